This is an optimization exercise on Yosys and OpenROAD, whose aim is small area, a short achievable clock period and few clock cycles per item, not a production implementation. Where RTL was checked, it was by simulation tests only, not by an equivalence proof against the original. Order is by start time. A run may have started before the one above it ended, and the first run may already hold edits. Not every run is shown, and edits may drop behaviour that the tests do not exercise. Only the layout flow was run in runs 4 and 12; the RTL was not checked for function there.

<file path="flow/config.mk">
export PLATFORM = sky130hd
export DESIGN_NAME = des_enc
export DESIGN_NICKNAME = des_enc
export VERILOG_FILES = /design/flow/design.v
export SDC_FILE = /design/flow/constraint.sdc
export NUM_CORES = 8
export LEC_CHECK = 0
export CAP_MARGIN = 20
export CORE_MARGIN = 2
export CORE_UTILIZATION = 40
export SLEW_MARGIN = 20
</file>
<file path="flow/constraint.sdc">
create_clock -name core_clock -period 50.0 [get_ports {clk}]
set_input_delay 10.0000 -clock core_clock [delete_from_list [all_inputs] [get_ports {clk}]]
set_output_delay 10.0000 -clock core_clock [all_outputs]
set_load 0.01 [all_outputs]
</file>
<file path="flow/design.v">
module ip #(
    parameter logic EN = 1
) (
    input [63:0] data_in,
    output [63:0] data_out
);
generate
    if (EN)
        assign data_out = {
            data_in[64-58], data_in[64-50], data_in[64-42], data_in[64-34],
            data_in[64-26], data_in[64-18], data_in[64-10], data_in[64-2],
            data_in[64-60], data_in[64-52], data_in[64-44], data_in[64-36],
            data_in[64-28], data_in[64-20], data_in[64-12], data_in[64-4],
            data_in[64-62], data_in[64-54], data_in[64-46], data_in[64-38],
            data_in[64-30], data_in[64-22], data_in[64-14], data_in[64-6],
            data_in[64-64], data_in[64-56], data_in[64-48], data_in[64-40],
            data_in[64-32], data_in[64-24], data_in[64-16], data_in[64-8],
            data_in[64-57], data_in[64-49], data_in[64-41], data_in[64-33],
            data_in[64-25], data_in[64-17], data_in[64-9], data_in[64-1],
            data_in[64-59], data_in[64-51], data_in[64-43], data_in[64-35],
            data_in[64-27], data_in[64-19], data_in[64-11], data_in[64-3],
            data_in[64-61], data_in[64-53], data_in[64-45], data_in[64-37],
            data_in[64-29], data_in[64-21], data_in[64-13], data_in[64-5],
            data_in[64-63], data_in[64-55], data_in[64-47], data_in[64-39],
            data_in[64-31], data_in[64-23], data_in[64-15], data_in[64-7]
        };
    else
        assign data_out = {
            data_in[64-40], data_in[64-8], data_in[64-48], data_in[64-16],
            data_in[64-56], data_in[64-24], data_in[64-64], data_in[64-32],
            data_in[64-39], data_in[64-7], data_in[64-47], data_in[64-15],
            data_in[64-55], data_in[64-23], data_in[64-63], data_in[64-31],
            data_in[64-38], data_in[64-6], data_in[64-46], data_in[64-14],
            data_in[64-54], data_in[64-22], data_in[64-62], data_in[64-30],
            data_in[64-37], data_in[64-5], data_in[64-45], data_in[64-13],
            data_in[64-53], data_in[64-21], data_in[64-61], data_in[64-29],
            data_in[64-36], data_in[64-4], data_in[64-44], data_in[64-12],
            data_in[64-52], data_in[64-20], data_in[64-60], data_in[64-28],
            data_in[64-35], data_in[64-3], data_in[64-43], data_in[64-11],
            data_in[64-51], data_in[64-19], data_in[64-59], data_in[64-27],
            data_in[64-34], data_in[64-2], data_in[64-42], data_in[64-10],
            data_in[64-50], data_in[64-18], data_in[64-58], data_in[64-26],
            data_in[64-33], data_in[64-1], data_in[64-41], data_in[64-9],
            data_in[64-49], data_in[64-17], data_in[64-57], data_in[64-25]
        };
endgenerate
endmodule
module key_schedule (
    input [63:0] data_in,
    output [767:0] data_out
);
wire [55:0] data_mid[17];
assign data_mid[0] = {
    data_in[64-57], data_in[64-49], data_in[64-41], data_in[64-33],
    data_in[64-25], data_in[64-17], data_in[64-9], data_in[64-1],
    data_in[64-58], data_in[64-50], data_in[64-42], data_in[64-34],
    data_in[64-26], data_in[64-18], data_in[64-10], data_in[64-2],
    data_in[64-59], data_in[64-51], data_in[64-43], data_in[64-35],
    data_in[64-27], data_in[64-19], data_in[64-11], data_in[64-3],
    data_in[64-60], data_in[64-52], data_in[64-44], data_in[64-36],
    data_in[64-63], data_in[64-55], data_in[64-47], data_in[64-39],
    data_in[64-31], data_in[64-23], data_in[64-15], data_in[64-7],
    data_in[64-62], data_in[64-54], data_in[64-46], data_in[64-38],
    data_in[64-30], data_in[64-22], data_in[64-14], data_in[64-6],
    data_in[64-61], data_in[64-53], data_in[64-45], data_in[64-37],
    data_in[64-29], data_in[64-21], data_in[64-13], data_in[64-5],
    data_in[64-28], data_in[64-20], data_in[64-12], data_in[64-4]
};
genvar index;
generate
    for (index = 0; index < 16; index = index + 1) begin: gen_key
        localparam int N = index == 0 || index == 1 || index == 8 || index == 15 ? 0 : 1;
        localparam int IN = index + 1;
        assign data_mid[IN] = {
            data_mid[index][55-N-1:28],
            data_mid[index][55:55-N],
            data_mid[index][27-N-1:0],
            data_mid[index][27:27-N]
        };
        assign data_out[index*48+:48] = {
            data_mid[IN][56-14], data_mid[IN][56-17], data_mid[IN][56-11],
            data_mid[IN][56-24], data_mid[IN][56-1], data_mid[IN][56-5],
            data_mid[IN][56-3], data_mid[IN][56-28], data_mid[IN][56-15],
            data_mid[IN][56-6], data_mid[IN][56-21], data_mid[IN][56-10],
            data_mid[IN][56-23], data_mid[IN][56-19], data_mid[IN][56-12],
            data_mid[IN][56-4], data_mid[IN][56-26], data_mid[IN][56-8],
            data_mid[IN][56-16], data_mid[IN][56-7], data_mid[IN][56-27],
            data_mid[IN][56-20], data_mid[IN][56-13], data_mid[IN][56-2],
            data_mid[IN][56-41], data_mid[IN][56-52], data_mid[IN][56-31],
            data_mid[IN][56-37], data_mid[IN][56-47], data_mid[IN][56-55],
            data_mid[IN][56-30], data_mid[IN][56-40], data_mid[IN][56-51],
            data_mid[IN][56-45], data_mid[IN][56-33], data_mid[IN][56-48],
            data_mid[IN][56-44], data_mid[IN][56-49], data_mid[IN][56-39],
            data_mid[IN][56-56], data_mid[IN][56-34], data_mid[IN][56-53],
            data_mid[IN][56-46], data_mid[IN][56-42], data_mid[IN][56-50],
            data_mid[IN][56-36], data_mid[IN][56-29], data_mid[IN][56-32]
        };
    end
endgenerate
endmodule
module sbox (
    input [47:0] data_in,
    output [31:0] data_out
);
wire [2047:0] DATA = {
    4'd14, 4'd4, 4'd13, 4'd1, 4'd2, 4'd15, 4'd11, 4'd8,
    4'd3, 4'd10, 4'd6, 4'd12, 4'd5, 4'd9, 4'd0, 4'd7,
    4'd0, 4'd15, 4'd7, 4'd4, 4'd14, 4'd2, 4'd13, 4'd1,
    4'd10, 4'd6, 4'd12, 4'd11, 4'd9, 4'd5, 4'd3, 4'd8,
    4'd4, 4'd1, 4'd14, 4'd8, 4'd13, 4'd6, 4'd2, 4'd11,
    4'd15, 4'd12, 4'd9, 4'd7, 4'd3, 4'd10, 4'd5, 4'd0,
    4'd15, 4'd12, 4'd8, 4'd2, 4'd4, 4'd9, 4'd1, 4'd7,
    4'd5, 4'd11, 4'd3, 4'd14, 4'd10, 4'd0, 4'd6, 4'd13,
    4'd15, 4'd1, 4'd8, 4'd14, 4'd6, 4'd11, 4'd3, 4'd4,
    4'd9, 4'd7, 4'd2, 4'd13, 4'd12, 4'd0, 4'd5, 4'd10,
    4'd3, 4'd13, 4'd4, 4'd7, 4'd15, 4'd2, 4'd8, 4'd14,
    4'd12, 4'd0, 4'd1, 4'd10, 4'd6, 4'd9, 4'd11, 4'd5,
    4'd0, 4'd14, 4'd7, 4'd11, 4'd10, 4'd4, 4'd13, 4'd1,
    4'd5, 4'd8, 4'd12, 4'd6, 4'd9, 4'd3, 4'd2, 4'd15,
    4'd13, 4'd8, 4'd10, 4'd1, 4'd3, 4'd15, 4'd4, 4'd2,
    4'd11, 4'd6, 4'd7, 4'd12, 4'd0, 4'd5, 4'd14, 4'd9,
    4'd10, 4'd0, 4'd9, 4'd14, 4'd6, 4'd3, 4'd15, 4'd5,
    4'd1, 4'd13, 4'd12, 4'd7, 4'd11, 4'd4, 4'd2, 4'd8,
    4'd13, 4'd7, 4'd0, 4'd9, 4'd3, 4'd4, 4'd6, 4'd10,
    4'd2, 4'd8, 4'd5, 4'd14, 4'd12, 4'd11, 4'd15, 4'd1,
    4'd13, 4'd6, 4'd4, 4'd9, 4'd8, 4'd15, 4'd3, 4'd0,
    4'd11, 4'd1, 4'd2, 4'd12, 4'd5, 4'd10, 4'd14, 4'd7,
    4'd1, 4'd10, 4'd13, 4'd0, 4'd6, 4'd9, 4'd8, 4'd7,
    4'd4, 4'd15, 4'd14, 4'd3, 4'd11, 4'd5, 4'd2, 4'd12,
    4'd7, 4'd13, 4'd14, 4'd3, 4'd0, 4'd6, 4'd9, 4'd10,
    4'd1, 4'd2, 4'd8, 4'd5, 4'd11, 4'd12, 4'd4, 4'd15,
    4'd13, 4'd8, 4'd11, 4'd5, 4'd6, 4'd15, 4'd0, 4'd3,
    4'd4, 4'd7, 4'd2, 4'd12, 4'd1, 4'd10, 4'd14, 4'd9,
    4'd10, 4'd6, 4'd9, 4'd0, 4'd12, 4'd11, 4'd7, 4'd13,
    4'd15, 4'd1, 4'd3, 4'd14, 4'd5, 4'd2, 4'd8, 4'd4,
    4'd3, 4'd15, 4'd0, 4'd6, 4'd10, 4'd1, 4'd13, 4'd8,
    4'd9, 4'd4, 4'd5, 4'd11, 4'd12, 4'd7, 4'd2, 4'd14,
    4'd2, 4'd12, 4'd4, 4'd1, 4'd7, 4'd10, 4'd11, 4'd6,
    4'd8, 4'd5, 4'd3, 4'd15, 4'd13, 4'd0, 4'd14, 4'd9,
    4'd14, 4'd11, 4'd2, 4'd12, 4'd4, 4'd7, 4'd13, 4'd1,
    4'd5, 4'd0, 4'd15, 4'd10, 4'd3, 4'd9, 4'd8, 4'd6,
    4'd4, 4'd2, 4'd1, 4'd11, 4'd10, 4'd13, 4'd7, 4'd8,
    4'd15, 4'd9, 4'd12, 4'd5, 4'd6, 4'd3, 4'd0, 4'd14,
    4'd11, 4'd8, 4'd12, 4'd7, 4'd1, 4'd14, 4'd2, 4'd13,
    4'd6, 4'd15, 4'd0, 4'd9, 4'd10, 4'd4, 4'd5, 4'd3,
    4'd12, 4'd1, 4'd10, 4'd15, 4'd9, 4'd2, 4'd6, 4'd8,
    4'd0, 4'd13, 4'd3, 4'd4, 4'd14, 4'd7, 4'd5, 4'd11,
    4'd10, 4'd15, 4'd4, 4'd2, 4'd7, 4'd12, 4'd9, 4'd5,
    4'd6, 4'd1, 4'd13, 4'd14, 4'd0, 4'd11, 4'd3, 4'd8,
    4'd9, 4'd14, 4'd15, 4'd5, 4'd2, 4'd8, 4'd12, 4'd3,
    4'd7, 4'd0, 4'd4, 4'd10, 4'd1, 4'd13, 4'd11, 4'd6,
    4'd4, 4'd3, 4'd2, 4'd12, 4'd9, 4'd5, 4'd15, 4'd10,
    4'd11, 4'd14, 4'd1, 4'd7, 4'd6, 4'd0, 4'd8, 4'd13,
    4'd4, 4'd11, 4'd2, 4'd14, 4'd15, 4'd0, 4'd8, 4'd13,
    4'd3, 4'd12, 4'd9, 4'd7, 4'd5, 4'd10, 4'd6, 4'd1,
    4'd13, 4'd0, 4'd11, 4'd7, 4'd4, 4'd9, 4'd1, 4'd10,
    4'd14, 4'd3, 4'd5, 4'd12, 4'd2, 4'd15, 4'd8, 4'd6,
    4'd1, 4'd4, 4'd11, 4'd13, 4'd12, 4'd3, 4'd7, 4'd14,
    4'd10, 4'd15, 4'd6, 4'd8, 4'd0, 4'd5, 4'd9, 4'd2,
    4'd6, 4'd11, 4'd13, 4'd8, 4'd1, 4'd4, 4'd10, 4'd7,
    4'd9, 4'd5, 4'd0, 4'd15, 4'd14, 4'd2, 4'd3, 4'd12,
    4'd13, 4'd2, 4'd8, 4'd4, 4'd6, 4'd15, 4'd11, 4'd1,
    4'd10, 4'd9, 4'd3, 4'd14, 4'd5, 4'd0, 4'd12, 4'd7,
    4'd1, 4'd15, 4'd13, 4'd8, 4'd10, 4'd3, 4'd7, 4'd4,
    4'd12, 4'd5, 4'd6, 4'd11, 4'd0, 4'd14, 4'd9, 4'd2,
    4'd7, 4'd11, 4'd4, 4'd1, 4'd9, 4'd12, 4'd14, 4'd2,
    4'd0, 4'd6, 4'd10, 4'd13, 4'd15, 4'd3, 4'd5, 4'd8,
    4'd2, 4'd1, 4'd14, 4'd7, 4'd4, 4'd10, 4'd8, 4'd13,
    4'd15, 4'd12, 4'd9, 4'd0, 4'd3, 4'd5, 4'd6, 4'd11
};
genvar index;
generate
for (index = 0; index < 8; index = index + 1) begin: gen_sbox
    localparam int START = index * 256;
    wire [7:0] index_now = {
        ~data_in[index * 6 + 5],
        ~data_in[index * 6 + 0],
        ~data_in[index * 6 + 4],
        ~data_in[index * 6 + 3],
        ~data_in[index * 6 + 2],
        ~data_in[index * 6 + 1],
        2'b00
    };
    assign data_out[index*4+:4] = DATA[START+index_now+:4];
end
endgenerate
endmodule
module feistel (
    input [63:0] data_in,
    input [47:0] key,
    output [63:0] data_out
);
wire [31:0] data_right;
wire [31:0] data_sbox;
wire [47:0] data_expansion;
assign data_right = data_in[31:0];
assign data_out[63:32] = data_in[31:0];
assign data_expansion = {
    data_right[32-32], data_right[32-1], data_right[32-2],
    data_right[32-3], data_right[32-4], data_right[32-5],
    data_right[32-4], data_right[32-5], data_right[32-6],
    data_right[32-7], data_right[32-8], data_right[32-9],
    data_right[32-8], data_right[32-9], data_right[32-10],
    data_right[32-11], data_right[32-12], data_right[32-13],
    data_right[32-12], data_right[32-13], data_right[32-14],
    data_right[32-15], data_right[32-16], data_right[32-17],
    data_right[32-16], data_right[32-17], data_right[32-18],
    data_right[32-19], data_right[32-20], data_right[32-21],
    data_right[32-20], data_right[32-21], data_right[32-22],
    data_right[32-23], data_right[32-24], data_right[32-25],
    data_right[32-24], data_right[32-25], data_right[32-26],
    data_right[32-27], data_right[32-28], data_right[32-29],
    data_right[32-28], data_right[32-29], data_right[32-30],
    data_right[32-31], data_right[32-32], data_right[32-1]
} ^ key;
sbox sbox_inst (
    .data_in(data_expansion),
    .data_out(data_sbox)
);
assign data_out[31:0] = {
    data_sbox[32-16], data_sbox[32-7], data_sbox[32-20], data_sbox[32-21],
    data_sbox[32-29], data_sbox[32-12], data_sbox[32-28], data_sbox[32-17],
    data_sbox[32-1], data_sbox[32-15], data_sbox[32-23], data_sbox[32-26],
    data_sbox[32-5], data_sbox[32-18], data_sbox[32-31], data_sbox[32-10],
    data_sbox[32-2], data_sbox[32-8], data_sbox[32-24], data_sbox[32-14],
    data_sbox[32-32], data_sbox[32-27], data_sbox[32-3], data_sbox[32-9],
    data_sbox[32-19], data_sbox[32-13], data_sbox[32-30], data_sbox[32-6],
    data_sbox[32-22], data_sbox[32-11], data_sbox[32-4], data_sbox[32-25]
} ^ data_in[63:32];
endmodule
module des_en (
    input [63:0] data_in,
    input [63:0] key,
    output [63:0] data_out
);
wire [767:0] keys_all;
wire [1087:0] data_mid;
ip #(
    .EN(1'b1)
) ip_inst1 (
    .data_in(data_in),
    .data_out(data_mid[63:0])
);
key_schedule keys_inst (
    .data_in(key),
    .data_out(keys_all)
);
genvar index;
generate
    for (index = 0; index < 16; index = index + 1) begin: gen_feistel
        feistel feistel_inst (
            .data_in(data_mid[index*64+:64]),
            .key(keys_all[index*48+:48]),
            .data_out(data_mid[index*64+64+:64])
        );
    end
endgenerate
ip #(
    .EN(1'b0)
) ip_inst2 (
    .data_in({data_mid[1055:1024], data_mid[1087:1056]}),
    .data_out(data_out)
);
endmodule
module des_enc (
    input         clk,
    input         rst,
    input         in_valid,
    output        in_ready,
    input  [63:0] in_block,
    input  [63:0] in_key,
    output        out_valid,
    output [63:0] out_block
);
reg        valid_q;
reg        out_valid_q;
reg [63:0] block_q;
reg [63:0] key_q;
reg [63:0] out_q;
wire [63:0] cipher;
des_en des_inst (
    .data_in(block_q),
    .key(key_q),
    .data_out(cipher)
);
always @(posedge clk) begin
    if (rst) begin
        valid_q <= 1'b0;
        out_valid_q <= 1'b0;
    end else begin
        valid_q <= in_valid;
        out_valid_q <= valid_q;
    end
    block_q <= in_block;
    key_q <= in_key;
    out_q <= cipher;
end
assign in_ready = 1'b1;
assign out_valid = out_valid_q;
assign out_block = out_q;
endmodule
</file>
<file path="flow/run.sh">
#!/bin/bash
# synth_recipe.tcl (not shown) runs the flow's synth.tcl, then flattens the netlist and writes it again
# the make line also repeats each setting of config.mk as NAME=value (left out here)
make -C /OpenROAD-flow-scripts/flow DESIGN_CONFIG=/design/flow/config.mk WORK_HOME=/design/flow/orfs CLKGATE_MAP_FILE= SYNTH_SCRIPT=/design/flow/synth_recipe.tcl finish
</file>
==> impl_metrics.tcl, run 1 <==
set metrics [dict create \
    status "finished clean" \
    vias 123923 \
    htreeDepth 4 \
    path_class "reg -> reg" \
    timing.final.hold_violations 0 \
    clockBufferDepth 3 \
    core-area_um2 288000 \
    min_period_ns 40.22 \
    io_buffers 187 \
    post_cts_buffers 0 \
    via_per_inst 6.66 \
    cts_buffers 25 \
    syn_avg_cell_area_um2 7.66 \
    regArea_um2 3790 \
    crit_path_max_fanout 15 \
    fin_crit_sh_pct 80.4 \
    synth_cell_type_count 168 \
    critPathLaunch "key_q[10]" \
    grt_pass1_wl_um 740000 \
    num-nets-final 15883 \
    skew_ns 0.0431 \
    drt_wl_total_um 516000 \
    initial_core_util_pct 40.2 \
    ant_nets 0 \
    grt_pass1_vias 106812 \
    multiInputGateArea_um2 105000 \
    antenna_found_initial 15 \
    synth_top_cell_area_share_pct 11.4 \
    grt_max_degree 36 \
    async_reset_ff_share_pct 0 \
    netlist_area_um2 116000 \
    place_congestion 1.07 \
    clock_latency_ns 0.58 \
    fin_tns_setup_ns 0 \
    worst_path_largest_cell_delay_ns 0.90 \
    drive_above_1_share_pct 10.6 \
    fp.dieH_um 541 \
    slew-limit-headroom_pct 10.1 \
    clkSlewWorstSetupHoldPaths_ns 0.08 \
    crit_path_top_delay_cell "xnor2_1" \
    worst_pin_slew_ns 1.34 \
    synth_largest_area_cell "xnor2_1" \
    ctsHoldBuffers 0 \
    hold_path_class "reg -> reg" \
    syn_nets 16148 \
    n_fill_cell 29298 \
    yosysMostFrequentCell "xnor2_1" \
    cp-endpoint "out_q[44]" \
    ios 197 \
    setup_viol 0 \
    yosysSeqAreaShare_pct 3.22 \
    cts_tree "built" \
    rrSetupSlack_ns 9.78 \
    min_from "valid_q" \
    grt.overflow.total 0 \
    cts_sinks 186 \
    r2r-start "key_q[10]" \
    synth-edff-count 0 \
    fmax_mhz 24.9 \
    area_growth_pct 5.57 \
    die_x_um 541 \
    cp-start-kind "flip-flop" \
    dp_hpwl_um 401000 \
    dieArea_um2 293000 \
    drc 0 \
    final-max-slew-violation-count 0 \
    drt_pass1_iterations 8 \
    r2r_cells 113 \
    cts_root_buffer "clkbuf_16" \
    crit_required_ns 50.41 \
    synthFlopType "dfxtp_1" \
    gr-usage-all-layers_pct 33.2 \
    netlist_top_cells_area "xnor2_1 11%, ha_1 10%, mux2i_1 5.2%" \
    synthCells 15077 \
    drt_iter0_drc 17660 \
    wl_per_cell_um 27.7 \
    yosys-top-cells-count "1499 x xnor2_1, 961 x nor2_1, 940 x ha_1" \
    r2r_end "out_q[44]" \
    synth_warnings 2 \
    ys_ff_latch 186 \
    rows 197 \
    critPathArrivalTime_ns 40.64 \
    holdPathStages 1 \
    critPathCaptureType "flip-flop" \
    cts-resized-gates 0 \
    cap_violations 0 \
    rsz0062_at_grt "no" \
]
## final cells by class
cell class / instances / share of cell area [%]
multi-input combinational: 13173 / 85.8
timing repair buffer: 594 / 4.05
tap: 3781 / 3.88
sequential: 186 / 3.11
inverter: 832 / 2.56
clock buffer: 29 / 0.542
clock inverter: 4 / 0.0421
antenna: 11 / 0.0226
## worst min path at each step
stage,end
after floorplan,out_valid_q
after global placement,out_valid_q
after detailed placement,out_valid_q
after CTS,out_valid_q
after global routing,out_valid_q
final,out_valid_q
## per-stage QoR
step	utilization [%]	instance area [µm²]	setup slack (ns)	hold slack [ns]	std cells
after floorplan	-	116000	19.94	0.414	15077
after global placement	42.1	121000	11.15	0.469	18561
after detailed placement	42.1	121000	11.06	0.467	18563
after CTS	42.3	122000	10.96	0.479	18596
after global routing	42.4	122000	8.32	0.504	18599
final	42.4	122000	9.78	0.469	18610
## worst max-delay path, delay by kind of cell (launching register included)
| family | cells | cell delay, ns |
|---|---|---|
| AO/OA/AOI/OAI | 42 | 12.58 |
| XOR/XNOR | 15 | 8.92 |
| adder cells (fa/ha/maj) | 14 | 5.21 |
| buffers and inverters | 18 | 4.37 |
| flip-flops | 1 | 0.53 |
| multiplexers | 5 | 2.77 |
| AND/OR/NAND/NOR | 19 | 5.49 |
## placed cells by master (no fill, tap or decap), types with 362 or more instances in the layout
| master | n |
|---|---|
| nor2_1 | 961 |
| o21ai_0 | 654 |
| a21oi_1 | 829 |
| inv_1 | 722 |
| nand3_1 | 640 |
| xnor2_1 | 1460 |
| nand2_1 | 939 |
| nor3_1 | 595 |
| ha_1 | 940 |
| buf_4 | 404 |
| o211ai_1 | 362 |
| mux2i_1 | 602 |
## metal layers
layer / wire length [µm] / vias up / global-route usage (%) / share of wire, %
met1: 203000 / 59006 / 43.3 / 39
li1: - / 56330 / - / -
met3: 60600 / 1387 / 8.57 / 12
met4: 44800 / 14 / 23.6 / 8.7
met5: 106 / - / 0 / 0.021
met2: 207000 / 7186 / 47.1 / 40
## sequential cells by signal, summed over array words and instances, names as in the netlist
| name | cells |
|---|---|
| block_q | 64 |
| key_q | 56 |
| out_q | 64 |
| out_valid_q | 1 |
| valid_q | 1 |
## cells by family after synthesis
family	synth area share, %
buf+inv	6.57
fa+ha+maj	10.2
compound gates	30.0
simple gates	18.7
mux	10.1
xor+xnor	21.1
other cells	0.00325
flops	3.22
Testbench counts, summed over its fixed seeds: cycles 2,064, items 2,048.
Power of run 1 is not shown: default switching activity piles up to over one toggle a cycle in this logic, so the estimate is an artifact.
==> run 2: changes to the inputs <==
==> flow/design.v (replaced) <==
module des_ip (
    input  [63:0] x,
    output [63:0] y
);
assign y = {x[6], x[14], x[22], x[30], x[38], x[46], x[54], x[62], x[4], x[12], x[20], x[28], x[36], x[44], x[52], x[60], x[2], x[10], x[18], x[26], x[34], x[42], x[50], x[58], x[0], x[8], x[16], x[24], x[32], x[40], x[48], x[56], x[7], x[15], x[23], x[31], x[39], x[47], x[55], x[63], x[5], x[13], x[21], x[29], x[37], x[45], x[53], x[61], x[3], x[11], x[19], x[27], x[35], x[43], x[51], x[59], x[1], x[9], x[17], x[25], x[33], x[41], x[49], x[57]};
endmodule
module des_fp (
    input  [63:0] x,
    output [63:0] y
);
assign y = {x[24], x[56], x[16], x[48], x[8], x[40], x[0], x[32], x[25], x[57], x[17], x[49], x[9], x[41], x[1], x[33], x[26], x[58], x[18], x[50], x[10], x[42], x[2], x[34], x[27], x[59], x[19], x[51], x[11], x[43], x[3], x[35], x[28], x[60], x[20], x[52], x[12], x[44], x[4], x[36], x[29], x[61], x[21], x[53], x[13], x[45], x[5], x[37], x[30], x[62], x[22], x[54], x[14], x[46], x[6], x[38], x[31], x[63], x[23], x[55], x[15], x[47], x[7], x[39]};
endmodule
module des_pc1 (
    input  [63:0] key,
    output [55:0] cd
);
assign cd = {key[7], key[15], key[23], key[31], key[39], key[47], key[55], key[63], key[6], key[14], key[22], key[30], key[38], key[46], key[54], key[62], key[5], key[13], key[21], key[29], key[37], key[45], key[53], key[61], key[4], key[12], key[20], key[28], key[1], key[9], key[17], key[25], key[33], key[41], key[49], key[57], key[2], key[10], key[18], key[26], key[34], key[42], key[50], key[58], key[3], key[11], key[19], key[27], key[35], key[43], key[51], key[59], key[36], key[44], key[52], key[60]};
endmodule
module des_subkey1 (
    input  [55:0] cd,
    output [47:0] k
);
assign k = {cd[41], cd[38], cd[44], cd[31], cd[54], cd[50], cd[52], cd[55], cd[40], cd[49], cd[34], cd[45], cd[32], cd[36], cd[43], cd[51], cd[29], cd[47], cd[39], cd[48], cd[28], cd[35], cd[42], cd[53], cd[14], cd[3], cd[24], cd[18], cd[8], cd[0], cd[25], cd[15], cd[4], cd[10], cd[22], cd[7], cd[11], cd[6], cd[16], cd[27], cd[21], cd[2], cd[9], cd[13], cd[5], cd[19], cd[26], cd[23]};
endmodule
module des_subkey2 (
    input  [55:0] cd,
    output [47:0] k
);
assign k = {cd[40], cd[37], cd[43], cd[30], cd[53], cd[49], cd[51], cd[54], cd[39], cd[48], cd[33], cd[44], cd[31], cd[35], cd[42], cd[50], cd[28], cd[46], cd[38], cd[47], cd[55], cd[34], cd[41], cd[52], cd[13], cd[2], cd[23], cd[17], cd[7], cd[27], cd[24], cd[14], cd[3], cd[9], cd[21], cd[6], cd[10], cd[5], cd[15], cd[26], cd[20], cd[1], cd[8], cd[12], cd[4], cd[18], cd[25], cd[22]};
endmodule
module des_subkey3 (
    input  [55:0] cd,
    output [47:0] k
);
assign k = {cd[38], cd[35], cd[41], cd[28], cd[51], cd[47], cd[49], cd[52], cd[37], cd[46], cd[31], cd[42], cd[29], cd[33], cd[40], cd[48], cd[54], cd[44], cd[36], cd[45], cd[53], cd[32], cd[39], cd[50], cd[11], cd[0], cd[21], cd[15], cd[5], cd[25], cd[22], cd[12], cd[1], cd[7], cd[19], cd[4], cd[8], cd[3], cd[13], cd[24], cd[18], cd[27], cd[6], cd[10], cd[2], cd[16], cd[23], cd[20]};
endmodule
module des_subkey4 (
    input  [55:0] cd,
    output [47:0] k
);
assign k = {cd[36], cd[33], cd[39], cd[54], cd[49], cd[45], cd[47], cd[50], cd[35], cd[44], cd[29], cd[40], cd[55], cd[31], cd[38], cd[46], cd[52], cd[42], cd[34], cd[43], cd[51], cd[30], cd[37], cd[48], cd[9], cd[26], cd[19], cd[13], cd[3], cd[23], cd[20], cd[10], cd[27], cd[5], cd[17], cd[2], cd[6], cd[1], cd[11], cd[22], cd[16], cd[25], cd[4], cd[8], cd[0], cd[14], cd[21], cd[18]};
endmodule
module des_subkey5 (
    input  [55:0] cd,
    output [47:0] k
);
assign k = {cd[34], cd[31], cd[37], cd[52], cd[47], cd[43], cd[45], cd[48], cd[33], cd[42], cd[55], cd[38], cd[53], cd[29], cd[36], cd[44], cd[50], cd[40], cd[32], cd[41], cd[49], cd[28], cd[35], cd[46], cd[7], cd[24], cd[17], cd[11], cd[1], cd[21], cd[18], cd[8], cd[25], cd[3], cd[15], cd[0], cd[4], cd[27], cd[9], cd[20], cd[14], cd[23], cd[2], cd[6], cd[26], cd[12], cd[19], cd[16]};
endmodule
module des_subkey6 (
    input  [55:0] cd,
    output [47:0] k
);
assign k = {cd[32], cd[29], cd[35], cd[50], cd[45], cd[41], cd[43], cd[46], cd[31], cd[40], cd[53], cd[36], cd[51], cd[55], cd[34], cd[42], cd[48], cd[38], cd[30], cd[39], cd[47], cd[54], cd[33], cd[44], cd[5], cd[22], cd[15], cd[9], cd[27], cd[19], cd[16], cd[6], cd[23], cd[1], cd[13], cd[26], cd[2], cd[25], cd[7], cd[18], cd[12], cd[21], cd[0], cd[4], cd[24], cd[10], cd[17], cd[14]};
endmodule
module des_subkey7 (
    input  [55:0] cd,
    output [47:0] k
);
assign k = {cd[30], cd[55], cd[33], cd[48], cd[43], cd[39], cd[41], cd[44], cd[29], cd[38], cd[51], cd[34], cd[49], cd[53], cd[32], cd[40], cd[46], cd[36], cd[28], cd[37], cd[45], cd[52], cd[31], cd[42], cd[3], cd[20], cd[13], cd[7], cd[25], cd[17], cd[14], cd[4], cd[21], cd[27], cd[11], cd[24], cd[0], cd[23], cd[5], cd[16], cd[10], cd[19], cd[26], cd[2], cd[22], cd[8], cd[15], cd[12]};
endmodule
module des_subkey8 (
    input  [55:0] cd,
    output [47:0] k
);
assign k = {cd[28], cd[53], cd[31], cd[46], cd[41], cd[37], cd[39], cd[42], cd[55], cd[36], cd[49], cd[32], cd[47], cd[51], cd[30], cd[38], cd[44], cd[34], cd[54], cd[35], cd[43], cd[50], cd[29], cd[40], cd[1], cd[18], cd[11], cd[5], cd[23], cd[15], cd[12], cd[2], cd[19], cd[25], cd[9], cd[22], cd[26], cd[21], cd[3], cd[14], cd[8], cd[17], cd[24], cd[0], cd[20], cd[6], cd[13], cd[10]};
endmodule
module des_subkey9 (
    input  [55:0] cd,
    output [47:0] k
);
assign k = {cd[55], cd[52], cd[30], cd[45], cd[40], cd[36], cd[38], cd[41], cd[54], cd[35], cd[48], cd[31], cd[46], cd[50], cd[29], cd[37], cd[43], cd[33], cd[53], cd[34], cd[42], cd[49], cd[28], cd[39], cd[0], cd[17], cd[10], cd[4], cd[22], cd[14], cd[11], cd[1], cd[18], cd[24], cd[8], cd[21], cd[25], cd[20], cd[2], cd[13], cd[7], cd[16], cd[23], cd[27], cd[19], cd[5], cd[12], cd[9]};
endmodule
module des_subkey10 (
    input  [55:0] cd,
    output [47:0] k
);
assign k = {cd[53], cd[50], cd[28], cd[43], cd[38], cd[34], cd[36], cd[39], cd[52], cd[33], cd[46], cd[29], cd[44], cd[48], cd[55], cd[35], cd[41], cd[31], cd[51], cd[32], cd[40], cd[47], cd[54], cd[37], cd[26], cd[15], cd[8], cd[2], cd[20], cd[12], cd[9], cd[27], cd[16], cd[22], cd[6], cd[19], cd[23], cd[18], cd[0], cd[11], cd[5], cd[14], cd[21], cd[25], cd[17], cd[3], cd[10], cd[7]};
endmodule
module des_subkey11 (
    input  [55:0] cd,
    output [47:0] k
);
assign k = {cd[51], cd[48], cd[54], cd[41], cd[36], cd[32], cd[34], cd[37], cd[50], cd[31], cd[44], cd[55], cd[42], cd[46], cd[53], cd[33], cd[39], cd[29], cd[49], cd[30], cd[38], cd[45], cd[52], cd[35], cd[24], cd[13], cd[6], cd[0], cd[18], cd[10], cd[7], cd[25], cd[14], cd[20], cd[4], cd[17], cd[21], cd[16], cd[26], cd[9], cd[3], cd[12], cd[19], cd[23], cd[15], cd[1], cd[8], cd[5]};
endmodule
module des_subkey12 (
    input  [55:0] cd,
    output [47:0] k
);
assign k = {cd[49], cd[46], cd[52], cd[39], cd[34], cd[30], cd[32], cd[35], cd[48], cd[29], cd[42], cd[53], cd[40], cd[44], cd[51], cd[31], cd[37], cd[55], cd[47], cd[28], cd[36], cd[43], cd[50], cd[33], cd[22], cd[11], cd[4], cd[26], cd[16], cd[8], cd[5], cd[23], cd[12], cd[18], cd[2], cd[15], cd[19], cd[14], cd[24], cd[7], cd[1], cd[10], cd[17], cd[21], cd[13], cd[27], cd[6], cd[3]};
endmodule
module des_subkey13 (
    input  [55:0] cd,
    output [47:0] k
);
assign k = {cd[47], cd[44], cd[50], cd[37], cd[32], cd[28], cd[30], cd[33], cd[46], cd[55], cd[40], cd[51], cd[38], cd[42], cd[49], cd[29], cd[35], cd[53], cd[45], cd[54], cd[34], cd[41], cd[48], cd[31], cd[20], cd[9], cd[2], cd[24], cd[14], cd[6], cd[3], cd[21], cd[10], cd[16], cd[0], cd[13], cd[17], cd[12], cd[22], cd[5], cd[27], cd[8], cd[15], cd[19], cd[11], cd[25], cd[4], cd[1]};
endmodule
module des_subkey14 (
    input  [55:0] cd,
    output [47:0] k
);
assign k = {cd[45], cd[42], cd[48], cd[35], cd[30], cd[54], cd[28], cd[31], cd[44], cd[53], cd[38], cd[49], cd[36], cd[40], cd[47], cd[55], cd[33], cd[51], cd[43], cd[52], cd[32], cd[39], cd[46], cd[29], cd[18], cd[7], cd[0], cd[22], cd[12], cd[4], cd[1], cd[19], cd[8], cd[14], cd[26], cd[11], cd[15], cd[10], cd[20], cd[3], cd[25], cd[6], cd[13], cd[17], cd[9], cd[23], cd[2], cd[27]};
endmodule
module des_subkey15 (
    input  [55:0] cd,
    output [47:0] k
);
assign k = {cd[43], cd[40], cd[46], cd[33], cd[28], cd[52], cd[54], cd[29], cd[42], cd[51], cd[36], cd[47], cd[34], cd[38], cd[45], cd[53], cd[31], cd[49], cd[41], cd[50], cd[30], cd[37], cd[44], cd[55], cd[16], cd[5], cd[26], cd[20], cd[10], cd[2], cd[27], cd[17], cd[6], cd[12], cd[24], cd[9], cd[13], cd[8], cd[18], cd[1], cd[23], cd[4], cd[11], cd[15], cd[7], cd[21], cd[0], cd[25]};
endmodule
module des_subkey16 (
    input  [55:0] cd,
    output [47:0] k
);
assign k = {cd[42], cd[39], cd[45], cd[32], cd[55], cd[51], cd[53], cd[28], cd[41], cd[50], cd[35], cd[46], cd[33], cd[37], cd[44], cd[52], cd[30], cd[48], cd[40], cd[49], cd[29], cd[36], cd[43], cd[54], cd[15], cd[4], cd[25], cd[19], cd[9], cd[1], cd[26], cd[16], cd[5], cd[11], cd[23], cd[8], cd[12], cd[7], cd[17], cd[0], cd[22], cd[3], cd[10], cd[14], cd[6], cd[20], cd[27], cd[24]};
endmodule
module des_sbk1 (
    input  [5:0] r,
    input  [5:0] k,
    input  [3:0] l,
    output [3:0] o
);
wire [5:0] b = r ^ k;
reg  [3:0] v;
always @* begin
    case (b)
        6'd0: v = 4'd14;
        6'd1: v = 4'd0;
        6'd2: v = 4'd4;
        6'd3: v = 4'd15;
        6'd4: v = 4'd13;
        6'd5: v = 4'd7;
        6'd6: v = 4'd1;
        6'd7: v = 4'd4;
        6'd8: v = 4'd2;
        6'd9: v = 4'd14;
        6'd10: v = 4'd15;
        6'd11: v = 4'd2;
        6'd12: v = 4'd11;
        6'd13: v = 4'd13;
        6'd14: v = 4'd8;
        6'd15: v = 4'd1;
        6'd16: v = 4'd3;
        6'd17: v = 4'd10;
        6'd18: v = 4'd10;
        6'd19: v = 4'd6;
        6'd20: v = 4'd6;
        6'd21: v = 4'd12;
        6'd22: v = 4'd12;
        6'd23: v = 4'd11;
        6'd24: v = 4'd5;
        6'd25: v = 4'd9;
        6'd26: v = 4'd9;
        6'd27: v = 4'd5;
        6'd28: v = 4'd0;
        6'd29: v = 4'd3;
        6'd30: v = 4'd7;
        6'd31: v = 4'd8;
        6'd32: v = 4'd4;
        6'd33: v = 4'd15;
        6'd34: v = 4'd1;
        6'd35: v = 4'd12;
        6'd36: v = 4'd14;
        6'd37: v = 4'd8;
        6'd38: v = 4'd8;
        6'd39: v = 4'd2;
        6'd40: v = 4'd13;
        6'd41: v = 4'd4;
        6'd42: v = 4'd6;
        6'd43: v = 4'd9;
        6'd44: v = 4'd2;
        6'd45: v = 4'd1;
        6'd46: v = 4'd11;
        6'd47: v = 4'd7;
        6'd48: v = 4'd15;
        6'd49: v = 4'd5;
        6'd50: v = 4'd12;
        6'd51: v = 4'd11;
        6'd52: v = 4'd9;
        6'd53: v = 4'd3;
        6'd54: v = 4'd7;
        6'd55: v = 4'd14;
        6'd56: v = 4'd3;
        6'd57: v = 4'd10;
        6'd58: v = 4'd10;
        6'd59: v = 4'd0;
        6'd60: v = 4'd5;
        6'd61: v = 4'd6;
        6'd62: v = 4'd0;
        6'd63: v = 4'd13;
        default: v = 4'd0;
    endcase
end
assign o = l ^ v;
endmodule
module des_sbk2 (
    input  [5:0] r,
    input  [5:0] k,
    input  [3:0] l,
    output [3:0] o
);
wire [5:0] b = r ^ k;
reg  [3:0] v;
always @* begin
    case (b)
        6'd0: v = 4'd15;
        6'd1: v = 4'd3;
        6'd2: v = 4'd1;
        6'd3: v = 4'd13;
        6'd4: v = 4'd8;
        6'd5: v = 4'd4;
        6'd6: v = 4'd14;
        6'd7: v = 4'd7;
        6'd8: v = 4'd6;
        6'd9: v = 4'd15;
        6'd10: v = 4'd11;
        6'd11: v = 4'd2;
        6'd12: v = 4'd3;
        6'd13: v = 4'd8;
        6'd14: v = 4'd4;
        6'd15: v = 4'd14;
        6'd16: v = 4'd9;
        6'd17: v = 4'd12;
        6'd18: v = 4'd7;
        6'd19: v = 4'd0;
        6'd20: v = 4'd2;
        6'd21: v = 4'd1;
        6'd22: v = 4'd13;
        6'd23: v = 4'd10;
        6'd24: v = 4'd12;
        6'd25: v = 4'd6;
        6'd26: v = 4'd0;
        6'd27: v = 4'd9;
        6'd28: v = 4'd5;
        6'd29: v = 4'd11;
        6'd30: v = 4'd10;
        6'd31: v = 4'd5;
        6'd32: v = 4'd0;
        6'd33: v = 4'd13;
        6'd34: v = 4'd14;
        6'd35: v = 4'd8;
        6'd36: v = 4'd7;
        6'd37: v = 4'd10;
        6'd38: v = 4'd11;
        6'd39: v = 4'd1;
        6'd40: v = 4'd10;
        6'd41: v = 4'd3;
        6'd42: v = 4'd4;
        6'd43: v = 4'd15;
        6'd44: v = 4'd13;
        6'd45: v = 4'd4;
        6'd46: v = 4'd1;
        6'd47: v = 4'd2;
        6'd48: v = 4'd5;
        6'd49: v = 4'd11;
        6'd50: v = 4'd8;
        6'd51: v = 4'd6;
        6'd52: v = 4'd12;
        6'd53: v = 4'd7;
        6'd54: v = 4'd6;
        6'd55: v = 4'd12;
        6'd56: v = 4'd9;
        6'd57: v = 4'd0;
        6'd58: v = 4'd3;
        6'd59: v = 4'd5;
        6'd60: v = 4'd2;
        6'd61: v = 4'd14;
        6'd62: v = 4'd15;
        6'd63: v = 4'd9;
        default: v = 4'd0;
    endcase
end
assign o = l ^ v;
endmodule
module des_sbk3 (
    input  [5:0] r,
    input  [5:0] k,
    input  [3:0] l,
    output [3:0] o
);
wire [5:0] b = r ^ k;
reg  [3:0] v;
always @* begin
    case (b)
        6'd0: v = 4'd10;
        6'd1: v = 4'd13;
        6'd2: v = 4'd0;
        6'd3: v = 4'd7;
        6'd4: v = 4'd9;
        6'd5: v = 4'd0;
        6'd6: v = 4'd14;
        6'd7: v = 4'd9;
        6'd8: v = 4'd6;
        6'd9: v = 4'd3;
        6'd10: v = 4'd3;
        6'd11: v = 4'd4;
        6'd12: v = 4'd15;
        6'd13: v = 4'd6;
        6'd14: v = 4'd5;
        6'd15: v = 4'd10;
        6'd16: v = 4'd1;
        6'd17: v = 4'd2;
        6'd18: v = 4'd13;
        6'd19: v = 4'd8;
        6'd20: v = 4'd12;
        6'd21: v = 4'd5;
        6'd22: v = 4'd7;
        6'd23: v = 4'd14;
        6'd24: v = 4'd11;
        6'd25: v = 4'd12;
        6'd26: v = 4'd4;
        6'd27: v = 4'd11;
        6'd28: v = 4'd2;
        6'd29: v = 4'd15;
        6'd30: v = 4'd8;
        6'd31: v = 4'd1;
        6'd32: v = 4'd13;
        6'd33: v = 4'd1;
        6'd34: v = 4'd6;
        6'd35: v = 4'd10;
        6'd36: v = 4'd4;
        6'd37: v = 4'd13;
        6'd38: v = 4'd9;
        6'd39: v = 4'd0;
        6'd40: v = 4'd8;
        6'd41: v = 4'd6;
        6'd42: v = 4'd15;
        6'd43: v = 4'd9;
        6'd44: v = 4'd3;
        6'd45: v = 4'd8;
        6'd46: v = 4'd0;
        6'd47: v = 4'd7;
        6'd48: v = 4'd11;
        6'd49: v = 4'd4;
        6'd50: v = 4'd1;
        6'd51: v = 4'd15;
        6'd52: v = 4'd2;
        6'd53: v = 4'd14;
        6'd54: v = 4'd12;
        6'd55: v = 4'd3;
        6'd56: v = 4'd5;
        6'd57: v = 4'd11;
        6'd58: v = 4'd10;
        6'd59: v = 4'd5;
        6'd60: v = 4'd14;
        6'd61: v = 4'd2;
        6'd62: v = 4'd7;
        6'd63: v = 4'd12;
        default: v = 4'd0;
    endcase
end
assign o = l ^ v;
endmodule
module des_sbk4 (
    input  [5:0] r,
    input  [5:0] k,
    input  [3:0] l,
    output [3:0] o
);
wire [5:0] b = r ^ k;
reg  [3:0] v;
always @* begin
    case (b)
        6'd0: v = 4'd7;
        6'd1: v = 4'd13;
        6'd2: v = 4'd13;
        6'd3: v = 4'd8;
        6'd4: v = 4'd14;
        6'd5: v = 4'd11;
        6'd6: v = 4'd3;
        6'd7: v = 4'd5;
        6'd8: v = 4'd0;
        6'd9: v = 4'd6;
        6'd10: v = 4'd6;
        6'd11: v = 4'd15;
        6'd12: v = 4'd9;
        6'd13: v = 4'd0;
        6'd14: v = 4'd10;
        6'd15: v = 4'd3;
        6'd16: v = 4'd1;
        6'd17: v = 4'd4;
        6'd18: v = 4'd2;
        6'd19: v = 4'd7;
        6'd20: v = 4'd8;
        6'd21: v = 4'd2;
        6'd22: v = 4'd5;
        6'd23: v = 4'd12;
        6'd24: v = 4'd11;
        6'd25: v = 4'd1;
        6'd26: v = 4'd12;
        6'd27: v = 4'd10;
        6'd28: v = 4'd4;
        6'd29: v = 4'd14;
        6'd30: v = 4'd15;
        6'd31: v = 4'd9;
        6'd32: v = 4'd10;
        6'd33: v = 4'd3;
        6'd34: v = 4'd6;
        6'd35: v = 4'd15;
        6'd36: v = 4'd9;
        6'd37: v = 4'd0;
        6'd38: v = 4'd0;
        6'd39: v = 4'd6;
        6'd40: v = 4'd12;
        6'd41: v = 4'd10;
        6'd42: v = 4'd11;
        6'd43: v = 4'd1;
        6'd44: v = 4'd7;
        6'd45: v = 4'd13;
        6'd46: v = 4'd13;
        6'd47: v = 4'd8;
        6'd48: v = 4'd15;
        6'd49: v = 4'd9;
        6'd50: v = 4'd1;
        6'd51: v = 4'd4;
        6'd52: v = 4'd3;
        6'd53: v = 4'd5;
        6'd54: v = 4'd14;
        6'd55: v = 4'd11;
        6'd56: v = 4'd5;
        6'd57: v = 4'd12;
        6'd58: v = 4'd2;
        6'd59: v = 4'd7;
        6'd60: v = 4'd8;
        6'd61: v = 4'd2;
        6'd62: v = 4'd4;
        6'd63: v = 4'd14;
        default: v = 4'd0;
    endcase
end
assign o = l ^ v;
endmodule
module des_sbk5 (
    input  [5:0] r,
    input  [5:0] k,
    input  [3:0] l,
    output [3:0] o
);
wire [5:0] b = r ^ k;
reg  [3:0] v;
always @* begin
    case (b)
        6'd0: v = 4'd2;
        6'd1: v = 4'd14;
        6'd2: v = 4'd12;
        6'd3: v = 4'd11;
        6'd4: v = 4'd4;
        6'd5: v = 4'd2;
        6'd6: v = 4'd1;
        6'd7: v = 4'd12;
        6'd8: v = 4'd7;
        6'd9: v = 4'd4;
        6'd10: v = 4'd10;
        6'd11: v = 4'd7;
        6'd12: v = 4'd11;
        6'd13: v = 4'd13;
        6'd14: v = 4'd6;
        6'd15: v = 4'd1;
        6'd16: v = 4'd8;
        6'd17: v = 4'd5;
        6'd18: v = 4'd5;
        6'd19: v = 4'd0;
        6'd20: v = 4'd3;
        6'd21: v = 4'd15;
        6'd22: v = 4'd15;
        6'd23: v = 4'd10;
        6'd24: v = 4'd13;
        6'd25: v = 4'd3;
        6'd26: v = 4'd0;
        6'd27: v = 4'd9;
        6'd28: v = 4'd14;
        6'd29: v = 4'd8;
        6'd30: v = 4'd9;
        6'd31: v = 4'd6;
        6'd32: v = 4'd4;
        6'd33: v = 4'd11;
        6'd34: v = 4'd2;
        6'd35: v = 4'd8;
        6'd36: v = 4'd1;
        6'd37: v = 4'd12;
        6'd38: v = 4'd11;
        6'd39: v = 4'd7;
        6'd40: v = 4'd10;
        6'd41: v = 4'd1;
        6'd42: v = 4'd13;
        6'd43: v = 4'd14;
        6'd44: v = 4'd7;
        6'd45: v = 4'd2;
        6'd46: v = 4'd8;
        6'd47: v = 4'd13;
        6'd48: v = 4'd15;
        6'd49: v = 4'd6;
        6'd50: v = 4'd9;
        6'd51: v = 4'd15;
        6'd52: v = 4'd12;
        6'd53: v = 4'd0;
        6'd54: v = 4'd5;
        6'd55: v = 4'd9;
        6'd56: v = 4'd6;
        6'd57: v = 4'd10;
        6'd58: v = 4'd3;
        6'd59: v = 4'd4;
        6'd60: v = 4'd0;
        6'd61: v = 4'd5;
        6'd62: v = 4'd14;
        6'd63: v = 4'd3;
        default: v = 4'd0;
    endcase
end
assign o = l ^ v;
endmodule
module des_sbk6 (
    input  [5:0] r,
    input  [5:0] k,
    input  [3:0] l,
    output [3:0] o
);
wire [5:0] b = r ^ k;
reg  [3:0] v;
always @* begin
    case (b)
        6'd0: v = 4'd12;
        6'd1: v = 4'd10;
        6'd2: v = 4'd1;
        6'd3: v = 4'd15;
        6'd4: v = 4'd10;
        6'd5: v = 4'd4;
        6'd6: v = 4'd15;
        6'd7: v = 4'd2;
        6'd8: v = 4'd9;
        6'd9: v = 4'd7;
        6'd10: v = 4'd2;
        6'd11: v = 4'd12;
        6'd12: v = 4'd6;
        6'd13: v = 4'd9;
        6'd14: v = 4'd8;
        6'd15: v = 4'd5;
        6'd16: v = 4'd0;
        6'd17: v = 4'd6;
        6'd18: v = 4'd13;
        6'd19: v = 4'd1;
        6'd20: v = 4'd3;
        6'd21: v = 4'd13;
        6'd22: v = 4'd4;
        6'd23: v = 4'd14;
        6'd24: v = 4'd14;
        6'd25: v = 4'd0;
        6'd26: v = 4'd7;
        6'd27: v = 4'd11;
        6'd28: v = 4'd5;
        6'd29: v = 4'd3;
        6'd30: v = 4'd11;
        6'd31: v = 4'd8;
        6'd32: v = 4'd9;
        6'd33: v = 4'd4;
        6'd34: v = 4'd14;
        6'd35: v = 4'd3;
        6'd36: v = 4'd15;
        6'd37: v = 4'd2;
        6'd38: v = 4'd5;
        6'd39: v = 4'd12;
        6'd40: v = 4'd2;
        6'd41: v = 4'd9;
        6'd42: v = 4'd8;
        6'd43: v = 4'd5;
        6'd44: v = 4'd12;
        6'd45: v = 4'd15;
        6'd46: v = 4'd3;
        6'd47: v = 4'd10;
        6'd48: v = 4'd7;
        6'd49: v = 4'd11;
        6'd50: v = 4'd0;
        6'd51: v = 4'd14;
        6'd52: v = 4'd4;
        6'd53: v = 4'd1;
        6'd54: v = 4'd10;
        6'd55: v = 4'd7;
        6'd56: v = 4'd1;
        6'd57: v = 4'd6;
        6'd58: v = 4'd13;
        6'd59: v = 4'd0;
        6'd60: v = 4'd11;
        6'd61: v = 4'd8;
        6'd62: v = 4'd6;
        6'd63: v = 4'd13;
        default: v = 4'd0;
    endcase
end
assign o = l ^ v;
endmodule
module des_sbk7 (
    input  [5:0] r,
    input  [5:0] k,
    input  [3:0] l,
    output [3:0] o
);
wire [5:0] b = r ^ k;
reg  [3:0] v;
always @* begin
    case (b)
        6'd0: v = 4'd4;
        6'd1: v = 4'd13;
        6'd2: v = 4'd11;
        6'd3: v = 4'd0;
        6'd4: v = 4'd2;
        6'd5: v = 4'd11;
        6'd6: v = 4'd14;
        6'd7: v = 4'd7;
        6'd8: v = 4'd15;
        6'd9: v = 4'd4;
        6'd10: v = 4'd0;
        6'd11: v = 4'd9;
        6'd12: v = 4'd8;
        6'd13: v = 4'd1;
        6'd14: v = 4'd13;
        6'd15: v = 4'd10;
        6'd16: v = 4'd3;
        6'd17: v = 4'd14;
        6'd18: v = 4'd12;
        6'd19: v = 4'd3;
        6'd20: v = 4'd9;
        6'd21: v = 4'd5;
        6'd22: v = 4'd7;
        6'd23: v = 4'd12;
        6'd24: v = 4'd5;
        6'd25: v = 4'd2;
        6'd26: v = 4'd10;
        6'd27: v = 4'd15;
        6'd28: v = 4'd6;
        6'd29: v = 4'd8;
        6'd30: v = 4'd1;
        6'd31: v = 4'd6;
        6'd32: v = 4'd1;
        6'd33: v = 4'd6;
        6'd34: v = 4'd4;
        6'd35: v = 4'd11;
        6'd36: v = 4'd11;
        6'd37: v = 4'd13;
        6'd38: v = 4'd13;
        6'd39: v = 4'd8;
        6'd40: v = 4'd12;
        6'd41: v = 4'd1;
        6'd42: v = 4'd3;
        6'd43: v = 4'd4;
        6'd44: v = 4'd7;
        6'd45: v = 4'd10;
        6'd46: v = 4'd14;
        6'd47: v = 4'd7;
        6'd48: v = 4'd10;
        6'd49: v = 4'd9;
        6'd50: v = 4'd15;
        6'd51: v = 4'd5;
        6'd52: v = 4'd6;
        6'd53: v = 4'd0;
        6'd54: v = 4'd8;
        6'd55: v = 4'd15;
        6'd56: v = 4'd0;
        6'd57: v = 4'd14;
        6'd58: v = 4'd5;
        6'd59: v = 4'd2;
        6'd60: v = 4'd9;
        6'd61: v = 4'd3;
        6'd62: v = 4'd2;
        6'd63: v = 4'd12;
        default: v = 4'd0;
    endcase
end
assign o = l ^ v;
endmodule
module des_sbk8 (
    input  [5:0] r,
    input  [5:0] k,
    input  [3:0] l,
    output [3:0] o
);
wire [5:0] b = r ^ k;
reg  [3:0] v;
always @* begin
    case (b)
        6'd0: v = 4'd13;
        6'd1: v = 4'd1;
        6'd2: v = 4'd2;
        6'd3: v = 4'd15;
        6'd4: v = 4'd8;
        6'd5: v = 4'd13;
        6'd6: v = 4'd4;
        6'd7: v = 4'd8;
        6'd8: v = 4'd6;
        6'd9: v = 4'd10;
        6'd10: v = 4'd15;
        6'd11: v = 4'd3;
        6'd12: v = 4'd11;
        6'd13: v = 4'd7;
        6'd14: v = 4'd1;
        6'd15: v = 4'd4;
        6'd16: v = 4'd10;
        6'd17: v = 4'd12;
        6'd18: v = 4'd9;
        6'd19: v = 4'd5;
        6'd20: v = 4'd3;
        6'd21: v = 4'd6;
        6'd22: v = 4'd14;
        6'd23: v = 4'd11;
        6'd24: v = 4'd5;
        6'd25: v = 4'd0;
        6'd26: v = 4'd0;
        6'd27: v = 4'd14;
        6'd28: v = 4'd12;
        6'd29: v = 4'd9;
        6'd30: v = 4'd7;
        6'd31: v = 4'd2;
        6'd32: v = 4'd7;
        6'd33: v = 4'd2;
        6'd34: v = 4'd11;
        6'd35: v = 4'd1;
        6'd36: v = 4'd4;
        6'd37: v = 4'd14;
        6'd38: v = 4'd1;
        6'd39: v = 4'd7;
        6'd40: v = 4'd9;
        6'd41: v = 4'd4;
        6'd42: v = 4'd12;
        6'd43: v = 4'd10;
        6'd44: v = 4'd14;
        6'd45: v = 4'd8;
        6'd46: v = 4'd2;
        6'd47: v = 4'd13;
        6'd48: v = 4'd0;
        6'd49: v = 4'd15;
        6'd50: v = 4'd6;
        6'd51: v = 4'd12;
        6'd52: v = 4'd10;
        6'd53: v = 4'd9;
        6'd54: v = 4'd13;
        6'd55: v = 4'd0;
        6'd56: v = 4'd15;
        6'd57: v = 4'd3;
        6'd58: v = 4'd3;
        6'd59: v = 4'd5;
        6'd60: v = 4'd5;
        6'd61: v = 4'd6;
        6'd62: v = 4'd8;
        6'd63: v = 4'd11;
        default: v = 4'd0;
    endcase
end
assign o = l ^ v;
endmodule
module des_round (
    input  [31:0] l,
    input  [31:0] r,
    input  [47:0] k,
    output [31:0] r_new
);
des_sbk1 u_s1 (.r({r[0], r[31], r[30], r[29], r[28], r[27]}), .k({k[47], k[46], k[45], k[44], k[43], k[42]}), .l({l[23], l[15], l[9], l[1]}), .o({r_new[23], r_new[15], r_new[9], r_new[1]}));
des_sbk2 u_s2 (.r({r[28], r[27], r[26], r[25], r[24], r[23]}), .k({k[41], k[40], k[39], k[38], k[37], k[36]}), .l({l[19], l[4], l[30], l[14]}), .o({r_new[19], r_new[4], r_new[30], r_new[14]}));
des_sbk3 u_s3 (.r({r[24], r[23], r[22], r[21], r[20], r[19]}), .k({k[35], k[34], k[33], k[32], k[31], k[30]}), .l({l[8], l[16], l[2], l[26]}), .o({r_new[8], r_new[16], r_new[2], r_new[26]}));
des_sbk4 u_s4 (.r({r[20], r[19], r[18], r[17], r[16], r[15]}), .k({k[29], k[28], k[27], k[26], k[25], k[24]}), .l({l[6], l[12], l[22], l[31]}), .o({r_new[6], r_new[12], r_new[22], r_new[31]}));
des_sbk5 u_s5 (.r({r[16], r[15], r[14], r[13], r[12], r[11]}), .k({k[23], k[22], k[21], k[20], k[19], k[18]}), .l({l[24], l[18], l[7], l[29]}), .o({r_new[24], r_new[18], r_new[7], r_new[29]}));
des_sbk6 u_s6 (.r({r[12], r[11], r[10], r[9], r[8], r[7]}), .k({k[17], k[16], k[15], k[14], k[13], k[12]}), .l({l[28], l[3], l[21], l[13]}), .o({r_new[28], r_new[3], r_new[21], r_new[13]}));
des_sbk7 u_s7 (.r({r[8], r[7], r[6], r[5], r[4], r[3]}), .k({k[11], k[10], k[9], k[8], k[7], k[6]}), .l({l[0], l[20], l[10], l[25]}), .o({r_new[0], r_new[20], r_new[10], r_new[25]}));
des_sbk8 u_s8 (.r({r[4], r[3], r[2], r[1], r[0], r[31]}), .k({k[5], k[4], k[3], k[2], k[1], k[0]}), .l({l[27], l[5], l[17], l[11]}), .o({r_new[27], r_new[5], r_new[17], r_new[11]}));
endmodule
module des_rounds_1_4 (
    input  [63:0] lr_in,
    input  [55:0] cd,
    output [63:0] lr_out
);
wire [31:0] h [0:5];
assign h[0] = lr_in[63:32];
assign h[1] = lr_in[31:0];
wire [47:0] k1;
des_subkey1 u_k1 (.cd(cd), .k(k1));
des_round u_r1 (.l(h[0]), .r(h[1]), .k(k1), .r_new(h[2]));
wire [47:0] k2;
des_subkey2 u_k2 (.cd(cd), .k(k2));
des_round u_r2 (.l(h[1]), .r(h[2]), .k(k2), .r_new(h[3]));
wire [47:0] k3;
des_subkey3 u_k3 (.cd(cd), .k(k3));
des_round u_r3 (.l(h[2]), .r(h[3]), .k(k3), .r_new(h[4]));
wire [47:0] k4;
des_subkey4 u_k4 (.cd(cd), .k(k4));
des_round u_r4 (.l(h[3]), .r(h[4]), .k(k4), .r_new(h[5]));
assign lr_out = {h[4], h[5]};
endmodule
module des_rounds_5_8 (
    input  [63:0] lr_in,
    input  [55:0] cd,
    output [63:0] lr_out
);
wire [31:0] h [4:9];
assign h[4] = lr_in[63:32];
assign h[5] = lr_in[31:0];
wire [47:0] k5;
des_subkey5 u_k5 (.cd(cd), .k(k5));
des_round u_r5 (.l(h[4]), .r(h[5]), .k(k5), .r_new(h[6]));
wire [47:0] k6;
des_subkey6 u_k6 (.cd(cd), .k(k6));
des_round u_r6 (.l(h[5]), .r(h[6]), .k(k6), .r_new(h[7]));
wire [47:0] k7;
des_subkey7 u_k7 (.cd(cd), .k(k7));
des_round u_r7 (.l(h[6]), .r(h[7]), .k(k7), .r_new(h[8]));
wire [47:0] k8;
des_subkey8 u_k8 (.cd(cd), .k(k8));
des_round u_r8 (.l(h[7]), .r(h[8]), .k(k8), .r_new(h[9]));
assign lr_out = {h[8], h[9]};
endmodule
module des_rounds_9_12 (
    input  [63:0] lr_in,
    input  [55:0] cd,
    output [63:0] lr_out
);
wire [31:0] h [8:13];
assign h[8] = lr_in[63:32];
assign h[9] = lr_in[31:0];
wire [47:0] k9;
des_subkey9 u_k9 (.cd(cd), .k(k9));
des_round u_r9 (.l(h[8]), .r(h[9]), .k(k9), .r_new(h[10]));
wire [47:0] k10;
des_subkey10 u_k10 (.cd(cd), .k(k10));
des_round u_r10 (.l(h[9]), .r(h[10]), .k(k10), .r_new(h[11]));
wire [47:0] k11;
des_subkey11 u_k11 (.cd(cd), .k(k11));
des_round u_r11 (.l(h[10]), .r(h[11]), .k(k11), .r_new(h[12]));
wire [47:0] k12;
des_subkey12 u_k12 (.cd(cd), .k(k12));
des_round u_r12 (.l(h[11]), .r(h[12]), .k(k12), .r_new(h[13]));
assign lr_out = {h[12], h[13]};
endmodule
module des_rounds_13_16 (
    input  [63:0] lr_in,
    input  [55:0] cd,
    output [63:0] lr_out
);
wire [31:0] h [12:17];
assign h[12] = lr_in[63:32];
assign h[13] = lr_in[31:0];
wire [47:0] k13;
des_subkey13 u_k13 (.cd(cd), .k(k13));
des_round u_r13 (.l(h[12]), .r(h[13]), .k(k13), .r_new(h[14]));
wire [47:0] k14;
des_subkey14 u_k14 (.cd(cd), .k(k14));
des_round u_r14 (.l(h[13]), .r(h[14]), .k(k14), .r_new(h[15]));
wire [47:0] k15;
des_subkey15 u_k15 (.cd(cd), .k(k15));
des_round u_r15 (.l(h[14]), .r(h[15]), .k(k15), .r_new(h[16]));
wire [47:0] k16;
des_subkey16 u_k16 (.cd(cd), .k(k16));
des_round u_r16 (.l(h[15]), .r(h[16]), .k(k16), .r_new(h[17]));
assign lr_out = {h[16], h[17]};
endmodule
module des_enc (
    input         clk,
    input         rst,
    input         in_valid,
    output        in_ready,
    input  [63:0] in_block,
    input  [63:0] in_key,
    output        out_valid,
    output [63:0] out_block
);
wire [63:0] ip_w;
wire [55:0] cd_w;
des_ip u_ip (.x(in_block), .y(ip_w));
des_pc1 u_pc1 (.key(in_key), .cd(cd_w));
reg [4:0] v_q;
reg [63:0] lr0_q;
reg [55:0] cd0_q;
reg [63:0] lr1_q;
reg [55:0] cd1_q;
reg [63:0] lr2_q;
reg [55:0] cd2_q;
reg [63:0] lr3_q;
reg [55:0] cd3_q;
reg [63:0] out_q;
wire [63:0] st0_w;
des_rounds_1_4 u_st0 (.lr_in(lr0_q), .cd(cd0_q), .lr_out(st0_w));
wire [63:0] st1_w;
des_rounds_5_8 u_st1 (.lr_in(lr1_q), .cd(cd1_q), .lr_out(st1_w));
wire [63:0] st2_w;
des_rounds_9_12 u_st2 (.lr_in(lr2_q), .cd(cd2_q), .lr_out(st2_w));
wire [63:0] st3_w;
des_rounds_13_16 u_st3 (.lr_in(lr3_q), .cd(cd3_q), .lr_out(st3_w));
wire [63:0] fp_w;
des_fp u_fp (.x({st3_w[31:0], st3_w[63:32]}), .y(fp_w));
always @(posedge clk) begin
    if (rst) v_q <= 0;
    else v_q <= {v_q[3:0], in_valid};
    lr0_q <= ip_w;
    cd0_q <= cd_w;
    lr1_q <= st0_w;
    cd1_q <= cd0_q;
    lr2_q <= st1_w;
    cd2_q <= cd1_q;
    lr3_q <= st2_w;
    cd3_q <= cd2_q;
    out_q <= fp_w;
end
assign in_ready = 1'b1;
assign out_valid = v_q[4];
assign out_block = out_q;
endmodule
==> impl_metrics.tcl, run 2 <==
set metrics [dict create \
    wl_per_cell_um 25.7 \
    synth_cell_type_count 165 \
    synth_largest_area_cell "ha_1" \
    htreeDepth 3 \
    slew-limit-headroom_pct 11.0 \
    die_x_um 551 \
    area_growth_pct 6.25 \
    yosys-top-cells-count "1170 x nand2_1, 1088 x xnor2_1, 1059 x nor2_1" \
    post_cts_buffers 0 \
    gr-usage-all-layers_pct 30.6 \
    crit_required_ns 50.56 \
    dieArea_um2 304000 \
    drt_wl_total_um 489000 \
    final-max-slew-violation-count 0 \
    cp-start-kind "flip-flop" \
    yosysSeqAreaShare_pct 9.18 \
    ys_ff_latch 549 \
    cap_violations 0 \
    grt_pass1_wl_um 716000 \
    grt.overflow.total 0 \
    rsz0062_at_grt "no" \
    antenna_found_initial 20 \
    core-area_um2 297000 \
    min_period_ns 11.81 \
    place_congestion 1.01 \
    dp_hpwl_um 380000 \
    rows 200 \
    ant_nets 0 \
    async_reset_ff_share_pct 0 \
    synth-edff-count 0 \
    cts-resized-gates 0 \
    io_buffers 187 \
    fin_crit_sh_pct 23.6 \
    min_from "v_q[3]" \
    instances_no_fill 18997 \
    n_fill_cell 30164 \
    grt_max_degree 38 \
    initial_core_util_pct 40.3 \
    critPathCaptureType "flip-flop" \
    clock_latency_ns 0.74 \
    min_to "v_q[4]" \
    yosysMostFrequentCell "nand2_1" \
    syn_nets 16456 \
    fin_area_um2 127000 \
    clkSlewWorstSetupHoldPaths_ns 0.06 \
    timing.final.hold_violations 0 \
    netlist_top_cells_area "ha_1 9.5%, dfxtp_1 9.2%, xnor2_1 8.0%" \
    rrSetupSlack_ns 38.19 \
    placed_area_um2 124000 \
    drt_iter0_drc 15457 \
    r2r_end "lr3_q[17]" \
    hold_path_class "reg -> reg" \
    multiInputGateArea_um2 101000 \
    fin_tns_setup_ns 0 \
    status "finished clean" \
    via_per_inst 6.45 \
    drc 0 \
    fp.dieH_um 551 \
    path_class "reg -> reg" \
    synthCells 15417 \
    worst_pin_slew_ns 1.30 \
    holdWs_ns 0.437 \
    r2r_cells 26 \
    layout_commonest_cell "nand2_1" \
    cts_root_buffer "clkbuf_16" \
    vias 122457 \
    regArea_um2 11000 \
    synth_warnings 13 \
    critPathArrivalTime_ns 12.37 \
    drt_pass1_iterations 14 \
    clockBufferDepth 3 \
    skew_ns 0.0295 \
    fmax_mhz 84.7 \
    ctsHoldBuffers 0 \
    crit_path_max_fanout 14 \
    drive_above_1_share_pct 9.88 \
    netlist_area_um2 120000 \
    syn_avg_cell_area_um2 7.77 \
    ios 197 \
    cts_sinks 549 \
    holdPathStages 1 \
    grt_pass1_vias 107379 \
    synthFlopType "dfxtp_1" \
    cts_buffers 75 \
    r2r-start "lr2_q[23]" \
    final_cell_mix "1170 x nand2_1, 1059 x nor2_1, 1050 x xnor2_1" \
    synth_top_cell_area_share_pct 9.49 \
    setup_viol 0 \
    cts_tree "built" \
    dp_cells 18850 \
    num-nets-final 16029 \
]
run 2: changes by cell type after synthesis, sizes merged, moves of 95 or more:
cell,before,now
buf,542,656
dfxtp,186,549
inv,801,664
mux2i,609,738
nand2,944,1179
nand3,644,549
xnor2,1652,1205
xor2,429,607
run 2: through the flow:
stage,setup slack [ns],utilization (%)
2_1_floorplan,39.67,-
3_3_place_gp,38.34,41.8
3_5_place_dp,38.59,41.8
4_1_cts,38.24,42.7
5_1_grt,37.63,42.8
6_report,38.19,42.8
run 2: how the worst max path moves through the flow:
stage,start,endpoint,depth (start not counted)
global placement,lr3_q[12],out_q[60],30
floorplan,out_q[0],out_block[0],0
CTS,out_q[38],out_block[38],1
finish,lr2_q[23],lr3_q[17],26
global route,lr2_q[23],lr3_q[17],26
detailed placement,lr2_q[23],lr3_q[17],26
run 2: kinds of logic (layout without fill, tap and decap cells):
group | after synthesis | after routing | synth area share [%]
flops | 549 | 549 | 9.18
simple gates | 4525 | 4525 | 18.4
fa+ha+maj | 909 | 909 | 9.49
buf+inv | 1743 | 1377 | 6.51
compound gates | 4741 | 4741 | 29.1
mux | 990 | 990 | 9.60
xor+xnor | 1959 | 1959 | 17.7
other cells | 1 | 8 | 0.00313
run 2: worst max-delay path, cell delays in order (launching register included):
cell	delay, ns
dfxtp_1	0.85
xor2_1	0.59
ha_1	0.49
inv_1	0.21
a32o_1	0.26
a2111oi_0	0.61
nor3_2	0.26
xnor2_1	0.21
buf_4	0.23
inv_1	0.11
ha_1	0.44
a2111oi_0	0.87
o211a_1	0.27
a211oi_1	0.05
a21oi_1	0.77
xor2_1	0.43
xnor2_1	0.90
a31oi_1	0.09
a211oi_1	0.85
xnor2_2	0.34
xor2_1	0.81
inv_1	0.27
ha_1	0.36
a2111oi_0	0.39
a311oi_1	0.08
mux2i_1	0.67
xnor2_1	0.19
run 2: final cells by class:
type | instances | area share (%)
multi-input cells | 13125 | 79.7
flip-flops and latches | 549 | 8.64
well taps | 3939 | 3.87
repair buffers | 562 | 3.69
inverters | 677 | 2.01
clock buffers | 96 | 1.66
clock inverters | 42 | 0.415
diodes | 7 | 0.0138
run 2: layer usage:
metal | share of wire, % | GRT usage [%]
met4 | 8.6 | 21.8
met3 | 9.0 | 5.43
met1 | 41 | 40.1
met5 | 0.0090 | 0
met2 | 42 | 45.1
Testbench counts for the RTL of run 2, summed over its fixed seeds: cycles 2,088, items 2,048.
Power of run 2 is left out for the same reason.
## Run 3: large edit since run 2, in outline
new, not shown: flow/flow/sbk_gates.v
removed: flow/run.sh
==> flow/flow/run.sh (new file) <==
#!/bin/bash
# Own flow: the standard layout (standard.sh), with the S-box modules replaced by
# pre-mapped gate-level netlists during synthesis (see swap.tcl).
set -euo pipefail
W=$(pwd)
export SYNTH_CANONICALIZE_TCL=$W/flow/swap.tcl
bash standard.sh finish > $W/standard.log 2>&1 || { tail -50 $W/standard.log; exit 1; }
for f in $W/orfs/logs/*/*/*/*.log; do cp "$f" $W/ 2>/dev/null || true; done
tail -5 $W/standard.log
==> flow/flow/swap.tcl (new file) <==
# Run by ORFS's synthesis canonicalize step (SYNTH_CANONICALIZE_TCL): replace the
# behavioural S-box modules with the gate-level ones in sbk_gates.v. Registers and
# everything else go through the standard synthesis unchanged.
foreach m {des_sbk1 des_sbk2 des_sbk3 des_sbk4 des_sbk5 des_sbk6 des_sbk7 des_sbk8} {
  delete $m
}
read_verilog [file join [file dirname [info script]] sbk_gates.v]
hierarchy -check -top $::env(DESIGN_NAME)
==> flow/standard.sh (new file) <==
#!/bin/bash
# synth_recipe.tcl (not shown) runs the flow's synth.tcl, then flattens the netlist and writes it again
# the make line also repeats each setting of config.mk as NAME=value (left out here)
make -C /OpenROAD-flow-scripts/flow DESIGN_CONFIG=/design/flow/config.mk WORK_HOME=/design/flow/orfs CLKGATE_MAP_FILE= SYNTH_SCRIPT=/design/flow/synth_recipe.tcl "${@:-finish}"
==> impl_metrics.tcl, run 3 <==
set metrics [dict create \
    layout_commonest_cell "nand2_1" \
    status "finished clean" \
    initial_core_util_pct 40.3 \
    crit_path_top_delay_cell "xor2_1" \
    ios 197 \
    synth_top_cell_area_share_pct 16.8 \
    dp_hpwl_um 217000 \
    netlist_top_cells_area "dfxtp_1 17%, xnor2_1 13%, xor2_1 10%" \
    worst_pin_slew_ns 1.30 \
    placed_area_um2 71800 \
    worst_path_largest_cell_delay_ns 0.95 \
    num-nets-final 10225 \
    ctsHoldBuffers 0 \
    async_reset_ff_share_pct 0 \
    hold_path_class "reg -> reg" \
    cp_common_cell "xor2_1" \
    syn_avg_cell_area_um2 6.81 \
    cp_num_buf_inv 0 \
    timing.final.hold_violations 0 \
    cts_tree "built" \
    cts-resized-gates 0 \
    grt_pass1_wl_um 401000 \
    slew-limit-headroom_pct 12.2 \
    min_period_ns 12.25 \
    rows 148 \
    final_cell_mix "1152 x nand2_1, 1131 x o21ai_0, 949 x xnor2_1" \
    critPathArrivalTime_ns 12.74 \
    clkSlewWorstSetupHoldPaths_ns 0.06 \
    synth_warnings 5 \
    antenna_found_initial 7 \
    path_delay_family "XOR/XNOR gates" \
    fp.dieH_um 408 \
    htreeDepth 3 \
    grt.overflow.total 0 \
    synthCells 9612 \
    yosys-top-cells-count "1152 x nand2_1, 1136 x o21ai_0, 976 x xnor2_1" \
    cap_violations 0 \
    via_per_inst 6.14 \
    final-max-slew-violation-count 0 \
    postLayoutCoreUtil_pct 45.7 \
    fin_crit_sh_pct 24.5 \
    place_congestion 1.03 \
    n_fill_cell 16683 \
    drt_wl_total_um 274000 \
    drt_pass1_iterations 6 \
    rsz0062_at_grt "no" \
    netlist_area_um2 65400 \
    crit_required_ns 50.49 \
    io_buffers 187 \
    critPathCaptureType "flip-flop" \
    drive_above_1_share_pct 3.72 \
    post_cts_buffers 0 \
    synth_cell_type_count 51 \
    dieArea_um2 167000 \
    cts_sinks 549 \
    synthFlopType "dfxtp_1" \
    clock_latency_ns 0.70 \
    ant_nets 0 \
    yosysSeqAreaShare_pct 16.8 \
    clockBufferDepth 3 \
    grt_pass1_vias 66928 \
    ys_ff_latch 549 \
    drc 0 \
    fin_tns_setup_ns 0 \
    cts_root_buffer "clkbuf_16" \
    drt_iter0_drc 9029 \
    fin_area_um2 74300 \
    die_x_um 408 \
    path_class "reg -> reg" \
    syn_nets 9743 \
    cp-start-kind "flip-flop" \
    setup_viol 0 \
    crit_path_max_fanout 15 \
    synth_largest_area_cell "dfxtp_1" \
    core-area_um2 163000 \
    area_growth_pct 13.5 \
    gr-usage-all-layers_pct 30.8 \
    cts_buffers 69 \
    grt_max_degree 18 \
    yosysMostFrequentCell "nand2_1" \
    holdWs_ns 0.439 \
    wl_per_cell_um 22.3 \
    fmax_mhz 81.6 \
    skew_ns 0.0535 \
    synth-edff-count 0 \
    vias 75688 \
]
## run 3: cell count changes after synthesis, sizes merged, moves of 268 or more
cell,previous run,this run
mux2i,738,64
clkinv,13,288
ha,908,0
o21ai,808,1136
clkbuf,410,0
inv,664,0
nor3,600,208
a211oi,404,112
o211ai,364,96
buf,656,1
## run 3: cell families (layout without fill, tap and decap cells)
group,count (synthesis),count (layout),synth area share [%]
DFF,549,549,16.8
xor gates and xnor gates,1744,1744,23.3
and+or+nand+nor,3445,3445,24.1
muxes,64,64,0.979
buffers and inverters,289,821,1.66
AOI/OAI and AO/OA,3520,3520,33.1
other,1,2,0.00573
## run 3: path summary, 6_finish.rpt
path	endpoint	from	depth (start not counted)	slack, ns
max reg2reg	lr1_q[17]	cd0_q[34]	33	37.75
max	lr1_q[17]	cd0_q[34]	33	37.75
min	cd3_q[11]	cd2_q[11]	0	0.44
min reg2reg	cd3_q[11]	cd2_q[11]	0	0.44
## run 3: layer usage
layer  wire length (µm)  vias to the layer above  track usage (%)
met4              32000                        2             30.7
met3              18800                      844             3.70
met1             100000                    34659             34.5
met2             123000                     3989             50.0
met5                 10                        -                0
li1                   -                    36194                -
## run 3: per-stage QoR
step	instances	setup WS [ns]
floorplan	9612	39.67
global placement	12196	38.15
finish	12320	37.75
detailed placement	12198	38.12
CTS	12319	38.06
global route	12319	37.09
## run 3: area by class of cell
type / count / area [µm²] / area share [%]
sequential: 549 / 11000 / 14.8
clock buffer: 82 / 1890 / 2.54
multi-input combinational: 8774 / 53600 / 72.2
inverter: 288 / 1080 / 1.46
antenna: 1 / 2.50 / 0.00337
tap: 2175 / 2720 / 3.66
timing repair buffer: 412 / 3560 / 4.79
clock inverter: 39 / 398 / 0.536
## run 3: worst reg2reg max path: cells and delay by family (launching register included)
family,cells,cell delay (ns)
and+or+nand+nor,13,2.45
DFF,1,0.58
AOI/OAI and AO/OA,10,3.00
xor gates and xnor gates,10,5.99
Power of run 3 is left out for the same reason.
==> run 4: changes to the inputs <==
--- a/flow/design.v
+++ b/flow/design.v
@@ -759,12 +759,12 @@
 des_sbk7 u_s7 (.r({r[8], r[7], r[6], r[5], r[4], r[3]}), .k({k[11], k[10], k[9], k[8], k[7], k[6]}), .l({l[0], l[20], l[10], l[25]}), .o({r_new[0], r_new[20], r_new[10], r_new[25]}));
 des_sbk8 u_s8 (.r({r[4], r[3], r[2], r[1], r[0], r[31]}), .k({k[5], k[4], k[3], k[2], k[1], k[0]}), .l({l[27], l[5], l[17], l[11]}), .o({r_new[27], r_new[5], r_new[17], r_new[11]}));
 endmodule
-module des_rounds_1_4 (
+module des_rounds_1_5 (
     input  [63:0] lr_in,
     input  [55:0] cd,
     output [63:0] lr_out
 );
-wire [31:0] h [0:5];
+wire [31:0] h [0:6];
 assign h[0] = lr_in[63:32];
 assign h[1] = lr_in[31:0];
 wire [47:0] k1;
@@ -779,19 +779,19 @@
 wire [47:0] k4;
 des_subkey4 u_k4 (.cd(cd), .k(k4));
 des_round u_r4 (.l(h[3]), .r(h[4]), .k(k4), .r_new(h[5]));
-assign lr_out = {h[4], h[5]};
+wire [47:0] k5;
+des_subkey5 u_k5 (.cd(cd), .k(k5));
+des_round u_r5 (.l(h[4]), .r(h[5]), .k(k5), .r_new(h[6]));
+assign lr_out = {h[5], h[6]};
 endmodule
-module des_rounds_5_8 (
+module des_rounds_6_10 (
     input  [63:0] lr_in,
     input  [55:0] cd,
     output [63:0] lr_out
 );
-wire [31:0] h [4:9];
-assign h[4] = lr_in[63:32];
-assign h[5] = lr_in[31:0];
-wire [47:0] k5;
-des_subkey5 u_k5 (.cd(cd), .k(k5));
-des_round u_r5 (.l(h[4]), .r(h[5]), .k(k5), .r_new(h[6]));
+wire [31:0] h [5:11];
+assign h[5] = lr_in[63:32];
+assign h[6] = lr_in[31:0];
 wire [47:0] k6;
 des_subkey6 u_k6 (.cd(cd), .k(k6));
 des_round u_r6 (.l(h[5]), .r(h[6]), .k(k6), .r_new(h[7]));
@@ -801,38 +801,28 @@
 wire [47:0] k8;
 des_subkey8 u_k8 (.cd(cd), .k(k8));
 des_round u_r8 (.l(h[7]), .r(h[8]), .k(k8), .r_new(h[9]));
-assign lr_out = {h[8], h[9]};
-endmodule
-module des_rounds_9_12 (
-    input  [63:0] lr_in,
-    input  [55:0] cd,
-    output [63:0] lr_out
-);
-wire [31:0] h [8:13];
-assign h[8] = lr_in[63:32];
-assign h[9] = lr_in[31:0];
 wire [47:0] k9;
 des_subkey9 u_k9 (.cd(cd), .k(k9));
 des_round u_r9 (.l(h[8]), .r(h[9]), .k(k9), .r_new(h[10]));
 wire [47:0] k10;
 des_subkey10 u_k10 (.cd(cd), .k(k10));
 des_round u_r10 (.l(h[9]), .r(h[10]), .k(k10), .r_new(h[11]));
+assign lr_out = {h[10], h[11]};
+endmodule
+module des_rounds_11_16 (
+    input  [63:0] lr_in,
+    input  [55:0] cd,
+    output [63:0] lr_out
+);
+wire [31:0] h [10:17];
+assign h[10] = lr_in[63:32];
+assign h[11] = lr_in[31:0];
 wire [47:0] k11;
 des_subkey11 u_k11 (.cd(cd), .k(k11));
 des_round u_r11 (.l(h[10]), .r(h[11]), .k(k11), .r_new(h[12]));
 wire [47:0] k12;
 des_subkey12 u_k12 (.cd(cd), .k(k12));
 des_round u_r12 (.l(h[11]), .r(h[12]), .k(k12), .r_new(h[13]));
-assign lr_out = {h[12], h[13]};
-endmodule
-module des_rounds_13_16 (
-    input  [63:0] lr_in,
-    input  [55:0] cd,
-    output [63:0] lr_out
-);
-wire [31:0] h [12:17];
-assign h[12] = lr_in[63:32];
-assign h[13] = lr_in[31:0];
 wire [47:0] k13;
 des_subkey13 u_k13 (.cd(cd), .k(k13));
 des_round u_r13 (.l(h[12]), .r(h[13]), .k(k13), .r_new(h[14]));
@@ -861,40 +851,34 @@
 wire [55:0] cd_w;
 des_ip u_ip (.x(in_block), .y(ip_w));
 des_pc1 u_pc1 (.key(in_key), .cd(cd_w));
-reg [4:0] v_q;
+reg [3:0] v_q;
 reg [63:0] lr0_q;
 reg [55:0] cd0_q;
 reg [63:0] lr1_q;
 reg [55:0] cd1_q;
 reg [63:0] lr2_q;
 reg [55:0] cd2_q;
-reg [63:0] lr3_q;
-reg [55:0] cd3_q;
 reg [63:0] out_q;
 wire [63:0] st0_w;
-des_rounds_1_4 u_st0 (.lr_in(lr0_q), .cd(cd0_q), .lr_out(st0_w));
+des_rounds_1_5 u_st0 (.lr_in(lr0_q), .cd(cd0_q), .lr_out(st0_w));
 wire [63:0] st1_w;
-des_rounds_5_8 u_st1 (.lr_in(lr1_q), .cd(cd1_q), .lr_out(st1_w));
+des_rounds_6_10 u_st1 (.lr_in(lr1_q), .cd(cd1_q), .lr_out(st1_w));
 wire [63:0] st2_w;
-des_rounds_9_12 u_st2 (.lr_in(lr2_q), .cd(cd2_q), .lr_out(st2_w));
-wire [63:0] st3_w;
-des_rounds_13_16 u_st3 (.lr_in(lr3_q), .cd(cd3_q), .lr_out(st3_w));
+des_rounds_11_16 u_st2 (.lr_in(lr2_q), .cd(cd2_q), .lr_out(st2_w));
 wire [63:0] fp_w;
-des_fp u_fp (.x({st3_w[31:0], st3_w[63:32]}), .y(fp_w));
+des_fp u_fp (.x({st2_w[31:0], st2_w[63:32]}), .y(fp_w));
 always @(posedge clk) begin
     if (rst) v_q <= 0;
-    else v_q <= {v_q[3:0], in_valid};
+    else v_q <= {v_q[2:0], in_valid};
     lr0_q <= ip_w;
     cd0_q <= cd_w;
     lr1_q <= st0_w;
     cd1_q <= cd0_q;
     lr2_q <= st1_w;
     cd2_q <= cd1_q;
-    lr3_q <= st2_w;
-    cd3_q <= cd2_q;
     out_q <= fp_w;
 end
 assign in_ready = 1'b1;
-assign out_valid = v_q[4];
+assign out_valid = v_q[3];
 assign out_block = out_q;
 endmodule
--- a/flow/flow/run.sh
+++ b/flow/flow/run.sh
@@ -4,6 +4,6 @@
 set -euo pipefail
 W=$(pwd)
 export SYNTH_CANONICALIZE_TCL=$W/flow/swap.tcl
-bash standard.sh finish > $W/standard.log 2>&1 || { tail -50 $W/standard.log; exit 1; }
+bash standard.sh SETUP_SLACK_MARGIN=39 finish > $W/standard.log 2>&1 || { tail -50 $W/standard.log; exit 1; }
 for f in $W/orfs/logs/*/*/*/*.log; do cp "$f" $W/ 2>/dev/null || true; done
 tail -5 $W/standard.log
==> impl_metrics.tcl, run 4 <==
set metrics [dict create \
    ctsHoldBuffers 0 \
    syn_avg_cell_area_um2 6.64 \
    cp-start-kind "flip-flop" \
    cts_tree "built" \
    hold_path_class "reg -> reg" \
    skew_ns 0.0206 \
    fmax_mhz 83.6 \
    min_period_ns 11.96 \
    path_class "reg -> reg" \
    die_x_um 401 \
    syn_nets 9621 \
    r2r_cells 65 \
    synth_warnings 4 \
    core-area_um2 156000 \
    clockBufferDepth 3 \
    area_growth_pct 55.9 \
    htreeDepth 2 \
    critPathArrivalTime_ns 12.51 \
    synth_top_cell_area_share_pct 13.6 \
    grt_pass1_wl_um 435000 \
    cts_buffers 54 \
    r2r_end "out_q[14]" \
    grt_max_degree 18 \
    grt.overflow.total 0 \
    drt_pass1_iterations 8 \
    yosys-top-cells-count "1152 x nand2_1, 1136 x o21ai_0, 976 x xnor2_1" \
    io_buffers 187 \
    drive_above_1_share_pct 30.1 \
    fin_crit_sh_pct 23.9 \
    drt_wl_total_um 310000 \
    grt_pass1_vias 73021 \
    place_congestion 1.00 \
    fin_tns_setup_ns 0 \
    netlist_area_um2 63000 \
    initial_core_util_pct 40.3 \
    synth_largest_area_cell "dfxtp_1" \
    instances_no_fill 13318 \
    min_to "v_q[2]" \
    ant_nets 0 \
    cts_sinks 428 \
    synth_cell_type_count 51 \
    gr-usage-all-layers_pct 34.6 \
    antenna_found_initial 4 \
    fp.dieH_um 401 \
    r2r-start "lr2_q[24]" \
    final_cell_mix "1322 x buf_4, 1108 x nand2_1, 986 x o21ai_0" \
    holdPathStages 1 \
    rows 145 \
    async_reset_ff_share_pct 0 \
    final-max-slew-violation-count 0 \
    synth-edff-count 0 \
    via_per_inst 6.27 \
    yosysSeqAreaShare_pct 13.6 \
    crit_path_max_fanout 5 \
    vias 83444 \
    dp_hpwl_um 216000 \
    crit_required_ns 50.55 \
    clock_latency_ns 0.69 \
    cts_root_buffer "clkbuf_16" \
    n_fill_cell 12970 \
    crit_path_top_delay_cell "a2111oi_4" \
    ys_ff_latch 428 \
    cp_common_cell "buf_6" \
    netlist_top_cells_area "dfxtp_1 14%, xnor2_1 14%, xor2_1 11%" \
    slew-limit-headroom_pct 23.4 \
    worst_path_largest_cell_delay_ns 0.83 \
    drt_iter0_drc 10390 \
    critPathCaptureType "flip-flop" \
    layout_commonest_cell "buf_4" \
    rrSetupSlack_ns 38.04 \
    synthCells 9490 \
    cap_violations 0 \
    min_from "v_q[1]" \
    timing.final.hold_violations 0 \
    yosysMostFrequentCell "nand2_1" \
    rsz0062_at_grt "yes" \
    status "finished clean" \
    postLayoutCoreUtil_pct 62.8 \
    synthFlopType "dfxtp_1" \
    clkSlewWorstSetupHoldPaths_ns 0.07 \
    wl_per_cell_um 23.3 \
    worst_pin_slew_ns 1.15 \
    ios 197 \
    setup_viol 0 \
    dieArea_um2 161000 \
    dp_cells 11955 \
    drc 0 \
    num-nets-final 11346 \
]
## run 4: cell count changes in the layout (fill, tap and decap cells not counted), sizes merged, moves of 5 or more
| cell | change |
|---|---|
| xor2 | +5 |
| clkdlybuf4s50 | -65 |
| inv | +24 |
| xnor2 | +9 |
| buf | +1307 |
| clkinvlp | +16 |
| dfxtp | -121 |
| clkbuf | -15 |
| clkinv | -45 |
## run 4: worst max-delay path: cells and delay by family, from the launching register on
family | cells | cell delay (ns)
flops | 1 | 0.44
compound gates | 19 | 4.58
buf+inv | 15 | 2.20
simple gates | 17 | 1.71
xor+xnor | 14 | 2.84
## run 4: kinds of logic (layout without fill, tap and decap cells)
kind of cell           Yosys count  after routing  share of synthesized area (%)
AO/OA/AOI/OAI                 3520           3520                           34.4
XOR/XNOR                      1744           1758                           24.2
buffers and inverters          289           2043                           1.73
flip-flops                     428            428                           13.6
multiplexers                    64             64                           1.02
other                            1              3                        0.00595
AND/OR/NAND/NOR               3444           3444                           25.0
## run 4: what timing repair did
item                                     CTS  global route
setup buffers                            726           519
hold endpoints to repair                   0             0
resized for setup                       1955           909
pin swaps                                454           434
gates cloned                               5            11
endpoints found under the setup margin   246           161
## run 4: per-layer routing
layer | GRT usage [%] | vias up | wire length [µm]
li1 | - | 38143 | -
met1 | 37.6 | 38994 | 107000
met2 | 56.3 | 5038 | 142000
met3 | 4.40 | 1269 | 22600
met4 | 36.7 | 0 | 38900
met5 | 0 | - | 0
## run 4: per-stage QoR
step | worst slack, ns | cell area (µm²) | hold WS [ns]
after floorplan | 38.99 | 64600 | 0.376
after global placement | 33.73 | 70700 | 0.415
after detailed placement | 33.64 | 70700 | 0.422
after CTS | 38.71 | 88800 | 0.436
after global routing | 37.73 | 98200 | 0.469
final | 38.04 | 98200 | 0.432
## run 4: layout make-up
type	count	area [µm²]	area share [%]
Clock buffer	66	1490	1.51
Antenna cell	2	5.00	0.00510
Inverter	288	1170	1.19
Multi-Input combinational cell	8787	69600	70.9
Sequential cell	428	9100	9.27
Timing Repair Buffer	1656	13900	14.2
Clock inverter	33	335	0.341
Tap cell	2058	2570	2.62
## run 4: worst max path at each step
stage / start / end / slack, ns / cells past startpoint
finish: lr2_q[24] / out_q[14] / 38.04 / 65
global route: lr2_q[24] / out_q[14] / 37.73 / 65
CTS: lr2_q[24] / out_q[50] / 38.71 / 60
detailed placement: cd2_q[52] / out_q[10] / 33.64 / 45
global placement: cd2_q[52] / out_q[10] / 33.73 / 45
floorplan: lr2_q[7] / out_q[50] / 38.99 / 51
Power of run 4 is left out for the same reason.
==> run 5: changes to the inputs <==
==> flow/design.v: back to that of run 2 <==
==> impl_metrics.tcl, run 5 <==
set metrics [dict create \
    final-max-slew-violation-count 0 \
    grt_pass1_vias 67136 \
    slew-limit-headroom_pct 11.8 \
    syn_nets 9743 \
    yosysSeqAreaShare_pct 16.8 \
    hold_path_class "reg -> reg" \
    rows 148 \
    setup_viol 0 \
    drt_pass1_iterations 7 \
    status "finished clean" \
    grt.overflow.total 0 \
    cp-start-kind "flip-flop" \
    drive_above_1_share_pct 7.14 \
    cts_buffers 69 \
    worst_path_largest_cell_delay_ns 0.33 \
    area_growth_pct 16.5 \
    min_period_ns 11.13 \
    synthSimpleGateAreaFrac_pct 24.1 \
    place_congestion 1.03 \
    yosys-top-cells-count "1152 x nand2_1, 1136 x o21ai_0, 976 x xnor2_1" \
    critPathArrivalTime_ns 1.13 \
    synth-edff-count 0 \
    antenna_found_initial 6 \
    critPathCaptureType "output port" \
    synth_largest_area_cell "dfxtp_1" \
    layout_commonest_cell "nand2_1" \
    path_delay_family "flip-flops" \
    r2r-start "cd0_q[47]" \
    fp.dieH_um 408 \
    fin_crit_sh_pct 22.3 \
    dp_cells 12198 \
    critPathLaunch "out_q[60]" \
    crit_cells 1 \
    synthCells 9612 \
    worst_pin_slew_ns 1.32 \
    clockBufferDepth 3 \
    netlist_top_cells_area "dfxtp_1 17%, xnor2_1 13%, xor2_1 10%" \
    cp-endpoint "out_block[60]" \
    fin_tns_setup_ns 0 \
    crit_path_max_fanout 1 \
    synth_xor_area_share_pct 23.3 \
    drt_iter0_drc 9314 \
    rsz0062_at_grt "yes" \
    grt_max_degree 18 \
    grt_pass1_wl_um 402000 \
    htreeDepth 3 \
    r2r_cells 32 \
    initial_core_util_pct 40.3 \
    vias 76148 \
    drt_wl_total_um 275000 \
    cts_tree "built" \
    ys_ff_latch 549 \
    cp_cell_sequence "buf_6" \
    synth_warnings 5 \
    async_reset_ff_share_pct 0 \
    synth_compound_gate_area_share_pct 33.1 \
    fmax_mhz 89.9 \
    wl_per_cell_um 22.3 \
    synthAdderAreaFrac_pct 0 \
    multiInputGateArea_um2 55700 \
    muxShareOfSynthArea_pct 0.979 \
    num-nets-final 10236 \
    drc 0 \
    dieArea_um2 167000 \
    core-area_um2 163000 \
    cap_violations 0 \
    ctsHoldBuffers 0 \
    via_per_inst 6.17 \
    cts_root_buffer "clkbuf_16" \
    die_x_um 408 \
    cts_sinks 549 \
    regArea_um2 11000 \
    crit_path_top_delay_cell "dfxtp_2" \
    timing.final.hold_violations 0 \
    dp_hpwl_um 217000 \
    synthFlopType "dfxtp_1" \
    n_fill_cell 16502 \
    final_cell_mix "1152 x nand2_1, 1122 x o21ai_0, 928 x nor2_1" \
    synth_top_family_by_area "compound AO/OA/AOI/OAI gates" \
    ios 197 \
    clkSlewWorstSetupHoldPaths_ns 0.06 \
    ant_nets 0 \
    cp_num_buf_inv 1 \
    clock_latency_ns 0.70 \
    path_class "reg -> out" \
    io_buffers 187 \
    netlist_area_um2 65400 \
    synth_cell_type_count 51 \
    r2r_end "lr1_q[17]" \
    skew_ns 0.0488 \
    crit_required_ns 40.00 \
    gr-usage-all-layers_pct 30.9 \
    syn_avg_cell_area_um2 6.81 \
    instances_no_fill 12332 \
    rrSetupSlack_ns 39.29 \
    yosysMostFrequentCell "nand2_1" \
    synth_top_cell_area_share_pct 16.8 \
]
==> run 5: repair_timing <==
action	4_1_cts	5_1_grt
pin swaps	3	5
endpoints found under the hold margin	0	0
resized for setup	343	249
setup buffers	6	5
endpoints found under the setup margin	138	186
==> run 5: routing by layer <==
| layer | vias to the layer above | track usage (%) | part of all wire (%) |
|---|---|---|---|
| met4 | 2 | 31.0 | 12 |
| met5 | - | 0 | 0.0051 |
| met1 | 35053 | 34.6 | 36 |
| met3 | 849 | 3.81 | 7.0 |
| met2 | 4020 | 49.9 | 45 |
| li1 | 36224 | - | - |
==> run 5: worst min-delay path by stage <==
| stage | from | end | slack, ns | cells past startpoint |
|---|---|---|---|---|
| 2_1_floorplan | cd0_q[17] | cd1_q[17] | 0.37 | 0 |
| 3_3_place_gp | v_q[0] | v_q[1] | 0.42 | 1 |
| 3_5_place_dp | v_q[2] | v_q[3] | 0.43 | 1 |
| 4_1_cts | cd2_q[20] | cd3_q[20] | 0.44 | 0 |
| 5_1_grt | cd2_q[11] | cd3_q[11] | 0.46 | 0 |
| 6_report | v_q[1] | v_q[2] | 0.44 | 1 |
==> run 5: cell type report <==
class	count	share of cell area (%)
Sequential cell	549	14.5
Clock inverter	39	0.522
Antenna cell	2	0.00656
Inverter	288	1.42
Tap cell	2175	3.57
Multi-Input combinational cell	8774	73.0
Timing Repair Buffer	423	4.59
Clock buffer	82	2.48
==> run 5: cells by family after synthesis <==
family,count (synthesis)
other cells,1
flops,549
simple gates,3445
mux,64
xor+xnor,1744
compound gates,3520
buf+inv,289
==> run 5: metrics by stage <==
stage                     instance area [µm²]  hold WS, ns  util [%]  setup slack, ns
after floorplan                         65400        0.373         -            39.67
after global placement                  71800        0.420      44.1            38.15
after detailed placement                71800        0.431      44.2            38.12
after CTS                               74300        0.435      45.7            38.83
after global routing                    76300        0.456      46.9            38.83
final                                   76300        0.440      46.9            38.87
Testbench counts for the RTL of run 5, summed over its fixed seeds: cycles 2,088, items 2,048.
Power of run 5 is left out for the same reason.
==> run 6: changes to the inputs <==
--- a/flow/config.mk
+++ b/flow/config.mk
@@ -7,5 +7,6 @@
 export LEC_CHECK = 0
 export CAP_MARGIN = 20
 export CORE_MARGIN = 2
-export CORE_UTILIZATION = 40
+export CORE_UTILIZATION = 65
+export PLACE_DENSITY = 0.75
 export SLEW_MARGIN = 20
==> impl_metrics.tcl, run 6 <==
set metrics [dict create \
    ys_ff_latch 549 \
    cp_cell_sequence "buf_6" \
    drc 0 \
    holdPathStages 0 \
    grt_max_degree 18 \
    hold_path_class "reg -> reg" \
    synth_largest_area_cell "dfxtp_1" \
    async_reset_ff_share_pct 0 \
    n_fill_cell 7865 \
    cts_tree "built" \
    fmax_mhz 89.8 \
    status "finished clean" \
    min_period_ns 11.14 \
    critPathCaptureType "output port" \
    grt.overflow.total 0 \
    gr-usage-all-layers_pct 48.0 \
    synth_cell_type_count 51 \
    die_x_um 321 \
    setup_viol 0 \
    io_buffers 187 \
    crit_path_top_delay_cell "dfxtp_2" \
    yosysSeqAreaShare_pct 16.8 \
    r2r_end "lr1_q[9]" \
    worst_pin_slew_ns 1.20 \
    path_delay_family "flip-flops" \
    cp_num_buf_inv 1 \
    place_congestion 1.14 \
    rsz0062_at_grt "yes" \
    skew_ns 0.0391 \
    ios 197 \
    synth_top_cell_area_share_pct 16.8 \
    r2r-start "cd0_q[21]" \
    cap_violations 0 \
    via_per_inst 6.97 \
    yosysMostFrequentCell "nand2_1" \
    crit_path_max_fanout 1 \
    path_class "reg -> out" \
    rows 116 \
    final_cell_mix "1152 x nand2_1, 1123 x o21ai_0, 928 x nor2_1" \
    synthCells 9612 \
    cts_root_buffer "clkbuf_16" \
    syn_avg_cell_area_um2 6.81 \
    clockBufferDepth 3 \
    drt_pass1_iterations 14 \
    slew-limit-headroom_pct 19.7 \
    worst_path_largest_cell_delay_ns 0.32 \
    initial_core_util_pct 65.4 \
    fin_crit_sh_pct 22.3 \
    rrSetupSlack_ns 38.95 \
    cp-start-kind "flip-flop" \
    critPathArrivalTime_ns 1.14 \
    synth_warnings 5 \
    num-nets-final 10198 \
    crit_required_ns 40.00 \
    clkSlewWorstSetupHoldPaths_ns 0.07 \
    cts_sinks 549 \
    cts_buffers 68 \
    min_to "cd1_q[12]" \
    final-max-slew-violation-count 0 \
    vias 79580 \
    ant_nets 0 \
    netlist_area_um2 65400 \
    grt_pass1_wl_um 392000 \
    drt_wl_total_um 265000 \
    synthFlopType "dfxtp_1" \
    fin_tns_setup_ns 0 \
    min_from "cd0_q[12]" \
    antenna_found_initial 5 \
    htreeDepth 3 \
    layout_commonest_cell "nand2_1" \
    ctsHoldBuffers 0 \
    timing.final.hold_violations 0 \
    dieArea_um2 103000 \
    drt_iter0_drc 13445 \
    core-area_um2 100000 \
    synth-edff-count 0 \
    area_growth_pct 14.5 \
    clock_latency_ns 0.70 \
    drive_above_1_share_pct 6.83 \
    syn_nets 9743 \
    yosys-top-cells-count "1152 x nand2_1, 1136 x o21ai_0, 976 x xnor2_1" \
    netlist_top_cells_area "dfxtp_1 17%, xnor2_1 13%, xor2_1 10%" \
    wl_per_cell_um 23.2 \
    dp_hpwl_um 197000 \
    r2r_cells 35 \
    fp.dieH_um 321 \
    grt_pass1_vias 68946 \
]
-- run 6: routing by layer --
| metal | track usage, % | wire [µm] | up-vias | part of all wire [%] |
|---|---|---|---|---|
| met2 | 75.1 | 114000 | 6391 | 43 |
| met5 | 0 | 20 | - | 0.0076 |
| li1 | - | - | 36054 | - |
| met1 | 50.8 | 84700 | 35490 | 32 |
| met4 | 53.0 | 35600 | 2 | 13 |
| met3 | 11.3 | 30200 | 1643 | 11 |
-- run 6: per-stage QoR --
stage / area [µm²] / setup slack, ns / hold WS [ns] / std cells / utilization [%]
floorplan: 65400 / 39.67 / 0.373 / 9612 / -
finish: 74900 / 38.86 / 0.406 / 11423 / 74.9
CTS: 72800 / 38.86 / 0.407 / 11404 / 72.8
global route: 74900 / 38.76 / 0.421 / 11421 / 74.9
detailed placement: 70300 / 37.62 / 0.401 / 11273 / 70.3
global placement: 70300 / 37.89 / 0.419 / 11273 / 70.3
-- run 6: final cells by class --
type / instances / area (µm²) / area share (%)
Tap cell: 1298 / 1620 / 2.17
Multi-Input combinational cell: 8774 / 55600 / 74.2
Inverter: 288 / 1080 / 1.44
Antenna cell: 3 / 7.51 / 0.0100
Clock buffer: 84 / 1910 / 2.54
Sequential cell: 549 / 11000 / 14.7
Timing Repair Buffer: 386 / 3240 / 4.32
Clock inverter: 41 / 457 / 0.610
-- run 6: worst max path at each step --
| stage | start | to | slack (ns) | cells after the start |
|---|---|---|---|---|
| floorplan | out_q[0] | out_block[0] | 39.67 | 0 |
| global placement | cd0_q[2] | lr1_q[14] | 37.89 | 35 |
| detailed placement | cd0_q[2] | lr1_q[14] | 37.62 | 35 |
| CTS | v_q[4] | out_valid | 38.86 | 1 |
| global route | cd0_q[28] | lr1_q[17] | 38.76 | 35 |
| finish | out_q[37] | out_block[37] | 38.86 | 1 |
-- run 6: kinds of logic (layout without fill, tap and decap cells) --
family                    Yosys count  in the layout  synth area share [%]
xor gates and xnor gates         1744           1744                  23.3
muxes                              64             64                 0.979
other                               1              4               0.00573
and+or+nand+nor                  3445           3445                  24.1
buffers and inverters             289            799                  1.66
DFF                               549            549                  16.8
AOI/OAI and AO/OA                3520           3520                  33.1
-- run 6: repair_timing --
item,in CTS,in global routing
buffers inserted,6,9
pin swaps,3,7
endpoints found under the setup margin,123,185
resized for setup,330,258
Power of run 6 is left out for the same reason.
==> run 7: changes to the inputs <==
==> flow/flow/run.sh (replaced) <==
#!/bin/bash
# Own flow: the standard layout (standard.sh), with the S-box modules replaced by
# pre-mapped gate-level netlists during synthesis (see swap.tcl).
set -euo pipefail
W=$(pwd)
export SYNTH_CANONICALIZE_TCL=$W/flow/swap.tcl
BUFFER_PORTS_ARGS="-buffer_cell sky130_fd_sc_hd__buf_1" bash standard.sh SETUP_SLACK_MARGIN=39 finish > $W/standard.log 2>&1 || { tail -50 $W/standard.log; exit 1; }
for f in $W/orfs/logs/*/*/*/*.log; do cp "$f" $W/ 2>/dev/null || true; done
tail -5 $W/standard.log
--- a/flow/config.mk
+++ b/flow/config.mk
@@ -7,6 +7,5 @@
 export LEC_CHECK = 0
 export CAP_MARGIN = 20
 export CORE_MARGIN = 2
-export CORE_UTILIZATION = 65
-export PLACE_DENSITY = 0.75
+export CORE_UTILIZATION = 40
 export SLEW_MARGIN = 20
==> impl_metrics.tcl, run 7 <==
set metrics [dict create \
    io_buffers 187 \
    core-area_um2 163000 \
    crit_path_max_fanout 1 \
    cts_buffers 72 \
    worst_path_largest_cell_delay_ns 0.32 \
    min_to "v_q[1]" \
    yosys-top-cells-count "1152 x nand2_1, 1136 x o21ai_0, 976 x xnor2_1" \
    crit_path_top_delay_cell "dfxtp_2" \
    crit_required_ns 40.00 \
    dp_hpwl_um 218000 \
    min_period_ns 11.14 \
    netlist_top_cells_area "dfxtp_1 17%, xnor2_1 13%, xor2_1 10%" \
    syn_nets 9743 \
    holdWs_ns 0.436 \
    area_growth_pct 15.7 \
    grt.busiest_layer "met2" \
    grt.overflow.total 0 \
    cap_violations 0 \
    synthFlopType "dfxtp_1" \
    ctsHoldBuffers 0 \
    slew-limit-headroom_pct 13.0 \
    ios 197 \
    grtUsageMet2_pct 49.8 \
    grt_pass1_wl_um 405000 \
    grt_use_met3_pct 3.68 \
    async_reset_ff_share_pct 0 \
    setup_viol 0 \
    synth_warnings 5 \
    num-nets-final 10246 \
    die_x_um 408 \
    critPathCaptureType "output port" \
    netlist_area_um2 65400 \
    clock_latency_ns 0.72 \
    final-max-slew-violation-count 0 \
    yosysSeqAreaShare_pct 16.8 \
    fp.dieH_um 408 \
    place_congestion 1.04 \
    path_delay_family "flip-flops" \
    cp-start-kind "flip-flop" \
    rrSetupSlack_ns 39.42 \
    cts_tree "built" \
    layout_commonest_cell "nand2_1" \
    holdPathStages 1 \
    synthCells 9612 \
    via_per_inst 6.17 \
    clockBufferDepth 3 \
    synth_top_cell_area_share_pct 16.8 \
    cts_root_buffer "clkbuf_16" \
    r2r_end "lr3_q[30]" \
    status "finished clean" \
    skew_ns 0.0397 \
    r2r_cells 34 \
    path_class "reg -> out" \
    antenna_found_initial 3 \
    timing.final.hold_violations 0 \
    cp_cell_sequence "buf_6" \
    fin_tns_setup_ns 0 \
    fmax_mhz 89.8 \
    hold_path_class "reg -> reg" \
    drt_iter0_drc 9108 \
    n_fill_cell 16701 \
    grt_use_met1_pct 35.0 \
    ant_nets 0 \
    htreeDepth 3 \
    initial_core_util_pct 40.3 \
    clkSlewWorstSetupHoldPaths_ns 0.06 \
    yosysMostFrequentCell "nand2_1" \
    r2r-start "lr2_q[20]" \
    syn_avg_cell_area_um2 6.81 \
    final_cell_mix "1152 x nand2_1, 1124 x o21ai_0, 928 x nor2_1" \
    synth_largest_area_cell "dfxtp_1" \
    drc 0 \
    wl_per_cell_um 22.3 \
    postLayoutCoreUtil_pct 46.6 \
    rsz0062_at_grt "yes" \
    rows 148 \
    critPathArrivalTime_ns 1.14 \
    min_from "v_q[0]" \
    gr-usage-all-layers_pct 31.0 \
    synth_cell_type_count 51 \
    drt_wl_total_um 275000 \
    drt_pass1_iterations 6 \
    cts_sinks 549 \
    worst_pin_slew_ns 1.30 \
    fin_crit_sh_pct 22.3 \
    cp_num_buf_inv 1 \
    grt_max_degree 18 \
    drive_above_1_share_pct 7.18 \
    vias 76172 \
    dieArea_um2 167000 \
    grt_pass1_vias 68183 \
    synth-edff-count 0 \
    ys_ff_latch 549 \
]
[run 7: cell types whose count changed in the layout (fill, tap and decap cells not counted), moves of 5 or more]
| cell | before | now |
|---|---|---|
| buf_2 | 38 | 45 |
| clkdlybuf4s50_1 | 122 | 0 |
| buf_6 | 28 | 23 |
| dfxtp_1 | 520 | 526 |
| xnor2_2 | 164 | 159 |
| clkbuf_8 | 8 | 3 |
| xnor2_1 | 805 | 811 |
| dfxtp_2 | 29 | 23 |
| buf_4 | 193 | 239 |
| buf_1 | 0 | 122 |
| bufinv_16 | 5 | 12 |
[run 7: what timing repair did]
item,4_1_cts,5_1_grt
buffers inserted,2,8
endpoints found under the setup margin,151,188
pin swaps,1,5
gates resized for setup,145,233
[run 7: cell type report]
type	instances	area (µm²)	area share [%]
clock inverters	47	642	0.848
flip-flops and latches	549	11000	14.6
repair buffers	430	2740	3.62
clock buffers	83	1920	2.53
multi-input cells	8774	55600	73.4
inverters	288	1080	1.43
well taps	2175	2720	3.60
diodes	1	2.50	0.00331
[run 7: kinds of logic after synthesis]
group	count (synthesis)	synth area share, %
compound gates	3520	33.1
simple gates	3445	24.1
other cells	1	0.00573
xor+xnor	1744	23.3
buf+inv	289	1.66
flops	549	16.8
mux	64	0.979
[run 7: how the worst max path moves through the flow]
stage,from,to,slack (ns),cells past startpoint
final,out_q[11],out_block[11],38.86,1
after global routing,cd2_q[52],lr3_q[9],38.81,40
after CTS,out_q[17],out_block[17],38.82,1
after detailed placement,lr3_q[24],out_q[62],37.99,36
after global placement,lr3_q[24],out_q[22],37.99,36
after floorplan,out_q[0],out_block[0],39.67,0
[run 7: per-stage QoR]
| step | instances | worst slack [ns] | area (µm²) |
|---|---|---|---|
| final | 12347 | 38.86 | 75700 |
| after global routing | 12346 | 38.81 | 75700 |
| after CTS | 12335 | 38.82 | 73800 |
| after detailed placement | 12203 | 37.99 | 70600 |
| after global placement | 12201 | 37.99 | 70600 |
| after floorplan | 9612 | 39.67 | 65400 |
[run 7: layer usage]
layer	vias to the layer above	wire [µm]
met4	0	32100
met5	-	0
li1	36200	-
met1	35223	101000
met2	3911	124000
met3	838	18900
Power of run 7 is left out for the same reason.
==> run 8: changes to the inputs <==
==> flow/flow/run.sh (replaced) <==
#!/bin/bash
# Own flow: the standard layout (standard.sh), with the S-box modules replaced by
# pre-mapped gate-level netlists during synthesis (see swap.tcl).
set -euo pipefail
W=$(pwd)
export SYNTH_CANONICALIZE_TCL=$W/flow/swap.tcl
bash standard.sh SETUP_SLACK_MARGIN=39 finish > $W/standard.log 2>&1 || { tail -50 $W/standard.log; exit 1; }
for f in $W/orfs/logs/*/*/*/*.log; do cp "$f" $W/ 2>/dev/null || true; done
tail -5 $W/standard.log
--- a/flow/config.mk
+++ b/flow/config.mk
@@ -8,4 +8,7 @@
 export CAP_MARGIN = 20
 export CORE_MARGIN = 2
 export CORE_UTILIZATION = 40
+export CTS_BUF_LIST = sky130_fd_sc_hd__clkbuf_8 sky130_fd_sc_hd__clkbuf_16
+export CTS_CLUSTER_DIAMETER = 60
+export CTS_CLUSTER_SIZE = 20
 export SLEW_MARGIN = 20
==> impl_metrics.tcl, run 8 <==
set metrics [dict create \
    ctsHoldBuffers 0 \
    synth_largest_area_cell "dfxtp_1" \
    final-max-slew-violation-count 0 \
    cts_root_buffer "clkbuf_16" \
    critPathCaptureType "output port" \
    fin_tns_setup_ns 0 \
    htreeDepth 3 \
    worst_pin_slew_ns 1.26 \
    ios 197 \
    ant_nets 0 \
    synthFlopType "dfxtp_1" \
    final_cell_mix "1152 x nand2_1, 1122 x o21ai_0, 928 x nor2_1" \
    synthSimpleGateAreaFrac_pct 24.1 \
    worst_path_largest_cell_delay_ns 0.33 \
    fp.dieH_um 408 \
    clock_latency_ns 0.72 \
    netlist_area_um2 65400 \
    async_reset_ff_share_pct 0 \
    yosys-top-cells-count "1152 x nand2_1, 1136 x o21ai_0, 976 x xnor2_1" \
    synthCells 9612 \
    skew_ns 0.0399 \
    netlist_top_cells_area "dfxtp_1 17%, xnor2_1 13%, xor2_1 10%" \
    gr-usage-all-layers_pct 30.8 \
    syn_nets 9743 \
    cts_sinks 549 \
    layout_commonest_cell "nand2_1" \
    path_delay_family "flip-flops" \
    crit_path_max_fanout 1 \
    rsz0062_at_grt "yes" \
    via_per_inst 6.14 \
    synth_xor_area_share_pct 23.3 \
    critPathArrivalTime_ns 1.16 \
    syn_avg_cell_area_um2 6.81 \
    die_x_um 408 \
    num-nets-final 10237 \
    yosysMostFrequentCell "nand2_1" \
    muxShareOfSynthArea_pct 0.979 \
    initial_core_util_pct 40.3 \
    vias 75749 \
    fin_crit_sh_pct 22.3 \
    synthAdderAreaFrac_pct 0 \
    r2r-start "cd0_q[47]" \
    cts_tree "built" \
    synth_compound_gate_area_share_pct 33.1 \
    drt_iter0_drc 9481 \
    clockBufferDepth 3 \
    synth-edff-count 0 \
    antenna_found_initial 5 \
    rows 148 \
    timing.final.hold_violations 0 \
    core-area_um2 163000 \
    critPathLaunch "out_q[43]" \
    wl_per_cell_um 22.3 \
    path_class "reg -> out" \
    grt_pass1_vias 67208 \
    yosysSeqAreaShare_pct 16.8 \
    dieArea_um2 167000 \
    n_fill_cell 16466 \
    synth_top_cell_area_share_pct 16.8 \
    grt_max_degree 21 \
    fmax_mhz 89.6 \
    setup_viol 0 \
    cts_buffers 70 \
    drive_above_1_share_pct 7.24 \
    clkSlewWorstSetupHoldPaths_ns 0.07 \
    cp_num_buf_inv 1 \
    synth_top_family_by_area "compound AO/OA/AOI/OAI gates" \
    hold_path_class "reg -> reg" \
    dp_hpwl_um 217000 \
    drt_pass1_iterations 9 \
    status "finished clean" \
    synth_cell_type_count 51 \
    cap_violations 0 \
    cp_cell_sequence "buf_6" \
    grt.overflow.total 0 \
    drt_wl_total_um 275000 \
    area_growth_pct 17.0 \
    synth_warnings 5 \
    ys_ff_latch 549 \
    crit_path_top_delay_cell "dfxtp_2" \
    io_buffers 187 \
    drc 0 \
    min_from "v_q[1]" \
    slew-limit-headroom_pct 15.6 \
    grt_pass1_wl_um 402000 \
    place_congestion 1.03 \
    crit_required_ns 40.00 \
    min_period_ns 11.16 \
    cp-start-kind "flip-flop" \
]
==> run 8: cell types whose count changed in the layout (fill, tap and decap cells not counted), moves of 5 or more <==
cell             before  now
inv_12                0   12
a2111oi_0            26   18
bufinv_16            12    2
clkinv_2              9    1
buf_2                45   40
xnor2_2             159  165
buf_1               122    0
clkinv_8              1   10
xnor2_1             811  803
clkbuf_1              6    0
clkdlybuf4s50_1       0  122
buf_4               239  234
a2111oi_1             1    8
==> run 8: layout make-up <==
type                            count  area (µm²)  area share (%)
Multi-Input combinational cell   8774       55700            72.8
Sequential cell                   549       11000            14.4
Tap cell                         2175        2720            3.56
Clock buffer                       73        1790            2.34
Timing Repair Buffer              423        3490            4.56
Inverter                          288        1080            1.41
Antenna cell                        4        10.0          0.0131
Clock inverter                     54         734           0.959
==> run 8: metrics by stage <==
step / hold WS [ns] / utilization, % / instance area, µm² / std cells / setup slack [ns]
global route: 0.453 / 47.1 / 76500 / 12336 / 38.81
global placement: 0.420 / 44.1 / 71800 / 12196 / 38.15
CTS: 0.440 / 45.9 / 74600 / 12331 / 38.78
detailed placement: 0.431 / 44.2 / 71800 / 12198 / 38.12
finish: 0.441 / 47.1 / 76500 / 12340 / 38.84
floorplan: 0.373 / - / 65400 / 9612 / 39.67
==> run 8: routing by layer <==
layer | share of wire [%] | GRT usage (%)
met1 | 36 | 34.4
met2 | 45 | 50.1
met3 | 7.1 | 3.70
met4 | 11 | 31.1
met5 | 0.0047 | 0
==> run 8: cells by family (layout without fill, tap and decap cells) <==
| group | Yosys count | in the layout |
|---|---|---|
| muxes | 64 | 64 |
| and+or+nand+nor | 3445 | 3445 |
| other | 1 | 5 |
| buffers and inverters | 289 | 838 |
| AOI/OAI and AO/OA | 3520 | 3520 |
| DFF | 549 | 549 |
| xor gates and xnor gates | 1744 | 1744 |
==> run 8: final timing paths <==
kind                   end  slack [ns]  cells after the start
max reg2reg      lr1_q[17]       39.15                     32
max          out_block[43]       38.84                      1
min                 v_q[2]        0.44                      1
min reg2reg         v_q[2]        0.44                      1
==> run 8: repair_timing <==
item,4_1_cts,5_1_grt
setup endpoints to repair,141,183
pin swaps,3,6
buffers inserted,6,4
gates resized for setup,345,252
Power of run 8 is left out for the same reason.
==> run 9: too many edits to list; what changed since run 8 <==
changed, not shown: flow/flow/sbk_gates.v
==> flow/flow/run.sh (replaced) <==
#!/bin/bash
# Own flow: the standard layout (standard.sh), with the S-box modules replaced by
# pre-mapped gate-level netlists during synthesis (see swap.tcl).
set -euo pipefail
W=$(pwd)
export SYNTH_CANONICALIZE_TCL=$W/flow/swap.tcl
BUFFER_PORTS_ARGS="-buffer_cell sky130_fd_sc_hd__buf_1" bash standard.sh SETUP_SLACK_MARGIN=39 finish > $W/standard.log 2>&1 || { tail -50 $W/standard.log; exit 1; }
for f in $W/orfs/logs/*/*/*/*.log; do cp "$f" $W/ 2>/dev/null || true; done
tail -5 $W/standard.log
--- a/flow/config.mk
+++ b/flow/config.mk
@@ -8,7 +8,4 @@
 export CAP_MARGIN = 20
 export CORE_MARGIN = 2
 export CORE_UTILIZATION = 40
-export CTS_BUF_LIST = sky130_fd_sc_hd__clkbuf_8 sky130_fd_sc_hd__clkbuf_16
-export CTS_CLUSTER_DIAMETER = 60
-export CTS_CLUSTER_SIZE = 20
 export SLEW_MARGIN = 20
==> impl_metrics.tcl, run 9 <==
set metrics [dict create \
    drt_iter0_drc 5571 \
    worst_path_largest_cell_delay_ns 0.33 \
    async_reset_ff_share_pct 0 \
    drt_wl_total_um 242000 \
    synth_largest_area_cell "dfxtp_1" \
    syn_nets 7503 \
    crit_required_ns 40.00 \
    critPathCaptureType "output port" \
    final-max-slew-violation-count 0 \
    min_from "v_q[1]" \
    grt_pass1_wl_um 343000 \
    dieArea_um2 152000 \
    clkSlewWorstSetupHoldPaths_ns 0.06 \
    grt.overflow.total 0 \
    grt_pass1_vias 56009 \
    via_per_inst 6.05 \
    io_buffers 187 \
    syn_avg_cell_area_um2 8.09 \
    cp_cell_sequence "buf_6" \
    critPathArrivalTime_ns 1.10 \
    rsz0062_at_grt "yes" \
    yosysSeqAreaShare_pct 18.4 \
    crit_path_top_delay_cell "dfxtp_2" \
    fin_ws_ns 38.90 \
    drt_pass1_iterations 9 \
    synth_top_cell_area_share_pct 18.4 \
    slew-limit-headroom_pct 29.3 \
    status "finished clean" \
    holdPathStages 1 \
    dp_hpwl_um 187000 \
    multiInputGateArea_um2 56400 \
    grt_max_degree 15 \
    min_to "v_q[2]" \
    skew_ns 0.0313 \
    fmax_mhz 90.1 \
    fin_tns_setup_ns 0 \
    vias 61364 \
    cap_violations 0 \
    final_cell_mix "698 x nor2_1, 644 x nand2_1, 612 x xor2_1" \
    gr-usage-all-layers_pct 29.8 \
    fp.dieH_um 390 \
    clockBufferDepth 3 \
    drive_above_1_share_pct 22.4 \
    core-area_um2 148000 \
    fin_crit_sh_pct 22.2 \
    cts_sinks 549 \
    yosysMostFrequentCell "xor2_1" \
    synthFlopType "dfxtp_1" \
    hold_path_class "reg -> reg" \
    ctsHoldBuffers 0 \
    antenna_found_initial 2 \
    path_delay_family "flip-flops" \
    r2r_cells 49 \
    setup_viol 0 \
    instances_no_fill 10141 \
    r2r_end "lr2_q[21]" \
    layout_commonest_cell "nor2_1" \
    ios 197 \
    ys_ff_latch 549 \
    dp_slack_ns 36.12 \
    cp_num_buf_inv 1 \
    wl_per_cell_um 23.9 \
    place_congestion 1.03 \
    netlist_area_um2 59600 \
    cts_tree "built" \
    area_growth_pct 32.7 \
    netlist_top_cells_area "dfxtp_1 18%, xor2_1 14%, mux4_1 14%" \
    n_fill_cell 13029 \
    num-nets-final 8292 \
    initial_core_util_pct 40.3 \
    htreeDepth 3 \
    clock_latency_ns 0.69 \
    synth-edff-count 0 \
    cts_root_buffer "clkbuf_16" \
    ant_nets 0 \
    synth_warnings 5 \
    r2r-start "cd1_q[52]" \
    regArea_um2 11500 \
    crit_path_max_fanout 1 \
    worst_pin_slew_ns 1.06 \
    cts_buffers 67 \
    yosys-top-cells-count "976 x xor2_1, 736 x nor2_1, 688 x o21ai_0" \
    synth_cell_type_count 41 \
    drc 0 \
    min_period_ns 11.10 \
    dp_cells 9540 \
    timing.final.hold_violations 0 \
    synthCells 7372 \
    die_x_um 390 \
    cp-start-kind "flip-flop" \
    rows 141 \
    path_class "reg -> out" \
    rrSetupSlack_ns 39.11 \
]
==> run 9: changes by cell type after synthesis, sizes merged, moves of 128 or more <==
cell,before,now
a31oi,224,48
xnor2,976,592
mux2i,64,208
a21oi,864,560
nor3,208,48
nor2,928,736
nand3,320,192
nand2,1152,656
mux4,0,320
o21ai,1136,688
xor2,768,976
==> run 9: logic make-up (layout without fill, tap and decap cells) <==
group | Yosys count | count (layout) | synth area share, %
multiplexers | 528 | 528 | 17.6
flip-flops | 549 | 549 | 18.4
buffers and inverters | 353 | 1190 | 2.23
other | 1 | 2 | 0.00629
XOR/XNOR | 1568 | 1569 | 23.0
AND/OR/NAND/NOR | 2389 | 2389 | 18.7
AO/OA/AOI/OAI | 1984 | 1984 | 20.0
==> run 9: worst max path at each step <==
| stage | slack, ns | from | cells after the start | end |
|---|---|---|---|---|
| after floorplan | 39.03 | cd0_q[54] | 53 | lr1_q[1] |
| after global placement | 36.21 | lr2_q[28] | 47 | lr3_q[29] |
| after detailed placement | 36.12 | cd2_q[19] | 51 | lr3_q[1] |
| after CTS | 38.86 | out_q[24] | 1 | out_block[24] |
| after global routing | 38.66 | cd1_q[34] | 50 | lr2_q[21] |
| final | 38.90 | out_q[49] | 1 | out_block[49] |
==> run 9: cell type report <==
| type | instances | share of cell area (%) |
|---|---|---|
| Antenna cell | 1 | 0.00316 |
| Clock buffer | 87 | 2.34 |
| Clock inverter | 31 | 0.373 |
| Inverter | 352 | 1.67 |
| Multi-Input combinational cell | 6471 | 71.3 |
| Sequential cell | 549 | 14.5 |
| Tap cell | 1930 | 3.05 |
| Timing Repair Buffer | 720 | 6.79 |
==> run 9: through the flow <==
step | cell area, µm² | util, % | hold WS [ns]
final | 79100 | 53.5 | 0.431
after global routing | 79100 | 53.5 | 0.449
after CTS | 73500 | 49.7 | 0.431
after detailed placement | 63100 | 42.7 | 0.408
after global placement | 63100 | 42.7 | 0.410
after floorplan | 59600 | - | 0.373
==> run 9: repair_timing <==
item | in CTS | in global routing
resized for setup | 1114 | 774
endpoints found under the setup margin | 194 | 191
pin swaps | 153 | 238
cloned | 0 | 1
setup buffers | 207 | 274
==> run 9: layer usage <==
metal / GRT usage [%] / up-vias / wire (µm)
li1: - / 27955 / -
met1: 32.7 / 29093 / 84800
met2: 49.3 / 3456 / 113000
met3: 3.98 / 856 / 16500
met4: 28.8 / 4 / 28200
met5: 0 / - / 22
Power of run 9 is left out for the same reason.
## Run 10: large edit since run 9, in outline
changed, not shown: flow/flow/sbk_gates.v
==> impl_metrics.tcl, run 10 <==
set metrics [dict create \
    status "finished clean" \
    path_class "reg -> out" \
    grt.overflow.total 0 \
    fp.dieH_um 391 \
    clockBufferDepth 3 \
    skew_ns 0.0230 \
    r2r_cells 32 \
    n_fill_cell 13820 \
    grt_max_degree 17 \
    drt_wl_total_um 238000 \
    synthFlopType "dfxtp_1" \
    via_per_inst 6.01 \
    grt_pass1_wl_um 342000 \
    ios 197 \
    synthCells 7484 \
    r2r-start "lr1_q[0]" \
    netlist_top_cells_area "dfxtp_1 18%, xor2_1 14%, mux4_1 11%" \
    grt_pass1_vias 54564 \
    critPathCaptureType "output port" \
    yosysSeqAreaShare_pct 18.3 \
    cp_cell_sequence "buf_6" \
    place_congestion 1.00 \
    slew-limit-headroom_pct 16.7 \
    final_cell_mix "720 x nand2_1, 705 x nor2_1, 628 x o21ai_0" \
    yosys-top-cells-count "928 x xor2_1, 720 x nand2_1, 720 x nor2_1, 720 x xnor2_1, 640 x o21ai_0" \
    die_x_um 391 \
    min_from "v_q[1]" \
    clkSlewWorstSetupHoldPaths_ns 0.07 \
    final-max-slew-violation-count 0 \
    crit_path_top_delay_cell "dfxtp_2" \
    drive_above_1_share_pct 14.2 \
    synth_largest_area_cell "dfxtp_1" \
    drt_pass1_iterations 8 \
    cts_buffers 68 \
    cp-start-kind "flip-flop" \
    vias 60129 \
    crit_path_max_fanout 1 \
    r2r_end "lr2_q[7]" \
    initial_core_util_pct 40.1 \
    clock_latency_ns 0.69 \
    rsz0062_at_grt "yes" \
    num-nets-final 8064 \
    path_delay_family "flip-flops" \
    io_buffers 187 \
    min_period_ns 11.13 \
    antenna_found_initial 0 \
    synth_warnings 5 \
    ys_ff_latch 549 \
    drc 0 \
    hold_path_class "reg -> reg" \
    cp_num_buf_inv 1 \
    netlist_area_um2 60000 \
    fin_crit_sh_pct 22.3 \
    core-area_um2 149000 \
    synth_cell_type_count 47 \
    syn_nets 7615 \
    cap_violations 0 \
    layout_commonest_cell "nand2_1" \
    async_reset_ff_share_pct 0 \
    cts_root_buffer "clkbuf_16" \
    holdPathStages 1 \
    drt_iter0_drc 5920 \
    syn_avg_cell_area_um2 8.01 \
    dieArea_um2 153000 \
    rows 142 \
    synth_top_cell_area_share_pct 18.3 \
    fin_tns_setup_ns 0 \
    synth-edff-count 0 \
    timing.final.hold_violations 0 \
    crit_required_ns 40.00 \
    wl_per_cell_um 23.8 \
    area_growth_pct 24.6 \
    setup_viol 0 \
    htreeDepth 3 \
    fin_area_um2 74700 \
    dp_hpwl_um 192000 \
    placed_area_um2 63600 \
    worst_path_largest_cell_delay_ns 0.33 \
    worst_pin_slew_ns 1.25 \
    ant_nets 0 \
    min_to "v_q[2]" \
    gr-usage-all-layers_pct 29.7 \
    cts_tree "built" \
    yosysMostFrequentCell "xor2_1" \
    fmax_mhz 89.9 \
    rrSetupSlack_ns 39.21 \
    critPathArrivalTime_ns 1.13 \
    cts_sinks 549 \
]
## run 10: changes by cell type after synthesis, moves of 64 or more
cell / change
nand2b_1: -128
xnor2_1: +128
a211oi_1: +80
a21oi_1: -80
mux2i_1: +80
mux4_1: -64
nand2_1: +64
nor3_1: +64
## run 10: layer usage
layer | vias up | GRT usage [%] | wire length [µm]
li1 | 27873 | - | -
met1 | 28321 | 32.6 | 84500
met2 | 3136 | 48.9 | 110000
met3 | 799 | 3.42 | 14600
met4 | 0 | 30.5 | 29200
met5 | - | 0 | 0
## run 10: worst max path at each step
| stage | start | to | slack, ns | cells past startpoint |
|---|---|---|---|---|
| final | out_q[15] | out_block[15] | 38.87 | 1 |
| after global routing | cd0_q[43] | lr1_q[15] | 38.83 | 45 |
| after CTS | out_q[15] | out_block[15] | 38.84 | 1 |
| after detailed placement | cd1_q[18] | lr2_q[9] | 36.76 | 42 |
| after global placement | cd1_q[18] | lr2_q[9] | 36.65 | 42 |
| after floorplan | out_q[0] | out_block[0] | 39.67 | 0 |
## run 10: layout make-up
type,instances,area (µm²),share of cell area (%)
Antenna cell,1,2.50,0.00335
Clock buffer,77,1830,2.45
Clock inverter,43,526,0.704
Inverter,352,1320,1.77
Multi-Input combinational cell,6582,54600,73.1
Sequential cell,549,11200,15.0
Tap cell,2016,2520,3.38
Timing Repair Buffer,380,2700,3.61
## run 10: timing repair
action	4_1_cts	5_1_grt
hold buffers	0	0
buffers inserted	20	122
setup endpoints to repair	193	191
gates resized for setup	553	552
pin swaps	13	63
## run 10: cell families (layout without fill, tap and decap cells)
| group | count (synthesis) | in the layout | share of synthesized area (%) |
|---|---|---|---|
| multiplexers | 544 | 544 | 16.0 |
| buffers and inverters | 353 | 852 | 2.22 |
| AO/OA/AOI/OAI | 2096 | 2096 | 21.9 |
| XOR/XNOR | 1648 | 1648 | 24.1 |
| other | 1 | 2 | 0.00625 |
| flip-flops | 549 | 549 | 18.3 |
| AND/OR/NAND/NOR | 2293 | 2293 | 17.4 |
## run 10: stage by stage
stage | setup WS, ns | std cells | util (%) | hold slack (ns)
2_1_floorplan | 39.67 | 7484 | - | 0.373
3_5_place_dp | 36.76 | 9737 | 42.5 | 0.420
6_report | 38.87 | 10000 | 50.0 | 0.434
5_1_grt | 38.83 | 9999 | 50.0 | 0.450
4_1_cts | 38.84 | 9877 | 46.7 | 0.431
3_3_place_gp | 36.65 | 9737 | 42.5 | 0.415
Power of run 10 is left out for the same reason.
## Run 11: large edit since run 10, in outline
changed, not shown: flow/flow/sbk_gates.v
==> flow/flow/run.sh (replaced) <==
#!/bin/bash
# Own flow: the standard layout (standard.sh), with the S-box modules replaced by
# pre-mapped gate-level netlists during synthesis (see swap.tcl).
set -euo pipefail
W=$(pwd)
export SYNTH_CANONICALIZE_TCL=$W/flow/swap.tcl
BUFFER_PORTS_ARGS="-buffer_cell sky130_fd_sc_hd__buf_1" bash standard.sh SETUP_SLACK_MARGIN=38.85 finish > $W/standard.log 2>&1 || { tail -50 $W/standard.log; exit 1; }
for f in $W/orfs/logs/*/*/*/*.log; do cp "$f" $W/ 2>/dev/null || true; done
tail -5 $W/standard.log
==> impl_metrics.tcl, run 11 <==
set metrics [dict create \
    drive_above_1_share_pct 6.89 \
    htreeDepth 3 \
    final_cell_mix "1136 x nand2_1, 976 x nor2_1, 924 x o21ai_0" \
    skew_ns 0.0403 \
    path_delay_family "flip-flops" \
    holdPathStages 1 \
    synth_warnings 5 \
    final-max-slew-violation-count 0 \
    fin_tns_setup_ns 0 \
    grt.overflow.total 0 \
    yosysMostFrequentCell "nand2_1" \
    cp_num_buf_inv 1 \
    drt_pass1_iterations 9 \
    syn_avg_cell_area_um2 6.81 \
    hold_path_class "reg -> reg" \
    antenna_found_initial 1 \
    cts_tree "built" \
    crit_required_ns 40.00 \
    placed_area_um2 70000 \
    ant_nets 0 \
    rows 147 \
    status "finished clean" \
    crit_cells 1 \
    rsz0062_at_grt "yes" \
    initial_core_util_pct 40.4 \
    grt_pass1_wl_um 407000 \
    place_congestion 1.03 \
    fp.dieH_um 407 \
    rrSetupSlack_ns 39.06 \
    synth-edff-count 0 \
    vias 76914 \
    slew-limit-headroom_pct 21.4 \
    async_reset_ff_share_pct 0 \
    min_period_ns 11.16 \
    yosys-top-cells-count "1136 x nand2_1, 976 x nor2_1, 960 x xnor2_1" \
    grt_max_degree 17 \
    cp_cell_sequence "buf_6" \
    crit_path_top_delay_cell "dfxtp_2" \
    cts_root_buffer "clkbuf_16" \
    setup_viol 0 \
    cts_sinks 549 \
    core-area_um2 161000 \
    ys_ff_latch 549 \
    synth_cell_type_count 52 \
    area_growth_pct 15.2 \
    dieArea_um2 166000 \
    netlist_top_cells_area "dfxtp_1 17%, xnor2_1 13%, xor2_1 9.1%" \
    worst_path_largest_cell_delay_ns 0.33 \
    synthFlopType "dfxtp_1" \
    drt_iter0_drc 9970 \
    crit_path_max_fanout 1 \
    cap_violations 0 \
    netlist_area_um2 65000 \
    wl_per_cell_um 22.7 \
    cts_buffers 74 \
    cp-start-kind "flip-flop" \
    timing.final.hold_violations 0 \
    ctsHoldBuffers 0 \
    fmax_mhz 89.6 \
    fin_crit_sh_pct 22.3 \
    critPathCaptureType "output port" \
    synth_largest_area_cell "dfxtp_1" \
    path_class "reg -> out" \
    ios 197 \
    fin_area_um2 74900 \
    synthCells 9548 \
    yosysSeqAreaShare_pct 16.9 \
    clock_latency_ns 0.72 \
    n_fill_cell 16155 \
    critPathArrivalTime_ns 1.16 \
    syn_nets 9679 \
    via_per_inst 6.28 \
    clockBufferDepth 3 \
    r2r_cells 31 \
    dp_hpwl_um 218000 \
    synth_top_cell_area_share_pct 16.9 \
    io_buffers 187 \
    die_x_um 407 \
    drc 0 \
    gr-usage-all-layers_pct 31.2 \
    drt_wl_total_um 277000 \
    layout_commonest_cell "nand2_1" \
    clkSlewWorstSetupHoldPaths_ns 0.07 \
    worst_pin_slew_ns 1.17 \
    grt_pass1_vias 68357 \
    num-nets-final 10152 \
]
run 11: layout make-up:
type	count	area, µm²	area share, %
multi-input cells	8678	54800	73.2
flip-flops and latches	549	11000	14.7
well taps	2160	2700	3.61
repair buffers	398	2580	3.44
clock buffers	90	2000	2.67
inverters	320	1200	1.60
clock inverters	44	554	0.740
diodes	1	2.50	0.00334
run 11: routing by layer:
metal	global-route usage [%]	share of wire, %	vias up
met1	35.3	36	35286
met5	0	0	-
met2	49.8	45	4416
li1	-	-	36273
met4	31.9	11	0
met3	4.08	7.3	939
run 11: logic make-up (layout without fill, tap and decap cells):
| logic type | count (synthesis) | in the layout | synth area share, % |
|---|---|---|---|
| flip-flops | 549 | 549 | 16.9 |
| other | 1 | 2 | 0.00577 |
| AND/OR/NAND/NOR | 3765 | 3765 | 27.1 |
| AO/OA/AOI/OAI | 3232 | 3232 | 31.4 |
| XOR/XNOR | 1632 | 1632 | 22.0 |
| buffers and inverters | 321 | 852 | 1.86 |
| multiplexers | 48 | 48 | 0.739 |
run 11: worst paths after layout:
kind	startpoint	to
setup / recovery	out_q[25]	out_block[25]
hold / removal	v_q[0]	v_q[1]
setup reg to reg	lr2_q[20]	lr3_q[27]
hold reg to reg	v_q[0]	v_q[1]
run 11: stage by stage:
stage	setup slack, ns	hold WS, ns	utilization (%)	std cells
2_1_floorplan	39.67	0.373	-	9548
3_3_place_gp	38.29	0.417	43.5	12094
3_5_place_dp	38.24	0.428	43.5	12094
4_1_cts	38.68	0.442	45.3	12228
5_1_grt	38.69	0.440	46.5	12239
6_report	38.84	0.436	46.5	12240
run 11: what timing repair did:
action                                  4_1_cts  5_1_grt
endpoints found under the setup margin      117      191
buffers inserted                              0       10
pin swaps                                     0        4
gates resized for setup                     129      248
Power of run 11 is left out for the same reason.
==> run 12: changes to the inputs <==
--- a/flow/design.v
+++ b/flow/design.v
@@ -759,12 +759,12 @@
 des_sbk7 u_s7 (.r({r[8], r[7], r[6], r[5], r[4], r[3]}), .k({k[11], k[10], k[9], k[8], k[7], k[6]}), .l({l[0], l[20], l[10], l[25]}), .o({r_new[0], r_new[20], r_new[10], r_new[25]}));
 des_sbk8 u_s8 (.r({r[4], r[3], r[2], r[1], r[0], r[31]}), .k({k[5], k[4], k[3], k[2], k[1], k[0]}), .l({l[27], l[5], l[17], l[11]}), .o({r_new[27], r_new[5], r_new[17], r_new[11]}));
 endmodule
-module des_rounds_1_4 (
+module des_rounds_1_3 (
     input  [63:0] lr_in,
     input  [55:0] cd,
     output [63:0] lr_out
 );
-wire [31:0] h [0:5];
+wire [31:0] h [0:4];
 assign h[0] = lr_in[63:32];
 assign h[1] = lr_in[31:0];
 wire [47:0] k1;
@@ -776,66 +776,76 @@
 wire [47:0] k3;
 des_subkey3 u_k3 (.cd(cd), .k(k3));
 des_round u_r3 (.l(h[2]), .r(h[3]), .k(k3), .r_new(h[4]));
-wire [47:0] k4;
-des_subkey4 u_k4 (.cd(cd), .k(k4));
-des_round u_r4 (.l(h[3]), .r(h[4]), .k(k4), .r_new(h[5]));
-assign lr_out = {h[4], h[5]};
+assign lr_out = {h[3], h[4]};
 endmodule
-module des_rounds_5_8 (
+module des_rounds_4_6 (
     input  [63:0] lr_in,
     input  [55:0] cd,
     output [63:0] lr_out
 );
-wire [31:0] h [4:9];
-assign h[4] = lr_in[63:32];
-assign h[5] = lr_in[31:0];
+wire [31:0] h [3:7];
+assign h[3] = lr_in[63:32];
+assign h[4] = lr_in[31:0];
+wire [47:0] k4;
+des_subkey4 u_k4 (.cd(cd), .k(k4));
+des_round u_r4 (.l(h[3]), .r(h[4]), .k(k4), .r_new(h[5]));
 wire [47:0] k5;
 des_subkey5 u_k5 (.cd(cd), .k(k5));
 des_round u_r5 (.l(h[4]), .r(h[5]), .k(k5), .r_new(h[6]));
 wire [47:0] k6;
 des_subkey6 u_k6 (.cd(cd), .k(k6));
 des_round u_r6 (.l(h[5]), .r(h[6]), .k(k6), .r_new(h[7]));
+assign lr_out = {h[6], h[7]};
+endmodule
+module des_rounds_7_10 (
+    input  [63:0] lr_in,
+    input  [55:0] cd,
+    output [63:0] lr_out
+);
+wire [31:0] h [6:11];
+assign h[6] = lr_in[63:32];
+assign h[7] = lr_in[31:0];
 wire [47:0] k7;
 des_subkey7 u_k7 (.cd(cd), .k(k7));
 des_round u_r7 (.l(h[6]), .r(h[7]), .k(k7), .r_new(h[8]));
 wire [47:0] k8;
 des_subkey8 u_k8 (.cd(cd), .k(k8));
 des_round u_r8 (.l(h[7]), .r(h[8]), .k(k8), .r_new(h[9]));
-assign lr_out = {h[8], h[9]};
-endmodule
-module des_rounds_9_12 (
-    input  [63:0] lr_in,
-    input  [55:0] cd,
-    output [63:0] lr_out
-);
-wire [31:0] h [8:13];
-assign h[8] = lr_in[63:32];
-assign h[9] = lr_in[31:0];
 wire [47:0] k9;
 des_subkey9 u_k9 (.cd(cd), .k(k9));
 des_round u_r9 (.l(h[8]), .r(h[9]), .k(k9), .r_new(h[10]));
 wire [47:0] k10;
 des_subkey10 u_k10 (.cd(cd), .k(k10));
 des_round u_r10 (.l(h[9]), .r(h[10]), .k(k10), .r_new(h[11]));
+assign lr_out = {h[10], h[11]};
+endmodule
+module des_rounds_11_13 (
+    input  [63:0] lr_in,
+    input  [55:0] cd,
+    output [63:0] lr_out
+);
+wire [31:0] h [10:14];
+assign h[10] = lr_in[63:32];
+assign h[11] = lr_in[31:0];
 wire [47:0] k11;
 des_subkey11 u_k11 (.cd(cd), .k(k11));
 des_round u_r11 (.l(h[10]), .r(h[11]), .k(k11), .r_new(h[12]));
 wire [47:0] k12;
 des_subkey12 u_k12 (.cd(cd), .k(k12));
 des_round u_r12 (.l(h[11]), .r(h[12]), .k(k12), .r_new(h[13]));
-assign lr_out = {h[12], h[13]};
+wire [47:0] k13;
+des_subkey13 u_k13 (.cd(cd), .k(k13));
+des_round u_r13 (.l(h[12]), .r(h[13]), .k(k13), .r_new(h[14]));
+assign lr_out = {h[13], h[14]};
 endmodule
-module des_rounds_13_16 (
+module des_rounds_14_16 (
     input  [63:0] lr_in,
     input  [55:0] cd,
     output [63:0] lr_out
 );
-wire [31:0] h [12:17];
-assign h[12] = lr_in[63:32];
-assign h[13] = lr_in[31:0];
-wire [47:0] k13;
-des_subkey13 u_k13 (.cd(cd), .k(k13));
-des_round u_r13 (.l(h[12]), .r(h[13]), .k(k13), .r_new(h[14]));
+wire [31:0] h [13:17];
+assign h[13] = lr_in[63:32];
+assign h[14] = lr_in[31:0];
 wire [47:0] k14;
 des_subkey14 u_k14 (.cd(cd), .k(k14));
 des_round u_r14 (.l(h[13]), .r(h[14]), .k(k14), .r_new(h[15]));
@@ -861,7 +871,7 @@
 wire [55:0] cd_w;
 des_ip u_ip (.x(in_block), .y(ip_w));
 des_pc1 u_pc1 (.key(in_key), .cd(cd_w));
-reg [4:0] v_q;
+reg [5:0] v_q;
 reg [63:0] lr0_q;
 reg [55:0] cd0_q;
 reg [63:0] lr1_q;
@@ -870,20 +880,24 @@
 reg [55:0] cd2_q;
 reg [63:0] lr3_q;
 reg [55:0] cd3_q;
+reg [63:0] lr4_q;
+reg [55:0] cd4_q;
 reg [63:0] out_q;
 wire [63:0] st0_w;
-des_rounds_1_4 u_st0 (.lr_in(lr0_q), .cd(cd0_q), .lr_out(st0_w));
+des_rounds_1_3 u_st0 (.lr_in(lr0_q), .cd(cd0_q), .lr_out(st0_w));
 wire [63:0] st1_w;
-des_rounds_5_8 u_st1 (.lr_in(lr1_q), .cd(cd1_q), .lr_out(st1_w));
+des_rounds_4_6 u_st1 (.lr_in(lr1_q), .cd(cd1_q), .lr_out(st1_w));
 wire [63:0] st2_w;
-des_rounds_9_12 u_st2 (.lr_in(lr2_q), .cd(cd2_q), .lr_out(st2_w));
+des_rounds_7_10 u_st2 (.lr_in(lr2_q), .cd(cd2_q), .lr_out(st2_w));
 wire [63:0] st3_w;
-des_rounds_13_16 u_st3 (.lr_in(lr3_q), .cd(cd3_q), .lr_out(st3_w));
+des_rounds_11_13 u_st3 (.lr_in(lr3_q), .cd(cd3_q), .lr_out(st3_w));
+wire [63:0] st4_w;
+des_rounds_14_16 u_st4 (.lr_in(lr4_q), .cd(cd4_q), .lr_out(st4_w));
 wire [63:0] fp_w;
-des_fp u_fp (.x({st3_w[31:0], st3_w[63:32]}), .y(fp_w));
+des_fp u_fp (.x({st4_w[31:0], st4_w[63:32]}), .y(fp_w));
 always @(posedge clk) begin
     if (rst) v_q <= 0;
-    else v_q <= {v_q[3:0], in_valid};
+    else v_q <= {v_q[4:0], in_valid};
     lr0_q <= ip_w;
     cd0_q <= cd_w;
     lr1_q <= st0_w;
@@ -892,9 +906,11 @@
     cd2_q <= cd1_q;
     lr3_q <= st2_w;
     cd3_q <= cd2_q;
+    lr4_q <= st3_w;
+    cd4_q <= cd3_q;
     out_q <= fp_w;
 end
 assign in_ready = 1'b1;
-assign out_valid = v_q[4];
+assign out_valid = v_q[5];
 assign out_block = out_q;
 endmodule
==> flow/flow/run.sh (replaced) <==
#!/bin/bash
# Own flow: the standard layout (standard.sh), with the S-box modules replaced by
# pre-mapped gate-level netlists during synthesis (see swap.tcl).
set -euo pipefail
W=$(pwd)
export SYNTH_CANONICALIZE_TCL=$W/flow/swap.tcl
BUFFER_PORTS_ARGS="-buffer_cell sky130_fd_sc_hd__buf_1" bash standard.sh SETUP_SLACK_MARGIN=39 finish > $W/standard.log 2>&1 || { tail -50 $W/standard.log; exit 1; }
for f in $W/orfs/logs/*/*/*/*.log; do cp "$f" $W/ 2>/dev/null || true; done
tail -5 $W/standard.log
==> flow/flow/sbk_gates.v: back to that of run 9 <==
==> impl_metrics.tcl, run 12 <==
set metrics [dict create \
    worst_pin_slew_ns 1.22 \
    cp_cell_sequence "buf_6" \
    grt_max_degree 15 \
    netlist_top_cells_area "dfxtp_1 22%, xor2_1 14%, mux4_1 14%" \
    skew_ns 0.0456 \
    rows 144 \
    syn_avg_cell_area_um2 8.28 \
    num-nets-final 8050 \
    grt_pass1_vias 54872 \
    fin_area_um2 72200 \
    synth_warnings 6 \
    drt_pass1_iterations 9 \
    drc 0 \
    antenna_found_initial 4 \
    cp_num_buf_inv 1 \
    wl_per_cell_um 23.2 \
    cts_tree "built" \
    layout_commonest_cell "xor2_1" \
    path_class "reg -> out" \
    yosysMostFrequentCell "xor2_1" \
    ant_nets 0 \
    fp.dieH_um 398 \
    cap_violations 0 \
    final-max-slew-violation-count 0 \
    drt_wl_total_um 232000 \
    place_congestion 1.02 \
    core-area_um2 154000 \
    status "finished clean" \
    min_period_ns 11.16 \
    drt_iter0_drc 5407 \
    initial_core_util_pct 40.3 \
    path_delay_family "flip-flops" \
    placed_area_um2 65700 \
    via_per_inst 5.90 \
    netlist_area_um2 62100 \
    clock_latency_ns 0.72 \
    ys_ff_latch 670 \
    yosysSeqAreaShare_pct 21.6 \
    synth_cell_type_count 41 \
    rsz0062_at_grt "yes" \
    htreeDepth 3 \
    timing.final.hold_violations 0 \
    dp_hpwl_um 190000 \
    synth_top_cell_area_share_pct 21.6 \
    die_x_um 398 \
    io_buffers 187 \
    ctsHoldBuffers 0 \
    drive_above_1_share_pct 8.59 \
    worst_path_largest_cell_delay_ns 0.33 \
    synthFlopType "dfxtp_1" \
    cts_root_buffer "clkbuf_16" \
    clockBufferDepth 3 \
    grt_pass1_wl_um 335000 \
    critPathCaptureType "output port" \
    vias 59110 \
    synthCells 7494 \
    synth_largest_area_cell "dfxtp_1" \
    ios 197 \
    crit_required_ns 40.00 \
    grt.overflow.total 0 \
    slew-limit-headroom_pct 18.1 \
    syn_nets 7625 \
    cts_buffers 77 \
    cts_sinks 670 \
    fin_tns_setup_ns 0 \
    hold_path_class "reg -> reg" \
    synth-edff-count 0 \
    setup_viol 0 \
    dieArea_um2 158000 \
    gr-usage-all-layers_pct 28.0 \
    async_reset_ff_share_pct 0 \
    cp-start-kind "flip-flop" \
    crit_path_max_fanout 1 \
    crit_path_top_delay_cell "dfxtp_2" \
    critPathArrivalTime_ns 1.16 \
    area_growth_pct 16.3 \
    fin_crit_sh_pct 22.3 \
    final_cell_mix "864 x xor2_1, 728 x nor2_1, 668 x o21ai_0" \
    fmax_mhz 89.6 \
    yosys-top-cells-count "976 x xor2_1, 736 x nor2_1, 688 x o21ai_0" \
    clkSlewWorstSetupHoldPaths_ns 0.06 \
]
==> run 12: changes by cell type after synthesis, sizes merged, moves of 121 or more <==
cell / previous run / this run
nand2: 1136 / 656
dfxtp: 549 / 670
xnor2: 960 / 592
o21ai: 928 / 688
nor3: 320 / 48
mux4: 0 / 320
nand4: 160 / 16
a21oi: 864 / 560
nor2: 976 / 736
mux2i: 48 / 208
nand3: 336 / 192
xor2: 672 / 976
==> run 12: metrics by stage <==
stage / hold slack, ns / std cells / utilization, % / setup slack [ns]
after floorplan: 0.349 / 7494 / - / 39.03
after global placement: 0.351 / 9775 / 42.7 / 36.33
final: 0.371 / 10024 / 46.8 / 38.84
after CTS: 0.372 / 9953 / 45.7 / 38.80
after detailed placement: 0.364 / 9775 / 42.7 / 36.34
after global routing: 0.378 / 10023 / 46.8 / 38.81
==> run 12: final timing paths <==
check	from	to	slack, ns	depth (start not counted)
worst max-delay path	out_q[35]	out_block[35]	38.84	1
worst min-delay path	cd0_q[17]	cd1_q[17]	0.37	0
worst max register to register	cd2_q[39]	lr3_q[27]	39.23	48
worst min register to register	cd0_q[17]	cd1_q[17]	0.37	0
==> run 12: cell type report <==
cell class                 instances  area, µm²
antenna                            1       2.50
sequential                       670      13600
multi-input combinational       6471      49800
timing repair buffer             347       2240
fill                           14816      81900
tap                             2044       2560
clock inverter                    44        549
clock buffer                      95       2080
inverter                         352       1320
==> run 12: repair_timing <==
item | in CTS | in global routing
setup buffers | 39 | 68
gates resized for setup | 332 | 250
pin swaps | 38 | 56
endpoints found under the setup margin | 97 | 126
==> run 12: logic make-up (layout without fill, tap and decap cells) <==
kind of cell | count (synthesis) | count (layout) | synth area share (%)
AO/OA/AOI/OAI | 1984 | 1984 | 19.2
XOR/XNOR | 1568 | 1568 | 22.1
buffers and inverters | 353 | 838 | 2.14
flip-flops | 670 | 670 | 21.6
multiplexers | 528 | 528 | 16.9
other | 1 | 2 | 0.00604
AND/OR/NAND/NOR | 2390 | 2390 | 18.0
==> run 12: layer usage <==
layer / share of wire [%] / up-vias / GRT usage (%)
li1: - / 27761 / -
met1: 36 / 27822 / 30.5
met2: 47 / 2807 / 47.5
met3: 5.5 / 720 / 3.10
met4: 11 / 0 / 26.4
met5: 0 / - / 0
Power of run 12 is left out for the same reason.
==> run 13: too many edits to list; what changed since run 12 <==
changed, not shown: flow/flow/sbk_gates.v
==> flow/design.v: back to that of run 2 <==
==> impl_metrics.tcl, run 13 <==
set metrics [dict create \
    dieArea_um2 153000 \
    core-area_um2 149000 \
    drt_pass1_iterations 7 \
    die_x_um 391 \
    ys_ff_latch 549 \
    syn_nets 7679 \
    slew-limit-headroom_pct 27.7 \
    num-nets-final 8007 \
    cp_num_buf_inv 1 \
    rsz0062_at_grt "yes" \
    cap_violations 0 \
    skew_ns 0.0480 \
    place_congestion 1.03 \
    fin_area_um2 69300 \
    synth_largest_area_cell "dfxtp_1" \
    yosysMostFrequentCell "xor2_1" \
    synthCells 7548 \
    final-max-slew-violation-count 0 \
    grt.overflow.total 0 \
    synth-edff-count 0 \
    min_period_ns 11.16 \
    gr-usage-all-layers_pct 29.2 \
    dp_cells 9743 \
    status "finished clean" \
    crit_required_ns 40.00 \
    crit_cells 1 \
    clockBufferDepth 3 \
    crit_path_top_delay_cell "dfxtp_2" \
    cts_sinks 549 \
    cp-endpoint "out_block[43]" \
    crit_path_max_fanout 1 \
    antenna_found_initial 4 \
    hold_path_class "reg -> reg" \
    synth_warnings 5 \
    critPathCaptureType "output port" \
    synth_top_cell_area_share_pct 18.3 \
    placed_area_um2 63500 \
    drive_above_1_share_pct 8.10 \
    cts_buffers 67 \
    rrSetupSlack_ns 39.33 \
    yosys-top-cells-count "928 x xor2_1, 896 x nand2_1, 768 x nor2_1" \
    grt_pass1_vias 54876 \
    r2r-start "lr0_q[0]" \
    cp_cell_sequence "buf_6" \
    wl_per_cell_um 23.6 \
    cp-start-kind "flip-flop" \
    critPathArrivalTime_ns 1.16 \
    cts_tree "built" \
    netlist_area_um2 59900 \
    dp_hpwl_um 190000 \
    fmax_mhz 89.6 \
    worst_path_largest_cell_delay_ns 0.32 \
    r2r_end "lr1_q[27]" \
    path_delay_family "flip-flops" \
    path_class "reg -> out" \
    netlist_top_cells_area "dfxtp_1 18%, xor2_1 14%, mux4_1 11%" \
    instances_no_fill 9873 \
    n_fill_cell 14489 \
    rows 142 \
    io_buffers 187 \
    initial_core_util_pct 40.1 \
    via_per_inst 6.03 \
    ios 197 \
    layout_commonest_cell "nand2_1" \
    vias 59490 \
    drt_wl_total_um 233000 \
    htreeDepth 3 \
    cts_root_buffer "clkbuf_16" \
    synthFlopType "dfxtp_1" \
    final_cell_mix "896 x nand2_1, 768 x nor2_1, 704 x xor2_1" \
    min_from "cd0_q[12]" \
    worst_pin_slew_ns 1.08 \
    drt_iter0_drc 5930 \
    clkSlewWorstSetupHoldPaths_ns 0.06 \
    ant_nets 0 \
    area_growth_pct 15.6 \
    yosysSeqAreaShare_pct 18.3 \
    timing.final.hold_violations 0 \
    setup_viol 0 \
    holdPathStages 0 \
    grt_pass1_wl_um 337000 \
    fp.dieH_um 391 \
    syn_avg_cell_area_um2 7.94 \
    r2r_cells 39 \
    synth_cell_type_count 44 \
    drc 0 \
    async_reset_ff_share_pct 0 \
    clock_latency_ns 0.72 \
    fin_tns_setup_ns 0 \
    critPathLaunch "out_q[43]" \
    grt_max_degree 16 \
    fin_crit_sh_pct 22.3 \
    postLayoutCoreUtil_pct 46.4 \
]
run 13: cell count changes after synthesis, sizes merged, moves of 65 or more:
cell   delta
nand2   +240
xnor2   +144
a21oi   -128
dfxtp   -121
mux2i    +80
o21ai    -80
nor2b    -65
run 13: area by class of cell:
cell class	count	area [µm²]	area share (%)
Multi-Input combinational cell	6710	50800	73.4
Sequential cell	549	11100	16.0
Tap cell	1944	2430	3.51
Clock buffer	79	1780	2.57
Timing Repair Buffer	260	1480	2.14
Inverter	288	1080	1.56
Clock inverter	41	588	0.849
Antenna cell	2	5.00	0.00723
run 13: worst min-delay path by stage:
stage / end / slack, ns
6_report: cd1_q[12] / 0.42
5_1_grt: cd1_q[12] / 0.43
3_5_place_dp: cd1_q[12] / 0.40
3_3_place_gp: cd1_q[12] / 0.40
4_1_cts: cd1_q[12] / 0.41
2_1_floorplan: cd1_q[17] / 0.37
run 13: cell families after synthesis:
kind of cell,Yosys count,synth area share (%)
mux,544,16.0
buf+inv,289,1.82
simple gates,2709,21.0
flops,549,18.3
other cells,1,0.00626
xor+xnor,1664,24.3
compound gates,1792,18.5
run 13: repair_timing:
| action | 4_1_cts | 5_1_grt |
|---|---|---|
| pin swaps | 0 | 8 |
| hold buffers | 0 | 0 |
| setup buffers | 0 | 8 |
| gates resized for setup | 167 | 357 |
| endpoints found under the setup margin | 154 | 189 |
| cloned | 0 | 0 |
| hold endpoints to repair | 0 | 0 |
run 13: layer usage:
metal | wire [µm] | up-vias | global-route usage (%)
li1 | - | 27741 | -
met5 | 0 | - | 0
met3 | 13900 | 761 | 3.24
met4 | 26200 | 0 | 28.0
met1 | 85200 | 28018 | 32.4
met2 | 107000 | 2970 | 48.5
run 13: metrics by stage:
step / hold slack [ns] / setup WS, ns
global placement: 0.397 / 37.70
detailed placement: 0.405 / 37.83
floorplan: 0.373 / 39.67
global route: 0.431 / 38.81
CTS: 0.407 / 38.80
finish: 0.421 / 38.84
Testbench counts for the RTL of run 13, summed over its fixed seeds: cycles 2,088, items 2,048.
Power of run 13 is left out for the same reason.
==> run 14: changes to the inputs <==
--- a/flow/config.mk
+++ b/flow/config.mk
@@ -8,4 +8,6 @@
 export CAP_MARGIN = 20
 export CORE_MARGIN = 2
 export CORE_UTILIZATION = 40
+export CTS_CLUSTER_DIAMETER = 100
+export CTS_CLUSTER_SIZE = 30
 export SLEW_MARGIN = 20
==> impl_metrics.tcl, run 14 <==
set metrics [dict create \
    synth_cell_type_count 44 \
    worst_path_largest_cell_delay_ns 0.32 \
    num-nets-final 7977 \
    n_fill_cell 14589 \
    dp_hpwl_um 190000 \
    synthCells 7548 \
    fin_crit_sh_pct 22.2 \
    skew_ns 0.0506 \
    drt_pass1_iterations 8 \
    fmax_mhz 90.0 \
    dp_cells 9743 \
    syn_nets 7679 \
    postLayoutCoreUtil_pct 45.7 \
    drive_above_1_share_pct 7.59 \
    synth_warnings 5 \
    grt_max_degree 31 \
    ctsHoldBuffers 0 \
    yosysSeqAreaShare_pct 18.3 \
    synth_top_cell_area_share_pct 18.3 \
    cp-start-kind "flip-flop" \
    timing.final.hold_violations 0 \
    rrSetupSlack_ns 39.35 \
    fp.dieH_um 391 \
    synthFlopType "dfxtp_1" \
    synth_largest_area_cell "dfxtp_1" \
    cap_violations 0 \
    yosysMostFrequentCell "xor2_1" \
    via_per_inst 6.04 \
    initial_core_util_pct 40.1 \
    final-max-slew-violation-count 0 \
    path_delay_family "flip-flops" \
    ios 197 \
    ant_nets 0 \
    clkSlewWorstSetupHoldPaths_ns 0.10 \
    cts_buffers 34 \
    synth-edff-count 0 \
    ys_ff_latch 549 \
    cts_root_buffer "clkbuf_16" \
    rows 142 \
    area_growth_pct 14.0 \
    syn_avg_cell_area_um2 7.94 \
    clockBufferDepth 3 \
    cp_cell_sequence "buf_2" \
    min_period_ns 11.11 \
    vias 59300 \
    antenna_found_initial 5 \
    cp_num_buf_inv 1 \
    yosys-top-cells-count "928 x xor2_1, 896 x nand2_1, 768 x nor2_1" \
    critPathCaptureType "output port" \
    grt_pass1_wl_um 335000 \
    async_reset_ff_share_pct 0 \
    dp_slack_ns 37.83 \
    status "finished clean" \
    final_cell_mix "896 x nand2_1, 768 x nor2_1, 701 x xor2_1" \
    drc 0 \
    cts_sinks 549 \
    gr-usage-all-layers_pct 28.9 \
    clock_latency_ns 0.66 \
    crit_path_max_fanout 1 \
    worst_pin_slew_ns 1.12 \
    core-area_um2 149000 \
    setup_viol 0 \
    grt.overflow.total 0 \
    rsz0062_at_grt "yes" \
    netlist_top_cells_area "dfxtp_1 18%, xor2_1 14%, mux4_1 11%" \
    die_x_um 391 \
    wl_per_cell_um 23.6 \
    dieArea_um2 153000 \
    htreeDepth 2 \
    crit_required_ns 40.00 \
    netlist_area_um2 59900 \
    instances_no_fill 9812 \
    layout_commonest_cell "nand2_1" \
    drt_wl_total_um 232000 \
    cts_tree "built" \
    critPathArrivalTime_ns 1.11 \
    io_buffers 187 \
    place_congestion 1.03 \
    fin_ws_ns 38.89 \
    path_class "reg -> out" \
    hold_path_class "reg -> reg" \
    drt_iter0_drc 6253 \
    fin_tns_setup_ns 0 \
    grt_pass1_vias 54488 \
    crit_path_top_delay_cell "dfxtp_1" \
    slew-limit-headroom_pct 24.9 \
]
## run 14: logic make-up (layout without fill, tap and decap cells)
family                    Yosys count  count (layout)  share of synthesized area, %
and+or+nand+nor                  2709            2709                          21.0
AOI/OAI and AO/OA                1792            1792                          18.5
xor gates and xnor gates         1664            1664                          24.3
DFF                               549             549                          18.3
muxes                             544             544                          16.0
buffers and inverters             289             607                          1.82
other                               1               3                       0.00626
## run 14: worst paths after layout
check / cells past startpoint / endpoint / start
min: 1 / v_q[4] / v_q[3]
min reg2reg: 1 / v_q[4] / v_q[3]
max reg2reg: 35 / lr1_q[27] / cd0_q[47]
max: 1 / out_block[3] / out_q[3]
## run 14: stage by stage
step | hold WS [ns] | instance area, µm²
floorplan | 0.373 | 59900
global placement | 0.397 | 63500
detailed placement | 0.405 | 63500
CTS | 0.426 | 65600
global route | 0.446 | 68300
finish | 0.440 | 68300
## run 14: cell type report
class	instances	area [µm²]	share of cell area, %
multi-input cells	6710	50900	74.5
flip-flops and latches	549	11100	16.2
well taps	1944	2430	3.56
repair buffers	263	1510	2.21
inverters	288	1080	1.58
clock buffers	35	865	1.27
clock inverters	21	420	0.616
diodes	2	5.00	0.00733
## run 14: repair_timing
item,CTS,global route
setup buffers,0,11
pin swaps,0,10
resized for setup,175,364
setup endpoints to repair,155,189
## run 14: per-layer routing
| layer | share of wire, % | track usage (%) | vias to the layer above |
|---|---|---|---|
| met3 | 5.6 | 2.67 | 730 |
| met5 | 0.0056 | 0 | - |
| li1 | - | - | 27622 |
| met1 | 37 | 32.3 | 28063 |
| met4 | 11 | 27.1 | 2 |
| met2 | 46 | 48.5 | 2883 |
Power of run 14 is left out for the same reason.
==> run 15: changes to the inputs <==
==> flow/flow/run.sh (replaced) <==
#!/bin/bash
# Own flow: the standard layout (standard.sh), with the S-box modules replaced by
# pre-mapped gate-level netlists during synthesis (see swap.tcl).
set -euo pipefail
W=$(pwd)
export SYNTH_CANONICALIZE_TCL=$W/flow/swap.tcl
BUFFER_PORTS_ARGS="-buffer_cell sky130_fd_sc_hd__buf_1" bash standard.sh SETUP_SLACK_MARGIN=39.3 finish > $W/standard.log 2>&1 || { tail -50 $W/standard.log; exit 1; }
for f in $W/orfs/logs/*/*/*/*.log; do cp "$f" $W/ 2>/dev/null || true; done
tail -5 $W/standard.log
==> impl_metrics.tcl, run 15 <==
set metrics [dict create \
    status "finished clean" \
    netlist_top_cells_area "dfxtp_1 18%, xor2_1 14%, mux4_1 11%" \
    crit_path_top_delay_cell "dfxtp_1" \
    muxShareOfSynthArea_pct 16.0 \
    fmax_mhz 90.0 \
    synthCells 7548 \
    ctsHoldBuffers 0 \
    synthSimpleGateAreaFrac_pct 21.0 \
    synth_largest_area_cell "dfxtp_1" \
    critPathArrivalTime_ns 1.11 \
    crit_required_ns 40.00 \
    wl_per_cell_um 23.7 \
    drt_pass1_iterations 6 \
    yosys-top-cells-count "928 x xor2_1, 896 x nand2_1, 768 x nor2_1" \
    slew-limit-headroom_pct 23.5 \
    critPathCaptureType "output port" \
    htreeDepth 2 \
    cts_sinks 549 \
    cts_root_buffer "clkbuf_16" \
    postLayoutCoreUtil_pct 46.8 \
    syn_nets 7679 \
    worst_pin_slew_ns 1.14 \
    dp_cells 9743 \
    cp_cell_sequence "buf_2" \
    dieArea_um2 153000 \
    worst_path_largest_cell_delay_ns 0.32 \
    setup_viol 0 \
    clock_latency_ns 0.67 \
    netlist_area_um2 59900 \
    via_per_inst 6.06 \
    antenna_found_initial 4 \
    synthFlopType "dfxtp_1" \
    final_cell_mix "896 x nand2_1, 768 x nor2_1, 648 x xor2_1" \
    fin_tns_setup_ns 0 \
    dp_hpwl_um 190000 \
    synth_top_cell_area_share_pct 18.3 \
    area_growth_pct 16.5 \
    synth_warnings 5 \
    instances_no_fill 9830 \
    core-area_um2 149000 \
    clockBufferDepth 3 \
    grt.overflow.total 0 \
    synth_top_family_by_area "XOR/XNOR gates" \
    layout_commonest_cell "nand2_1" \
    ant_nets 0 \
    hold_path_class "reg -> reg" \
    cp_num_buf_inv 1 \
    num-nets-final 7994 \
    clkSlewWorstSetupHoldPaths_ns 0.10 \
    crit_path_max_fanout 1 \
    synth_cell_type_count 44 \
    vias 59572 \
    place_congestion 1.03 \
    drc 0 \
    fp.dieH_um 391 \
    async_reset_ff_share_pct 0 \
    drive_above_1_share_pct 9.55 \
    cp-start-kind "flip-flop" \
    grt_pass1_vias 54569 \
    min_period_ns 11.11 \
    path_class "reg -> out" \
    rows 142 \
    ys_ff_latch 549 \
    syn_avg_cell_area_um2 7.94 \
    io_buffers 187 \
    drt_iter0_drc 6026 \
    synthAdderAreaFrac_pct 0 \
    cts_tree "built" \
    drt_wl_total_um 233000 \
    rsz0062_at_grt "yes" \
    grt_max_degree 31 \
    cap_violations 0 \
    skew_ns 0.0579 \
    synth_xor_area_share_pct 24.3 \
    grt_pass1_wl_um 335000 \
    initial_core_util_pct 40.1 \
    yosysSeqAreaShare_pct 18.3 \
    die_x_um 391 \
    ios 197 \
    gr-usage-all-layers_pct 29.0 \
    timing.final.hold_violations 0 \
    final-max-slew-violation-count 0 \
    fin_crit_sh_pct 22.2 \
    cts_buffers 34 \
    synth-edff-count 0 \
    path_delay_family "flip-flops" \
    yosysMostFrequentCell "xor2_1" \
    synth_compound_gate_area_share_pct 18.5 \
]
[run 15: path summary, 6_finish.rpt]
check / start / endpoint / slack [ns] / depth (start not counted)
setup / recovery: out_q[3] / out_block[3] / 38.89 / 1
hold / removal: v_q[3] / v_q[4] / 0.44 / 1
hold reg to reg: v_q[3] / v_q[4] / 0.44 / 1
setup reg to reg: lr2_q[28] / lr3_q[15] / 39.43 / 39
[run 15: cell families (layout without fill, tap and decap cells)]
logic type	after synthesis	in the layout
other	1	4
AO/OA/AOI/OAI	1792	1792
flip-flops	549	549
XOR/XNOR	1664	1664
buffers and inverters	289	624
multiplexers	544	544
AND/OR/NAND/NOR	2709	2709
[run 15: metal layers]
layer	wire length, µm	part of all wire, %	global-route usage, %
met3	14000	6.0	2.57
met2	107000	46	48.5
met1	84900	37	32.4
met5	0	0	0
met4	26800	12	27.3
[run 15: timing repair]
| item | in CTS | in global routing |
|---|---|---|
| resized for setup | 281 | 451 |
| pin swaps | 0 | 19 |
| buffers inserted | 0 | 28 |
| endpoints found under the setup margin | 184 | 192 |
[run 15: area by class of cell]
cell class              count  area [µm²]
clock inverters            21         420
multi-input cells        6710       52200
inverters                 288        1080
repair buffers            280        1660
diodes                      3        7.51
flip-flops and latches    549       11100
well taps                1944        2430
clock buffers              35         865
fillers                 14392       79400
[run 15: metrics by stage]
stage | area [µm²] | setup WS [ns] | hold WS [ns]
after floorplan | 59900 | 39.67 | 0.373
after global placement | 63500 | 37.70 | 0.397
after detailed placement | 63500 | 37.83 | 0.405
after CTS | 66400 | 38.86 | 0.426
after global routing | 69800 | 38.85 | 0.449
final | 69800 | 38.89 | 0.440
Power of run 15 is left out for the same reason.
==> run 16: changes to the inputs <==
==> flow/flow/run.sh (replaced) <==
#!/bin/bash
# Own flow: the standard layout (standard.sh), with the S-box modules replaced by
# pre-mapped gate-level netlists during synthesis (see swap.tcl).
set -euo pipefail
W=$(pwd)
export SYNTH_CANONICALIZE_TCL=$W/flow/swap.tcl
BUFFER_PORTS_ARGS="-buffer_cell sky130_fd_sc_hd__buf_1" bash standard.sh SETUP_SLACK_MARGIN=38.5 finish > $W/standard.log 2>&1 || { tail -50 $W/standard.log; exit 1; }
for f in $W/orfs/logs/*/*/*/*.log; do cp "$f" $W/ 2>/dev/null || true; done
tail -5 $W/standard.log
==> impl_metrics.tcl, run 16 <==
set metrics [dict create \
    path_delay_family "flip-flops" \
    worst_pin_slew_ns 1.13 \
    grt_max_degree 31 \
    final-max-slew-violation-count 0 \
    place_congestion 1.03 \
    clkSlewWorstSetupHoldPaths_ns 0.10 \
    yosysSeqAreaShare_pct 18.3 \
    critPathCaptureType "output port" \
    synth_cell_type_count 44 \
    synth_largest_area_cell "dfxtp_1" \
    crit_path_max_fanout 1 \
    synth-edff-count 0 \
    fmax_mhz 89.8 \
    synth_top_cell_area_share_pct 18.3 \
    grt.overflow.total 0 \
    min_period_ns 11.14 \
    clock_latency_ns 0.67 \
    drt_pass1_iterations 6 \
    cp-start-kind "flip-flop" \
    post_cts_buffers 0 \
    crit_path_top_delay_cell "dfxtp_1" \
    min_from "cd0_q[12]" \
    vias 59163 \
    dp_slack_ns 37.83 \
    wl_per_cell_um 23.6 \
    antenna_found_initial 4 \
    layout_commonest_cell "nand2_1" \
    fin_tns_setup_ns 0 \
    hold_path_class "reg -> reg" \
    grt_pass1_wl_um 335000 \
    yosysMostFrequentCell "xor2_1" \
    syn_nets 7679 \
    gr-usage-all-layers_pct 28.9 \
    drc 0 \
    io_buffers 187 \
    cts_tree "built" \
    cp_cell_sequence "buf_1" \
    path_class "reg -> out" \
    fp.dieH_um 391 \
    fin_ws_ns 38.86 \
    yosys-top-cells-count "928 x xor2_1, 896 x nand2_1, 768 x nor2_1" \
    ios 197 \
    r2r-start "cd0_q[51]" \
    cts_root_buffer "clkbuf_16" \
    fin_crit_sh_pct 22.3 \
    critPathLaunch "out_q[3]" \
    dieArea_um2 153000 \
    syn_avg_cell_area_um2 7.94 \
    n_fill_cell 14811 \
    rows 142 \
    cap_violations 0 \
    setup_viol 0 \
    final_cell_mix "896 x nand2_1, 801 x xor2_1, 768 x nor2_1" \
    placed_area_um2 63500 \
    ctsHoldBuffers 0 \
    drive_above_1_share_pct 4.06 \
    synthCells 7548 \
    critPathArrivalTime_ns 1.14 \
    via_per_inst 6.04 \
    cts_buffers 34 \
    dp_hpwl_um 190000 \
    num-nets-final 7966 \
    timing.final.hold_violations 0 \
    ys_ff_latch 549 \
    ant_nets 0 \
    skew_ns 0.0539 \
    async_reset_ff_share_pct 0 \
    initial_core_util_pct 40.1 \
    die_x_um 391 \
    cp_num_buf_inv 1 \
    netlist_top_cells_area "dfxtp_1 18%, xor2_1 14%, mux4_1 11%" \
    clockBufferDepth 3 \
    htreeDepth 2 \
    area_growth_pct 10.8 \
    slew-limit-headroom_pct 24.3 \
    worst_path_largest_cell_delay_ns 0.33 \
    core-area_um2 149000 \
    synthFlopType "dfxtp_1" \
    fin_area_um2 66300 \
    rsz0062_at_grt "yes" \
    status "finished clean" \
    netlist_area_um2 59900 \
    crit_required_ns 40.00 \
    drt_iter0_drc 6080 \
    synth_warnings 5 \
    grt_pass1_vias 54431 \
    cts_sinks 549 \
    drt_wl_total_um 231000 \
]
-- run 16: cell counts after synthesis --
No cell type changed its count.
-- run 16: cell type report --
type	count	area [µm²]	area share, %
tap	1944	2430	3.67
antenna	3	7.51	0.0113
sequential	549	11000	16.6
timing repair buffer	252	1190	1.79
clock buffer	35	865	1.30
clock inverter	21	420	0.634
inverter	288	1080	1.63
multi-input combinational	6710	49400	74.4
-- run 16: through the flow --
step	util, %	instances	hold WS (ns)
2_1_floorplan	-	7548	0.373
3_3_place_gp	42.6	9743	0.397
3_5_place_dp	42.6	9743	0.405
4_1_cts	43.5	9799	0.426
5_1_grt	44.5	9799	0.438
6_report	44.5	9802	0.431
-- run 16: worst reg2reg max path: cells and delay by family, from the launching register on --
family	cells	cell delay, ns
AOI/OAI and AO/OA	8	1.54
xor gates and xnor gates	10	4.28
muxes	4	2.10
DFF	1	0.67
buffers and inverters	1	0.29
and+or+nand+nor	15	2.20
-- run 16: repair_timing --
item / in CTS / in global routing
pin swaps: 0 / 2
setup endpoints to repair: 51 / 112
resized for setup: 26 / 181
endpoints found under the hold margin: 0 / 0
-- run 16: path summary, 6_finish.rpt --
kind                   to  slack (ns)  depth (start not counted)
min             cd1_q[12]        0.43                          0
min reg2reg     cd1_q[12]        0.43                          0
max reg2reg      lr1_q[9]       38.86                         38
max          out_block[3]       38.86                          1
-- run 16: kinds of logic after synthesis --
group                     Yosys count  share of synthesized area [%]
AOI/OAI and AO/OA                1792                           18.5
DFF                               549                           18.3
xor gates and xnor gates         1664                           24.3
muxes                             544                           16.0
other                               1                        0.00626
buffers and inverters             289                           1.82
and+or+nand+nor                  2709                           21.0
-- run 16: routing by layer --
layer | GRT usage, % | up-vias | wire, µm
met5 | 0 | - | 0
met2 | 48.4 | 2860 | 107000
met3 | 2.67 | 733 | 13200
met4 | 27.1 | 0 | 25800
met1 | 32.3 | 27907 | 85700
li1 | - | 27663 | -
Power of run 16 is left out for the same reason.
==> run 17: changes to the inputs <==
==> flow/flow/run.sh (replaced) <==
#!/bin/bash
# Own flow: the standard layout (standard.sh), with the S-box modules replaced by
# pre-mapped gate-level netlists during synthesis (see swap.tcl).
set -euo pipefail
W=$(pwd)
export SYNTH_CANONICALIZE_TCL=$W/flow/swap.tcl
BUFFER_PORTS_ARGS="-buffer_cell sky130_fd_sc_hd__buf_1" bash standard.sh SETUP_SLACK_MARGIN=38 finish > $W/standard.log 2>&1 || { tail -50 $W/standard.log; exit 1; }
for f in $W/orfs/logs/*/*/*/*.log; do cp "$f" $W/ 2>/dev/null || true; done
tail -5 $W/standard.log
==> impl_metrics.tcl, run 17 <==
set metrics [dict create \
    status "finished clean" \
    netlist_top_cells_area "dfxtp_1 18%, xor2_1 14%, mux4_1 11%" \
    min_to "cd1_q[12]" \
    n_fill_cell 14921 \
    synth_cell_type_count 44 \
    cts_sinks 549 \
    min_period_ns 11.57 \
    yosysMostFrequentCell "xor2_1" \
    drc 0 \
    timing.final.hold_violations 0 \
    grt_pass1_vias 54399 \
    dieArea_um2 153000 \
    crit_path_max_fanout 9 \
    skew_ns 0.0577 \
    clockBufferDepth 3 \
    r2r_end "lr3_q[15]" \
    path_delay_family "XOR/XNOR gates" \
    crit_path_top_delay_cell "xnor2_1" \
    holdWs_ns 0.433 \
    rsz0062_at_grt "yes" \
    grt.overflow.total 0 \
    drt_wl_total_um 231000 \
    cts_root_buffer "clkbuf_16" \
    dp_hpwl_um 190000 \
    num-nets-final 7966 \
    netlist_area_um2 59900 \
    grt_max_degree 31 \
    antenna_found_initial 3 \
    syn_avg_cell_area_um2 7.94 \
    worst_pin_slew_ns 1.19 \
    grt_pass1_wl_um 334000 \
    cts_tree "built" \
    post_cts_buffers 0 \
    gr-usage-all-layers_pct 28.9 \
    clock_latency_ns 0.67 \
    min_from "cd0_q[12]" \
    fp.dieH_um 391 \
    drive_above_1_share_pct 2.51 \
    dp_cells 9743 \
    path_class "reg -> reg" \
    synthFlopType "dfxtp_1" \
    async_reset_ff_share_pct 0 \
    synth_top_cell_area_share_pct 18.3 \
    cp-start-kind "flip-flop" \
    ios 197 \
    synth_warnings 5 \
    drt_pass1_iterations 6 \
    instances_no_fill 9801 \
    ant_nets 0 \
    yosysSeqAreaShare_pct 18.3 \
    layout_commonest_cell "nand2_1" \
    crit_required_ns 50.50 \
    critPathCaptureType "flip-flop" \
    die_x_um 391 \
    holdPathStages 0 \
    synthCells 7548 \
    vias 59116 \
    setup_viol 0 \
    fin_tns_setup_ns 0 \
    synth-edff-count 0 \
    htreeDepth 2 \
    rows 142 \
    r2r_cells 39 \
    yosys-top-cells-count "928 x xor2_1, 896 x nand2_1, 768 x nor2_1" \
    place_congestion 1.03 \
    fmax_mhz 86.5 \
    final-max-slew-violation-count 0 \
    clkSlewWorstSetupHoldPaths_ns 0.11 \
    slew-limit-headroom_pct 20.7 \
    final_cell_mix "896 x nand2_1, 886 x xor2_1, 768 x nor2_1" \
    syn_nets 7679 \
    r2r-start "cd2_q[14]" \
    synth_largest_area_cell "dfxtp_1" \
    core-area_um2 149000 \
    hold_path_class "reg -> reg" \
    area_growth_pct 9.12 \
    via_per_inst 6.03 \
    wl_per_cell_um 23.6 \
    cp_num_buf_inv 1 \
    ys_ff_latch 549 \
    cts_buffers 34 \
    rrSetupSlack_ns 38.43 \
    drt_iter0_drc 6213 \
    ctsHoldBuffers 0 \
    io_buffers 187 \
    worst_path_largest_cell_delay_ns 0.74 \
    critPathArrivalTime_ns 12.07 \
    fin_crit_sh_pct 23.1 \
    cap_violations 0 \
    initial_core_util_pct 40.1 \
]
==> run 17: cell types whose count changed in the layout (fill, tap and decap cells not counted), sizes merged <==
cell,before,now
diode,3,2
==> run 17: layer usage <==
| layer | wire [µm] | track usage [%] | up-vias |
|---|---|---|---|
| li1 | - | - | 27731 |
| met1 | 85900 | 32.3 | 27901 |
| met2 | 107000 | 48.5 | 2819 |
| met3 | 13400 | 2.67 | 665 |
| met4 | 25100 | 26.7 | 0 |
| met5 | 0 | 0 | - |
==> run 17: worst max path at each step <==
stage	from	end	slack, ns	depth (start not counted)
3_5_place_dp	cd2_q[2]	lr3_q[3]	37.83	40
4_1_cts	cd1_q[21]	lr2_q[27]	38.01	41
6_report	cd2_q[14]	lr3_q[15]	38.43	39
3_3_place_gp	cd2_q[2]	lr3_q[21]	37.70	40
5_1_grt	cd0_q[0]	lr1_q[25]	37.96	41
2_1_floorplan	out_q[0]	out_block[0]	39.67	0
==> run 17: worst register-to-register path: cells and delay by family (launching register included) <==
family / cells / cell delay [ns]
and+or+nand+nor: 16 / 2.90
buffers and inverters: 1 / 0.32
AOI/OAI and AO/OA: 8 / 1.45
DFF: 1 / 0.70
muxes: 4 / 1.76
xor gates and xnor gates: 10 / 4.25
==> run 17: repair_timing <==
item / 4_1_cts / 5_1_grt
gates resized for setup: 5 / 70
endpoints found under the hold margin: 0 / 0
endpoints found under the setup margin: 7 / 85
==> run 17: logic make-up after synthesis <==
| family | Yosys count | share of synthesized area [%] |
|---|---|---|
| buffers and inverters | 289 | 1.82 |
| AOI/OAI and AO/OA | 1792 | 18.5 |
| muxes | 544 | 16.0 |
| DFF | 549 | 18.3 |
| other | 1 | 0.00626 |
| xor gates and xnor gates | 1664 | 24.3 |
| and+or+nand+nor | 2709 | 21.0 |
==> run 17: layout make-up <==
type	count	area, µm²	area share (%)
multi-input combinational	6710	48400	74.0
sequential	549	11000	16.8
tap	1944	2430	3.72
timing repair buffer	252	1190	1.82
inverter	288	1080	1.65
clock buffer	35	865	1.32
clock inverter	21	420	0.643
antenna	2	5.00	0.00766
==> run 17: metrics by stage <==
stage	utilization, %	setup slack, ns	instance area [µm²]
finish	43.8	38.43	65400
global route	43.8	37.96	65400
CTS	43.4	38.01	64800
detailed placement	42.6	37.83	63500
global placement	42.6	37.70	63500
floorplan	-	39.67	59900
Power of run 17 is left out for the same reason.
==> run 18: changes to the inputs <==
==> flow/flow/run.sh (replaced) <==
#!/bin/bash
# Own flow: the standard layout (standard.sh), with the S-box modules replaced by
# pre-mapped gate-level netlists during synthesis (see swap.tcl).
set -euo pipefail
W=$(pwd)
export SYNTH_CANONICALIZE_TCL=$W/flow/swap.tcl
BUFFER_PORTS_ARGS="-buffer_cell sky130_fd_sc_hd__buf_1" bash standard.sh SETUP_SLACK_MARGIN=37.5 finish > $W/standard.log 2>&1 || { tail -50 $W/standard.log; exit 1; }
for f in $W/orfs/logs/*/*/*/*.log; do cp "$f" $W/ 2>/dev/null || true; done
tail -5 $W/standard.log
==> impl_metrics.tcl, run 18 <==
set metrics [dict create \
    clockBufferDepth 3 \
    async_reset_ff_share_pct 0 \
    via_per_inst 6.05 \
    rrSetupSlack_ns 37.94 \
    fmax_mhz 82.9 \
    place_congestion 1.03 \
    synth_top_cell_area_share_pct 18.3 \
    area_growth_pct 8.43 \
    netlist_top_cells_area "dfxtp_1 18%, xor2_1 14%, mux4_1 11%" \
    multiInputGateArea_um2 48000 \
    cp-start-kind "flip-flop" \
    clock_latency_ns 0.66 \
    postLayoutCoreUtil_pct 43.5 \
    skew_ns 0.0527 \
    core-area_um2 149000 \
    ios 197 \
    antenna_found_initial 4 \
    fin_area_um2 64900 \
    dieArea_um2 153000 \
    synth_cell_type_count 44 \
    die_x_um 391 \
    netlist_area_um2 59900 \
    critPathLaunch "cd0_q[10]" \
    clkSlewWorstSetupHoldPaths_ns 0.11 \
    r2r_end "lr1_q[9]" \
    path_class "reg -> reg" \
    final_cell_mix "918 x xor2_1, 896 x nand2_1, 768 x nor2_1" \
    htreeDepth 2 \
    cts_root_buffer "clkbuf_16" \
    cp-endpoint "lr1_q[9]" \
    dp_hpwl_um 190000 \
    cp_common_cell "xnor2_1" \
    cts_buffers 34 \
    fp.dieH_um 391 \
    ctsHoldBuffers 0 \
    cap_violations 0 \
    placed_area_um2 63500 \
    synth-edff-count 0 \
    post_cts_buffers 0 \
    drt_wl_total_um 231000 \
    syn_avg_cell_area_um2 7.94 \
    final-max-slew-violation-count 0 \
    drive_above_1_share_pct 1.78 \
    yosys-top-cells-count "928 x xor2_1, 896 x nand2_1, 768 x nor2_1" \
    layout_commonest_cell "xor2_1" \
    synth_largest_area_cell "dfxtp_1" \
    yosysSeqAreaShare_pct 18.3 \
    critPathArrivalTime_ns 12.65 \
    fin_crit_sh_pct 24.1 \
    rsz0062_at_grt "yes" \
    grt.overflow.total 0 \
    crit_path_max_fanout 7 \
    min_period_ns 12.06 \
    worst_pin_slew_ns 1.20 \
    r2r-start "cd0_q[10]" \
    cts-resized-gates 0 \
    setup_viol 0 \
    grt_pass1_wl_um 334000 \
    r2r_cells 39 \
    wl_per_cell_um 23.6 \
    synthCells 7548 \
    timing.final.hold_violations 0 \
    slew-limit-headroom_pct 19.5 \
    worst_path_largest_cell_delay_ns 0.91 \
    cts_sinks 549 \
    crit_path_top_delay_cell "xnor2_1" \
    yosysMostFrequentCell "xor2_1" \
    gr-usage-all-layers_pct 28.9 \
    synthFlopType "dfxtp_1" \
    vias 59285 \
    drt_iter0_drc 6229 \
    rows 142 \
    cts_tree "built" \
    drc 0 \
    regArea_um2 11000 \
    synth_warnings 5 \
    crit_required_ns 50.58 \
    status "finished clean" \
    syn_nets 7679 \
    grt_pass1_vias 54395 \
    n_fill_cell 14957 \
    drt_pass1_iterations 6 \
    hold_path_class "reg -> reg" \
    ant_nets 0 \
    num-nets-final 7966 \
    initial_core_util_pct 40.1 \
    ys_ff_latch 549 \
    critPathCaptureType "flip-flop" \
    grt_max_degree 31 \
    fin_tns_setup_ns 0 \
    io_buffers 187 \
]
run 18: area by class of cell:
class	instances	area share, %
multi-input cells	6710	73.8
flip-flops and latches	549	16.9
well taps	1944	3.74
repair buffers	252	1.83
inverters	288	1.66
clock buffers	35	1.33
clock inverters	21	0.647
diodes	3	0.0116
run 18: worst min path at each step:
stage,from,to,slack (ns),depth (start not counted)
2_1_floorplan,cd0_q[17],cd1_q[17],0.37,0
3_3_place_gp,cd0_q[12],cd1_q[12],0.40,0
5_1_grt,cd0_q[12],cd1_q[12],0.43,0
6_report,cd0_q[12],cd1_q[12],0.43,0
3_5_place_dp,cd0_q[12],cd1_q[12],0.40,0
4_1_cts,cd0_q[12],cd1_q[12],0.43,0
run 18: kinds of logic after synthesis:
logic type	synth area share, %
xor gates and xnor gates	24.3
AOI/OAI and AO/OA	18.5
other	0.00626
and+or+nand+nor	21.0
buffers and inverters	1.82
DFF	18.3
muxes	16.0
run 18: routing by layer:
metal  up-vias  GRT usage [%]  part of all wire [%]
met5         -              0                     0
met4         0           26.7                    11
met3       689           2.67                   5.9
met2      2937           48.5                    46
met1     27865           32.3                    37
li1      27794              -                     -
run 18: per-stage QoR:
step / hold slack (ns) / std cells / setup slack (ns)
after floorplan: 0.373 / 7548 / 39.67
after global placement: 0.397 / 9743 / 37.70
after detailed placement: 0.405 / 9743 / 37.83
after CTS: 0.426 / 9799 / 37.66
after global routing: 0.435 / 9799 / 37.39
final: 0.433 / 9802 / 37.94
run 18: critical path, delay by kind of cell, from the launching register on:
| kind | cells | cell delay [ns] |
|---|---|---|
| and+or+nand+nor | 17 | 2.54 |
| AOI/OAI and AO/OA | 6 | 1.07 |
| xor gates and xnor gates | 11 | 5.42 |
| buffers and inverters | 1 | 0.29 |
| DFF | 1 | 0.46 |
| muxes | 4 | 2.17 |
Power of run 18 is left out for the same reason.
==> run 19: changes to the inputs <==
==> flow/flow/run.sh (replaced) <==
#!/bin/bash
# Own flow: the standard layout (standard.sh), with the S-box modules replaced by
# pre-mapped gate-level netlists during synthesis (see swap.tcl).
set -euo pipefail
W=$(pwd)
export SYNTH_CANONICALIZE_TCL=$W/flow/swap.tcl
BUFFER_PORTS_ARGS="-buffer_cell sky130_fd_sc_hd__buf_1" bash standard.sh SETUP_SLACK_MARGIN=38.75 finish > $W/standard.log 2>&1 || { tail -50 $W/standard.log; exit 1; }
for f in $W/orfs/logs/*/*/*/*.log; do cp "$f" $W/ 2>/dev/null || true; done
tail -5 $W/standard.log
==> impl_metrics.tcl, run 19 <==
set metrics [dict create \
    synth-edff-count 0 \
    via_per_inst 6.03 \
    critPathArrivalTime_ns 1.15 \
    cts_tree "built" \
    cts_buffers 34 \
    synth_cell_type_count 44 \
    ios 197 \
    rows 142 \
    holdWs_ns 0.424 \
    netlist_top_cells_area "dfxtp_1 18%, xor2_1 14%, mux4_1 11%" \
    path_delay_family "flip-flops" \
    layout_commonest_cell "nand2_1" \
    skew_ns 0.0563 \
    drive_above_1_share_pct 5.19 \
    status "finished clean" \
    cts_sinks 549 \
    ant_nets 0 \
    grt.overflow.total 0 \
    synthFlopType "dfxtp_1" \
    wl_per_cell_um 23.6 \
    crit_path_top_delay_cell "dfxtp_1" \
    critPathCaptureType "output port" \
    fin_tns_setup_ns 0 \
    clockBufferDepth 3 \
    drt_pass1_iterations 8 \
    cp_cell_sequence "buf_1" \
    drc 0 \
    path_class "reg -> out" \
    setup_viol 0 \
    synth_top_cell_area_share_pct 18.3 \
    grt_pass1_vias 54485 \
    final_cell_mix "896 x nand2_1, 768 x nor2_1, 750 x xor2_1" \
    synth_warnings 5 \
    worst_path_largest_cell_delay_ns 0.33 \
    async_reset_ff_share_pct 0 \
    clock_latency_ns 0.67 \
    grt_pass1_wl_um 335000 \
    fp.dieH_um 391 \
    timing.final.hold_violations 0 \
    vias 59120 \
    place_congestion 1.03 \
    antenna_found_initial 6 \
    cts_root_buffer "clkbuf_16" \
    io_buffers 187 \
    cp_num_buf_inv 1 \
    fin_crit_sh_pct 22.3 \
    dp_hpwl_um 190000 \
    htreeDepth 2 \
    core-area_um2 149000 \
    cp-start-kind "flip-flop" \
    ys_ff_latch 549 \
    crit_path_max_fanout 1 \
    clkSlewWorstSetupHoldPaths_ns 0.10 \
    cap_violations 0 \
    drt_iter0_drc 5964 \
    drt_wl_total_um 232000 \
    die_x_um 391 \
    initial_core_util_pct 40.1 \
    num-nets-final 7968 \
    area_growth_pct 11.9 \
    synthCells 7548 \
    crit_required_ns 40.00 \
    yosysSeqAreaShare_pct 18.3 \
    yosysMostFrequentCell "xor2_1" \
    slew-limit-headroom_pct 23.2 \
    worst_pin_slew_ns 1.15 \
    final-max-slew-violation-count 0 \
    dieArea_um2 153000 \
    hold_path_class "reg -> reg" \
    fmax_mhz 89.7 \
    min_period_ns 11.15 \
    synth_largest_area_cell "dfxtp_1" \
    syn_nets 7679 \
    yosys-top-cells-count "928 x xor2_1, 896 x nand2_1, 768 x nor2_1" \
    rsz0062_at_grt "yes" \
    syn_avg_cell_area_um2 7.94 \
    grt_max_degree 31 \
    gr-usage-all-layers_pct 28.9 \
    netlist_area_um2 59900 \
]
run 19: changes by cell type in the layout (fill, tap and decap cells not counted), moves of 13 or more:
cell     previous run  this run
dfxtp_2             0        20
xnor2_1           727       654
xor2_4              0        13
xor2_1            918       750
xor2_2             10       165
xnor2_2             9        77
dfxtp_1           549       529
run 19: area by class of cell:
| cell class | instances | area (µm²) |
|---|---|---|
| antenna | 3 | 7.51 |
| clock buffer | 35 | 865 |
| clock inverter | 21 | 420 |
| fill | 14743 | 82200 |
| inverter | 288 | 1080 |
| multi-input combinational | 6710 | 50000 |
| sequential | 549 | 11000 |
| tap | 1944 | 2430 |
| timing repair buffer | 254 | 1200 |
run 19: final timing paths:
path / start / end / slack [ns] / cells past startpoint
worst max-delay path: out_q[3] / out_block[3] / 38.85 / 1
worst min-delay path: cd0_q[12] / cd1_q[12] / 0.42 / 0
worst max register to register: cd0_q[16] / lr1_q[9] / 39.09 / 39
worst min register to register: cd0_q[12] / cd1_q[12] / 0.42 / 0
run 19: layer usage:
layer	GRT usage [%]	vias to the layer above	wire length, µm
met5	0	-	0
met4	27.6	0	25600
met3	2.71	695	13800
met2	48.2	2824	107000
met1	32.3	27962	85400
li1	-	27639	-
run 19: cells by family (layout without fill, tap and decap cells):
logic type / count (synthesis) / after routing / share of synthesized area, %
simple gates: 2709 / 2709 / 21.0
flops: 549 / 549 / 18.3
xor+xnor: 1664 / 1664 / 24.3
buf+inv: 289 / 598 / 1.82
mux: 544 / 544 / 16.0
other cells: 1 / 4 / 0.00626
compound gates: 1792 / 1792 / 18.5
run 19: repair_timing:
action / in CTS / in global routing
pin swaps: 0 / 4
gates resized for setup: 47 / 255
setup endpoints to repair: 71 / 122
endpoints found under the hold margin: 0 / 0
hold buffers: 0 / 0
setup buffers: 0 / 2
run 19: per-stage QoR:
stage          util (%)  cell area (µm²)  std cells  worst slack, ns
6_report           44.9            67000       9804            38.85
5_1_grt            44.9            67000       9801            38.65
4_1_cts            43.6            65100       9799            38.68
2_1_floorplan         -            59900       7548            39.67
3_5_place_dp       42.6            63500       9743            37.83
3_3_place_gp       42.6            63500       9743            37.70
Power of run 19 is left out for the same reason.
==> run 20: changes to the inputs <==
==> flow/flow/run.sh (replaced) <==
#!/bin/bash
# Own flow: the standard layout (standard.sh), with the S-box modules replaced by
# pre-mapped gate-level netlists during synthesis (see swap.tcl).
set -euo pipefail
W=$(pwd)
export SYNTH_CANONICALIZE_TCL=$W/flow/swap.tcl
BUFFER_PORTS_ARGS="-buffer_cell sky130_fd_sc_hd__buf_1" bash standard.sh SETUP_SLACK_MARGIN=38.3 finish > $W/standard.log 2>&1 || { tail -50 $W/standard.log; exit 1; }
for f in $W/orfs/logs/*/*/*/*.log; do cp "$f" $W/ 2>/dev/null || true; done
tail -5 $W/standard.log
==> impl_metrics.tcl, run 20 <==
set metrics [dict create \
    status "finished clean" \
    critPathCaptureType "flip-flop" \
    synthFlopType "dfxtp_1" \
    drt_iter0_drc 6362 \
    synth_cell_type_count 44 \
    rows 142 \
    cts_sinks 549 \
    place_congestion 1.03 \
    area_growth_pct 10.1 \
    dp_slack_ns 37.83 \
    cp_common_cell "nand2_1" \
    dieArea_um2 153000 \
    wl_per_cell_um 23.6 \
    ctsHoldBuffers 0 \
    cts_root_buffer "clkbuf_16" \
    dp_hpwl_um 190000 \
    initial_core_util_pct 40.1 \
    ys_ff_latch 549 \
    timing.final.hold_violations 0 \
    cts_buffers 34 \
    ios 197 \
    async_reset_ff_share_pct 0 \
    yosysMostFrequentCell "xor2_1" \
    num-nets-final 7966 \
    synth_top_cell_area_share_pct 18.3 \
    crit_required_ns 50.58 \
    min_to "cd1_q[12]" \
    vias 59296 \
    fp.dieH_um 391 \
    htreeDepth 2 \
    skew_ns 0.0525 \
    synth_warnings 5 \
    synth_largest_area_cell "dfxtp_1" \
    synthCells 7548 \
    r2r_end "lr2_q[9]" \
    crit_path_max_fanout 10 \
    r2r_cells 41 \
    r2r-start "cd1_q[3]" \
    hold_path_class "reg -> reg" \
    final_cell_mix "896 x nand2_1, 835 x xor2_1, 768 x nor2_1" \
    cp-start-kind "flip-flop" \
    yosys-top-cells-count "928 x xor2_1, 896 x nand2_1, 768 x nor2_1" \
    clockBufferDepth 3 \
    io_buffers 187 \
    drt_pass1_iterations 7 \
    slew-limit-headroom_pct 20.1 \
    core-area_um2 149000 \
    via_per_inst 6.05 \
    grt_max_degree 31 \
    critPathArrivalTime_ns 11.93 \
    cap_violations 0 \
    clkSlewWorstSetupHoldPaths_ns 0.11 \
    drc 0 \
    syn_avg_cell_area_um2 7.94 \
    rrSetupSlack_ns 38.65 \
    fin_tns_setup_ns 0 \
    fmax_mhz 88.1 \
    grt_pass1_vias 54402 \
    clock_latency_ns 0.66 \
    grt.overflow.total 0 \
    rsz0062_at_grt "yes" \
    final-max-slew-violation-count 0 \
    path_class "reg -> reg" \
    syn_nets 7679 \
    grt_pass1_wl_um 334000 \
    worst_path_largest_cell_delay_ns 0.71 \
    min_from "cd0_q[12]" \
    yosysSeqAreaShare_pct 18.3 \
    ant_nets 0 \
    cts_tree "built" \
    die_x_um 391 \
    drive_above_1_share_pct 3.42 \
    layout_commonest_cell "nand2_1" \
    fin_crit_sh_pct 22.7 \
    setup_viol 0 \
    synth-edff-count 0 \
    drt_wl_total_um 232000 \
    netlist_area_um2 59900 \
    netlist_top_cells_area "dfxtp_1 18%, xor2_1 14%, mux4_1 11%" \
    fin_ws_ns 38.65 \
    antenna_found_initial 3 \
    holdPathStages 0 \
    min_period_ns 11.35 \
    gr-usage-all-layers_pct 28.9 \
    worst_pin_slew_ns 1.19 \
    crit_path_top_delay_cell "xnor2_1" \
]
[run 20: cell types whose count changed in the layout (fill, tap and decap cells not counted), moves of 2 or more]
cell	before	now
xnor2_1	654	686
xor2_2	165	90
xor2_1	750	835
xnor2_2	77	49
dfxtp_2	20	1
buf_4	67	65
xor2_4	13	3
xnor2_4	5	1
dfxtp_1	529	548
[run 20: logic make-up after synthesis]
kind of cell	synth area share [%]
buf+inv	1.82
xor+xnor	24.3
other cells	0.00626
compound gates	18.5
mux	16.0
simple gates	21.0
flops	18.3
[run 20: per-stage QoR]
stage	std cells	cell area (µm²)	hold WS, ns	util [%]
final	9801	65900	0.430	44.2
after global routing	9799	65900	0.435	44.2
after CTS	9799	64900	0.426	43.5
after detailed placement	9743	63500	0.405	42.6
after global placement	9743	63500	0.397	42.6
after floorplan	7548	59900	0.373	-
[run 20: layout make-up]
| cell class | count | area [µm²] |
|---|---|---|
| Tap cell | 1944 | 2430 |
| Clock buffer | 35 | 865 |
| Inverter | 288 | 1080 |
| Timing Repair Buffer | 252 | 1190 |
| Sequential cell | 549 | 11000 |
| Clock inverter | 21 | 420 |
| Antenna cell | 2 | 5.00 |
| Fill cell | 14855 | 83300 |
| Multi-Input combinational cell | 6710 | 49000 |
[run 20: what timing repair did]
action                                  4_1_cts  5_1_grt
resized for setup                            15      136
endpoints found under the hold margin         0        0
setup buffers                                 0        0
endpoints found under the setup margin       31      105
pin swaps                                     0        1
[run 20: critical path: cells and delay by family (launching register included)]
kind,cells,cell delay [ns]
muxes,4,1.75
and+or+nand+nor,20,3.11
DFF,1,0.42
buffers and inverters,2,0.55
AOI/OAI and AO/OA,6,0.87
xor gates and xnor gates,9,4.55
[run 20: worst max-delay path by stage]
stage | depth (start not counted) | to | slack, ns | from
2_1_floorplan | 0 | out_block[0] | 39.67 | out_q[0]
3_3_place_gp | 40 | lr3_q[21] | 37.70 | cd2_q[2]
3_5_place_dp | 40 | lr3_q[3] | 37.83 | cd2_q[2]
4_1_cts | 38 | lr3_q[3] | 38.30 | lr2_q[28]
5_1_grt | 44 | out_q[50] | 38.24 | lr3_q[0]
6_report | 41 | lr2_q[9] | 38.65 | cd1_q[3]
[run 20: metal layers]
layer	GRT usage, %	routed length, µm
met5	0	0
met4	26.8	25700
met3	2.69	13600
met2	48.5	107000
met1	32.3	85800
Power of run 20 is left out for the same reason.
==> run 21: too many edits to list; what changed since run 20 <==
changed, not shown: flow/flow/sbk_gates.v
==> flow/flow/run.sh (replaced) <==
#!/bin/bash
# Own flow: the standard layout (standard.sh), with the S-box modules replaced by
# pre-mapped gate-level netlists during synthesis (see swap.tcl).
set -euo pipefail
W=$(pwd)
export SYNTH_CANONICALIZE_TCL=$W/flow/swap.tcl
BUFFER_PORTS_ARGS="-buffer_cell sky130_fd_sc_hd__buf_1" bash standard.sh SETUP_SLACK_MARGIN=39 finish > $W/standard.log 2>&1 || { tail -50 $W/standard.log; exit 1; }
for f in $W/orfs/logs/*/*/*/*.log; do cp "$f" $W/ 2>/dev/null || true; done
tail -5 $W/standard.log
==> impl_metrics.tcl, run 21 <==
set metrics [dict create \
    syn_avg_cell_area_um2 6.72 \
    crit_required_ns 40.00 \
    status "finished clean" \
    synth_warnings 5 \
    drc 0 \
    clkSlewWorstSetupHoldPaths_ns 0.11 \
    rows 140 \
    fmax_mhz 90.0 \
    hold_path_class "reg -> reg" \
    netlist_area_um2 58500 \
    wl_per_cell_um 21.8 \
    timing.final.hold_violations 0 \
    syn_nets 8831 \
    async_reset_ff_share_pct 0 \
    synth_cell_type_count 34 \
    synthFlopType "dfxtp_1" \
    cts_root_buffer "clkbuf_16" \
    cap_violations 0 \
    crit_path_max_fanout 1 \
    htreeDepth 2 \
    layout_commonest_cell "nand2_1" \
    fin_crit_sh_pct 22.2 \
    worst_path_largest_cell_delay_ns 0.34 \
    r2r_cells 37 \
    cts_sinks 549 \
    core-area_um2 145000 \
    yosysSeqAreaShare_pct 18.8 \
    cp-start-kind "flip-flop" \
    grt_pass1_wl_um 348000 \
    path_delay_family "flip-flops" \
    worst_pin_slew_ns 1.21 \
    post_cts_buffers 0 \
    critPathArrivalTime_ns 1.11 \
    io_buffers 187 \
    drt_wl_total_um 239000 \
    antenna_found_initial 1 \
    path_class "reg -> out" \
    vias 64255 \
    min_from "cd0_q[12]" \
    grt_use_met1_pct 33.5 \
    grt_use_met3_pct 2.80 \
    holdPathStages 0 \
    rrSetupSlack_ns 39.48 \
    grtUsageMet2_pct 50.7 \
    skew_ns 0.0487 \
    r2r_end "lr1_q[8]" \
    die_x_um 386 \
    ys_ff_latch 549 \
    initial_core_util_pct 40.2 \
    yosys-top-cells-count "1712 x nand2_1, 1360 x nor2_1, 880 x xor2_1" \
    num-nets-final 9112 \
    synth_largest_area_cell "dfxtp_1" \
    grt_pass1_vias 58881 \
    netlist_top_cells_area "dfxtp_1 19%, xor2_1 13%, xnor2_1 12%" \
    slew-limit-headroom_pct 18.5 \
    rsz0062_at_grt "yes" \
    grt_max_degree 31 \
    grt.overflow.total 0 \
    fin_tns_setup_ns 0 \
    dp_hpwl_um 197000 \
    clock_latency_ns 0.67 \
    fp.dieH_um 386 \
    ios 197 \
    place_congestion 1.03 \
    cts_tree "built" \
    critPathCaptureType "output port" \
    synthCells 8700 \
    cp_num_buf_inv 1 \
    n_fill_cell 14841 \
    setup_viol 0 \
    r2r-start "cd0_q[19]" \
    cp_cell_sequence "buf_6" \
    drt_pass1_iterations 13 \
    dieArea_um2 149000 \
    gr-usage-all-layers_pct 30.7 \
    ant_nets 0 \
    final-max-slew-violation-count 0 \
    via_per_inst 5.88 \
    drive_above_1_share_pct 4.76 \
    synth-edff-count 0 \
    yosysMostFrequentCell "nand2_1" \
    min_period_ns 11.11 \
    grt.busiest_layer "met2" \
    crit_path_top_delay_cell "dfxtp_2" \
    cts_buffers 37 \
    min_to "cd1_q[12]" \
    clockBufferDepth 3 \
    area_growth_pct 11.8 \
    drt_iter0_drc 8789 \
    final_cell_mix "1712 x nand2_1, 1360 x nor2_1, 791 x xor2_1" \
    synth_top_cell_area_share_pct 18.8 \
]
==> run 21: cell types whose count changed in the layout (fill, tap and decap cells not counted), sizes merged, moves of 141 or more <==
cell / previous run / this run
clkinv: 299 / 440
mux2i: 288 / 128
nor2: 768 / 1360
mux4: 256 / 0
nand2: 896 / 1712
a222oi: 0 / 384
==> run 21: worst max-delay path by stage <==
stage                     slack, ns      start  cells after the start       endpoint
after floorplan               39.67   out_q[0]                      0   out_block[0]
after global placement        38.60  cd0_q[10]                     33       lr1_q[8]
after detailed placement      38.64  cd0_q[10]                     34       lr1_q[8]
after CTS                     38.86  out_q[11]                      1  out_block[11]
after global routing          38.85  out_q[22]                      1  out_block[22]
final                         38.89  out_q[11]                      1  out_block[11]
==> run 21: metrics by stage <==
| stage | cell area, µm² | setup slack (ns) | hold slack, ns | util [%] | cells |
|---|---|---|---|---|---|
| finish | 65400 | 38.89 | 0.411 | 45.0 | 10927 |
| global route | 65400 | 38.85 | 0.413 | 45.0 | 10926 |
| CTS | 63700 | 38.86 | 0.419 | 43.8 | 10926 |
| detailed placement | 62000 | 38.64 | 0.418 | 42.6 | 10859 |
| global placement | 62000 | 38.60 | 0.418 | 42.6 | 10858 |
| floorplan | 58500 | 39.67 | 0.373 | - | 8700 |
==> run 21: kinds of logic after synthesis <==
group	count (synthesis)	share of synthesized area [%]
other	1	0.00641
AO/OA/AOI/OAI	2000	22.7
buffers and inverters	433	2.79
XOR/XNOR	1664	24.9
flip-flops	549	18.8
multiplexers	128	2.19
AND/OR/NAND/NOR	3925	28.6
==> run 21: final cells by class <==
class | instances | area, µm² | share of cell area (%)
clock inverters | 29 | 542 | 0.828
diodes | 1 | 2.50 | 0.00383
clock buffers | 38 | 940 | 1.44
multi-input cells | 7718 | 47400 | 72.5
repair buffers | 243 | 1440 | 2.20
well taps | 1917 | 2400 | 3.67
inverters | 432 | 1620 | 2.48
flip-flops and latches | 549 | 11100 | 16.9
==> run 21: what timing repair did <==
action / CTS / global route
gates resized for setup: 89 / 260
setup endpoints to repair: 83 / 193
hold buffers: 0 / 0
==> run 21: metal layers <==
| layer | part of all wire [%] | vias to the layer above |
|---|---|---|
| li1 | - | 30659 |
| met1 | 36 | 29301 |
| met2 | 45 | 3482 |
| met3 | 6.5 | 813 |
| met4 | 13 | 0 |
| met5 | 0 | - |
Power of run 21 is left out for the same reason.
==> run 22: changes to the inputs <==
==> flow/flow/run.sh (replaced) <==
#!/bin/bash
# Own flow: the standard layout (standard.sh), with the S-box modules replaced by
# pre-mapped gate-level netlists during synthesis (see swap.tcl).
set -euo pipefail
W=$(pwd)
export SYNTH_CANONICALIZE_TCL=$W/flow/swap.tcl
BUFFER_PORTS_ARGS="-buffer_cell sky130_fd_sc_hd__buf_1" bash standard.sh SETUP_SLACK_MARGIN=38.75 finish > $W/standard.log 2>&1 || { tail -50 $W/standard.log; exit 1; }
for f in $W/orfs/logs/*/*/*/*.log; do cp "$f" $W/ 2>/dev/null || true; done
tail -5 $W/standard.log
==> impl_metrics.tcl, run 22 <==
set metrics [dict create \
    synth_largest_area_cell "dfxtp_1" \
    yosysMostFrequentCell "nand2_1" \
    synth_warnings 5 \
    skew_ns 0.0467 \
    setup_viol 0 \
    htreeDepth 2 \
    cts_sinks 549 \
    crit_path_top_delay_cell "dfxtp_1" \
    r2r-start "cd2_q[45]" \
    vias 64274 \
    initial_core_util_pct 40.2 \
    min_from "cd0_q[12]" \
    min_period_ns 11.15 \
    drt_wl_total_um 239000 \
    grt_pass1_wl_um 348000 \
    slew-limit-headroom_pct 18.8 \
    gr-usage-all-layers_pct 30.7 \
    drt_iter0_drc 9002 \
    antenna_found_initial 2 \
    fmax_mhz 89.7 \
    worst_path_largest_cell_delay_ns 0.35 \
    via_per_inst 5.88 \
    synth_cell_type_count 34 \
    clkSlewWorstSetupHoldPaths_ns 0.11 \
    io_buffers 187 \
    worst_pin_slew_ns 1.21 \
    async_reset_ff_share_pct 0 \
    holdWs_ns 0.417 \
    crit_path_max_fanout 1 \
    postLayoutCoreUtil_pct 44.2 \
    ios 197 \
    ant_nets 0 \
    critPathLaunch "out_q[35]" \
    synthCells 8700 \
    cts_root_buffer "clkbuf_16" \
    critPathCaptureType "output port" \
    syn_avg_cell_area_um2 6.72 \
    status "finished clean" \
    cp-start-kind "flip-flop" \
    post_cts_buffers 0 \
    fp.dieH_um 386 \
    rsz0062_at_grt "yes" \
    drive_above_1_share_pct 2.54 \
    timing.final.hold_violations 0 \
    syn_nets 8831 \
    synth-edff-count 0 \
    cp_cell_sequence "buf_1" \
    cts_tree "built" \
    clock_latency_ns 0.67 \
    netlist_top_cells_area "dfxtp_1 19%, xor2_1 13%, xnor2_1 12%" \
    yosysSeqAreaShare_pct 18.8 \
    dp_hpwl_um 197000 \
    netlist_area_um2 58500 \
    dieArea_um2 149000 \
    fin_crit_sh_pct 22.3 \
    n_fill_cell 14956 \
    crit_required_ns 40.00 \
    layout_commonest_cell "nand2_1" \
    critPathArrivalTime_ns 1.15 \
    grt.overflow.total 0 \
    cp_num_buf_inv 1 \
    cts_buffers 37 \
    yosys-top-cells-count "1712 x nand2_1, 1360 x nor2_1, 880 x xor2_1" \
    path_delay_family "flip-flops" \
    wl_per_cell_um 21.8 \
    rows 140 \
    cap_violations 0 \
    ys_ff_latch 549 \
    num-nets-final 9112 \
    grt_pass1_vias 58861 \
    final-max-slew-violation-count 0 \
    fin_tns_setup_ns 0 \
    clockBufferDepth 3 \
    synthFlopType "dfxtp_1" \
    core-area_um2 145000 \
    place_congestion 1.03 \
    synth_top_cell_area_share_pct 18.8 \
    path_class "reg -> out" \
    drt_pass1_iterations 13 \
    area_growth_pct 9.95 \
    die_x_um 386 \
    final_cell_mix "1712 x nand2_1, 1360 x nor2_1, 836 x xor2_1" \
    grt_max_degree 31 \
    hold_path_class "reg -> reg" \
    drc 0 \
]
-- run 22: cell counts after synthesis --
Identical to the previous run, type by type.
-- run 22: layout make-up --
cell class                 count  area (µm²)  share of cell area [%]
antenna                        1        2.50                 0.00389
timing repair buffer         243        1120                    1.75
clock inverter                29         542                   0.843
tap                         1917        2400                    3.73
sequential                   549       11000                    17.1
clock buffer                  38         940                    1.46
multi-input combinational   7718       46700                    72.6
inverter                     432        1620                    2.52
-- run 22: logic make-up after synthesis --
kind of cell | after synthesis | synth area share [%]
other | 1 | 0.00641
multiplexers | 128 | 2.19
AND/OR/NAND/NOR | 3925 | 28.6
XOR/XNOR | 1664 | 24.9
buffers and inverters | 433 | 2.79
AO/OA/AOI/OAI | 2000 | 22.7
flip-flops | 549 | 18.8
-- run 22: path summary, 6_finish.rpt --
check / end / slack [ns] / cells after the start
hold reg to reg: cd1_q[12] / 0.42 / 0
hold / removal: cd1_q[12] / 0.42 / 0
setup reg to reg: lr3_q[25] / 39.17 / 40
setup / recovery: out_block[35] / 38.85 / 1
-- run 22: routing by layer --
layer | vias up | share of wire, % | track usage, %
met5 | - | 0 | 0
met3 | 766 | 6.7 | 2.82
met1 | 29380 | 36 | 33.5
li1 | 30725 | - | -
met2 | 3403 | 45 | 50.7
met4 | 0 | 13 | 32.3
-- run 22: through the flow --
| step | setup slack, ns | std cells | instance area (µm²) |
|---|---|---|---|
| 6_report | 38.85 | 10927 | 64300 |
| 5_1_grt | 38.66 | 10926 | 64300 |
| 4_1_cts | 38.76 | 10926 | 63500 |
| 3_5_place_dp | 38.64 | 10859 | 62000 |
| 3_3_place_gp | 38.60 | 10858 | 62000 |
| 2_1_floorplan | 39.67 | 8700 | 58500 |
-- run 22: repair_timing --
item	4_1_cts	5_1_grt
endpoints found under the setup margin	1	122
pin swaps	0	0
hold buffers	0	0
resized for setup	1	104
Power of run 22 is left out for the same reason.
## Run 23: large edit since run 22, in outline
changed, not shown: flow/flow/sbk_gates.v
==> impl_metrics.tcl, run 23 <==
set metrics [dict create \
    drt_pass1_iterations 22 \
    io_buffers 187 \
    grt_pass1_vias 58556 \
    cp_cell_sequence "buf_1" \
    fp.dieH_um 385 \
    path_class "reg -> out" \
    fin_crit_sh_pct 22.3 \
    synthSimpleGateAreaFrac_pct 25.0 \
    yosysMostFrequentCell "nand2_1" \
    netlist_top_cells_area "dfxtp_1 19%, xnor2_1 13%, xor2_1 12%" \
    worst_pin_slew_ns 1.20 \
    antenna_found_initial 1 \
    wl_per_cell_um 22.5 \
    timing.final.hold_violations 0 \
    area_growth_pct 12.1 \
    muxShareOfSynthArea_pct 0 \
    gr-usage-all-layers_pct 31.3 \
    synth_warnings 5 \
    worst_path_largest_cell_delay_ns 0.34 \
    yosys-top-cells-count "1568 x nand2_1, 1152 x nor2_1, 848 x xnor2_1" \
    num-nets-final 9008 \
    htreeDepth 2 \
    drc 0 \
    crit_required_ns 40.00 \
    status "finished clean" \
    dieArea_um2 148000 \
    cts_root_buffer "clkbuf_16" \
    cts-resized-gates 11 \
    clkSlewWorstSetupHoldPaths_ns 0.11 \
    path_delay_family "flip-flops" \
    cap_violations 0 \
    synth_top_cell_area_share_pct 19.0 \
    setup_viol 0 \
    synth_cell_type_count 34 \
    synth-edff-count 0 \
    netlist_area_um2 57900 \
    synthCells 8588 \
    critPathArrivalTime_ns 1.17 \
    async_reset_ff_share_pct 0 \
    synthAdderAreaFrac_pct 0 \
    drive_above_1_share_pct 3.85 \
    slew-limit-headroom_pct 19.7 \
    synth_largest_area_cell "dfxtp_1" \
    initial_core_util_pct 40.3 \
    crit_path_top_delay_cell "dfxtp_1" \
    drt_wl_total_um 243000 \
    cts_sinks 549 \
    syn_avg_cell_area_um2 6.75 \
    cp-start-kind "flip-flop" \
    critPathCaptureType "output port" \
    syn_nets 8719 \
    drt_iter0_drc 8930 \
    clockBufferDepth 3 \
    grt.overflow.total 0 \
    grt_max_degree 31 \
    synthFlopType "dfxtp_1" \
    rows 139 \
    via_per_inst 5.97 \
    clock_latency_ns 0.69 \
    die_x_um 385 \
    core-area_um2 144000 \
    ant_nets 0 \
    rsz0062_at_grt "yes" \
    fmax_mhz 89.5 \
    final_cell_mix "1568 x nand2_1, 1152 x nor2_1, 749 x xor2_1" \
    synth_top_family_by_area "compound AO/OA/AOI/OAI gates" \
    min_period_ns 11.17 \
    grt_pass1_wl_um 352000 \
    post_cts_buffers 0 \
    cts_tree "built" \
    cp_num_buf_inv 1 \
    synth_compound_gate_area_share_pct 27.4 \
    dp_hpwl_um 200000 \
    place_congestion 1.05 \
    final-max-slew-violation-count 0 \
    fin_tns_setup_ns 0 \
    crit_path_max_fanout 1 \
    cts_buffers 42 \
    ys_ff_latch 549 \
    synth_xor_area_share_pct 25.2 \
    yosysSeqAreaShare_pct 19.0 \
    ctsHoldBuffers 0 \
    skew_ns 0.0454 \
    ios 197 \
    hold_path_class "reg -> reg" \
    vias 64552 \
    layout_commonest_cell "nand2_1" \
]
==> run 23: cell types whose count changed in the layout (fill, tap and decap cells not counted), sizes merged, moves of 96 or more <==
cell    delta
nor2     -208
a22oi    +144
nand2    -144
mux2i    -128
nand2b   -112
clkinv   +106
o21ai     +96
==> run 23: path summary, 6_finish.rpt <==
check	from	to	slack (ns)	cells after the start
worst min-delay path	cd2_q[45]	cd3_q[45]	0.43	0
worst max register to register	lr3_q[21]	out_q[42]	39.17	38
worst max-delay path	out_q[41]	out_block[41]	38.83	1
worst min register to register	cd2_q[45]	cd3_q[45]	0.43	0
==> run 23: layer usage <==
layer / vias up / wire length, µm / track usage, %
met1: 29313 / 85700 / 33.4
met4: 2 / 30900 / 33.9
met5: - / 13 / 0
met3: 833 / 16700 / 3.45
li1: 30825 / - / -
met2: 3579 / 110000 / 51.9
==> run 23: cell type report <==
type                    instances  area (µm²)
fillers                     14555       78700
multi-input cells            7510       46600
flip-flops and latches        549       11000
well taps                    1903        2380
inverters                     528        1980
repair buffers                246        1140
clock buffers                  46        1130
clock inverters                29         677
diodes                          1        2.50
==> run 23: cell families after synthesis <==
family | after synthesis
compound gates | 2416
xor+xnor | 1664
buf+inv | 529
flops | 549
other cells | 1
simple gates | 3429
==> run 23: per-stage QoR <==
stage          util [%]  hold WS [ns]  worst slack (ns)  std cells  area, µm²
2_1_floorplan         -         0.373             39.67       8588      57900
3_3_place_gp       42.8         0.421             38.22      10735      61500
3_5_place_dp       42.8         0.424             38.39      10735      61500
4_1_cts            44.1         0.432             38.72      10810      63300
5_1_grt            45.2         0.463             38.70      10811      64900
6_report           45.2         0.432             38.83      10812      64900
Power of run 23 is left out for the same reason.
## Run 24: large edit since run 23, in outline
changed, not shown: flow/flow/sbk_gates.v
==> impl_metrics.tcl, run 24 <==
set metrics [dict create \
    instances_no_fill 10997 \
    grt_pass1_vias 58998 \
    postLayoutCoreUtil_pct 44.3 \
    dp_cells 10923 \
    drt_wl_total_um 239000 \
    worst_path_largest_cell_delay_ns 0.34 \
    die_x_um 386 \
    crit_required_ns 40.00 \
    fin_tns_setup_ns 0 \
    synthCells 8764 \
    syn_avg_cell_area_um2 6.65 \
    synth_warnings 5 \
    final-max-slew-violation-count 0 \
    critPathCaptureType "output port" \
    worst_pin_slew_ns 1.26 \
    netlist_area_um2 58300 \
    initial_core_util_pct 40.1 \
    rows 140 \
    timing.final.hold_violations 0 \
    min_period_ns 11.14 \
    path_class "reg -> out" \
    status "finished clean" \
    path_delay_family "flip-flops" \
    skew_ns 0.0351 \
    ant_nets 0 \
    dp_slack_ns 38.44 \
    synth_largest_area_cell "dfxtp_1" \
    dieArea_um2 149000 \
    netlist_top_cells_area "dfxtp_1 19%, xor2_1 13%, xnor2_1 12%" \
    gr-usage-all-layers_pct 30.7 \
    cts_sinks 549 \
    crit_path_top_delay_cell "dfxtp_1" \
    via_per_inst 5.91 \
    place_congestion 1.05 \
    cp_cell_sequence "buf_1" \
    post_cts_buffers 0 \
    drive_above_1_share_pct 2.66 \
    antenna_found_initial 9 \
    drt_pass1_iterations 14 \
    htreeDepth 2 \
    yosys-top-cells-count "1648 x nand2_1, 1424 x nor2_1, 896 x xor2_1" \
    n_fill_cell 14810 \
    drc 0 \
    cts_tree "built" \
    critPathArrivalTime_ns 1.14 \
    synth_cell_type_count 34 \
    num-nets-final 9177 \
    clock_latency_ns 0.65 \
    cts_root_buffer "clkbuf_16" \
    vias 65010 \
    fin_ws_ns 38.86 \
    area_growth_pct 10.2 \
    hold_path_class "reg -> reg" \
    slew-limit-headroom_pct 15.5 \
    drt_iter0_drc 9254 \
    cp_num_buf_inv 1 \
    synth_top_cell_area_share_pct 18.9 \
    grt_max_degree 31 \
    synthFlopType "dfxtp_1" \
    ios 197 \
    final_cell_mix "1648 x nand2_1, 1424 x nor2_1, 829 x xor2_1" \
    rsz0062_at_grt "yes" \
    core-area_um2 145000 \
    clockBufferDepth 3 \
    fin_crit_sh_pct 22.3 \
    dp_hpwl_um 197000 \
    syn_nets 8895 \
    fp.dieH_um 386 \
    layout_commonest_cell "nand2_1" \
    io_buffers 187 \
    regArea_um2 11000 \
    cts_buffers 38 \
    yosysMostFrequentCell "nand2_1" \
    grt_pass1_wl_um 348000 \
    fmax_mhz 89.7 \
    wl_per_cell_um 21.7 \
    async_reset_ff_share_pct 0 \
    grt.overflow.total 0 \
    clkSlewWorstSetupHoldPaths_ns 0.11 \
    ys_ff_latch 549 \
    setup_viol 0 \
    crit_path_max_fanout 1 \
    cap_violations 0 \
    multiInputGateArea_um2 46400 \
    yosysSeqAreaShare_pct 18.9 \
    synth-edff-count 0 \
    cp-start-kind "flip-flop" \
    ctsHoldBuffers 0 \
]
## run 24: path summary, 6_finish.rpt
| kind | slack [ns] | to | start | cells past startpoint |
|---|---|---|---|---|
| setup / recovery | 38.86 | out_block[19] | out_q[19] | 1 |
| hold / removal | 0.44 | cd2_q[4] | cd1_q[4] | 0 |
| setup reg to reg | 39.31 | out_q[60] | lr3_q[4] | 40 |
| hold reg to reg | 0.44 | cd2_q[4] | cd1_q[4] | 0 |
## run 24: cell families (layout without fill, tap and decap cells)
family	count (synthesis)	after routing	synth area share [%]
flops	549	549	18.9
simple gates	3973	3973	29.1
compound gates	2096	2096	23.9
other cells	1	5	0.00643
buf+inv	481	793	3.10
xor+xnor	1664	1664	25.0
## run 24: timing repair
| action | CTS | global route |
|---|---|---|
| endpoints found under the setup margin | 15 | 110 |
| resized for setup | 5 | 111 |
| pin swaps | 0 | 0 |
## run 24: stage by stage
| step | cell area (µm²) | hold WS [ns] |
|---|---|---|
| 5_1_grt | 64300 | 0.449 |
| 2_1_floorplan | 58300 | 0.373 |
| 6_report | 64300 | 0.441 |
| 3_3_place_gp | 61800 | 0.425 |
| 4_1_cts | 63400 | 0.441 |
| 3_5_place_dp | 61800 | 0.427 |
## run 24: layout make-up
cell class              count  area share (%)
multi-input cells        7734            72.2
flip-flops and latches    549            17.1
well taps                1917            3.73
inverters                 480            2.80
repair buffers            243            1.75
clock buffers              41            1.55
clock inverters            29           0.866
diodes                      4          0.0156
## run 24: worst reg2reg max path, delay by kind of cell (launching register included)
family	cells	cell delay [ns]
compound gates	10	2.19
xor+xnor	11	4.22
flops	1	0.69
simple gates	19	3.45
## run 24: per-layer routing
metal | track usage, % | vias to the layer above | part of all wire (%)
met1 | 33.4 | 29511 | 36
met2 | 50.8 | 3732 | 45
met3 | 3.22 | 819 | 7.3
li1 | - | 30944 | -
met5 | 0 | - | 0.011
met4 | 31.7 | 4 | 12
Power of run 24 is left out for the same reason.
==> run 25: changes to the inputs <==
--- a/flow/flow/sbk_gates.v
+++ b/flow/flow/sbk_gates.v
@@ -8,55 +8,49 @@
 wire [5:0] x;
 wire [3:0] y;
 wire [15:0] z;
-wire n21, n22, n23, n24, n25, n26, n28, n29, n30, n31, n32, n34, n35, n36, n37, n39, n40, n41, n42, n43, n44, n45, n49, n52, n53, n54;
-sky130_fd_sc_hd__xnor2_1 i0 (.A(r[0]), .B(k[0]), .Y(x[0]));
+wire n21, n22, n23, n24, n25, n26, n27, n28, n29, n30, n33, n34, n35, n36, n39, n41, n42, n45, n49, n53;
+sky130_fd_sc_hd__xor2_1 i0 (.A(r[0]), .B(k[0]), .X(x[0]));
 sky130_fd_sc_hd__xnor2_1 i1 (.A(r[1]), .B(k[1]), .Y(x[1]));
-sky130_fd_sc_hd__xor2_1 i2 (.A(r[2]), .B(k[2]), .X(x[2]));
+sky130_fd_sc_hd__xnor2_1 i2 (.A(r[2]), .B(k[2]), .Y(x[2]));
 sky130_fd_sc_hd__xor2_1 i3 (.A(r[3]), .B(k[3]), .X(x[3]));
-sky130_fd_sc_hd__xnor2_1 i4 (.A(r[4]), .B(k[4]), .Y(x[4]));
+sky130_fd_sc_hd__xor2_1 i4 (.A(r[4]), .B(k[4]), .X(x[4]));
 sky130_fd_sc_hd__xnor2_1 i5 (.A(r[5]), .B(k[5]), .Y(x[5]));
-sky130_fd_sc_hd__clkinv_1 g0 (.A(x[5]), .Y(n21));
-sky130_fd_sc_hd__nand2_1 g1 (.A(n21), .B(x[2]), .Y(n22));
-sky130_fd_sc_hd__xor2_1 g2 (.A(x[5]), .B(x[2]), .X(n23));
-sky130_fd_sc_hd__nor2_1 g3 (.A(x[3]), .B(n23), .Y(n24));
-sky130_fd_sc_hd__nor2_1 g4 (.A(x[2]), .B(x[0]), .Y(n25));
-sky130_fd_sc_hd__xor2_1 g5 (.A(x[2]), .B(x[0]), .X(n26));
-sky130_fd_sc_hd__nor2_1 g6 (.A(n24), .B(n26), .Y(z[00]));
-sky130_fd_sc_hd__nor2_1 g7 (.A(x[5]), .B(x[3]), .Y(n28));
-sky130_fd_sc_hd__nand2b_1 g8 (.A_N(x[0]), .B(n23), .Y(n29));
-sky130_fd_sc_hd__and2_0 g9 (.A(x[5]), .B(x[2]), .X(n30));
-sky130_fd_sc_hd__nand2_1 g10 (.A(x[0]), .B(n30), .Y(n31));
-sky130_fd_sc_hd__nand2_1 g11 (.A(n29), .B(n31), .Y(n32));
-sky130_fd_sc_hd__a21oi_1 g12 (.A1(x[0]), .A2(n28), .B1(n32), .Y(z[01]));
-sky130_fd_sc_hd__nand2_1 g13 (.A(x[3]), .B(n23), .Y(n34));
-sky130_fd_sc_hd__nor2_1 g14 (.A(x[3]), .B(x[0]), .Y(n35));
-sky130_fd_sc_hd__xnor2_1 g15 (.A(x[3]), .B(x[0]), .Y(n36));
-sky130_fd_sc_hd__or2_0 g16 (.A(n23), .B(n36), .X(n37));
-sky130_fd_sc_hd__nand2_1 g17 (.A(n34), .B(n37), .Y(z[02]));
-sky130_fd_sc_hd__nor2_1 g18 (.A(n22), .B(n36), .Y(n39));
-sky130_fd_sc_hd__nand2_1 g19 (.A(x[5]), .B(x[3]), .Y(n40));
-sky130_fd_sc_hd__nor2_1 g20 (.A(x[0]), .B(n28), .Y(n41));
-sky130_fd_sc_hd__nand2_1 g21 (.A(x[5]), .B(n35), .Y(n42));
-sky130_fd_sc_hd__nand2_1 g22 (.A(n40), .B(n41), .Y(n43));
-sky130_fd_sc_hd__o21ai_0 g23 (.A1(n30), .A2(n43), .B1(n37), .Y(n44));
-sky130_fd_sc_hd__nor2_1 g24 (.A(n25), .B(n34), .Y(n45));
-sky130_fd_sc_hd__nor2_1 g25 (.A(n24), .B(n45), .Y(z[09]));
-sky130_fd_sc_hd__a21oi_1 g26 (.A1(n26), .A2(z[09]), .B1(n44), .Y(z[10]));
-sky130_fd_sc_hd__a21oi_1 g27 (.A1(n22), .A2(z[10]), .B1(n39), .Y(z[03]));
-sky130_fd_sc_hd__and2_0 g28 (.A(n21), .B(n26), .X(n49));
-sky130_fd_sc_hd__a21o_1 g29 (.A1(n32), .A2(n36), .B1(n45), .X(z[13]));
-sky130_fd_sc_hd__o21bai_1 g30 (.A1(n21), .A2(z[13]), .B1_N(n49), .Y(z[04]));
-sky130_fd_sc_hd__nor2_1 g31 (.A(n25), .B(n28), .Y(n52));
-sky130_fd_sc_hd__nor2_1 g32 (.A(n35), .B(n52), .Y(n53));
-sky130_fd_sc_hd__a21oi_1 g33 (.A1(x[2]), .A2(n43), .B1(n53), .Y(n54));
-sky130_fd_sc_hd__clkinv_1 g34 (.A(n54), .Y(z[05]));
-sky130_fd_sc_hd__or2_0 g35 (.A(n44), .B(n49), .X(z[14]));
-sky130_fd_sc_hd__a21boi_0 g36 (.A1(n36), .A2(z[14]), .B1_N(n34), .Y(z[06]));
-sky130_fd_sc_hd__nor2_1 g37 (.A(n44), .B(n45), .Y(z[07]));
-sky130_fd_sc_hd__a21oi_1 g38 (.A1(x[5]), .A2(n35), .B1(n53), .Y(z[08]));
-sky130_fd_sc_hd__nand2_1 g39 (.A(n31), .B(n43), .Y(z[11]));
-sky130_fd_sc_hd__o21ai_0 g40 (.A1(n30), .A2(z[07]), .B1(n42), .Y(z[12]));
-sky130_fd_sc_hd__a21oi_1 g41 (.A1(n21), .A2(n54), .B1(n30), .Y(z[15]));
+sky130_fd_sc_hd__clkinv_1 g0 (.A(x[2]), .Y(n21));
+sky130_fd_sc_hd__nor2_1 g1 (.A(x[2]), .B(x[0]), .Y(n22));
+sky130_fd_sc_hd__xnor2_1 g2 (.A(x[2]), .B(x[0]), .Y(n23));
+sky130_fd_sc_hd__nor2_1 g3 (.A(x[5]), .B(n23), .Y(n24));
+sky130_fd_sc_hd__nand2_1 g4 (.A(x[5]), .B(x[2]), .Y(n25));
+sky130_fd_sc_hd__xnor2_1 g5 (.A(x[5]), .B(x[2]), .Y(n26));
+sky130_fd_sc_hd__nor2_1 g6 (.A(x[3]), .B(x[0]), .Y(n27));
+sky130_fd_sc_hd__nand2_1 g7 (.A(x[3]), .B(x[0]), .Y(n28));
+sky130_fd_sc_hd__nor2_1 g8 (.A(n21), .B(n28), .Y(n29));
+sky130_fd_sc_hd__nor2_1 g9 (.A(n27), .B(n29), .Y(n30));
+sky130_fd_sc_hd__o21ai_0 g10 (.A1(n22), .A2(n26), .B1(n30), .Y(z[09]));
+sky130_fd_sc_hd__a21oi_1 g11 (.A1(x[5]), .A2(z[09]), .B1(n24), .Y(z[00]));
+sky130_fd_sc_hd__nor2b_1 g12 (.A(x[3]), .B_N(x[5]), .Y(n33));
+sky130_fd_sc_hd__nand2b_1 g13 (.A_N(x[5]), .B(x[3]), .Y(n34));
+sky130_fd_sc_hd__nand2b_1 g14 (.A_N(n33), .B(n34), .Y(n35));
+sky130_fd_sc_hd__and2_0 g15 (.A(x[0]), .B(n35), .X(n36));
+sky130_fd_sc_hd__o22a_1 g16 (.A1(n30), .A2(n33), .B1(n36), .B2(x[2]), .X(z[01]));
+sky130_fd_sc_hd__o22ai_1 g17 (.A1(x[3]), .A2(x[0]), .B1(n24), .B2(n26), .Y(z[02]));
+sky130_fd_sc_hd__xor2_1 g18 (.A(x[3]), .B(n26), .X(n39));
+sky130_fd_sc_hd__nor2_1 g19 (.A(n29), .B(n39), .Y(z[13]));
+sky130_fd_sc_hd__o21a_1 g20 (.A1(n24), .A2(n26), .B1(z[13]), .X(n41));
+sky130_fd_sc_hd__a32o_1 g21 (.A1(x[3]), .A2(x[0]), .A3(n25), .B1(n33), .B2(n23), .X(n42));
+sky130_fd_sc_hd__nor2_1 g22 (.A(n41), .B(n42), .Y(z[03]));
+sky130_fd_sc_hd__o21ai_0 g23 (.A1(x[3]), .A2(n26), .B1(n23), .Y(z[04]));
+sky130_fd_sc_hd__a21oi_1 g24 (.A1(x[5]), .A2(x[2]), .B1(x[0]), .Y(n45));
+sky130_fd_sc_hd__a22o_1 g25 (.A1(x[0]), .A2(n26), .B1(n34), .B2(n45), .X(z[05]));
+sky130_fd_sc_hd__o21ai_0 g26 (.A1(x[0]), .A2(n39), .B1(n28), .Y(z[06]));
+sky130_fd_sc_hd__or2_0 g27 (.A(n24), .B(n42), .X(z[10]));
+sky130_fd_sc_hd__nor2_1 g28 (.A(n35), .B(z[10]), .Y(n49));
+sky130_fd_sc_hd__a21oi_1 g29 (.A1(n21), .A2(n36), .B1(n49), .Y(z[07]));
+sky130_fd_sc_hd__nor2_1 g30 (.A(n36), .B(n41), .Y(z[08]));
+sky130_fd_sc_hd__o21ai_0 g31 (.A1(x[5]), .A2(z[01]), .B1(n25), .Y(z[11]));
+sky130_fd_sc_hd__nand2_1 g32 (.A(x[0]), .B(n33), .Y(n53));
+sky130_fd_sc_hd__o21ai_0 g33 (.A1(n30), .A2(n33), .B1(n53), .Y(z[12]));
+sky130_fd_sc_hd__a21oi_1 g34 (.A1(x[5]), .A2(n27), .B1(z[10]), .Y(z[14]));
+sky130_fd_sc_hd__a21o_1 g35 (.A1(x[5]), .A2(n22), .B1(n36), .X(z[15]));
 wire na, nb, d0, d1, d2, d3;
 sky130_fd_sc_hd__clkinv_1 ia (.A(x[1]), .Y(na));
 sky130_fd_sc_hd__clkinv_1 ib (.A(x[4]), .Y(nb));
@@ -82,8 +76,8 @@
 sky130_fd_sc_hd__nand2_1 c3 (.A(p3), .B(q3), .Y(y[3]));
 sky130_fd_sc_hd__xnor2_1 o0 (.A(l[0]), .B(y[0]), .Y(o[0]));
 sky130_fd_sc_hd__xnor2_1 o1 (.A(l[1]), .B(y[1]), .Y(o[1]));
-sky130_fd_sc_hd__xnor2_1 o2 (.A(l[2]), .B(y[2]), .Y(o[2]));
-sky130_fd_sc_hd__xnor2_1 o3 (.A(l[3]), .B(y[3]), .Y(o[3]));
+sky130_fd_sc_hd__xor2_1 o2 (.A(l[2]), .B(y[2]), .X(o[2]));
+sky130_fd_sc_hd__xor2_1 o3 (.A(l[3]), .B(y[3]), .X(o[3]));
 endmodule
 
 module des_sbk2 (r, k, l, o);
@@ -475,55 +469,50 @@
 wire [5:0] x;
 wire [3:0] y;
 wire [15:0] z;
-wire n21, n22, n23, n24, n25, n26, n27, n28, n29, n30, n31, n32, n33, n35, n36, n38, n39, n40, n42, n44, n47, n48, n51, n54, n56, n61;
+wire n21, n22, n23, n24, n25, n26, n27, n28, n29, n30, n31, n32, n35, n38, n39, n40, n42, n43, n46, n50, n56;
 sky130_fd_sc_hd__xor2_1 i0 (.A(r[0]), .B(k[0]), .X(x[0]));
 sky130_fd_sc_hd__xor2_1 i1 (.A(r[1]), .B(k[1]), .X(x[1]));
 sky130_fd_sc_hd__xor2_1 i2 (.A(r[2]), .B(k[2]), .X(x[2]));
 sky130_fd_sc_hd__xor2_1 i3 (.A(r[3]), .B(k[3]), .X(x[3]));
 sky130_fd_sc_hd__xor2_1 i4 (.A(r[4]), .B(k[4]), .X(x[4]));
 sky130_fd_sc_hd__xor2_1 i5 (.A(r[5]), .B(k[5]), .X(x[5]));
-sky130_fd_sc_hd__clkinv_1 g0 (.A(x[3]), .Y(n21));
+sky130_fd_sc_hd__clkinv_1 g0 (.A(x[1]), .Y(n21));
 sky130_fd_sc_hd__nor2_1 g1 (.A(x[1]), .B(x[0]), .Y(n22));
 sky130_fd_sc_hd__nand2_1 g2 (.A(x[3]), .B(n22), .Y(n23));
-sky130_fd_sc_hd__nand2_1 g3 (.A(x[1]), .B(x[0]), .Y(n24));
-sky130_fd_sc_hd__nor2b_1 g4 (.A(n22), .B_N(n24), .Y(n25));
-sky130_fd_sc_hd__nor2b_1 g5 (.A(x[3]), .B_N(x[5]), .Y(n26));
-sky130_fd_sc_hd__nand2_1 g6 (.A(x[5]), .B(n21), .Y(n27));
-sky130_fd_sc_hd__nor2_1 g7 (.A(x[5]), .B(n21), .Y(n28));
-sky130_fd_sc_hd__nor2_1 g8 (.A(n26), .B(n28), .Y(n29));
-sky130_fd_sc_hd__nor2_1 g9 (.A(n25), .B(n29), .Y(n30));
-sky130_fd_sc_hd__nand2b_1 g10 (.A_N(x[5]), .B(n25), .Y(n31));
-sky130_fd_sc_hd__nor2_1 g11 (.A(x[3]), .B(n31), .Y(n32));
-sky130_fd_sc_hd__nor2_1 g12 (.A(n30), .B(n32), .Y(n33));
-sky130_fd_sc_hd__o21ai_0 g13 (.A1(n22), .A2(n33), .B1(n23), .Y(z[00]));
-sky130_fd_sc_hd__nand2b_1 g14 (.A_N(x[5]), .B(x[0]), .Y(n35));
-sky130_fd_sc_hd__nand2_1 g15 (.A(n27), .B(n35), .Y(n36));
-sky130_fd_sc_hd__xnor2_1 g16 (.A(n25), .B(n36), .Y(z[01]));
-sky130_fd_sc_hd__nor2b_1 g17 (.A(x[0]), .B_N(x[1]), .Y(n38));
-sky130_fd_sc_hd__nor2_1 g18 (.A(n22), .B(n27), .Y(n39));
-sky130_fd_sc_hd__a21oi_1 g19 (.A1(n24), .A2(n28), .B1(n39), .Y(n40));
-sky130_fd_sc_hd__clkinv_1 g20 (.A(n40), .Y(z[10]));
-sky130_fd_sc_hd__nor2_1 g21 (.A(n38), .B(n40), .Y(n42));
-sky130_fd_sc_hd__a22oi_1 g22 (.A1(n29), .A2(n38), .B1(n42), .B2(n31), .Y(z[02]));
-sky130_fd_sc_hd__nand4_1 g23 (.A(n25), .B(n27), .C(n35), .D(n40), .Y(n44));
-sky130_fd_sc_hd__nor2b_1 g24 (.A(n30), .B_N(n44), .Y(z[14]));
-sky130_fd_sc_hd__and2_0 g25 (.A(n33), .B(n44), .X(z[03]));
-sky130_fd_sc_hd__a21oi_1 g26 (.A1(n21), .A2(n25), .B1(z[02]), .Y(n47));
-sky130_fd_sc_hd__nor2_1 g27 (.A(n38), .B(n39), .Y(n48));
-sky130_fd_sc_hd__nand2_1 g28 (.A(z[03]), .B(n48), .Y(z[08]));
-sky130_fd_sc_hd__a21oi_1 g29 (.A1(z[03]), .A2(n48), .B1(n47), .Y(z[04]));
-sky130_fd_sc_hd__nand2_1 g30 (.A(x[1]), .B(n26), .Y(n51));
-sky130_fd_sc_hd__o21ai_0 g31 (.A1(n26), .A2(z[03]), .B1(n51), .Y(z[05]));
-sky130_fd_sc_hd__nand2_1 g32 (.A(n23), .B(z[02]), .Y(z[06]));
-sky130_fd_sc_hd__nand2_1 g33 (.A(x[5]), .B(n48), .Y(n54));
-sky130_fd_sc_hd__nand2_1 g34 (.A(n31), .B(n54), .Y(z[07]));
-sky130_fd_sc_hd__nor2_1 g35 (.A(x[1]), .B(z[06]), .Y(n56));
-sky130_fd_sc_hd__nor2_1 g36 (.A(n30), .B(n56), .Y(z[09]));
-sky130_fd_sc_hd__o21ai_0 g37 (.A1(z[07]), .A2(z[09]), .B1(n44), .Y(z[11]));
-sky130_fd_sc_hd__nand2_1 g38 (.A(z[08]), .B(n51), .Y(z[12]));
-sky130_fd_sc_hd__nand2_1 g39 (.A(n24), .B(n33), .Y(z[13]));
-sky130_fd_sc_hd__nand2_1 g40 (.A(x[1]), .B(n31), .Y(n61));
-sky130_fd_sc_hd__o22ai_1 g41 (.A1(x[1]), .A2(n29), .B1(n42), .B2(n61), .Y(z[15]));
+sky130_fd_sc_hd__nand2_1 g3 (.A(x[5]), .B(x[3]), .Y(n24));
+sky130_fd_sc_hd__nand2_1 g4 (.A(x[1]), .B(x[0]), .Y(n25));
+sky130_fd_sc_hd__nor2b_1 g5 (.A(n22), .B_N(n25), .Y(n26));
+sky130_fd_sc_hd__nand2b_1 g6 (.A_N(n22), .B(n25), .Y(n27));
+sky130_fd_sc_hd__or2_0 g7 (.A(x[5]), .B(x[3]), .X(n28));
+sky130_fd_sc_hd__nand2_1 g8 (.A(n24), .B(n28), .Y(n29));
+sky130_fd_sc_hd__nor2_1 g9 (.A(n26), .B(n29), .Y(n30));
+sky130_fd_sc_hd__o21ai_0 g10 (.A1(x[5]), .A2(x[0]), .B1(n24), .Y(n31));
+sky130_fd_sc_hd__nand3_1 g11 (.A(n26), .B(n29), .C(n31), .Y(n32));
+sky130_fd_sc_hd__nor2b_1 g12 (.A(n30), .B_N(n32), .Y(z[14]));
+sky130_fd_sc_hd__o21a_1 g13 (.A1(n27), .A2(n28), .B1(z[14]), .X(z[03]));
+sky130_fd_sc_hd__a21o_1 g14 (.A1(x[5]), .A2(x[3]), .B1(z[03]), .X(n35));
+sky130_fd_sc_hd__o21ai_0 g15 (.A1(n22), .A2(n35), .B1(n23), .Y(z[00]));
+sky130_fd_sc_hd__xnor2_1 g16 (.A(n27), .B(n31), .Y(z[01]));
+sky130_fd_sc_hd__nor2b_1 g17 (.A(x[3]), .B_N(x[5]), .Y(n38));
+sky130_fd_sc_hd__nand2_1 g18 (.A(x[0]), .B(n38), .Y(n39));
+sky130_fd_sc_hd__nand2b_1 g19 (.A_N(x[0]), .B(x[1]), .Y(n40));
+sky130_fd_sc_hd__nand3_1 g20 (.A(z[03]), .B(n39), .C(n40), .Y(z[08]));
+sky130_fd_sc_hd__o21ai_0 g21 (.A1(x[0]), .A2(n24), .B1(n23), .Y(n42));
+sky130_fd_sc_hd__a21oi_1 g22 (.A1(x[0]), .A2(n38), .B1(n42), .Y(n43));
+sky130_fd_sc_hd__o21ai_0 g23 (.A1(n28), .A2(n40), .B1(n43), .Y(z[06]));
+sky130_fd_sc_hd__nand2_1 g24 (.A(z[08]), .B(z[06]), .Y(z[02]));
+sky130_fd_sc_hd__nand2_1 g25 (.A(x[1]), .B(n38), .Y(n46));
+sky130_fd_sc_hd__nand2_1 g26 (.A(z[08]), .B(n46), .Y(z[12]));
+sky130_fd_sc_hd__a21oi_1 g27 (.A1(n40), .A2(z[12]), .B1(n42), .Y(z[04]));
+sky130_fd_sc_hd__o21ai_0 g28 (.A1(z[03]), .A2(n38), .B1(n46), .Y(z[05]));
+sky130_fd_sc_hd__nand3_1 g29 (.A(x[5]), .B(n39), .C(n40), .Y(n50));
+sky130_fd_sc_hd__o21ai_0 g30 (.A1(x[5]), .A2(n27), .B1(n50), .Y(z[07]));
+sky130_fd_sc_hd__a21oi_1 g31 (.A1(n21), .A2(n43), .B1(n30), .Y(z[09]));
+sky130_fd_sc_hd__a21oi_1 g32 (.A1(n27), .A2(n43), .B1(n29), .Y(z[10]));
+sky130_fd_sc_hd__o21ai_0 g33 (.A1(z[07]), .A2(z[09]), .B1(n32), .Y(z[11]));
+sky130_fd_sc_hd__nand2_1 g34 (.A(n25), .B(n35), .Y(z[13]));
+sky130_fd_sc_hd__o211ai_1 g35 (.A1(x[5]), .A2(x[0]), .B1(n39), .C1(x[1]), .Y(n56));
+sky130_fd_sc_hd__o21ai_0 g36 (.A1(x[1]), .A2(n29), .B1(n56), .Y(z[15]));
 wire na, nb, d0, d1, d2, d3;
 sky130_fd_sc_hd__clkinv_1 ia (.A(x[2]), .Y(na));
 sky130_fd_sc_hd__clkinv_1 ib (.A(x[4]), .Y(nb));
==> impl_metrics.tcl, run 25 <==
set metrics [dict create \
    netlist_top_cells_area "dfxtp_1 19%, xor2_1 14%, xnor2_1 11%" \
    cts_sinks 549 \
    grt.overflow.total 0 \
    critPathCaptureType "output port" \
    ant_nets 0 \
    place_congestion 1.04 \
    fp.dieH_um 385 \
    cts_buffers 36 \
    post_cts_buffers 0 \
    syn_avg_cell_area_um2 6.76 \
    cp_num_buf_inv 1 \
    path_delay_family "flip-flops" \
    yosys-top-cells-count "1504 x nand2_1, 1232 x nor2_1, 928 x xor2_1" \
    rows 139 \
    drt_wl_total_um 239000 \
    multiInputGateArea_um2 46300 \
    slew-limit-headroom_pct 18.1 \
    drc 0 \
    htreeDepth 2 \
    die_x_um 385 \
    yosysSeqAreaShare_pct 18.9 \
    layout_commonest_cell "nand2_1" \
    hold_path_class "reg -> reg" \
    final_cell_mix "1504 x nand2_1, 1232 x nor2_1, 860 x xor2_1" \
    async_reset_ff_share_pct 0 \
    cap_violations 0 \
    via_per_inst 5.95 \
    syn_nets 8719 \
    final-max-slew-violation-count 0 \
    regArea_um2 11000 \
    dieArea_um2 148000 \
    synth-edff-count 0 \
    path_class "reg -> out" \
    status "finished clean" \
    io_buffers 187 \
    crit_path_top_delay_cell "dfxtp_1" \
    synth_cell_type_count 37 \
    synth_top_cell_area_share_pct 18.9 \
    cp_cell_sequence "buf_1" \
    drt_pass1_iterations 16 \
    synthFlopType "dfxtp_1" \
    drive_above_1_share_pct 2.63 \
    wl_per_cell_um 22.2 \
    min_period_ns 11.13 \
    clock_latency_ns 0.68 \
    cts_root_buffer "clkbuf_16" \
    synth_largest_area_cell "dfxtp_1" \
    worst_pin_slew_ns 1.22 \
    drt_iter0_drc 8557 \
    yosysMostFrequentCell "nand2_1" \
    synth_warnings 5 \
    area_growth_pct 10.1 \
    clockBufferDepth 3 \
    ios 197 \
    rrSetupSlack_ns 39.20 \
    fin_tns_setup_ns 0 \
    cp-start-kind "flip-flop" \
    setup_viol 0 \
    rsz0062_at_grt "yes" \
    n_fill_cell 14612 \
    skew_ns 0.0549 \
    initial_core_util_pct 40.4 \
    fin_crit_sh_pct 22.3 \
    timing.final.hold_violations 0 \
    netlist_area_um2 58100 \
    dp_hpwl_um 197000 \
    grt_pass1_wl_um 349000 \
    grt_max_degree 31 \
    crit_required_ns 40.00 \
    vias 64290 \
    antenna_found_initial 5 \
    crit_path_max_fanout 1 \
    clkSlewWorstSetupHoldPaths_ns 0.10 \
    gr-usage-all-layers_pct 30.9 \
    cts_tree "built" \
    core-area_um2 144000 \
    num-nets-final 9000 \
    critPathArrivalTime_ns 1.13 \
    worst_path_largest_cell_delay_ns 0.32 \
    synthCells 8588 \
    ys_ff_latch 549 \
    grt_pass1_vias 57964 \
    fmax_mhz 89.9 \
]
## run 25: path summary, 6_finish.rpt
kind,from,end,cells after the start
worst min register to register,cd0_q[17],cd1_q[17],0
worst max register to register,cd0_q[44],lr1_q[21],37
worst max-delay path,v_q[4],out_valid,1
worst min-delay path,cd0_q[17],cd1_q[17],0
## run 25: stage by stage
step           hold slack [ns]  cell area [µm²]  instances  utilization (%)  setup WS [ns]
4_1_cts                  0.422            63100      10799             43.9          38.81
3_3_place_gp             0.403            61600      10734             42.8          38.34
5_1_grt                  0.428            64000      10799             44.5          38.65
2_1_floorplan            0.373            58100       8588                -          39.67
3_5_place_dp             0.409            61600      10734             42.8          38.35
6_report                 0.422            64000      10800             44.5          38.87
## run 25: cells by family after synthesis
family | share of synthesized area (%)
buf+inv | 2.91
compound gates | 26.0
simple gates | 27.1
other cells | 0.00646
xor+xnor | 25.1
flops | 18.9
## run 25: cell type report
cell class                      count  area share (%)
Multi-Input combinational cell   7590            72.4
Sequential cell                   549            17.2
Tap cell                         1903            3.72
Inverter                          448            2.63
Timing Repair Buffer              244            1.77
Clock buffer                       41            1.50
Clock inverter                     24           0.743
Antenna cell                        1         0.00391
## run 25: per-layer routing
metal	global-route usage, %	part of all wire [%]	vias up
met4	31.3	12	4
met2	51.5	45	3623
met3	3.32	6.8	801
li1	-	-	30670
met1	33.5	36	29192
met5	0	0.012	-
## run 25: what timing repair did
action                                  4_1_cts  5_1_grt
endpoints found under the setup margin       13      124
hold buffers                                  0        0
cloned                                        0        0
resized for setup                             6      113
Power of run 25 is left out for the same reason.
==> run 26: too many edits to list; what changed since run 25 <==
changed, not shown: flow/flow/sbk_gates.v
==> impl_metrics.tcl, run 26 <==
set metrics [dict create \
    status "finished clean" \
    cp_cell_sequence "buf_1" \
    drt_iter0_drc 8469 \
    worst_path_largest_cell_delay_ns 0.35 \
    fp.dieH_um 378 \
    synth-edff-count 0 \
    yosysMostFrequentCell "nand2_1" \
    grt_pass1_vias 57753 \
    drt_wl_total_um 245000 \
    drt_pass1_iterations 15 \
    regArea_um2 11000 \
    clock_latency_ns 0.69 \
    die_x_um 378 \
    dp_hpwl_um 202000 \
    async_reset_ff_share_pct 0 \
    multiInputGateArea_um2 46200 \
    fmax_mhz 89.7 \
    core-area_um2 139000 \
    critPathArrivalTime_ns 1.15 \
    cp-start-kind "flip-flop" \
    dieArea_um2 143000 \
    timing.final.hold_violations 0 \
    crit_path_max_fanout 1 \
    n_fill_cell 14293 \
    cap_violations 0 \
    hold_path_class "reg -> reg" \
    syn_nets 8319 \
    netlist_area_um2 56100 \
    rsz0062_at_grt "no" \
    fin_tns_setup_ns 0 \
    wl_per_cell_um 23.6 \
    num-nets-final 8595 \
    crit_path_top_delay_cell "dfxtp_1" \
    clkSlewWorstSetupHoldPaths_ns 0.11 \
    synthCells 8188 \
    grt_max_degree 31 \
    cts_sinks 549 \
    cts_root_buffer "clkbuf_16" \
    min_period_ns 11.15 \
    path_delay_family "flip-flops" \
    grt_pass1_wl_um 353000 \
    vias 63176 \
    ys_ff_latch 549 \
    final_cell_mix "1552 x nand2_1, 1168 x nor2_1, 786 x xor2_1" \
    fin_ws_ns 38.85 \
    setup_viol 0 \
    slew-limit-headroom_pct 23.1 \
    netlist_top_cells_area "dfxtp_1 20%, xor2_1 14%, xnor2_1 10%" \
    yosys-top-cells-count "1552 x nand2_1, 1168 x nor2_1, 896 x xor2_1" \
    cts_tree "built" \
    gr-usage-all-layers_pct 32.7 \
    dp_slack_ns 38.43 \
    critPathCaptureType "output port" \
    antenna_found_initial 3 \
    synth_cell_type_count 35 \
    synth_largest_area_cell "dfxtp_1" \
    via_per_inst 6.09 \
    syn_avg_cell_area_um2 6.85 \
    io_buffers 187 \
    initial_core_util_pct 40.3 \
    worst_pin_slew_ns 1.15 \
    drive_above_1_share_pct 4.11 \
    synthFlopType "dfxtp_1" \
    cts_buffers 38 \
    drc 0 \
    htreeDepth 2 \
    synth_warnings 5 \
    ios 197 \
    final-max-slew-violation-count 0 \
    synth_top_cell_area_share_pct 19.6 \
    area_growth_pct 11.8 \
    place_congestion 1.07 \
    crit_required_ns 40.00 \
    skew_ns 0.0551 \
    yosysSeqAreaShare_pct 19.6 \
    clockBufferDepth 3 \
    cp_num_buf_inv 1 \
    path_class "reg -> out" \
    layout_commonest_cell "nand2_1" \
    fin_crit_sh_pct 22.3 \
    rows 137 \
    grt.overflow.total 0 \
    ant_nets 0 \
]
run 26: cells by family after synthesis:
kind of cell           share of synthesized area, %
other                                       0.00668
AND/OR/NAND/NOR                                27.2
XOR/XNOR                                       24.5
buffers and inverters                          1.19
flip-flops                                     19.6
AO/OA/AOI/OAI                                  27.5
run 26: layout make-up:
cell class / instances / share of cell area [%]
Sequential cell: 549 / 17.5
Antenna cell: 3 / 0.0120
Timing Repair Buffer: 237 / 1.72
Tap cell: 1876 / 3.74
Clock inverter: 25 / 0.676
Clock buffer: 44 / 1.67
Inverter: 176 / 1.05
Multi-Input combinational cell: 7462 / 73.6
run 26: stage by stage:
step                cells  util [%]  cell area (µm²)  hold WS, ns
CTS                 10369      43.9            61100        0.432
floorplan            8188         -            56100        0.373
finish              10372      45.0            62700        0.430
detailed placement  10300      42.7            59500        0.416
global route        10369      45.0            62700        0.441
global placement    10300      42.7            59500        0.421
run 26: worst paths after layout:
path,startpoint,endpoint,slack [ns],cells after the start
setup / recovery,out_q[19],out_block[19],38.85,1
hold / removal,cd1_q[4],cd2_q[4],0.43,0
setup reg to reg,cd1_q[34],lr2_q[21],39.24,40
hold reg to reg,cd1_q[4],cd2_q[4],0.43,0
run 26: layer usage:
metal	up-vias	share of wire (%)	global-route usage, %
li1	29750	-	-
met1	29168	35	34.4
met2	3441	46	54.7
met3	817	6.7	3.64
met4	0	13	35.4
met5	-	0	0
run 26: timing repair:
item,in CTS,in global routing
hold buffers,0,0
buffers inserted,0,0
endpoints found under the setup margin,36,128
gates resized for setup,19,231
Power of run 26 is left out for the same reason.
==> run 27: too many edits to list; what changed since run 26 <==
changed, not shown: flow/flow/sbk_gates.v
==> impl_metrics.tcl, run 27 <==
set metrics [dict create \
    status "finished clean" \
    syn_nets 8271 \
    clkSlewWorstSetupHoldPaths_ns 0.11 \
    drc 0 \
    cp_num_buf_inv 1 \
    min_period_ns 11.17 \
    async_reset_ff_share_pct 0 \
    wl_per_cell_um 22.3 \
    clock_latency_ns 0.68 \
    fp.dieH_um 377 \
    r2r_end "lr3_q[22]" \
    via_per_inst 6.11 \
    antenna_found_initial 4 \
    min_from "cd1_q[54]" \
    dp_hpwl_um 187000 \
    num-nets-final 8536 \
    drt_pass1_iterations 14 \
    drt_wl_total_um 229000 \
    holdPathStages 0 \
    final_cell_mix "1520 x nand2_1, 1248 x nor2_1, 823 x xor2_1" \
    r2r_cells 38 \
    layout_commonest_cell "nand2_1" \
    core-area_um2 138000 \
    synth-edff-count 0 \
    gr-usage-all-layers_pct 30.6 \
    ant_nets 0 \
    yosys-top-cells-count "1520 x nand2_1, 1248 x nor2_1, 912 x xor2_1" \
    crit_required_ns 40.00 \
    place_congestion 1.08 \
    cp-start-kind "flip-flop" \
    fmax_mhz 89.6 \
    netlist_area_um2 55700 \
    slew-limit-headroom_pct 28.5 \
    cts_buffers 41 \
    rrSetupSlack_ns 39.22 \
    syn_avg_cell_area_um2 6.84 \
    dieArea_um2 142000 \
    cts_sinks 549 \
    path_class "reg -> out" \
    synthCells 8140 \
    area_growth_pct 10.9 \
    path_delay_family "flip-flops" \
    vias 62496 \
    cap_violations 0 \
    io_buffers 187 \
    cts_root_buffer "clkbuf_16" \
    cts_tree "built" \
    cp_cell_sequence "buf_1" \
    setup_viol 0 \
    drive_above_1_share_pct 2.96 \
    initial_core_util_pct 40.4 \
    crit_path_max_fanout 1 \
    final-max-slew-violation-count 0 \
    synth_top_cell_area_share_pct 19.7 \
    ys_ff_latch 549 \
    die_x_um 377 \
    hold_path_class "reg -> reg" \
    fin_tns_setup_ns 0 \
    crit_path_top_delay_cell "dfxtp_1" \
    worst_pin_slew_ns 1.06 \
    skew_ns 0.0484 \
    worst_path_largest_cell_delay_ns 0.35 \
    ios 197 \
    rows 136 \
    grt_pass1_wl_um 333000 \
    yosysSeqAreaShare_pct 19.7 \
    critPathCaptureType "output port" \
    synth_largest_area_cell "dfxtp_1" \
    clockBufferDepth 3 \
    netlist_top_cells_area "dfxtp_1 20%, xor2_1 14%, xnor2_1 11%" \
    rsz0062_at_grt "yes" \
    drt_iter0_drc 8868 \
    synthFlopType "dfxtp_1" \
    htreeDepth 2 \
    min_to "cd2_q[54]" \
    grt_pass1_vias 56285 \
    grt.overflow.total 0 \
    critPathArrivalTime_ns 1.17 \
    fin_crit_sh_pct 22.3 \
    timing.final.hold_violations 0 \
    n_fill_cell 14034 \
    r2r-start "lr2_q[8]" \
    yosysMostFrequentCell "nand2_1" \
    grt_max_degree 31 \
    synth_warnings 5 \
    synth_cell_type_count 35 \
]
==> run 27: worst max path at each step <==
stage	start	depth (start not counted)	to
after CTS	cd0_q[21]	40	lr1_q[2]
after global routing	cd0_q[2]	44	lr1_q[2]
after detailed placement	cd0_q[21]	43	lr1_q[2]
final	out_q[39]	1	out_block[39]
after floorplan	out_q[0]	0	out_block[0]
after global placement	cd0_q[21]	43	lr1_q[2]
==> run 27: cell type report <==
cell class                      count  area (µm²)  share of cell area, %
Multi-Input combinational cell   7382       45000                   72.9
Sequential cell                   549       11000                   17.8
Tap cell                         1794        2240                   3.64
Clock buffer                       42        1040                   1.69
Timing Repair Buffer              223         972                   1.58
Inverter                          208         781                   1.27
Clock inverter                     30         673                   1.09
Antenna cell                        2        5.00                0.00811
==> run 27: kinds of logic (layout without fill, tap and decap cells) <==
group | Yosys count | in the layout | share of synthesized area [%]
AND/OR/NAND/NOR | 3509 | 3509 | 26.5
buffers and inverters | 209 | 503 | 1.42
other | 1 | 3 | 0.00674
AO/OA/AOI/OAI | 2288 | 2288 | 27.4
flip-flops | 549 | 549 | 19.7
XOR/XNOR | 1584 | 1584 | 24.9
==> run 27: repair_timing <==
item	4_1_cts	5_1_grt
setup endpoints to repair	17	128
gates resized for setup	5	156
hold buffers	0	0
pin swaps	0	0
buffers inserted	0	0
==> run 27: through the flow <==
stage	worst slack, ns	instance area [µm²]	cells	hold slack, ns	util [%]
6_report	38.83	61700	10230	0.409	44.8
5_1_grt	38.62	61700	10228	0.417	44.8
4_1_cts	38.73	60600	10228	0.401	44.0
3_5_place_dp	38.27	58900	10156	0.421	42.7
3_3_place_gp	38.33	58900	10156	0.422	42.7
2_1_floorplan	39.67	55700	8140	0.373	-
==> run 27: layer usage <==
layer  routed length [µm]  global-route usage [%]  part of all wire, %  vias to the layer above
met2               101000                    50.1                   44                     3797
met3                17900                    3.68                  7.9                      822
met5                   13                       0               0.0057                        -
met1                80700                    33.3                   35                    28435
met4                29200                    32.3                   13                        2
li1                     -                       -                    -                    29440
Power of run 27 is left out for the same reason.
==> run 28: changes to the inputs <==
==> flow/flow/run.sh (replaced) <==
#!/bin/bash
# Own flow: the standard layout (standard.sh), with the S-box modules replaced by
# pre-mapped gate-level netlists during synthesis (see swap.tcl).
set -euo pipefail
W=$(pwd)
export SYNTH_CANONICALIZE_TCL=$W/flow/swap.tcl
BUFFER_PORTS_ARGS="-buffer_cell sky130_fd_sc_hd__buf_1" bash standard.sh SETUP_SLACK_MARGIN=38.5 finish > $W/standard.log 2>&1 || { tail -50 $W/standard.log; exit 1; }
for f in $W/orfs/logs/*/*/*/*.log; do cp "$f" $W/ 2>/dev/null || true; done
tail -5 $W/standard.log
==> impl_metrics.tcl, run 28 <==
set metrics [dict create \
    synth_warnings 5 \
    ant_nets 0 \
    synthFlopType "dfxtp_1" \
    layout_commonest_cell "nand2_1" \
    via_per_inst 6.10 \
    cts_sinks 549 \
    final_cell_mix "1520 x nand2_1, 1248 x nor2_1, 861 x xor2_1" \
    status "finished clean" \
    syn_nets 8271 \
    hold_path_class "reg -> reg" \
    yosys-top-cells-count "1520 x nand2_1, 1248 x nor2_1, 912 x xor2_1" \
    critPathArrivalTime_ns 1.17 \
    cp_num_buf_inv 1 \
    crit_path_top_delay_cell "dfxtp_1" \
    grt_max_degree 31 \
    setup_viol 0 \
    rrSetupSlack_ns 38.94 \
    rows 136 \
    dieArea_um2 142000 \
    synth_largest_area_cell "dfxtp_1" \
    ios 197 \
    ys_ff_latch 549 \
    critPathCaptureType "output port" \
    async_reset_ff_share_pct 0 \
    drt_pass1_iterations 17 \
    grt_pass1_vias 56284 \
    cts_tree "built" \
    final-max-slew-violation-count 0 \
    cp_cell_sequence "buf_1" \
    drc 0 \
    fin_crit_sh_pct 22.3 \
    fp.dieH_um 377 \
    cap_violations 0 \
    clockBufferDepth 3 \
    path_class "reg -> out" \
    fmax_mhz 89.5 \
    dp_hpwl_um 187000 \
    instances_no_fill 10231 \
    skew_ns 0.0460 \
    worst_pin_slew_ns 1.14 \
    dp_cells 10156 \
    path_delay_family "flip-flops" \
    netlist_top_cells_area "dfxtp_1 20%, xor2_1 14%, xnor2_1 11%" \
    worst_path_largest_cell_delay_ns 0.35 \
    fin_tns_setup_ns 0 \
    area_growth_pct 10.0 \
    yosysMostFrequentCell "nand2_1" \
    gr-usage-all-layers_pct 30.6 \
    postLayoutCoreUtil_pct 44.4 \
    drt_wl_total_um 228000 \
    synth-edff-count 0 \
    drt_iter0_drc 8934 \
    wl_per_cell_um 22.3 \
    synth_top_cell_area_share_pct 19.7 \
    slew-limit-headroom_pct 23.6 \
    grt.overflow.total 0 \
    core-area_um2 138000 \
    netlist_area_um2 55700 \
    place_congestion 1.08 \
    io_buffers 187 \
    initial_core_util_pct 40.4 \
    n_fill_cell 14094 \
    antenna_found_initial 4 \
    synth_cell_type_count 35 \
    cts_root_buffer "clkbuf_16" \
    htreeDepth 2 \
    cp-start-kind "flip-flop" \
    die_x_um 377 \
    num-nets-final 8536 \
    cts_buffers 41 \
    yosysSeqAreaShare_pct 19.7 \
    syn_avg_cell_area_um2 6.84 \
    rsz0062_at_grt "yes" \
    clkSlewWorstSetupHoldPaths_ns 0.11 \
    crit_path_max_fanout 1 \
    clock_latency_ns 0.68 \
    timing.final.hold_violations 0 \
    crit_required_ns 40.00 \
    ctsHoldBuffers 0 \
    holdWs_ns 0.414 \
    vias 62416 \
    synthCells 8140 \
    drive_above_1_share_pct 2.24 \
    grt_pass1_wl_um 333000 \
    min_period_ns 11.17 \
]
run 28: changes by cell type in the layout (fill, tap and decap cells not counted), sizes merged:
cell,change
diode,+1
run 28: worst paths after layout:
kind                            startpoint       endpoint  cells past startpoint
worst max register to register    cd0_q[7]       lr1_q[2]                     38
worst min register to register   cd1_q[54]      cd2_q[54]                      0
worst min-delay path             cd1_q[54]      cd2_q[54]                      0
worst max-delay path             out_q[39]  out_block[39]                      1
run 28: layout make-up:
type | instances | area, µm² | share of cell area (%)
diodes | 3 | 7.51 | 0.0123
clock buffers | 42 | 1040 | 1.70
clock inverters | 30 | 673 | 1.10
inverters | 208 | 781 | 1.27
multi-input cells | 7382 | 44500 | 72.7
flip-flops and latches | 549 | 11000 | 17.9
well taps | 1794 | 2240 | 3.67
repair buffers | 223 | 972 | 1.59
run 28: through the flow:
step           worst slack (ns)  cell area [µm²]
2_1_floorplan             39.67            55700
3_3_place_gp              38.33            58900
3_5_place_dp              38.27            58900
4_1_cts                   38.52            60600
5_1_grt                   38.38            61200
6_report                  38.83            61200
run 28: routing by layer:
metal,up-vias,global-route usage [%],share of wire [%]
met2,3681,50.0,44
met3,804,3.72,7.7
met1,28464,33.3,36
met5,-,0,0.0057
li1,29465,-,-
met4,2,32.5,13
run 28: what timing repair did:
action                                 CTS  global route
setup buffers                            0             0
setup endpoints to repair                3           117
gates resized for setup                  3            90
endpoints found under the hold margin    0             0
run 28: cell families after synthesis:
logic type / after synthesis / synth area share [%]
buf+inv: 209 / 1.42
other cells: 1 / 0.00674
simple gates: 3509 / 26.5
compound gates: 2288 / 27.4
flops: 549 / 19.7
xor+xnor: 1584 / 24.9
Power of run 28 is left out for the same reason.
==> run 29: changes to the inputs <==
==> flow/flow/run.sh (replaced) <==
#!/bin/bash
# Own flow: the standard layout (standard.sh), with the S-box modules replaced by
# pre-mapped gate-level netlists during synthesis (see swap.tcl).
set -euo pipefail
W=$(pwd)
export SYNTH_CANONICALIZE_TCL=$W/flow/swap.tcl
BUFFER_PORTS_ARGS="-buffer_cell sky130_fd_sc_hd__buf_1" bash standard.sh SETUP_SLACK_MARGIN=38.6 finish > $W/standard.log 2>&1 || { tail -50 $W/standard.log; exit 1; }
for f in $W/orfs/logs/*/*/*/*.log; do cp "$f" $W/ 2>/dev/null || true; done
tail -5 $W/standard.log
==> impl_metrics.tcl, run 29 <==
set metrics [dict create \
    worst_path_largest_cell_delay_ns 0.35 \
    syn_nets 8271 \
    die_x_um 377 \
    fin_tns_setup_ns 0 \
    rows 136 \
    cts_tree "built" \
    synth_largest_area_cell "dfxtp_1" \
    area_growth_pct 10.3 \
    crit_path_max_fanout 1 \
    grt.overflow.total 0 \
    cp_num_buf_inv 1 \
    vias 62416 \
    drive_above_1_share_pct 2.49 \
    cts_root_buffer "clkbuf_16" \
    synth_warnings 5 \
    critPathCaptureType "output port" \
    place_congestion 1.08 \
    cap_violations 0 \
    drt_iter0_drc 8782 \
    grt_use_met1_pct 33.3 \
    grt_max_degree 31 \
    final_cell_mix "1520 x nand2_1, 1248 x nor2_1, 847 x xor2_1" \
    layout_commonest_cell "nand2_1" \
    grt_pass1_vias 56285 \
    drt_wl_total_um 229000 \
    num-nets-final 8536 \
    slew-limit-headroom_pct 24.9 \
    worst_pin_slew_ns 1.12 \
    yosysMostFrequentCell "nand2_1" \
    yosysSeqAreaShare_pct 19.7 \
    fin_crit_sh_pct 22.3 \
    grt_pass1_wl_um 333000 \
    crit_required_ns 40.00 \
    hold_path_class "reg -> reg" \
    status "finished clean" \
    muxShareOfSynthArea_pct 0 \
    syn_avg_cell_area_um2 6.84 \
    clockBufferDepth 3 \
    gr-usage-all-layers_pct 30.6 \
    grt.busiest_layer "met2" \
    cts_sinks 549 \
    synth_top_family_by_area "compound AO/OA/AOI/OAI gates" \
    cp_cell_sequence "buf_1" \
    wl_per_cell_um 22.3 \
    ctsHoldBuffers 0 \
    ios 197 \
    fmax_mhz 89.5 \
    n_fill_cell 14071 \
    skew_ns 0.0466 \
    critPathArrivalTime_ns 1.17 \
    postLayoutCoreUtil_pct 44.6 \
    min_period_ns 11.17 \
    synthCells 8140 \
    crit_path_top_delay_cell "dfxtp_1" \
    cts_buffers 41 \
    synth_cell_type_count 35 \
    grtUsageMet2_pct 50.1 \
    dp_slack_ns 38.27 \
    synth_xor_area_share_pct 24.9 \
    drt_pass1_iterations 13 \
    path_class "reg -> out" \
    synthAdderAreaFrac_pct 0 \
    synth-edff-count 0 \
    core-area_um2 138000 \
    yosys-top-cells-count "1520 x nand2_1, 1248 x nor2_1, 912 x xor2_1" \
    netlist_top_cells_area "dfxtp_1 20%, xor2_1 14%, xnor2_1 11%" \
    cp-start-kind "flip-flop" \
    regArea_um2 11000 \
    ys_ff_latch 549 \
    path_delay_family "flip-flops" \
    netlist_area_um2 55700 \
    grt_use_met3_pct 3.68 \
    clkSlewWorstSetupHoldPaths_ns 0.11 \
    timing.final.hold_violations 0 \
    fin_ws_ns 38.83 \
    synthSimpleGateAreaFrac_pct 26.5 \
    antenna_found_initial 4 \
    dp_hpwl_um 187000 \
    synthFlopType "dfxtp_1" \
    io_buffers 187 \
    synth_top_cell_area_share_pct 19.7 \
    fp.dieH_um 377 \
    rsz0062_at_grt "yes" \
    htreeDepth 2 \
    async_reset_ff_share_pct 0 \
    via_per_inst 6.10 \
    multiInputGateArea_um2 44700 \
    setup_viol 0 \
    ant_nets 0 \
    initial_core_util_pct 40.4 \
    dieArea_um2 142000 \
    clock_latency_ns 0.68 \
    drc 0 \
    final-max-slew-violation-count 0 \
    synth_compound_gate_area_share_pct 27.4 \
]
==> run 29: path summary, 6_finish.rpt <==
kind / from / endpoint / slack, ns / depth (start not counted)
setup / recovery: out_q[39] / out_block[39] / 38.83 / 1
hold / removal: cd1_q[54] / cd2_q[54] / 0.41 / 0
setup reg to reg: lr3_q[8] / out_q[40] / 39.01 / 38
hold reg to reg: cd1_q[54] / cd2_q[54] / 0.41 / 0
==> run 29: stage by stage <==
| stage | instances | cell area [µm²] | hold slack [ns] |
|---|---|---|---|
| 4_1_cts | 10228 | 60600 | 0.401 |
| 5_1_grt | 10228 | 61400 | 0.417 |
| 6_report | 10230 | 61400 | 0.412 |
| 2_1_floorplan | 8140 | 55700 | 0.373 |
| 3_3_place_gp | 10156 | 58900 | 0.422 |
| 3_5_place_dp | 10156 | 58900 | 0.421 |
==> run 29: kinds of logic (layout without fill, tap and decap cells) <==
kind of cell	after synthesis	after routing
AOI/OAI and AO/OA	2288	2288
xor gates and xnor gates	1584	1584
buffers and inverters	209	503
DFF	549	549
other	1	3
and+or+nand+nor	3509	3509
==> run 29: layout make-up <==
class,count,share of cell area (%)
antenna,2,0.00815
clock buffer,42,1.69
clock inverter,30,1.10
inverter,208,1.27
multi-input combinational,7382,72.8
sequential,549,17.9
tap,1794,3.66
timing repair buffer,223,1.58
==> run 29: routing by layer <==
| metal | up-vias | wire length [µm] |
|---|---|---|
| met3 | 803 | 18200 |
| li1 | 29445 | - |
| met2 | 3704 | 101000 |
| met1 | 28460 | 80400 |
| met5 | - | 22 |
| met4 | 4 | 29100 |
==> run 29: repair_timing <==
action                                  CTS  global route
resized for setup                         5           113
endpoints found under the setup margin    5           120
gates cloned                              0             0
endpoints found under the hold margin     0             0
setup buffers                             0             0
Power of run 29 is left out for the same reason.
## Run 30: large edit since run 29, in outline
changed, not shown: flow/flow/sbk_gates.v
==> flow/flow/run.sh (replaced) <==
#!/bin/bash
# Own flow: the standard layout (standard.sh), with the S-box modules replaced by
# pre-mapped gate-level netlists during synthesis (see swap.tcl).
set -euo pipefail
W=$(pwd)
export SYNTH_CANONICALIZE_TCL=$W/flow/swap.tcl
BUFFER_PORTS_ARGS="-buffer_cell sky130_fd_sc_hd__buf_1" bash standard.sh SETUP_SLACK_MARGIN=38.75 finish > $W/standard.log 2>&1 || { tail -50 $W/standard.log; exit 1; }
for f in $W/orfs/logs/*/*/*/*.log; do cp "$f" $W/ 2>/dev/null || true; done
tail -5 $W/standard.log
==> impl_metrics.tcl, run 30 <==
set metrics [dict create \
    r2r_cells 43 \
    fmax_mhz 89.7 \
    drt_pass1_iterations 14 \
    setup_viol 0 \
    dp_slack_ns 37.98 \
    cap_violations 0 \
    grt_pass1_vias 56568 \
    holdWs_ns 0.451 \
    cts_buffers 38 \
    cts_sinks 549 \
    place_congestion 1.05 \
    netlist_area_um2 55100 \
    grt.overflow.total 0 \
    regArea_um2 11000 \
    worst_path_largest_cell_delay_ns 0.33 \
    fin_crit_sh_pct 22.3 \
    clkSlewWorstSetupHoldPaths_ns 0.11 \
    timing.final.hold_violations 0 \
    antenna_found_initial 2 \
    worst_pin_slew_ns 1.17 \
    path_delay_family "flip-flops" \
    synthCells 8092 \
    cp-start-kind "flip-flop" \
    fin_ws_ns 38.86 \
    drt_wl_total_um 231000 \
    htreeDepth 2 \
    synth_largest_area_cell "dfxtp_1" \
    ios 197 \
    multiInputGateArea_um2 46000 \
    vias 62509 \
    synth-edff-count 0 \
    async_reset_ff_share_pct 0 \
    critPathArrivalTime_ns 1.14 \
    dieArea_um2 141000 \
    synth_warnings 5 \
    yosysMostFrequentCell "nand2_1" \
    cts_root_buffer "clkbuf_16" \
    area_growth_pct 14.1 \
    rsz0062_at_grt "yes" \
    hold_path_class "reg -> reg" \
    gr-usage-all-layers_pct 31.3 \
    die_x_um 375 \
    clock_latency_ns 0.66 \
    wl_per_cell_um 22.7 \
    layout_commonest_cell "nand2_1" \
    rows 136 \
    skew_ns 0.0270 \
    synth_cell_type_count 39 \
    cp_num_buf_inv 1 \
    crit_cells 1 \
    min_period_ns 11.14 \
    crit_path_top_delay_cell "dfxtp_1" \
    via_per_inst 6.13 \
    diodes 0 \
    initial_core_util_pct 40.2 \
    syn_nets 8223 \
    netlist_top_cells_area "dfxtp_1 20%, xor2_1 13%, xnor2_1 11%" \
    n_fill_cell 13807 \
    cts_tree "built" \
    ys_ff_latch 549 \
    io_buffers 187 \
    grt_max_degree 31 \
    cp-endpoint "out_block[24]" \
    final_cell_mix "1551 x nand2_1, 1255 x nor2_1, 690 x xor2_1" \
    crit_path_max_fanout 1 \
    path_class "reg -> out" \
    critPathLaunch "out_q[24]" \
    rrSetupSlack_ns 39.16 \
    crit_required_ns 40.00 \
    slew-limit-headroom_pct 21.4 \
    r2r_end "lr3_q[8]" \
    yosys-top-cells-count "1552 x nand2_1, 1264 x nor2_1, 848 x xor2_1" \
    r2r-start "cd2_q[53]" \
    yosysSeqAreaShare_pct 20.0 \
    num-nets-final 8508 \
    status "finished clean" \
    critPathCaptureType "output port" \
    synthFlopType "dfxtp_1" \
    drc 0 \
    ctsHoldBuffers 0 \
    drt_iter0_drc 8867 \
    clockBufferDepth 3 \
    core-area_um2 137000 \
    fin_tns_setup_ns 0 \
    dp_hpwl_um 190000 \
    synth_top_cell_area_share_pct 20.0 \
    drive_above_1_share_pct 5.53 \
    fp.dieH_um 375 \
    cp_cell_sequence "buf_1" \
    ant_nets 0 \
    syn_avg_cell_area_um2 6.81 \
    final-max-slew-violation-count 0 \
    grt_pass1_wl_um 337000 \
]
==> run 30: repair_timing <==
action                     CTS  global route
setup endpoints to repair   56           128
pin swaps                    0            16
buffers inserted             0            21
resized for setup           27           360
==> run 30: layout make-up <==
cell class                 count  share of cell area, %
multi-input combinational   7350                   73.3
sequential                   549                   17.6
tap                         1794                   3.57
timing repair buffer         246                   1.98
clock buffer                  43                   1.68
inverter                     192                   1.15
clock inverter                26                  0.777
==> run 30: per-layer routing <==
layer | vias up | GRT usage, % | part of all wire, % | routed length, µm
met5 | - | 0 | 0 | 0
met4 | 0 | 33.8 | 13 | 29800
met3 | 839 | 3.71 | 7.5 | 17300
met2 | 3671 | 51.2 | 45 | 103000
met1 | 28535 | 33.8 | 35 | 80900
li1 | 29464 | - | - | -
==> run 30: worst min path at each step <==
| stage | from | endpoint | slack (ns) | depth (start not counted) |
|---|---|---|---|---|
| after floorplan | cd0_q[17] | cd1_q[17] | 0.37 | 0 |
| final | cd2_q[0] | cd3_q[0] | 0.45 | 0 |
| after global routing | cd0_q[30] | cd1_q[30] | 0.45 | 0 |
| after detailed placement | v_q[3] | v_q[4] | 0.43 | 1 |
| after global placement | v_q[1] | v_q[2] | 0.42 | 1 |
| after CTS | cd0_q[30] | cd1_q[30] | 0.46 | 0 |
==> run 30: through the flow <==
stage               util [%]  area (µm²)  std cells
floorplan                  -       55100       8092
global placement        42.5       58300      10110
detailed placement      42.5       58300      10110
CTS                     43.8       60100      10179
global route            45.8       62800      10200
finish                  45.8       62800      10200
==> run 30: kinds of logic after synthesis <==
kind of cell              Yosys count  synth area share [%]
buffers and inverters             193                  1.32
muxes                              16                 0.291
other                               1               0.00681
DFF                               549                  20.0
and+or+nand+nor                  3509                  26.5
xor gates and xnor gates         1552                  24.7
AOI/OAI and AO/OA                2272                  27.3
Power of run 30 is left out for the same reason.
==> run 31: changes to the inputs <==
--- a/flow/flow/sbk_gates.v
+++ b/flow/flow/sbk_gates.v
@@ -159,66 +159,66 @@
 output [3:0] o;
 wire [5:0] x;
 wire [3:0] y;
-wire c0, c3, c5, c10, c12, c13, c14, c16, c17, c18, c20, c22, c24, c25, c26, c28, c33, c34, c37, c38, c39, c41, c43, c45, c46, c48, c50, c51, c52, c53, c54, c57, c58, c59, c60, c62, c64, c65, c66, c67, c72, c73, c74, c75, c76, c79, c85, c86, c88;
+wire c1, c2, c7, c8, c10, c12, c16, c18, c19, c23, c26, c29, c30, c32, c33, c34, c36, c37, c38, c39, c40, c41, c42, c43, c45, c46, c47, c49, c51, c52, c53, c55, c56, c58, c59, c61, c63, c65, c66, c67, c68, c70, c71, c72, c74, c76, c80, c84, c87;
 sky130_fd_sc_hd__xnor2_1 i0 (.A(r[0]), .B(k[0]), .Y(x[0]));
 sky130_fd_sc_hd__xor2_1 i1 (.A(r[1]), .B(k[1]), .X(x[1]));
 sky130_fd_sc_hd__xor2_1 i2 (.A(r[2]), .B(k[2]), .X(x[2]));
 sky130_fd_sc_hd__xnor2_1 i3 (.A(r[3]), .B(k[3]), .Y(x[3]));
 sky130_fd_sc_hd__xnor2_1 i4 (.A(r[4]), .B(k[4]), .Y(x[4]));
 sky130_fd_sc_hd__xor2_1 i5 (.A(r[5]), .B(k[5]), .X(x[5]));
-sky130_fd_sc_hd__nand2_1 g0 (.A(x[2]), .B(x[3]), .Y(c0));
-sky130_fd_sc_hd__nor2_1 g3 (.A(x[4]), .B(x[5]), .Y(c3));
-sky130_fd_sc_hd__xor2_1 g5 (.A(x[0]), .B(x[2]), .X(c5));
-sky130_fd_sc_hd__xor2_1 g10 (.A(x[3]), .B(x[0]), .X(c10));
-sky130_fd_sc_hd__nand2_1 g12 (.A(x[1]), .B(c10), .Y(c12));
-sky130_fd_sc_hd__o21ai_0 g13 (.A1(x[1]), .A2(c5), .B1(c12), .Y(c13));
-sky130_fd_sc_hd__clkinv_1 g14 (.A(c13), .Y(c14));
-sky130_fd_sc_hd__o21ai_0 g16 (.A1(x[3]), .A2(c14), .B1(x[1]), .Y(c16));
-sky130_fd_sc_hd__nor2_1 g17 (.A(c3), .B(x[4]), .Y(c17));
-sky130_fd_sc_hd__xnor2_1 g18 (.A(x[3]), .B(x[1]), .Y(c18));
-sky130_fd_sc_hd__nor2_1 g20 (.A(c10), .B(x[1]), .Y(c20));
-sky130_fd_sc_hd__nor2b_1 g22 (.A(c20), .B_N(c12), .Y(c22));
-sky130_fd_sc_hd__nor2_1 g24 (.A(c5), .B(c22), .Y(c24));
-sky130_fd_sc_hd__a21oi_1 g25 (.A1(c5), .A2(c18), .B1(c24), .Y(c25));
-sky130_fd_sc_hd__nand2_1 g26 (.A(c12), .B(x[2]), .Y(c26));
-sky130_fd_sc_hd__a21boi_0 g28 (.A1(c25), .A2(c13), .B1_N(c26), .Y(c28));
-sky130_fd_sc_hd__nor2_1 g33 (.A(c3), .B(x[5]), .Y(c33));
-sky130_fd_sc_hd__a222oi_1 g34 (.A1(c3), .A2(c14), .B1(c28), .B2(c17), .C1(c13), .C2(c33), .Y(c34));
-sky130_fd_sc_hd__nor3_1 g37 (.A(c33), .B(c3), .C(c17), .Y(c37));
-sky130_fd_sc_hd__nand2_1 g38 (.A(c25), .B(c37), .Y(c38));
-sky130_fd_sc_hd__nor2_1 g39 (.A(c16), .B(c0), .Y(c39));
-sky130_fd_sc_hd__nand2_1 g41 (.A(x[2]), .B(c5), .Y(c41));
-sky130_fd_sc_hd__xnor2_1 g43 (.A(c18), .B(c5), .Y(c43));
-sky130_fd_sc_hd__nand2b_1 g45 (.A_N(x[3]), .B(c43), .Y(c45));
-sky130_fd_sc_hd__nand2_1 g46 (.A(c38), .B(c34), .Y(c46));
-sky130_fd_sc_hd__xnor2_1 g48 (.A(c5), .B(c16), .Y(c48));
-sky130_fd_sc_hd__a31oi_1 g50 (.A1(c26), .A2(x[1]), .A3(c5), .B1(c20), .Y(c50));
-sky130_fd_sc_hd__nand2_1 g51 (.A(c41), .B(c50), .Y(c51));
-sky130_fd_sc_hd__nand2_1 g52 (.A(c51), .B(c45), .Y(c52));
-sky130_fd_sc_hd__nor2_1 g53 (.A(c39), .B(c52), .Y(c53));
-sky130_fd_sc_hd__nor2_1 g54 (.A(c53), .B(c24), .Y(c54));
-sky130_fd_sc_hd__o21ai_0 g57 (.A1(c43), .A2(x[1]), .B1(c22), .Y(c57));
-sky130_fd_sc_hd__nor2_1 g58 (.A(x[1]), .B(c41), .Y(c58));
-sky130_fd_sc_hd__o22ai_1 g59 (.A1(x[1]), .A2(x[3]), .B1(c58), .B2(c43), .Y(c59));
-sky130_fd_sc_hd__a222oi_1 g60 (.A1(c3), .A2(c54), .B1(c57), .B2(c17), .C1(c59), .C2(c33), .Y(c60));
-sky130_fd_sc_hd__nor2_1 g62 (.A(x[1]), .B(c18), .Y(c62));
-sky130_fd_sc_hd__nor2_1 g64 (.A(c39), .B(c62), .Y(c64));
-sky130_fd_sc_hd__nand3_1 g65 (.A(c64), .B(c45), .C(c37), .Y(c65));
-sky130_fd_sc_hd__nand2_1 g66 (.A(c48), .B(c37), .Y(c66));
-sky130_fd_sc_hd__nand2_1 g67 (.A(c45), .B(c25), .Y(c67));
-sky130_fd_sc_hd__o21ai_0 g72 (.A1(c50), .A2(c62), .B1(c0), .Y(c72));
-sky130_fd_sc_hd__clkinv_1 g73 (.A(c43), .Y(c73));
-sky130_fd_sc_hd__a222oi_1 g74 (.A1(c72), .A2(c3), .B1(c50), .B2(c17), .C1(c33), .C2(c52), .Y(c74));
-sky130_fd_sc_hd__nand2_1 g75 (.A(c53), .B(c37), .Y(c75));
-sky130_fd_sc_hd__a21oi_1 g76 (.A1(c64), .A2(c26), .B1(c58), .Y(c76));
-sky130_fd_sc_hd__a222oi_1 g79 (.A1(c67), .A2(c3), .B1(c17), .B2(c73), .C1(c33), .C2(c76), .Y(c79));
-sky130_fd_sc_hd__nand2_1 g85 (.A(c75), .B(c74), .Y(c85));
-sky130_fd_sc_hd__nand2_1 g86 (.A(c66), .B(c79), .Y(c86));
-sky130_fd_sc_hd__nand2_1 g88 (.A(c65), .B(c60), .Y(c88));
-assign y[0] = c46;
-assign y[1] = c88;
-assign y[2] = c85;
-assign y[3] = c86;
+sky130_fd_sc_hd__nand2_1 g1 (.A(x[3]), .B(x[2]), .Y(c1));
+sky130_fd_sc_hd__nor2_1 g2 (.A(x[5]), .B(x[4]), .Y(c2));
+sky130_fd_sc_hd__xor2_1 g7 (.A(x[2]), .B(x[0]), .X(c7));
+sky130_fd_sc_hd__xor2_1 g8 (.A(x[0]), .B(x[3]), .X(c8));
+sky130_fd_sc_hd__nand2_1 g10 (.A(x[1]), .B(c8), .Y(c10));
+sky130_fd_sc_hd__o21ai_0 g12 (.A1(x[1]), .A2(c7), .B1(c10), .Y(c12));
+sky130_fd_sc_hd__o21ai_0 g16 (.A1(c10), .A2(x[3]), .B1(x[1]), .Y(c16));
+sky130_fd_sc_hd__nor2_1 g18 (.A(x[4]), .B(c2), .Y(c18));
+sky130_fd_sc_hd__xnor2_1 g19 (.A(x[3]), .B(x[1]), .Y(c19));
+sky130_fd_sc_hd__nor2_1 g23 (.A(x[1]), .B(c8), .Y(c23));
+sky130_fd_sc_hd__nor2b_1 g26 (.A(c23), .B_N(c10), .Y(c26));
+sky130_fd_sc_hd__clkinv_1 g29 (.A(c12), .Y(c29));
+sky130_fd_sc_hd__nor2_1 g30 (.A(c7), .B(c26), .Y(c30));
+sky130_fd_sc_hd__a21oi_1 g32 (.A1(c19), .A2(c7), .B1(c30), .Y(c32));
+sky130_fd_sc_hd__nand2_1 g33 (.A(x[2]), .B(c10), .Y(c33));
+sky130_fd_sc_hd__a21boi_0 g34 (.A1(c12), .A2(c32), .B1_N(c33), .Y(c34));
+sky130_fd_sc_hd__nor2_1 g36 (.A(x[5]), .B(c2), .Y(c36));
+sky130_fd_sc_hd__a222oi_1 g37 (.A1(c29), .A2(c2), .B1(c34), .B2(c18), .C1(c36), .C2(c12), .Y(c37));
+sky130_fd_sc_hd__nor3_1 g38 (.A(c18), .B(c2), .C(c36), .Y(c38));
+sky130_fd_sc_hd__nand2_1 g39 (.A(c38), .B(c32), .Y(c39));
+sky130_fd_sc_hd__nor2_1 g40 (.A(c1), .B(c16), .Y(c40));
+sky130_fd_sc_hd__nand2_1 g41 (.A(x[2]), .B(c7), .Y(c41));
+sky130_fd_sc_hd__xnor2_1 g42 (.A(c7), .B(c19), .Y(c42));
+sky130_fd_sc_hd__nand2b_1 g43 (.A_N(x[3]), .B(c42), .Y(c43));
+sky130_fd_sc_hd__nand2_1 g45 (.A(c39), .B(c37), .Y(c45));
+sky130_fd_sc_hd__a31oi_1 g46 (.A1(c33), .A2(x[1]), .A3(c7), .B1(c23), .Y(c46));
+sky130_fd_sc_hd__nand2_1 g47 (.A(c41), .B(c46), .Y(c47));
+sky130_fd_sc_hd__nand2_1 g49 (.A(c43), .B(c47), .Y(c49));
+sky130_fd_sc_hd__nor2_1 g51 (.A(c40), .B(c49), .Y(c51));
+sky130_fd_sc_hd__nor2_1 g52 (.A(c51), .B(c30), .Y(c52));
+sky130_fd_sc_hd__clkinv_1 g53 (.A(c42), .Y(c53));
+sky130_fd_sc_hd__o21ai_0 g55 (.A1(x[1]), .A2(c42), .B1(c26), .Y(c55));
+sky130_fd_sc_hd__nor2_1 g56 (.A(c41), .B(x[1]), .Y(c56));
+sky130_fd_sc_hd__o22ai_1 g58 (.A1(x[1]), .A2(c43), .B1(c42), .B2(c56), .Y(c58));
+sky130_fd_sc_hd__a222oi_1 g59 (.A1(c52), .A2(c2), .B1(c18), .B2(c55), .C1(c58), .C2(c36), .Y(c59));
+sky130_fd_sc_hd__nor2_1 g61 (.A(x[1]), .B(c19), .Y(c61));
+sky130_fd_sc_hd__nor2_1 g63 (.A(c40), .B(c61), .Y(c63));
+sky130_fd_sc_hd__nand3_1 g65 (.A(c43), .B(c63), .C(c38), .Y(c65));
+sky130_fd_sc_hd__nand2_1 g66 (.A(c43), .B(c32), .Y(c66));
+sky130_fd_sc_hd__xnor2_1 g67 (.A(c16), .B(c7), .Y(c67));
+sky130_fd_sc_hd__nand2_1 g68 (.A(c67), .B(c38), .Y(c68));
+sky130_fd_sc_hd__o21ai_0 g70 (.A1(c46), .A2(c61), .B1(c1), .Y(c70));
+sky130_fd_sc_hd__a222oi_1 g71 (.A1(c2), .A2(c70), .B1(c46), .B2(c18), .C1(c36), .C2(c49), .Y(c71));
+sky130_fd_sc_hd__nand2_1 g72 (.A(c38), .B(c51), .Y(c72));
+sky130_fd_sc_hd__a21oi_1 g74 (.A1(c63), .A2(c33), .B1(c56), .Y(c74));
+sky130_fd_sc_hd__a222oi_1 g76 (.A1(c66), .A2(c2), .B1(c53), .B2(c18), .C1(c74), .C2(c36), .Y(c76));
+sky130_fd_sc_hd__nand2_1 g80 (.A(c71), .B(c72), .Y(c80));
+sky130_fd_sc_hd__nand2_1 g84 (.A(c76), .B(c68), .Y(c84));
+sky130_fd_sc_hd__nand2_1 g87 (.A(c65), .B(c59), .Y(c87));
+assign y[0] = c45;
+assign y[1] = c87;
+assign y[2] = c80;
+assign y[3] = c84;
 sky130_fd_sc_hd__xor2_1 o0 (.A(l[0]), .B(y[0]), .X(o[0]));
 sky130_fd_sc_hd__xor2_1 o1 (.A(l[1]), .B(y[1]), .X(o[1]));
 sky130_fd_sc_hd__xor2_1 o2 (.A(l[2]), .B(y[2]), .X(o[2]));
@@ -291,72 +291,75 @@
 output [3:0] o;
 wire [5:0] x;
 wire [3:0] y;
-wire c0, c5, c7, c8, c10, c12, c13, c14, c18, c19, c20, c22, c23, c25, c26, c28, c30, c33, c34, c37, c38, c39, c41, c43, c45, c47, c50, c51, c52, c53, c54, c57, c58, c59, c61, c62, c63, c64, c65, c67, c68, c69, c71, c74, c75, c79, c80, c82, c83, c85, c90, c92;
+wire c2, c3, c6, c7, c8, c10, c11, c12, c13, c14, c18, c19, c23, c25, c27, c29, c34, c37, c39, c40, c42, c43, c44, c47, c49, c50, c51, c52, c55, c57, c60, c61, c62, c63, c65, c66, c67, c68, c69, c71, c72, c74, c75, c78, c84, c85, c86, c87, c88, c89, c90, c94, c96, c98, c99;
 sky130_fd_sc_hd__xor2_1 i0 (.A(r[0]), .B(k[0]), .X(x[0]));
-sky130_fd_sc_hd__xnor2_1 i1 (.A(r[1]), .B(k[1]), .Y(x[1]));
-sky130_fd_sc_hd__xor2_1 i2 (.A(r[2]), .B(k[2]), .X(x[2]));
-sky130_fd_sc_hd__xor2_1 i3 (.A(r[3]), .B(k[3]), .X(x[3]));
-sky130_fd_sc_hd__xnor2_1 i4 (.A(r[4]), .B(k[4]), .Y(x[4]));
-sky130_fd_sc_hd__xnor2_1 i5 (.A(r[5]), .B(k[5]), .Y(x[5]));
-sky130_fd_sc_hd__nor2_1 g0 (.A(x[4]), .B(x[2]), .Y(c0));
-sky130_fd_sc_hd__clkinv_1 g5 (.A(x[3]), .Y(c5));
-sky130_fd_sc_hd__nand2_1 g7 (.A(x[4]), .B(x[2]), .Y(c7));
-sky130_fd_sc_hd__nor2_1 g8 (.A(x[5]), .B(c5), .Y(c8));
-sky130_fd_sc_hd__nor2_1 g10 (.A(x[0]), .B(c5), .Y(c10));
-sky130_fd_sc_hd__nor2_1 g12 (.A(x[5]), .B(x[1]), .Y(c12));
-sky130_fd_sc_hd__o21ai_0 g13 (.A1(c8), .A2(x[0]), .B1(x[1]), .Y(c13));
-sky130_fd_sc_hd__and2_0 g14 (.A(x[5]), .B(x[1]), .X(c14));
-sky130_fd_sc_hd__nor2_1 g18 (.A(c14), .B(c12), .Y(c18));
-sky130_fd_sc_hd__a21oi_1 g19 (.A1(x[1]), .A2(c13), .B1(c12), .Y(c19));
-sky130_fd_sc_hd__nand2b_1 g20 (.A_N(x[0]), .B(c12), .Y(c20));
-sky130_fd_sc_hd__nand3_1 g22 (.A(c18), .B(x[0]), .C(c5), .Y(c22));
-sky130_fd_sc_hd__o211ai_1 g23 (.A1(c18), .A2(c5), .B1(c20), .C1(c22), .Y(c23));
-sky130_fd_sc_hd__o22ai_1 g25 (.A1(x[5]), .A2(c5), .B1(c10), .B2(c12), .Y(c25));
-sky130_fd_sc_hd__o21ai_0 g26 (.A1(c13), .A2(c23), .B1(c25), .Y(c26));
-sky130_fd_sc_hd__a21o_1 g28 (.A1(x[0]), .A2(c5), .B1(c10), .X(c28));
-sky130_fd_sc_hd__nor4_1 g30 (.A(x[0]), .B(c12), .C(c14), .D(x[3]), .Y(c30));
-sky130_fd_sc_hd__a21oi_1 g33 (.A1(c14), .A2(c28), .B1(c30), .Y(c33));
-sky130_fd_sc_hd__o21ai_0 g34 (.A1(c26), .A2(c5), .B1(c33), .Y(c34));
-sky130_fd_sc_hd__nor2_1 g37 (.A(c12), .B(c34), .Y(c37));
-sky130_fd_sc_hd__a21oi_1 g38 (.A1(c8), .A2(c20), .B1(c37), .Y(c38));
-sky130_fd_sc_hd__nor2_1 g39 (.A(c0), .B(x[2]), .Y(c39));
-sky130_fd_sc_hd__nand3_1 g41 (.A(x[0]), .B(c18), .C(x[3]), .Y(c41));
-sky130_fd_sc_hd__nand3_1 g43 (.A(c33), .B(c20), .C(c41), .Y(c43));
-sky130_fd_sc_hd__nand2_1 g45 (.A(c43), .B(x[3]), .Y(c45));
-sky130_fd_sc_hd__nand2_1 g47 (.A(c22), .B(c45), .Y(c47));
-sky130_fd_sc_hd__nor2_1 g50 (.A(x[4]), .B(c0), .Y(c50));
-sky130_fd_sc_hd__and3_1 g51 (.A(x[3]), .B(x[1]), .C(x[0]), .X(c51));
-sky130_fd_sc_hd__a21oi_1 g52 (.A1(c18), .A2(x[1]), .B1(c51), .Y(c52));
-sky130_fd_sc_hd__mux2i_1 g53 (.A0(c41), .A1(c47), .S(c52), .Y(c53));
-sky130_fd_sc_hd__a222oi_1 g54 (.A1(c0), .A2(c38), .B1(c47), .B2(c39), .C1(c50), .C2(c53), .Y(c54));
-sky130_fd_sc_hd__inv_1 g57 (.A(c7), .Y(c57));
-sky130_fd_sc_hd__nand2_1 g58 (.A(x[1]), .B(c53), .Y(c58));
-sky130_fd_sc_hd__o311a_1 g59 (.A1(c5), .A2(x[1]), .A3(x[0]), .B1(c57), .C1(c22), .X(c59));
-sky130_fd_sc_hd__nand2_1 g61 (.A(c58), .B(c59), .Y(c61));
-sky130_fd_sc_hd__nand2_1 g62 (.A(c54), .B(c61), .Y(c62));
-sky130_fd_sc_hd__nand2_1 g63 (.A(c28), .B(c12), .Y(c63));
-sky130_fd_sc_hd__nand2_1 g64 (.A(c63), .B(c52), .Y(c64));
-sky130_fd_sc_hd__a211oi_1 g65 (.A1(c12), .A2(c28), .B1(c30), .C1(c51), .Y(c65));
-sky130_fd_sc_hd__o21a_1 g67 (.A1(c34), .A2(c25), .B1(c52), .X(c67));
-sky130_fd_sc_hd__a222oi_1 g68 (.A1(c0), .A2(c64), .B1(c39), .B2(c65), .C1(c50), .C2(c67), .Y(c68));
-sky130_fd_sc_hd__nand2_1 g69 (.A(c57), .B(c26), .Y(c69));
-sky130_fd_sc_hd__nand2_1 g71 (.A(c69), .B(c68), .Y(c71));
-sky130_fd_sc_hd__o21ai_0 g74 (.A1(c43), .A2(x[5]), .B1(c33), .Y(c74));
-sky130_fd_sc_hd__a222oi_1 g75 (.A1(c0), .A2(c74), .B1(c34), .B2(c39), .C1(c50), .C2(c43), .Y(c75));
-sky130_fd_sc_hd__o21ai_0 g79 (.A1(c8), .A2(c19), .B1(c41), .Y(c79));
-sky130_fd_sc_hd__o22ai_1 g80 (.A1(c59), .A2(c75), .B1(c43), .B2(c7), .Y(c80));
-sky130_fd_sc_hd__a21oi_1 g82 (.A1(c79), .A2(c63), .B1(c51), .Y(c82));
-sky130_fd_sc_hd__o32a_1 g83 (.A1(c30), .A2(c64), .A3(c28), .B1(c52), .B2(c34), .X(c83));
-sky130_fd_sc_hd__a222oi_1 g85 (.A1(c79), .A2(c0), .B1(c82), .B2(c39), .C1(c83), .C2(c50), .Y(c85));
-sky130_fd_sc_hd__nand2_1 g90 (.A(c23), .B(c57), .Y(c90));
-sky130_fd_sc_hd__nand2_1 g92 (.A(c90), .B(c85), .Y(c92));
-assign y[0] = c62;
-assign y[1] = c71;
-assign y[2] = c80;
-assign y[3] = c92;
-sky130_fd_sc_hd__xor2_1 o0 (.A(l[0]), .B(y[0]), .X(o[0]));
+sky130_fd_sc_hd__xor2_1 i1 (.A(r[1]), .B(k[1]), .X(x[1]));
+sky130_fd_sc_hd__xnor2_1 i2 (.A(r[2]), .B(k[2]), .Y(x[2]));
+sky130_fd_sc_hd__xnor2_1 i3 (.A(r[3]), .B(k[3]), .Y(x[3]));
+sky130_fd_sc_hd__xor2_1 i4 (.A(r[4]), .B(k[4]), .X(x[4]));
+sky130_fd_sc_hd__xor2_1 i5 (.A(r[5]), .B(k[5]), .X(x[5]));
+sky130_fd_sc_hd__nor2_1 g2 (.A(x[1]), .B(x[5]), .Y(c2));
+sky130_fd_sc_hd__and3_1 g3 (.A(x[2]), .B(x[4]), .C(x[4]), .X(c3));
+sky130_fd_sc_hd__xor2_1 g6 (.A(x[4]), .B(x[3]), .X(c6));
+sky130_fd_sc_hd__a21oi_1 g7 (.A1(x[2]), .A2(x[0]), .B1(c6), .Y(c7));
+sky130_fd_sc_hd__xor2_1 g8 (.A(x[0]), .B(x[2]), .X(c8));
+sky130_fd_sc_hd__nand2_1 g10 (.A(c8), .B(x[4]), .Y(c10));
+sky130_fd_sc_hd__clkinv_1 g11 (.A(c10), .Y(c11));
+sky130_fd_sc_hd__nor3_1 g12 (.A(x[2]), .B(x[4]), .C(x[0]), .Y(c12));
+sky130_fd_sc_hd__a21oi_1 g13 (.A1(x[0]), .A2(x[4]), .B1(c12), .Y(c13));
+sky130_fd_sc_hd__nor2_1 g14 (.A(c8), .B(x[4]), .Y(c14));
+sky130_fd_sc_hd__nand2_1 g18 (.A(x[3]), .B(c13), .Y(c18));
+sky130_fd_sc_hd__o22ai_1 g19 (.A1(x[3]), .A2(c13), .B1(c18), .B2(c14), .Y(c19));
+sky130_fd_sc_hd__xnor2_1 g23 (.A(c7), .B(c3), .Y(c23));
+sky130_fd_sc_hd__nor2_1 g25 (.A(c2), .B(x[1]), .Y(c25));
+sky130_fd_sc_hd__a21oi_1 g27 (.A1(c23), .A2(c11), .B1(c14), .Y(c27));
+sky130_fd_sc_hd__nor2_1 g29 (.A(x[5]), .B(c2), .Y(c29));
+sky130_fd_sc_hd__nand3_1 g34 (.A(x[2]), .B(x[3]), .C(c6), .Y(c34));
+sky130_fd_sc_hd__nand2_1 g37 (.A(x[3]), .B(c34), .Y(c37));
+sky130_fd_sc_hd__o21ai_0 g39 (.A1(c7), .A2(x[2]), .B1(c37), .Y(c39));
+sky130_fd_sc_hd__xnor2_1 g40 (.A(x[0]), .B(c39), .Y(c40));
+sky130_fd_sc_hd__a222oi_1 g42 (.A1(c2), .A2(c23), .B1(c27), .B2(c25), .C1(c40), .C2(c29), .Y(c42));
+sky130_fd_sc_hd__nor2b_1 g43 (.A(c29), .B_N(x[1]), .Y(c43));
+sky130_fd_sc_hd__a21boi_0 g44 (.A1(c8), .A2(c18), .B1_N(c37), .Y(c44));
+sky130_fd_sc_hd__nand2_1 g47 (.A(c43), .B(c44), .Y(c47));
+sky130_fd_sc_hd__nand2_1 g49 (.A(c47), .B(c42), .Y(c49));
+sky130_fd_sc_hd__nand2_1 g50 (.A(c3), .B(x[2]), .Y(c50));
+sky130_fd_sc_hd__nand2b_1 g51 (.A_N(x[3]), .B(x[0]), .Y(c51));
+sky130_fd_sc_hd__and3_1 g52 (.A(c6), .B(x[2]), .C(x[0]), .X(c52));
+sky130_fd_sc_hd__a21oi_1 g55 (.A1(c51), .A2(c50), .B1(c52), .Y(c55));
+sky130_fd_sc_hd__a21oi_1 g57 (.A1(x[3]), .A2(c12), .B1(c55), .Y(c57));
+sky130_fd_sc_hd__nor2_1 g60 (.A(c7), .B(c52), .Y(c60));
+sky130_fd_sc_hd__nor2_1 g61 (.A(c12), .B(c11), .Y(c61));
+sky130_fd_sc_hd__nand2_1 g62 (.A(c57), .B(c51), .Y(c62));
+sky130_fd_sc_hd__o21ai_0 g63 (.A1(c60), .A2(x[4]), .B1(c50), .Y(c63));
+sky130_fd_sc_hd__o22ai_1 g65 (.A1(c62), .A2(c60), .B1(c51), .B2(c27), .Y(c65));
+sky130_fd_sc_hd__nor2_1 g66 (.A(c55), .B(c12), .Y(c66));
+sky130_fd_sc_hd__a222oi_1 g67 (.A1(c2), .A2(c57), .B1(c25), .B2(c63), .C1(c29), .C2(c65), .Y(c67));
+sky130_fd_sc_hd__nand2_1 g68 (.A(c43), .B(c60), .Y(c68));
+sky130_fd_sc_hd__nand2_1 g69 (.A(c67), .B(c68), .Y(c69));
+sky130_fd_sc_hd__nand2_1 g71 (.A(c63), .B(c66), .Y(c71));
+sky130_fd_sc_hd__o21ai_0 g72 (.A1(c3), .A2(c19), .B1(c71), .Y(c72));
+sky130_fd_sc_hd__o22a_1 g74 (.A1(c14), .A2(c18), .B1(x[3]), .B2(c27), .X(c74));
+sky130_fd_sc_hd__a222oi_1 g75 (.A1(c19), .A2(c2), .B1(c25), .B2(c72), .C1(c29), .C2(c74), .Y(c75));
+sky130_fd_sc_hd__nand2_1 g78 (.A(c34), .B(c61), .Y(c78));
+sky130_fd_sc_hd__nand2_1 g84 (.A(c43), .B(c78), .Y(c84));
+sky130_fd_sc_hd__nand2_1 g85 (.A(c84), .B(c75), .Y(c85));
+sky130_fd_sc_hd__o21bai_1 g86 (.A1(x[0]), .A2(x[4]), .B1_N(c18), .Y(c86));
+sky130_fd_sc_hd__nand2_1 g87 (.A(x[2]), .B(c86), .Y(c87));
+sky130_fd_sc_hd__nand2_1 g88 (.A(c87), .B(c37), .Y(c88));
+sky130_fd_sc_hd__nand2_1 g89 (.A(c88), .B(c10), .Y(c89));
+sky130_fd_sc_hd__nand2_1 g90 (.A(c86), .B(c71), .Y(c90));
+sky130_fd_sc_hd__a222oi_1 g94 (.A1(c89), .A2(c2), .B1(c25), .B2(c90), .C1(c29), .C2(c66), .Y(c94));
+sky130_fd_sc_hd__o22ai_1 g96 (.A1(c11), .A2(c19), .B1(c61), .B2(c60), .Y(c96));
+sky130_fd_sc_hd__nand2_1 g98 (.A(c43), .B(c96), .Y(c98));
+sky130_fd_sc_hd__nand2_1 g99 (.A(c94), .B(c98), .Y(c99));
+assign y[0] = c49;
+assign y[1] = c69;
+assign y[2] = c85;
+assign y[3] = c99;
+sky130_fd_sc_hd__xnor2_1 o0 (.A(l[0]), .B(y[0]), .Y(o[0]));
 sky130_fd_sc_hd__xor2_1 o1 (.A(l[1]), .B(y[1]), .X(o[1]));
-sky130_fd_sc_hd__xor2_1 o2 (.A(l[2]), .B(y[2]), .X(o[2]));
+sky130_fd_sc_hd__xnor2_1 o2 (.A(l[2]), .B(y[2]), .Y(o[2]));
 sky130_fd_sc_hd__xor2_1 o3 (.A(l[3]), .B(y[3]), .X(o[3]));
 endmodule
 
@@ -514,69 +517,69 @@
 output [3:0] o;
 wire [5:0] x;
 wire [3:0] y;
-wire c0, c1, c2, c3, c5, c6, c9, c12, c14, c15, c16, c17, c18, c19, c23, c24, c26, c28, c31, c33, c35, c36, c38, c41, c43, c44, c45, c50, c51, c52, c53, c57, c58, c62, c63, c66, c67, c68, c70, c71, c72, c76, c77, c78, c79, c80, c82, c88, c92, c94;
+wire c0, c1, c2, c3, c4, c5, c9, c10, c12, c13, c14, c18, c20, c22, c23, c24, c25, c26, c27, c28, c29, c30, c31, c32, c38, c39, c43, c44, c45, c46, c47, c48, c51, c53, c57, c58, c59, c61, c62, c63, c65, c67, c69, c72, c75, c79, c85, c88, c89, c96;
 sky130_fd_sc_hd__xor2_1 i0 (.A(r[0]), .B(k[0]), .X(x[0]));
-sky130_fd_sc_hd__xnor2_1 i1 (.A(r[1]), .B(k[1]), .Y(x[1]));
+sky130_fd_sc_hd__xor2_1 i1 (.A(r[1]), .B(k[1]), .X(x[1]));
 sky130_fd_sc_hd__xor2_1 i2 (.A(r[2]), .B(k[2]), .X(x[2]));
-sky130_fd_sc_hd__xnor2_1 i3 (.A(r[3]), .B(k[3]), .Y(x[3]));
+sky130_fd_sc_hd__xor2_1 i3 (.A(r[3]), .B(k[3]), .X(x[3]));
 sky130_fd_sc_hd__xnor2_1 i4 (.A(r[4]), .B(k[4]), .Y(x[4]));
-sky130_fd_sc_hd__xnor2_1 i5 (.A(r[5]), .B(k[5]), .Y(x[5]));
-sky130_fd_sc_hd__nor2_1 g0 (.A(x[5]), .B(x[0]), .Y(c0));
-sky130_fd_sc_hd__nand2_1 g1 (.A(x[4]), .B(x[1]), .Y(c1));
-sky130_fd_sc_hd__xor2_1 g2 (.A(x[1]), .B(x[3]), .X(c2));
-sky130_fd_sc_hd__nand2_1 g3 (.A(x[2]), .B(x[4]), .Y(c3));
-sky130_fd_sc_hd__a21oi_1 g5 (.A1(x[1]), .A2(x[3]), .B1(x[4]), .Y(c5));
-sky130_fd_sc_hd__a21oi_1 g6 (.A1(x[4]), .A2(x[3]), .B1(c5), .Y(c6));
-sky130_fd_sc_hd__nor2_1 g9 (.A(x[2]), .B(c6), .Y(c9));
-sky130_fd_sc_hd__nor2_1 g12 (.A(x[4]), .B(x[2]), .Y(c12));
-sky130_fd_sc_hd__nor2_1 g14 (.A(c1), .B(c3), .Y(c14));
-sky130_fd_sc_hd__a21oi_1 g15 (.A1(x[3]), .A2(c12), .B1(c14), .Y(c15));
-sky130_fd_sc_hd__o21ai_0 g16 (.A1(c9), .A2(c2), .B1(c15), .Y(c16));
-sky130_fd_sc_hd__nand2_1 g17 (.A(x[3]), .B(c12), .Y(c17));
-sky130_fd_sc_hd__nor2_1 g18 (.A(c0), .B(x[0]), .Y(c18));
-sky130_fd_sc_hd__a21oi_1 g19 (.A1(c6), .A2(x[2]), .B1(c9), .Y(c19));
-sky130_fd_sc_hd__nand2_1 g23 (.A(x[1]), .B(c19), .Y(c23));
-sky130_fd_sc_hd__o21ai_0 g24 (.A1(c16), .A2(x[1]), .B1(c23), .Y(c24));
-sky130_fd_sc_hd__nor2_1 g26 (.A(c0), .B(x[5]), .Y(c26));
-sky130_fd_sc_hd__nor3_1 g28 (.A(x[2]), .B(c6), .C(x[1]), .Y(c28));
-sky130_fd_sc_hd__nor2_1 g31 (.A(x[1]), .B(c3), .Y(c31));
-sky130_fd_sc_hd__nor3b_1 g33 (.A(x[2]), .B(x[3]), .C_N(x[1]), .Y(c33));
-sky130_fd_sc_hd__nor2_1 g35 (.A(c33), .B(c31), .Y(c35));
-sky130_fd_sc_hd__o21ai_0 g36 (.A1(c2), .A2(x[4]), .B1(c35), .Y(c36));
-sky130_fd_sc_hd__o21ai_0 g38 (.A1(c36), .A2(c28), .B1(c15), .Y(c38));
-sky130_fd_sc_hd__o21ai_0 g41 (.A1(c17), .A2(c5), .B1(c38), .Y(c41));
-sky130_fd_sc_hd__nand2_1 g43 (.A(c1), .B(c41), .Y(c43));
-sky130_fd_sc_hd__a222oi_1 g44 (.A1(c0), .A2(c16), .B1(c18), .B2(c24), .C1(c43), .C2(c26), .Y(c44));
-sky130_fd_sc_hd__and2_0 g45 (.A(x[5]), .B(x[0]), .X(c45));
-sky130_fd_sc_hd__nand2_1 g50 (.A(c36), .B(c45), .Y(c50));
-sky130_fd_sc_hd__nand2_1 g51 (.A(c44), .B(c50), .Y(c51));
-sky130_fd_sc_hd__nand2b_1 g52 (.A_N(c6), .B(x[1]), .Y(c52));
-sky130_fd_sc_hd__nor3_1 g53 (.A(x[2]), .B(x[1]), .C(x[4]), .Y(c53));
-sky130_fd_sc_hd__nor2_1 g57 (.A(c31), .B(c53), .Y(c57));
-sky130_fd_sc_hd__nand2_1 g58 (.A(c57), .B(c52), .Y(c58));
-sky130_fd_sc_hd__o211ai_1 g62 (.A1(c14), .A2(c3), .B1(c17), .C1(c52), .Y(c62));
-sky130_fd_sc_hd__a21oi_1 g63 (.A1(x[2]), .A2(c6), .B1(c28), .Y(c63));
-sky130_fd_sc_hd__o21ai_0 g66 (.A1(c16), .A2(c58), .B1(c63), .Y(c66));
-sky130_fd_sc_hd__a222oi_1 g67 (.A1(c0), .A2(c19), .B1(c58), .B2(c18), .C1(c26), .C2(c66), .Y(c67));
-sky130_fd_sc_hd__nand2_1 g68 (.A(c45), .B(c62), .Y(c68));
-sky130_fd_sc_hd__nand2_1 g70 (.A(c67), .B(c68), .Y(c70));
-sky130_fd_sc_hd__nand2_1 g71 (.A(c52), .B(c41), .Y(c71));
-sky130_fd_sc_hd__nand2_1 g72 (.A(c15), .B(c63), .Y(c72));
-sky130_fd_sc_hd__nand2_1 g76 (.A(c57), .B(c23), .Y(c76));
-sky130_fd_sc_hd__clkinv_1 g77 (.A(c72), .Y(c77));
-sky130_fd_sc_hd__a222oi_1 g78 (.A1(c71), .A2(c0), .B1(c18), .B2(c77), .C1(c26), .C2(c76), .Y(c78));
-sky130_fd_sc_hd__nand2_1 g79 (.A(c45), .B(c72), .Y(c79));
-sky130_fd_sc_hd__nand2_1 g80 (.A(c79), .B(c78), .Y(c80));
-sky130_fd_sc_hd__o21bai_1 g82 (.A1(c58), .A2(c76), .B1_N(c33), .Y(c82));
-sky130_fd_sc_hd__a222oi_1 g88 (.A1(c82), .A2(c0), .B1(c18), .B2(c38), .C1(c26), .C2(c16), .Y(c88));
-sky130_fd_sc_hd__nand2_1 g92 (.A(c45), .B(c24), .Y(c92));
-sky130_fd_sc_hd__nand2_1 g94 (.A(c88), .B(c92), .Y(c94));
-assign y[0] = c51;
-assign y[1] = c70;
-assign y[2] = c80;
-assign y[3] = c94;
-sky130_fd_sc_hd__xnor2_1 o0 (.A(l[0]), .B(y[0]), .Y(o[0]));
-sky130_fd_sc_hd__xnor2_1 o1 (.A(l[1]), .B(y[1]), .Y(o[1]));
+sky130_fd_sc_hd__xor2_1 i5 (.A(r[5]), .B(k[5]), .X(x[5]));
+sky130_fd_sc_hd__nor2_1 g0 (.A(x[0]), .B(x[5]), .Y(c0));
+sky130_fd_sc_hd__nor2b_1 g1 (.A(x[1]), .B_N(x[3]), .Y(c1));
+sky130_fd_sc_hd__nor2_1 g2 (.A(x[4]), .B(x[2]), .Y(c2));
+sky130_fd_sc_hd__and2_0 g3 (.A(x[4]), .B(x[2]), .X(c3));
+sky130_fd_sc_hd__nand2_1 g4 (.A(x[4]), .B(c1), .Y(c4));
+sky130_fd_sc_hd__nand2_1 g5 (.A(x[5]), .B(c4), .Y(c5));
+sky130_fd_sc_hd__nor2_1 g9 (.A(x[3]), .B(c2), .Y(c9));
+sky130_fd_sc_hd__nor2_1 g10 (.A(c2), .B(c3), .Y(c10));
+sky130_fd_sc_hd__nor2_1 g12 (.A(c1), .B(c10), .Y(c12));
+sky130_fd_sc_hd__a21oi_1 g13 (.A1(c1), .A2(c10), .B1(c12), .Y(c13));
+sky130_fd_sc_hd__and2_0 g14 (.A(c2), .B(x[3]), .X(c14));
+sky130_fd_sc_hd__o21ai_0 g18 (.A1(c14), .A2(c9), .B1(x[1]), .Y(c18));
+sky130_fd_sc_hd__o21ai_0 g20 (.A1(x[1]), .A2(c13), .B1(c18), .Y(c20));
+sky130_fd_sc_hd__nor2_1 g22 (.A(c20), .B(x[5]), .Y(c22));
+sky130_fd_sc_hd__nor2_1 g23 (.A(x[0]), .B(c0), .Y(c23));
+sky130_fd_sc_hd__nor2_1 g24 (.A(x[4]), .B(x[3]), .Y(c24));
+sky130_fd_sc_hd__or2_0 g25 (.A(c24), .B(x[1]), .X(c25));
+sky130_fd_sc_hd__o21ai_0 g26 (.A1(c3), .A2(c25), .B1(c18), .Y(c26));
+sky130_fd_sc_hd__nand2_1 g27 (.A(c24), .B(x[1]), .Y(c27));
+sky130_fd_sc_hd__or3_1 g28 (.A(c23), .B(c22), .C(c26), .X(c28));
+sky130_fd_sc_hd__nand2_1 g29 (.A(x[0]), .B(c13), .Y(c29));
+sky130_fd_sc_hd__nor2_1 g30 (.A(c24), .B(x[2]), .Y(c30));
+sky130_fd_sc_hd__nor2_1 g31 (.A(c0), .B(x[5]), .Y(c31));
+sky130_fd_sc_hd__nand2_1 g32 (.A(c30), .B(x[1]), .Y(c32));
+sky130_fd_sc_hd__a21oi_1 g38 (.A1(x[4]), .A2(c1), .B1(c25), .Y(c38));
+sky130_fd_sc_hd__a31oi_1 g39 (.A1(x[3]), .A2(x[4]), .A3(c13), .B1(c38), .Y(c39));
+sky130_fd_sc_hd__and2_0 g43 (.A(c39), .B(c27), .X(c43));
+sky130_fd_sc_hd__a21oi_1 g44 (.A1(c43), .A2(c32), .B1(c14), .Y(c44));
+sky130_fd_sc_hd__a222oi_1 g45 (.A1(c22), .A2(c0), .B1(c23), .B2(c26), .C1(c44), .C2(c31), .Y(c45));
+sky130_fd_sc_hd__nor2_1 g46 (.A(c30), .B(c13), .Y(c46));
+sky130_fd_sc_hd__nor2_1 g47 (.A(c23), .B(c5), .Y(c47));
+sky130_fd_sc_hd__or2_0 g48 (.A(c14), .B(c43), .X(c48));
+sky130_fd_sc_hd__nand2_1 g51 (.A(c48), .B(c47), .Y(c51));
+sky130_fd_sc_hd__nand2_1 g53 (.A(c45), .B(c51), .Y(c53));
+sky130_fd_sc_hd__a21oi_1 g57 (.A1(c12), .A2(x[1]), .B1(c38), .Y(c57));
+sky130_fd_sc_hd__and3_1 g58 (.A(x[3]), .B(c18), .C(c10), .X(c58));
+sky130_fd_sc_hd__a21oi_1 g59 (.A1(c32), .A2(c20), .B1(c58), .Y(c59));
+sky130_fd_sc_hd__nor2_1 g61 (.A(c38), .B(c46), .Y(c61));
+sky130_fd_sc_hd__a222oi_1 g62 (.A1(c0), .A2(c57), .B1(c23), .B2(c59), .C1(c61), .C2(c31), .Y(c62));
+sky130_fd_sc_hd__o21ai_0 g63 (.A1(c51), .A2(c59), .B1(c39), .Y(c63));
+sky130_fd_sc_hd__nand2_1 g65 (.A(c47), .B(c63), .Y(c65));
+sky130_fd_sc_hd__a21oi_1 g67 (.A1(c32), .A2(c26), .B1(c58), .Y(c67));
+sky130_fd_sc_hd__nand2_1 g69 (.A(c62), .B(c65), .Y(c69));
+sky130_fd_sc_hd__inv_1 g72 (.A(c67), .Y(c72));
+sky130_fd_sc_hd__a222oi_1 g75 (.A1(x[5]), .A2(c29), .B1(c0), .B2(c72), .C1(c31), .C2(c67), .Y(c75));
+sky130_fd_sc_hd__a22oi_1 g79 (.A1(c75), .A2(c75), .B1(c23), .B2(c43), .Y(c79));
+sky130_fd_sc_hd__nand2_1 g85 (.A(c29), .B(c48), .Y(c85));
+sky130_fd_sc_hd__a21oi_1 g88 (.A1(c10), .A2(c38), .B1(c12), .Y(c88));
+sky130_fd_sc_hd__a222oi_1 g89 (.A1(c85), .A2(c0), .B1(c23), .B2(c88), .C1(c31), .C2(c20), .Y(c89));
+sky130_fd_sc_hd__nand2_1 g96 (.A(c28), .B(c89), .Y(c96));
+assign y[0] = c53;
+assign y[1] = c69;
+assign y[2] = c79;
+assign y[3] = c96;
+sky130_fd_sc_hd__xor2_1 o0 (.A(l[0]), .B(y[0]), .X(o[0]));
+sky130_fd_sc_hd__xor2_1 o1 (.A(l[1]), .B(y[1]), .X(o[1]));
 sky130_fd_sc_hd__xor2_1 o2 (.A(l[2]), .B(y[2]), .X(o[2]));
 sky130_fd_sc_hd__xor2_1 o3 (.A(l[3]), .B(y[3]), .X(o[3]));
 endmodule
==> impl_metrics.tcl, run 31 <==
set metrics [dict create \
    drc 0 \
    status "finished clean" \
    layout_commonest_cell "nand2_1" \
    clkSlewWorstSetupHoldPaths_ns 0.10 \
    multiInputGateArea_um2 45200 \
    path_delay_family "flip-flops" \
    critPathCaptureType "output port" \
    cp_cell_sequence "buf_1" \
    path_class "reg -> out" \
    wl_per_cell_um 22.8 \
    synthCells 8140 \
    yosys-top-cells-count "1568 x nand2_1, 1312 x nor2_1, 928 x xor2_1" \
    grt_pass1_vias 56042 \
    min_period_ns 11.15 \
    ios 197 \
    async_reset_ff_share_pct 0 \
    htreeDepth 2 \
    initial_core_util_pct 40.2 \
    clockBufferDepth 3 \
    yosysSeqAreaShare_pct 19.9 \
    antenna_found_initial 3 \
    critPathArrivalTime_ns 1.15 \
    regArea_um2 11000 \
    synth_largest_area_cell "dfxtp_1" \
    drt_iter0_drc 8760 \
    fmax_mhz 89.7 \
    ant_nets 0 \
    num-nets-final 8540 \
    clock_latency_ns 0.67 \
    timing.final.hold_violations 0 \
    slew-limit-headroom_pct 11.8 \
    gr-usage-all-layers_pct 31.4 \
    rsz0062_at_grt "yes" \
    final-max-slew-violation-count 0 \
    skew_ns 0.0488 \
    fin_crit_sh_pct 22.3 \
    worst_pin_slew_ns 1.31 \
    fin_tns_setup_ns 0 \
    fp.dieH_um 376 \
    cp-start-kind "flip-flop" \
    crit_path_top_delay_cell "dfxtp_1" \
    cts_tree "built" \
    cts_root_buffer "clkbuf_16" \
    drive_above_1_share_pct 3.84 \
    worst_path_largest_cell_delay_ns 0.35 \
    rows 136 \
    synthFlopType "dfxtp_1" \
    hold_path_class "reg -> reg" \
    core-area_um2 137000 \
    via_per_inst 6.03 \
    area_growth_pct 11.5 \
    cts_sinks 549 \
    grt_max_degree 31 \
    cts_buffers 37 \
    drt_wl_total_um 233000 \
    cp_num_buf_inv 1 \
    vias 61715 \
    n_fill_cell 13915 \
    cap_violations 0 \
    place_congestion 1.04 \
    syn_avg_cell_area_um2 6.79 \
    synth_top_cell_area_share_pct 19.9 \
    setup_viol 0 \
    synth-edff-count 0 \
    ys_ff_latch 549 \
    dp_hpwl_um 193000 \
    netlist_top_cells_area "dfxtp_1 20%, xor2_1 15%, nand2_1 11%" \
    crit_path_max_fanout 1 \
    dieArea_um2 141000 \
    die_x_um 376 \
    crit_required_ns 40.00 \
    grt.overflow.total 0 \
    final_cell_mix "1568 x nand2_1, 1312 x nor2_1, 814 x xor2_1" \
    grt_pass1_wl_um 337000 \
    drt_pass1_iterations 14 \
    syn_nets 8271 \
    io_buffers 187 \
    synth_warnings 5 \
    synth_cell_type_count 34 \
    yosysMostFrequentCell "nand2_1" \
    netlist_area_um2 55300 \
]
## run 31: worst paths after layout
path / startpoint / to / slack, ns / depth (start not counted)
setup reg to reg: cd1_q[24] / lr2_q[17] / 39.18 / 41
hold reg to reg: v_q[0] / v_q[1] / 0.44 / 1
hold / removal: v_q[0] / v_q[1] / 0.44 / 1
setup / recovery: out_q[41] / out_block[41] / 38.85 / 1
## run 31: area by class of cell
| type | instances | area share (%) |
|---|---|---|
| Antenna cell | 2 | 0.00812 |
| Clock buffer | 37 | 1.50 |
| Clock inverter | 27 | 0.804 |
| Inverter | 176 | 1.07 |
| Multi-Input combinational cell | 7414 | 73.4 |
| Sequential cell | 549 | 17.9 |
| Tap cell | 1794 | 3.64 |
| Timing Repair Buffer | 231 | 1.68 |
## run 31: cells by family (layout without fill, tap and decap cells)
family,count (synthesis),count (layout),synth area share [%]
compound gates,2208,2208,26.3
xor+xnor,1600,1600,25.4
buf+inv,177,471,1.21
flops,549,549,19.9
other cells,1,3,0.00679
simple gates,3605,3605,27.3
## run 31: metal layers
| layer | wire length [µm] | track usage [%] | part of all wire (%) | up-vias |
|---|---|---|---|---|
| met1 | 81300 | 33.2 | 35 | 28079 |
| met3 | 15400 | 3.17 | 6.6 | 765 |
| li1 | - | - | - | 29411 |
| met5 | 0 | 0 | 0 | - |
| met4 | 28900 | 34.3 | 12 | 0 |
| met2 | 107000 | 52.5 | 46 | 3460 |
## run 31: metrics by stage
step	instance area [µm²]	instances	setup slack, ns	hold WS, ns	utilization [%]
after global placement	58500	10159	38.38	0.409	42.6
after floorplan	55300	8140	39.67	0.373	-
after CTS	60000	10223	38.75	0.430	43.7
after detailed placement	58500	10159	38.42	0.422	42.6
after global routing	61600	10228	38.73	0.457	44.9
final	61600	10230	38.85	0.441	44.9
## run 31: timing repair
action | 4_1_cts | 5_1_grt
pin swaps | 0 | 1
hold buffers | 0 | 0
setup endpoints to repair | 22 | 128
gates resized for setup | 10 | 214
setup buffers | 0 | 5
Power of run 31 is left out for the same reason.
==> run 32: changes to the inputs <==
==> flow/flow/run.sh (replaced) <==
#!/bin/bash
# Own flow: the standard layout (standard.sh), with the S-box modules replaced by
# pre-mapped gate-level netlists during synthesis (see swap.tcl).
set -euo pipefail
W=$(pwd)
export SYNTH_CANONICALIZE_TCL=$W/flow/swap.tcl
BUFFER_PORTS_ARGS="-buffer_cell sky130_fd_sc_hd__buf_1" bash standard.sh SETUP_SLACK_MARGIN=38.75 SKIP_CTS_REPAIR_TIMING=1 finish > $W/standard.log 2>&1 || { tail -50 $W/standard.log; exit 1; }
for f in $W/orfs/logs/*/*/*/*.log; do cp "$f" $W/ 2>/dev/null || true; done
tail -5 $W/standard.log
==> impl_metrics.tcl, run 32 <==
set metrics [dict create \
    cp_num_buf_inv 1 \
    core-area_um2 137000 \
    synthFlopType "dfxtp_1" \
    min_to "v_q[1]" \
    fin_crit_sh_pct 22.3 \
    drc 0 \
    synth-edff-count 0 \
    setup_viol 0 \
    grt_pass1_vias 56049 \
    grt.overflow.total 0 \
    fmax_mhz 89.7 \
    min_from "v_q[0]" \
    vias 61753 \
    syn_nets 8271 \
    ios 197 \
    cp-start-kind "flip-flop" \
    holdWs_ns 0.440 \
    dp_hpwl_um 193000 \
    ys_ff_latch 549 \
    placed_area_um2 58500 \
    r2r_cells 41 \
    final_cell_mix "1568 x nand2_1, 1312 x nor2_1, 816 x xor2_1" \
    regArea_um2 11000 \
    num-nets-final 8540 \
    slew-limit-headroom_pct 11.4 \
    layout_commonest_cell "nand2_1" \
    async_reset_ff_share_pct 0 \
    grt_max_degree 31 \
    dieArea_um2 141000 \
    synth_top_cell_area_share_pct 19.9 \
    crit_cells 1 \
    timing.final.hold_violations 0 \
    fin_area_um2 61600 \
    crit_path_top_delay_cell "dfxtp_1" \
    synth_cell_type_count 34 \
    multiInputGateArea_um2 45200 \
    r2r-start "cd1_q[24]" \
    fin_tns_setup_ns 0 \
    via_per_inst 6.04 \
    fp.dieH_um 376 \
    drt_pass1_iterations 13 \
    min_period_ns 11.15 \
    clkSlewWorstSetupHoldPaths_ns 0.10 \
    htreeDepth 2 \
    cap_violations 0 \
    die_x_um 376 \
    drt_wl_total_um 233000 \
    gr-usage-all-layers_pct 31.4 \
    synth_warnings 5 \
    crit_required_ns 40.00 \
    n_fill_cell 13915 \
    grt_pass1_wl_um 337000 \
    yosys-top-cells-count "1568 x nand2_1, 1312 x nor2_1, 928 x xor2_1" \
    cts_root_buffer "clkbuf_16" \
    rsz0062_at_grt "yes" \
    clock_latency_ns 0.67 \
    synth_largest_area_cell "dfxtp_1" \
    path_class "reg -> out" \
    worst_pin_slew_ns 1.31 \
    synthCells 8140 \
    syn_avg_cell_area_um2 6.79 \
    cts_sinks 549 \
    critPathCaptureType "output port" \
    crit_path_max_fanout 1 \
    initial_core_util_pct 40.2 \
    io_buffers 187 \
    holdPathStages 1 \
    skew_ns 0.0495 \
    place_congestion 1.04 \
    cts_buffers 37 \
    final-max-slew-violation-count 0 \
    netlist_area_um2 55300 \
    hold_path_class "reg -> reg" \
    rrSetupSlack_ns 39.19 \
    drt_iter0_drc 8778 \
    critPathArrivalTime_ns 1.15 \
    status "finished clean" \
    wl_per_cell_um 22.8 \
    antenna_found_initial 2 \
    yosysMostFrequentCell "nand2_1" \
    drive_above_1_share_pct 3.75 \
    clockBufferDepth 3 \
    cp_cell_sequence "buf_1" \
    rows 136 \
    diodes 0 \
    cts_tree "built" \
    r2r_end "lr2_q[17]" \
    yosysSeqAreaShare_pct 19.9 \
    netlist_top_cells_area "dfxtp_1 20%, xor2_1 15%, nand2_1 11%" \
    path_delay_family "flip-flops" \
    area_growth_pct 11.4 \
    ant_nets 0 \
    worst_path_largest_cell_delay_ns 0.35 \
]
## run 32: worst max path at each step
stage | startpoint | end
after floorplan | out_q[0] | out_block[0]
after detailed placement | cd0_q[21] | lr1_q[25]
after global routing | cd1_q[23] | lr2_q[9]
final | out_q[41] | out_block[41]
after global placement | cd1_q[0] | lr2_q[2]
after CTS | cd0_q[21] | lr1_q[25]
## run 32: logic make-up (layout without fill, tap and decap cells)
group                     count (synthesis)  count (layout)  share of synthesized area, %
AOI/OAI and AO/OA                      2208            2208                          26.3
and+or+nand+nor                        3605            3605                          27.3
other                                     1               1                       0.00679
buffers and inverters                   177             471                          1.21
xor gates and xnor gates               1600            1600                          25.4
DFF                                     549             549                          19.9
## run 32: area by class of cell
type / count / share of cell area [%]
Tap cell: 1794 / 3.65
Clock buffer: 37 / 1.50
Multi-Input combinational cell: 7414 / 73.4
Sequential cell: 549 / 17.9
Clock inverter: 27 / 0.805
Timing Repair Buffer: 231 / 1.68
Inverter: 176 / 1.07
## run 32: through the flow
step,utilization (%),setup WS [ns],instances
global placement,42.6,38.38,10159
finish,44.8,38.85,10228
global route,44.8,38.69,10228
floorplan,-,39.67,8140
CTS,43.6,38.34,10223
detailed placement,42.6,38.42,10159
## run 32: layer usage
metal	vias to the layer above	track usage [%]	routed length, µm
met4	0	35.0	29500
met1	28111	33.2	81200
met5	-	0	0
met3	775	3.23	15600
li1	29406	-	-
met2	3461	52.2	107000
Power of run 32 is left out for the same reason.
==> run 33: changes to the inputs <==
==> flow/flow/run.sh (replaced) <==
#!/bin/bash
# Own flow: the standard layout (standard.sh), with the S-box modules replaced by
# pre-mapped gate-level netlists during synthesis (see swap.tcl).
set -euo pipefail
W=$(pwd)
export SYNTH_CANONICALIZE_TCL=$W/flow/swap.tcl
BUFFER_PORTS_ARGS="-buffer_cell sky130_fd_sc_hd__buf_1" bash standard.sh SETUP_SLACK_MARGIN=39 SKIP_INCREMENTAL_REPAIR=1 finish > $W/standard.log 2>&1 || { tail -50 $W/standard.log; exit 1; }
for f in $W/orfs/logs/*/*/*/*.log; do cp "$f" $W/ 2>/dev/null || true; done
tail -5 $W/standard.log
==> impl_metrics.tcl, run 33 <==
set metrics [dict create \
    ys_ff_latch 549 \
    rows 136 \
    synth_cell_type_count 34 \
    io_buffers 187 \
    fp.dieH_um 376 \
    layout_commonest_cell "nand2_1" \
    clock_latency_ns 0.67 \
    cap_violations 0 \
    antenna_found_initial 1 \
    postLayoutCoreUtil_pct 43.9 \
    hold_path_class "reg -> reg" \
    drt_iter0_drc 8685 \
    grt.overflow.total 0 \
    cts_buffers 37 \
    cts-resized-gates 116 \
    path_delay_family "XOR/XNOR gates" \
    cp_common_cell "xnor2_1" \
    final-max-slew-violation-count 0 \
    synth_top_cell_area_share_pct 19.9 \
    status "finished clean" \
    synth_warnings 5 \
    yosys-top-cells-count "1568 x nand2_1, 1312 x nor2_1, 928 x xor2_1" \
    ios 197 \
    grt_pass1_wl_um 337000 \
    crit_path_max_fanout 8 \
    syn_nets 8271 \
    synthFlopType "dfxtp_1" \
    final_cell_mix "1568 x nand2_1, 1312 x nor2_1, 902 x xor2_1" \
    grt_max_degree 31 \
    clockBufferDepth 3 \
    post_cts_buffers 0 \
    worst_pin_slew_ns 1.24 \
    num-nets-final 8535 \
    dp_hpwl_um 193000 \
    critPathArrivalTime_ns 11.87 \
    instances_no_fill 10225 \
    wl_per_cell_um 22.8 \
    synth_largest_area_cell "dfxtp_1" \
    drt_wl_total_um 233000 \
    via_per_inst 6.03 \
    htreeDepth 2 \
    fin_crit_sh_pct 22.8 \
    yosysMostFrequentCell "nand2_1" \
    initial_core_util_pct 40.2 \
    netlist_top_cells_area "dfxtp_1 20%, xor2_1 15%, nand2_1 11%" \
    critPathCaptureType "flip-flop" \
    drt_pass1_iterations 14 \
    fin_tns_setup_ns 0 \
    path_class "reg -> reg" \
    timing.final.hold_violations 0 \
    async_reset_ff_share_pct 0 \
    fmax_mhz 87.8 \
    cp_num_buf_inv 0 \
    ant_nets 0 \
    ctsHoldBuffers 0 \
    clkSlewWorstSetupHoldPaths_ns 0.11 \
    drc 0 \
    slew-limit-headroom_pct 16.9 \
    synthCells 8140 \
    die_x_um 376 \
    yosysSeqAreaShare_pct 19.9 \
    core-area_um2 137000 \
    grt_pass1_vias 56046 \
    crit_path_top_delay_cell "xor2_1" \
    cts_sinks 549 \
    area_growth_pct 9.20 \
    dieArea_um2 141000 \
    gr-usage-all-layers_pct 31.4 \
    worst_path_largest_cell_delay_ns 0.85 \
    netlist_area_um2 55300 \
    crit_required_ns 50.49 \
    skew_ns 0.0467 \
    setup_viol 0 \
    cp-start-kind "flip-flop" \
    place_congestion 1.04 \
    dp_cells 10159 \
    syn_avg_cell_area_um2 6.79 \
    drive_above_1_share_pct 2.54 \
    vias 61609 \
    min_period_ns 11.38 \
    synth-edff-count 0 \
    cts_root_buffer "clkbuf_16" \
    cts_tree "built" \
]
-- run 33: worst paths after layout --
path                                 from  slack (ns)  cells after the start        end
worst min-delay path            cd0_q[17]        0.43                      0  cd1_q[17]
worst min register to register  cd0_q[17]        0.43                      0  cd1_q[17]
worst max-delay path            lr3_q[25]       38.62                     34  out_q[54]
worst max register to register  lr3_q[25]       38.62                     34  out_q[54]
-- run 33: layout make-up --
cell class,instances,area (µm²)
diodes,2,5.00
repair buffers,226,1130
flip-flops and latches,549,11000
inverters,176,661
well taps,1794,2240
clock inverters,27,495
multi-input cells,7414,43900
fillers,14026,77000
clock buffers,37,926
-- run 33: cell families after synthesis --
group | share of synthesized area (%)
AND/OR/NAND/NOR | 27.3
AO/OA/AOI/OAI | 26.3
flip-flops | 19.9
other | 0.00679
buffers and inverters | 1.21
XOR/XNOR | 25.4
-- run 33: per-layer routing --
metal	GRT usage, %	routed length [µm]	vias up
met5	0	0	-
met4	34.1	29500	0
met3	3.14	14900	768
met2	52.6	106000	3307
met1	33.2	82500	28064
li1	-	-	29470
-- run 33: worst reg2reg max path, delay by kind of cell, from the launching register on --
family           cells  cell delay (ns)
XOR/XNOR            10             4.69
AO/OA/AOI/OAI       18             4.58
AND/OR/NAND/NOR      6             1.54
flip-flops           1             0.46
-- run 33: per-stage QoR --
stage | setup WS (ns) | cell area [µm²] | hold WS [ns]
floorplan | 39.67 | 55300 | 0.373
global placement | 38.38 | 58500 | 0.409
detailed placement | 38.42 | 58500 | 0.422
CTS | 38.86 | 60300 | 0.430
global route | 37.83 | 60300 | 0.440
finish | 38.62 | 60300 | 0.433
Power of run 33 is left out for the same reason.
--- run 34: outline of the changes from run 33 ---
changed, not shown: flow/flow/sbk_gates.v
==> flow/flow/run.sh (replaced) <==
#!/bin/bash
# Own flow: the standard layout (standard.sh), with the S-box modules replaced by
# pre-mapped gate-level netlists during synthesis (see swap.tcl).
set -euo pipefail
W=$(pwd)
export SYNTH_CANONICALIZE_TCL=$W/flow/swap.tcl
BUFFER_PORTS_ARGS="-buffer_cell sky130_fd_sc_hd__buf_1" bash standard.sh SETUP_SLACK_MARGIN=38.75 finish > $W/standard.log 2>&1 || { tail -50 $W/standard.log; exit 1; }
for f in $W/orfs/logs/*/*/*/*.log; do cp "$f" $W/ 2>/dev/null || true; done
tail -5 $W/standard.log
==> impl_metrics.tcl, run 34 <==
set metrics [dict create \
    vias 61662 \
    cts_root_buffer "clkbuf_16" \
    dieArea_um2 141000 \
    synth-edff-count 0 \
    crit_path_top_delay_cell "dfxtp_1" \
    via_per_inst 6.06 \
    grt.overflow.total 0 \
    async_reset_ff_share_pct 0 \
    crit_required_ns 40.00 \
    drive_above_1_share_pct 3.06 \
    num-nets-final 8491 \
    dp_hpwl_um 191000 \
    final_cell_mix "1520 x nand2_1, 1312 x nor2_1, 840 x xor2_1" \
    drc 0 \
    drt_wl_total_um 231000 \
    dp_slack_ns 38.46 \
    drt_iter0_drc 8715 \
    rsz0062_at_grt "yes" \
    path_class "reg -> out" \
    core-area_um2 137000 \
    crit_path_max_fanout 1 \
    grt_max_degree 31 \
    hold_path_class "reg -> reg" \
    drt_pass1_iterations 14 \
    place_congestion 1.06 \
    ctsHoldBuffers 0 \
    netlist_area_um2 55000 \
    min_period_ns 11.16 \
    critPathCaptureType "output port" \
    cp_cell_sequence "buf_1" \
    status "finished clean" \
    slew-limit-headroom_pct 25.3 \
    syn_avg_cell_area_um2 6.80 \
    grt_pass1_wl_um 334000 \
    cp-start-kind "flip-flop" \
    worst_path_largest_cell_delay_ns 0.33 \
    instances_no_fill 10183 \
    yosys-top-cells-count "1520 x nand2_1, 1312 x nor2_1, 928 x xor2_1" \
    clock_latency_ns 0.70 \
    cts_buffers 39 \
    ios 197 \
    diodes 0 \
    io_buffers 187 \
    grt_pass1_vias 55881 \
    antenna_found_initial 5 \
    syn_nets 8223 \
    fin_crit_sh_pct 22.3 \
    rows 136 \
    area_growth_pct 10.9 \
    synth_largest_area_cell "dfxtp_1" \
    path_delay_family "flip-flops" \
    netlist_top_cells_area "dfxtp_1 20%, xor2_1 15%, xnor2_1 11%" \
    dp_cells 10111 \
    gr-usage-all-layers_pct 31.2 \
    critPathArrivalTime_ns 1.16 \
    yosysMostFrequentCell "nand2_1" \
    fmax_mhz 89.6 \
    synth_warnings 5 \
    wl_per_cell_um 22.7 \
    clockBufferDepth 3 \
    htreeDepth 2 \
    holdWs_ns 0.430 \
    fin_ws_ns 38.84 \
    clkSlewWorstSetupHoldPaths_ns 0.10 \
    setup_viol 0 \
    yosysSeqAreaShare_pct 20.0 \
    layout_commonest_cell "nand2_1" \
    n_fill_cell 13944 \
    initial_core_util_pct 40.2 \
    worst_pin_slew_ns 1.11 \
    fp.dieH_um 375 \
    synthCells 8092 \
    synthFlopType "dfxtp_1" \
    cp_num_buf_inv 1 \
    synth_cell_type_count 33 \
    final-max-slew-violation-count 0 \
    ant_nets 0 \
    cts_sinks 549 \
    synth_top_cell_area_share_pct 20.0 \
    skew_ns 0.0689 \
    timing.final.hold_violations 0 \
    ys_ff_latch 549 \
    cap_violations 0 \
    rrSetupSlack_ns 39.37 \
    die_x_um 375 \
    cts_tree "built" \
    fin_tns_setup_ns 0 \
]
## run 34: changes by cell type in the layout (fill, tap and decap cells not counted), sizes merged, moves of 16 or more
cell / before / now
nor2b: 133 / 149
o21bai: 32 / 16
nand2: 1568 / 1520
nand2b: 80 / 96
o211ai: 32 / 16
o22ai: 128 / 144
or3: 48 / 32
a21oi: 560 / 576
a22oi: 176 / 208
a32oi: 16 / 0
a21boi: 48 / 32
o21ai: 576 / 560
## run 34: area by class of cell
class / instances / area (µm²) / share of cell area, %
multi-input cells: 7366 / 44500 / 73.0
flip-flops and latches: 549 / 11000 / 18.0
well taps: 1794 / 2240 / 3.68
repair buffers: 228 / 1010 / 1.65
clock buffers: 40 / 980 / 1.61
inverters: 176 / 661 / 1.08
clock inverters: 30 / 601 / 0.984
## run 34: repair_timing
item                       CTS  global route
gates resized for setup      4           152
setup endpoints to repair   12           125
pin swaps                    0             1
setup buffers                0             2
## run 34: kinds of logic after synthesis
kind of cell / count (synthesis) / synth area share (%)
AND/OR/NAND/NOR: 3573 / 27.2
AO/OA/AOI/OAI: 2192 / 26.1
XOR/XNOR: 1600 / 25.5
flip-flops: 549 / 20.0
buffers and inverters: 177 / 1.21
other: 1 / 0.00682
## run 34: layer usage
layer  part of all wire, %  track usage (%)
met4                    13             34.6
met1                    35             33.2
met2                    45             51.7
met3                   6.9             3.23
met5                     0                0
## run 34: final timing paths
kind              from       endpoint  cells after the start
max          out_q[21]  out_block[21]                      1
min           cd1_q[4]       cd2_q[4]                      0
max reg2reg   cd0_q[2]       lr1_q[4]                     36
min reg2reg   cd1_q[4]       cd2_q[4]                      0
## run 34: per-stage QoR
step	utilization (%)	instance area, µm²
3_5_place_dp	42.5	58200
3_3_place_gp	42.5	58200
6_report	44.5	61000
5_1_grt	44.5	61000
4_1_cts	43.7	59900
2_1_floorplan	-	55000
Power of run 34 is left out for the same reason.
--- run 35: outline of the changes from run 34 ---
changed, not shown: flow/flow/sbk_gates.v
==> impl_metrics.tcl, run 35 <==
set metrics [dict create \
    die_x_um 374 \
    htreeDepth 2 \
    cts_buffers 38 \
    core-area_um2 136000 \
    fp.dieH_um 374 \
    cts_sinks 549 \
    final-max-slew-violation-count 0 \
    fmax_mhz 89.5 \
    drt_wl_total_um 236000 \
    io_buffers 187 \
    ios 197 \
    fin_ws_ns 38.83 \
    drt_iter0_drc 8677 \
    slew-limit-headroom_pct 25.0 \
    synth_cell_type_count 36 \
    synth_warnings 5 \
    clock_latency_ns 0.67 \
    dp_cells 10000 \
    grt_pass1_vias 55555 \
    fin_area_um2 61000 \
    layout_commonest_cell "nand2_1" \
    initial_core_util_pct 40.3 \
    hold_path_class "reg -> reg" \
    rows 135 \
    cp_cell_sequence "buf_1" \
    fin_tns_setup_ns 0 \
    async_reset_ff_share_pct 0 \
    drt_pass1_iterations 13 \
    instances_no_fill 10070 \
    grt_max_degree 31 \
    drc 0 \
    yosys-top-cells-count "1344 x nand2_1, 1296 x nor2_1, 912 x xor2_1" \
    min_period_ns 11.17 \
    netlist_area_um2 54700 \
    via_per_inst 6.13 \
    timing.final.hold_violations 0 \
    synth-edff-count 0 \
    wl_per_cell_um 23.4 \
    ys_ff_latch 549 \
    antenna_found_initial 4 \
    crit_cells 1 \
    synthFlopType "dfxtp_1" \
    dp_hpwl_um 195000 \
    ant_nets 0 \
    synth_largest_area_cell "dfxtp_1" \
    gr-usage-all-layers_pct 31.9 \
    path_class "reg -> out" \
    placed_area_um2 57900 \
    syn_avg_cell_area_um2 6.84 \
    yosysSeqAreaShare_pct 20.1 \
    vias 61710 \
    skew_ns 0.0351 \
    r2r_cells 44 \
    diodes 0 \
    holdPathStages 0 \
    num-nets-final 8392 \
    clockBufferDepth 3 \
    synth_top_cell_area_share_pct 20.1 \
    rrSetupSlack_ns 39.23 \
    syn_nets 8127 \
    yosysMostFrequentCell "nand2_1" \
    fin_crit_sh_pct 22.3 \
    crit_path_top_delay_cell "dfxtp_1" \
    critPathCaptureType "output port" \
    grt_pass1_wl_um 339000 \
    path_delay_family "flip-flops" \
    setup_viol 0 \
    n_fill_cell 13757 \
    critPathArrivalTime_ns 1.17 \
    cap_violations 0 \
    worst_path_largest_cell_delay_ns 0.34 \
    rsz0062_at_grt "yes" \
    final_cell_mix "1344 x nand2_1, 1296 x nor2_1, 780 x xor2_1" \
    cts_root_buffer "clkbuf_16" \
    dp_slack_ns 38.66 \
    netlist_top_cells_area "dfxtp_1 20%, xor2_1 15%, xnor2_1 10%" \
    drive_above_1_share_pct 3.70 \
    status "finished clean" \
    place_congestion 1.03 \
    worst_pin_slew_ns 1.12 \
    crit_required_ns 40.00 \
    cp-start-kind "flip-flop" \
    clkSlewWorstSetupHoldPaths_ns 0.11 \
    cts_tree "built" \
    crit_path_max_fanout 1 \
    area_growth_pct 11.5 \
    grt.overflow.total 0 \
    dieArea_um2 140000 \
    cp_num_buf_inv 1 \
    synthCells 7996 \
]
[run 35: cell types whose count changed in the layout (fill, tap and decap cells not counted), moves of 31 or more]
cell / delta
inv_1: +64
clkinv_1: -32
o21ai_0: +31
nand2_1: -176
xnor2_1: -44
xor2_2: +38
or2_0: -32
nand3_1: +48
xor2_1: -60
or3_1: +48
[run 35: routing by layer]
metal | up-vias | global-route usage (%) | wire [µm] | share of wire, %
met3 | 811 | 3.47 | 16500 | 7.0
met2 | 3553 | 53.7 | 106000 | 45
li1 | 29194 | - | - | -
met4 | 0 | 33.9 | 31100 | 13
met1 | 28152 | 33.8 | 82000 | 35
met5 | - | 0 | 0 | 0
[run 35: path summary, 6_finish.rpt]
kind              startpoint       endpoint
hold / removal     cd1_q[54]      cd2_q[54]
setup reg to reg   cd0_q[14]       lr1_q[7]
hold reg to reg    cd1_q[54]      cd2_q[54]
setup / recovery   out_q[27]  out_block[27]
[run 35: kinds of logic after synthesis]
| group | count (synthesis) | synth area share [%] |
|---|---|---|
| and+or+nand+nor | 3445 | 26.7 |
| AOI/OAI and AO/OA | 2256 | 27.2 |
| xor gates and xnor gates | 1536 | 24.6 |
| DFF | 549 | 20.1 |
| buffers and inverters | 209 | 1.44 |
| other | 1 | 0.00686 |
[run 35: cell type report]
cell class                 count  area [µm²]  share of cell area (%)
clock inverter                29         557                   0.913
timing repair buffer         226         996                    1.63
tap                         1781        2230                    3.65
clock buffer                  39         976                    1.60
sequential                   549       11000                    18.1
multi-input combinational   7238       44400                    72.9
inverter                     208         781                    1.28
[run 35: stage by stage]
stage,utilization [%],hold slack [ns]
2_1_floorplan,-,0.373
3_3_place_gp,42.7,0.424
3_5_place_dp,42.7,0.427
4_1_cts,43.8,0.432
5_1_grt,45.0,0.429
6_report,45.0,0.422
[run 35: timing repair]
| item | CTS | global route |
|---|---|---|
| setup endpoints to repair | 5 | 128 |
| hold buffers | 0 | 0 |
| resized for setup | 2 | 209 |
| setup buffers | 0 | 2 |
Power of run 35 is left out for the same reason.
==> run 36: changes to the inputs <==
--- a/flow/config.mk
+++ b/flow/config.mk
@@ -10,4 +10,5 @@
 export CORE_UTILIZATION = 40
 export CTS_CLUSTER_DIAMETER = 100
 export CTS_CLUSTER_SIZE = 30
+export PLACE_DENSITY = 0.85
 export SLEW_MARGIN = 20
==> impl_metrics.tcl, run 36 <==
set metrics [dict create \
    crit_path_top_delay_cell "dfxtp_1" \
    r2r_end "lr3_q[2]" \
    setup_viol 0 \
    fin_crit_sh_pct 22.3 \
    drt_pass1_iterations 13 \
    path_class "reg -> out" \
    die_x_um 374 \
    drive_above_1_share_pct 3.07 \
    area_growth_pct 10.7 \
    yosysSeqAreaShare_pct 20.1 \
    drt_iter0_drc 10846 \
    rows 135 \
    top_layer "met5" \
    skew_ns 0.0482 \
    rsz0062_at_grt "yes" \
    htreeDepth 2 \
    fmax_mhz 89.6 \
    fin_tns_setup_ns 0 \
    fin_ws_ns 38.85 \
    final-max-slew-violation-count 0 \
    cp_num_buf_inv 1 \
    grt.overflow.total 0 \
    holdWs_ns 0.438 \
    netlist_top_cells_area "dfxtp_1 20%, xor2_1 15%, xnor2_1 10%" \
    worst_pin_slew_ns 1.20 \
    min_from "v_q[3]" \
    ios 197 \
    clock_latency_ns 0.68 \
    met2RoutedLength_um 94900 \
    cp_cell_sequence "buf_1" \
    clkSlewWorstSetupHoldPaths_ns 0.10 \
    slew-limit-headroom_pct 19.2 \
    wl_met3_um 23100 \
    hold_path_class "reg -> reg" \
    syn_avg_cell_area_um2 6.84 \
    cp-start-kind "flip-flop" \
    synthFlopType "dfxtp_1" \
    syn_nets 8127 \
    rrSetupSlack_ns 39.19 \
    cap_violations 0 \
    timing.final.hold_violations 0 \
    async_reset_ff_share_pct 0 \
    crit_required_ns 40.00 \
    crit_path_max_fanout 1 \
    vias 63725 \
    r2r_cells 39 \
    io_buffers 187 \
    initial_core_util_pct 40.3 \
    cts_tree "built" \
    wl_met1_um 75100 \
    min_period_ns 11.15 \
    dp_slack_ns 38.76 \
    synth_top_cell_area_share_pct 20.1 \
    dp_hpwl_um 177000 \
    final_cell_mix "1344 x nand2_1, 1296 x nor2_1, 789 x xor2_1" \
    cts_sinks 549 \
    path_delay_family "flip-flops" \
    ant_nets 0 \
    synth-edff-count 0 \
    min_to "v_q[4]" \
    gr-usage-all-layers_pct 29.2 \
    yosys-top-cells-count "1344 x nand2_1, 1296 x nor2_1, 912 x xor2_1" \
    wl_per_cell_um 21.8 \
    yosysMostFrequentCell "nand2_1" \
    crit_cells 1 \
    ys_ff_latch 549 \
    grt_max_degree 31 \
    synth_cell_type_count 36 \
    holdPathStages 1 \
    fp.dieH_um 374 \
    drc 0 \
    synth_largest_area_cell "dfxtp_1" \
    synthCells 7996 \
    netlist_area_um2 54700 \
    antenna_found_initial 3 \
    r2r-start "cd2_q[10]" \
    cts_buffers 36 \
    dieArea_um2 140000 \
    status "finished clean" \
    worst_path_largest_cell_delay_ns 0.34 \
    critPathCaptureType "output port" \
    critPathArrivalTime_ns 1.15 \
    via_per_inst 6.34 \
    cts_root_buffer "clkbuf_16" \
    grt_pass1_wl_um 322000 \
    synth_warnings 5 \
    core-area_um2 136000 \
    grt_pass1_vias 56985 \
    place_congestion 1.09 \
    drt_wl_total_um 219000 \
    clockBufferDepth 3 \
    layout_commonest_cell "nand2_1" \
    ctsHoldBuffers 0 \
    num-nets-final 8370 \
]
==> run 36: how the worst max path moves through the flow <==
stage,to,slack (ns),start
4_1_cts,out_block[35],38.83,out_q[35]
2_1_floorplan,out_block[0],39.67,out_q[0]
6_report,out_block[7],38.85,out_q[7]
3_5_place_dp,lr2_q[25],38.76,cd1_q[44]
5_1_grt,out_q[10],38.65,lr3_q[14]
3_3_place_gp,lr2_q[25],38.83,cd1_q[44]
==> run 36: layer usage <==
| layer | vias to the layer above | GRT usage, % |
|---|---|---|
| met5 | - | 0 |
| met4 | 2 | 28.2 |
| met3 | 942 | 4.76 |
| met2 | 4715 | 46.8 |
| met1 | 28921 | 32.8 |
| li1 | 29145 | - |
==> run 36: final cells by class <==
| type | count | area (µm²) |
|---|---|---|
| multi-input combinational | 7238 | 44300 |
| tap | 1781 | 2230 |
| timing repair buffer | 206 | 845 |
| clock buffer | 39 | 932 |
| sequential | 549 | 11000 |
| fill | 13565 | 75100 |
| clock inverter | 25 | 527 |
| antenna | 2 | 5.00 |
| inverter | 208 | 781 |
==> run 36: cells by family after synthesis <==
kind of cell	Yosys count	share of synthesized area, %
flops	549	20.1
buf+inv	209	1.44
compound gates	2256	27.2
simple gates	3445	26.7
xor+xnor	1536	24.6
other cells	1	0.00686
==> run 36: through the flow <==
step / utilization [%] / instances / area (µm²)
3_3_place_gp: 42.6 / 9980 / 57700
4_1_cts: 43.7 / 10044 / 59200
6_report: 44.7 / 10048 / 60600
2_1_floorplan: - / 7996 / 54700
5_1_grt: 44.7 / 10046 / 60600
3_5_place_dp: 42.6 / 9980 / 57700
==> run 36: what timing repair did <==
action / in CTS / in global routing
endpoints found under the setup margin: 1 / 125
gates resized for setup: 1 / 181
buffers inserted: 0 / 2
pin swaps: 0 / 1
Power of run 36 is left out for the same reason.
==> run 37: too many edits to list; what changed since run 36 <==
changed, not shown: flow/flow/sbk_gates.v
--- a/flow/config.mk
+++ b/flow/config.mk
@@ -10,5 +10,5 @@
 export CORE_UTILIZATION = 40
 export CTS_CLUSTER_DIAMETER = 100
 export CTS_CLUSTER_SIZE = 30
-export PLACE_DENSITY = 0.85
+export PLACE_DENSITY = 0.75
 export SLEW_MARGIN = 20
==> impl_metrics.tcl, run 37 <==
set metrics [dict create \
    holdWs_ns 0.432 \
    final_cell_mix "1328 x nand2_1, 1295 x nor2_1, 784 x xor2_1" \
    skew_ns 0.0329 \
    wl_per_cell_um 22.5 \
    status "finished clean" \
    grt_pass1_vias 56103 \
    synthSimpleGateAreaFrac_pct 26.2 \
    netlist_area_um2 54600 \
    io_buffers 187 \
    yosys-top-cells-count "1328 x nand2_1, 1296 x nor2_1, 912 x xor2_1" \
    antenna_found_initial 1 \
    core-area_um2 135000 \
    dp_hpwl_um 183000 \
    fp.dieH_um 374 \
    path_class "reg -> out" \
    grt_pass1_wl_um 330000 \
    syn_avg_cell_area_um2 6.86 \
    ant_nets 0 \
    ys_ff_latch 549 \
    dieArea_um2 140000 \
    cp_num_buf_inv 1 \
    worst_pin_slew_ns 1.28 \
    grt_max_degree 31 \
    dp_cells 9959 \
    netlist_top_cells_area "dfxtp_1 20%, xor2_1 15%, xnor2_1 10%" \
    ctsHoldBuffers 0 \
    initial_core_util_pct 40.3 \
    setup_viol 0 \
    critPathArrivalTime_ns 1.21 \
    cts_sinks 549 \
    vias 62805 \
    layout_commonest_cell "nand2_1" \
    fmax_mhz 89.2 \
    synthFlopType "dfxtp_1" \
    htreeDepth 1 \
    instances_no_fill 10020 \
    min_to "cd3_q[0]" \
    grt.overflow.total 0 \
    cp_cell_sequence "buf_1" \
    fin_tns_setup_ns 0 \
    r2r_cells 40 \
    holdPathStages 0 \
    crit_path_max_fanout 1 \
    ios 197 \
    yosysSeqAreaShare_pct 20.1 \
    crit_path_top_delay_cell "dfxtp_1" \
    crit_cells 1 \
    area_growth_pct 10.4 \
    fin_crit_sh_pct 22.4 \
    place_congestion 1.08 \
    rrSetupSlack_ns 39.16 \
    via_per_inst 6.27 \
    crit_required_ns 40.00 \
    yosysMostFrequentCell "nand2_1" \
    drt_iter0_drc 9990 \
    cts_tree "built" \
    dp_slack_ns 38.62 \
    n_fill_cell 13516 \
    die_x_um 374 \
    clock_latency_ns 0.72 \
    drt_wl_total_um 226000 \
    cp-start-kind "flip-flop" \
    cts_buffers 31 \
    synthAdderAreaFrac_pct 0 \
    synth_compound_gate_area_share_pct 27.7 \
    path_delay_family "flip-flops" \
    diodes 0 \
    timing.final.hold_violations 0 \
    synth-edff-count 0 \
    rows 135 \
    r2r_end "lr1_q[14]" \
    synth_largest_area_cell "dfxtp_1" \
    r2r-start "cd0_q[19]" \
    syn_nets 8095 \
    async_reset_ff_share_pct 0 \
    synth_top_cell_area_share_pct 20.1 \
    slew-limit-headroom_pct 13.9 \
    clockBufferDepth 3 \
    min_from "cd2_q[0]" \
    muxShareOfSynthArea_pct 0 \
    clkSlewWorstSetupHoldPaths_ns 0.11 \
    gr-usage-all-layers_pct 30.4 \
    synth_top_family_by_area "compound AO/OA/AOI/OAI gates" \
    worst_path_largest_cell_delay_ns 0.35 \
    multiInputGateArea_um2 44200 \
    num-nets-final 8348 \
    regArea_um2 11000 \
    synth_cell_type_count 36 \
    synth_xor_area_share_pct 24.6 \
    min_period_ns 11.21 \
    rsz0062_at_grt "yes" \
    drc 0 \
    drive_above_1_share_pct 3.20 \
    hold_path_class "reg -> reg" \
    critPathCaptureType "output port" \
    synth_warnings 5 \
    drt_pass1_iterations 14 \
    cap_violations 0 \
    synthCells 7964 \
    cts_root_buffer "clkbuf_16" \
    final-max-slew-violation-count 0 \
    fin_ws_ns 38.79 \
]
## run 37: layout make-up
class | count | area share [%]
tap | 1781 | 3.70
multi-input combinational | 7222 | 73.3
clock buffer | 32 | 1.29
sequential | 549 | 18.2
inverter | 192 | 1.20
clock inverter | 23 | 0.683
timing repair buffer | 221 | 1.59
## run 37: worst max path at each step
stage,end,startpoint
floorplan,out_block[0],out_q[0]
global placement,lr3_q[1],cd2_q[11]
detailed placement,lr2_q[2],cd1_q[15]
CTS,lr2_q[2],cd1_q[15]
global route,lr1_q[5],cd0_q[31]
finish,out_block[53],out_q[53]
## run 37: layer usage
metal  wire, µm  global-route usage [%]  vias up
met5         10                       0        -
met4      27200                    30.1        2
met3      19200                    3.85      944
met2     100000                    49.6     4218
met1      79100                    33.8    28558
li1           -                       -    29083
## run 37: logic make-up (layout without fill, tap and decap cells)
| logic type | Yosys count | after routing |
|---|---|---|
| AOI/OAI and AO/OA | 2304 | 2304 |
| xor gates and xnor gates | 1536 | 1536 |
| buffers and inverters | 193 | 468 |
| DFF | 549 | 549 |
| other | 1 | 1 |
| and+or+nand+nor | 3381 | 3381 |
## run 37: timing repair
action                                  in CTS  in global routing
endpoints found under the setup margin       4                125
pin swaps                                    0                  3
buffers inserted                             0                  6
resized for setup                            2                178
## run 37: through the flow
step | instance area, µm² | util, %
after floorplan | 54600 | -
after global placement | 57700 | 42.6
after detailed placement | 57700 | 42.6
after CTS | 59000 | 43.5
after global routing | 60300 | 44.5
final | 60300 | 44.5
Power of run 37 is left out for the same reason.
==> run 38: changes to the inputs <==
==> flow/flow/sbk_gates.v: back to that of run 35 <==
==> impl_metrics.tcl, run 38 <==
set metrics [dict create \
    status "finished clean" \
    initial_core_util_pct 40.3 \
    clock_latency_ns 0.65 \
    synthCells 7996 \
    syn_nets 8127 \
    dieArea_um2 140000 \
    cts_buffers 39 \
    dp_hpwl_um 181000 \
    cp_cell_sequence "buf_1" \
    yosys-top-cells-count "1344 x nand2_1, 1296 x nor2_1, 912 x xor2_1" \
    synth-edff-count 0 \
    cts_root_buffer "clkbuf_16" \
    rsz0062_at_grt "no" \
    synth_top_cell_area_share_pct 20.1 \
    drive_above_1_share_pct 3.19 \
    io_buffers 187 \
    yosysSeqAreaShare_pct 20.1 \
    fp.dieH_um 374 \
    crit_path_max_fanout 1 \
    rows 135 \
    ant_nets 0 \
    slew-limit-headroom_pct 23.5 \
    place_congestion 1.08 \
    drc 0 \
    drt_pass1_iterations 14 \
    clockBufferDepth 3 \
    core-area_um2 136000 \
    critPathCaptureType "output port" \
    layout_commonest_cell "nand2_1" \
    syn_avg_cell_area_um2 6.84 \
    grt_pass1_vias 55662 \
    worst_pin_slew_ns 1.14 \
    cp_num_buf_inv 1 \
    critPathArrivalTime_ns 1.14 \
    postLayoutCoreUtil_pct 44.7 \
    min_period_ns 11.14 \
    die_x_um 374 \
    clkSlewWorstSetupHoldPaths_ns 0.10 \
    fin_crit_sh_pct 22.3 \
    worst_path_largest_cell_delay_ns 0.36 \
    area_growth_pct 10.9 \
    synth_cell_type_count 36 \
    grt.overflow.total 0 \
    fin_tns_setup_ns 0 \
    htreeDepth 2 \
    wl_per_cell_um 22.1 \
    multiInputGateArea_um2 44100 \
    via_per_inst 6.24 \
    yosysMostFrequentCell "nand2_1" \
    ios 197 \
    setup_viol 0 \
    grt_max_degree 31 \
    synth_largest_area_cell "dfxtp_1" \
    crit_path_top_delay_cell "dfxtp_1" \
    crit_required_ns 40.00 \
    timing.final.hold_violations 0 \
    n_fill_cell 13467 \
    ctsHoldBuffers 0 \
    skew_ns 0.0545 \
    synth_warnings 5 \
    cp-start-kind "flip-flop" \
    drt_iter0_drc 10103 \
    cap_violations 0 \
    ys_ff_latch 549 \
    num-nets-final 8386 \
    regArea_um2 11000 \
    async_reset_ff_share_pct 0 \
    antenna_found_initial 3 \
    cts_tree "built" \
    synthFlopType "dfxtp_1" \
    netlist_area_um2 54700 \
    final-max-slew-violation-count 0 \
    path_class "reg -> out" \
    path_delay_family "flip-flops" \
    drt_wl_total_um 223000 \
    vias 62796 \
    grt_pass1_wl_um 323000 \
    hold_path_class "reg -> reg" \
    final_cell_mix "1344 x nand2_1, 1296 x nor2_1, 798 x xor2_1" \
    gr-usage-all-layers_pct 29.7 \
    rrSetupSlack_ns 39.22 \
    netlist_top_cells_area "dfxtp_1 20%, xor2_1 15%, xnor2_1 10%" \
    cts_sinks 549 \
    fmax_mhz 89.8 \
]
run 38: layout make-up:
| type | instances | share of cell area, % |
|---|---|---|
| repair buffers | 219 | 1.55 |
| flip-flops and latches | 549 | 18.1 |
| diodes | 2 | 0.00825 |
| clock inverters | 28 | 0.889 |
| multi-input cells | 7238 | 72.8 |
| inverters | 208 | 1.29 |
| clock buffers | 41 | 1.69 |
| well taps | 1781 | 3.67 |
run 38: worst paths after layout:
| kind | from | endpoint | cells past startpoint |
|---|---|---|---|
| setup / recovery | out_q[33] | out_block[33] | 1 |
| hold / removal | cd2_q[0] | cd3_q[0] | 0 |
| setup reg to reg | cd0_q[11] | lr1_q[4] | 35 |
| hold reg to reg | cd2_q[0] | cd3_q[0] | 0 |
run 38: logic make-up (layout without fill, tap and decap cells):
kind of cell / after synthesis / count (layout) / share of synthesized area [%]
AO/OA/AOI/OAI: 2256 / 2256 / 27.2
XOR/XNOR: 1536 / 1536 / 24.6
buffers and inverters: 209 / 496 / 1.44
flip-flops: 549 / 549 / 20.1
other: 1 / 3 / 0.00686
AND/OR/NAND/NOR: 3445 / 3445 / 26.7
run 38: metal layers:
| layer | routed length [µm] | global-route usage (%) | up-vias |
|---|---|---|---|
| met1 | 78000 | 32.9 | 28317 |
| met2 | 96600 | 48.1 | 4329 |
| li1 | - | - | 29177 |
| met4 | 28100 | 30.8 | 4 |
| met5 | 13 | 0 | - |
| met3 | 19800 | 3.78 | 969 |
run 38: repair_timing:
item,4_1_cts,5_1_grt
gates resized for setup,0,168
setup buffers,0,2
endpoints found under the setup margin,0,121
run 38: through the flow:
stage | std cells | worst slack [ns] | hold slack (ns) | area, µm²
after floorplan | 7996 | 39.67 | 0.373 | 54700
final | 10066 | 38.86 | 0.424 | 60700
after detailed placement | 9993 | 38.87 | 0.426 | 57900
after global routing | 10064 | 38.67 | 0.444 | 60700
after global placement | 9993 | 38.98 | 0.420 | 57800
after CTS | 10062 | 38.83 | 0.426 | 59400
Power of run 38 is left out for the same reason.

==> afterwards: timing with drivers on the ports <==
How much do the figures lean on ideal ports? The routed layouts below were timed once more, with nothing changed but the port constraints.
Step 1 assumes that a clkbuf_16 drives the clock port and a buf_2 every other input.
Step 2 times the ports against the registers' clock, not the clock port: input delays grow and output delays shrink by t, the midpoint of the rising clock arrivals with the driver on.
Three values: no drivers, after step 1, after step 2; two values: the first two.
run | shift t [ns] | slack for setup (ns) | latest minus earliest clock arrival (ns)
run 1 | 0.641 | 9.777 / 9.777 / 9.777 | 0.043 / 0.044
run 2 | 0.822 | 38.187 / 38.187 / 38.187 | 0.032 / 0.032
run 3 | 0.758 | 37.752 / 37.752 / 37.752 | 0.055 / 0.055
run 4 | 0.762 | 38.041 / 38.041 / 38.041 | 0.022 / 0.021
run 5 | 0.758 | 38.874 / 38.786 / 39.270 | 0.051 / 0.051
run 6 | 0.770 | 38.862 / 38.776 / 38.948 | 0.040 / 0.040
run 7 | 0.784 | 38.862 / 38.779 / 39.421 | 0.045 / 0.044
run 8 | 0.775 | 38.840 / 38.761 / 39.147 | 0.041 / 0.040
run 9 | 0.756 | 38.898 / 38.817 / 39.115 | 0.038 / 0.039
run 10 | 0.756 | 38.874 / 38.796 / 39.210 | 0.024 / 0.024
run 11 | 0.778 | 38.843 / 38.767 / 39.062 | 0.041 / 0.041
run 12 | 0.773 | 38.844 / 38.770 / 39.232 | 0.056 / 0.056
run 13 | 0.780 | 38.843 / 38.761 / 39.326 | 0.052 / 0.051
run 14 | 0.720 | 38.894 / 38.813 / 39.346 | 0.051 / 0.051
run 15 | 0.720 | 38.890 / 38.814 / 39.429 | 0.058 / 0.058
run 16 | 0.714 | 38.859 / 38.782 / 38.863 | 0.054 / 0.054
run 17 | 0.721 | 38.435 / 38.435 / 38.435 | 0.058 / 0.058
run 18 | 0.718 | 37.936 / 37.936 / 37.936 | 0.052 / 0.053
run 19 | 0.720 | 38.855 / 38.774 / 39.093 | 0.057 / 0.056
run 20 | 0.719 | 38.645 / 38.645 / 38.645 | 0.054 / 0.054
run 21 | 0.728 | 38.893 / 38.815 / 39.479 | 0.049 / 0.049
run 22 | 0.726 | 38.851 / 38.772 / 39.165 | 0.047 / 0.047
run 23 | 0.746 | 38.829 / 38.750 / 39.172 | 0.052 / 0.052
run 24 | 0.714 | 38.856 / 38.778 / 39.314 | 0.035 / 0.035
run 25 | 0.720 | 38.871 / 38.794 / 39.198 | 0.067 / 0.067
run 26 | 0.740 | 38.849 / 38.768 / 39.244 | 0.059 / 0.059
run 27 | 0.735 | 38.835 / 38.758 / 39.215 | 0.049 / 0.048
run 28 | 0.734 | 38.832 / 38.757 / 38.936 | 0.046 / 0.047
run 29 | 0.736 | 38.828 / 38.752 / 39.009 | 0.046 / 0.047
run 30 | 0.729 | 38.858 / 38.777 / 39.156 | 0.034 / 0.034
run 31 | 0.718 | 38.850 / 38.772 / 39.178 | 0.048 / 0.049
run 32 | 0.722 | 38.854 / 38.775 / 39.193 | 0.050 / 0.049
run 33 | 0.722 | 38.616 / 38.616 / 38.616 | 0.047 / 0.047
run 34 | 0.746 | 38.839 / 38.757 / 39.370 | 0.070 / 0.069
run 35 | 0.735 | 38.827 / 38.746 / 39.227 | 0.038 / 0.038
run 36 | 0.722 | 38.845 / 38.770 / 39.190 | 0.055 / 0.055
run 37 | 0.785 | 38.788 / 38.707 / 39.160 | 0.034 / 0.034
run 38 | 0.704 | 38.864 / 38.785 / 39.221 | 0.055 / 0.055
After both steps setup and hold are still met in every run listed.
